Context: an optimization exercise on an open-source flow, tuned for small area. The choices shown serve that exercise and are no tape-out recipe.
RTL that was checked went through simulation tests only; none was proved equivalent to the original.
The runs stand in the order in which they began. Some may have run side by side, so a run need not build on the results above it, and the first need not be the original design.
Not every run is shown, and edits may drop behaviour that the tests do not exercise.
The RTL of runs 6, 11, 12, 24 and 26 to 32 was laid out without a check of its function.
Power and IR drop assume default switching activity.

--- design/flow/run.sh ---
#!/bin/bash
# synth_recipe.tcl (not shown) runs the flow's synth.tcl, then flattens the netlist and writes it again
# the make line also repeats each setting of config.mk as NAME=value (left out here)
make -C /OpenROAD-flow-scripts/flow DESIGN_CONFIG=/design/flow/config.mk WORK_HOME=/design/flow/orfs CLKGATE_MAP_FILE= SYNTH_SCRIPT=/design/flow/synth_recipe.tcl finish
--- design/flow/design.v ---
module regfile (writenum, readnum, write, data_in, clk, data_out) ;
  input write ;
  input clk ;
  input [2:0] writenum ;
  input [2:0] readnum ;
  input [15:0] data_in ;
  output [15:0] data_out ;
  wire [7:0] decoder1_out;  
  wire [7:0] decoder2_out;  
  wire load0 ; 
  wire load1 ; 
  wire load2 ;
  wire load3 ;
  wire load4 ;
  wire load5 ;
  wire load6 ;
  wire load7 ;
  wire [15:0] R0_out ; 
  wire [15:0] R1_out ; 
  wire [15:0] R2_out ; 
  wire [15:0] R3_out ;
  wire [15:0] R4_out ;
  wire [15:0] R5_out ;
  wire [15:0] R6_out ;
  wire [15:0] R7_out ;
  Dec #(3,8) decoder1 (.dec_in(writenum), .dec_out(decoder1_out));  
  assign load0 = decoder1_out[0] & write ;  
  assign load1 = decoder1_out[1] & write ;
  assign load2 = decoder1_out[2] & write ;
  assign load3 = decoder1_out[3] & write ;
  assign load4 = decoder1_out[4] & write ;
  assign load5 = decoder1_out[5] & write ;
  assign load6 = decoder1_out[6] & write ;
  assign load7 = decoder1_out[7] & write ;
  dflipflop #(16) R0 (.in(data_in),.clk(clk), .load(load0), .out(R0_out)) ;  
  dflipflop #(16) R1 (.in(data_in),.clk(clk), .load(load1), .out(R1_out)) ;  
  dflipflop #(16) R2 (.in(data_in),.clk(clk), .load(load2), .out(R2_out)) ;  
  dflipflop #(16) R3 (.in(data_in),.clk(clk), .load(load3), .out(R3_out)) ;  
  dflipflop #(16) R4 (.in(data_in),.clk(clk), .load(load4), .out(R4_out)) ;  
  dflipflop #(16) R5 (.in(data_in),.clk(clk), .load(load5), .out(R5_out)) ;  
  dflipflop #(16) R6 (.in(data_in),.clk(clk), .load(load6), .out(R6_out)) ;  
  dflipflop #(16) R7 (.in(data_in),.clk(clk), .load(load7), .out(R7_out)) ;  
  Dec #(3,8) decoder2(.dec_in(readnum),.dec_out(decoder2_out)) ;  
  Mux8a #(16) mux(.in0(R0_out), .in1(R1_out), .in2(R2_out), .in3(R3_out), .in4(R4_out), .in5(R5_out), .in6(R6_out), .in7(R7_out), .sel(decoder2_out), .out(data_out)) ;
endmodule
module dflipflop(in, clk, load, out);
  parameter p = 16 ;
	input [p-1:0] in ;
	input clk ;
	input load ;
	output reg [p-1:0] out ;
    always@(posedge clk) begin 
		if(load) 
			out <= in;  
	end
endmodule
module Dec( dec_in, dec_out) ;  
  parameter n = 3 ;
  parameter m = 8 ;
  input  [n-1:0] dec_in ;  
  output [m-1:0] dec_out ;  
  wire [m-1:0] dec_out = 1'b1 << dec_in ;  
endmodule
module Mux8a(in0, in1, in2, in3, in4, in5, in6, in7, sel, out) ;  
  parameter p = 1 ;
  input [p-1:0] in0, in1, in2, in3, in4, in5, in6, in7 ;   
  input [7:0] sel ;  
  output [p-1:0] out ; 
  reg [p-1:0] out ; 
  always @(*) begin
    case(sel) 
      8'b00000001: out = in0 ;  
      8'b00000010: out = in1 ;  
      8'b00000100: out = in2 ;
      8'b00001000: out = in3 ;
      8'b00010000: out = in4 ;
      8'b00100000: out = in5 ;
      8'b01000000: out = in6 ;
      8'b10000000: out = in7 ;
	  default: out =  {p{1'bx}} ;  
    endcase
  end
endmodule
module shifter(shift, b, shift_out);
parameter m = 2;
parameter n = 16 ;
input [m-1:0] shift ;
input [n-1:0] b ;  
output reg [n-1:0] shift_out ;
always @ (*) begin
	case(shift)
		2'b00: shift_out = b ;
		2'b01: shift_out = b << 1 ;  
		2'b10: shift_out = b >> 1 ;  
		2'b11: {shift_out[15], shift_out[14:0]} = {b[15], b[15:1]} ;  
		default: shift_out = 16'bx ; 
	endcase
end
endmodule 
module ALU (ain, bin, alu_out, ALUop, status_in);
parameter m = 16 ;
parameter n = 2 ;
input [m-1:0] ain ;
input [m-1:0] bin ;
input [n-1:0] ALUop ;
output reg [m-1:0] alu_out ;
output reg status_in ;
always @ (*) begin
	case(ALUop)
		2'b00: alu_out = ain + bin ;
		2'b01: alu_out = ain - bin ;
		2'b10: alu_out = ain & bin ;
		2'b11: alu_out = ain ;
	endcase
	if (alu_out == 16'b0)
		status_in = 1'b1 ;
	else
		status_in = 1'b0 ;
 end
endmodule
module datapath (datapath_in, vsel, asel, bsel, loada, loadb, loadc, loads, writenum, write, readnum, clk, ALUop, shift, datapath_out, status) ;
parameter m = 16 ;
input  [m-1:0] datapath_in ;
input  [0:0] vsel ;
input  [0:0] asel ;
input  [0:0] bsel ;
input  [0:0] loada ;
input  [0:0] loadb ;
input  [0:0] loadc ;
input  [0:0] loads ;
input  [2:0] writenum ;
input  [0:0] write ;
input  [2:0] readnum ;
input  [0:0] clk ;
input  [1:0] ALUop ;
input  [1:0] shift ;
output [m-1:0] datapath_out ;
output [0:0] status ;  
wire [m-1:0] data_in ;  
wire [m-1:0] data_out ;
wire [m-1:0] aout ;  
wire [m-1:0] bout ;  
wire [m-1:0] shift_out ;  
wire [m-1:0] Ain ;  
wire [m-1:0] Bin ;  
wire [m-1:0] alu_out ;  
wire [0:0] status_in ;  
Mux2in #(16) mux1 (.in0(datapath_in), .in1(datapath_out), .sel(vsel), .out(data_in)) ; 
regfile regfile (.writenum(writenum), .readnum(readnum), .write(write), .data_in(data_in), .clk(clk), .data_out(data_out)) ;
dflipflop #(16) apipe (.in(data_out), .clk(clk), .load(loada), .out(aout)) ;  
dflipflop #(16) bpipe (.in(data_out), .clk(clk), .load(loadb), .out(bout)) ;  
shifter #(2, 16) shifter (.shift(shift), .b(bout), .shift_out(shift_out)) ;
Mux2in #(16) muxasel(.in0(aout), .in1(16'b0), .sel(asel), .out(Ain)) ;  
Mux2in #(16) muxbsel(.in0(shift_out), .in1({11'b0, datapath_in[4:0]}), .sel(bsel), .out(Bin)) ;  
ALU #(16, 2) alu (.ain(Ain), .bin(Bin), .alu_out(alu_out), .ALUop(ALUop), .status_in(status_in)) ;
dflipflop #(16) cpipe (.in(alu_out), .clk(clk), .load(loadc), .out(datapath_out)) ;  
dflipflop #(1) statuspipe (.in(status_in), .clk(clk), .load(loads), .out(status)) ;
endmodule
module Mux2in(in0, in1, sel, out) ;  
  parameter p = 1 ;
  input [p-1:0] in0, in1 ;   
  input [0:0] sel ;  
  output [p-1:0] out ; 
  reg [p-1:0] out ; 
  always @(*) begin
    case(sel) 
      1'b1: out = in0 ;  
      1'b0: out = in1 ;  
        default: out =  {p{1'bx}} ;  
    endcase
  end
endmodule
--- design/flow/constraint.sdc ---
create_clock -name core_clock -period 5.0 [get_ports {clk}]
set_input_delay 1.0000 -clock core_clock [delete_from_list [all_inputs] [get_ports {clk}]]
set_output_delay 1.0000 -clock core_clock [all_outputs]
set_load 0.01 [all_outputs]
--- design/flow/config.mk ---
export PLATFORM = sky130hd
export DESIGN_NAME = datapath
export DESIGN_NICKNAME = datapath
export VERILOG_FILES = /design/flow/design.v
export SDC_FILE = /design/flow/constraint.sdc
export NUM_CORES = 4
export LEC_CHECK = 0
export CAP_MARGIN = 20
export CORE_MARGIN = 2
export CORE_UTILIZATION = 40
export SLEW_MARGIN = 20
==> run notes, run 1 <==
* Outcome: no timing/DRC/antenna violations
* Setup violators final at 0
* DRT iter0 DRCs at about 370
* Req. time, crit path at 5260 ps
* RSZ-0062 raised after global routing: no
* GRT overflow at 0
* Power Density at about 350 nW/um2
* Final net count at about 840
* Share of layout cells above drive strength 1 at 0.219
* Synth unique cells at 67
* Share of the synthesized area in the top cell type at 0.614
* Number of remaining DRC errors at 0
* Most common cell after layout, fill and taps aside: edfxtp_1
* Met3 global-route usage at 0.0268
* Clk sinks at ~180
* Die Footprint at 22,800 um2
* Critical path class: input pin to register
* CTS tree: yes
* Buffers added on ports at 51
* RR Startpoint: bpipe.out[2]$_DFFE_PP_
* CORE AREA at approximately 21,000 um2
* CTS Buf Count at 17
* Synth warn at 6
* Peak VDD IR at 0.000201 V
* Final wirelength at 20,600 um
* Main synth FF type: edfxtp_1
* Max FO, Critical Path at 3
* Commonest non-fill, non-tap cells in the layout: edfxtp_1 (177), buf_4 (82), nor2_1 (58)
* Simple-gate share of the synthesized area at 0.101
* FP Rows at 53
* Initial Util at 0.409
* Antenna violations before repair at 0
* Hold_ws at approximately 600 ps
* Vias in the first global route at approximately 5,900
* M2 GR Usage at 0.331
* CP arrival at 4940 ps
* First-pass GRT wire length at around 33,000 um
* Final setup margin at 321 ps
* Top cells by area, synth: edfxtp_1 (61%), mux2i_1 (3.1%), mux2_2 (3.0%)
* Worst Reg-to-Reg Cells at 17
* XOR/XNOR Fraction of Synth Area at 0.0223
* CP endpoint: statuspipe.out$_DFFE_PP_
* Clk slew on worst S/H paths at 70 ps
* Leakage power at 3.93 nW
* Worst-Skew Late Latency at between 400 and 500 ps
* Slew headroom at 0.364
* Area grow syn2layout at 23.0%
* Reg2reg end: statuspipe.out$_DFFE_PP_
* Adder-cell share of the synthesized area at 0.0254
* I/O Pins at 52
* Avg Cell Area, Syn at around 13 um2
* Sequential share of the synthesized area at 0.614
* Vert. Die Dim at approximately 150 um
* Final worst path period need at 4680 ps
* Fin. max-slew vios at 0
* Final hold vios at 0
* Vias per cell at between 5 and 6
* Mapped cell area at around 8700 um2
* Vias after detailed routing at between 5,000 and 6,000
* Wirelength per Cell at approximately 19 um
* Hpwl dp at ~15,000 um
* Max frequency at 214 MHz
* Clock buffer depth at 2
* Area leader, netlist: edfxtp_1
* Largest family of logic cells by synthesized area: compound AO/OA/AOI/OAI gates
* Worst-margin pin slew at ~950 ps
* Share of synthesized registers carrying an async set or reset at 0
* Setup crit start kind: input pin
* Synth Area in Compound Gates at 0.123
* Worst reg-to-reg setup slack at just over 700 ps
* Pre-CTS setup slack at -518 ps
* Final worst-path cycle share at 0.936
* Die Wd at 151 um
* Clk_skew at about 15 ps
* Cells after synthesis at approximately 670
* Post-synthesis mux area share at 0.0807
* Largest net degree at the start of global routing at 44
* Min-delay worst type: register to register
* Number of synthesized register bits at 177
* Clock Root Buffer: clkbuf_16
* Detail Route Antenna Nets at 0
* Hold wc startpoint: regfile.R0.out[15]$_DFFE_PP_
* First drt pass iteration count at 4
* Max_cap viols at 0
* Total track usage at 0.190
* Crit path capture type: register
* Syn nets at 720
* Met1 usage in global routing at 0.247
* Launch point of the worst path: datapath_in[0]
* # H-tree levels at 4
* Most used routing layer: met2
* Number of diodes at 0
* EDFF count, synth at about 180
* RD Place Congestion at just under 0.9
* Hold-fix buffers, CTS at 0
## flip-flops by register name, summed over array words and instances (netlist names)
| name | flops |
|---|---|
| apipe.out | 16 |
| bpipe.out | 16 |
| cpipe.out | 16 |
| regfile.R0.out | 16 |
| regfile.R1.out | 16 |
| regfile.R2.out | 16 |
| regfile.R3.out | 16 |
| regfile.R4.out | 16 |
| regfile.R5.out | 16 |
| regfile.R6.out | 16 |
| regfile.R7.out | 16 |
| statuspipe.out | 1 |
## synthesized netlist by cell type (3+ instances only)
cell and n:
buf_2 4, nor3_1 10, ha_1 16, xnor2_1 12
a21oi_1 28, o21ai_0 32, clkbuf_1 21, o221ai_1 3
o31ai_1 5, a211oi_1 5, a221oi_1 20, xor2_1 10
o211ai_1 14, nor2b_1 8, nand2b_1 11, a31oi_1 5
buf_1 4, mux4_2 7, nand2_1 41, nand3_1 13
mux2i_1 27, nor2_1 58, a21o_1 3, o21a_1 5
buf_6 4, and2_1 13, mux2_2 23, edfxtp_1 177
or3_1 6, inv_1 31, a22o_1 6, a21oi_2 3
## worst min-delay path by stage
stage / endpoint / slack, ps / cells after the start
after CTS: bpipe.out[15]$_DFFE_PP_ / 610 / 2
after floorplan: apipe.out[0]$_DFFE_PP_ / 550 / 2
after global placement: apipe.out[15]$_DFFE_PP_ / 580 / 2
after detailed placement: apipe.out[9]$_DFFE_PP_ / 590 / 2
final: bpipe.out[15]$_DFFE_PP_ / 600 / 2
after global routing: apipe.out[4]$_DFFE_PP_ / 650 / 2
## report_power, final
group	internal, mW	switching [mW]
registers	1.74	0.0317
logic	0.309	0.357
clock network	0.671	0.624
total	2.72	1.01
## kinds of logic after synthesis
group | after synthesis
simple gates | 177
flops | 177
compound gates | 150
buf+inv | 67
mux | 58
xor+xnor | 22
fa+ha+maj | 17
## routing by layer
layer | up-vias | share of wire
met2 | 106 | 0.52
met5 | - | 0
li1 | 2794 | -
met4 | 0 | 0.013
met3 | 17 | 0.030
met1 | 2896 | 0.44
## critical path: stages
cell and delay, ps:
clkdlybuf4s50_1 450, nor2_1 100, a31o_2 130, inv_2 60, nor4_4 280, inv_1 80, or3_1 330, nor2_1 100
nor2_1 50, xnor2_1 120, ha_1 190, or2_1 240, buf_4 140, o311a_1 310, nor3_1 250, xor2_1 180
o21ai_0 140, or4_1 570, nor4_2 210
## layout make-up
class | instances | area [um2]
clock buffer | 17 | 425
clock inverter | 15 | 168
fill | 1801 | 10500
inverter | 34 | 128
multi-input combinational | 424 | 3110
sequential | 177 | 5320
tap | 275 | 344
timing repair buffer | 136 | 1160
## metrics by stage
step                instances  power [mW]   util  setup TNS, ps  area, um2
finish                   1078        3.73  0.503              0      10600
global route             1078        3.88  0.503              0      10600
floorplan                 668        2.15      -              0       8650
global placement         1044        2.43  0.472          -1140       9990
CTS                      1076        3.74  0.501              0      10600
detailed placement       1044        2.45  0.472          -1440       9990
## timing repair
action	4_1_cts	5_1_grt
gates resized for setup	5	13
pin swaps	2	5
buffers inserted	0	2
endpoints found under the setup margin	1	3
==> run 2: changes to the inputs <==
--- a/design/flow/config.mk
+++ b/design/flow/config.mk
@@ -5,7 +5,9 @@
 export SDC_FILE = /design/flow/constraint.sdc
 export NUM_CORES = 4
 export LEC_CHECK = 0
+export ABC_AREA = 1
 export CAP_MARGIN = 20
 export CORE_MARGIN = 2
 export CORE_UTILIZATION = 40
+export GPL_TIMING_DRIVEN = 0
 export SLEW_MARGIN = 20
==> run notes, run 2 <==
* Sequential share of the synthesized area at 0.604 (-0.00987)
* Largest net degree at the start of global routing at 20 (-55%)
* Final net count at 978 (+16%)
* I/O Pins at 52 (unchanged)
* Leakage power at 4.28 nW (+8.8%)
* DRT iter0 DRCs at 349 (-6.4%)
* Final worst-path cycle share at 0.904 (-0.0320)
* Power Density at 352 nW/um2 (+0.37%)
* Outcome: no timing/DRC/antenna violations
* Combinational Power Share at 0.154 (-0.025)
* Buffers added on ports at 45 (-12%)
* FP Rows at 54 (+1.9%)
* Main synth FF type: edfxtp_1
* Number of synthesized register bits at 177 (unchanged)
* CP arrival at 4790 ps (-150 ps)
* Power Internal at 2.61 mW (-3.9%)
* Max frequency at 221 MHz (+3.5%)
* Setup crit start kind: input pin
* Hpwl dp at 14,900 um (+0.23%)
* Sw Ratio at 0.276 (+0.00473)
* Avg Cell Area, Syn at 10.3 um2 (-21%)
* Antenna violations before repair at 0 (unchanged)
* Clock buffer depth at 2 (unchanged)
* Final worst path period need at 4520 ps (-160 ps)
* Min-delay worst type: register to register
* Number of diodes at 0 (unchanged)
* Share of the synthesized area in the top cell type at 0.604 (-0.00987)
* Clk sinks at 177 (unchanged)
* Worst-Skew Late Latency at 430 ps (about the same)
* Vert. Die Dim at 152 um (+0.79%)
* Worst Reg-to-Reg Cells at 20 (+3)
* Reg power frac at 0.490 (+0.016)
* Initial Util at 0.406 (-0.00356)
* Mapped cell area at 8800 um2 (+1.6%)
* Final wirelength at 19,200 um (-6.5%)
* Clock Root Buffer: clkbuf_16
* Clock share of power at 0.355 (+0.008)
* Post-CTS setup buffers at 0 (unchanged)
* Area grow syn2layout at 16.6%
* Setup violators final at 0 (unchanged)
* Hold Path Depth at 2 (unchanged)
* Share of synthesized registers carrying an async set or reset at 0 (unchanged)
* GRT overflow at 0 (unchanged)
* Top cells by instance count after synthesis: edfxtp_1 (177), inv_1 (170), nand2_1 (113)
* First-pass GRT wire length at 30,200 um (-7.3%)
* Most common cell after layout, fill and taps aside: edfxtp_1
* Worst-margin pin slew at 920 ps (-30.7 ps)
* Clk slew on worst S/H paths at 70 ps (about the same)
* Slew headroom at 0.386 (+0.0218)
* TNS Setup at 0 ps (unchanged)
* Area leader, netlist: edfxtp_1
* EDFF count, synth at 177 (unchanged)
* Die Footprint at 23,200 um2 (+1.6%)
* # H-tree levels at 4 (unchanged)
* Max FO, Critical Path at 10 (+7)
* Req. time, crit path at 5270 ps (about the same)
* Fin. max-slew vios at 0 (unchanged)
* Vias per cell at 4.89 (-9.3%)
* Detail Route Antenna Nets at 0 (unchanged)
* Commonest non-fill, non-tap cells in the layout: edfxtp_1 (177), inv_1 (170), nand2_1 (113)
* Number of remaining DRC errors at 0 (unchanged)
* First drt pass iteration count at 5 (+1)
* CTS Buf Count at 17 (unchanged)
* Clk_skew at 11.7 ps (-3.06 ps)
* Synth warn at 6 (unchanged)
* CTS tree: yes
* Wirelength per Cell at 15.8 um (-17%)
* RSZ-0062 raised after global routing: no
* Vias after detailed routing at 5,964 (+2.6%)
* RD Place Congestion at 0.872 (-0.25%)
* Vias in the first global route at 5,799 (-2.4%)
* Max_cap viols at 0 (unchanged)
* CORE AREA at 21,700 um2 (+2.5%)
* Syn nets at 910 (+26%)
* Net Sw Power at 0.996 mW (-1.6%)
* Cells after synthesis at 858 (+28%)
* Most frequent cell after synthesis: edfxtp_1
* Final hold vios at 0 (unchanged)
* Hold-fix buffers, CTS at 0 (unchanged)
* Crit path capture type: register
* Share of layout cells above drive strength 1 at 0.101 (-0.118)
* Final setup margin at 480 ps (+160 ps)
* Top cells by area, synth: edfxtp_1 (60%), inv_1 (7.3%), nand2_1 (4.8%)
* Peak VDD IR at 0.000236 V (+17%)
* CTS resizes at 0 (-5)
* Synth unique cells at 47 (-30%)
* Critical path class: input pin to register
* Die Wd at 152 um (+0.79%)
* Pre-CTS setup slack at 78.4 ps (+597 ps)
* Total track usage at 0.168 (-0.0224)
==> run 2: changes by cell type in the layout (fill, tap and decap cells not counted), moves of 26 or more <==
cell and delta:
buf_4 -81, inv_1 +139, mux2i_1 -26, nand2_1 +72, nand3_1 +58, o22ai_1 +50
==> run 2: power by group through the flow <==
stage	clock (mW)	combinational (mW)	sequential, mW
CTS	1.30	0.560	1.77
global route	1.35	0.622	1.78
global placement	0	0.548	1.80
floorplan	0	0.353	1.80
finish	1.28	0.557	1.77
detailed placement	0	0.557	1.80
==> run 2: per-layer routing <==
layer	GRT usage	wire, um
met2	0.306	9930
met3	0.0247	444
met4	0.0570	372
met5	0	0
met1	0.203	8470
==> run 2: stage by stage <==
stage | power (mW) | utilization | area [um2] | std cells | hold WS, ps
detailed placement | 2.36 | 0.446 | 9670 | 1187 | 590
floorplan | 2.15 | - | 8800 | 858 | 538
finish | 3.61 | 0.473 | 10300 | 1219 | 613
CTS | 3.63 | 0.473 | 10300 | 1219 | 608
global placement | 2.35 | 0.442 | 9600 | 1183 | 578
global route | 3.75 | 0.473 | 10300 | 1219 | 627
==> run 2: worst paths after layout <==
path,start,end,slack [ps]
max,shift[1],statuspipe.out$_DFFE_PP_,480
min,regfile.R1.out[13]$_DFFE_PP_,bpipe.out[13]$_DFFE_PP_,610
max reg2reg,bpipe.out[1]$_DFFE_PP_,statuspipe.out$_DFFE_PP_,1350
min reg2reg,regfile.R1.out[13]$_DFFE_PP_,bpipe.out[13]$_DFFE_PP_,610
==> run 2: cell type report <==
class	instances	area, um2
fillers	1991	11400
flip-flops and latches	177	5320
multi-input cells	476	2700
inverters	178	668
repair buffers	49	503
clock buffers	17	425
well taps	280	350
clock inverters	15	164
plain buffers	27	133
==> run 2: kinds of logic (layout without fill, tap and decap cells) <==
| kind of cell | Yosys count | in the layout | synth area share |
|---|---|---|---|
| adder cells (fa/ha/maj) | 17 | 17 | 0.0250 |
| flip-flops | 177 | 177 | 0.604 |
| multiplexers | 16 | 16 | 0.0205 |
| XOR/XNOR | 17 | 17 | 0.0169 |
| AND/OR/NAND/NOR | 277 | 277 | 0.141 |
| AO/OA/AOI/OAI | 149 | 149 | 0.102 |
| buffers and inverters | 205 | 286 | 0.0910 |
==> run 2: critical path, stage by stage <==
cell,delay (ps)
clkdlybuf4s50_1,560
buf_6,180
inv_2,90
nand3_1,80
nand3_1,100
nand2_2,110
nand3_1,130
nor2_1,140
and2_1,150
a21oi_1,80
xor2_1,140
inv_1,60
ha_1,350
a21oi_1,230
a21boi_1,260
nand2_1,150
a21oi_1,280
o21ai_0,120
a21oi_1,170
nor2_1,90
nor2_1,90
nand2_1,70
nor3_2,170
==> run 3: changes to the inputs <==
==> design/flow/design.v (replaced) <==
module datapath (datapath_in, vsel, asel, bsel, loada, loadb, loadc, loads,
                 writenum, write, readnum, clk, ALUop, shift, datapath_out, status);
  input  [15:0] datapath_in;
  input  [0:0]  vsel, asel, bsel, loada, loadb, loadc, loads;
  input  [2:0]  writenum;
  input  [0:0]  write;
  input  [2:0]  readnum;
  input  [0:0]  clk;
  input  [1:0]  ALUop;
  input  [1:0]  shift;
  output [15:0] datapath_out;
  output [0:0]  status;
  reg [15:0] R0, R1, R2, R3, R4, R5, R6, R7, A, B, C;
  reg        S;
  assign datapath_out = C;
  assign status = S;
  wire [7:0]  we, rs;
  wire [15:0] data_in;
  wire [15:0] rf, bb, alu, p, g;
  wire [16:0] cy;
  wire        zero;
  wire        t0, t1, t2, t03, nbi, sub, andop;
  wire [2:0] wn, rn;
  genvar k;
  generate
    for (k = 0; k < 3; k = k + 1) begin : dinv
      dp_inv iw (.a(writenum[k]), .y(wn[k]));
      dp_inv ir (.a(readnum[k]), .y(rn[k]));
    end
    for (k = 0; k < 8; k = k + 1) begin : dec
      dp_and4 dw (.a(write[0]), .b(k & 4 ? writenum[2] : wn[2]), .c(k & 2 ? writenum[1] : wn[1]),
                  .d(k & 1 ? writenum[0] : wn[0]), .y(we[k]));
      dp_and3 dr (.a(k & 4 ? readnum[2] : rn[2]), .b(k & 2 ? readnum[1] : rn[1]),
                  .c(k & 1 ? readnum[0] : rn[0]), .y(rs[k]));
    end
  endgenerate
  dp_ctl  ctl  (.ALUop(ALUop), .bsel(bsel[0]), .shift(shift), .t0(t0), .t1(t1),
                .t2(t2), .t03(t03), .nbi(nbi), .sub(sub), .andop(andop));
  always @(posedge clk) begin
    if (we[0]) R0 <= data_in;
    if (we[1]) R1 <= data_in;
    if (we[2]) R2 <= data_in;
    if (we[3]) R3 <= data_in;
    if (we[4]) R4 <= data_in;
    if (we[5]) R5 <= data_in;
    if (we[6]) R6 <= data_in;
    if (we[7]) R7 <= data_in;
    if (loada) A <= rf;
    if (loadb) B <= rf;
    if (loadc) C <= alu;
    if (loads) S <= zero;
  end
  assign cy[0] = sub;
  genvar i;
  generate
    for (i = 0; i < 16; i = i + 1) begin : sl
      wire dn;
      dp_mux2i dm (.a0(C[i]), .a1(datapath_in[i]), .s(vsel[0]), .y(dn));
      dp_inv   di (.a(dn), .y(data_in[i]));
      wire y1, y2;
      dp_aoi222 ra (.a1(rs[0]), .a2(R0[i]), .b1(rs[1]), .b2(R1[i]), .c1(rs[2]), .c2(R2[i]), .y(y1));
      dp_aoi222 rb (.a1(rs[3]), .a2(R3[i]), .b1(rs[4]), .b2(R4[i]), .c1(rs[5]), .c2(R5[i]), .y(y2));
      dp_rdtail rc (.y1(y1), .y2(y2), .a1(rs[6]), .a2(R6[i]), .b1(rs[7]), .b2(R7[i]), .y(rf[i]));
      if (i == 0) begin : b0
        wire ns;
        dp_aoi22 sa (.a1(t0), .a2(B[0]), .b1(t2), .b2(B[1]), .y(ns));
        dp_immx  sb (.ns(ns), .nbi(nbi), .d(datapath_in[0]), .sub(sub), .bb(bb[0]));
      end else if (i < 5) begin : imm
        wire ns;
        dp_aoi222 sa (.a1(t0), .a2(B[i]), .b1(t1), .b2(B[i-1]), .c1(t2), .c2(B[i+1]), .y(ns));
        dp_immx   sb (.ns(ns), .nbi(nbi), .d(datapath_in[i]), .sub(sub), .bb(bb[i]));
      end else if (i < 15) begin : mid
        dp_opb ob (.t0(t0), .t1(t1), .t2(t2), .b(B[i]), .bl(B[i-1]), .br(B[i+1]),
                   .sub(sub), .bb(bb[i]));
      end else begin : hi
        dp_opb15 ob (.t03(t03), .t1(t1), .b(B[15]), .bl(B[14]), .sub(sub), .bb(bb[15]));
      end
      wire xn;
      dp_nand2 an (.a(asel[0]), .b(A[i]), .y(xn));
      if (i % 2 == 0) begin : ev
        dp_xnor2 pp (.a(xn), .b(bb[i]), .y(p[i]));
        dp_and3  gg (.a(asel[0]), .b(A[i]), .c(bb[i]), .y(g[i]));
        dp_sum0  sm (.p(p[i]), .ci(cy[i]), .g(g[i]), .andop(andop), .r(alu[i]));
      end else begin : od
        dp_xor2  pp (.a(xn), .b(bb[i]), .y(p[i]));
        dp_nand3 gg (.a(asel[0]), .b(A[i]), .c(bb[i]), .y(g[i]));
        wire sn;
        dp_sn1   sx (.p0(p[i-1]), .g0(g[i-1]), .pn1(p[i]), .ci(cy[i-1]), .sn(sn));
        dp_mux2i sm (.a0(sn), .a1(g[i]), .s(andop), .y(alu[i]));
        if (i < 15) begin : cc
          dp_cy2 cy2 (.p0(p[i-1]), .g0(g[i-1]), .pn1(p[i]), .gn1(g[i]), .ci(cy[i-1]),
                      .co(cy[i+1]));
        end
      end
    end
  endgenerate
  dp_zero zr (.r(alu), .zero(zero));
endmodule
module dp_ctl (input [1:0] ALUop, input bsel, input [1:0] shift,
               output t0, t1, t2, t03, nbi, sub, andop);
  wire pass = ALUop[1] & ALUop[0];
  wire e = bsel & ~pass;
  assign t0 = e & ~shift[1] & ~shift[0];
  assign t1 = e & ~shift[1] & shift[0];
  assign t2 = e & shift[1];
  assign t03 = e & ~(shift[1] ^ shift[0]);
  assign nbi = ~bsel & ~pass;
  assign sub = ~ALUop[1] & ALUop[0];
  assign andop = ALUop[1] & ~ALUop[0];
endmodule
module dp_aoi222 (input a1, a2, b1, b2, c1, c2, output y);
  assign y = ~((a1 & a2) | (b1 & b2) | (c1 & c2));
endmodule
module dp_aoi22 (input a1, a2, b1, b2, output y);
  assign y = ~((a1 & a2) | (b1 & b2));
endmodule
module dp_rdtail (input y1, y2, a1, a2, b1, b2, output y);
  assign y = ~(y1 & y2 & ~((a1 & a2) | (b1 & b2)));
endmodule
module dp_immx (input ns, nbi, d, sub, output bb);
  wire nbin = ns & ~(nbi & d);
  assign bb = ~(nbin ^ sub);
endmodule
module dp_opb (input t0, t1, t2, b, bl, br, sub, output bb);
  wire nbin = ~((t0 & b) | (t1 & bl) | (t2 & br));
  assign bb = ~(nbin ^ sub);
endmodule
module dp_opb15 (input t03, t1, b, bl, sub, output bb);
  wire nbin = ~((t03 & b) | (t1 & bl));
  assign bb = ~(nbin ^ sub);
endmodule
module dp_nand2 (input a, b, output y);
  assign y = ~(a & b);
endmodule
module dp_nand3 (input a, b, c, output y);
  assign y = ~(a & b & c);
endmodule
module dp_and3 (input a, b, c, output y);
  assign y = a & b & c;
endmodule
module dp_xor2 (input a, b, output y);
  assign y = a ^ b;
endmodule
module dp_xnor2 (input a, b, output y);
  assign y = ~(a ^ b);
endmodule
module dp_sum0 (input p, ci, g, andop, output r);
  assign r = andop ? g : (p ^ ci);
endmodule
module dp_sn1 (input p0, g0, pn1, ci, output sn);
  wire c1n = ~(g0 | (p0 & ci));
  assign sn = ~(pn1 ^ c1n);
endmodule
module dp_cy2 (input p0, g0, pn1, gn1, ci, output co);
  wire c1n = ~(g0 | (p0 & ci));
  assign co = ~(gn1 & (pn1 | c1n));
endmodule
module dp_inv (input a, output y);
  assign y = ~a;
endmodule
module dp_and4 (input a, b, c, d, output y);
  assign y = a & b & c & d;
endmodule
module dp_mux2i (input a0, a1, s, output y);
  assign y = ~(s ? a1 : a0);
endmodule
module dp_zero (input [15:0] r, output zero);
  assign zero = ~|r;
endmodule
--- a/design/flow/config.mk
+++ b/design/flow/config.mk
@@ -5,9 +5,8 @@
 export SDC_FILE = /design/flow/constraint.sdc
 export NUM_CORES = 4
 export LEC_CHECK = 0
-export ABC_AREA = 1
 export CAP_MARGIN = 20
 export CORE_MARGIN = 2
 export CORE_UTILIZATION = 40
-export GPL_TIMING_DRIVEN = 0
 export SLEW_MARGIN = 20
+export SYNTH_HIERARCHICAL = 1
==> run notes, run 3 <==
* # H-tree levels at 4 (unchanged)
* GRT overflow at 0 (unchanged)
* CP most frequent cell: o21ai_2
* Worst-margin pin slew at 1070 ps (+148 ps)
* Number of synthesized register bits at 177 (unchanged)
* Largest net degree at the start of global routing at 30 (+50%)
* Synth warn at 7 (+1)
* Synth unique cells at 23 (-51%)
* RR Startpoint: B[1]$_DFFE_PP_
* Fillers at 1,493 (-25%)
* Final net count at 600 (-39%)
* FP Rows at 49 (-9.3%)
* Clk slew on worst S/H paths at 70 ps (about the same)
* Fin. max-slew vios at 0 (unchanged)
* I/O Pins at 52 (unchanged)
* CTS tree: yes
* Antenna violations before repair at 0 (unchanged)
* Leakage power at 3.23 nW (-24%)
* Share of layout cells above drive strength 1 at 0.182 (+0.0808)
* Sequential share of the synthesized area at 0.720 (+0.115)
* Buffers added on ports at 51 (+13%)
* Final wirelength at 17,300 um (-10%)
* DRT iter0 DRCs at 483 (+38%)
* Max frequency at 220 MHz (-0.71%)
* Power Density at 399 nW/um2 (+14%)
* Hold wc startpoint: R6[4]$_DFFE_PP_
* Clock buffer depth at 2 (unchanged)
* Share of synthesized registers carrying an async set or reset at 0 (unchanged)
* Slew headroom at 0.285 (-0.100)
* Main synth FF type: edfxtp_1
* Most frequent cell after synthesis: edfxtp_1
* Req. time, crit path at 5300 ps (+30 ps)
* Avg Cell Area, Syn at 16.2 um2 (+58%)
* Critical path class: input pin to register
* Net Sw Power at 0.885 mW (-11%)
* Outcome: no timing/DRC/antenna violations
* Worst-Skew Late Latency at 420 ps (about the same)
* Initial Util at 0.410 (+0.00427)
* Min-delay worst type: register to register
* Max_cap viols at 0 (unchanged)
* First drt pass iteration count at 7 (+2)
* Top cells by area, synth: edfxtp_1 (72%), a222oi_1 (6.2%), xnor2_1 (4.7%)
* CP arrival at 4850 ps (+60 ps)
* Clock share of power at 0.370 (+0.015)
* Vias after detailed routing at 4,614 (-23%)
* Bufs and invs on worst path at 2 (-2)
* Clk sinks at 177 (unchanged)
* Hpwl dp at 11,300 um (-24%)
* Top cells by instance count after synthesis: edfxtp_1 (177), a222oi_1 (46), xnor2_1 (40)
* EDFF count, synth at 177 (unchanged)
* Placed Area at 8500 um2 (-12%)
* Crit-path leading delay family: compound AO/OA/AOI/OAI gates
* Clk_skew at 7.88 ps (-3.85 ps)
* Max FO, Critical Path at 4 (-6)
* Design area at 9200 um2 (-10%)
* Commonest non-fill, non-tap cells in the layout: edfxtp_1 (177), a222oi_1 (46), clkdlybuf4s50_1 (46)
* Vert. Die Dim at 140 um (-8.1%)
* CORE AREA at 18,000 um2 (-17%)
* Syn nets at 492 (-46%)
* CTS Buf Count at 17 (unchanged)
* Pre-CTS setup slack at -274 ps (-353 ps)
* Crit path capture type: register
* Setup crit start kind: input pin
* Number of remaining DRC errors at 0 (unchanged)
* Final worst path period need at 4550 ps (+32.3 ps)
* Critical path's largest stage delay at 250 ps (-310 ps)
* Hold_ws at 592 ps (-20.8 ps)
* Overall power at 3.67 mW (+1.9%)
* Die Wd at 140 um (-8.1%)
* Vias in the first global route at 4,542 (-22%)
* Combinational Power Share at 0.141 (-0.013)
* First-pass GRT wire length at 26,200 um (-13%)
* Slowest-stage cell, CP: a21bo_4
* Total track usage at 0.179 (+0.0112)
* Reg power frac at 0.489 (about the same)
* Most common cell after layout, fill and taps aside: edfxtp_1
* Launch point of the worst path: ALUop[0]
* RSZ-0062 raised after global routing: no
* Die Footprint at 19,600 um2 (-16%)
* Number of diodes at 0 (unchanged)
* Wirelength per Cell at 21.4 um (+36%)
* Share of the synthesized area in the top cell type at 0.720 (+0.115)
* Mapped cell area at 7390 um2 (-16%)
* Final hold vios at 0 (unchanged)
* Cells after synthesis at 457 (-47%)
* Peak VDD IR at 0.000248 V (+5.2%)
* Vias per cell at 5.72 (+17%)
* RD Place Congestion at 0.767 (-12%)
* Clock Root Buffer: clkbuf_16
* Setup violators final at 0 (unchanged)
* Area leader, netlist: edfxtp_1
* Final setup margin at 448 ps (-32.3 ps)
* Area grow syn2layout at 24.5%
* Detail Route Antenna Nets at 0 (unchanged)
* Final worst-path cycle share at 0.910 (+0.00646)
* Power Internal at 2.79 mW (+6.9%)
* Sw Ratio at 0.241 (-0.0354)
==> run 3: cells by family after synthesis <==
logic type,count (synthesis),synth area share
XOR/XNOR,49,0.0581
flip-flops,177,0.720
AO/OA/AOI/OAI,101,0.117
AND/OR/NAND/NOR,83,0.0613
multiplexers,24,0.0325
buffers and inverters,23,0.0117
==> run 3: final cells by class <==
class,count,area (um2),share of cell area
Clock buffer,18,429,0.0466
Clock inverter,13,179,0.0194
Inverter,23,86.3,0.00938
Multi-Input combinational cell,257,2090,0.227
Sequential cell,177,5320,0.578
Tap cell,229,287,0.0311
Timing Repair Buffer,89,812,0.0883
==> run 3: routing by layer <==
layer | track usage | vias to the layer above | part of all wire
met2 | 0.298 | 145 | 0.50
li1 | - | 2120 | -
met5 | 0 | - | 0
met4 | 0.0511 | 0 | 0.011
met3 | 0.0315 | 12 | 0.052
met1 | 0.243 | 2337 | 0.43
==> run 3: modules after synthesis (local to each module, per instance), a selection <==
module / cell area, um2 / cells inside / flops+latches / times used
dp_and4: 8.76 / 1 / 0 / 8
dp_zero: 33.8 / 5 / 0 / 1
dp_opb15: 21.3 / 2 / 0 / 1
dp_ctl: 72.6 / 10 / 0 / 1
dp_immx: 20.0 / 2 / 0 / 5
dp_inv: 3.75 / 1 / 0 / 22
dp_sn1: 17.5 / 2 / 0 / 8
dp_cy2: 10.0 / 2 / 0 / 7
dp_nand3: 5.00 / 1 / 0 / 8
dp_rdtail: 12.5 / 2 / 0 / 16
dp_aoi222: 10.0 / 1 / 0 / 36
dp_nand2: 3.75 / 1 / 0 / 16
datapath: 5320 / 177 / 177 / 1
dp_aoi22: 12.5 / 1 / 0 / 1
dp_and3: 6.26 / 1 / 0 / 16
dp_sum0: 17.5 / 3 / 0 / 8
==> run 3: worst paths after layout <==
check	endpoint	slack, ps	cells past startpoint
min reg2reg	A[4]$_DFFE_PP_	590	2
max	S$_DFFE_PP_	450	26
min	A[4]$_DFFE_PP_	590	2
max reg2reg	S$_DFFE_PP_	1090	22
==> run 3: through the flow <==
step / utilization / instances / TNS (ps)
finish: 0.510 / 806 / 0
global route: 0.510 / 806 / 0
CTS: 0.505 / 804 / 0
detailed placement: 0.472 / 773 / -430
floorplan: - / 457 / -277
global placement: 0.472 / 773 / -164
==> run 3: worst reg2reg max path, stage by stage, from the launching register on <==
cell      delay, ps
edfxtp_1        430
a222oi_1        350
a21boi_2        250
xnor2_2          90
xor2_1          170
o21ai_2         160
a21oi_2          80
o21ai_2         170
a21oi_2          80
o21ai_2         180
a21oi_2          80
o21ai_2         180
a21oi_2          80
o21ai_2         180
a21oi_2          80
o21ai_2         190
a21oi_2          80
o21ai_2         190
buf_4           130
xnor2_1         100
o21ai_1          90
nor4_1          240
and4_1          210
==> run 3: repair_timing <==
item	in CTS	in global routing
buffers inserted	0	2
hold buffers	0	0
hold endpoints to repair	0	0
setup endpoints to repair	0	3
gates resized for setup	0	18
==> run 3: power groups by stage <==
stage	Clock (mW)	Combinational, mW	Sequential (mW)
finish	1.36	0.518	1.80
global route	1.44	0.562	1.80
CTS	1.39	0.511	1.80
detailed placement	0	0.510	1.83
global placement	0	0.499	1.83
floorplan	0	0.257	1.82
==> run 4: changes to the inputs <==
--- a/design/flow/config.mk
+++ b/design/flow/config.mk
@@ -8,5 +8,6 @@
 export CAP_MARGIN = 20
 export CORE_MARGIN = 2
 export CORE_UTILIZATION = 40
+export GPL_TIMING_DRIVEN = 0
 export SLEW_MARGIN = 20
 export SYNTH_HIERARCHICAL = 1
==> run notes, run 4 <==
* Hold-fix buffers, CTS at 0 (unchanged)
* Req. time, crit path at 5280 ps (-20 ps)
* Fin. max-slew vios at 0 (unchanged)
* Total track usage at 0.178 (-0.000519)
* Critical path class: input pin to register
* Setup violators final at 0 (unchanged)
* XOR/XNOR Fraction of Synth Area at 0.0581 (unchanged)
* Final wirelength at 17,000 um (-1.6%)
* Largest net degree at the start of global routing at 33 (+10%)
* Synth unique cells at 23 (unchanged)
* First drt pass iteration count at 5 (-2)
* Share of the synthesized area in the top cell type at 0.720 (unchanged)
* Top cells by instance count after synthesis: edfxtp_1 (177), a222oi_1 (46), xnor2_1 (40)
* Final worst path period need at 4720 ps (+169 ps)
* Setup crit start kind: input pin
* FP Rows at 49 (unchanged)
* Max FO, Critical Path at 4 (unchanged)
* Share of layout cells above drive strength 1 at 0.173 (-0.00914)
* CORE AREA at 18,000 um2 (unchanged)
* Hold wc startpoint: R4[5]$_DFFE_PP_
* Clk sinks at 177 (unchanged)
* Worst-margin pin slew at 1070 ps (-0.897 ps)
* Slew headroom at 0.286 (+0.000600)
* GRT overflow at 0 (unchanged)
* Vert. Die Dim at 140 um (unchanged)
* Clock buffer depth at 2 (unchanged)
* Peak VDD IR at 0.000252 V (+1.7%)
* Mapped cell area at 7390 um2 (unchanged)
* I/O Pins at 52 (unchanged)
* Power Density at 405 nW/um2 (+1.4%)
* Antenna violations before repair at 0 (unchanged)
* RR Startpoint: B[1]$_DFFE_PP_
* Final core occ at 0.507 (-0.00319)
* Critical path's largest stage delay at 280 ps (+30 ps)
* CP arrival at 5000 ps (+150 ps)
* Slowest-stage cell, CP: a21bo_4
* Overall power at 3.70 mW (+0.74%)
* Vias after detailed routing at 4,517 (-2.1%)
* Number of diodes at 0 (unchanged)
* RD Place Congestion at 0.754 (-1.8%)
* Vias per cell at 5.67 (-0.87%)
* CP most frequent cell: o21ai_2
* Largest family of logic cells by synthesized area: compound AO/OA/AOI/OAI gates
* Die Wd at 140 um (unchanged)
* Die Footprint at 19,600 um2 (unchanged)
* Leakage power at 3.17 nW (-1.9%)
* Initial Util at 0.410 (unchanged)
* Number of synthesized register bits at 177 (unchanged)
* Simple-gate share of the synthesized area at 0.0613 (unchanged)
* Max_cap viols at 0 (unchanged)
* Cells after synthesis at 457 (unchanged)
* EDFF count, synth at 177 (unchanged)
* Hold_ws at 585 ps (-7.14 ps)
* Crit path capture type: register
* CTS Buf Count at 17 (unchanged)
* Area leader, netlist: edfxtp_1
* Top cells by area, synth: edfxtp_1 (72%), a222oi_1 (6.2%), xnor2_1 (4.7%)
* First-pass GRT wire length at 25,900 um (-0.87%)
* Outcome: no timing/DRC/antenna violations
* Buffers added on ports at 51 (unchanged)
* Area grow syn2layout at 23.8%
* Clk_skew at 13.8 ps (+5.92 ps)
* Number of remaining DRC errors at 0 (unchanged)
* Most common cell after layout, fill and taps aside: edfxtp_1
* Avg Cell Area, Syn at 16.2 um2 (unchanged)
* Clk slew on worst S/H paths at 70 ps (about the same)
* Final hold vios at 0 (unchanged)
* Adder-cell share of the synthesized area at 0 (unchanged)
* CTS tree: yes
* Most frequent cell after synthesis: edfxtp_1
* Post-synthesis mux area share at 0.0325 (unchanged)
* DRT iter0 DRCs at 611 (+27%)
* Commonest non-fill, non-tap cells in the layout: edfxtp_1 (177), a222oi_1 (46), clkdlybuf4s50_1 (45)
* Synth Area in Compound Gates at 0.117 (unchanged)
* # H-tree levels at 4 (unchanged)
* Detail Route Antenna Nets at 0 (unchanged)
* Hpwl dp at 10,800 um (-5.1%)
* Vias in the first global route at 4,532 (-0.22%)
* Worst-Skew Late Latency at 420 ps (about the same)
* Fillers at 1,494 (+0.067%)
* Synth warn at 7 (unchanged)
* Syn nets at 492 (unchanged)
* Final net count at 589 (-1.8%)
* Min-delay worst type: register to register
* Max frequency at 212 MHz (-3.6%)
* Share of synthesized registers carrying an async set or reset at 0 (unchanged)
* Final worst-path cycle share at 0.944 (+0.0337)
* Main synth FF type: edfxtp_1
* Sequential share of the synthesized area at 0.720 (unchanged)
* Bufs and invs on worst path at 2 (unchanged)
* Wirelength per Cell at 21.3 um (-0.40%)
* Launch point of the worst path: bsel[0]
* Clock Root Buffer: clkbuf_16
* Crit-path leading delay family: compound AO/OA/AOI/OAI gates
## run 4: cell counts after synthesis
Identical to the previous run, type by type.
## run 4: cell type report
class                   instances  area (um2)  area share
clock buffers                  18         429      0.0469
clock inverters                14         201      0.0220
inverters                      23        86.3     0.00944
multi-input cells             257        2110       0.230
flip-flops and latches        177        5320       0.581
well taps                     229         287      0.0313
repair buffers                 78         718      0.0786
## run 4: per-stage QoR
| step | setup WS, ps | instances | cell area [um2] | setup TNS (ps) |
|---|---|---|---|---|
| floorplan | -277 | 457 | 7430 | -277 |
| global placement | -1380 | 737 | 8230 | -5360 |
| detailed placement | -1480 | 738 | 8240 | -6200 |
| CTS | 5.11 | 790 | 9080 | 0 |
| global route | -11.3 | 796 | 9140 | -11.3 |
| finish | 279 | 796 | 9140 | 0 |
## run 4: tightest hold or removal path: cells and delay by family (launching register included)
family / cells / cell delay [ps]
flip-flops: 1 / 320
AO/OA/AOI/OAI: 1 / 60
AND/OR/NAND/NOR: 1 / 90
## run 4: logic make-up after synthesis
group                     after synthesis
and+or+nand+nor                        83
DFF                                   177
muxes                                  24
AOI/OAI and AO/OA                     101
buffers and inverters                  23
xor gates and xnor gates               49
## run 4: path summary, 6_finish.rpt
check | end | slack [ps] | cells past startpoint
worst max-delay path | S$_DFFE_PP_ | 280 | 26
worst min-delay path | B[5]$_DFFE_PP_ | 580 | 2
worst min register to register | B[5]$_DFFE_PP_ | 580 | 2
worst max register to register | S$_DFFE_PP_ | 1100 | 21
## run 4: where the power goes
| part | leakage, nW | internal (mW) | switching, mW |
|---|---|---|---|
| Clock | 0.310 | 0.848 | 0.551 |
| Sequential | 1.66 | 1.76 | 0.0391 |
| Combinational | 1.21 | 0.223 | 0.282 |
| Total | 3.17 | 2.83 | 0.873 |
## run 4: repair_timing
action,in CTS,in global routing
resized for setup,17,10
setup buffers,20,6
endpoints found under the setup margin,5,3
pin swaps,23,21
## run 4: Yosys stat by module (local to each module, per instance), excerpt
module | cells | copies in the design
dp_xor2 | 1 | 8
dp_ctl | 10 | 1
dp_xnor2 | 1 | 8
dp_opb15 | 2 | 1
dp_aoi22 | 1 | 1
dp_sum0 | 3 | 8
dp_rdtail | 2 | 16
dp_and3 | 1 | 16
dp_sn1 | 2 | 8
dp_aoi222 | 1 | 36
dp_mux2i | 1 | 24
datapath | 177 | 1
## run 4: routing by layer
layer / routed length [um] / vias to the layer above / track usage
met1: 6980 / 2217 / 0.223
met2: 8270 / 171 / 0.291
met3: 1020 / 32 / 0.0403
met4: 716 / 0 / 0.0926
li1: - / 2097 / -
met5: 0 / - / 0
==> run 5: changes to the inputs <==
--- a/design/flow/config.mk
+++ b/design/flow/config.mk
@@ -8,6 +8,8 @@
 export CAP_MARGIN = 20
 export CORE_MARGIN = 2
 export CORE_UTILIZATION = 40
+export CTS_CLUSTER_DIAMETER = 100
+export CTS_CLUSTER_SIZE = 50
 export GPL_TIMING_DRIVEN = 0
 export SLEW_MARGIN = 20
 export SYNTH_HIERARCHICAL = 1
==> run notes, run 5 <==
* Share of the synthesized area in the top cell type at 0.720 (unchanged)
* Number of diodes at 0 (unchanged)
* Design area at 9140 um2 (unchanged)
* Pre-CTS setup slack at -1480 ps (unchanged)
* I/O Pins at 52 (unchanged)
* Detail Route Antenna Nets at 0 (unchanged)
* CORE AREA at 18,000 um2 (unchanged)
* CP arrival at 5000 ps (about the same)
* Vert. Die Dim at 140 um (unchanged)
* Synth unique cells at 23 (unchanged)
* Slowest-stage cell, CP: a21bo_4
* FP Rows at 49 (unchanged)
* Vias after detailed routing at 4,517 (unchanged)
* Die Footprint at 19,600 um2 (unchanged)
* EDFF count, synth at 177 (unchanged)
* CTS Buf Count at 17 (unchanged)
* Critical path class: input pin to register
* Vias per cell at 5.67 (unchanged)
* Final wirelength at 17,000 um (unchanged)
* Non-Filler Instances at 796 (unchanged)
* Outcome: no timing/DRC/antenna violations
* Most common cell after layout, fill and taps aside: edfxtp_1
* First drt pass iteration count at 5 (unchanged)
* Clock Root Buffer: clkbuf_16
* Final worst-path cycle share at 0.944 (unchanged)
* Share of layout cells above drive strength 1 at 0.173 (unchanged)
* Power Density at 405 nW/um2 (unchanged)
* Sequential share of the synthesized area at 0.720 (unchanged)
* Largest net degree at the start of global routing at 33 (unchanged)
* Top cells by instance count after synthesis: edfxtp_1 (177), a222oi_1 (46), xnor2_1 (40)
* Wirelength per Cell at 21.3 um (unchanged)
* Reg power frac at 0.485 (about the same)
* Final net count at 589 (unchanged)
* GRT overflow at 0 (unchanged)
* Final hold vios at 0 (unchanged)
* Setup violators final at 0 (unchanged)
* Number of synthesized register bits at 177 (unchanged)
* Setup crit start kind: input pin
* Hold Path Depth at 2 (unchanged)
* Worst-Skew Late Latency at 420 ps (about the same)
* Max FO, Critical Path at 4 (unchanged)
* Critical path's largest stage delay at 280 ps (about the same)
* Fin. max-slew vios at 0 (unchanged)
* First-pass GRT wire length at 25,900 um (unchanged)
* Clock share of power at 0.378 (about the same)
* Worst reg-to-reg setup slack at 1100 ps (about the same)
* Reg2reg end: S$_DFFE_PP_
* Commonest non-fill, non-tap cells in the layout: edfxtp_1 (177), a222oi_1 (46), clkdlybuf4s50_1 (45)
* Worst-margin pin slew at 1070 ps (unchanged)
* Clock buffer depth at 2 (unchanged)
* Crit path capture type: register
* Top cells by area, synth: edfxtp_1 (72%), a222oi_1 (6.2%), xnor2_1 (4.7%)
* Area leader, netlist: edfxtp_1
* Net Sw Power at 0.873 mW (unchanged)
* Vias in the first global route at 4,532 (unchanged)
* Syn nets at 492 (unchanged)
* Max frequency at 212 MHz (unchanged)
* Clk sinks at 177 (unchanged)
* Max_cap viols at 0 (unchanged)
* Final core occ at 0.507 (unchanged)
* Number of remaining DRC errors at 0 (unchanged)
* Area grow syn2layout at 23.8% (unchanged)
* Buffers added on ports at 51 (unchanged)
* Main synth FF type: edfxtp_1
* Antenna violations before repair at 0 (unchanged)
* Hold Crit Endpoint: B[5]$_DFFE_PP_
* Synth warn at 7 (unchanged)
* Total track usage at 0.178 (unchanged)
* Leakage power at 3.17 nW (unchanged)
* Combinational Power Share at 0.137 (about the same)
* Hpwl dp at 10,800 um (unchanged)
* Placed Area at 8240 um2 (unchanged)
* Avg Cell Area, Syn at 16.2 um2 (unchanged)
* Mapped cell area at 7390 um2 (unchanged)
* Final setup margin at 279 ps (unchanged)
* RD Place Congestion at 0.754 (unchanged)
* Clk_skew at 13.8 ps (unchanged)
* Share of synthesized registers carrying an async set or reset at 0 (unchanged)
* DP Cell Count at 738 (unchanged)
* Cells after synthesis at 457 (unchanged)
* Min-delay worst type: register to register
* Initial Util at 0.410 (unchanged)
* Slew headroom at 0.286 (unchanged)
* Power Internal at 2.83 mW (unchanged)
* Req. time, crit path at 5280 ps (about the same)
* Peak VDD IR at 0.000252 V (unchanged)
* Worst Reg-to-Reg Cells at 21 (unchanged)
* CTS tree: yes
* DRT iter0 DRCs at 611 (unchanged)
* CP most frequent cell: o21ai_2
* Clk slew on worst S/H paths at 70 ps (about the same)
* Final worst path period need at 4720 ps (unchanged)
* Hold wc startpoint: R4[5]$_DFFE_PP_
* Fillers at 1,494 (unchanged)
* RR Startpoint: B[1]$_DFFE_PP_
* Die Wd at 140 um (unchanged)
* Most frequent cell after synthesis: edfxtp_1
* # H-tree levels at 4 (unchanged)
* Sw Ratio at 0.236 (unchanged)
[run 5: through the flow]
step                      hold slack (ps)  TNS, ps  power (mW)
final                                 585        0        3.70
after global routing                  604    -11.3        3.84
after CTS                             585        0        3.71
after detailed placement              572    -6200        2.27
after global placement                566    -5360        2.26
after floorplan                       535     -277        2.08
[run 5: how the worst max path moves through the flow]
stage	startpoint	endpoint	slack, ps
final	bsel[0]	S$_DFFE_PP_	280
after global routing	bsel[0]	S$_DFFE_PP_	-10
after CTS	ALUop[0]	S$_DFFE_PP_	5
after detailed placement	ALUop[0]	S$_DFFE_PP_	-1480
after global placement	bsel[0]	S$_DFFE_PP_	-1380
after floorplan	bsel[0]	S$_DFFE_PP_	-280
[run 5: logic make-up (layout without fill, tap and decap cells)]
group	Yosys count	in the layout	share of synthesized area
xor gates and xnor gates	49	49	0.0581
AOI/OAI and AO/OA	101	101	0.117
muxes	24	24	0.0325
buffers and inverters	23	133	0.0117
and+or+nand+nor	83	83	0.0613
DFF	177	177	0.720
[run 5: cell type report]
cell class	instances	area, um2	share of cell area
clock buffers	18	429	0.0469
clock inverters	14	201	0.0220
inverters	23	86.3	0.00944
multi-input cells	257	2110	0.230
flip-flops and latches	177	5320	0.581
well taps	229	287	0.0313
repair buffers	78	718	0.0786
[run 5: power by group through the flow]
stage	sequential, mW	clock (mW)	combinational (mW)
6_report	1.80	1.40	0.505
5_1_grt	1.80	1.49	0.550
4_1_cts	1.80	1.42	0.491
3_5_place_dp	1.83	0	0.449
3_3_place_gp	1.83	0	0.434
2_1_floorplan	1.82	0	0.257
[run 5: per-layer routing]
metal / share of wire / GRT usage / vias up
met2: 0.49 / 0.291 / 171
met4: 0.042 / 0.0926 / 0
li1: - / - / 2097
met3: 0.060 / 0.0403 / 32
met5: 0 / 0 / -
met1: 0.41 / 0.223 / 2217
[run 5: critical path: cells and delay by family]
| family | cells | cell delay (ps) |
|---|---|---|
| AOI/OAI and AO/OA | 18 | 2370 |
| buffers and inverters | 2 | 330 |
| xor gates and xnor gates | 2 | 370 |
| and+or+nand+nor | 4 | 930 |
[run 5: timing repair]
item / CTS / global route
pin swaps: 23 / 21
resized for setup: 17 / 10
setup buffers: 20 / 6
hold buffers: 0 / 0
endpoints found under the setup margin: 5 / 3
[run 5: Yosys stat by module (local to each module, per instance), a selection]
| module | area, um2 | times used |
|---|---|---|
| dp_nand2 | 3.75 | 16 |
| dp_nand3 | 5.00 | 8 |
| dp_rdtail | 12.5 | 16 |
| dp_cy2 | 10.0 | 7 |
| dp_xnor2 | 8.76 | 8 |
| dp_and3 | 6.26 | 16 |
| dp_aoi222 | 10.0 | 36 |
| dp_ctl | 72.6 | 1 |
| dp_zero | 33.8 | 1 |
| dp_xor2 | 8.76 | 8 |
| dp_opb | 18.8 | 10 |
| dp_mux2i | 10.0 | 24 |
| dp_sum0 | 17.5 | 8 |
| dp_aoi22 | 12.5 | 1 |
| dp_sn1 | 17.5 | 8 |
| dp_immx | 20.0 | 5 |
==> run 6: changes to the inputs <==
--- a/design/flow/design.v
+++ b/design/flow/design.v
@@ -94,7 +94,10 @@
       end
     end
   endgenerate
-  dp_zero zr (.r(alu), .zero(zero));
+  wire zl, zh;
+  dp_zlow  zr0 (.r(alu[11:0]), .y(zl));
+  dp_or4   zr1 (.a(zl), .b(alu[12]), .c(alu[13]), .d(alu[14]), .y(zh));
+  dp_nor2  zr2 (.a(zh), .b(alu[15]), .y(zero));
 endmodule
 module dp_ctl (input [1:0] ALUop, input bsel, input [1:0] shift,
                output t0, t1, t2, t03, nbi, sub, andop);
@@ -164,6 +167,12 @@
 module dp_mux2i (input a0, a1, s, output y);
   assign y = ~(s ? a1 : a0);
 endmodule
-module dp_zero (input [15:0] r, output zero);
-  assign zero = ~|r;
+module dp_zlow (input [11:0] r, output y);
+  assign y = ~(~|r[3:0] & ~|r[7:4] & ~|r[11:8]);
 endmodule
+module dp_or4 (input a, b, c, d, output y);
+  assign y = a | b | c | d;
+endmodule
+module dp_nor2 (input a, b, output y);
+  assign y = ~(a | b);
+endmodule
--- a/design/flow/config.mk
+++ b/design/flow/config.mk
@@ -8,8 +8,6 @@
 export CAP_MARGIN = 20
 export CORE_MARGIN = 2
 export CORE_UTILIZATION = 40
-export CTS_CLUSTER_DIAMETER = 100
-export CTS_CLUSTER_SIZE = 50
 export GPL_TIMING_DRIVEN = 0
 export SLEW_MARGIN = 20
 export SYNTH_HIERARCHICAL = 1
==> run notes, run 6 <==
* Outcome: no timing/DRC/antenna violations
* DP Cell Count at 739 (+0.14%)
* RSZ-0062 raised after global routing: yes
* First-pass GRT wire length at 25,300 um (-2.4%)
* Share of layout cells above drive strength 1 at 0.188 (+0.0148)
* DRT iter0 DRCs at 475 (-22%)
* Clk_skew at 9.06 ps (-4.74 ps)
* Top cells by area, synth: edfxtp_1 (72%), a222oi_1 (6.2%), xnor2_1 (4.7%)
* Share of the synthesized area in the top cell type at 0.719 (about the same)
* Mapped cell area at 7390 um2 (about the same)
* Avg Cell Area, Syn at 16.1 um2 (-0.20%)
* Fillers at 1,516 (+1.5%)
* Area leader, netlist: edfxtp_1
* Hold Path Depth at 2 (unchanged)
* Largest family of logic cells by synthesized area: compound AO/OA/AOI/OAI gates
* Crit path capture type: register
* Non-Filler Instances at 794 (-0.25%)
* Buffers added on ports at 51 (unchanged)
* Synth warn at 7 (unchanged)
* Slowest-stage cell, CP: or4_4
* First drt pass iteration count at 6 (+1)
* Final core occ at 0.507 (about the same)
* Final worst-path cycle share at 0.990 (+0.0454)
* Worst-Skew Late Latency at 430 ps (about the same)
* Hold_ws at 589 ps (+4.36 ps)
* Final hold vios at 0 (unchanged)
* Number of remaining DRC errors at 0 (unchanged)
* Commonest non-fill, non-tap cells in the layout: edfxtp_1 (177), a222oi_1 (46), clkdlybuf4s50_1 (44)
* Die Wd at 140 um (about the same)
* Sw Ratio at 0.247 (+0.0114)
* Syn nets at 493 (+0.20%)
* I/O Pins at 52 (unchanged)
* Hold-fix buffers, CTS at 0 (unchanged)
* Slew headroom at 0.319 (+0.0333)
* Clock share of power at 0.367 (-0.011)
* Clock Root Buffer: clkbuf_16
* Setup crit start kind: input pin
* Worst-margin pin slew at 1020 ps (-46.6 ps)
* CTS tree: yes
* Clk sinks at 177 (unchanged)
* Worst path cell trace: buf_8, a21bo_4, buf_6, nor3b_4, a222oi_1, a21boi_2, xnor2_2, xor2_2, o21ai_2, a21oi_2, o21ai_2, a21oi_2, o21ai_2, a21oi_2, o21ai_2, a21oi_2, o21ai_2, a21oi_2, xnor2_1, mux2i_1, nor4_1, nand3_1, or4_4, nor2_4
* Final net count at 587 (-0.34%)
* Fin. max-slew vios at 0 (unchanged)
* Post-synthesis mux area share at 0.0325 (about the same)
* # H-tree levels at 4 (unchanged)
* Antenna violations before repair at 0 (unchanged)
* Vias in the first global route at 4,568 (+0.79%)
* Worst Reg-to-Reg Cells at 20 (-4.8%)
* Leakage power at 3.15 nW (-0.65%)
* Setup violators final at 0 (unchanged)
* Critical Path Stages at 24 (-7.7%)
* Number of diodes at 0 (unchanged)
* Peak VDD IR at 0.000241 V (-4.3%)
* Hpwl dp at 10,500 um (-2.8%)
* Top cells by instance count after synthesis: edfxtp_1 (177), a222oi_1 (46), xnor2_1 (40)
* CP arrival at 5240 ps (+240 ps)
* GRT overflow at 0 (unchanged)
* Area grow syn2layout at 23.8% (about the same)
* Die Footprint at 19,600 um2 (about the same)
* Main synth FF type: edfxtp_1
* Synth Area in Compound Gates at 0.117 (about the same)
* Largest net degree at the start of global routing at 33 (unchanged)
* Number of synthesized register bits at 177 (unchanged)
* Final setup margin at 52.5 ps (-227 ps)
* Cells after synthesis at 458 (+0.22%)
* Min-delay worst type: register to register
* Max_cap viols at 0 (unchanged)
* Initial Util at 0.410 (about the same)
* Vias per cell at 5.61 (-1.2%)
* Critical path's largest stage delay at 590 ps (+310 ps)
* Max frequency at 202 MHz (-4.6%)
* Clock buffer depth at 2 (unchanged)
* Pre-CTS setup slack at -1450 ps (+33.4 ps)
* Final wirelength at 16,900 um (-0.48%)
* Share of synthesized registers carrying an async set or reset at 0 (unchanged)
* Wirelength per Cell at 21.3 um (-0.23%)
* Req. time, crit path at 5290 ps (about the same)
* TNS Setup at 0 ps (unchanged)
* Total track usage at 0.175 (-0.00294)
* Synth unique cells at 24 (+4.3%)
* Multi-input gate area at 2140 um2 (+1.8%)
* Power Density at 396 nW/um2 (-2.2%)
* Crit-path leading delay family: compound AO/OA/AOI/OAI gates
* Power Internal at 2.73 mW (-3.6%)
* FP Rows at 49 (unchanged)
* Register area at 5320 um2 (unchanged)
* Bufs and invs on worst path at 2 (unchanged)
* Simple-gate share of the synthesized area at 0.0615 (+0.000159)
* CTS Buf Count at 17 (unchanged)
* RD Place Congestion at 0.758 (+0.61%)
* Adder-cell share of the synthesized area at 0 (unchanged)
* Final worst path period need at 4950 ps (+227 ps)
* Max FO, Critical Path at 4 (unchanged)
* CORE AREA at 18,000 um2 (unchanged)
* Combinational Power Share at 0.137 (about the same)
* Most frequent cell after synthesis: edfxtp_1
* Most common cell after layout, fill and taps aside: edfxtp_1
* Clk slew on worst S/H paths at 70 ps (about the same)
* EDFF count, synth at 177 (unchanged)
* Vert. Die Dim at 140 um (about the same)
* Critical path class: input pin to register
* Vias after detailed routing at 4,452 (-1.4%)
* Detail Route Antenna Nets at 0 (unchanged)
* Net Sw Power at 0.895 mW (+2.6%)
* Sequential share of the synthesized area at 0.719 (about the same)
* XOR/XNOR Fraction of Synth Area at 0.0581 (about the same)
* Reg power frac at 0.496 (+0.011)
run 6: area by class of cell:
| class | count | share of cell area |
|---|---|---|
| multi-input combinational | 258 | 0.234 |
| clock buffer | 17 | 0.0465 |
| sequential | 177 | 0.581 |
| tap | 229 | 0.0313 |
| clock inverter | 15 | 0.0194 |
| timing repair buffer | 75 | 0.0778 |
| inverter | 23 | 0.00944 |
run 6: per-stage QoR:
stage                     total power [mW]  instance area [um2]
after floorplan                       2.08                 7430
after global placement                2.26                 8230
after detailed placement              2.27                 8250
after CTS                             3.62                 9030
after global routing                  3.75                 9150
final                                 3.62                 9150
run 6: Yosys stat by module (local to each module, per instance), a selection:
module | copies in the design | cells inside | flip-flops and latches | area (um2)
dp_or4 | 1 | 1 | 0 | 7.51
dp_xor2 | 8 | 1 | 0 | 8.76
dp_opb15 | 1 | 2 | 0 | 21.3
dp_zlow | 1 | 4 | 0 | 23.8
dp_rdtail | 16 | 2 | 0 | 12.5
dp_immx | 5 | 2 | 0 | 20.0
dp_sum0 | 8 | 3 | 0 | 17.5
dp_cy2 | 7 | 2 | 0 | 10.0
dp_mux2i | 24 | 1 | 0 | 10.0
dp_nand2 | 16 | 1 | 0 | 3.75
dp_sn1 | 8 | 2 | 0 | 17.5
datapath | 1 | 177 | 177 | 5320
dp_aoi22 | 1 | 1 | 0 | 12.5
dp_xnor2 | 8 | 1 | 0 | 8.76
dp_aoi222 | 36 | 1 | 0 | 10.0
dp_inv | 22 | 1 | 0 | 3.75
run 6: timing repair:
| item | 4_1_cts | 5_1_grt |
|---|---|---|
| buffers inserted | 16 | 8 |
| endpoints found under the setup margin | 6 | 3 |
| hold endpoints to repair | 0 | 0 |
| gates resized for setup | 17 | 30 |
| pin swaps | 15 | 25 |
| cloned | 0 | 0 |
run 6: worst paths after layout:
path	slack, ps	startpoint	endpoint
min	590	R4[4]$_DFFE_PP_	B[4]$_DFFE_PP_
max	50	ALUop[1]	S$_DFFE_PP_
max reg2reg	780	B[1]$_DFFE_PP_	S$_DFFE_PP_
min reg2reg	590	R4[4]$_DFFE_PP_	B[4]$_DFFE_PP_
run 6: worst reg2reg max path: stages, from the launching register on:
cell and delay (ps):
edfxtp_1 420, a222oi_1 340, a21boi_2 250, xnor2_2 110, xor2_2 210, o21ai_2 190
a21oi_2 80, o21ai_2 160, a21oi_2 80, o21ai_2 160, a21oi_2 80, o21ai_2 170
a21oi_2 80, o21ai_2 200, a21oi_2 90, xnor2_1 170, mux2i_1 120, nor4_1 300
nand3_1 180, or4_4 590, nor2_4 110
run 6: routing by layer:
| layer | global-route usage | vias to the layer above | part of all wire | wire [um] |
|---|---|---|---|---|
| met5 | 0 | - | 0 | 0 |
| met4 | 0.0621 | 0 | 0.018 | 302 |
| met3 | 0.0335 | 17 | 0.051 | 862 |
| met2 | 0.294 | 132 | 0.51 | 8620 |
| met1 | 0.229 | 2213 | 0.42 | 7110 |
| li1 | - | 2090 | - | - |
run 6: cell families after synthesis:
kind of cell	count (synthesis)
AO/OA/AOI/OAI	101
XOR/XNOR	49
buffers and inverters	23
flip-flops	177
multiplexers	24
AND/OR/NAND/NOR	84
run 6: power groups by stage:
| stage | combinational [mW] | sequential (mW) | clock (mW) |
|---|---|---|---|
| after floorplan | 0.257 | 1.82 | 0 |
| after global placement | 0.432 | 1.82 | 0 |
| after detailed placement | 0.445 | 1.82 | 0 |
| after CTS | 0.476 | 1.79 | 1.35 |
| after global routing | 0.539 | 1.80 | 1.41 |
| final | 0.496 | 1.80 | 1.33 |
==> run 7: changes to the inputs <==
--- a/design/flow/design.v
+++ b/design/flow/design.v
@@ -94,10 +94,7 @@
       end
     end
   endgenerate
-  wire zl, zh;
-  dp_zlow  zr0 (.r(alu[11:0]), .y(zl));
-  dp_or4   zr1 (.a(zl), .b(alu[12]), .c(alu[13]), .d(alu[14]), .y(zh));
-  dp_nor2  zr2 (.a(zh), .b(alu[15]), .y(zero));
+  dp_zero zr (.r(alu), .zero(zero));
 endmodule
 module dp_ctl (input [1:0] ALUop, input bsel, input [1:0] shift,
                output t0, t1, t2, t03, nbi, sub, andop);
@@ -167,12 +164,6 @@
 module dp_mux2i (input a0, a1, s, output y);
   assign y = ~(s ? a1 : a0);
 endmodule
-module dp_zlow (input [11:0] r, output y);
-  assign y = ~(~|r[3:0] & ~|r[7:4] & ~|r[11:8]);
+module dp_zero (input [15:0] r, output zero);
+  assign zero = ~|r;
 endmodule
-module dp_or4 (input a, b, c, d, output y);
-  assign y = a | b | c | d;
-endmodule
-module dp_nor2 (input a, b, output y);
-  assign y = ~(a | b);
-endmodule
--- a/design/flow/config.mk
+++ b/design/flow/config.mk
@@ -8,6 +8,7 @@
 export CAP_MARGIN = 20
 export CORE_MARGIN = 2
 export CORE_UTILIZATION = 40
+export CTS_BUF_LIST = sky130_fd_sc_hd__clkbuf_8
 export GPL_TIMING_DRIVEN = 0
 export SLEW_MARGIN = 20
 export SYNTH_HIERARCHICAL = 1
==> run notes, run 7 <==
* Clock share of power at 0.317 (-0.050)
* Vias per cell at 5.69 (+1.4%)
* Max frequency at 210 MHz (+4.1%)
* Final hold vios at 0 (unchanged)
* Overall power at 3.36 mW (-7.1%)
* Slew headroom at 0.284 (-0.0348)
* Wirelength per Cell at 21.3 um (+0.21%)
* Vias after detailed routing at 4,526 (+1.7%)
* Reg power frac at 0.533 (+0.037)
* Leakage power at 3.09 nW (-2.0%)
* RD Place Congestion at 0.754 (-0.61%)
* CP most frequent cell: o21ai_2
* Power Internal at 2.53 mW (-7.1%)
* Final wirelength at 17,000 um (+0.46%)
* Avg Cell Area, Syn at 16.2 um2 (+0.20%)
* Met2 wire length at 8670 um (+0.57%)
* Die Footprint at 19,600 um2 (about the same)
* Metal-1 WL at 7100 um (-0.21%)
* Number of remaining DRC errors at 0 (unchanged)
* Crit-path leading delay family: compound AO/OA/AOI/OAI gates
* First-pass GRT wire length at 26,100 um (+3.1%)
* Vert. Die Dim at 140 um (about the same)
* Initial Util at 0.410 (about the same)
* Setup violators final at 0 (unchanged)
* Max FO, Critical Path at 4 (unchanged)
* Share of the synthesized area in the top cell type at 0.720 (about the same)
* Commonest non-fill, non-tap cells in the layout: edfxtp_1 (177), a222oi_1 (46), clkdlybuf4s50_1 (45)
* Most frequent cell after synthesis: edfxtp_1
* Max_cap viols at 0 (unchanged)
* Worst-margin pin slew at 1070 ps (+48.9 ps)
* CP arrival at 5070 ps (-170 ps)
* Clk_skew at 6.93 ps (-2.13 ps)
* # H-tree levels at 4 (unchanged)
* Min-delay worst type: register to register
* Largest net degree at the start of global routing at 33 (unchanged)
* Mapped cell area at 7390 um2 (about the same)
* DP Cell Count at 738 (-0.14%)
* Number of synthesized register bits at 177 (unchanged)
* Hpwl dp at 10,800 um (+2.8%)
* Placed Area at 8240 um2 (about the same)
* Die Wd at 140 um (about the same)
* Net Sw Power at 0.832 mW (-7.1%)
* Detail Route Antenna Nets at 0 (unchanged)
* Area leader, netlist: edfxtp_1
* FP Rows at 49 (unchanged)
* Critical path class: input pin to register
* Area grow syn2layout at 21.2%
* Critical path's largest stage delay at 320 ps (-270 ps)
* Design area at 8950 um2 (-2.2%)
* Register area at 5320 um2 (unchanged)
* Antenna violations before repair at 0 (unchanged)
* CTS Buf Count at 17 (unchanged)
* Synth unique cells at 23 (-4.2%)
* Combinational Power Share at 0.150 (+0.013)
* Most common cell after layout, fill and taps aside: edfxtp_1
* Number of diodes at 0 (unchanged)
* Sequential share of the synthesized area at 0.720 (about the same)
* Main synth FF type: edfxtp_1
* Cells after synthesis at 457 (-0.22%)
* Top cells by area, synth: edfxtp_1 (72%), a222oi_1 (6.2%), xnor2_1 (4.7%)
* Crit path capture type: register
* Met3 wire length at 908 um (+5.3%)
* Final net count at 589 (+0.34%)
* Top cells by instance count after synthesis: edfxtp_1 (177), a222oi_1 (46), xnor2_1 (40)
* Syn nets at 492 (-0.20%)
* CORE AREA at 18,000 um2 (unchanged)
* Buffers added on ports at 51 (unchanged)
* GRT overflow at 0 (unchanged)
* CTS tree: yes
* Power Density at 376 nW/um2 (-5.1%)
* Synth warn at 7 (unchanged)
* Slowest-stage cell, CP: a222oi_1
* I/O Pins at 52 (unchanged)
* Clk slew on worst S/H paths at 90 ps (+20 ps)
* First drt pass iteration count at 8 (+2)
* Hold_ws at 584 ps (-5.57 ps)
* Share of layout cells above drive strength 1 at 0.173 (-0.0148)
* Total track usage at 0.178 (+0.00294)
* Peak VDD IR at 0.000184 V (-24%)
* Fillers at 1,518 (+0.13%)
* Sw Ratio at 0.247 (about the same)
* Final worst path period need at 4750 ps (-194 ps)
* Clk sinks at 177 (unchanged)
* Clock buffer depth at 2 (unchanged)
* Req. time, crit path at 5310 ps (+20 ps)
* EDFF count, synth at 177 (unchanged)
* Share of synthesized registers carrying an async set or reset at 0 (unchanged)
* Top sig layer: met4
* Worst-Skew Late Latency at 440 ps (about the same)
* Setup crit start kind: input pin
* Multi-input gate area at 2110 um2 (-1.8%)
* Final worst-path cycle share at 0.951 (-0.0388)
* Clock Root Buffer: clkbuf_8
* Vias in the first global route at 4,533 (-0.77%)
* DRT iter0 DRCs at 602 (+27%)
* Non-Filler Instances at 796 (+0.25%)
* Bufs and invs on worst path at 2 (unchanged)
* Fin. max-slew vios at 0 (unchanged)
* Outcome: no timing/DRC/antenna violations
[run 7: cell count changes in the layout (fill, tap and decap cells not counted), sizes merged, moves of 2 or more]
cell         change
clkinvlp         -3
bufinv           +2
inv              +2
dlygate4sd2      +2
[run 7: power groups by stage]
stage          Clock [mW]  Sequential [mW]  Combinational [mW]
6_report             1.07             1.79               0.504
5_1_grt              1.15             1.80               0.549
4_1_cts              1.09             1.79               0.491
3_5_place_dp            0             1.83               0.449
3_3_place_gp            0             1.83               0.434
2_1_floorplan           0             1.82               0.257
[run 7: worst paths after layout]
path	start	endpoint	slack, ps	cells after the start
worst max-delay path	bsel[0]	S$_DFFE_PP_	250	25
worst min-delay path	R4[8]$_DFFE_PP_	B[8]$_DFFE_PP_	580	2
worst min register to register	R4[8]$_DFFE_PP_	B[8]$_DFFE_PP_	580	2
worst max register to register	B[1]$_DFFE_PP_	S$_DFFE_PP_	1060	21
[run 7: cell type report]
cell class / count / area share
well taps: 229 / 0.0320
clock inverters: 15 / 0.0229
repair buffers: 78 / 0.0801
flip-flops and latches: 177 / 0.594
inverters: 23 / 0.00965
clock buffers: 17 / 0.0261
multi-input cells: 257 / 0.235
[run 7: per-module statistics from Yosys, one instance, submodules excluded, a selection]
| module | flip-flops and latches | cell area (um2) |
|---|---|---|
| dp_opb15 | 0 | 21.3 |
| dp_and3 | 0 | 6.26 |
| dp_rdtail | 0 | 12.5 |
| dp_sum0 | 0 | 17.5 |
| datapath | 177 | 5320 |
| dp_aoi222 | 0 | 10.0 |
| dp_aoi22 | 0 | 12.5 |
| dp_nand3 | 0 | 5.00 |
[run 7: logic make-up after synthesis]
logic type	Yosys count	share of synthesized area
DFF	177	0.720
AOI/OAI and AO/OA	101	0.117
and+or+nand+nor	83	0.0613
xor gates and xnor gates	49	0.0581
muxes	24	0.0325
buffers and inverters	23	0.0117
[run 7: worst min-delay path: stages, from the launching register on]
cell	delay [ps]
edfxtp_1	330
a222oi_1	60
nand3_1	90
[run 7: timing repair]
action	in CTS	in global routing
gates resized for setup	17	9
endpoints found under the setup margin	5	2
hold buffers	0	0
setup buffers	20	6
pin swaps	23	19
hold endpoints to repair	0	0
[run 7: stage by stage]
stage	setup WS (ps)	util	TNS, ps
floorplan	-277	-	-277
global placement	-1380	0.456	-5360
detailed placement	-1480	0.457	-6200
CTS	48.0	0.493	0
global route	-5.09	0.497	-5.09
finish	246	0.497	0
[run 7: layer usage]
layer	vias to the layer above	global-route usage
li1	2094	-
met1	2263	0.230
met2	152	0.306
met3	17	0.0328
met4	0	0.0600
met5	-	0
==> run 8: changes to the inputs <==
--- a/design/flow/config.mk
+++ b/design/flow/config.mk
@@ -8,7 +8,7 @@
 export CAP_MARGIN = 20
 export CORE_MARGIN = 2
 export CORE_UTILIZATION = 40
-export CTS_BUF_LIST = sky130_fd_sc_hd__clkbuf_8
+export CTS_BUF_LIST = sky130_fd_sc_hd__clkbuf_4 sky130_fd_sc_hd__clkbuf_8
 export GPL_TIMING_DRIVEN = 0
 export SLEW_MARGIN = 20
 export SYNTH_HIERARCHICAL = 1
==> run notes, run 8 <==
* Outcome: no timing/DRC/antenna violations
* Most frequent cell after synthesis: edfxtp_1
* Number of remaining DRC errors at 0 (unchanged)
* Final wirelength at 17,000 um (-0.15%)
* Wirelength per Cell at 21.3 um (-0.15%)
* # H-tree levels at 4 (unchanged)
* Max FO, Critical Path at 4 (unchanged)
* Share of synthesized registers carrying an async set or reset at 0 (unchanged)
* FP Rows at 49 (unchanged)
* Mapped cell area at 7390 um2 (unchanged)
* Slew headroom at 0.287 (+0.00275)
* Max frequency at 210 MHz (about the same)
* Final net count at 589 (unchanged)
* Slowest-stage cell, CP: a222oi_1
* Crit path capture type: register
* Clock Root Buffer: clkbuf_8
* CORE AREA at 18,000 um2 (unchanged)
* Worst reg-to-reg setup slack at 1070 ps (about the same)
* Min-delay worst type: register to register
* CTS tree: yes
* Final worst path period need at 4750 ps (-2.42 ps)
* Vias per cell at 5.68 (about the same)
* Vias in the first global route at 4,533 (unchanged)
* Worst-margin pin slew at 1070 ps (-4.11 ps)
* Antenna violations before repair at 0 (unchanged)
* CP most frequent cell: o21ai_2
* Top cells by instance count after synthesis: edfxtp_1 (177), a222oi_1 (46), xnor2_1 (40)
* Share of the synthesized area in the top cell type at 0.720 (unchanged)
* Critical path class: input pin to register
* Leakage power at 3.09 nW (about the same)
* I/O Pins at 52 (unchanged)
* Initial Util at 0.410 (unchanged)
* Final setup margin at 249 ps (+2.42 ps)
* Buffers added on ports at 51 (unchanged)
* Number of synthesized register bits at 177 (unchanged)
* Fillers at 1,518 (unchanged)
* Final hold vios at 0 (unchanged)
* GRT overflow at 0 (unchanged)
* Sequential share of the synthesized area at 0.720 (unchanged)
* Worst-Skew Late Latency at 440 ps (about the same)
* Final worst-path cycle share at 0.950 (about the same)
* Share of layout cells above drive strength 1 at 0.175 (+0.00176)
* Vias after detailed routing at 4,522 (-0.088%)
* Non-Filler Instances at 796 (unchanged)
* Top cells by area, synth: edfxtp_1 (72%), a222oi_1 (6.2%), xnor2_1 (4.7%)
* Overall power at 3.37 mW (+0.17%)
* DP Cell Count at 738 (unchanged)
* Largest net degree at the start of global routing at 33 (unchanged)
* Placed Area at 8240 um2 (unchanged)
* Die Wd at 140 um (unchanged)
* First-pass GRT wire length at 26,100 um (unchanged)
* Cells after synthesis at 457 (unchanged)
* DRT iter0 DRCs at 601 (-0.17%)
* Setup crit start kind: input pin
* Avg Cell Area, Syn at 16.2 um2 (unchanged)
* Number of diodes at 0 (unchanged)
* Design area at 8950 um2 (about the same)
* Fin. max-slew vios at 0 (unchanged)
* Clk_skew at 7.15 ps (+0.220 ps)
* Setup violators final at 0 (unchanged)
* CTS Buf Count at 17 (unchanged)
* Synth warn at 7 (unchanged)
* Main synth FF type: edfxtp_1
* First drt pass iteration count at 7 (-1)
* Area leader, netlist: edfxtp_1
* Pre-CTS setup slack at -1480 ps (unchanged)
* Commonest non-fill, non-tap cells in the layout: edfxtp_1 (177), a222oi_1 (46), clkdlybuf4s50_1 (45)
* Clk slew on worst S/H paths at 90 ps (about the same)
* Most common cell after layout, fill and taps aside: edfxtp_1
* Area grow syn2layout at 21.2% (about the same)
* Syn nets at 492 (unchanged)
* CP arrival at 5060 ps (about the same)
* RD Place Congestion at 0.754 (unchanged)
* Crit-path leading delay family: compound AO/OA/AOI/OAI gates
* Hold-fix buffers, CTS at 0 (unchanged)
* Bufs and invs on worst path at 2 (unchanged)
* Detail Route Antenna Nets at 0 (unchanged)
* Hpwl dp at 10,800 um (unchanged)
* Vert. Die Dim at 140 um (unchanged)
* Clk sinks at 177 (unchanged)
* Max_cap viols at 0 (unchanged)
* Critical path's largest stage delay at 320 ps (about the same)
* Total track usage at 0.178 (unchanged)
* EDFF count, synth at 177 (unchanged)
* Die Footprint at 19,600 um2 (unchanged)
* Clock buffer depth at 2 (unchanged)
* Power Density at 376 nW/um2 (+0.13%)
* Req. time, crit path at 5310 ps (about the same)
* Synth unique cells at 23 (unchanged)
* Hold_ws at 583 ps (-0.916 ps)
* Peak VDD IR at 0.000183 V (-0.30%)
==> run 8: what timing repair did <==
action | CTS | global route
gates resized for setup | 17 | 9
buffers inserted | 20 | 6
pin swaps | 23 | 19
hold endpoints to repair | 0 | 0
endpoints found under the setup margin | 5 | 2
==> run 8: layout make-up <==
cell class                 count  area (um2)  area share
timing repair buffer          78         717      0.0801
sequential                   177        5320       0.594
multi-input combinational    257        2110       0.235
clock inverter                14         201      0.0225
tap                          229         287      0.0320
inverter                      23        86.3     0.00964
clock buffer                  18         241      0.0270
==> run 8: kinds of logic after synthesis <==
logic type,count (synthesis),synth area share
xor gates and xnor gates,49,0.0581
AOI/OAI and AO/OA,101,0.117
and+or+nand+nor,83,0.0613
buffers and inverters,23,0.0117
muxes,24,0.0325
DFF,177,0.720
==> run 8: layer usage <==
layer	up-vias	part of all wire	GRT usage
met1	2262	0.41	0.230
met3	18	0.056	0.0328
li1	2093	-	-
met4	0	0.018	0.0600
met2	149	0.51	0.306
met5	-	0	0
==> run 8: per-module statistics from Yosys (local to each module, per instance), excerpt <==
module,area (um2),copies in the design
dp_aoi222,10.0,36
dp_sum0,17.5,8
dp_nand3,5.00,8
dp_inv,3.75,22
dp_aoi22,12.5,1
dp_rdtail,12.5,16
dp_immx,20.0,5
dp_mux2i,10.0,24
dp_xor2,8.76,8
dp_ctl,72.6,1
dp_opb,18.8,10
dp_nand2,3.75,16
dp_opb15,21.3,1
datapath,5320,1
dp_sn1,17.5,8
dp_zero,33.8,1
==> run 8: metrics by stage <==
step | TNS [ps] | util
4_1_cts | 0 | 0.493
3_5_place_dp | -6200 | 0.457
2_1_floorplan | -277 | -
6_report | 0 | 0.497
5_1_grt | -5.09 | 0.497
3_3_place_gp | -5360 | 0.456
==> run 8: report_power, final <==
| part | switching, mW | internal [mW] |
|---|---|---|
| clock network | 0.510 | 0.562 |
| registers | 0.0392 | 1.76 |
| logic | 0.281 | 0.223 |
| total | 0.831 | 2.54 |
==> run 8: worst reg2reg max path, cell delays in order, from the launching register on <==
cell and delay (ps):
edfxtp_1 430, a222oi_1 360, a21boi_2 250, xnor2_2 90
xor2_1 220, o21ai_2 220, a21oi_2 80, o21ai_2 150
a21oi_2 80, o21ai_2 160, a21oi_2 80, o21ai_2 170
a21oi_2 80, o21ai_2 170, a21oi_2 80, o21ai_2 160
a21oi_2 80, o21ai_2 200, xnor2_1 140, o21ai_1 110
nor4_1 280, and4_1 210
==> run 8: path summary, 6_finish.rpt <==
path	depth (start not counted)	startpoint	endpoint
worst max-delay path	25	bsel[0]	S$_DFFE_PP_
worst min-delay path	2	R4[8]$_DFFE_PP_	B[8]$_DFFE_PP_
worst max register to register	21	B[1]$_DFFE_PP_	S$_DFFE_PP_
worst min register to register	2	R4[8]$_DFFE_PP_	B[8]$_DFFE_PP_
==> run 9: changes to the inputs <==
--- a/design/flow/config.mk
+++ b/design/flow/config.mk
@@ -7,8 +7,8 @@
 export LEC_CHECK = 0
 export CAP_MARGIN = 20
 export CORE_MARGIN = 2
-export CORE_UTILIZATION = 40
-export CTS_BUF_LIST = sky130_fd_sc_hd__clkbuf_4 sky130_fd_sc_hd__clkbuf_8
+export CORE_UTILIZATION = 60
+export CTS_BUF_LIST = sky130_fd_sc_hd__clkbuf_8
 export GPL_TIMING_DRIVEN = 0
 export SLEW_MARGIN = 20
 export SYNTH_HIERARCHICAL = 1
==> run notes, run 9 <==
* Most common cell after layout, fill and taps aside: edfxtp_1
* CTS Buf Count at 17 (unchanged)
* Vias after detailed routing at 4,568 (+1.0%)
* First drt pass iteration count at 6 (-1)
* Pre-CTS setup slack at -1520 ps (-40.3 ps)
* CTS tree: yes
* Reg power frac at 0.537 (+0.005)
* Top cells by area, synth: edfxtp_1 (72%), a222oi_1 (6.2%), xnor2_1 (4.7%)
* Clk slew on worst S/H paths at 100 ps (about the same)
* Largest net degree at the start of global routing at 33 (unchanged)
* CORE AREA at 12,000 um2 (-33%)
* Cells after synthesis at 457 (unchanged)
* DP Cell Count at 656 (-11%)
* Clk sinks at 177 (unchanged)
* Peak VDD IR at 0.000362 V (+98%)
* Total track usage at 0.258 (+0.0796)
* Buffers added on ports at 51 (unchanged)
* Top cells by instance count after synthesis: edfxtp_1 (177), a222oi_1 (46), xnor2_1 (40)
* Sw Ratio at 0.266 (+0.0201)
* Area grow syn2layout at 19.5%
* Slew headroom at 0.278 (-0.00940)
* Max_cap viols at 0 (unchanged)
* Req. time, crit path at 5230 ps (-80 ps)
* Die Footprint at 13,200 um2 (-32%)
* Commonest non-fill, non-tap cells in the layout: edfxtp_1 (177), a222oi_1 (46), clkdlybuf4s50_1 (45)
* Final hold vios at 0 (unchanged)
* Antenna violations before repair at 0 (unchanged)
* Share of the synthesized area in the top cell type at 0.720 (unchanged)
* Mapped cell area at 7390 um2 (unchanged)
* Main synth FF type: edfxtp_1
* Clock share of power at 0.313 (-0.005)
* Min-delay worst type: register to register
* DRT iter0 DRCs at 674 (+12%)
* Setup crit start kind: input pin
* Final setup margin at 236 ps (-12.4 ps)
* Worst-Skew Late Latency at 470 ps (+30 ps)
* Clock Root Buffer: clkbuf_8
* Vias per cell at 6.44 (+13%)
* Initial Util at 0.615 (+0.205)
* Final wirelength at 16,300 um (-3.8%)
* Syn nets at 492 (unchanged)
* Worst-margin pin slew at 1080 ps (+14.0 ps)
* Power Density at 378 nW/um2 (+0.49%)
* Fin. max-slew vios at 0 (unchanged)
* Avg Cell Area, Syn at 16.2 um2 (unchanged)
* EDFF count, synth at 177 (unchanged)
* Crit path capture type: register
* Detail Route Antenna Nets at 0 (unchanged)
* Max FO, Critical Path at 13 (+9)
* Synth warn at 7 (unchanged)
* Leakage power at 3.05 nW (-1.1%)
* Vias in the first global route at 4,355 (-3.9%)
* CP arrival at 5000 ps (-60 ps)
* Final worst-path cycle share at 0.953 (+0.00249)
* First-pass GRT wire length at 24,100 um (-7.6%)
* Share of synthesized registers carrying an async set or reset at 0 (unchanged)
* Combinational Power Share at 0.150 (about the same)
* Vert. Die Dim at 115 um (-18%)
* Overall power at 3.34 mW (-0.89%)
* FP Rows at 40 (-18%)
* Clock buffer depth at 2 (unchanged)
* Most frequent cell after synthesis: edfxtp_1
* Final net count at 584 (-0.85%)
* Synth unique cells at 23 (unchanged)
* Hpwl dp at 10,100 um (-5.8%)
* Critical path class: input pin to register
* Max frequency at 210 MHz (-0.26%)
* Number of diodes at 0 (unchanged)
* Clk_skew at 11.2 ps (+4.08 ps)
* Power Internal at 2.45 mW (-3.5%)
* RD Place Congestion at 0.785 (+4.2%)
* Number of synthesized register bits at 177 (unchanged)
* Final worst path period need at 4760 ps (+12.4 ps)
* GRT overflow at 0 (unchanged)
* Final core occ at 0.735 (+0.238)
* # H-tree levels at 4 (unchanged)
* Sequential share of the synthesized area at 0.720 (unchanged)
* Share of layout cells above drive strength 1 at 0.174 (-0.000226)
* Setup violators final at 0 (unchanged)
* Net Sw Power at 0.890 mW (+7.2%)
* Number of remaining DRC errors at 0 (unchanged)
* Die Wd at 115 um (-18%)
* Non-Filler Instances at 709 (-11%)
* Area leader, netlist: edfxtp_1
* Wirelength per Cell at 23.0 um (+8.0%)
* Outcome: no timing/DRC/antenna violations
* I/O Pins at 52 (unchanged)
run 9: cell counts after synthesis:
No cell type changed its count.
run 9: area by class of cell:
class / count / area (um2)
clock buffer: 17 / 234
clock inverter: 15 / 213
fill: 753 / 3180
inverter: 23 / 86.3
multi-input combinational: 257 / 2120
sequential: 177 / 5320
tap: 147 / 184
timing repair buffer: 73 / 679
run 9: critical path, cell delays in order:
cell and delay [ps]:
dlygate4sd2_1 260, a21bo_4 240, nor3_4 60, buf_4 150, buf_6 140, a222oi_1 310, a21boi_2 260, xnor2_2 160
and3_4 240, a21oi_1 50, o21ai_2 140, a21oi_1 90, o21ai_2 160, a21oi_2 70, o21ai_2 150, a21oi_2 70
o21ai_2 150, a21oi_2 80, o21ai_2 200, a21oi_2 80, o21ai_2 180, a21oi_2 80, xnor2_1 160, mux2i_1 110
buf_4 160, buf_4 120, buf_4 120
run 9: logic make-up after synthesis:
group,Yosys count,synth area share
AO/OA/AOI/OAI,101,0.117
AND/OR/NAND/NOR,83,0.0613
flip-flops,177,0.720
XOR/XNOR,49,0.0581
buffers and inverters,23,0.0117
multiplexers,24,0.0325
run 9: path summary, 6_finish.rpt:
kind / startpoint / end / slack (ps) / cells after the start
min: R4[4]$_DFFE_PP_ / A[4]$_DFFE_PP_ / 580 / 2
max reg2reg: B[1]$_DFFE_PP_ / C[15]$_DFFE_PP_ / 1080 / 23
max: bsel[0] / C[15]$_DFFE_PP_ / 240 / 27
min reg2reg: R4[4]$_DFFE_PP_ / A[4]$_DFFE_PP_ / 580 / 2
run 9: per-module statistics from Yosys (local to each module, per instance), excerpt:
module / times used / flops+latches
dp_cy2: 7 / 0
dp_and4: 8 / 0
dp_sn1: 8 / 0
dp_immx: 5 / 0
dp_aoi22: 1 / 0
dp_mux2i: 24 / 0
dp_xor2: 8 / 0
run 9: per-layer routing:
layer	up-vias	wire length, um	track usage
met4	0	227	0.0932
met2	210	8220	0.424
li1	2082	-	-
met5	-	0	0
met3	20	1160	0.0485
met1	2256	6700	0.350
run 9: stage by stage:
| stage | TNS [ps] | hold WS, ps | area [um2] |
|---|---|---|---|
| global route | -76.5 | 619 | 8830 |
| CTS | 0 | 565 | 8760 |
| finish | 0 | 580 | 8830 |
| global placement | -5180 | 551 | 8120 |
| floorplan | -277 | 535 | 7430 |
| detailed placement | -5660 | 560 | 8140 |
run 9: what timing repair did:
item | in CTS | in global routing
hold buffers | 0 | 0
cloned | 0 | 0
buffers inserted | 16 | 5
pin swaps | 18 | 19
resized for setup | 15 | 14
setup endpoints to repair | 5 | 2
run 9: power by group through the flow:
stage | Combinational (mW) | Sequential [mW] | Clock (mW)
3_5_place_dp | 0.445 | 1.83 | 0
5_1_grt | 0.544 | 1.80 | 1.12
2_1_floorplan | 0.257 | 1.82 | 0
4_1_cts | 0.480 | 1.79 | 1.06
3_3_place_gp | 0.428 | 1.82 | 0
6_report | 0.500 | 1.79 | 1.05
==> run 10: changes to the inputs <==
--- a/design/flow/config.mk
+++ b/design/flow/config.mk
@@ -5,10 +5,11 @@
 export SDC_FILE = /design/flow/constraint.sdc
 export NUM_CORES = 4
 export LEC_CHECK = 0
-export CAP_MARGIN = 20
+export CAP_MARGIN = 0
 export CORE_MARGIN = 2
 export CORE_UTILIZATION = 60
 export CTS_BUF_LIST = sky130_fd_sc_hd__clkbuf_8
 export GPL_TIMING_DRIVEN = 0
-export SLEW_MARGIN = 20
+export SLEW_MARGIN = 0
 export SYNTH_HIERARCHICAL = 1
+export TNS_END_PERCENT = 0
==> run notes, run 10 <==
* Die Wd at 115 um (unchanged)
* TNS Setup at 0 ps (unchanged)
* Final net count at 581 (-0.51%)
* Clock buffer depth at 2 (unchanged)
* Die Footprint at 13,200 um2 (unchanged)
* Clk slew on worst S/H paths at 90 ps (about the same)
* Leakage power at 3.06 nW (+0.17%)
* Final wirelength at 16,400 um (+0.41%)
* Setup crit start kind: input pin
* Cells after synthesis at 457 (unchanged)
* Wirelength per Cell at 23.2 um (+0.84%)
* Clk sinks at 177 (unchanged)
* Most used routing layer: met2
* Final core occ at 0.733 (-0.00198)
* Outcome: no timing/DRC/antenna violations
* First-pass GRT wire length at 24,700 um (+2.3%)
* Max FO, Critical Path at 4 (-9)
* Buffers added on ports at 51 (unchanged)
* Max_cap viols at 0 (unchanged)
* Req. time, crit path at 5220 ps (about the same)
* Initial Util at 0.615 (unchanged)
* Final setup margin at 288 ps (+51.4 ps)
* Largest net degree at the start of global routing at 33 (unchanged)
* First drt pass iteration count at 7 (+1)
* CORE AREA at 12,000 um2 (unchanged)
* Vias per cell at 6.43 (-0.21%)
* Met3 global-route usage at 0.0675 (+0.0190)
* Top cells by area, synth: edfxtp_1 (72%), a222oi_1 (6.2%), xnor2_1 (4.7%)
* Area grow syn2layout at 19.2%
* Worst-margin pin slew at 1060 ps (-22.6 ps)
* Vias in the first global route at 4,480 (+2.9%)
* CP most frequent cell: o21ai_2
* Clk_skew at 10.4 ps (-0.801 ps)
* CTS Buf Count at 17 (unchanged)
* Clock Root Buffer: clkbuf_8
* Critical path's largest stage delay at 320 ps (about the same)
* Clock share of power at 0.314 (about the same)
* Number of remaining DRC errors at 0 (unchanged)
* M2 GR Usage at 0.433 (+0.00980)
* Bufs and invs on worst path at 1 (-5)
* Setup violators final at 0 (unchanged)
* Synth warn at 7 (unchanged)
* Final hold vios at 0 (unchanged)
* CTS tree: yes
* Worst-Skew Late Latency at 470 ps (about the same)
* Reg power frac at 0.539 (+0.002)
* Crit-path leading delay family: compound AO/OA/AOI/OAI gates
* Met1 usage in global routing at 0.350 (-0.000853)
* Antenna violations before repair at 0 (unchanged)
* Top cells by instance count after synthesis: edfxtp_1 (177), a222oi_1 (46), xnor2_1 (40)
* Main synth FF type: edfxtp_1
* Critical path class: input pin to register
* Fin. max-slew vios at 0 (unchanged)
* Slew headroom at 0.293 (+0.0151)
* Hold_ws at 588 ps (+8.27 ps)
* Slowest-stage cell, CP: nor3_4
* Commonest non-fill, non-tap cells in the layout: edfxtp_1 (177), a222oi_1 (46), clkdlybuf4s50_1 (45)
* Power Density at 378 nW/um2 (about the same)
* Pre-CTS setup slack at -1530 ps (-9.66 ps)
* Worst reg-to-reg setup slack at 1180 ps (+100 ps)
* Final worst-path cycle share at 0.942 (-0.0103)
* Total track usage at 0.263 (+0.00514)
* Max frequency at 212 MHz (+1.1%)
* Syn nets at 492 (unchanged)
* Sw Ratio at 0.257 (-0.00988)
* Number of synthesized register bits at 177 (unchanged)
* Combinational Power Share at 0.147 (-0.003)
* Mapped cell area at 7390 um2 (unchanged)
* Share of layout cells above drive strength 1 at 0.168 (-0.00622)
* Most frequent cell after synthesis: edfxtp_1
* Vert. Die Dim at 115 um (unchanged)
* Net Sw Power at 0.855 mW (-3.9%)
* Area leader, netlist: edfxtp_1
* Synth unique cells at 23 (unchanged)
* RD Place Congestion at 0.785 (unchanged)
* Min-delay worst type: register to register
* Fillers at 756 (+0.40%)
* Power Internal at 2.48 mW (+1.1%)
* FP Rows at 40 (unchanged)
* CP arrival at 4930 ps (-70 ps)
* I/O Pins at 52 (unchanged)
* Number of diodes at 0 (unchanged)
* DRT iter0 DRCs at 627 (-7.0%)
* # H-tree levels at 4 (unchanged)
* Detail Route Antenna Nets at 0 (unchanged)
* Hpwl dp at 10,100 um (-0.22%)
* Peak VDD IR at 0.000261 V (-28%)
* Final worst path period need at 4710 ps (-51.4 ps)
* Share of synthesized registers carrying an async set or reset at 0 (unchanged)
* EDFF count, synth at 177 (unchanged)
* Sequential share of the synthesized area at 0.720 (unchanged)
* Most common cell after layout, fill and taps aside: edfxtp_1
* Share of the synthesized area in the top cell type at 0.720 (unchanged)
* Avg Cell Area, Syn at 16.2 um2 (unchanged)
* Vias after detailed routing at 4,539 (-0.63%)
* GRT overflow at 0 (unchanged)
* Crit path capture type: register
[run 10: cell count changes in the layout (fill, tap and decap cells not counted), moves of 2 or more]
| cell | delta |
|---|---|
| buf_6 | -2 |
| clkinv_2 | +2 |
| clkinv_8 | -3 |
| inv_8 | -2 |
| inv_6 | +3 |
| buf_4 | -2 |
[run 10: cells by family (layout without fill, tap and decap cells)]
logic type,count (synthesis),after routing,synth area share
DFF,177,177,0.720
AOI/OAI and AO/OA,101,101,0.117
and+or+nand+nor,83,83,0.0613
xor gates and xnor gates,49,49,0.0581
muxes,24,24,0.0325
buffers and inverters,23,125,0.0117
[run 10: final timing paths]
kind | from | to | depth (start not counted)
max reg2reg | B[1]$_DFFE_PP_ | S$_DFFE_PP_ | 22
max | bsel[0] | S$_DFFE_PP_ | 26
min reg2reg | R4[8]$_DFFE_PP_ | B[8]$_DFFE_PP_ | 2
min | R4[8]$_DFFE_PP_ | B[8]$_DFFE_PP_ | 2
[run 10: layer usage]
metal	part of all wire	vias to the layer above	wire length (um)
li1	-	2080	-
met1	0.41	2267	6720
met2	0.50	177	8260
met3	0.077	15	1260
met4	0.0082	0	134
met5	0	-	0
[run 10: timing repair]
| item | in CTS | in global routing |
|---|---|---|
| pin swaps | 19 | 13 |
| endpoints found under the setup margin | 5 | 2 |
| gates resized for setup | 18 | 10 |
| hold endpoints to repair | 0 | 0 |
| hold buffers | 0 | 0 |
| buffers inserted | 17 | 1 |
[run 10: per-stage QoR]
stage | area [um2] | power, mW | cells
2_1_floorplan | 7430 | 2.08 | 457
3_3_place_gp | 8120 | 2.25 | 655
3_5_place_dp | 8150 | 2.27 | 656
4_1_cts | 8780 | 3.34 | 705
5_1_grt | 8810 | 3.46 | 706
6_report | 8810 | 3.33 | 706
[run 10: worst min-delay path: cells and delay by family, from the launching register on]
family	cells	cell delay (ps)
AOI/OAI and AO/OA	1	60
DFF	1	330
and+or+nand+nor	1	90
[run 10: power by group through the flow]
stage / sequential, mW / clock, mW / combinational (mW)
after global placement: 1.82 / 0 / 0.428
after global routing: 1.80 / 1.13 / 0.534
after floorplan: 1.82 / 0 / 0.257
after detailed placement: 1.83 / 0 / 0.446
final: 1.79 / 1.05 / 0.491
after CTS: 1.79 / 1.07 / 0.485
[run 10: layout make-up]
| class | count | area (um2) | share of cell area |
|---|---|---|---|
| clock buffer | 17 | 234 | 0.0266 |
| clock inverter | 15 | 195 | 0.0222 |
| tap | 147 | 184 | 0.0209 |
| multi-input combinational | 257 | 2120 | 0.241 |
| inverter | 23 | 86.3 | 0.00980 |
| timing repair buffer | 70 | 673 | 0.0764 |
| sequential | 177 | 5320 | 0.603 |
[run 10: per-module statistics from Yosys (local to each module, per instance), a selection]
module / area (um2) / cells / flip-flops and latches / copies in the design
dp_rdtail: 12.5 / 2 / 0 / 16
dp_ctl: 72.6 / 10 / 0 / 1
dp_immx: 20.0 / 2 / 0 / 5
datapath: 5320 / 177 / 177 / 1
dp_aoi222: 10.0 / 1 / 0 / 36
dp_xor2: 8.76 / 1 / 0 / 8
dp_sn1: 17.5 / 2 / 0 / 8
dp_sum0: 17.5 / 3 / 0 / 8
dp_opb15: 21.3 / 2 / 0 / 1
dp_nand2: 3.75 / 1 / 0 / 16
dp_aoi22: 12.5 / 1 / 0 / 1
dp_cy2: 10.0 / 2 / 0 / 7
dp_xnor2: 8.76 / 1 / 0 / 8
dp_and4: 8.76 / 1 / 0 / 8
dp_zero: 33.8 / 5 / 0 / 1
==> run 11: changes to the inputs <==
--- a/design/flow/design.v
+++ b/design/flow/design.v
@@ -77,24 +77,35 @@
       end
       wire xn;
       dp_nand2 an (.a(asel[0]), .b(A[i]), .y(xn));
-      if (i % 2 == 0) begin : ev
-        dp_xnor2 pp (.a(xn), .b(bb[i]), .y(p[i]));
-        dp_and3  gg (.a(asel[0]), .b(A[i]), .c(bb[i]), .y(g[i]));
-        dp_sum0  sm (.p(p[i]), .ci(cy[i]), .g(g[i]), .andop(andop), .r(alu[i]));
-      end else begin : od
-        dp_xor2  pp (.a(xn), .b(bb[i]), .y(p[i]));
-        dp_nand3 gg (.a(asel[0]), .b(A[i]), .c(bb[i]), .y(g[i]));
-        wire sn;
-        dp_sn1   sx (.p0(p[i-1]), .g0(g[i-1]), .pn1(p[i]), .ci(cy[i-1]), .sn(sn));
-        dp_mux2i sm (.a0(sn), .a1(g[i]), .s(andop), .y(alu[i]));
-        if (i < 15) begin : cc
-          dp_cy2 cy2 (.p0(p[i-1]), .g0(g[i-1]), .pn1(p[i]), .gn1(g[i]), .ci(cy[i-1]),
-                      .co(cy[i+1]));
+      dp_xor2  pp (.a(xn), .b(bb[i]), .y(p[i]));
+      dp_nand3 gg (.a(asel[0]), .b(A[i]), .c(bb[i]), .y(g[i]));
+      if (i % 2 == 1) begin : grp
+        wire y1;
+        if ((i / 2) % 2 == 0) begin : ev
+          dp_res_c  r0 (.pn(p[i-1]), .c(cy[i-1]), .gn(g[i-1]), .andop(andop), .r(alu[i-1]));
+          dp_hi_c   h1 (.pn0(p[i-1]), .gn0(g[i-1]), .c(cy[i-1]), .pn1(p[i]), .y(y1));
+          if (i < 15) begin : nx
+            wire pg, gg2;
+            dp_gp_t  gp (.pn0(p[i-1]), .gn0(g[i-1]), .pn1(p[i]), .gn1(g[i]), .p(pg), .g(gg2));
+            dp_cy_t  cc (.p(pg), .g(gg2), .c(cy[i-1]), .con(cy[i+1]));
+          end
+        end else begin : od
+          dp_res_cn r0 (.pn(p[i-1]), .cn(cy[i-1]), .gn(g[i-1]), .andop(andop), .r(alu[i-1]));
+          dp_hi_cn  h1 (.pn0(p[i-1]), .gn0(g[i-1]), .cn(cy[i-1]), .pn1(p[i]), .y(y1));
+          if (i < 15) begin : nx
+            wire pgn, ggn;
+            dp_gp_n  gp (.pn0(p[i-1]), .gn0(g[i-1]), .pn1(p[i]), .gn1(g[i]), .pn(pgn), .gn(ggn));
+            dp_cy_n  cc (.pn(pgn), .gn(ggn), .cn(cy[i-1]), .co(cy[i+1]));
+          end
         end
+        dp_mux2i m1 (.a0(y1), .a1(g[i]), .s(andop), .y(alu[i]));
       end
     end
   endgenerate
-  dp_zero zr (.r(alu), .zero(zero));
+  wire zl, zh;
+  dp_zlow  zr0 (.r(alu[11:0]), .y(zl));
+  dp_or4   zr1 (.a(zl), .b(alu[12]), .c(alu[13]), .d(alu[14]), .y(zh));
+  dp_nor2  zr2 (.a(zh), .b(alu[15]), .y(zero));
 endmodule
 module dp_ctl (input [1:0] ALUop, input bsel, input [1:0] shift,
                output t0, t1, t2, t03, nbi, sub, andop);
@@ -144,17 +155,6 @@
 module dp_xnor2 (input a, b, output y);
   assign y = ~(a ^ b);
 endmodule
-module dp_sum0 (input p, ci, g, andop, output r);
-  assign r = andop ? g : (p ^ ci);
-endmodule
-module dp_sn1 (input p0, g0, pn1, ci, output sn);
-  wire c1n = ~(g0 | (p0 & ci));
-  assign sn = ~(pn1 ^ c1n);
-endmodule
-module dp_cy2 (input p0, g0, pn1, gn1, ci, output co);
-  wire c1n = ~(g0 | (p0 & ci));
-  assign co = ~(gn1 & (pn1 | c1n));
-endmodule
 module dp_inv (input a, output y);
   assign y = ~a;
 endmodule
@@ -164,6 +164,40 @@
 module dp_mux2i (input a0, a1, s, output y);
   assign y = ~(s ? a1 : a0);
 endmodule
-module dp_zero (input [15:0] r, output zero);
-  assign zero = ~|r;
-endmodule
+module dp_zlow (input [11:0] r, output y);
+  assign y = ~(~|r[3:0] & ~|r[7:4] & ~|r[11:8]);
+endmodule
+module dp_or4 (input a, b, c, d, output y);
+  assign y = a | b | c | d;
+endmodule
+module dp_nor2 (input a, b, output y);
+  assign y = ~(a | b);
+endmodule
+module dp_res_c (input pn, c, gn, andop, output r);
+  assign r = andop ? ~gn : ~(pn ^ c);
+endmodule
+module dp_res_cn (input pn, cn, gn, andop, output r);
+  assign r = andop ? ~gn : (pn ^ cn);
+endmodule
+module dp_hi_c (input pn0, gn0, c, pn1, output y);
+  wire c1 = ~gn0 | (~pn0 & c);
+  assign y = pn1 ^ c1;
+endmodule
+module dp_hi_cn (input pn0, gn0, cn, pn1, output y);
+  wire c1 = ~gn0 | (~pn0 & ~cn);
+  assign y = pn1 ^ c1;
+endmodule
+module dp_gp_t (input pn0, gn0, pn1, gn1, output p, g);
+  assign p = ~(pn0 | pn1);
+  assign g = ~((pn1 | gn0) & gn1);
+endmodule
+module dp_gp_n (input pn0, gn0, pn1, gn1, output pn, gn);
+  assign pn = pn0 | pn1;
+  assign gn = (pn1 | gn0) & gn1;
+endmodule
+module dp_cy_t (input p, g, c, output con);
+  assign con = ~(g | (p & c));
+endmodule
+module dp_cy_n (input pn, gn, cn, output co);
+  assign co = ~((pn | cn) & gn);
+endmodule
==> design/flow/config.mk (replaced) <==
export PLATFORM = sky130hd
export DESIGN_NAME = datapath
export DESIGN_NICKNAME = datapath
export VERILOG_FILES = /design/flow/design.v
export SDC_FILE = /design/flow/constraint.sdc
export NUM_CORES = 4
export LEC_CHECK = 0
export CAP_MARGIN = 20
export CORE_MARGIN = 2
export CORE_UTILIZATION = 60
export CTS_BUF_LIST = sky130_fd_sc_hd__clkbuf_8
export GPL_TIMING_DRIVEN = 0
export SLEW_MARGIN = 20
export SYNTH_HIERARCHICAL = 1
==> run notes, run 11 <==
* Clk sinks at 177 (unchanged)
* Synth Area in Compound Gates at 0.113 (-0.00349)
* DRT iter0 DRCs at 618 (-1.4%)
* Initial Util at 0.618 (+0.00346)
* Share of the synthesized area in the top cell type at 0.713 (-0.00700)
* Top cells by instance count after synthesis: edfxtp_1 (177), a222oi_1 (46), nand3_1 (33)
* I/O Pins at 52 (unchanged)
* Overall power at 3.27 mW (-1.8%)
* Vert. Die Dim at 116 um (+0.47%)
* Final wirelength at 16,200 um (-1.1%)
* Area grow syn2layout at 18.6%
* Total track usage at 0.255 (-0.00815)
* Buffers added on ports at 51 (unchanged)
* Largest net degree at the start of global routing at 33 (unchanged)
* RD Place Congestion at 0.814 (+3.7%)
* Number of remaining DRC errors at 0 (unchanged)
* First drt pass iteration count at 7 (unchanged)
* Synth unique cells at 27 (+17%)
* Crit path capture type: register
* Power Density at 370 nW/um2 (-2.2%)
* Final setup margin at 98.3 ps (-189 ps)
* Simple-gate share of the synthesized area at 0.0600 (-0.00127)
* Outcome: no timing/DRC/antenna violations
* Hold-fix buffers, CTS at 0 (unchanged)
* Hpwl dp at 10,200 um (+0.77%)
* Wirelength per Cell at 22.1 um (-4.7%)
* First-pass GRT wire length at 24,400 um (-1.1%)
* Hold wc startpoint: R4[15]$_DFFE_PP_
* Worst-margin pin slew at 1090 ps (+33.4 ps)
* CTS tree: yes
* Commonest non-fill, non-tap cells in the layout: edfxtp_1 (177), clkdlybuf4s50_1 (48), a222oi_1 (46)
* Vias in the first global route at 4,415 (-1.5%)
* Final worst path period need at 4900 ps (+189 ps)
* Die Footprint at 13,300 um2 (+0.94%)
* Launch point of the worst path: bsel[0]
* XOR/XNOR Fraction of Synth Area at 0.0575 (-0.000565)
* TNS Setup at 0 ps (unchanged)
* Non-Filler Instances at 733 (+3.8%)
* Die Wd at 116 um (+0.47%)
* Top cells by area, synth: edfxtp_1 (71%), a222oi_1 (6.2%), mux2i_1 (4.3%)
* Vias after detailed routing at 4,634 (+2.1%)
* Cells after synthesis at 461 (+0.88%)
* Slew headroom at 0.271 (-0.0223)
* Number of diodes at 0 (unchanged)
* Most common cell after layout, fill and taps aside: edfxtp_1
* FP Rows at 40 (unchanged)
* Placed Area at 8200 um2 (+0.55%)
* Clock buffer depth at 2 (unchanged)
* Largest family of logic cells by synthesized area: compound AO/OA/AOI/OAI gates
* Area leader, netlist: edfxtp_1
* Fin. max-slew vios at 0 (unchanged)
* Detail Route Antenna Nets at 0 (unchanged)
* Fillers at 771 (+2.0%)
* RR Startpoint: B[1]$_DFFE_PP_
* Max_cap viols at 0 (unchanged)
* Req. time, crit path at 5320 ps (+100 ps)
* Share of synthesized registers carrying an async set or reset at 0 (unchanged)
* Main synth FF type: edfxtp_1
* Pre-CTS setup slack at -1270 ps (+260 ps)
* Met3 wire length at 1120 um (-11%)
* Max FO, Critical Path at 4 (unchanged)
* Share of layout cells above drive strength 1 at 0.145 (-0.0230)
* Mapped cell area at 7460 um2 (+0.98%)
* Min-delay worst type: register to register
* Peak VDD IR at 0.000381 V (+46%)
* Setup violators final at 0 (unchanged)
* Synth warn at 7 (unchanged)
* DP Cell Count at 681 (+3.8%)
* Avg Cell Area, Syn at 16.2 um2 (+0.11%)
* CORE AREA at 12,100 um2 (+0.42%)
* Final core occ at 0.734 (about the same)
* Critical path class: input pin to register
* Final hold vios at 0 (unchanged)
* Clock Root Buffer: clkbuf_8
* Syn nets at 496 (+0.81%)
* GRT overflow at 0 (unchanged)
* CTS Buf Count at 17 (unchanged)
* Metal-1 WL at 6890 um (+2.7%)
* # H-tree levels at 4 (unchanged)
* Design area at 8850 um2 (+0.47%)
* Leakage power at 3.07 nW (+0.18%)
* EDFF count, synth at 177 (unchanged)
* Worst-Skew Late Latency at 450 ps (-20 ps)
* CP arrival at 5220 ps (+290 ps)
* Hold_ws at 588 ps (-0.129 ps)
* Antenna violations before repair at 0 (unchanged)
* Post-synthesis mux area share at 0.0429 (+0.0104)
* Clk_skew at 15.9 ps (+5.44 ps)
* Top sig layer: met4
* Final net count at 588 (+1.2%)
* Most frequent cell after synthesis: edfxtp_1
* Final worst-path cycle share at 0.980 (+0.0379)
* Clk slew on worst S/H paths at 90 ps (about the same)
* Sequential share of the synthesized area at 0.713 (-0.00700)
* Worst reg-to-reg setup slack at 990 ps (-190 ps)
* Met2 wire length at 7880 um (-4.6%)
* Number of synthesized register bits at 177 (unchanged)
* Max frequency at 204 MHz (-3.9%)
* Setup crit start kind: input pin
* Adder-cell share of the synthesized area at 0 (unchanged)
* Vias per cell at 6.32 (-1.7%)
-- run 11: cell count changes after synthesis, moves of 4 or more --
cell | previous run | this run
xnor2_1 | 40 | 20
xor2_1 | 9 | 29
nand3_1 | 24 | 33
and3_1 | 16 | 8
mux2i_1 | 24 | 32
nand2_1 | 24 | 16
o21ai_1 | 15 | 7
o21ai_2 | 0 | 8
a21oi_1 | 8 | 1
nor2_1 | 2 | 7
a21oi_2 | 8 | 4
inv_1 | 23 | 27
-- run 11: critical path, stage by stage --
cell	delay, ps
clkdlybuf4s50_1	430
a21bo_4	250
nor3_4	70
a222oi_1	370
a21boi_2	250
xnor2_2	140
xor2_1	300
nor2_1	120
a21oi_2	230
o21ai_4	110
a21oi_4	200
o21ai_4	90
a21oi_4	210
o21ai_2	90
xor2_1	140
mux2i_1	120
nor4_2	270
nand3_1	200
or4_1	540
nor2_1	90
-- run 11: final timing paths --
| check | to | cells after the start |
|---|---|---|
| setup / recovery | S$_DFFE_PP_ | 20 |
| hold / removal | A[15]$_DFFE_PP_ | 2 |
| setup reg to reg | S$_DFFE_PP_ | 17 |
| hold reg to reg | A[15]$_DFFE_PP_ | 2 |
-- run 11: Yosys stat by module (local to each module, per instance), a selection --
module	cells	cell area [um2]	flip-flops and latches	copies in the design
datapath	177	5320	177	1
dp_aoi22	1	12.5	0	1
dp_gp_t	2	8.76	0	4
dp_hi_c	3	21.3	0	4
dp_nand2	1	3.75	0	16
dp_opb	2	18.8	0	10
dp_res_cn	2	18.8	0	4
dp_xor2	1	8.76	0	16
dp_zlow	4	23.8	0	1
-- run 11: power breakdown --
part           switching (mW)  internal, mW  total [mW]
sequential             0.0402          1.76        1.80
clock                   0.528         0.459       0.987
combinational           0.283         0.208       0.491
total                   0.851          2.42        3.27
-- run 11: cells by family (layout without fill, tap and decap cells) --
kind of cell	count (synthesis)	in the layout
compound gates	93	93
xor+xnor	49	49
buf+inv	27	131
flops	177	177
mux	32	32
simple gates	83	83
-- run 11: layout make-up --
cell class / instances / area (um2) / area share
timing repair buffer: 73 / 687 / 0.0776
clock inverter: 14 / 174 / 0.0197
inverter: 27 / 101 / 0.0115
tap: 168 / 210 / 0.0238
clock buffer: 17 / 234 / 0.0264
sequential: 177 / 5320 / 0.601
multi-input combinational: 257 / 2130 / 0.240
-- run 11: per-layer routing --
metal | global-route usage | up-vias
met5 | 0 | -
met4 | 0.0940 | 0
met3 | 0.0617 | 25
met2 | 0.404 | 196
met1 | 0.348 | 2324
li1 | - | 2089
-- run 11: timing repair --
item	in CTS	in global routing
buffers inserted	17	4
pin swaps	10	8
resized for setup	9	8
endpoints found under the setup margin	4	1
==> run 12: changes to the inputs <==
--- a/design/flow/design.v
+++ b/design/flow/design.v
@@ -77,35 +77,33 @@
       end
       wire xn;
       dp_nand2 an (.a(asel[0]), .b(A[i]), .y(xn));
-      dp_xor2  pp (.a(xn), .b(bb[i]), .y(p[i]));
-      dp_nand3 gg (.a(asel[0]), .b(A[i]), .c(bb[i]), .y(g[i]));
-      if (i % 2 == 1) begin : grp
-        wire y1;
-        if ((i / 2) % 2 == 0) begin : ev
-          dp_res_c  r0 (.pn(p[i-1]), .c(cy[i-1]), .gn(g[i-1]), .andop(andop), .r(alu[i-1]));
-          dp_hi_c   h1 (.pn0(p[i-1]), .gn0(g[i-1]), .c(cy[i-1]), .pn1(p[i]), .y(y1));
-          if (i < 15) begin : nx
-            wire pg, gg2;
-            dp_gp_t  gp (.pn0(p[i-1]), .gn0(g[i-1]), .pn1(p[i]), .gn1(g[i]), .p(pg), .g(gg2));
-            dp_cy_t  cc (.p(pg), .g(gg2), .c(cy[i-1]), .con(cy[i+1]));
-          end
-        end else begin : od
-          dp_res_cn r0 (.pn(p[i-1]), .cn(cy[i-1]), .gn(g[i-1]), .andop(andop), .r(alu[i-1]));
-          dp_hi_cn  h1 (.pn0(p[i-1]), .gn0(g[i-1]), .cn(cy[i-1]), .pn1(p[i]), .y(y1));
-          if (i < 15) begin : nx
-            wire pgn, ggn;
-            dp_gp_n  gp (.pn0(p[i-1]), .gn0(g[i-1]), .pn1(p[i]), .gn1(g[i]), .pn(pgn), .gn(ggn));
-            dp_cy_n  cc (.pn(pgn), .gn(ggn), .cn(cy[i-1]), .co(cy[i+1]));
-          end
+      if (i % 2 == 0) begin : ev
+        dp_xnor2 pp (.a(xn), .b(bb[i]), .y(p[i]));
+        dp_and3  gg (.a(asel[0]), .b(A[i]), .c(bb[i]), .y(g[i]));
+        dp_sum0  sm (.p(p[i]), .ci(cy[i]), .g(g[i]), .andop(andop), .r(alu[i]));
+      end else begin : od
+        dp_xor2  pp (.a(xn), .b(bb[i]), .y(p[i]));
+        dp_nand3 gg (.a(asel[0]), .b(A[i]), .c(bb[i]), .y(g[i]));
+        wire sn;
+        dp_sn1   sx (.p0(p[i-1]), .g0(g[i-1]), .pn1(p[i]), .ci(cy[i-1]), .sn(sn));
+        dp_mux2i sm (.a0(sn), .a1(g[i]), .s(andop), .y(alu[i]));
+        if (i < 15) begin : cc
+          dp_cy2 cy2 (.p0(p[i-1]), .g0(g[i-1]), .pn1(p[i]), .gn1(g[i]), .ci(cy[i-1]),
+                      .co(cy[i+1]));
         end
-        dp_mux2i m1 (.a0(y1), .a1(g[i]), .s(andop), .y(alu[i]));
       end
     end
   endgenerate
-  wire zl, zh;
-  dp_zlow  zr0 (.r(alu[11:0]), .y(zl));
-  dp_or4   zr1 (.a(zl), .b(alu[12]), .c(alu[13]), .d(alu[14]), .y(zh));
-  dp_nor2  zr2 (.a(zh), .b(alu[15]), .y(zero));
+  wire [7:0] zp;
+  wire [1:0] zq;
+  generate
+    for (k = 0; k < 8; k = k + 1) begin : zt
+      dp_nor2 z0 (.a(alu[2*k]), .b(alu[2*k+1]), .y(zp[k]));
+    end
+  endgenerate
+  dp_nand4 z1 (.a(zp[0]), .b(zp[1]), .c(zp[2]), .d(zp[3]), .y(zq[0]));
+  dp_nand4 z2 (.a(zp[4]), .b(zp[5]), .c(zp[6]), .d(zp[7]), .y(zq[1]));
+  dp_nor2  z3 (.a(zq[0]), .b(zq[1]), .y(zero));
 endmodule
 module dp_ctl (input [1:0] ALUop, input bsel, input [1:0] shift,
                output t0, t1, t2, t03, nbi, sub, andop);
@@ -155,6 +153,17 @@
 module dp_xnor2 (input a, b, output y);
   assign y = ~(a ^ b);
 endmodule
+module dp_sum0 (input p, ci, g, andop, output r);
+  assign r = andop ? g : (p ^ ci);
+endmodule
+module dp_sn1 (input p0, g0, pn1, ci, output sn);
+  wire c1n = ~(g0 | (p0 & ci));
+  assign sn = ~(pn1 ^ c1n);
+endmodule
+module dp_cy2 (input p0, g0, pn1, gn1, ci, output co);
+  wire c1n = ~(g0 | (p0 & ci));
+  assign co = ~(gn1 & (pn1 | c1n));
+endmodule
 module dp_inv (input a, output y);
   assign y = ~a;
 endmodule
@@ -164,40 +173,9 @@
 module dp_mux2i (input a0, a1, s, output y);
   assign y = ~(s ? a1 : a0);
 endmodule
-module dp_zlow (input [11:0] r, output y);
-  assign y = ~(~|r[3:0] & ~|r[7:4] & ~|r[11:8]);
-endmodule
-module dp_or4 (input a, b, c, d, output y);
-  assign y = a | b | c | d;
+module dp_nand4 (input a, b, c, d, output y);
+  assign y = ~(a & b & c & d);
 endmodule
 module dp_nor2 (input a, b, output y);
   assign y = ~(a | b);
 endmodule
-module dp_res_c (input pn, c, gn, andop, output r);
-  assign r = andop ? ~gn : ~(pn ^ c);
-endmodule
-module dp_res_cn (input pn, cn, gn, andop, output r);
-  assign r = andop ? ~gn : (pn ^ cn);
-endmodule
-module dp_hi_c (input pn0, gn0, c, pn1, output y);
-  wire c1 = ~gn0 | (~pn0 & c);
-  assign y = pn1 ^ c1;
-endmodule
-module dp_hi_cn (input pn0, gn0, cn, pn1, output y);
-  wire c1 = ~gn0 | (~pn0 & ~cn);
-  assign y = pn1 ^ c1;
-endmodule
-module dp_gp_t (input pn0, gn0, pn1, gn1, output p, g);
-  assign p = ~(pn0 | pn1);
-  assign g = ~((pn1 | gn0) & gn1);
-endmodule
-module dp_gp_n (input pn0, gn0, pn1, gn1, output pn, gn);
-  assign pn = pn0 | pn1;
-  assign gn = (pn1 | gn0) & gn1;
-endmodule
-module dp_cy_t (input p, g, c, output con);
-  assign con = ~(g | (p & c));
-endmodule
-module dp_cy_n (input pn, gn, cn, output co);
-  assign co = ~((pn | cn) & gn);
-endmodule
--- a/design/flow/config.mk
+++ b/design/flow/config.mk
@@ -5,10 +5,11 @@
 export SDC_FILE = /design/flow/constraint.sdc
 export NUM_CORES = 4
 export LEC_CHECK = 0
-export CAP_MARGIN = 20
+export CAP_MARGIN = 0
 export CORE_MARGIN = 2
 export CORE_UTILIZATION = 60
 export CTS_BUF_LIST = sky130_fd_sc_hd__clkbuf_8
 export GPL_TIMING_DRIVEN = 0
-export SLEW_MARGIN = 20
+export SLEW_MARGIN = 0
 export SYNTH_HIERARCHICAL = 1
+export TNS_END_PERCENT = 0
==> run notes, run 12 <==
* Pre-CTS setup slack at -1420 ps (-151 ps)
* Vias after detailed routing at 4,591 (-0.93%)
* Clk_skew at 17.9 ps (+2.00 ps)
* Sequential share of the synthesized area at 0.718 (+0.00578)
* Most common cell after layout, fill and taps aside: edfxtp_1
* Mapped cell area at 7400 um2 (-0.81%)
* Area grow syn2layout at 18.4%
* Vias in the first global route at 4,531 (+2.6%)
* Max FO, Critical Path at 4 (unchanged)
* CP arrival at 4940 ps (-280 ps)
* Total track usage at 0.265 (+0.00990)
* Crit-path leading delay family: compound AO/OA/AOI/OAI gates
* Req. time, crit path at 5210 ps (-110 ps)
* Final net count at 590 (+0.34%)
* Commonest non-fill, non-tap cells in the layout: edfxtp_1 (177), a222oi_1 (46), clkdlybuf4s50_1 (45)
* Hold wc startpoint: R4[3]$_DFFE_PP_
* TNS Setup at 0 ps (unchanged)
* Setup crit start kind: input pin
* Fillers at 814 (+5.6%)
* Share of layout cells above drive strength 1 at 0.168 (+0.0224)
* Most frequent cell after synthesis: edfxtp_1
* Antenna violations before repair at 0 (unchanged)
* Overall power at 3.21 mW (-2.0%)
* Critical path's largest stage delay at 280 ps (-260 ps)
* First-pass GRT wire length at 25,200 um (+3.5%)
* Number of remaining DRC errors at 0 (unchanged)
* Power Density at 366 nW/um2 (-1.0%)
* Avg Cell Area, Syn at 16.0 um2 (-1.2%)
* Clk slew on worst S/H paths at 100 ps (about the same)
* Final worst-path cycle share at 0.947 (-0.0334)
* Vias per cell at 6.43 (+1.7%)
* Fin. max-slew vios at 0 (unchanged)
* Synth warn at 7 (unchanged)
* Share of the synthesized area in the top cell type at 0.718 (+0.00578)
* Final hold vios at 0 (unchanged)
* GRT overflow at 0 (unchanged)
* Wirelength per Cell at 23.5 um (+6.1%)
* Synth unique cells at 23 (-15%)
* Worst-Skew Late Latency at 460 ps (about the same)
* DP Cell Count at 662 (-2.8%)
* Launch point of the worst path: bsel[0]
* Syn nets at 498 (+0.40%)
* CP most frequent cell: o21ai_2
* Top cells by area, synth: edfxtp_1 (72%), a222oi_1 (6.2%), xnor2_1 (4.7%)
* Number of synthesized register bits at 177 (unchanged)
* RR Startpoint: B[2]$_DFFE_PP_
* Hpwl dp at 10,300 um (+0.66%)
* FP Rows at 40 (unchanged)
* Initial Util at 0.616 (-0.00242)
* Largest net degree at the start of global routing at 33 (unchanged)
* # H-tree levels at 4 (unchanged)
* Die Footprint at 13,200 um2 (-0.78%)
* RD Place Congestion at 0.823 (+1.2%)
* First drt pass iteration count at 8 (+1)
* Bufs and invs on worst path at 2 (+1)
* CTS tree: yes
* Worst-margin pin slew at 1070 ps (-17.9 ps)
* Clock buffer depth at 2 (unchanged)
* Top cells by instance count after synthesis: edfxtp_1 (177), a222oi_1 (46), xnor2_1 (40)
* EDFF count, synth at 177 (unchanged)
* Peak VDD IR at 0.000290 V (-24%)
* Number of diodes at 0 (unchanged)
* Main synth FF type: edfxtp_1
* Final wirelength at 16,700 um (+3.3%)
* Min-delay worst type: register to register
* Max frequency at 211 MHz (+3.5%)
* Non-Filler Instances at 714 (-2.6%)
* Crit path capture type: register
* Critical path class: input pin to register
* Final setup margin at 265 ps (+167 ps)
* Vert. Die Dim at 115 um (-0.39%)
* Hold-fix buffers, CTS at 0 (unchanged)
* Slew headroom at 0.285 (+0.0142)
* I/O Pins at 52 (unchanged)
* DRT iter0 DRCs at 642 (+3.9%)
* Buffers added on ports at 51 (unchanged)
* Detail Route Antenna Nets at 0 (unchanged)
* Slowest-stage cell, CP: nor3b_4
* Leakage power at 3.03 nW (-1.2%)
* CTS Buf Count at 17 (unchanged)
* Cells after synthesis at 463 (+0.43%)
* CORE AREA at 12,000 um2 (-0.42%)
* Area leader, netlist: edfxtp_1
* Die Wd at 115 um (-0.39%)
* Outcome: no timing/DRC/antenna violations
* Max_cap viols at 0 (unchanged)
* Clk sinks at 177 (unchanged)
* Clock Root Buffer: clkbuf_8
* Setup violators final at 0 (unchanged)
* Final worst path period need at 4730 ps (-167 ps)
* Share of synthesized registers carrying an async set or reset at 0 (unchanged)
## run 12: changes by cell type after synthesis, moves of 8 or more
| cell | before | now |
|---|---|---|
| xor2_1 | 29 | 9 |
| o21ai_1 | 7 | 15 |
| nand2_1 | 16 | 24 |
| xnor2_1 | 20 | 40 |
| nand3_1 | 33 | 24 |
| and3_1 | 8 | 16 |
| mux2i_1 | 32 | 24 |
| o21ai_2 | 8 | 0 |
## run 12: modules after synthesis (local to each module, per instance), excerpt
| module | cells | cell area (um2) | flip-flops and latches |
|---|---|---|---|
| dp_nand3 | 1 | 5.00 | 0 |
| dp_immx | 2 | 20.0 | 0 |
| dp_and3 | 1 | 6.26 | 0 |
| dp_opb | 2 | 18.8 | 0 |
| dp_nand4 | 1 | 6.26 | 0 |
| dp_rdtail | 2 | 12.5 | 0 |
| dp_inv | 1 | 3.75 | 0 |
| dp_opb15 | 2 | 21.3 | 0 |
| dp_xnor2 | 1 | 8.76 | 0 |
| dp_nand2 | 1 | 3.75 | 0 |
| dp_sum0 | 3 | 17.5 | 0 |
| dp_mux2i | 1 | 10.0 | 0 |
| dp_sn1 | 2 | 17.5 | 0 |
| dp_ctl | 10 | 72.6 | 0 |
## run 12: cell type report
type / count / area, um2 / area share
clock buffer: 17 / 234 / 0.0267
clock inverter: 14 / 138 / 0.0157
inverter: 23 / 86.3 / 0.00986
multi-input combinational: 263 / 2130 / 0.243
sequential: 177 / 5320 / 0.607
tap: 147 / 184 / 0.0210
timing repair buffer: 73 / 672 / 0.0767
## run 12: timing repair
item,4_1_cts,5_1_grt
endpoints found under the setup margin,5,2
pin swaps,15,16
gates resized for setup,16,12
buffers inserted,14,7
## run 12: path summary, 6_finish.rpt
kind         cells after the start  slack (ps)              to
max                             27         270     S$_DFFE_PP_
min                              2         580  B[3]$_DFFE_PP_
max reg2reg                     22        1110     S$_DFFE_PP_
min reg2reg                      2         580  B[3]$_DFFE_PP_
## run 12: cells by family (layout without fill, tap and decap cells)
logic type	Yosys count	in the layout	synth area share
AOI/OAI and AO/OA	101	101	0.117
xor gates and xnor gates	49	49	0.0580
buffers and inverters	23	127	0.0117
DFF	177	177	0.718
muxes	24	24	0.0325
and+or+nand+nor	89	89	0.0629
## run 12: worst min-delay path, cell delays in order, from the launching register on
cell and delay (ps):
edfxtp_1 330, a222oi_1 60, nand3_1 100
## run 12: through the flow
step           cell area (um2)  hold WS [ps]  utilization
2_1_floorplan             7440           535            -
5_1_grt                   8760           619        0.729
4_1_cts                   8670           591        0.722
3_3_place_gp              8140           556        0.677
3_5_place_dp              8150           567        0.679
6_report                  8760           585        0.729
## run 12: power breakdown
group | internal [mW] | switching [mW] | leakage (nW)
Sequential | 1.76 | 0.0388 | 1.66
Combinational | 0.211 | 0.281 | 1.18
Clock | 0.400 | 0.522 | 0.195
Total | 2.37 | 0.842 | 3.03
## run 12: per-layer routing
layer | wire length [um] | track usage | up-vias | share of wire
li1 | - | - | 2089 | -
met1 | 7030 | 0.365 | 2303 | 0.42
met2 | 8350 | 0.427 | 180 | 0.50
met3 | 1170 | 0.0601 | 19 | 0.070
met4 | 193 | 0.0843 | 0 | 0.012
met5 | 0 | 0 | - | 0
==> run 13: changes to the inputs <==
--- a/design/flow/design.v
+++ b/design/flow/design.v
@@ -77,20 +77,28 @@
       end
       wire xn;
       dp_nand2 an (.a(asel[0]), .b(A[i]), .y(xn));
-      if (i % 2 == 0) begin : ev
-        dp_xnor2 pp (.a(xn), .b(bb[i]), .y(p[i]));
-        dp_and3  gg (.a(asel[0]), .b(A[i]), .c(bb[i]), .y(g[i]));
-        dp_sum0  sm (.p(p[i]), .ci(cy[i]), .g(g[i]), .andop(andop), .r(alu[i]));
-      end else begin : od
-        dp_xor2  pp (.a(xn), .b(bb[i]), .y(p[i]));
-        dp_nand3 gg (.a(asel[0]), .b(A[i]), .c(bb[i]), .y(g[i]));
-        wire sn;
-        dp_sn1   sx (.p0(p[i-1]), .g0(g[i-1]), .pn1(p[i]), .ci(cy[i-1]), .sn(sn));
-        dp_mux2i sm (.a0(sn), .a1(g[i]), .s(andop), .y(alu[i]));
-        if (i < 15) begin : cc
-          dp_cy2 cy2 (.p0(p[i-1]), .g0(g[i-1]), .pn1(p[i]), .gn1(g[i]), .ci(cy[i-1]),
-                      .co(cy[i+1]));
+      dp_xor2  pp (.a(xn), .b(bb[i]), .y(p[i]));
+      dp_nand3 gg (.a(asel[0]), .b(A[i]), .c(bb[i]), .y(g[i]));
+      if (i % 2 == 1) begin : grp
+        wire y1;
+        if ((i / 2) % 2 == 0) begin : ev
+          dp_res_c  r0 (.pn(p[i-1]), .c(cy[i-1]), .gn(g[i-1]), .andop(andop), .r(alu[i-1]));
+          dp_hi_c   h1 (.pn0(p[i-1]), .gn0(g[i-1]), .c(cy[i-1]), .pn1(p[i]), .y(y1));
+          if (i < 15) begin : nx
+            wire pg, gg2;
+            dp_gp_t  gp (.pn0(p[i-1]), .gn0(g[i-1]), .pn1(p[i]), .gn1(g[i]), .p(pg), .g(gg2));
+            dp_cy_t  cc (.p(pg), .g(gg2), .c(cy[i-1]), .con(cy[i+1]));
+          end
+        end else begin : od
+          dp_res_cn r0 (.pn(p[i-1]), .cn(cy[i-1]), .gn(g[i-1]), .andop(andop), .r(alu[i-1]));
+          dp_hi_cn  h1 (.pn0(p[i-1]), .gn0(g[i-1]), .cn(cy[i-1]), .pn1(p[i]), .y(y1));
+          if (i < 15) begin : nx
+            wire pgn, ggn;
+            dp_gp_n  gp (.pn0(p[i-1]), .gn0(g[i-1]), .pn1(p[i]), .gn1(g[i]), .pn(pgn), .gn(ggn));
+            dp_cy_n  cc (.pn(pgn), .gn(ggn), .cn(cy[i-1]), .co(cy[i+1]));
+          end
         end
+        dp_mux2i m1 (.a0(y1), .a1(g[i]), .s(andop), .y(alu[i]));
       end
     end
   endgenerate
@@ -153,17 +161,6 @@
 module dp_xnor2 (input a, b, output y);
   assign y = ~(a ^ b);
 endmodule
-module dp_sum0 (input p, ci, g, andop, output r);
-  assign r = andop ? g : (p ^ ci);
-endmodule
-module dp_sn1 (input p0, g0, pn1, ci, output sn);
-  wire c1n = ~(g0 | (p0 & ci));
-  assign sn = ~(pn1 ^ c1n);
-endmodule
-module dp_cy2 (input p0, g0, pn1, gn1, ci, output co);
-  wire c1n = ~(g0 | (p0 & ci));
-  assign co = ~(gn1 & (pn1 | c1n));
-endmodule
 module dp_inv (input a, output y);
   assign y = ~a;
 endmodule
@@ -173,9 +170,37 @@
 module dp_mux2i (input a0, a1, s, output y);
   assign y = ~(s ? a1 : a0);
 endmodule
+module dp_nor2 (input a, b, output y);
+  assign y = ~(a | b);
+endmodule
+module dp_res_c (input pn, c, gn, andop, output r);
+  assign r = andop ? ~gn : ~(pn ^ c);
+endmodule
+module dp_res_cn (input pn, cn, gn, andop, output r);
+  assign r = andop ? ~gn : (pn ^ cn);
+endmodule
+module dp_hi_c (input pn0, gn0, c, pn1, output y);
+  wire c1 = ~gn0 | (~pn0 & c);
+  assign y = pn1 ^ c1;
+endmodule
+module dp_hi_cn (input pn0, gn0, cn, pn1, output y);
+  wire c1 = ~gn0 | (~pn0 & ~cn);
+  assign y = pn1 ^ c1;
+endmodule
+module dp_gp_t (input pn0, gn0, pn1, gn1, output p, g);
+  assign p = ~(pn0 | pn1);
+  assign g = ~((pn1 | gn0) & gn1);
+endmodule
+module dp_gp_n (input pn0, gn0, pn1, gn1, output pn, gn);
+  assign pn = pn0 | pn1;
+  assign gn = (pn1 | gn0) & gn1;
+endmodule
+module dp_cy_t (input p, g, c, output con);
+  assign con = ~(g | (p & c));
+endmodule
+module dp_cy_n (input pn, gn, cn, output co);
+  assign co = ~((pn | cn) & gn);
+endmodule
 module dp_nand4 (input a, b, c, d, output y);
   assign y = ~(a & b & c & d);
 endmodule
-module dp_nor2 (input a, b, output y);
-  assign y = ~(a | b);
-endmodule
==> run notes, run 13 <==
* Outcome: no timing/DRC/antenna violations
* Final wirelength at 16,000 um (-4.6%)
* GRT overflow at 0 (unchanged)
* Die Wd at 116 um (+0.47%)
* Share of synthesized registers carrying an async set or reset at 0 (unchanged)
* First-pass GRT wire length at 23,900 um (-5.2%)
* Hold Path Depth at 2 (unchanged)
* Design area at 8740 um2 (-0.23%)
* Number of remaining DRC errors at 0 (unchanged)
* Peak VDD IR at 0.000269 V (-7.3%)
* Hold-fix buffers, CTS at 0 (unchanged)
* FP Rows at 40 (unchanged)
* Sequential share of the synthesized area at 0.711 (-0.00686)
* Commonest non-fill, non-tap cells in the layout: edfxtp_1 (177), clkdlybuf4s50_1 (50), a222oi_1 (46)
* Synth warn at 7 (unchanged)
* TNS Setup at 0 ps (unchanged)
* Critical path class: input pin to register
* Vert. Die Dim at 116 um (+0.47%)
* Hpwl dp at 10,100 um (-1.2%)
* Most common cell after layout, fill and taps aside: edfxtp_1
* CORE AREA at 12,100 um2 (+0.42%)
* Power Density at 366 nW/um2 (about the same)
* Mapped cell area at 7470 um2 (+0.96%)
* Hold wc startpoint: R4[3]$_DFFE_PP_
* Buffers added on ports at 51 (unchanged)
* Die Footprint at 13,400 um2 (+0.93%)
* Most frequent cell after synthesis: edfxtp_1
* Antenna violations before repair at 0 (unchanged)
* First drt pass iteration count at 6 (-2)
* Final worst path period need at 4820 ps (+83.5 ps)
* Wirelength per Cell at 22.0 um (-6.4%)
* Worst-margin pin slew at 1090 ps (+19.5 ps)
* Number of diodes at 0 (unchanged)
* Req. time, crit path at 5300 ps (+90 ps)
* DRT iter0 DRCs at 525 (-18%)
* Initial Util at 0.619 (+0.00336)
* CP arrival at 5120 ps (+180 ps)
* Final net count at 582 (-1.4%)
* Hold Crit Endpoint: A[3]$_DFFE_PP_
* CTS tree: yes
* RD Place Congestion at 0.835 (+1.4%)
* Vias in the first global route at 4,317 (-4.7%)
* Vias after detailed routing at 4,519 (-1.6%)
* Setup violators final at 0 (unchanged)
* I/O Pins at 52 (unchanged)
* Worst-Skew Late Latency at 440 ps (-20 ps)
* Worst reg-to-reg setup slack at 1240 ps (+130 ps)
* Slew headroom at 0.269 (-0.0153)
* Leakage power at 3.00 nW (-0.85%)
* Final worst-path cycle share at 0.964 (+0.0167)
* Avg Cell Area, Syn at 16.0 um2 (+0.31%)
* Placed Area at 8210 um2 (+0.74%)
* Top cells by area, synth: edfxtp_1 (71%), a222oi_1 (6.2%), mux2i_1 (4.3%)
* Largest net degree at the start of global routing at 33 (unchanged)
* CTS Buf Count at 17 (unchanged)
* Max FO, Critical Path at 9 (+5)
* Setup crit start kind: input pin
* Area grow syn2layout at 17.0%
* Hold_ws at 595 ps (+10.0 ps)
* Max frequency at 208 MHz (-1.7%)
* Max_cap viols at 0 (unchanged)
* EDFF count, synth at 177 (unchanged)
* Number of synthesized register bits at 177 (unchanged)
* Fin. max-slew vios at 0 (unchanged)
* Main synth FF type: edfxtp_1
* Syn nets at 501 (+0.60%)
* Clk_skew at 9.98 ps (-7.89 ps)
* Clock Root Buffer: clkbuf_8
* Area leader, netlist: edfxtp_1
* Worst Reg-to-Reg Cells at 19 (-14%)
* Share of the synthesized area in the top cell type at 0.711 (-0.00686)
* Total track usage at 0.248 (-0.0172)
* Crit path capture type: register
* Share of layout cells above drive strength 1 at 0.129 (-0.0390)
* Vias per cell at 6.21 (-3.5%)
* Detail Route Antenna Nets at 0 (unchanged)
* Final hold vios at 0 (unchanged)
* Reg2reg end: S$_DFFE_PP_
* Final core occ at 0.725 (-0.00469)
* Min-delay worst type: register to register
* Cells after synthesis at 466 (+0.65%)
* Clk sinks at 177 (unchanged)
* # H-tree levels at 4 (unchanged)
* Overall power at 3.20 mW (-0.23%)
* Clock buffer depth at 2 (unchanged)
* RR Startpoint: B[1]$_DFFE_PP_
* Synth unique cells at 26 (+13%)
* Clk slew on worst S/H paths at 100 ps (about the same)
* Top cells by instance count after synthesis: edfxtp_1 (177), a222oi_1 (46), mux2i_1 (32), nand3_1 (32), xor2_1 (29)
run 13: cell types whose count changed in the layout (fill, tap and decap cells not counted), sizes merged, moves of 3 or more:
cell	change
inv	+6
and3	-8
nor2	+4
o21a	+3
or2	+3
nand2	-8
buf	-11
nand3	+8
mux2i	+8
xnor2	-20
xor2	+20
clkdlybuf4s50	+5
dlygate4sd2	-4
a21oi	-11
run 13: power breakdown:
| part | switching (mW) | leakage, nW | internal, mW |
|---|---|---|---|
| registers | 0.0389 | 1.66 | 1.76 |
| clock network | 0.526 | 0.198 | 0.410 |
| logic | 0.276 | 1.15 | 0.193 |
| total | 0.841 | 3.00 | 2.36 |
run 13: how the worst max path moves through the flow:
stage                  start     endpoint  slack [ps]  cells after the start
floorplan            bsel[0]  S$_DFFE_PP_         290                     20
global placement     bsel[0]  S$_DFFE_PP_        -890                     21
detailed placement   bsel[0]  S$_DFFE_PP_        -960                     21
CTS                 ALUop[0]  S$_DFFE_PP_          30                     22
global route        ALUop[1]  S$_DFFE_PP_         -20                     23
finish              ALUop[1]  S$_DFFE_PP_         180                     22
run 13: area by class of cell:
cell class	instances	area, um2
Clock inverter	15	154
Sequential cell	177	5320
Tap cell	168	210
Timing Repair Buffer	62	616
Multi-Input combinational cell	262	2110
Inverter	27	101
Fill cell	787	3320
Clock buffer	17	234
run 13: stage by stage:
stage          std cells  worst slack [ps]
5_1_grt              728             -18.6
3_3_place_gp         685              -892
3_5_place_dp         686              -962
4_1_cts              722              26.3
6_report             728               182
2_1_floorplan        466               291
run 13: Yosys stat by module, one instance, submodules excluded, a selection:
module | copies in the design | area [um2] | flip-flops and latches
datapath | 1 | 5320 | 177
dp_hi_c | 4 | 21.3 | 0
dp_immx | 5 | 20.0 | 0
dp_res_c | 4 | 18.8 | 0
dp_res_cn | 4 | 18.8 | 0
dp_hi_cn | 4 | 17.5 | 0
dp_aoi22 | 1 | 12.5 | 0
dp_aoi222 | 36 | 10.0 | 0
dp_mux2i | 24 | 10.0 | 0
dp_nand4 | 2 | 6.26 | 0
dp_nand3 | 16 | 5.00 | 0
dp_nand2 | 16 | 3.75 | 0
dp_inv | 22 | 3.75 | 0
run 13: worst max-delay path, stage by stage:
cell and delay [ps]:
clkdlybuf4s50_1 520, a21bo_4 210, nor3_4 60, buf_12 150, a222oi_1 380, a21boi_2 230
xnor2_1 100, xor2_1 220, or2_1 260, o21ai_2 230, a21oi_2 110, o21ai_2 220
a21oi_2 100, buf_4 140, buf_4 120, buf_4 130, o21ai_2 140, xor2_1 170
mux2i_1 120, nor2_1 140, nand4_1 200, nor2_1 160
run 13: timing repair:
item / CTS / global route
buffers inserted: 4 / 6
pin swaps: 4 / 9
resized for setup: 5 / 6
setup endpoints to repair: 4 / 2
run 13: layer usage:
| layer | global-route usage | part of all wire | vias up | wire, um |
|---|---|---|---|---|
| li1 | - | - | 2083 | - |
| met5 | 0 | 0 | - | 0 |
| met2 | 0.396 | 0.48 | 175 | 7730 |
| met1 | 0.351 | 0.44 | 2242 | 6960 |
| met4 | 0.0731 | 0.013 | 0 | 201 |
| met3 | 0.0481 | 0.068 | 19 | 1090 |
run 13: logic make-up after synthesis:
| logic type | synth area share |
|---|---|
| AND/OR/NAND/NOR | 0.0615 |
| AO/OA/AOI/OAI | 0.113 |
| multiplexers | 0.0429 |
| buffers and inverters | 0.0136 |
| flip-flops | 0.711 |
| XOR/XNOR | 0.0574 |
==> run 14: changes to the inputs <==
--- a/design/flow/config.mk
+++ b/design/flow/config.mk
@@ -9,6 +9,7 @@
 export CORE_MARGIN = 2
 export CORE_UTILIZATION = 60
 export CTS_BUF_LIST = sky130_fd_sc_hd__clkbuf_8
+export GPL_ROUTABILITY_DRIVEN = 0
 export GPL_TIMING_DRIVEN = 0
 export SLEW_MARGIN = 0
 export SYNTH_HIERARCHICAL = 1
==> run notes, run 14 <==
* Largest net degree at the start of global routing at 33 (unchanged)
* CP arrival at 5120 ps (about the same)
* Power Density at 366 nW/um2 (unchanged)
* Pre-CTS setup slack at -962 ps (unchanged)
* Total track usage at 0.248 (unchanged)
* GRT overflow at 0 (unchanged)
* Final setup margin at 182 ps (unchanged)
* First drt pass iteration count at 6 (unchanged)
* Multi-input gate area at 2110 um2 (unchanged)
* Final wirelength at 16,000 um (unchanged)
* FP Rows at 40 (unchanged)
* Reg2reg end: S$_DFFE_PP_
* Clock share of power at 0.293 (about the same)
* Setup crit start kind: input pin
* Number of remaining DRC errors at 0 (unchanged)
* Share of the synthesized area in the top cell type at 0.711 (unchanged)
* Clk sinks at 177 (unchanged)
* Cells after synthesis at 466 (unchanged)
* Area grow syn2layout at 17.0% (unchanged)
* First-pass GRT wire length at 23,900 um (unchanged)
* Share of synthesized registers carrying an async set or reset at 0 (unchanged)
* Final core occ at 0.725 (unchanged)
* Setup violators final at 0 (unchanged)
* Peak VDD IR at 0.000269 V (unchanged)
* CTS Buf Count at 17 (unchanged)
* DRT iter0 DRCs at 525 (unchanged)
* Max FO, Critical Path at 9 (unchanged)
* Net Sw Power at 0.841 mW (unchanged)
* Synth warn at 7 (unchanged)
* Number of diodes at 0 (unchanged)
* Commonest non-fill, non-tap cells in the layout: edfxtp_1 (177), clkdlybuf4s50_1 (50), a222oi_1 (46)
* Number of synthesized register bits at 177 (unchanged)
* Worst-Skew Late Latency at 440 ps (about the same)
* Vert. Die Dim at 116 um (unchanged)
* Outcome: no timing/DRC/antenna violations
* CTS tree: yes
* Area leader, netlist: edfxtp_1
* Clk_skew at 9.98 ps (unchanged)
* Hold_ws at 595 ps (unchanged)
* Min-delay worst type: register to register
* Hold Crit Endpoint: A[3]$_DFFE_PP_
* # H-tree levels at 4 (unchanged)
* Die Footprint at 13,400 um2 (unchanged)
* Buffers added on ports at 51 (unchanged)
* Register area at 5320 um2 (unchanged)
* Hpwl dp at 10,100 um (unchanged)
* Top cells by area, synth: edfxtp_1 (71%), a222oi_1 (6.2%), mux2i_1 (4.3%)
* Synth unique cells at 26 (unchanged)
* EDFF count, synth at 177 (unchanged)
* Hold wc startpoint: R4[3]$_DFFE_PP_
* Fin. max-slew vios at 0 (unchanged)
* Reg power frac at 0.561 (about the same)
* Fillers at 787 (unchanged)
* Share of layout cells above drive strength 1 at 0.129 (unchanged)
* Combinational Power Share at 0.147 (about the same)
* Worst reg-to-reg setup slack at 1240 ps (about the same)
* Most common cell after layout, fill and taps aside: edfxtp_1
* Critical path class: input pin to register
* Sequential share of the synthesized area at 0.711 (unchanged)
* Final hold vios at 0 (unchanged)
* RR Startpoint: B[1]$_DFFE_PP_
* Max_cap viols at 0 (unchanged)
* Vias in the first global route at 4,317 (unchanged)
* Initial Util at 0.619 (unchanged)
* Detail Route Antenna Nets at 0 (unchanged)
* Avg Cell Area, Syn at 16.0 um2 (unchanged)
* Clock buffer depth at 2 (unchanged)
* Top cells by instance count after synthesis: edfxtp_1 (177), a222oi_1 (46), mux2i_1 (32), nand3_1 (32), xor2_1 (29)
* Hold Path Depth at 2 (unchanged)
* Final net count at 582 (unchanged)
* Final worst-path cycle share at 0.964 (unchanged)
* Mapped cell area at 7470 um2 (unchanged)
* Final worst path period need at 4820 ps (unchanged)
* Vias after detailed routing at 4,519 (unchanged)
* Max frequency at 208 MHz (unchanged)
* Die Wd at 116 um (unchanged)
* Most frequent cell after synthesis: edfxtp_1
* Syn nets at 501 (unchanged)
* Req. time, crit path at 5300 ps (about the same)
* Crit path capture type: register
* Slew headroom at 0.269 (unchanged)
* Sw Ratio at 0.263 (unchanged)
* I/O Pins at 52 (unchanged)
* Power Internal at 2.36 mW (unchanged)
* Worst-margin pin slew at 1090 ps (unchanged)
* Clk slew on worst S/H paths at 100 ps (about the same)
* Worst Reg-to-Reg Cells at 19 (unchanged)
* Leakage power at 3.00 nW (unchanged)
* Wirelength per Cell at 22.0 um (unchanged)
* Clock Root Buffer: clkbuf_8
* Main synth FF type: edfxtp_1
* Vias per cell at 6.21 (unchanged)
* Antenna violations before repair at 0 (unchanged)
* CORE AREA at 12,100 um2 (unchanged)
[run 14: worst max-delay path by stage]
stage                         from           to  slack [ps]  depth (start not counted)
after floorplan            bsel[0]  S$_DFFE_PP_         290                         20
after global placement     bsel[0]  S$_DFFE_PP_        -890                         21
after detailed placement   bsel[0]  S$_DFFE_PP_        -960                         21
after CTS                 ALUop[0]  S$_DFFE_PP_          30                         22
after global routing      ALUop[1]  S$_DFFE_PP_         -20                         23
final                     ALUop[1]  S$_DFFE_PP_         180                         22
[run 14: area by class of cell]
class / instances / share of cell area
clock buffer: 17 / 0.0268
tap: 168 / 0.0241
inverter: 27 / 0.0116
sequential: 177 / 0.608
multi-input combinational: 262 / 0.241
clock inverter: 15 / 0.0176
timing repair buffer: 62 / 0.0704
[run 14: metrics by stage]
step | power [mW] | std cells | cell area (um2) | setup TNS, ps
floorplan | 2.08 | 466 | 7480 | 0
global placement | 2.25 | 685 | 8200 | -3200
detailed placement | 2.27 | 686 | 8210 | -3740
CTS | 3.20 | 722 | 8670 | 0
global route | 3.32 | 728 | 8740 | -18.6
finish | 3.20 | 728 | 8740 | 0
[run 14: worst max-delay path: stages]
cell and delay [ps]:
clkdlybuf4s50_1 520, a21bo_4 210, nor3_4 60, buf_12 150
a222oi_1 380, a21boi_2 230, xnor2_1 100, xor2_1 220
or2_1 260, o21ai_2 230, a21oi_2 110, o21ai_2 220
a21oi_2 100, buf_4 140, buf_4 120, buf_4 130
o21ai_2 140, xor2_1 170, mux2i_1 120, nor2_1 140
nand4_1 200, nor2_1 160
[run 14: kinds of logic (layout without fill, tap and decap cells)]
| family | Yosys count | after routing | share of synthesized area |
|---|---|---|---|
| AO/OA/AOI/OAI | 93 | 93 | 0.113 |
| XOR/XNOR | 49 | 49 | 0.0574 |
| buffers and inverters | 27 | 121 | 0.0136 |
| flip-flops | 177 | 177 | 0.711 |
| multiplexers | 32 | 32 | 0.0429 |
| AND/OR/NAND/NOR | 88 | 88 | 0.0615 |
[run 14: modules after synthesis (local to each module, per instance), excerpt]
| module | cell area, um2 | copies in the design | cells inside | flip-flops and latches |
|---|---|---|---|---|
| datapath | 5320 | 1 | 177 | 177 |
| dp_aoi222 | 10.0 | 36 | 1 | 0 |
| dp_ctl | 72.6 | 1 | 10 | 0 |
| dp_cy_n | 5.00 | 3 | 1 | 0 |
| dp_cy_t | 8.76 | 4 | 1 | 0 |
| dp_gp_n | 13.8 | 3 | 2 | 0 |
| dp_immx | 20.0 | 5 | 2 | 0 |
| dp_nand3 | 5.00 | 16 | 1 | 0 |
| dp_res_cn | 18.8 | 4 | 2 | 0 |
| dp_xor2 | 8.76 | 16 | 1 | 0 |
[run 14: per-layer routing]
metal  vias up  part of all wire  GRT usage
met5         -                 0          0
met4         0             0.013     0.0731
met1      2242              0.44      0.351
met3        19             0.068     0.0481
li1       2083                 -          -
met2       175              0.48      0.396
[run 14: repair_timing]
item,4_1_cts,5_1_grt
endpoints found under the setup margin,4,2
hold buffers,0,0
buffers inserted,4,6
pin swaps,4,9
gates resized for setup,5,6
[run 14: power groups by stage]
stage          logic, mW  clock network, mW  registers (mW)
2_1_floorplan      0.259                  0            1.83
3_3_place_gp       0.429                  0            1.82
3_5_place_dp       0.446                  0            1.83
4_1_cts            0.453              0.951            1.79
5_1_grt            0.514               1.01            1.80
6_report           0.469              0.936            1.80
==> run 15: changes to the inputs <==
--- a/design/flow/config.mk
+++ b/design/flow/config.mk
@@ -9,7 +9,8 @@
 export CORE_MARGIN = 2
 export CORE_UTILIZATION = 60
 export CTS_BUF_LIST = sky130_fd_sc_hd__clkbuf_8
-export GPL_ROUTABILITY_DRIVEN = 0
+export CTS_CLUSTER_DIAMETER = 30
+export CTS_CLUSTER_SIZE = 8
 export GPL_TIMING_DRIVEN = 0
 export SLEW_MARGIN = 0
 export SYNTH_HIERARCHICAL = 1
==> run notes, run 15 <==
* Outcome: no timing/DRC/antenna violations
* Top cells by instance count after synthesis: edfxtp_1 (177), a222oi_1 (46), mux2i_1 (32), nand3_1 (32), xor2_1 (29)
* Die Footprint at 13,400 um2 (unchanged)
* Worst reg-to-reg setup slack at 1240 ps (about the same)
* Largest family of logic cells by synthesized area: compound AO/OA/AOI/OAI gates
* Total track usage at 0.248 (unchanged)
* Vias per cell at 6.21 (unchanged)
* GRT overflow at 0 (unchanged)
* Launch point of the worst path: ALUop[1]
* Commonest non-fill, non-tap cells in the layout: edfxtp_1 (177), clkdlybuf4s50_1 (50), a222oi_1 (46)
* Clk slew on worst S/H paths at 100 ps (about the same)
* Area grow syn2layout at 17.0% (unchanged)
* Synth Area in Compound Gates at 0.113 (unchanged)
* Post-synthesis mux area share at 0.0429 (unchanged)
* Die Wd at 116 um (unchanged)
* Placed Area at 8210 um2 (unchanged)
* Vias after detailed routing at 4,519 (unchanged)
* Share of synthesized registers carrying an async set or reset at 0 (unchanged)
* TNS Setup at 0 ps (unchanged)
* Design area at 8740 um2 (unchanged)
* Mapped cell area at 7470 um2 (unchanged)
* Worst Reg-to-Reg Cells at 19 (unchanged)
* Share of the synthesized area in the top cell type at 0.711 (unchanged)
* CP endpoint: S$_DFFE_PP_
* Cells after synthesis at 466 (unchanged)
* RR Startpoint: B[1]$_DFFE_PP_
* Final core occ at 0.725 (unchanged)
* Buffers added on ports at 51 (unchanged)
* CP arrival at 5120 ps (about the same)
* Number of synthesized register bits at 177 (unchanged)
* Worst-Skew Late Latency at 440 ps (about the same)
* Simple-gate share of the synthesized area at 0.0615 (unchanged)
* Final hold vios at 0 (unchanged)
* Antenna violations before repair at 0 (unchanged)
* Slew headroom at 0.269 (unchanged)
* Detail Route Antenna Nets at 0 (unchanged)
* Reg2reg end: S$_DFFE_PP_
* Clock buffer depth at 2 (unchanged)
* First-pass GRT wire length at 23,900 um (unchanged)
* Wirelength per Cell at 22.0 um (unchanged)
* Critical path class: input pin to register
* Vias in the first global route at 4,317 (unchanged)
* Synth warn at 7 (unchanged)
* DRT iter0 DRCs at 525 (unchanged)
* Hold Path Depth at 2 (unchanged)
* EDFF count, synth at 177 (unchanged)
* CTS Buf Count at 17 (unchanged)
* Fin. max-slew vios at 0 (unchanged)
* Worst-margin pin slew at 1090 ps (unchanged)
* Avg Cell Area, Syn at 16.0 um2 (unchanged)
* Main synth FF type: edfxtp_1
* Most frequent cell after synthesis: edfxtp_1
* Hpwl dp at 10,100 um (unchanged)
* Crit path capture type: register
* Vert. Die Dim at 116 um (unchanged)
* Clk_skew at 9.98 ps (unchanged)
* Min-delay worst type: register to register
* Synth unique cells at 26 (unchanged)
* Share of layout cells above drive strength 1 at 0.129 (unchanged)
* Number of diodes at 0 (unchanged)
* Leakage power at 3.00 nW (unchanged)
* Area leader, netlist: edfxtp_1
* Largest net degree at the start of global routing at 33 (unchanged)
* Top cells by area, synth: edfxtp_1 (71%), a222oi_1 (6.2%), mux2i_1 (4.3%)
* Setup violators final at 0 (unchanged)
* FP Rows at 40 (unchanged)
* Final wirelength at 16,000 um (unchanged)
* Clk sinks at 177 (unchanged)
* Max frequency at 208 MHz (unchanged)
* Adder-cell share of the synthesized area at 0 (unchanged)
* First drt pass iteration count at 6 (unchanged)
* Max_cap viols at 0 (unchanged)
* Final worst-path cycle share at 0.964 (unchanged)
* XOR/XNOR Fraction of Synth Area at 0.0574 (unchanged)
* Power Density at 366 nW/um2 (unchanged)
* Final net count at 582 (unchanged)
* Most common cell after layout, fill and taps aside: edfxtp_1
* RD Place Congestion at around 0.83
* Sequential share of the synthesized area at 0.711 (unchanged)
* Syn nets at 501 (unchanged)
* Clock Root Buffer: clkbuf_8
* Initial Util at 0.619 (unchanged)
* CORE AREA at 12,100 um2 (unchanged)
* # H-tree levels at 4 (unchanged)
* CTS tree: yes
* Peak VDD IR at 0.000269 V (unchanged)
* Hold-fix buffers, CTS at 0 (unchanged)
* Final worst path period need at 4820 ps (unchanged)
* Number of remaining DRC errors at 0 (unchanged)
* Max FO, Critical Path at 9 (unchanged)
* Setup crit start kind: input pin
* I/O Pins at 52 (unchanged)
* Req. time, crit path at 5300 ps (about the same)
==> run 15: cell counts after synthesis <==
No cell type changed its count.
==> run 15: worst min-delay path by stage <==
stage	from	end	slack [ps]
after CTS	R6[3]$_DFFE_PP_	A[3]$_DFFE_PP_	590
after global routing	R4[10]$_DFFE_PP_	B[10]$_DFFE_PP_	610
after detailed placement	R4[3]$_DFFE_PP_	A[3]$_DFFE_PP_	560
after global placement	R4[10]$_DFFE_PP_	A[10]$_DFFE_PP_	550
after floorplan	R4[0]$_DFFE_PP_	A[0]$_DFFE_PP_	530
final	R4[3]$_DFFE_PP_	A[3]$_DFFE_PP_	590
==> run 15: final cells by class <==
class | instances | area [um2]
flip-flops and latches | 177 | 5320
fillers | 787 | 3320
multi-input cells | 262 | 2110
repair buffers | 62 | 616
clock buffers | 17 | 234
well taps | 168 | 210
clock inverters | 15 | 154
inverters | 27 | 101
==> run 15: power by group <==
part,internal (mW),switching [mW],total (mW)
Clock,0.410,0.526,0.936
Combinational,0.193,0.276,0.469
Sequential,1.76,0.0389,1.80
Total,2.36,0.841,3.20
==> run 15: metrics by stage <==
step / cells / total power, mW / setup slack, ps / hold slack (ps)
6_report: 728 / 3.20 / 182 / 595
3_5_place_dp: 686 / 2.27 / -962 / 559
4_1_cts: 722 / 3.20 / 26.3 / 592
5_1_grt: 728 / 3.32 / -18.6 / 614
2_1_floorplan: 466 / 2.08 / 291 / 535
3_3_place_gp: 685 / 2.25 / -892 / 553
==> run 15: repair_timing <==
action | in CTS | in global routing
gates resized for setup | 5 | 6
pin swaps | 4 | 9
setup endpoints to repair | 4 | 2
cloned | 0 | 0
buffers inserted | 4 | 6
==> run 15: layer usage <==
| metal | GRT usage | wire length (um) | vias to the layer above |
|---|---|---|---|
| met2 | 0.396 | 7730 | 175 |
| met3 | 0.0481 | 1090 | 19 |
| met1 | 0.351 | 6960 | 2242 |
| met5 | 0 | 0 | - |
| met4 | 0.0731 | 201 | 0 |
| li1 | - | - | 2083 |
==> run 15: per-module statistics from Yosys (local to each module, per instance), a selection <==
module / times used / area (um2) / cells
dp_res_cn: 4 / 18.8 / 2
dp_rdtail: 16 / 12.5 / 2
dp_aoi22: 1 / 12.5 / 1
datapath: 1 / 5320 / 177
dp_opb15: 1 / 21.3 / 2
dp_xor2: 16 / 8.76 / 1
dp_cy_t: 4 / 8.76 / 1
dp_gp_n: 3 / 13.8 / 2
dp_mux2i: 24 / 10.0 / 1
dp_and4: 8 / 8.76 / 1
dp_hi_cn: 4 / 17.5 / 2
==> run 15: critical path, stage by stage <==
cell	delay [ps]
clkdlybuf4s50_1	520
a21bo_4	210
nor3_4	60
buf_12	150
a222oi_1	380
a21boi_2	230
xnor2_1	100
xor2_1	220
or2_1	260
o21ai_2	230
a21oi_2	110
o21ai_2	220
a21oi_2	100
buf_4	140
buf_4	120
buf_4	130
o21ai_2	140
xor2_1	170
mux2i_1	120
nor2_1	140
nand4_1	200
nor2_1	160
==> run 15: cells by family (layout without fill, tap and decap cells) <==
| group | count (synthesis) | after routing |
|---|---|---|
| AOI/OAI and AO/OA | 93 | 93 |
| xor gates and xnor gates | 49 | 49 |
| buffers and inverters | 27 | 121 |
| DFF | 177 | 177 |
| muxes | 32 | 32 |
| and+or+nand+nor | 88 | 88 |
==> run 16: changes to the inputs <==
--- a/design/flow/config.mk
+++ b/design/flow/config.mk
@@ -9,8 +9,8 @@
 export CORE_MARGIN = 2
 export CORE_UTILIZATION = 60
 export CTS_BUF_LIST = sky130_fd_sc_hd__clkbuf_8
-export CTS_CLUSTER_DIAMETER = 30
-export CTS_CLUSTER_SIZE = 8
+export CTS_CLUSTER_DIAMETER = 300
+export CTS_CLUSTER_SIZE = 30
 export GPL_TIMING_DRIVEN = 0
 export SLEW_MARGIN = 0
 export SYNTH_HIERARCHICAL = 1
==> run notes, run 16 <==
* Detail Route Antenna Nets at 0 (unchanged)
* CTS Buf Count at 17 (unchanged)
* Share of layout cells above drive strength 1 at 0.129 (unchanged)
* Final hold vios at 0 (unchanged)
* Synth warn at 7 (unchanged)
* Slew headroom at 0.269 (unchanged)
* Max FO, Critical Path at 9 (unchanged)
* Clk_skew at 9.98 ps (unchanged)
* Area grow syn2layout at 17.0% (unchanged)
* Min-delay worst type: register to register
* EDFF count, synth at 177 (unchanged)
* CP arrival at 5120 ps (about the same)
* Clock buffer depth at 2 (unchanged)
* Buffers added on ports at 51 (unchanged)
* Peak VDD IR at 0.000269 V (unchanged)
* Placed Area at 8210 um2 (unchanged)
* Overall power at 3.20 mW (unchanged)
* Largest net degree at the start of global routing at 33 (unchanged)
* Vert. Die Dim at 116 um (unchanged)
* Sequential share of the synthesized area at 0.711 (unchanged)
* Avg Cell Area, Syn at 16.0 um2 (unchanged)
* Main synth FF type: edfxtp_1
* Initial Util at 0.619 (unchanged)
* TNS Setup at 0 ps (unchanged)
* Clk slew on worst S/H paths at 100 ps (about the same)
* Hpwl dp at 10,100 um (unchanged)
* DRT iter0 DRCs at 525 (unchanged)
* Power Density at 366 nW/um2 (unchanged)
* Wirelength per Cell at 22.0 um (unchanged)
* Syn nets at 501 (unchanged)
* Critical path class: input pin to register
* FP Rows at 40 (unchanged)
* Design area at 8740 um2 (unchanged)
* Crit path capture type: register
* GRT overflow at 0 (unchanged)
* Worst-Skew Late Latency at 440 ps (about the same)
* Setup crit start kind: input pin
* Commonest non-fill, non-tap cells in the layout: edfxtp_1 (177), clkdlybuf4s50_1 (50), a222oi_1 (46)
* Top cells by area, synth: edfxtp_1 (71%), a222oi_1 (6.2%), mux2i_1 (4.3%)
* Antenna violations before repair at 0 (unchanged)
* Hold-fix buffers, CTS at 0 (unchanged)
* Number of synthesized register bits at 177 (unchanged)
* Number of remaining DRC errors at 0 (unchanged)
* Area leader, netlist: edfxtp_1
* Share of synthesized registers carrying an async set or reset at 0 (unchanged)
* Vias after detailed routing at 4,519 (unchanged)
* Clock Root Buffer: clkbuf_8
* Vias in the first global route at 4,317 (unchanged)
* Outcome: no timing/DRC/antenna violations
* Req. time, crit path at 5300 ps (about the same)
* Most frequent cell after synthesis: edfxtp_1
* Vias per cell at 6.21 (unchanged)
* Most common cell after layout, fill and taps aside: edfxtp_1
* Final wirelength at 16,000 um (unchanged)
* Max frequency at 208 MHz (unchanged)
* Worst-margin pin slew at 1090 ps (unchanged)
* I/O Pins at 52 (unchanged)
* # H-tree levels at 4 (unchanged)
* Mapped cell area at 7470 um2 (unchanged)
* Share of the synthesized area in the top cell type at 0.711 (unchanged)
* Die Footprint at 13,400 um2 (unchanged)
* Top cells by instance count after synthesis: edfxtp_1 (177), a222oi_1 (46), mux2i_1 (32), nand3_1 (32), xor2_1 (29)
* Cells after synthesis at 466 (unchanged)
* Final worst path period need at 4820 ps (unchanged)
* Die Wd at 116 um (unchanged)
* Max_cap viols at 0 (unchanged)
* First drt pass iteration count at 6 (unchanged)
* Number of diodes at 0 (unchanged)
* CTS tree: yes
* Final net count at 582 (unchanged)
* Total track usage at 0.248 (unchanged)
* CORE AREA at 12,100 um2 (unchanged)
* Final worst-path cycle share at 0.964 (unchanged)
* First-pass GRT wire length at 23,900 um (unchanged)
* Fin. max-slew vios at 0 (unchanged)
* Synth unique cells at 26 (unchanged)
* Clk sinks at 177 (unchanged)
* RD Place Congestion at 0.835 (unchanged)
* Setup violators final at 0 (unchanged)
* Hold_ws at 595 ps (unchanged)
* Leakage power at 3.00 nW (unchanged)
run 16: worst paths after layout:
path | from | slack, ps | depth (start not counted) | to
worst max-delay path | ALUop[1] | 180 | 22 | S$_DFFE_PP_
worst min-delay path | R4[3]$_DFFE_PP_ | 590 | 2 | A[3]$_DFFE_PP_
worst max register to register | B[1]$_DFFE_PP_ | 1240 | 19 | S$_DFFE_PP_
worst min register to register | R4[3]$_DFFE_PP_ | 590 | 2 | A[3]$_DFFE_PP_
run 16: kinds of logic after synthesis:
| kind of cell | share of synthesized area |
|---|---|
| flops | 0.711 |
| simple gates | 0.0615 |
| mux | 0.0429 |
| compound gates | 0.113 |
| buf+inv | 0.0136 |
| xor+xnor | 0.0574 |
run 16: per-module statistics from Yosys, one instance, submodules excluded, excerpt:
module	flops+latches	cell area [um2]	cells
dp_res_c	0	18.8	2
dp_nand3	0	5.00	1
dp_rdtail	0	12.5	2
dp_immx	0	20.0	2
dp_cy_n	0	5.00	1
dp_mux2i	0	10.0	1
dp_gp_n	0	13.8	2
dp_xor2	0	8.76	1
dp_nor2	0	3.75	1
dp_hi_cn	0	17.5	2
dp_opb	0	18.8	2
dp_nand4	0	6.26	1
dp_aoi22	0	12.5	1
dp_gp_t	0	8.76	2
dp_hi_c	0	21.3	3
datapath	177	5320	177
run 16: power breakdown:
part	internal (mW)	total (mW)	switching [mW]
Sequential	1.76	1.80	0.0389
Clock	0.410	0.936	0.526
Combinational	0.193	0.469	0.276
Total	2.36	3.20	0.841
run 16: cell type report:
class | instances | area, um2
Sequential cell | 177 | 5320
Clock inverter | 15 | 154
Inverter | 27 | 101
Timing Repair Buffer | 62 | 616
Clock buffer | 17 | 234
Fill cell | 787 | 3320
Multi-Input combinational cell | 262 | 2110
Tap cell | 168 | 210
run 16: critical path, cell delays in order:
cell	delay, ps
clkdlybuf4s50_1	520
a21bo_4	210
nor3_4	60
buf_12	150
a222oi_1	380
a21boi_2	230
xnor2_1	100
xor2_1	220
or2_1	260
o21ai_2	230
a21oi_2	110
o21ai_2	220
a21oi_2	100
buf_4	140
buf_4	120
buf_4	130
o21ai_2	140
xor2_1	170
mux2i_1	120
nor2_1	140
nand4_1	200
nor2_1	160
run 16: timing repair:
action                                  CTS  global route
endpoints found under the setup margin    4             2
pin swaps                                 4             9
buffers inserted                          4             6
resized for setup                         5             6
run 16: per-layer routing:
| layer | global-route usage | up-vias | routed length, um |
|---|---|---|---|
| met5 | 0 | - | 0 |
| met4 | 0.0731 | 0 | 201 |
| met3 | 0.0481 | 19 | 1090 |
| met2 | 0.396 | 175 | 7730 |
| met1 | 0.351 | 2242 | 6960 |
| li1 | - | 2083 | - |
run 16: per-stage QoR:
stage	worst slack, ps	cells	util
after global routing	-18.6	728	0.725
after floorplan	291	466	-
after detailed placement	-962	686	0.681
after CTS	26.3	722	0.719
after global placement	-892	685	0.680
final	182	728	0.725
==> run 17: changes to the inputs <==
--- a/design/flow/design.v
+++ b/design/flow/design.v
@@ -19,7 +19,7 @@
   wire [15:0] rf, bb, alu, p, g;
   wire [16:0] cy;
   wire        zero;
-  wire        t0, t1, t2, t03, nbi, sub, andop;
+  wire        t0, t1, t2, t3, nbi, sub, andop;
   wire [2:0] wn, rn;
   genvar k;
   generate
@@ -35,7 +35,7 @@
     end
   endgenerate
   dp_ctl  ctl  (.ALUop(ALUop), .bsel(bsel[0]), .shift(shift), .t0(t0), .t1(t1),
-                .t2(t2), .t03(t03), .nbi(nbi), .sub(sub), .andop(andop));
+                .t2(t2), .t3(t3), .nbi(nbi), .sub(sub), .andop(andop));
   always @(posedge clk) begin
     if (we[0]) R0 <= data_in;
     if (we[1]) R1 <= data_in;
@@ -62,18 +62,20 @@
       dp_aoi222 rb (.a1(rs[3]), .a2(R3[i]), .b1(rs[4]), .b2(R4[i]), .c1(rs[5]), .c2(R5[i]), .y(y2));
       dp_rdtail rc (.y1(y1), .y2(y2), .a1(rs[6]), .a2(R6[i]), .b1(rs[7]), .b2(R7[i]), .y(rf[i]));
       if (i == 0) begin : b0
-        wire ns;
-        dp_aoi22 sa (.a1(t0), .a2(B[0]), .b1(t2), .b2(B[1]), .y(ns));
-        dp_immx  sb (.ns(ns), .nbi(nbi), .d(datapath_in[0]), .sub(sub), .bb(bb[0]));
+        dp_opb ob (.t0(t0), .t1(nbi), .t2(t2), .b(B[0]), .bl(datapath_in[0]), .br(B[1]),
+                   .sub(sub), .bb(bb[0]));
       end else if (i < 5) begin : imm
         wire ns;
         dp_aoi222 sa (.a1(t0), .a2(B[i]), .b1(t1), .b2(B[i-1]), .c1(t2), .c2(B[i+1]), .y(ns));
-        dp_immx   sb (.ns(ns), .nbi(nbi), .d(datapath_in[i]), .sub(sub), .bb(bb[i]));
+        wire nd;
+        dp_nand2  sd (.a(nbi), .b(datapath_in[i]), .y(nd));
+        dp_immx   sb (.ns(ns), .nd(nd), .sub(sub), .bb(bb[i]));
       end else if (i < 15) begin : mid
         dp_opb ob (.t0(t0), .t1(t1), .t2(t2), .b(B[i]), .bl(B[i-1]), .br(B[i+1]),
                    .sub(sub), .bb(bb[i]));
       end else begin : hi
-        dp_opb15 ob (.t03(t03), .t1(t1), .b(B[15]), .bl(B[14]), .sub(sub), .bb(bb[15]));
+        dp_opb ob (.t0(t0), .t1(t1), .t2(t3), .b(B[15]), .bl(B[14]), .br(B[15]),
+                   .sub(sub), .bb(bb[15]));
       end
       wire xn;
       dp_nand2 an (.a(asel[0]), .b(A[i]), .y(xn));
@@ -114,13 +116,13 @@
   dp_nor2  z3 (.a(zq[0]), .b(zq[1]), .y(zero));
 endmodule
 module dp_ctl (input [1:0] ALUop, input bsel, input [1:0] shift,
-               output t0, t1, t2, t03, nbi, sub, andop);
+               output t0, t1, t2, t3, nbi, sub, andop);
   wire pass = ALUop[1] & ALUop[0];
   wire e = bsel & ~pass;
   assign t0 = e & ~shift[1] & ~shift[0];
   assign t1 = e & ~shift[1] & shift[0];
   assign t2 = e & shift[1];
-  assign t03 = e & ~(shift[1] ^ shift[0]);
+  assign t3 = e & shift[1] & shift[0];
   assign nbi = ~bsel & ~pass;
   assign sub = ~ALUop[1] & ALUop[0];
   assign andop = ALUop[1] & ~ALUop[0];
@@ -128,24 +130,16 @@
 module dp_aoi222 (input a1, a2, b1, b2, c1, c2, output y);
   assign y = ~((a1 & a2) | (b1 & b2) | (c1 & c2));
 endmodule
-module dp_aoi22 (input a1, a2, b1, b2, output y);
-  assign y = ~((a1 & a2) | (b1 & b2));
-endmodule
 module dp_rdtail (input y1, y2, a1, a2, b1, b2, output y);
   assign y = ~(y1 & y2 & ~((a1 & a2) | (b1 & b2)));
 endmodule
-module dp_immx (input ns, nbi, d, sub, output bb);
-  wire nbin = ns & ~(nbi & d);
-  assign bb = ~(nbin ^ sub);
+module dp_immx (input ns, nd, sub, output bb);
+  assign bb = ~((ns & nd) ^ sub);
 endmodule
 module dp_opb (input t0, t1, t2, b, bl, br, sub, output bb);
   wire nbin = ~((t0 & b) | (t1 & bl) | (t2 & br));
   assign bb = ~(nbin ^ sub);
 endmodule
-module dp_opb15 (input t03, t1, b, bl, sub, output bb);
-  wire nbin = ~((t03 & b) | (t1 & bl));
-  assign bb = ~(nbin ^ sub);
-endmodule
 module dp_nand2 (input a, b, output y);
   assign y = ~(a & b);
 endmodule
--- a/design/flow/config.mk
+++ b/design/flow/config.mk
@@ -9,9 +9,8 @@
 export CORE_MARGIN = 2
 export CORE_UTILIZATION = 60
 export CTS_BUF_LIST = sky130_fd_sc_hd__clkbuf_8
-export CTS_CLUSTER_DIAMETER = 300
-export CTS_CLUSTER_SIZE = 30
 export GPL_TIMING_DRIVEN = 0
+export PLACE_DENSITY = 0.7
 export SLEW_MARGIN = 0
 export SYNTH_HIERARCHICAL = 1
 export TNS_END_PERCENT = 0
==> run notes, run 17 <==
* I/O Pins at 52 (unchanged)
* Req. time, crit path at 5200 ps (-100 ps)
* Share of layout cells above drive strength 1 at 0.106 (-0.0225)
* Final setup margin at 279 ps (+96.9 ps)
* EDFF count, synth at 177 (unchanged)
* Area leader, netlist: edfxtp_1
* Non-Filler Instances at 724 (-0.55%)
* Placed Area at 8150 um2 (-0.73%)
* Overall power at 3.15 mW (-1.6%)
* Antenna violations before repair at 0 (unchanged)
* Total track usage at 0.250 (+0.00275)
* Hold-fix buffers, CTS at 0 (unchanged)
* First drt pass iteration count at 6 (unchanged)
* Final hold vios at 0 (unchanged)
* Most common cell after layout, fill and taps aside: edfxtp_1
* Detail Route Antenna Nets at 0 (unchanged)
* Crit-path leading delay family: compound AO/OA/AOI/OAI gates
* CP arrival at 4930 ps (-190 ps)
* Net Sw Power at 0.810 mW (-3.7%)
* Wirelength per Cell at 21.8 um (-0.86%)
* Sequential share of the synthesized area at 0.715 (+0.00359)
* Sw Ratio at 0.257 (-0.00580)
* Clock buffer depth at 2 (unchanged)
* Clk_skew at 9.87 ps (-0.114 ps)
* Vias after detailed routing at 4,493 (-0.58%)
* Buffers added on ports at 51 (unchanged)
* Reg power frac at 0.570 (+0.009)
* Clk slew on worst S/H paths at 90 ps (about the same)
* RD Place Congestion at 0.804 (-3.7%)
* Worst-margin pin slew at 1120 ps (+29.1 ps)
* Combinational Power Share at 0.145 (-0.002)
* Pre-CTS setup slack at -611 ps (+350 ps)
* Number of remaining DRC errors at 0 (unchanged)
* Slew headroom at 0.250 (-0.0195)
* Max frequency at 212 MHz (+2.1%)
* Vias in the first global route at 4,242 (-1.7%)
* Mapped cell area at 7430 um2 (-0.50%)
* Top cells by area, synth: edfxtp_1 (72%), a222oi_1 (6.5%), mux2i_1 (4.3%)
* Share of the synthesized area in the top cell type at 0.715 (+0.00359)
* Final worst path period need at 4720 ps (-96.9 ps)
* Min-delay worst type: register to register
* Critical path class: input pin to register
* Syn nets at 502 (+0.20%)
* Design area at 8590 um2 (-1.7%)
* Final net count at 578 (-0.69%)
* Worst-Skew Late Latency at 440 ps (about the same)
* Bufs and invs on worst path at 1 (-4)
* Power Internal at 2.34 mW (-0.78%)
* CORE AREA at 12,100 um2 (unchanged)
* FP Rows at 40 (unchanged)
* DP Cell Count at 686 (unchanged)
* # H-tree levels at 4 (unchanged)
* Setup crit start kind: input pin
* Vias per cell at 6.21 (about the same)
* Leakage power at 2.96 nW (-1.4%)
* Initial Util at 0.616 (-0.00311)
* Area grow syn2layout at 15.6%
* Top cells by instance count after synthesis: edfxtp_1 (177), a222oi_1 (48), mux2i_1 (32), nand3_1 (32), xor2_1 (32)
* Die Wd at 115 um (-0.24%)
* Final wirelength at 15,800 um (-1.4%)
* Max FO, Critical Path at 15 (+6)
* Setup violators final at 0 (unchanged)
* Crit path capture type: register
* First-pass GRT wire length at 23,700 um (-0.92%)
* Fin. max-slew vios at 0 (unchanged)
* Final worst-path cycle share at 0.944 (-0.0194)
* Synth unique cells at 23 (-12%)
* Clock Root Buffer: clkbuf_8
* Critical path's largest stage delay at 530 ps (about the same)
* Commonest non-fill, non-tap cells in the layout: edfxtp_1 (177), clkdlybuf4s50_1 (51), a222oi_1 (48)
* Slowest-stage cell, CP: clkdlybuf4s50_1
* Vert. Die Dim at 115 um (-0.24%)
* Clk sinks at 177 (unchanged)
* Power Density at 367 nW/um2 (+0.13%)
* Most frequent cell after synthesis: edfxtp_1
* Avg Cell Area, Syn at 15.9 um2 (-0.72%)
* Die Footprint at 13,300 um2 (-0.48%)
* Cells after synthesis at 467 (+0.21%)
* Hpwl dp at 10,100 um (-0.17%)
* GRT overflow at 0 (unchanged)
* Worst reg-to-reg setup slack at 1380 ps (+140 ps)
* Worst path cell trace: clkdlybuf4s50_1, nand2_2, and3_2, a222oi_1, nand2_1, xor2_2, xor2_1, o21ai_1, a21oi_2, o21ai_2, a21oi_2, o21ai_2, a21oi_2, o21ai_2, a21oi_2, o21ai_2, xor2_1, mux2i_1, nor2_1, nand4_1, nor2_1
* CTS tree: yes
* Peak VDD IR at 0.000275 V (+2.1%)
* Outcome: no timing/DRC/antenna violations
* Main synth FF type: edfxtp_1
* Number of synthesized register bits at 177 (unchanged)
* Share of synthesized registers carrying an async set or reset at 0 (unchanged)
* Max_cap viols at 0 (unchanged)
* Hold_ws at 578 ps (-16.5 ps)
* Number of diodes at 0 (unchanged)
* Synth warn at 7 (unchanged)
* CTS Buf Count at 17 (unchanged)
* DRT iter0 DRCs at 636 (+21%)
* Clock share of power at 0.285 (-0.008)
* Largest net degree at the start of global routing at 33 (unchanged)
==> run 17: kinds of logic (layout without fill, tap and decap cells) <==
logic type                Yosys count  in the layout  synth area share
AOI/OAI and AO/OA                  87             87             0.103
xor gates and xnor gates           48             48            0.0566
buffers and inverters              26            115            0.0131
DFF                               177            177             0.715
muxes                              32             32            0.0431
and+or+nand+nor                    97             97            0.0688
==> run 17: routing by layer <==
metal / vias up / GRT usage / wire [um]
met1: 2197 / 0.369 / 6890
li1: 2077 / - / -
met3: 23 / 0.0522 / 1140
met4: 0 / 0.0779 / 309
met5: - / 0 / 0
met2: 196 / 0.381 / 7420
==> run 17: final timing paths <==
check	startpoint	endpoint	depth (start not counted)
worst max-delay path	ALUop[1]	S$_DFFE_PP_	21
worst min-delay path	R4[9]$_DFFE_PP_	B[9]$_DFFE_PP_	2
worst max register to register	B[1]$_DFFE_PP_	S$_DFFE_PP_	18
worst min register to register	R4[9]$_DFFE_PP_	B[9]$_DFFE_PP_	2
==> run 17: stage by stage <==
stage	utilization	TNS (ps)
after CTS	0.708	0
after global placement	0.676	-830
after floorplan	-	0
final	0.712	0
after global routing	0.712	-38.8
after detailed placement	0.676	-1260
==> run 17: modules after synthesis (local to each module, per instance), excerpt <==
module / cells inside / flip-flops and latches
datapath: 177 / 177
dp_res_cn: 2 / 0
dp_hi_cn: 2 / 0
dp_gp_n: 2 / 0
dp_mux2i: 1 / 0
dp_cy_t: 1 / 0
dp_xor2: 1 / 0
dp_gp_t: 2 / 0
dp_and3: 1 / 0
dp_nand3: 1 / 0
dp_nand2: 1 / 0
==> run 17: final cells by class <==
class                      instances  area [um2]
clock inverter                    15         134
timing repair buffer              57         556
inverter                          26        97.6
clock buffer                      17         234
tap                              168         210
multi-input combinational        264        2050
sequential                       177        5320
fill                             806        3470
==> run 17: power by group through the flow <==
stage	logic, mW	registers, mW	clock network, mW
2_1_floorplan	0.253	1.82	0
3_3_place_gp	0.421	1.82	0
3_5_place_dp	0.438	1.83	0
4_1_cts	0.443	1.79	0.915
5_1_grt	0.502	1.80	0.979
6_report	0.456	1.80	0.900
==> run 17: worst register-to-register path, cell delays in order, from the launching register on <==
cell,delay [ps]
edfxtp_1,420
a222oi_1,340
nand2_1,140
xor2_2,170
xor2_1,270
o21ai_1,130
a21oi_2,200
o21ai_2,130
a21oi_2,250
o21ai_2,120
a21oi_2,200
o21ai_2,120
a21oi_2,220
o21ai_2,90
xor2_1,140
mux2i_1,160
nor2_1,80
nand4_1,140
nor2_1,60
==> run 17: repair_timing <==
item	in CTS	in global routing
setup endpoints to repair	1	2
resized for setup	2	6
pin swaps	2	5
setup buffers	2	4
==> run 18: changes to the inputs <==
--- a/design/flow/config.mk
+++ b/design/flow/config.mk
@@ -10,7 +10,6 @@
 export CORE_UTILIZATION = 60
 export CTS_BUF_LIST = sky130_fd_sc_hd__clkbuf_8
 export GPL_TIMING_DRIVEN = 0
-export PLACE_DENSITY = 0.7
 export SLEW_MARGIN = 0
 export SYNTH_HIERARCHICAL = 1
 export TNS_END_PERCENT = 0
==> run notes, run 18 <==
* Top sig layer: met4
* Buffers added on ports at 51 (unchanged)
* FP Rows at 40 (unchanged)
* Final wirelength at 15,800 um (+0.53%)
* Setup violators final at 0 (unchanged)
* Sequential share of the synthesized area at 0.715 (unchanged)
* CTS tree: yes
* Initial Util at 0.616 (unchanged)
* Clock Root Buffer: clkbuf_8
* Critical path's largest stage delay at 540 ps (about the same)
* Vias in the first global route at 4,232 (-0.24%)
* Clk sinks at 177 (unchanged)
* CTS Buf Count at 17 (unchanged)
* RSZ-0062 raised after global routing: no
* Number of remaining DRC errors at 0 (unchanged)
* First drt pass iteration count at 6 (unchanged)
* Commonest non-fill, non-tap cells in the layout: edfxtp_1 (177), clkdlybuf4s50_1 (51), a222oi_1 (48)
* Max frequency at 214 MHz (+0.93%)
* Number of synthesized register bits at 177 (unchanged)
* Fillers at 812 (+0.74%)
* Detail Route Antenna Nets at 0 (unchanged)
* Syn nets at 502 (unchanged)
* Fin. max-slew vios at 0 (unchanged)
* Crit-path leading delay family: compound AO/OA/AOI/OAI gates
* Cells after synthesis at 467 (unchanged)
* Final worst-path cycle share at 0.936 (-0.00870)
* Final net count at 577 (-0.17%)
* Top cells by instance count after synthesis: edfxtp_1 (177), a222oi_1 (48), mux2i_1 (32), nand3_1 (32), xor2_1 (32)
* Outcome: no timing/DRC/antenna violations
* Max_cap viols at 0 (unchanged)
* Vert. Die Dim at 115 um (unchanged)
* Bufs and invs on worst path at 1 (unchanged)
* Number of diodes at 0 (unchanged)
* Clk slew on worst S/H paths at 90 ps (about the same)
* Synth unique cells at 23 (unchanged)
* Die Wd at 115 um (unchanged)
* Avg Cell Area, Syn at 15.9 um2 (unchanged)
* Slew headroom at 0.295 (+0.0451)
* Mapped cell area at 7430 um2 (unchanged)
* Req. time, crit path at 5210 ps (about the same)
* Main synth FF type: edfxtp_1
* Setup crit start kind: input pin
* Largest net degree at the start of global routing at 33 (unchanged)
* Share of layout cells above drive strength 1 at 0.0995 (-0.00666)
* Vias per cell at 6.27 (+0.97%)
* Share of the synthesized area in the top cell type at 0.715 (unchanged)
* Wirelength per Cell at 22.0 um (+0.95%)
* Clk_skew at 9.68 ps (-0.188 ps)
* DP Cell Count at 686 (unchanged)
* I/O Pins at 52 (unchanged)
* Non-Filler Instances at 721 (-0.41%)
* Combinational Power Share at 0.146 (about the same)
* RD Place Congestion at 0.792 (-1.6%)
* Critical path class: input pin to register
* Area leader, netlist: edfxtp_1
* Clock share of power at 0.276 (-0.009)
* Worst path cell trace: clkdlybuf4s50_1, nand2_2, and4bb_2, a222oi_1, nand2_1, xor2_2, xor2_2, o21ai_1, a21oi_2, o21ai_2, a21oi_2, o21ai_2, a21oi_2, o21ai_2, a21oi_2, o21ai_2, xor2_1, mux2i_1, nor2_1, nand4_1, nor2_1
* Worst-margin pin slew at 1050 ps (-67.4 ps)
* GRT overflow at 0 (unchanged)
* Slowest-stage cell, CP: clkdlybuf4s50_1
* Hpwl dp at 9840 um (-2.8%)
* Met3 wire length at 1070 um (-6.8%)
* Area grow syn2layout at 15.2%
* CORE AREA at 12,100 um2 (unchanged)
* Die Footprint at 13,300 um2 (unchanged)
* Final hold vios at 0 (unchanged)
* Final worst path period need at 4680 ps (-43.5 ps)
* Vias after detailed routing at 4,518 (+0.56%)
* Sw Ratio at 0.262 (+0.00467)
* Peak VDD IR at 0.000277 V (+1.0%)
* EDFF count, synth at 177 (unchanged)
* Leakage power at 2.94 nW (-0.62%)
* Crit path capture type: register
* Min-delay worst type: register to register
* Antenna violations before repair at 0 (unchanged)
* Total track usage at 0.246 (-0.00379)
* Reg power frac at 0.578 (+0.008)
* DRT iter0 DRCs at 689 (+8.3%)
* Most common cell after layout, fill and taps aside: edfxtp_1
* Clock buffer depth at 2 (unchanged)
* Max FO, Critical Path at 16 (+1)
* Overall power at 3.10 mW (-1.6%)
* Worst-Skew Late Latency at 440 ps (about the same)
* First-pass GRT wire length at 23,500 um (-1.0%)
* CP arrival at 4880 ps (-50 ps)
* Metal-1 WL at 6990 um (+1.5%)
* Share of synthesized registers carrying an async set or reset at 0 (unchanged)
* Power Density at 362 nW/um2 (-1.3%)
* Synth warn at 7 (unchanged)
* Top cells by area, synth: edfxtp_1 (72%), a222oi_1 (6.5%), mux2i_1 (4.3%)
* Most frequent cell after synthesis: edfxtp_1
* Met2 wire length at 7670 um (+3.3%)
* Net Sw Power at 0.812 mW (+0.21%)
* Power Internal at 2.29 mW (-2.2%)
* # H-tree levels at 4 (unchanged)
* Hold-fix buffers, CTS at 0 (unchanged)
==> run 18: cell counts after synthesis <==
Identical to the previous run, type by type.
==> run 18: routing by layer <==
layer / vias up / GRT usage
met5: - / 0
met4: 0 / 0.0771
met3: 15 / 0.0517
met2: 191 / 0.386
met1: 2241 / 0.353
li1: 2071 / -
==> run 18: cells by family after synthesis <==
group	count (synthesis)	share of synthesized area
compound gates	87	0.103
xor+xnor	48	0.0566
buf+inv	26	0.0131
flops	177	0.715
mux	32	0.0431
simple gates	97	0.0688
==> run 18: tightest hold or removal path: stages (launching register included) <==
cell and delay [ps]:
edfxtp_1 320, a222oi_1 60, nand3_1 90
==> run 18: per-stage QoR <==
| step | hold slack (ps) | setup slack [ps] | cell area, um2 | util | setup TNS [ps] |
|---|---|---|---|---|---|
| 2_1_floorplan | 535 | 625 | 7430 | - | 0 |
| 3_3_place_gp | 555 | -389 | 8150 | 0.676 | -612 |
| 3_5_place_dp | 567 | -521 | 8150 | 0.676 | -1120 |
| 4_1_cts | 583 | 12.8 | 8500 | 0.705 | 0 |
| 5_1_grt | 609 | 57.3 | 8560 | 0.710 | 0 |
| 6_report | 574 | 322 | 8560 | 0.710 | 0 |
==> run 18: area by class of cell <==
type	count	area [um2]	share of cell area
flip-flops and latches	177	5320	0.621
clock inverters	13	110	0.0129
repair buffers	56	548	0.0640
well taps	168	210	0.0245
multi-input cells	264	2050	0.239
clock buffers	17	234	0.0273
inverters	26	97.6	0.0114
==> run 18: repair_timing <==
item	4_1_cts	5_1_grt
hold endpoints to repair	0	0
pin swaps	0	5
buffers inserted	0	5
setup endpoints to repair	1	2
resized for setup	1	6
==> run 18: final timing paths <==
kind | from | end | slack (ps) | depth (start not counted)
worst max-delay path | ALUop[1] | S$_DFFE_PP_ | 320 | 21
worst min register to register | R4[3]$_DFFE_PP_ | B[3]$_DFFE_PP_ | 570 | 2
worst max register to register | B[1]$_DFFE_PP_ | S$_DFFE_PP_ | 1470 | 18
worst min-delay path | R4[3]$_DFFE_PP_ | B[3]$_DFFE_PP_ | 570 | 2
==> run 18: per-module statistics from Yosys (local to each module, per instance), a selection <==
module / cells inside / flops+latches
dp_gp_n: 2 / 0
dp_rdtail: 2 / 0
dp_cy_t: 1 / 0
dp_res_c: 2 / 0
dp_hi_cn: 2 / 0
dp_and4: 1 / 0
dp_mux2i: 1 / 0
dp_and3: 1 / 0
dp_nand2: 1 / 0
dp_nor2: 1 / 0
dp_cy_n: 1 / 0
dp_opb: 2 / 0
dp_hi_c: 3 / 0
==> run 18: power by group through the flow <==
stage,sequential [mW],combinational [mW],clock [mW]
2_1_floorplan,1.82,0.253,0
3_3_place_gp,1.82,0.417,0
3_5_place_dp,1.83,0.434,0
4_1_cts,1.79,0.434,0.872
5_1_grt,1.80,0.494,0.928
6_report,1.79,0.453,0.855
==> run 19: changes to the inputs <==
--- a/design/flow/config.mk
+++ b/design/flow/config.mk
@@ -7,7 +7,7 @@
 export LEC_CHECK = 0
 export CAP_MARGIN = 0
 export CORE_MARGIN = 2
-export CORE_UTILIZATION = 60
+export CORE_UTILIZATION = 55
 export CTS_BUF_LIST = sky130_fd_sc_hd__clkbuf_8
 export GPL_TIMING_DRIVEN = 0
 export SLEW_MARGIN = 0
==> run notes, run 19 <==
* Cells after synthesis at 467 (unchanged)
* Buffers added on ports at 51 (unchanged)
* Mapped cell area at 7430 um2 (unchanged)
* Leakage power at 2.96 nW (+0.84%)
* Initial Util at 0.561 (-0.0550)
* RR Startpoint: B[1]$_DFFE_PP_
* Setup crit start kind: input pin
* Commonest non-fill, non-tap cells in the layout: edfxtp_1 (177), clkdlybuf4s50_1 (51), a222oi_1 (48)
* Placed Area at 8160 um2 (+0.12%)
* Min-delay worst type: register to register
* Power Density at 373 nW/um2 (+3.1%)
* Largest net degree at the start of global routing at 33 (unchanged)
* Final setup margin at 240 ps (-82.2 ps)
* Syn nets at 502 (unchanged)
* First drt pass iteration count at 6 (unchanged)
* Share of the synthesized area in the top cell type at 0.715 (unchanged)
* Number of diodes at 0 (unchanged)
* Outcome: no timing/DRC/antenna violations
* Detail Route Antenna Nets at 0 (unchanged)
* I/O Pins at 52 (unchanged)
* Top cells by instance count after synthesis: edfxtp_1 (177), a222oi_1 (48), mux2i_1 (32), nand3_1 (32), xor2_1 (32)
* Critical path class: input pin to register
* Clock Root Buffer: clkbuf_8
* Avg Cell Area, Syn at 15.9 um2 (unchanged)
* Peak VDD IR at 0.000226 V (-18%)
* Vias per cell at 6.19 (-1.2%)
* Power Internal at 2.39 mW (+4.3%)
* Hold wc startpoint: R4[2]$_DFFE_PP_
* Share of layout cells above drive strength 1 at 0.0944 (-0.00508)
* Clk_skew at 13.4 ps (+3.76 ps)
* Crit-path leading delay family: compound AO/OA/AOI/OAI gates
* RSZ-0062 raised after global routing: no
* Crit path capture type: register
* Max_cap viols at 0 (unchanged)
* Synth warn at 7 (unchanged)
* CTS Buf Count at 17 (unchanged)
* Non-Filler Instances at 727 (+0.83%)
* Wirelength per Cell at 22.1 um (+0.78%)
* Combinational Power Share at 0.139 (-0.007)
* Design area at 8600 um2 (+0.48%)
* Sw Ratio at 0.256 (-0.00542)
* Worst path cell trace: clkdlybuf4s50_1, nand2_2, and4bb_2, a222oi_1, nand2_1, xor2_1, xor2_1, o21ai_1, a21oi_2, o21ai_2, a21oi_4, o21ai_2, a21oi_2, o21ai_2, a21oi_2, o21ai_2, xor2_1, mux2i_1, nor2_1, nand4_1, nor2_1
* DP Cell Count at 694 (+1.2%)
* Max frequency at 210 MHz (-1.7%)
* Area grow syn2layout at 15.8%
* Most frequent cell after synthesis: edfxtp_1
* First-pass GRT wire length at 24,600 um (+5.0%)
* Vias after detailed routing at 4,502 (-0.35%)
* Critical path's largest stage delay at 530 ps (about the same)
* Die Wd at 120 um (+4.3%)
* EDFF count, synth at 177 (unchanged)
* Worst-margin pin slew at 1110 ps (+55.7 ps)
* DRT iter0 DRCs at 635 (-7.8%)
* Req. time, crit path at 5200 ps (about the same)
* Bufs and invs on worst path at 1 (unchanged)
* Met1 usage in global routing at 0.335 (-0.0183)
* CTS tree: yes
* RD Place Congestion at 0.815 (+3.0%)
* Reg power frac at 0.559 (-0.019)
* Vert. Die Dim at 120 um (+4.3%)
* Final worst path period need at 4760 ps (+82.2 ps)
* Total track usage at 0.235 (-0.0116)
* Most common cell after layout, fill and taps aside: edfxtp_1
* Die Footprint at 14,500 um2 (+8.8%)
* FP Rows at 42 (+5.0%)
* Final hold vios at 0 (unchanged)
* CORE AREA at 13,200 um2 (+9.8%)
* Number of remaining DRC errors at 0 (unchanged)
* Hold-fix buffers, CTS at 0 (unchanged)
* Final net count at 575 (-0.35%)
* Main synth FF type: edfxtp_1
* Worst-Skew Late Latency at 450 ps (about the same)
* Vias in the first global route at 4,424 (+4.5%)
* Number of synthesized register bits at 177 (unchanged)
* Fin. max-slew vios at 0 (unchanged)
* Hpwl dp at 10,200 um (+3.2%)
* Final wirelength at 16,100 um (+1.6%)
* GRT overflow at 0 (unchanged)
* Antenna violations before repair at 0 (unchanged)
* M2 GR Usage at 0.373 (-0.0127)
* Clk slew on worst S/H paths at 100 ps (about the same)
* Slowest-stage cell, CP: clkdlybuf4s50_1
* Net Sw Power at 0.823 mW (+1.4%)
* Setup violators final at 0 (unchanged)
* CP arrival at 4960 ps (+80 ps)
* Max FO, Critical Path at 16 (unchanged)
* Synth unique cells at 23 (unchanged)
* Area leader, netlist: edfxtp_1
* Final worst-path cycle share at 0.952 (+0.0164)
* Most used routing layer: met2
* Overall power at 3.21 mW (+3.6%)
* Pre-CTS setup slack at -648 ps (-128 ps)
* Top cells by area, synth: edfxtp_1 (72%), a222oi_1 (6.5%), mux2i_1 (4.3%)
* Sequential share of the synthesized area at 0.715 (unchanged)
* Met3 global-route usage at 0.0519 (+0.000226)
* Clk sinks at 177 (unchanged)
* Share of synthesized registers carrying an async set or reset at 0 (unchanged)
* Launch point of the worst path: ALUop[1]
* Clock buffer depth at 2 (unchanged)
* Clock share of power at 0.302 (+0.026)
* CP most frequent cell: o21ai_2
* Slew headroom at 0.258 (-0.0373)
* # H-tree levels at 4 (unchanged)
-- run 19: metrics by stage --
| stage | hold slack (ps) | util | setup TNS (ps) |
|---|---|---|---|
| CTS | 587 | 0.647 | 0 |
| global placement | 557 | 0.616 | -958 |
| detailed placement | 572 | 0.616 | -1450 |
| floorplan | 535 | - | 0 |
| global route | 623 | 0.650 | 0 |
| finish | 583 | 0.650 | 0 |
-- run 19: final cells by class --
| type | count | area [um2] |
|---|---|---|
| fillers | 957 | 4640 |
| well taps | 176 | 220 |
| inverters | 26 | 97.6 |
| flip-flops and latches | 177 | 5320 |
| repair buffers | 54 | 533 |
| clock buffers | 17 | 234 |
| multi-input cells | 264 | 2040 |
| clock inverters | 13 | 163 |
-- run 19: repair_timing --
| item | in CTS | in global routing |
|---|---|---|
| pin swaps | 3 | 4 |
| buffers inserted | 1 | 2 |
| gates resized for setup | 3 | 4 |
| endpoints found under the hold margin | 0 | 0 |
| endpoints found under the setup margin | 1 | 1 |
-- run 19: power by group through the flow --
| stage | clock (mW) | combinational [mW] | sequential [mW] |
|---|---|---|---|
| CTS | 0.985 | 0.440 | 1.80 |
| global placement | 0 | 0.423 | 1.83 |
| global route | 1.04 | 0.489 | 1.81 |
| detailed placement | 0 | 0.437 | 1.83 |
| finish | 0.968 | 0.447 | 1.80 |
| floorplan | 0 | 0.253 | 1.82 |
-- run 19: cell families (layout without fill, tap and decap cells) --
| logic type | after synthesis | after routing | share of synthesized area |
|---|---|---|---|
| simple gates | 97 | 97 | 0.0688 |
| flops | 177 | 177 | 0.715 |
| xor+xnor | 48 | 48 | 0.0566 |
| buf+inv | 26 | 110 | 0.0131 |
| mux | 32 | 32 | 0.0431 |
| compound gates | 87 | 87 | 0.103 |
-- run 19: metal layers --
| layer | wire (um) | share of wire | vias up |
|---|---|---|---|
| met3 | 1040 | 0.065 | 9 |
| met5 | 0 | 0 | - |
| li1 | - | - | 2066 |
| met2 | 7690 | 0.48 | 182 |
| met1 | 7240 | 0.45 | 2245 |
| met4 | 129 | 0.0080 | 0 |
-- run 19: final timing paths --
path	end	slack [ps]	depth (start not counted)
max reg2reg	S$_DFFE_PP_	1310	18
min	A[2]$_DFFE_PP_	580	2
max	S$_DFFE_PP_	240	21
min reg2reg	A[2]$_DFFE_PP_	580	2
-- run 19: tightest hold or removal path, stage by stage, from the launching register on --
cell and delay, ps:
edfxtp_1 330, a222oi_1 60, nand3_1 90
-- run 19: Yosys stat by module (local to each module, per instance), excerpt --
| module | cell area [um2] | times used | flip-flops and latches |
|---|---|---|---|
| dp_hi_c | 21.3 | 4 | 0 |
| dp_mux2i | 10.0 | 24 | 0 |
| dp_nand3 | 5.00 | 16 | 0 |
| dp_aoi222 | 10.0 | 36 | 0 |
| dp_cy_n | 5.00 | 3 | 0 |
| dp_res_c | 18.8 | 4 | 0 |
| dp_xor2 | 8.76 | 16 | 0 |
| dp_gp_t | 8.76 | 4 | 0 |
| datapath | 5320 | 1 | 177 |
==> run 20: changes to the inputs <==
--- a/design/flow/config.mk
+++ b/design/flow/config.mk
@@ -7,9 +7,9 @@
 export LEC_CHECK = 0
 export CAP_MARGIN = 0
 export CORE_MARGIN = 2
-export CORE_UTILIZATION = 55
+export CORE_UTILIZATION = 60
 export CTS_BUF_LIST = sky130_fd_sc_hd__clkbuf_8
-export GPL_TIMING_DRIVEN = 0
+export GPL_TIMING_DRIVEN = 1
 export SLEW_MARGIN = 0
 export SYNTH_HIERARCHICAL = 1
 export TNS_END_PERCENT = 0
==> run notes, run 20 <==
* Area grow syn2layout at 16.2%
* Min-delay worst type: register to register
* Slew headroom at 0.316 (+0.0579)
* Final net count at 590 (+2.6%)
* Placed Area at 8290 um2 (+1.5%)
* Post-CTS setup buffers at 0 (-1)
* Number of remaining DRC errors at 0 (unchanged)
* Non-Filler Instances at 735 (+1.1%)
* Clock Root Buffer: clkbuf_8
* CTS tree: yes
* Vias after detailed routing at 4,551 (+1.1%)
* Power Density at 362 nW/um2 (-3.0%)
* GRT overflow at 0 (unchanged)
* Top cells by instance count after synthesis: edfxtp_1 (177), a222oi_1 (48), mux2i_1 (32), nand3_1 (32), xor2_1 (32)
* CTS Buf Count at 17 (unchanged)
* # H-tree levels at 4 (unchanged)
* Clock share of power at 0.279 (-0.023)
* First-pass GRT wire length at 23,800 um (-3.4%)
* Multi-input gate area at 2020 um2 (-1.0%)
* Final worst-path cycle share at 0.902 (-0.0500)
* Reg power frac at 0.573 (+0.014)
* Setup crit start kind: input pin
* Max_cap viols at 0 (unchanged)
* Syn nets at 502 (unchanged)
* Detail Route Antenna Nets at 0 (unchanged)
* DRT iter0 DRCs at 495 (-22%)
* First drt pass iteration count at 8 (+2)
* Sequential share of the synthesized area at 0.715 (unchanged)
* Buffers added on ports at 51 (unchanged)
* Hpwl dp at 10,100 um (-0.18%)
* TNS Setup at 0 ps (unchanged)
* Clk sinks at 177 (unchanged)
* CTS resizes at 0 (-3)
* Max frequency at 222 MHz (+5.5%)
* Final hold vios at 0 (unchanged)
* Crit path capture type: register
* Net Sw Power at 0.783 mW (-4.9%)
* Share of the synthesized area in the top cell type at 0.715 (unchanged)
* Worst-margin pin slew at 1020 ps (-86.5 ps)
* Hold-fix buffers, CTS at 0 (unchanged)
* Share of layout cells above drive strength 1 at 0.104 (+0.00968)
* Initial Util at 0.616 (+0.0550)
* Clock buffer depth at 2 (unchanged)
* EDFF count, synth at 177 (unchanged)
* Vias in the first global route at 4,357 (-1.5%)
* I/O Pins at 52 (unchanged)
* Max FO, Critical Path at 16 (unchanged)
* Final core occ at 0.716 (+0.0664)
* Wirelength per Cell at 21.1 um (-4.6%)
* Peak VDD IR at 0.000327 V (+45%)
* Area leader, netlist: edfxtp_1
* Final worst path period need at 4510 ps (-250 ps)
* Clk_skew at 10.7 ps (-2.74 ps)
* Total track usage at 0.249 (+0.0141)
* Power Internal at 2.34 mW (-1.9%)
* Synth unique cells at 23 (unchanged)
* Vias per cell at 6.19 (about the same)
* Final setup margin at 490 ps (+250 ps)
* Clk slew on worst S/H paths at 90 ps (about the same)
* Overall power at 3.13 mW (-2.7%)
* Mapped cell area at 7430 um2 (unchanged)
* RD Place Congestion at 0.838 (+2.8%)
* Design area at 8640 um2 (+0.39%)
* Outcome: no timing/DRC/antenna violations
* Worst-Skew Late Latency at 440 ps (about the same)
* Hold_ws at 588 ps (+5.43 ps)
* Final wirelength at 15,500 um (-3.6%)
* Synth warn at 7 (unchanged)
* Avg Cell Area, Syn at 15.9 um2 (unchanged)
* Critical path class: input pin to register
* Fin. max-slew vios at 0 (unchanged)
* Main synth FF type: edfxtp_1
* Antenna violations before repair at 0 (unchanged)
* Fillers at 800 (-16%)
* Setup violators final at 0 (unchanged)
* Sw Ratio at 0.250 (-0.00600)
* Most common cell after layout, fill and taps aside: edfxtp_1
* Pre-CTS setup slack at 31.7 ps (+680 ps)
* Number of diodes at 0 (unchanged)
* RSZ-0062 raised after global routing: no
* Die Footprint at 13,300 um2 (-8.1%)
* Most frequent cell after synthesis: edfxtp_1
* Top cells by area, synth: edfxtp_1 (72%), a222oi_1 (6.5%), mux2i_1 (4.3%)
* Cells after synthesis at 467 (unchanged)
* CP arrival at 4820 ps (-140 ps)
* Req. time, crit path at 5310 ps (+110 ps)
* Die Wd at 115 um (-4.1%)
* Number of synthesized register bits at 177 (unchanged)
* CORE AREA at 12,100 um2 (-8.9%)
* Commonest non-fill, non-tap cells in the layout: edfxtp_1 (177), clkdlybuf4s50_1 (51), a222oi_1 (48)
* Vert. Die Dim at 115 um (-4.1%)
* Combinational Power Share at 0.148 (+0.009)
* Share of synthesized registers carrying an async set or reset at 0 (unchanged)
* FP Rows at 40 (-4.8%)
* Largest net degree at the start of global routing at 27 (-18%)
* Register area at 5320 um2 (unchanged)
* Leakage power at 3.02 nW (+1.8%)
* DP Cell Count at 704 (+1.4%)
[run 20: cell counts after synthesis]
Identical to the previous run, type by type.
[run 20: power groups by stage]
stage	Sequential [mW]	Clock [mW]	Combinational, mW
after CTS	1.79	0.894	0.464
final	1.79	0.872	0.462
after detailed placement	1.83	0	0.463
after floorplan	1.82	0	0.253
after global placement	1.82	0	0.450
after global routing	1.80	0.950	0.510
[run 20: logic make-up (layout without fill, tap and decap cells)]
| family | count (synthesis) | count (layout) | share of synthesized area |
|---|---|---|---|
| flip-flops | 177 | 177 | 0.715 |
| AND/OR/NAND/NOR | 97 | 97 | 0.0688 |
| AO/OA/AOI/OAI | 87 | 87 | 0.103 |
| XOR/XNOR | 48 | 48 | 0.0566 |
| multiplexers | 32 | 32 | 0.0431 |
| buffers and inverters | 26 | 126 | 0.0131 |
[run 20: layout make-up]
class | instances | area share
clock buffer | 17 | 0.0271
clock inverter | 14 | 0.0133
inverter | 26 | 0.0113
multi-input combinational | 264 | 0.234
sequential | 177 | 0.615
tap | 168 | 0.0243
timing repair buffer | 69 | 0.0747
[run 20: worst paths after layout]
kind,startpoint,end,slack [ps],cells past startpoint
setup / recovery,ALUop[0],S$_DFFE_PP_,490,21
hold / removal,R4[2]$_DFFE_PP_,B[2]$_DFFE_PP_,590,2
setup reg to reg,B[1]$_DFFE_PP_,S$_DFFE_PP_,1680,18
hold reg to reg,R4[2]$_DFFE_PP_,B[2]$_DFFE_PP_,590,2
[run 20: per-layer routing]
layer / vias up / global-route usage / wire length, um
met3: 16 / 0.0585 / 1250
met2: 203 / 0.399 / 7430
met5: - / 0 / 0
met1: 2231 / 0.350 / 6700
li1: 2101 / - / -
met4: 0 / 0.0643 / 142
[run 20: modules after synthesis, one instance, submodules excluded, excerpt]
module / flip-flops and latches / times used / cells inside / cell area, um2
dp_and3: 0 / 8 / 1 / 6.26
dp_and4: 0 / 8 / 1 / 8.76
dp_cy_t: 0 / 4 / 1 / 8.76
dp_gp_n: 0 / 3 / 2 / 13.8
dp_inv: 0 / 22 / 1 / 3.75
dp_opb: 0 / 12 / 2 / 18.8
dp_rdtail: 0 / 16 / 2 / 12.5
dp_res_cn: 0 / 4 / 2 / 18.8
[run 20: worst max-delay path, cell delays in order]
cell and delay (ps):
clkdlybuf4s50_1 530, nand2_2 80, and4bb_1 370, a222oi_1 420, nand2_1 110, xor2_1 170
xor2_1 200, nor2_1 150, a21oi_2 80, o21ai_1 220, a21oi_2 90, o21ai_1 220
a21oi_2 90, o21ai_1 250, a21oi_2 110, o21ai_2 150, xor2_1 140, mux2i_1 100
nor2_1 130, nand4_1 100, nor2_1 100
==> run 21: changes to the inputs <==
--- a/design/flow/config.mk
+++ b/design/flow/config.mk
@@ -7,9 +7,9 @@
 export LEC_CHECK = 0
 export CAP_MARGIN = 0
 export CORE_MARGIN = 2
-export CORE_UTILIZATION = 60
+export CORE_UTILIZATION = 65
 export CTS_BUF_LIST = sky130_fd_sc_hd__clkbuf_8
-export GPL_TIMING_DRIVEN = 1
+export GPL_TIMING_DRIVEN = 0
 export SLEW_MARGIN = 0
 export SYNTH_HIERARCHICAL = 1
 export TNS_END_PERCENT = 0
==> run notes, run 21 <==
* Outcome: no timing/DRC/antenna violations
* CTS Buf Count at 17 (unchanged)
* Metal-1 WL at 6410 um (-4.3%)
* Met2 wire length at 7540 um (+1.5%)
* Met3 wire length at 1280 um (+1.7%)
* First-pass GRT wire length at 23,800 um (about the same)
* Design area at 8550 um2 (-0.97%)
* Clock buffer depth at 2 (unchanged)
* Reg power frac at 0.565 (-0.008)
* Main synth FF type: edfxtp_1
* Initial Util at 0.659 (+0.0432)
* Overall power at 3.17 mW (+1.5%)
* Number of remaining DRC errors at 0 (unchanged)
* Vias in the first global route at 4,469 (+2.6%)
* Area grow syn2layout at 15.1%
* Sw Ratio at 0.261 (+0.0104)
* Critical path class: input pin to register
* Sequential share of the synthesized area at 0.715 (unchanged)
* Setup crit start kind: input pin
* CORE AREA at 11,300 um2 (-6.5%)
* Req. time, crit path at 5300 ps (about the same)
* Hpwl dp at 10,000 um (-0.94%)
* CP arrival at 5030 ps (+210 ps)
* Hold-fix buffers, CTS at 0 (unchanged)
* Clock Root Buffer: clkbuf_8
* Die Footprint at 12,300 um2 (-7.4%)
* Vias per cell at 6.51 (+5.2%)
* DRT iter0 DRCs at 547 (+11%)
* Worst-Skew Late Latency at 450 ps (about the same)
* Clk_skew at 14.9 ps (+4.24 ps)
* Top sig layer: met4
* Antenna violations before repair at 0 (unchanged)
* Worst Reg-to-Reg Cells at 18 (unchanged)
* Number of synthesized register bits at 177 (unchanged)
* Most common cell after layout, fill and taps aside: edfxtp_1
* Worst-margin pin slew at 1060 ps (+36.6 ps)
* Fin. max-slew vios at 0 (unchanged)
* GRT overflow at 0 (unchanged)
* Power Density at 371 nW/um2 (+2.5%)
* Final net count at 577 (-2.2%)
* Pre-CTS setup slack at -593 ps (-624 ps)
* Vias after detailed routing at 4,539 (-0.26%)
* Cells after synthesis at 467 (unchanged)
* Mapped cell area at 7430 um2 (unchanged)
* Final worst path period need at 4730 ps (+220 ps)
* Leakage power at 2.95 nW (-2.2%)
* Max FO, Critical Path at 16 (unchanged)
* Vert. Die Dim at 111 um (-3.8%)
* Share of the synthesized area in the top cell type at 0.715 (unchanged)
* Wirelength per Cell at 22.2 um (+5.0%)
* Max_cap viols at 0 (unchanged)
* Combinational Power Share at 0.142 (-0.006)
* Buffers added on ports at 51 (unchanged)
* Largest net degree at the start of global routing at 33 (+22%)
* Top cells by instance count after synthesis: edfxtp_1 (177), a222oi_1 (48), mux2i_1 (32), nand3_1 (32), xor2_1 (32)
* Synth unique cells at 23 (unchanged)
* Final worst-path cycle share at 0.946 (+0.0441)
* Most frequent cell after synthesis: edfxtp_1
* Placed Area at 8120 um2 (-2.0%)
* Top cells by area, synth: edfxtp_1 (72%), a222oi_1 (6.5%), mux2i_1 (4.3%)
* FP Rows at 39 (-2.5%)
* Clk sinks at 177 (unchanged)
* Share of synthesized registers carrying an async set or reset at 0 (unchanged)
* Power Internal at 2.35 mW (+0.15%)
* Number of diodes at 0 (unchanged)
* Slew headroom at 0.291 (-0.0245)
* First drt pass iteration count at 6 (-2)
* Area leader, netlist: edfxtp_1
* Commonest non-fill, non-tap cells in the layout: edfxtp_1 (177), clkdlybuf4s50_1 (51), a222oi_1 (48)
* EDFF count, synth at 177 (unchanged)
* Share of layout cells above drive strength 1 at 0.101 (-0.00297)
* Detail Route Antenna Nets at 0 (unchanged)
* # H-tree levels at 4 (unchanged)
* Min-delay worst type: register to register
* Setup violators final at 0 (unchanged)
* Peak VDD IR at 0.000300 V (-8.5%)
* Syn nets at 502 (unchanged)
* Hold Path Depth at 2 (unchanged)
* Final hold vios at 0 (unchanged)
* Crit path capture type: register
* Die Wd at 111 um (-3.8%)
* CTS tree: yes
* RSZ-0062 raised after global routing: no
* Avg Cell Area, Syn at 15.9 um2 (unchanged)
* Net Sw Power at 0.828 mW (+5.8%)
* Clock share of power at 0.293 (+0.014)
* RD Place Congestion at 0.783 (-6.6%)
* Final setup margin at 270 ps (-220 ps)
* Synth warn at 7 (unchanged)
* Final wirelength at 15,500 um (-0.39%)
* Total track usage at 0.260 (+0.0110)
* I/O Pins at 52 (unchanged)
* Clk slew on worst S/H paths at 90 ps (about the same)
* Max frequency at 211 MHz (-4.7%)
-- run 21: cell counts after synthesis --
Identical to the previous run, type by type.
-- run 21: layout make-up --
class	count	area [um2]
clock buffer	17	234
sequential	177	5320
tap	143	179
multi-input combinational	264	2030
inverter	26	97.6
fill	685	2720
clock inverter	14	146
timing repair buffer	56	548
-- run 21: timing repair --
| action | 4_1_cts | 5_1_grt |
|---|---|---|
| setup endpoints to repair | 1 | 1 |
| setup buffers | 0 | 5 |
| resized for setup | 2 | 4 |
| pin swaps | 0 | 4 |
-- run 21: worst max-delay path: stages --
cell             delay, ps
clkdlybuf4s50_1        530
nand2_2                 80
and4bb_2               340
a222oi_1               440
xnor2_1                210
nand3_1                190
o21ai_1                240
a21oi_2                 70
o21ai_2                240
a21oi_2                120
o21ai_2                240
a21oi_2                100
o21ai_2                230
a21oi_2                120
o21ai_2                150
xor2_1                 150
mux2i_1                100
nor2_1                 140
nand4_1                180
nor2_1                 160
-- run 21: cells by family (layout without fill, tap and decap cells) --
logic type,after synthesis,after routing,share of synthesized area
multiplexers,32,32,0.0431
XOR/XNOR,48,48,0.0566
AO/OA/AOI/OAI,87,87,0.103
buffers and inverters,26,113,0.0131
AND/OR/NAND/NOR,97,97,0.0688
flip-flops,177,177,0.715
-- run 21: final timing paths --
check / start / end / slack, ps
max: ALUop[0] / S$_DFFE_PP_ / 270
max reg2reg: B[1]$_DFFE_PP_ / S$_DFFE_PP_ / 1380
min reg2reg: R4[6]$_DFFE_PP_ / A[6]$_DFFE_PP_ / 580
min: R4[6]$_DFFE_PP_ / A[6]$_DFFE_PP_ / 580
-- run 21: metrics by stage --
stage	util	std cells	hold WS (ps)	setup TNS [ps]
after floorplan	-	467	535	0
after global placement	0.721	661	552	-685
after detailed placement	0.721	661	560	-1160
after CTS	0.755	692	579	0
after global routing	0.759	697	600	0
final	0.759	697	579	0
-- run 21: power by group through the flow --
stage	Sequential, mW	Combinational, mW	Clock (mW)
2_1_floorplan	1.82	0.253	0
3_3_place_gp	1.82	0.415	0
3_5_place_dp	1.83	0.436	0
4_1_cts	1.79	0.436	0.944
5_1_grt	1.80	0.488	1.00
6_report	1.79	0.450	0.930
-- run 21: metal layers --
layer,global-route usage,vias up
met3,0.0678,21
met4,0.0767,0
li1,-,2073
met5,0,-
met2,0.411,200
met1,0.363,2245
-- run 21: modules after synthesis (local to each module, per instance), excerpt --
module | copies in the design | area, um2
dp_cy_t | 4 | 8.76
dp_opb | 12 | 18.8
dp_res_cn | 4 | 18.8
dp_aoi222 | 36 | 10.0
dp_mux2i | 24 | 10.0
dp_and4 | 8 | 8.76
dp_res_c | 4 | 18.8
dp_immx | 4 | 12.5
==> run 22: changes to the inputs <==
--- a/design/flow/config.mk
+++ b/design/flow/config.mk
@@ -6,8 +6,9 @@
 export NUM_CORES = 4
 export LEC_CHECK = 0
 export CAP_MARGIN = 0
+export CORE_ASPECT_RATIO = 0.6
 export CORE_MARGIN = 2
-export CORE_UTILIZATION = 65
+export CORE_UTILIZATION = 60
 export CTS_BUF_LIST = sky130_fd_sc_hd__clkbuf_8
 export GPL_TIMING_DRIVEN = 0
 export SLEW_MARGIN = 0
==> run notes, run 22 <==
* Final core occ at 0.708 (-0.0508)
* Max_cap viols at 0 (unchanged)
* Die Wd at 148 um (+33%)
* # H-tree levels at 4 (unchanged)
* Initial Util at 0.616 (-0.0432)
* Final worst-path cycle share at 0.964 (+0.0180)
* Max frequency at 207 MHz (-1.9%)
* CORE AREA at 12,100 um2 (+7.0%)
* Buffers added on ports at 51 (unchanged)
* Vias in the first global route at 4,518 (+1.1%)
* Number of synthesized register bits at 177 (unchanged)
* CP arrival at 5020 ps (about the same)
* DP Cell Count at 683 (+3.3%)
* Clk sinks at 177 (unchanged)
* Total track usage at 0.262 (+0.00159)
* Number of diodes at 0 (unchanged)
* Crit-path leading delay family: compound AO/OA/AOI/OAI gates
* Most common cell after layout, fill and taps aside: edfxtp_1
* Main synth FF type: edfxtp_1
* Power Density at 362 nW/um2 (-2.6%)
* Slew headroom at 0.199 (-0.0921)
* Worst path cell trace: clkdlybuf4s50_1, nand2_2, and3_2, a222oi_1, xnor2_1, xor2_1, nor2_1, a21oi_2, o21ai_2, a21oi_2, o21ai_2, a21oi_2, o21ai_2, a21oi_2, o21ai_2, xor2_1, mux2i_1, nor2_1, nand4_1, nor2_1
* Most frequent cell after synthesis: edfxtp_1
* Synth warn at 7 (unchanged)
* Leakage power at 2.94 nW (-0.48%)
* Vias after detailed routing at 4,564 (+0.55%)
* Syn nets at 502 (unchanged)
* Sequential share of the synthesized area at 0.715 (unchanged)
* Avg Cell Area, Syn at 15.9 um2 (unchanged)
* Synth unique cells at 23 (unchanged)
* Hold-fix buffers, CTS at 0 (unchanged)
* Critical path class: input pin to register
* Final hold vios at 0 (unchanged)
* Share of layout cells above drive strength 1 at 0.0975 (-0.00361)
* Critical path's largest stage delay at 540 ps (about the same)
* Vias per cell at 6.35 (-2.5%)
* Commonest non-fill, non-tap cells in the layout: edfxtp_1 (177), clkdlybuf4s50_1 (51), a222oi_1 (48)
* Clk slew on worst S/H paths at 90 ps (about the same)
* Vert. Die Dim at 90.2 um (-19%)
* Outcome: no timing/DRC/antenna violations
* Largest net degree at the start of global routing at 33 (unchanged)
* Top cells by area, synth: edfxtp_1 (72%), a222oi_1 (6.5%), mux2i_1 (4.3%)
* Die Footprint at 13,300 um2 (+8.3%)
* Setup violators final at 0 (unchanged)
* EDFF count, synth at 177 (unchanged)
* Worst-margin pin slew at 1200 ps (+138 ps)
* Top cells by instance count after synthesis: edfxtp_1 (177), a222oi_1 (48), mux2i_1 (32), nand3_1 (32), xor2_1 (32)
* Worst-Skew Late Latency at 440 ps (about the same)
* Number of remaining DRC errors at 0 (unchanged)
* Share of synthesized registers carrying an async set or reset at 0 (unchanged)
* Final worst path period need at 4820 ps (+89.9 ps)
* Area grow syn2layout at 14.9%
* FP Rows at 31 (-21%)
* Clock Root Buffer: clkbuf_8
* Clk_skew at 16.3 ps (+1.40 ps)
* First-pass GRT wire length at 25,600 um (+7.3%)
* Peak VDD IR at 0.000218 V (-27%)
* Share of the synthesized area in the top cell type at 0.715 (unchanged)
* Cells after synthesis at 467 (unchanged)
* Detail Route Antenna Nets at 0 (unchanged)
* Bufs and invs on worst path at 1 (unchanged)
* Req. time, crit path at 5200 ps (-100 ps)
* Wirelength per Cell at 23.2 um (+4.5%)
* First drt pass iteration count at 6 (unchanged)
* Min-delay worst type: register to register
* Mapped cell area at 7430 um2 (unchanged)
* Slowest-stage cell, CP: clkdlybuf4s50_1
* DRT iter0 DRCs at 611 (+12%)
* RD Place Congestion at 0.832 (+6.4%)
* Antenna violations before repair at 0 (unchanged)
* Clock buffer depth at 2 (unchanged)
* Hpwl dp at 10,800 um (+8.0%)
* CTS tree: yes
* Fin. max-slew vios at 0 (unchanged)
* Setup crit start kind: input pin
* CTS Buf Count at 17 (unchanged)
* I/O Pins at 52 (unchanged)
* GRT overflow at 0 (unchanged)
* Non-Filler Instances at 719 (+3.2%)
* Final wirelength at 16,700 um (+7.8%)
* Max FO, Critical Path at 15 (-1)
* Area leader, netlist: edfxtp_1
* Final net count at 576 (-0.17%)
* Crit path capture type: register
-- run 22: cell counts after synthesis --
No cell type changed its count.
-- run 22: cell type report --
type / instances / area [um2]
Sequential cell: 177 / 5320
Fill cell: 791 / 3520
Multi-Input combinational cell: 264 / 2050
Timing Repair Buffer: 55 / 541
Clock buffer: 17 / 234
Tap cell: 165 / 206
Inverter: 26 / 97.6
Clock inverter: 15 / 95.1
-- run 22: power breakdown --
part           leakage, nW  switching (mW)  internal [mW]
Combinational         1.11           0.278          0.182
Clock                0.173           0.498          0.340
Sequential            1.66          0.0353           1.76
-- run 22: repair_timing --
item,4_1_cts,5_1_grt
gates cloned,0,0
gates resized for setup,3,6
setup endpoints to repair,1,1
buffers inserted,2,2
pin swaps,4,3
-- run 22: through the flow --
step | setup WS (ps) | area [um2] | hold slack [ps] | TNS, ps | total power, mW
2_1_floorplan | 625 | 7430 | 535 | 0 | 2.08
3_3_place_gp | -523 | 8150 | 564 | -1110 | 2.25
3_5_place_dp | -700 | 8150 | 564 | -1870 | 2.27
4_1_cts | 36.6 | 8500 | 583 | 0 | 3.09
5_1_grt | -11.7 | 8540 | 630 | -11.7 | 3.21
6_report | 180 | 8540 | 580 | 0 | 3.09
-- run 22: modules after synthesis, one instance, submodules excluded, excerpt --
module | copies in the design | flops+latches
dp_gp_t | 4 | 0
dp_rdtail | 16 | 0
dp_aoi222 | 36 | 0
dp_nand4 | 2 | 0
dp_gp_n | 3 | 0
dp_nand2 | 20 | 0
dp_ctl | 1 | 0
dp_hi_c | 4 | 0
dp_cy_n | 3 | 0
dp_cy_t | 4 | 0
dp_inv | 22 | 0
datapath | 1 | 177
dp_hi_cn | 4 | 0
-- run 22: tightest hold or removal path, stage by stage (launching register included) --
cell	delay, ps
edfxtp_1	320
a222oi_1	60
nand3_1	90
-- run 22: per-layer routing --
layer / GRT usage / part of all wire / vias to the layer above
li1: - / - / 2065
met1: 0.387 / 0.42 / 2273
met2: 0.399 / 0.48 / 215
met3: 0.0609 / 0.090 / 11
met4: 0.0641 / 0.0094 / 0
met5: 0 / 0 / -
-- run 22: worst paths after layout --
check	end	cells after the start	from	slack, ps
worst max register to register	S$_DFFE_PP_	17	B[3]$_DFFE_PP_	1270
worst min-delay path	A[6]$_DFFE_PP_	2	R4[6]$_DFFE_PP_	580
worst min register to register	A[6]$_DFFE_PP_	2	R4[6]$_DFFE_PP_	580
worst max-delay path	S$_DFFE_PP_	20	ALUop[1]	180
-- run 22: cells by family (layout without fill, tap and decap cells) --
kind of cell	Yosys count	in the layout	share of synthesized area
AOI/OAI and AO/OA	87	87	0.103
muxes	32	32	0.0431
buffers and inverters	26	113	0.0131
DFF	177	177	0.715
and+or+nand+nor	97	97	0.0688
xor gates and xnor gates	48	48	0.0566
==> run 23: changes to the inputs <==
--- a/design/flow/design.v
+++ b/design/flow/design.v
@@ -21,6 +21,9 @@
   wire        zero;
   wire        t0, t1, t2, t3, nbi, sub, andop;
   wire [2:0] wn, rn;
+  wire [1:0] wh;      
+  dp_and2 wh0 (.a(write[0]), .b(wn[2]), .y(wh[0]));
+  dp_and2 wh1 (.a(write[0]), .b(writenum[2]), .y(wh[1]));
   genvar k;
   generate
     for (k = 0; k < 3; k = k + 1) begin : dinv
@@ -28,8 +31,8 @@
       dp_inv ir (.a(readnum[k]), .y(rn[k]));
     end
     for (k = 0; k < 8; k = k + 1) begin : dec
-      dp_and4 dw (.a(write[0]), .b(k & 4 ? writenum[2] : wn[2]), .c(k & 2 ? writenum[1] : wn[1]),
-                  .d(k & 1 ? writenum[0] : wn[0]), .y(we[k]));
+      dp_and3 dw (.a(wh[k >> 2]), .b(k & 2 ? writenum[1] : wn[1]),
+                  .c(k & 1 ? writenum[0] : wn[0]), .y(we[k]));
       dp_and3 dr (.a(k & 4 ? readnum[2] : rn[2]), .b(k & 2 ? readnum[1] : rn[1]),
                   .c(k & 1 ? readnum[0] : rn[0]), .y(rs[k]));
     end
@@ -104,16 +107,7 @@
       end
     end
   endgenerate
-  wire [7:0] zp;
-  wire [1:0] zq;
-  generate
-    for (k = 0; k < 8; k = k + 1) begin : zt
-      dp_nor2 z0 (.a(alu[2*k]), .b(alu[2*k+1]), .y(zp[k]));
-    end
-  endgenerate
-  dp_nand4 z1 (.a(zp[0]), .b(zp[1]), .c(zp[2]), .d(zp[3]), .y(zq[0]));
-  dp_nand4 z2 (.a(zp[4]), .b(zp[5]), .c(zp[6]), .d(zp[7]), .y(zq[1]));
-  dp_nor2  z3 (.a(zq[0]), .b(zq[1]), .y(zero));
+  dp_zero zr (.r(alu), .zero(zero));
 endmodule
 module dp_ctl (input [1:0] ALUop, input bsel, input [1:0] shift,
                output t0, t1, t2, t3, nbi, sub, andop);
@@ -158,8 +152,8 @@
 module dp_inv (input a, output y);
   assign y = ~a;
 endmodule
-module dp_and4 (input a, b, c, d, output y);
-  assign y = a & b & c & d;
+module dp_and2 (input a, b, output y);
+  assign y = a & b;
 endmodule
 module dp_mux2i (input a0, a1, s, output y);
   assign y = ~(s ? a1 : a0);
@@ -195,6 +189,6 @@
 module dp_cy_n (input pn, gn, cn, output co);
   assign co = ~((pn | cn) & gn);
 endmodule
-module dp_nand4 (input a, b, c, d, output y);
-  assign y = ~(a & b & c & d);
+module dp_zero (input [15:0] r, output zero);
+  assign zero = ~|r;
 endmodule
==> run notes, run 23 <==
* Vias after detailed routing at 4,665 (+2.2%)
* Hold-fix buffers, CTS at 0 (unchanged)
* Die Wd at 148 um (-0.13%)
* Vert. Die Dim at 90.1 um (-0.13%)
* First-pass GRT wire length at 26,400 um (+3.5%)
* RR Startpoint: B[3]$_DFFE_PP_
* Number of remaining DRC errors at 0 (unchanged)
* Total track usage at 0.272 (+0.0102)
* Final worst path period need at 4880 ps (+59.4 ps)
* Mapped cell area at 7410 um2 (-0.27%)
* Power Internal at 2.42 mW (+6.5%)
* Setup violators final at 0 (unchanged)
* Worst-Skew Late Latency at 440 ps (about the same)
* # H-tree levels at 4 (unchanged)
* Synth warn at 7 (unchanged)
* TNS Setup at 0 ps (unchanged)
* RD Place Congestion at 0.821 (-1.4%)
* Share of synthesized registers carrying an async set or reset at 0 (unchanged)
* Max FO, Critical Path at 5 (-10)
* EDFF count, synth at 177 (unchanged)
* Critical path class: input pin to register
* Combinational Power Share at 0.150 (about the same)
* Clock share of power at 0.308 (+0.037)
* Detail Route Antenna Nets at 0 (unchanged)
* Most frequent cell after synthesis: edfxtp_1
* Number of synthesized register bits at 177 (unchanged)
* Share of the synthesized area in the top cell type at 0.717 (+0.00193)
* Final core occ at 0.724 (+0.0157)
* Launch point of the worst path: bsel[0]
* Overall power at 3.31 mW (+7.2%)
* Net Sw Power at 0.887 mW (+9.4%)
* FP Rows at 31 (unchanged)
* Setup crit start kind: input pin
* CTS Buf Count at 17 (unchanged)
* Clock buffer depth at 2 (unchanged)
* DRT iter0 DRCs at 653 (+6.9%)
* Clk_skew at 20.7 ps (+4.37 ps)
* Avg Cell Area, Syn at 16.0 um2 (+0.59%)
* Clock Root Buffer: clkbuf_8
* Synth unique cells at 24 (+4.3%)
* Reg power frac at 0.541 (-0.039)
* Main synth FF type: edfxtp_1
* Top cells by area, synth: edfxtp_1 (72%), a222oi_1 (6.5%), mux2i_1 (4.3%)
* Power Density at 379 nW/um2 (+4.9%)
* GRT overflow at 0 (unchanged)
* Placed Area at 8130 um2 (-0.25%)
* Final worst-path cycle share at 0.976 (+0.0119)
* Wirelength per Cell at 24.1 um (+3.8%)
* Design area at 8730 um2 (+2.2%)
* Vias per cell at 6.47 (+1.9%)
* Slew headroom at 0.206 (+0.00672)
* Number of diodes at 0 (unchanged)
* Clk slew on worst S/H paths at 110 ps (+20 ps)
* Hpwl dp at 11,300 um (+4.1%)
* Outcome: no timing/DRC/antenna violations
* Die Footprint at 13,300 um2 (-0.26%)
* Leakage power at 3.06 nW (+4.1%)
* Share of layout cells above drive strength 1 at 0.121 (+0.0230)
* Fillers at 801 (+1.3%)
* First drt pass iteration count at 8 (+2)
* CTS tree: yes
* Area grow syn2layout at 17.8%
* Req. time, crit path at 5320 ps (+120 ps)
* Final net count at 578 (+0.35%)
* Largest net degree at the start of global routing at 33 (unchanged)
* CORE AREA at 12,100 um2 (unchanged)
* Min-delay worst type: register to register
* Sequential share of the synthesized area at 0.717 (+0.00193)
* Final wirelength at 17,400 um (+4.1%)
* Clk sinks at 177 (unchanged)
* Max_cap viols at 0 (unchanged)
* I/O Pins at 52 (unchanged)
* Most common cell after layout, fill and taps aside: edfxtp_1
* Initial Util at 0.615 (-0.00166)
* Buffers added on ports at 51 (unchanged)
* Sw Ratio at 0.268 (+0.00532)
* Final hold vios at 0 (unchanged)
* Crit path capture type: register
* Top cells by instance count after synthesis: edfxtp_1 (177), a222oi_1 (48), mux2i_1 (32), nand3_1 (32), xor2_1 (32)
* Max frequency at 205 MHz (-1.2%)
* Hold wc startpoint: R4[10]$_DFFE_PP_
* Fin. max-slew vios at 0 (unchanged)
* Cells after synthesis at 463 (-0.86%)
* CP arrival at 5200 ps (+180 ps)
* Worst-margin pin slew at 1190 ps (-8.28 ps)
* Peak VDD IR at 0.000209 V (-4.0%)
* Commonest non-fill, non-tap cells in the layout: edfxtp_1 (177), a222oi_1 (48), clkdlybuf4s50_1 (48)
* Vias in the first global route at 4,661 (+3.2%)
* Antenna violations before repair at 0 (unchanged)
* Area leader, netlist: edfxtp_1
* Syn nets at 498 (-0.80%)
-- run 23: cell type report --
class                   instances  area (um2)  share of cell area
flip-flops and latches        177        5320               0.609
multi-input cells             260        2080               0.239
repair buffers                 61         606              0.0694
clock buffers                  17         234              0.0268
well taps                     165         206              0.0236
clock inverters                15         188              0.0215
inverters                      26        97.6              0.0112
-- run 23: kinds of logic (layout without fill, tap and decap cells) --
kind of cell / Yosys count / after routing / synth area share
flip-flops: 177 / 177 / 0.717
XOR/XNOR: 48 / 48 / 0.0567
multiplexers: 32 / 32 / 0.0432
AO/OA/AOI/OAI: 87 / 87 / 0.104
buffers and inverters: 26 / 119 / 0.0132
AND/OR/NAND/NOR: 93 / 93 / 0.0663
-- run 23: through the flow --
| step | setup slack, ps | std cells | hold WS (ps) |
|---|---|---|---|
| after floorplan | 550 | 463 | 535 |
| after global placement | -1230 | 679 | 570 |
| after detailed placement | -1360 | 679 | 592 |
| after CTS | 19.4 | 714 | 610 |
| after global routing | -24.6 | 721 | 636 |
| final | 121 | 721 | 610 |
-- run 23: power groups by stage --
| stage | combinational, mW | clock, mW | sequential (mW) |
|---|---|---|---|
| 3_3_place_gp | 0.432 | 0 | 1.82 |
| 4_1_cts | 0.468 | 1.04 | 1.79 |
| 2_1_floorplan | 0.248 | 0 | 1.82 |
| 6_report | 0.497 | 1.02 | 1.79 |
| 3_5_place_dp | 0.449 | 0 | 1.83 |
| 5_1_grt | 0.536 | 1.09 | 1.80 |
-- run 23: per-module statistics from Yosys (local to each module, per instance), a selection --
| module | cell area (um2) | flops+latches | times used | cells |
|---|---|---|---|---|
| dp_and2 | 6.26 | 0 | 2 | 1 |
| dp_hi_cn | 17.5 | 0 | 4 | 2 |
| dp_aoi222 | 10.0 | 0 | 36 | 1 |
| dp_res_cn | 18.8 | 0 | 4 | 2 |
| dp_xor2 | 8.76 | 0 | 16 | 1 |
| dp_nand3 | 5.00 | 0 | 16 | 1 |
| dp_gp_n | 13.8 | 0 | 3 | 2 |
| dp_ctl | 66.3 | 0 | 1 | 8 |
| dp_res_c | 18.8 | 0 | 4 | 2 |
| dp_opb | 18.8 | 0 | 12 | 2 |
| dp_hi_c | 21.3 | 0 | 4 | 3 |
| dp_inv | 3.75 | 0 | 22 | 1 |
-- run 23: metal layers --
metal / share of wire / GRT usage / vias up
li1: - / - / 2064
met1: 0.40 / 0.392 / 2316
met2: 0.47 / 0.413 / 259
met3: 0.12 / 0.0756 / 26
met4: 0.016 / 0.0745 / 0
met5: 0 / 0 / -
-- run 23: timing repair --
item / 4_1_cts / 5_1_grt
buffers inserted: 3 / 7
resized for setup: 8 / 12
setup endpoints to repair: 5 / 1
pin swaps: 6 / 9
gates cloned: 0 / 0
-- run 23: worst paths after layout --
check                                  endpoint  slack (ps)  cells past startpoint
worst min register to register  B[10]$_DFFE_PP_         610                      2
worst max-delay path                S$_DFFE_PP_         120                     19
worst max register to register      S$_DFFE_PP_        1020                     17
worst min-delay path            B[10]$_DFFE_PP_         610                      2
-- run 23: critical path, stage by stage --
cell,delay (ps)
clkdlybuf4s50_1,510
a21oi_1,600
a222oi_1,210
xnor2_1,270
nand3_1,190
o21ai_1,240
a21oi_2,80
o21ai_4,190
buf_12,140
a21oi_4,70
o21ai_4,190
a21oi_2,110
o21ai_2,230
a21oi_2,120
o21ai_2,160
xor2_1,150
mux2i_1,130
nor4_4,340
and4_1,230
==> run 24: changes to the inputs <==
--- a/design/flow/design.v
+++ b/design/flow/design.v
@@ -57,9 +57,10 @@
   genvar i;
   generate
     for (i = 0; i < 16; i = i + 1) begin : sl
-      wire dn;
-      dp_mux2i dm (.a0(C[i]), .a1(datapath_in[i]), .s(vsel[0]), .y(dn));
-      dp_inv   di (.a(dn), .y(data_in[i]));
+      wire cn, dn;
+      dp_inv   ci (.a(C[i]), .y(cn));
+      dp_nand2 dd (.a(vsel[0]), .b(datapath_in[i]), .y(dn));
+      dp_o21ai dm (.a1(vsel[0]), .a2(cn), .b1(dn), .y(data_in[i]));
       wire y1, y2;
       dp_aoi222 ra (.a1(rs[0]), .a2(R0[i]), .b1(rs[1]), .b2(R1[i]), .c1(rs[2]), .c2(R2[i]), .y(y1));
       dp_aoi222 rb (.a1(rs[3]), .a2(R3[i]), .b1(rs[4]), .b2(R4[i]), .c1(rs[5]), .c2(R5[i]), .y(y2));
@@ -155,6 +156,9 @@
 module dp_and2 (input a, b, output y);
   assign y = a & b;
 endmodule
+module dp_o21ai (input a1, a2, b1, output y);
+  assign y = ~((a1 | a2) & b1);
+endmodule
 module dp_mux2i (input a0, a1, s, output y);
   assign y = ~(s ? a1 : a0);
 endmodule
--- a/design/flow/config.mk
+++ b/design/flow/config.mk
@@ -6,7 +6,6 @@
 export NUM_CORES = 4
 export LEC_CHECK = 0
 export CAP_MARGIN = 0
-export CORE_ASPECT_RATIO = 0.6
 export CORE_MARGIN = 2
 export CORE_UTILIZATION = 60
 export CTS_BUF_LIST = sky130_fd_sc_hd__clkbuf_8
==> run notes, run 24 <==
* Outcome: no timing/DRC/antenna violations
* Most frequent cell after synthesis: edfxtp_1
* Peak VDD IR at 0.000271 V (+30%)
* Clk slew on worst S/H paths at 90 ps (-20 ps)
* Syn nets at 514 (+3.2%)
* Final worst path period need at 4740 ps (-137 ps)
* Antenna violations before repair at 0 (unchanged)
* Sequential share of the synthesized area at 0.719 (+0.00194)
* Design area at 8560 um2 (-1.9%)
* Final net count at 590 (+2.1%)
* Fillers at 806 (+0.62%)
* Area leader, netlist: edfxtp_1
* Register area at 5320 um2 (unchanged)
* Worst reg-to-reg setup slack at 1370 ps (+350 ps)
* Number of diodes at 0 (unchanged)
* Hold_ws at 598 ps (-12.0 ps)
* Top cells by area, synth: edfxtp_1 (72%), a222oi_1 (6.5%), xor2_1 (3.8%)
* Multi-input gate area at 2000 um2 (-3.9%)
* CTS tree: yes
* I/O Pins at 52 (unchanged)
* Placed Area at 8090 um2 (-0.52%)
* Clk sinks at 177 (unchanged)
* Vert. Die Dim at 115 um (+28%)
* First drt pass iteration count at 6 (-2)
* Fin. max-slew vios at 0 (unchanged)
* CTS Buf Count at 17 (unchanged)
* Vias per cell at 6.36 (-1.7%)
* Final wirelength at 16,300 um (-6.0%)
* Hold Crit Endpoint: A[3]$_DFFE_PP_
* Mapped cell area at 7390 um2 (-0.27%)
* Max_cap viols at 0 (unchanged)
* TNS Setup at 0 ps (unchanged)
* Main synth FF type: edfxtp_1
* Max frequency at 211 MHz (+2.9%)
* Vias after detailed routing at 4,548 (-2.5%)
* Setup crit start kind: input pin
* FP Rows at 40 (+29%)
* Crit path capture type: register
* Largest net degree at the start of global routing at 33 (unchanged)
* Synth warn at 7 (unchanged)
* Number of remaining DRC errors at 0 (unchanged)
* Area grow syn2layout at 15.8%
* Max FO, Critical Path at 15 (+10)
* # H-tree levels at 4 (unchanged)
* Sw Ratio at 0.275 (+0.00698)
* Most common cell after layout, fill and taps aside: edfxtp_1
* Final worst-path cycle share at 0.948 (-0.0274)
* Setup violators final at 0 (unchanged)
* Clock buffer depth at 2 (unchanged)
* Slew headroom at 0.130 (-0.0759)
* Total track usage at 0.259 (-0.0129)
* Clock share of power at 0.296 (-0.012)
* Power Density at 372 nW/um2 (-2.0%)
* Detail Route Antenna Nets at 0 (unchanged)
* Hold wc startpoint: R4[3]$_DFFE_PP_
* Combinational Power Share at 0.141 (-0.009)
* Reg2reg end: S$_DFFE_PP_
* Number of synthesized register bits at 177 (unchanged)
* Worst Reg-to-Reg Cells at 17 (unchanged)
* Clock Root Buffer: clkbuf_8
* Buffers added on ports at 51 (unchanged)
* Initial Util at 0.616 (+0.000958)
* CP arrival at 4950 ps (-250 ps)
* Clk_skew at 14.4 ps (-6.35 ps)
* Critical path class: input pin to register
* Final setup margin at 258 ps (+137 ps)
* Share of synthesized registers carrying an async set or reset at 0 (unchanged)
* Share of layout cells above drive strength 1 at 0.104 (-0.0166)
* Top cells by instance count after synthesis: edfxtp_1 (177), a222oi_1 (48), nand2_1 (40)
* First-pass GRT wire length at 24,600 um (-6.8%)
* RR Startpoint: B[1]$_DFFE_PP_
* EDFF count, synth at 177 (unchanged)
* Min-delay worst type: register to register
* Pre-CTS setup slack at -737 ps (+619 ps)
* Final hold vios at 0 (unchanged)
* Die Footprint at 13,200 um2 (-0.48%)
* Cells after synthesis at 479 (+3.5%)
* Hold Path Depth at 2 (unchanged)
* Share of the synthesized area in the top cell type at 0.719 (+0.00194)
* Commonest non-fill, non-tap cells in the layout: edfxtp_1 (177), clkdlybuf4s50_1 (51), a222oi_1 (48)
* Die Wd at 115 um (-22%)
* Worst-margin pin slew at 1300 ps (+112 ps)
* Wirelength per Cell at 22.8 um (-5.2%)
* Leakage power at 2.94 nW (-3.7%)
* Net Sw Power at 0.875 mW (-1.4%)
* Synth unique cells at 24 (unchanged)
* Overall power at 3.18 mW (-3.9%)
* DRT iter0 DRCs at 511 (-22%)
* RD Place Congestion at 0.788 (-4.0%)
* GRT overflow at 0 (unchanged)
* Req. time, crit path at 5210 ps (-110 ps)
* Reg power frac at 0.563 (+0.022)
* Vias in the first global route at 4,395 (-5.7%)
* Worst-Skew Late Latency at 450 ps (about the same)
* Avg Cell Area, Syn at 15.4 um2 (-3.6%)
* Power Internal at 2.31 mW (-4.8%)
* CORE AREA at 12,000 um2 (-0.43%)
* Hpwl dp at 10,300 um (-8.7%)
-- run 24: logic make-up after synthesis --
family                 after synthesis  synth area share
multiplexers                        16            0.0217
flip-flops                         177             0.719
AO/OA/AOI/OAI                      103             0.115
buffers and inverters               26            0.0132
XOR/XNOR                            48            0.0569
AND/OR/NAND/NOR                    109            0.0746
-- run 24: repair_timing --
action | CTS | global route
endpoints found under the setup margin | 1 | 2
setup buffers | 1 | 5
pin swaps | 2 | 4
hold buffers | 0 | 0
gates resized for setup | 4 | 3
-- run 24: stage by stage --
stage | std cells | util
after detailed placement | 677 | 0.673
final | 715 | 0.713
after global routing | 715 | 0.713
after global placement | 677 | 0.673
after CTS | 710 | 0.709
after floorplan | 479 | -
-- run 24: area by class of cell --
type,count,area share
Clock inverter,15,0.0200
Timing Repair Buffer,57,0.0649
Clock buffer,17,0.0273
Sequential cell,177,0.621
Inverter,26,0.0114
Multi-Input combinational cell,276,0.234
Tap cell,147,0.0215
-- run 24: power groups by stage --
stage | Clock [mW] | Sequential, mW | Combinational [mW]
after floorplan | 0 | 1.82 | 0.245
after global placement | 0 | 1.82 | 0.413
after detailed placement | 0 | 1.82 | 0.428
after CTS | 0.961 | 1.79 | 0.433
after global routing | 1.02 | 1.80 | 0.492
final | 0.941 | 1.79 | 0.449
-- run 24: worst max-delay path by stage --
| stage | from | to | slack, ps | cells after the start |
|---|---|---|---|---|
| global route | ALUop[0] | S$_DFFE_PP_ | -50 | 20 |
| global placement | ALUop[1] | S$_DFFE_PP_ | -660 | 20 |
| CTS | ALUop[0] | S$_DFFE_PP_ | 3 | 20 |
| floorplan | ALUop[1] | S$_DFFE_PP_ | 550 | 19 |
| finish | ALUop[1] | S$_DFFE_PP_ | 260 | 20 |
| detailed placement | ALUop[0] | S$_DFFE_PP_ | -740 | 20 |
-- run 24: Yosys stat by module, one instance, submodules excluded, a selection --
module	cell area (um2)	flip-flops and latches	copies in the design	cells
dp_xor2	8.76	0	16	1
datapath	5320	177	1	177
dp_cy_t	8.76	0	4	1
dp_res_cn	18.8	0	4	2
dp_res_c	18.8	0	4	2
dp_cy_n	5.00	0	3	1
dp_rdtail	12.5	0	16	2
dp_opb	18.8	0	12	2
dp_nand2	3.75	0	36	1
dp_immx	12.5	0	4	2
dp_aoi222	10.0	0	36	1
dp_inv	3.75	0	22	1
dp_zero	33.8	0	1	5
dp_ctl	66.3	0	1	8
dp_gp_n	13.8	0	3	2
dp_and3	6.26	0	16	1
-- run 24: worst max-delay path, cell delays in order --
cell,delay [ps]
clkdlybuf4s50_1,530
nand2_2,80
and4b_1,370
a222oi_1,330
nand2_1,110
xor2_1,200
xor2_1,270
nor2_1,110
a21oi_2,230
o21ai_2,120
a21oi_2,210
o21ai_2,110
a21oi_2,190
o21ai_2,120
a21oi_2,210
o21ai_2,90
xor2_1,140
mux2i_1,230
nor4_2,80
and4_1,190
-- run 24: per-layer routing --
metal / track usage / routed length [um] / up-vias
li1: - / - / 2114
met5: 0 / 0 / -
met3: 0.0617 / 1400 / 20
met2: 0.418 / 7970 / 206
met4: 0.0867 / 262 / 0
met1: 0.352 / 6670 / 2208
==> run 25: changes to the inputs <==
--- a/design/flow/design.v
+++ b/design/flow/design.v
@@ -57,10 +57,9 @@
   genvar i;
   generate
     for (i = 0; i < 16; i = i + 1) begin : sl
-      wire cn, dn;
-      dp_inv   ci (.a(C[i]), .y(cn));
-      dp_nand2 dd (.a(vsel[0]), .b(datapath_in[i]), .y(dn));
-      dp_o21ai dm (.a1(vsel[0]), .a2(cn), .b1(dn), .y(data_in[i]));
+      wire dn;
+      dp_mux2i dm (.a0(C[i]), .a1(datapath_in[i]), .s(vsel[0]), .y(dn));
+      dp_inv   di (.a(dn), .y(data_in[i]));
       wire y1, y2;
       dp_aoi222 ra (.a1(rs[0]), .a2(R0[i]), .b1(rs[1]), .b2(R1[i]), .c1(rs[2]), .c2(R2[i]), .y(y1));
       dp_aoi222 rb (.a1(rs[3]), .a2(R3[i]), .b1(rs[4]), .b2(R4[i]), .c1(rs[5]), .c2(R5[i]), .y(y2));
@@ -156,9 +155,6 @@
 module dp_and2 (input a, b, output y);
   assign y = a & b;
 endmodule
-module dp_o21ai (input a1, a2, b1, output y);
-  assign y = ~((a1 | a2) & b1);
-endmodule
 module dp_mux2i (input a0, a1, s, output y);
   assign y = ~(s ? a1 : a0);
 endmodule
==> run notes, run 25 <==
* Outcome: no timing/DRC/antenna violations
* Final wirelength at 15,900 um (-2.7%)
* Clock share of power at 0.274 (-0.022)
* Top cells by instance count after synthesis: edfxtp_1 (177), a222oi_1 (48), mux2i_1 (32), nand3_1 (32), xor2_1 (32)
* Antenna violations before repair at 0 (unchanged)
* Vert. Die Dim at 115 um (+0.13%)
* Clock buffer depth at 2 (unchanged)
* Reg2reg end: S$_DFFE_PP_
* Most frequent cell after synthesis: edfxtp_1
* I/O Pins at 52 (unchanged)
* Wirelength per Cell at 22.8 um (+0.12%)
* Sw Ratio at 0.252 (-0.0223)
* CP arrival at 4980 ps (+30 ps)
* Clk sinks at 177 (unchanged)
* Final worst-path cycle share at 0.953 (+0.00477)
* CTS tree: yes
* Share of the synthesized area in the top cell type at 0.717 (-0.00194)
* Final net count at 572 (-3.1%)
* Clock Root Buffer: clkbuf_8
* FP Rows at 40 (unchanged)
* Worst-Skew Late Latency at 450 ps (about the same)
* Share of synthesized registers carrying an async set or reset at 0 (unchanged)
* EDFF count, synth at 177 (unchanged)
* Non-Filler Instances at 695 (-2.8%)
* Top cells by area, synth: edfxtp_1 (72%), a222oi_1 (6.5%), mux2i_1 (4.3%)
* Worst-margin pin slew at 1110 ps (-194 ps)
* Max FO, Critical Path at 16 (+1)
* Number of diodes at 0 (unchanged)
* Mapped cell area at 7410 um2 (+0.27%)
* Most common cell after layout, fill and taps aside: edfxtp_1
* Setup crit start kind: input pin
* RR Startpoint: B[1]$_DFFE_PP_
* First drt pass iteration count at 6 (unchanged)
* Vias in the first global route at 4,470 (+1.7%)
* Worst Reg-to-Reg Cells at 17 (unchanged)
* Worst reg-to-reg setup slack at 1340 ps (-30 ps)
* Largest net degree at the start of global routing at 33 (unchanged)
* CORE AREA at 12,000 um2 (unchanged)
* Slowest-stage cell, CP: clkdlybuf4s50_1
* Req. time, crit path at 5210 ps (about the same)
* RD Place Congestion at 0.820 (+4.0%)
* Area grow syn2layout at 15.0%
* Vias after detailed routing at 4,464 (-1.8%)
* CTS Buf Count at 17 (unchanged)
* Leakage power at 2.97 nW (+0.75%)
* Power Density at 364 nW/um2 (-2.1%)
* Cells after synthesis at 463 (-3.3%)
* Synth unique cells at 24 (unchanged)
* Sequential share of the synthesized area at 0.717 (-0.00194)
* First-pass GRT wire length at 23,900 um (-3.0%)
* Pre-CTS setup slack at -745 ps (-7.84 ps)
* Number of remaining DRC errors at 0 (unchanged)
* Min-delay worst type: register to register
* Peak VDD IR at 0.000258 V (-4.7%)
* Overall power at 3.10 mW (-2.5%)
* # H-tree levels at 4 (unchanged)
* Critical path's largest stage delay at 530 ps (about the same)
* Final setup margin at 234 ps (-23.8 ps)
* Max frequency at 210 MHz (-0.50%)
* Reg power frac at 0.579 (+0.016)
* DRT iter0 DRCs at 544 (+6.5%)
* Combinational Power Share at 0.147 (+0.006)
* Syn nets at 498 (-3.1%)
* Clk slew on worst S/H paths at 80 ps (about the same)
* Total track usage at 0.252 (-0.00732)
* Detail Route Antenna Nets at 0 (unchanged)
* GRT overflow at 0 (unchanged)
* Final hold vios at 0 (unchanged)
* Vias per cell at 6.42 (+0.98%)
* TNS Setup at 0 ps (unchanged)
* Initial Util at 0.617 (+0.00167)
* Hpwl dp at 10,200 um (-0.76%)
* Share of layout cells above drive strength 1 at 0.0985 (-0.00533)
* CP endpoint: S$_DFFE_PP_
* Worst path cell trace: clkdlybuf4s50_1, nand2_2, and4bb_2, a222oi_1, nand2_1, xor2_2, xor2_1, nor2_1, a21oi_2, o21ai_4, a21oi_4, o21ai_2, a21oi_2, o21ai_2, a21oi_2, o21ai_2, xor2_1, mux2i_1, nor4_2, and4_1
* Number of synthesized register bits at 177 (unchanged)
* Commonest non-fill, non-tap cells in the layout: edfxtp_1 (177), clkdlybuf4s50_1 (51), a222oi_1 (48)
* Crit path capture type: register
* Net Sw Power at 0.784 mW (-10%)
* Critical path class: input pin to register
* Slew headroom at 0.260 (+0.130)
* Fin. max-slew vios at 0 (unchanged)
* Setup violators final at 0 (unchanged)
* Fillers at 809 (+0.37%)
* Area leader, netlist: edfxtp_1
* Final worst path period need at 4770 ps (+23.8 ps)
* DP Cell Count at 661 (-2.4%)
* Max_cap viols at 0 (unchanged)
* Main synth FF type: edfxtp_1
* Avg Cell Area, Syn at 16.0 um2 (+3.7%)
* Clk_skew at 10.8 ps (-3.53 ps)
* Power Internal at 2.32 mW (+0.49%)
* Synth warn at 7 (unchanged)
* Launch point of the worst path: ALUop[1]
* Hold-fix buffers, CTS at 0 (unchanged)
* Die Footprint at 13,300 um2 (+0.26%)
* Hold wc startpoint: R6[0]$_DFFE_PP_
* Buffers added on ports at 51 (unchanged)
* Die Wd at 115 um (+0.13%)
run 25: cell types whose count changed after synthesis, sizes merged:
cell,previous run,this run
nand2,41,25
o21ai,31,15
mux2i,16,32
run 25: worst min-delay path by stage:
| stage | end | slack (ps) | cells past startpoint |
|---|---|---|---|
| global route | B[0]$_DFFE_PP_ | 610 | 2 |
| finish | A[0]$_DFFE_PP_ | 590 | 2 |
| global placement | B[6]$_DFFE_PP_ | 560 | 2 |
| floorplan | A[0]$_DFFE_PP_ | 530 | 2 |
| CTS | B[9]$_DFFE_PP_ | 580 | 2 |
| detailed placement | A[9]$_DFFE_PP_ | 560 | 2 |
run 25: per-stage QoR:
step / hold slack (ps) / cell area, um2 / util
5_1_grt: 608 / 8520 / 0.709
6_report: 586 / 8520 / 0.709
3_3_place_gp: 555 / 8110 / 0.675
2_1_floorplan: 535 / 7410 / -
4_1_cts: 582 / 8470 / 0.705
3_5_place_dp: 564 / 8110 / 0.675
run 25: final cells by class:
cell class,instances,area (um2),area share
sequential,177,5320,0.624
multi-input combinational,260,2050,0.241
timing repair buffer,55,541,0.0634
clock buffer,17,234,0.0275
tap,147,184,0.0216
clock inverter,13,98.8,0.0116
inverter,26,97.6,0.0115
run 25: power groups by stage:
| stage | logic (mW) | clock network [mW] | registers (mW) |
|---|---|---|---|
| after floorplan | 0.248 | 0 | 1.82 |
| after global placement | 0.421 | 0 | 1.83 |
| after detailed placement | 0.435 | 0 | 1.83 |
| after CTS | 0.444 | 0.865 | 1.80 |
| after global routing | 0.498 | 0.929 | 1.80 |
| final | 0.456 | 0.852 | 1.80 |
run 25: routing by layer:
metal / global-route usage / vias up / part of all wire
li1: - / 2049 / -
met1: 0.347 / 2241 / 0.43
met2: 0.403 / 153 / 0.49
met3: 0.0506 / 21 / 0.058
met4: 0.0948 / 0 / 0.014
met5: 0 / - / 0
run 25: cell families (layout without fill, tap and decap cells):
logic type	Yosys count	in the layout	synth area share
AOI/OAI and AO/OA	87	87	0.104
xor gates and xnor gates	48	48	0.0567
buffers and inverters	26	111	0.0132
DFF	177	177	0.717
muxes	32	32	0.0432
and+or+nand+nor	93	93	0.0663
run 25: per-module statistics from Yosys (local to each module, per instance), excerpt:
module    area (um2)  flops+latches
datapath        5320            177
dp_hi_c         21.3              0
dp_immx         12.5              0
dp_mux2i        10.0              0
dp_nand2        3.75              0
dp_res_c        18.8              0
dp_zero         33.8              0
run 25: timing repair:
item,in CTS,in global routing
cloned,0,0
setup endpoints to repair,1,1
pin swaps,2,3
setup buffers,2,2
resized for setup,4,7
run 25: critical path: cells and delay by family:
kind | cells | cell delay [ps]
compound gates | 9 | 1630
xor+xnor | 3 | 630
buf+inv | 1 | 530
mux | 1 | 220
simple gates | 6 | 960
==> run 26: changes to the inputs <==
--- a/design/flow/design.v
+++ b/design/flow/design.v
@@ -57,9 +57,10 @@
   genvar i;
   generate
     for (i = 0; i < 16; i = i + 1) begin : sl
-      wire dn;
-      dp_mux2i dm (.a0(C[i]), .a1(datapath_in[i]), .s(vsel[0]), .y(dn));
-      dp_inv   di (.a(dn), .y(data_in[i]));
+      wire cn, dn;
+      dp_inv   ci (.a(C[i]), .y(cn));
+      dp_nand2 dd (.a(vsel[0]), .b(datapath_in[i]), .y(dn));
+      dp_o21ai dm (.a1(vsel[0]), .a2(cn), .b1(dn), .y(data_in[i]));
       wire y1, y2;
       dp_aoi222 ra (.a1(rs[0]), .a2(R0[i]), .b1(rs[1]), .b2(R1[i]), .c1(rs[2]), .c2(R2[i]), .y(y1));
       dp_aoi222 rb (.a1(rs[3]), .a2(R3[i]), .b1(rs[4]), .b2(R4[i]), .c1(rs[5]), .c2(R5[i]), .y(y2));
@@ -155,6 +156,9 @@
 module dp_and2 (input a, b, output y);
   assign y = a & b;
 endmodule
+module dp_o21ai (input a1, a2, b1, output y);
+  assign y = ~((a1 | a2) & b1);
+endmodule
 module dp_mux2i (input a0, a1, s, output y);
   assign y = ~(s ? a1 : a0);
 endmodule
--- a/design/flow/config.mk
+++ b/design/flow/config.mk
@@ -7,7 +7,7 @@
 export LEC_CHECK = 0
 export CAP_MARGIN = 0
 export CORE_MARGIN = 2
-export CORE_UTILIZATION = 60
+export CORE_UTILIZATION = 58
 export CTS_BUF_LIST = sky130_fd_sc_hd__clkbuf_8
 export GPL_TIMING_DRIVEN = 0
 export SLEW_MARGIN = 0
==> run notes, run 26 <==
* Critical path class: input pin to register
* GRT overflow at 0 (unchanged)
* Share of the synthesized area in the top cell type at 0.719 (+0.00194)
* Synth unique cells at 24 (unchanged)
* Max frequency at 212 MHz (+1.2%)
* Final worst-path cycle share at 0.942 (-0.0110)
* # H-tree levels at 4 (unchanged)
* Worst-Skew Late Latency at 450 ps (about the same)
* Die Wd at 117 um (+1.5%)
* Power Density at 377 nW/um2 (+3.4%)
* CP arrival at 5030 ps (+50 ps)
* Mapped cell area at 7390 um2 (-0.27%)
* Worst-margin pin slew at 1300 ps (+197 ps)
* Most common cell after layout, fill and taps aside: edfxtp_1
* Final worst path period need at 4710 ps (-54.8 ps)
* Outcome: no timing/DRC/antenna violations
* Avg Cell Area, Syn at 15.4 um2 (-3.6%)
* Detail Route Antenna Nets at 0 (unchanged)
* Number of remaining DRC errors at 0 (unchanged)
* Peak VDD IR at 0.000287 V (+11%)
* Clock Root Buffer: clkbuf_8
* Final setup margin at 289 ps (+54.8 ps)
* Top cells by area, synth: edfxtp_1 (72%), a222oi_1 (6.5%), xor2_1 (3.8%)
* Die Footprint at 13,700 um2 (+3.1%)
* Vert. Die Dim at 117 um (+1.5%)
* CTS tree: yes
* Number of synthesized register bits at 177 (unchanged)
* Top cells by instance count after synthesis: edfxtp_1 (177), a222oi_1 (48), nand2_1 (40)
* Overall power at 3.24 mW (+4.4%)
* First-pass GRT wire length at 23,100 um (-3.3%)
* Largest net degree at the start of global routing at 33 (unchanged)
* Share of layout cells above drive strength 1 at 0.101 (+0.00270)
* Design area at 8600 um2 (+0.97%)
* Area leader, netlist: edfxtp_1
* Clk sinks at 177 (unchanged)
* Area grow syn2layout at 16.4%
* Vias per cell at 6.10 (-5.0%)
* Min-delay worst type: register to register
* Wirelength per Cell at 21.5 um (-5.9%)
* Vias after detailed routing at 4,486 (+0.49%)
* Clock buffer depth at 2 (unchanged)
* Worst Reg-to-Reg Cells at 17 (unchanged)
* Main synth FF type: edfxtp_1
* Number of diodes at 0 (unchanged)
* Antenna violations before repair at 0 (unchanged)
* CORE AREA at 12,500 um2 (+4.2%)
* Crit path capture type: register
* Sequential share of the synthesized area at 0.719 (+0.00194)
* Max_cap viols at 0 (unchanged)
* Final wirelength at 15,800 um (-0.48%)
* I/O Pins at 52 (unchanged)
* Setup crit start kind: input pin
* Clk slew on worst S/H paths at 90 ps (about the same)
* Commonest non-fill, non-tap cells in the layout: edfxtp_1 (177), clkdlybuf4s50_1 (51), a222oi_1 (48)
* Syn nets at 514 (+3.2%)
* Hpwl dp at 10,100 um (-1.2%)
* Setup violators final at 0 (unchanged)
* First drt pass iteration count at 5 (-1)
* Initial Util at 0.591 (-0.0265)
* Total track usage at 0.243 (-0.00844)
* Max FO, Critical Path at 15 (-1)
* Req. time, crit path at 5320 ps (+110 ps)
* TNS Setup at 0 ps (unchanged)
* Fin. max-slew vios at 0 (unchanged)
* Cells after synthesis at 479 (+3.5%)
* Synth warn at 7 (unchanged)
* FP Rows at 41 (+2.5%)
* DRT iter0 DRCs at 577 (+6.1%)
* Pre-CTS setup slack at -725 ps (+20.1 ps)
* CTS Buf Count at 17 (unchanged)
* RD Place Congestion at 0.813 (-0.87%)
* Clk_skew at 13.2 ps (+2.38 ps)
* Buffers added on ports at 51 (unchanged)
* Placed Area at 8120 um2 (+0.14%)
* Final hold vios at 0 (unchanged)
* Hold Path Depth at 2 (unchanged)
* Share of synthesized registers carrying an async set or reset at 0 (unchanged)
* Final net count at 588 (+2.8%)
* Slew headroom at 0.128 (-0.132)
* Vias in the first global route at 4,236 (-5.2%)
* Leakage power at 2.95 nW (-0.50%)
* Most frequent cell after synthesis: edfxtp_1
* EDFF count, synth at 177 (unchanged)
==> run 26: cell types whose count changed in the layout (fill, tap and decap cells not counted), moves of 2 or more <==
cell / delta
o21ai_1: +16
clkinv_2: -4
nand2_1: +16
mux2i_1: -16
bufinv_16: +2
clkinv_1: -2
inv_8: +3
==> run 26: cell type report <==
type	instances	area [um2]
fill	901	3910
clock inverter	12	179
tap	172	215
inverter	26	97.6
timing repair buffer	55	541
clock buffer	17	234
multi-input combinational	276	2020
sequential	177	5320
==> run 26: path summary, 6_finish.rpt <==
kind	from	to	slack, ps
worst max-delay path	ALUop[1]	S$_DFFE_PP_	290
worst min-delay path	R6[2]$_DFFE_PP_	B[2]$_DFFE_PP_	590
worst max register to register	B[1]$_DFFE_PP_	S$_DFFE_PP_	1370
worst min register to register	R6[2]$_DFFE_PP_	B[2]$_DFFE_PP_	590
==> run 26: power breakdown <==
group / internal, mW / leakage (nW) / switching [mW]
Sequential: 1.75 / 1.66 / 0.0400
Clock: 0.503 / 0.213 / 0.501
Combinational: 0.179 / 1.08 / 0.267
Total: 2.43 / 2.95 / 0.808
==> run 26: kinds of logic after synthesis <==
kind of cell,Yosys count,share of synthesized area
xor+xnor,48,0.0569
flops,177,0.719
mux,16,0.0217
buf+inv,26,0.0132
simple gates,109,0.0746
compound gates,103,0.115
==> run 26: modules after synthesis, one instance, submodules excluded, excerpt <==
| module | copies in the design | cells inside | area (um2) |
|---|---|---|---|
| dp_mux2i | 8 | 1 | 10.0 |
| dp_cy_t | 4 | 1 | 8.76 |
| dp_rdtail | 16 | 2 | 12.5 |
| dp_res_c | 4 | 2 | 18.8 |
| dp_hi_cn | 4 | 2 | 17.5 |
| dp_ctl | 1 | 8 | 66.3 |
| dp_hi_c | 4 | 3 | 21.3 |
| dp_gp_t | 4 | 2 | 8.76 |
| dp_gp_n | 3 | 2 | 13.8 |
| dp_aoi222 | 36 | 1 | 10.0 |
| dp_immx | 4 | 2 | 12.5 |
| dp_nand2 | 36 | 1 | 3.75 |
| dp_and3 | 16 | 1 | 6.26 |
| dp_zero | 1 | 5 | 33.8 |
| dp_nand3 | 16 | 1 | 5.00 |
| dp_and2 | 2 | 1 | 6.26 |
==> run 26: worst max-delay path: stages <==
cell             delay (ps)
clkdlybuf4s50_1         530
nand2_2                  90
and3_2                  330
a222oi_1                350
nand2_1                 160
xor2_2                  190
xor2_2                  220
nor2_1                  140
a21oi_2                  90
o21ai_2                 230
a21oi_2                 120
o21ai_2                 200
a21oi_2                 100
o21ai_2                 220
a21oi_2                 110
o21ai_2                 150
xor2_1                  150
mux2i_1                 110
nor4_2                  310
and4_1                  220
==> run 26: per-stage QoR <==
stage                util  hold slack [ps]  std cells
detailed placement  0.649              566        702
finish              0.687              594        735
floorplan               -              535        479
CTS                 0.684              594        733
global route        0.687              622        735
global placement    0.649              551        702
==> run 26: repair_timing <==
item                       4_1_cts  5_1_grt
pin swaps                        4        5
buffers inserted                 2        2
resized for setup                4        7
hold buffers                     0        0
setup endpoints to repair        1        1
==> run 26: per-layer routing <==
metal / track usage / wire length (um)
met1: 0.336 / 6860
met4: 0.101 / 271
met3: 0.0510 / 1150
met2: 0.382 / 7520
met5: 0 / 0
==> run 27: changes to the inputs <==
--- a/design/flow/config.mk
+++ b/design/flow/config.mk
@@ -7,7 +7,7 @@
 export LEC_CHECK = 0
 export CAP_MARGIN = 0
 export CORE_MARGIN = 2
-export CORE_UTILIZATION = 58
+export CORE_UTILIZATION = 62
 export CTS_BUF_LIST = sky130_fd_sc_hd__clkbuf_8
 export GPL_TIMING_DRIVEN = 0
 export SLEW_MARGIN = 0
==> run notes, run 27 <==
* Vias in the first global route at 4,419 (+4.3%)
* CTS tree: yes
* CTS Buf Count at 17 (unchanged)
* Min-delay worst type: register to register
* Area grow syn2layout at 15.2%
* Final hold vios at 0 (unchanged)
* Top cells by instance count after synthesis: edfxtp_1 (177), a222oi_1 (48), nand2_1 (40)
* GRT overflow at 0 (unchanged)
* FP Rows at 39 (-4.9%)
* Total track usage at 0.260 (+0.0173)
* CORE AREA at 11,500 um2 (-8.0%)
* Power Density at 375 nW/um2 (-0.53%)
* Placed Area at 8080 um2 (-0.45%)
* Final setup margin at 262 ps (-26.9 ps)
* Worst-margin pin slew at 1350 ps (+48.5 ps)
* Clock Root Buffer: clkbuf_8
* Outcome: no timing/DRC/antenna violations
* Worst-Skew Late Latency at 450 ps (about the same)
* Hpwl dp at 10,200 um (+1.4%)
* Fin. max-slew vios at 0 (unchanged)
* Non-Filler Instances at 707 (-3.8%)
* Critical path class: input pin to register
* Die Footprint at 12,800 um2 (-6.2%)
* Setup crit start kind: input pin
* Number of diodes at 0 (unchanged)
* Vias per cell at 6.51 (+6.6%)
* Detail Route Antenna Nets at 0 (unchanged)
* Most common cell after layout, fill and taps aside: edfxtp_1
* Hold-fix buffers, CTS at 0 (unchanged)
* Max frequency at 211 MHz (-0.57%)
* Synth warn at 7 (unchanged)
* Vias after detailed routing at 4,602 (+2.6%)
* Final wirelength at 16,000 um (+1.4%)
* Buffers added on ports at 51 (unchanged)
* Main synth FF type: edfxtp_1
* Mapped cell area at 7390 um2 (unchanged)
* Die Wd at 113 um (-3.2%)
* Share of layout cells above drive strength 1 at 0.0940 (-0.00727)
* Cells after synthesis at 479 (unchanged)
* Design area at 8520 um2 (-1.0%)
* Top cells by area, synth: edfxtp_1 (72%), a222oi_1 (6.5%), xor2_1 (3.8%)
* Req. time, crit path at 5320 ps (about the same)
* Synth unique cells at 24 (unchanged)
* Avg Cell Area, Syn at 15.4 um2 (unchanged)
* Max_cap viols at 0 (unchanged)
* Fillers at 738 (-18%)
* Initial Util at 0.642 (+0.0513)
* Vert. Die Dim at 113 um (-3.2%)
* First-pass GRT wire length at 24,300 um (+5.0%)
* Wirelength per Cell at 22.7 um (+5.4%)
* Sequential share of the synthesized area at 0.719 (unchanged)
* I/O Pins at 52 (unchanged)
* CP arrival at 5060 ps (+30 ps)
* Area leader, netlist: edfxtp_1
* Share of the synthesized area in the top cell type at 0.719 (unchanged)
* Max FO, Critical Path at 15 (unchanged)
* Share of synthesized registers carrying an async set or reset at 0 (unchanged)
* DRT iter0 DRCs at 507 (-12%)
* Peak VDD IR at 0.000339 V (+18%)
* Syn nets at 514 (unchanged)
* Leakage power at 2.92 nW (-1.2%)
* EDFF count, synth at 177 (unchanged)
* Setup violators final at 0 (unchanged)
* DP Cell Count at 673 (-4.1%)
* Largest net degree at the start of global routing at 33 (unchanged)
* Number of remaining DRC errors at 0 (unchanged)
* Most frequent cell after synthesis: edfxtp_1
* First drt pass iteration count at 17 (+12)
* Final net count at 586 (-0.34%)
* Clock buffer depth at 2 (unchanged)
* Slew headroom at 0.0957 (-0.0325)
* Antenna violations before repair at 0 (unchanged)
* # H-tree levels at 4 (unchanged)
* Clk_skew at 8.61 ps (-4.60 ps)
* Final worst path period need at 4740 ps (+26.9 ps)
* RD Place Congestion at 0.819 (+0.76%)
* Clk sinks at 177 (unchanged)
* Clk slew on worst S/H paths at 90 ps (about the same)
* Number of synthesized register bits at 177 (unchanged)
* RSZ-0062 raised after global routing: no
* Final worst-path cycle share at 0.948 (+0.00538)
* Commonest non-fill, non-tap cells in the layout: edfxtp_1 (177), clkdlybuf4s50_1 (51), a222oi_1 (48)
* Pre-CTS setup slack at -682 ps (+43.4 ps)
* Crit path capture type: register
run 27: cell counts after synthesis:
No cell type changed its count.
run 27: worst max-delay path, cell delays in order:
cell	delay [ps]
clkdlybuf4s50_1	530
nand2_2	80
and3_2	330
a222oi_1	350
nand2_1	150
xor2_2	170
xor2_1	220
o21ai_1	180
a21oi_2	80
o21ai_2	250
a21oi_2	100
o21ai_2	210
a21oi_2	100
o21ai_2	240
inv_1	80
o21ai_2	150
xor2_1	160
mux2i_1	120
nor4_1	320
and4_1	230
run 27: timing repair:
item	4_1_cts	5_1_grt
pin swaps	2	3
setup endpoints to repair	1	1
resized for setup	4	5
buffers inserted	1	1
run 27: kinds of logic after synthesis:
logic type,Yosys count,share of synthesized area
flops,177,0.719
simple gates,109,0.0746
compound gates,103,0.115
xor+xnor,48,0.0569
buf+inv,26,0.0132
mux,16,0.0217
run 27: per-layer routing:
metal	routed length [um]	vias up	share of wire	global-route usage
met3	1300	21	0.081	0.0605
met1	6600	2257	0.41	0.357
met5	0	-	0	0
met2	7830	227	0.49	0.418
li1	-	2097	-	-
met4	289	0	0.018	0.0894
run 27: worst paths after layout:
| check | depth (start not counted) | to | slack [ps] | start |
|---|---|---|---|---|
| max reg2reg | 17 | S$_DFFE_PP_ | 1350 | B[1]$_DFFE_PP_ |
| min | 2 | A[13]$_DFFE_PP_ | 590 | R4[13]$_DFFE_PP_ |
| min reg2reg | 2 | A[13]$_DFFE_PP_ | 590 | R4[13]$_DFFE_PP_ |
| max | 20 | S$_DFFE_PP_ | 260 | ALUop[0] |
run 27: through the flow:
step / utilization / power (mW) / hold WS (ps) / setup TNS (ps)
after floorplan: - / 2.06 / 535 / 0
after CTS: 0.737 / 3.20 / 594 / 0
final: 0.740 / 3.19 / 590 / 0
after global placement: 0.702 / 2.24 / 550 / -900
after detailed placement: 0.702 / 2.25 / 570 / -1180
after global routing: 0.740 / 3.31 / 633 / 0
run 27: per-module statistics from Yosys, one instance, submodules excluded, a selection:
| module | copies in the design | cell area, um2 |
|---|---|---|
| dp_and2 | 2 | 6.26 |
| dp_cy_n | 3 | 5.00 |
| dp_hi_c | 4 | 21.3 |
| dp_hi_cn | 4 | 17.5 |
| dp_res_c | 4 | 18.8 |
| dp_res_cn | 4 | 18.8 |
run 27: area by class of cell:
type	count	area, um2	area share
Clock buffer	17	234	0.0275
Tap cell	143	179	0.0210
Inverter	26	97.6	0.0115
Sequential cell	177	5320	0.624
Clock inverter	15	155	0.0182
Timing Repair Buffer	53	526	0.0617
Multi-Input combinational cell	276	2010	0.236
run 27: where the power goes:
part           internal [mW]  leakage (nW)  total [mW]  switching, mW
Combinational          0.175          1.06       0.438          0.263
Sequential              1.75          1.66        1.79         0.0434
Clock                  0.450         0.191       0.959          0.509
==> run 28: changes to the inputs <==
--- a/design/flow/config.mk
+++ b/design/flow/config.mk
@@ -7,9 +7,10 @@
 export LEC_CHECK = 0
 export CAP_MARGIN = 0
 export CORE_MARGIN = 2
-export CORE_UTILIZATION = 62
+export CORE_UTILIZATION = 60
 export CTS_BUF_LIST = sky130_fd_sc_hd__clkbuf_8
 export GPL_TIMING_DRIVEN = 0
+export PLACE_DENSITY = 0.65
 export SLEW_MARGIN = 0
 export SYNTH_HIERARCHICAL = 1
 export TNS_END_PERCENT = 0
==> run notes, run 28 <==
* Number of diodes at 0 (unchanged)
* Placed Area at 8090 um2 (about the same)
* Vias in the first global route at 4,395 (-0.54%)
* Clock Root Buffer: clkbuf_8
* Final worst-path cycle share at 0.948 (about the same)
* CP arrival at 4950 ps (-110 ps)
* Final worst path period need at 4740 ps (+4.03 ps)
* Buffers added on ports at 51 (unchanged)
* First drt pass iteration count at 6 (-11)
* Wirelength per Cell at 22.8 um (+0.68%)
* Initial Util at 0.616 (-0.0265)
* Vias per cell at 6.36 (-2.3%)
* Clock buffer depth at 2 (unchanged)
* CP endpoint: S$_DFFE_PP_
* Hpwl dp at 10,300 um (+0.55%)
* Worst-margin pin slew at 1300 ps (-50.9 ps)
* Top cells by instance count after synthesis: edfxtp_1 (177), a222oi_1 (48), nand2_1 (40)
* Synth unique cells at 24 (unchanged)
* Commonest non-fill, non-tap cells in the layout: edfxtp_1 (177), clkdlybuf4s50_1 (51), a222oi_1 (48)
* Share of synthesized registers carrying an async set or reset at 0 (unchanged)
* Vias after detailed routing at 4,548 (-1.2%)
* # H-tree levels at 4 (unchanged)
* Non-Filler Instances at 715 (+1.1%)
* Clk slew on worst S/H paths at 90 ps (about the same)
* Final wirelength at 16,300 um (+1.8%)
* Max FO, Critical Path at 15 (unchanged)
* DP Cell Count at 677 (+0.59%)
* Total track usage at 0.259 (-0.00157)
* Most common cell after layout, fill and taps aside: edfxtp_1
* Share of layout cells above drive strength 1 at 0.104 (+0.00990)
* Fin. max-slew vios at 0 (unchanged)
* Min-delay worst type: register to register
* Critical path class: input pin to register
* Crit path capture type: register
* Vert. Die Dim at 115 um (+1.6%)
* Final net count at 590 (+0.68%)
* Setup violators final at 0 (unchanged)
* RD Place Congestion at 0.788 (-3.7%)
* Detail Route Antenna Nets at 0 (unchanged)
* Peak VDD IR at 0.000271 V (-20%)
* Avg Cell Area, Syn at 15.4 um2 (unchanged)
* Main synth FF type: edfxtp_1
* Area grow syn2layout at 15.8%
* Overall power at 3.18 mW (-0.24%)
* Most frequent cell after synthesis: edfxtp_1
* Die Wd at 115 um (+1.6%)
* CORE AREA at 12,000 um2 (+4.3%)
* Req. time, crit path at 5210 ps (-110 ps)
* Worst path cell trace: clkdlybuf4s50_1, nand2_2, and4b_1, a222oi_1, nand2_1, xor2_1, xor2_1, nor2_1, a21oi_2, o21ai_2, a21oi_2, o21ai_2, a21oi_2, o21ai_2, a21oi_2, o21ai_2, xor2_1, mux2i_1, nor4_2, and4_1
* CTS Buf Count at 17 (unchanged)
* Number of synthesized register bits at 177 (unchanged)
* Launch point of the worst path: ALUop[1]
* GRT overflow at 0 (unchanged)
* Die Footprint at 13,200 um2 (+3.2%)
* Worst-Skew Late Latency at 450 ps (about the same)
* Worst Reg-to-Reg Cells at 17 (unchanged)
* Power Density at 372 nW/um2 (-0.74%)
* Cells after synthesis at 479 (unchanged)
* Reg2reg end: S$_DFFE_PP_
* RR Startpoint: B[1]$_DFFE_PP_
* Synth warn at 7 (unchanged)
* Clk_skew at 14.4 ps (+5.76 ps)
* Design area at 8560 um2 (+0.50%)
* Largest net degree at the start of global routing at 33 (unchanged)
* Area leader, netlist: edfxtp_1
* EDFF count, synth at 177 (unchanged)
* Critical Path Stages at 20 (unchanged)
* Top cells by area, synth: edfxtp_1 (72%), a222oi_1 (6.5%), xor2_1 (3.8%)
* First-pass GRT wire length at 24,600 um (+1.5%)
* Max_cap viols at 0 (unchanged)
* Slowest-stage cell, CP: clkdlybuf4s50_1
* Slew headroom at 0.130 (+0.0341)
* Final hold vios at 0 (unchanged)
* Leakage power at 2.94 nW (+0.93%)
* CTS tree: yes
* Mapped cell area at 7390 um2 (unchanged)
* Worst reg-to-reg setup slack at 1370 ps (+20 ps)
* Number of remaining DRC errors at 0 (unchanged)
* Crit-path leading delay family: compound AO/OA/AOI/OAI gates
* Outcome: no timing/DRC/antenna violations
* I/O Pins at 52 (unchanged)
* Bufs and invs on worst path at 1 (-1)
* FP Rows at 40 (+2.6%)
* Share of the synthesized area in the top cell type at 0.719 (unchanged)
* DRT iter0 DRCs at 511 (+0.79%)
* Max frequency at 211 MHz (about the same)
* Setup crit start kind: input pin
* Clk sinks at 177 (unchanged)
* Sequential share of the synthesized area at 0.719 (unchanged)
* Antenna violations before repair at 0 (unchanged)
* Syn nets at 514 (unchanged)
* Critical path's largest stage delay at 530 ps (about the same)
## run 28: cell counts after synthesis
Identical to the previous run, type by type.
## run 28: kinds of logic after synthesis
| group | count (synthesis) | share of synthesized area |
|---|---|---|
| DFF | 177 | 0.719 |
| and+or+nand+nor | 109 | 0.0746 |
| AOI/OAI and AO/OA | 103 | 0.115 |
| xor gates and xnor gates | 48 | 0.0569 |
| buffers and inverters | 26 | 0.0132 |
| muxes | 16 | 0.0217 |
## run 28: metrics by stage
| step | hold WS (ps) | setup WS, ps | util | TNS [ps] |
|---|---|---|---|---|
| 6_report | 598 | 258 | 0.713 | 0 |
| 5_1_grt | 626 | -45.7 | 0.713 | -45.7 |
| 4_1_cts | 599 | 2.88 | 0.709 | 0 |
| 3_5_place_dp | 570 | -737 | 0.673 | -1290 |
| 3_3_place_gp | 552 | -663 | 0.673 | -964 |
| 2_1_floorplan | 535 | 550 | - | 0 |
## run 28: cell type report
cell class | instances | area, um2
inverters | 26 | 97.6
clock buffers | 17 | 234
multi-input cells | 276 | 2000
well taps | 147 | 184
flip-flops and latches | 177 | 5320
fillers | 806 | 3450
clock inverters | 15 | 171
repair buffers | 57 | 556
## run 28: worst min-delay path by stage
stage	start	to	slack, ps	cells after the start
6_report	R4[3]$_DFFE_PP_	A[3]$_DFFE_PP_	600	2
5_1_grt	R4[3]$_DFFE_PP_	A[3]$_DFFE_PP_	630	2
4_1_cts	R4[3]$_DFFE_PP_	A[3]$_DFFE_PP_	600	2
3_5_place_dp	R4[0]$_DFFE_PP_	A[0]$_DFFE_PP_	570	2
3_3_place_gp	R4[3]$_DFFE_PP_	A[3]$_DFFE_PP_	550	2
2_1_floorplan	R4[0]$_DFFE_PP_	A[0]$_DFFE_PP_	530	2
## run 28: routing by layer
layer | part of all wire | up-vias | track usage
li1 | - | 2114 | -
met1 | 0.41 | 2208 | 0.352
met2 | 0.49 | 206 | 0.418
met3 | 0.086 | 20 | 0.0617
met4 | 0.016 | 0 | 0.0867
met5 | 0 | - | 0
## run 28: what timing repair did
action | in CTS | in global routing
buffers inserted | 1 | 5
pin swaps | 2 | 4
gates resized for setup | 4 | 3
endpoints found under the setup margin | 1 | 2
hold buffers | 0 | 0
## run 28: modules after synthesis (local to each module, per instance), a selection
module,flops+latches,cells inside,area [um2]
dp_mux2i,0,1,10.0
dp_cy_t,0,1,8.76
dp_immx,0,2,12.5
dp_hi_cn,0,2,17.5
dp_o21ai,0,1,5.00
dp_opb,0,2,18.8
dp_aoi222,0,1,10.0
dp_xor2,0,1,8.76
dp_res_cn,0,2,18.8
dp_nand3,0,1,5.00
## run 28: worst reg2reg max path: cells and delay by family (launching register included)
| family | cells | cell delay (ps) |
|---|---|---|
| AOI/OAI and AO/OA | 9 | 1620 |
| muxes | 1 | 230 |
| DFF | 1 | 420 |
| and+or+nand+nor | 4 | 490 |
| xor gates and xnor gates | 3 | 610 |
## run 28: power by group
group          total [mW]  leakage [nW]  internal [mW]  switching, mW
clock network       0.941         0.200          0.376          0.565
logic               0.449          1.08          0.182          0.267
registers            1.79          1.66           1.75         0.0429
total                3.18          2.94           2.31          0.875
==> run 29: changes to the inputs <==
--- a/design/flow/config.mk
+++ b/design/flow/config.mk
@@ -6,11 +6,11 @@
 export NUM_CORES = 4
 export LEC_CHECK = 0
 export CAP_MARGIN = 0
+export CORE_ASPECT_RATIO = 1.5
 export CORE_MARGIN = 2
 export CORE_UTILIZATION = 60
 export CTS_BUF_LIST = sky130_fd_sc_hd__clkbuf_8
 export GPL_TIMING_DRIVEN = 0
-export PLACE_DENSITY = 0.65
 export SLEW_MARGIN = 0
 export SYNTH_HIERARCHICAL = 1
 export TNS_END_PERCENT = 0
==> run notes, run 29 <==
* Top cells by instance count after synthesis: edfxtp_1 (177), a222oi_1 (48), nand2_1 (40)
* CTS Buf Count at 17 (unchanged)
* Vias per cell at 6.40 (+0.67%)
* Clk slew on worst S/H paths at 100 ps (about the same)
* Worst-margin pin slew at 1350 ps (+53.0 ps)
* Number of remaining DRC errors at 0 (unchanged)
* Worst path cell trace: clkdlybuf4s50_1, nand2_2, and4bb_4, a222oi_1, nand2_1, xor2_2, xor2_2, nor2_1, a21oi_2, o21ai_2, a21oi_2, o21ai_2, a21oi_2, o21ai_2, a21oi_2, o21ai_2, xor2_1, mux2i_1, nor4_2, and4_1
* Met3 global-route usage at 0.0436 (-0.0181)
* Crit path capture type: register
* Top cells by area, synth: edfxtp_1 (72%), a222oi_1 (6.5%), xor2_1 (3.8%)
* Final worst path period need at 4730 ps (-10.4 ps)
* # H-tree levels at 4 (unchanged)
* Cells after synthesis at 479 (unchanged)
* Antenna violations before repair at 0 (unchanged)
* Vias in the first global route at 4,530 (+3.1%)
* Buffers added on ports at 51 (unchanged)
* Initial Util at 0.615 (about the same)
* First-pass GRT wire length at 24,500 um (-0.65%)
* Met1 usage in global routing at 0.328 (-0.0245)
* Slew headroom at 0.0943 (-0.0355)
* Combinational Power Share at 0.139 (-0.002)
* Commonest non-fill, non-tap cells in the layout: edfxtp_1 (177), clkdlybuf4s50_1 (51), a222oi_1 (48)
* Pre-CTS setup slack at -810 ps (-73.1 ps)
* Clock Root Buffer: clkbuf_8
* Number of diodes at 0 (unchanged)
* Share of layout cells above drive strength 1 at 0.101 (-0.00263)
* Die Footprint at 13,200 um2 (+0.14%)
* Share of the synthesized area in the top cell type at 0.719 (unchanged)
* Hold-fix buffers, CTS at 0 (unchanged)
* CP arrival at 5060 ps (+110 ps)
* Fillers at 822 (+2.0%)
* DRT iter0 DRCs at 429 (-16%)
* CTS tree: yes
* Vias after detailed routing at 4,585 (+0.81%)
* First drt pass iteration count at 8 (+2)
* Final setup margin at 268 ps (+10.4 ps)
* Worst Reg-to-Reg Cells at 17 (unchanged)
* Hpwl dp at 10,500 um (+2.3%)
* Area grow syn2layout at 15.7% (about the same)
* Max_cap viols at 0 (unchanged)
* Clk_skew at 11.8 ps (-2.61 ps)
* Mapped cell area at 7390 um2 (unchanged)
* Main synth FF type: edfxtp_1
* GRT overflow at 0 (unchanged)
* Final wirelength at 16,300 um (-0.17%)
* Final worst-path cycle share at 0.946 (-0.00208)
* Max FO, Critical Path at 16 (+1)
* I/O Pins at 52 (unchanged)
* Overall power at 3.20 mW (+0.52%)
* Worst-Skew Late Latency at 450 ps (about the same)
* RR Startpoint: B[1]$_DFFE_PP_
* Setup violators final at 0 (unchanged)
* Largest net degree at the start of global routing at 33 (unchanged)
* RD Place Congestion at 0.779 (-1.2%)
* Slowest-stage cell, CP: clkdlybuf4s50_1
* Power Density at 374 nW/um2 (+0.61%)
* CORE AREA at 12,000 um2 (about the same)
* Vert. Die Dim at 140 um (+22%)
* Net Sw Power at 0.853 mW (-2.4%)
* Max frequency at 211 MHz (+0.22%)
* FP Rows at 49 (+23%)
* Die Wd at 94.6 um (-18%)
* Hold wc startpoint: R4[3]$_DFFE_PP_
* EDFF count, synth at 177 (unchanged)
* Synth unique cells at 24 (unchanged)
* Area leader, netlist: edfxtp_1
* Synth warn at 7 (unchanged)
* TNS Setup at 0 ps (unchanged)
* Most frequent cell after synthesis: edfxtp_1
* Reg2reg end: S$_DFFE_PP_
* Fin. max-slew vios at 0 (unchanged)
* Setup crit start kind: input pin
* Clock buffer depth at 2 (unchanged)
* Power Internal at 2.35 mW (+1.6%)
* Leakage power at 2.93 nW (-0.50%)
* Outcome: no timing/DRC/antenna violations
* Detail Route Antenna Nets at 0 (unchanged)
* Syn nets at 514 (unchanged)
* Wirelength per Cell at 22.7 um (-0.31%)
* Clock share of power at 0.302 (+0.006)
* Most used routing layer: met2
* Avg Cell Area, Syn at 15.4 um2 (unchanged)
* Sw Ratio at 0.267 (-0.00811)
* Peak VDD IR at 0.000241 V (-11%)
* Reg power frac at 0.559 (-0.004)
* Total track usage at 0.256 (-0.00254)
* Final net count at 586 (-0.68%)
* Critical path class: input pin to register
* Final hold vios at 0 (unchanged)
* Share of synthesized registers carrying an async set or reset at 0 (unchanged)
* Req. time, crit path at 5330 ps (+120 ps)
* Sequential share of the synthesized area at 0.719 (unchanged)
* M2 GR Usage at 0.442 (+0.0247)
* Worst reg-to-reg setup slack at 1280 ps (-90 ps)
* RSZ-0062 raised after global routing: no
* Critical path's largest stage delay at 530 ps (about the same)
* Number of synthesized register bits at 177 (unchanged)
* Hold Path Depth at 2 (unchanged)
* Min-delay worst type: register to register
* Most common cell after layout, fill and taps aside: edfxtp_1
* Clk sinks at 177 (unchanged)
* Hold Crit Endpoint: B[3]$_DFFE_PP_
## run 29: final cells by class
type	count	area, um2	share of cell area
multi-input combinational	276	2030	0.237
sequential	177	5320	0.621
clock inverter	14	164	0.0192
inverter	26	97.6	0.0114
timing repair buffer	53	526	0.0614
clock buffer	17	234	0.0274
tap	153	191	0.0224
## run 29: power groups by stage
stage / Clock, mW / Combinational [mW] / Sequential, mW
floorplan: 0 / 0.245 / 1.82
global placement: 0 / 0.417 / 1.82
detailed placement: 0 / 0.433 / 1.82
CTS: 0.979 / 0.441 / 1.79
global route: 1.03 / 0.487 / 1.79
finish: 0.967 / 0.446 / 1.79
## run 29: modules after synthesis, one instance, submodules excluded, a selection
module / cell area [um2] / times used / flops+latches
dp_aoi222: 10.0 / 36 / 0
dp_hi_c: 21.3 / 4 / 0
dp_inv: 3.75 / 22 / 0
dp_res_c: 18.8 / 4 / 0
dp_xor2: 8.76 / 16 / 0
dp_rdtail: 12.5 / 16 / 0
dp_zero: 33.8 / 1 / 0
dp_res_cn: 18.8 / 4 / 0
dp_nand2: 3.75 / 36 / 0
dp_cy_t: 8.76 / 4 / 0
dp_cy_n: 5.00 / 3 / 0
datapath: 5320 / 1 / 177
dp_and2: 6.26 / 2 / 0
dp_gp_n: 13.8 / 3 / 0
dp_nand3: 5.00 / 16 / 0
dp_and3: 6.26 / 16 / 0
## run 29: through the flow
stage               hold WS (ps)  instances  instance area (um2)  utilization
floorplan                    535        479                 7390            -
global placement             555        683                 8100        0.674
detailed placement           565        683                 8100        0.674
CTS                          581        716                 8520        0.709
global route                 622        716                 8550        0.712
finish                       576        716                 8550        0.712
## run 29: cell families after synthesis
group / share of synthesized area
mux: 0.0217
buf+inv: 0.0132
compound gates: 0.115
simple gates: 0.0746
xor+xnor: 0.0569
flops: 0.719
## run 29: worst max path at each step
stage               cells past startpoint           to     start  slack (ps)
global placement                       20  S$_DFFE_PP_  ALUop[1]        -700
global route                           20  S$_DFFE_PP_  ALUop[1]          30
finish                                 20  S$_DFFE_PP_  ALUop[1]         270
detailed placement                     20  S$_DFFE_PP_  ALUop[1]        -810
floorplan                              19  S$_DFFE_PP_  ALUop[1]         550
CTS                                    20  S$_DFFE_PP_  ALUop[1]          10
## run 29: timing repair
| item | 4_1_cts | 5_1_grt |
|---|---|---|
| resized for setup | 4 | 8 |
| buffers inserted | 2 | 0 |
| cloned | 0 | 0 |
| pin swaps | 3 | 5 |
| setup endpoints to repair | 1 | 1 |
## run 29: layer usage
metal	share of wire	up-vias
li1	-	2098
met1	0.38	2243
met2	0.53	225
met3	0.074	19
met4	0.014	0
met5	0	-
## run 29: worst max-delay path: cells and delay by family
kind,cells,cell delay (ps)
AND/OR/NAND/NOR,6,1220
AO/OA/AOI/OAI,9,1630
buffers and inverters,1,530
multiplexers,1,110
XOR/XNOR,3,550
==> run 30: changes to the inputs <==
--- a/design/flow/config.mk
+++ b/design/flow/config.mk
@@ -6,7 +6,7 @@
 export NUM_CORES = 4
 export LEC_CHECK = 0
 export CAP_MARGIN = 0
-export CORE_ASPECT_RATIO = 1.5
+export CORE_ASPECT_RATIO = 0.8
 export CORE_MARGIN = 2
 export CORE_UTILIZATION = 60
 export CTS_BUF_LIST = sky130_fd_sc_hd__clkbuf_8
==> run notes, run 30 <==
* Register area at 5320 um2 (unchanged)
* Non-Filler Instances at 714 (-0.28%)
* Die Footprint at 13,200 um2 (-0.10%)
* Launch point of the worst path: ALUop[0]
* DP Cell Count at 682 (-0.15%)
* Hold wc startpoint: R4[9]$_DFFE_PP_
* Number of synthesized register bits at 177 (unchanged)
* Most common cell after layout, fill and taps aside: edfxtp_1
* # H-tree levels at 4 (unchanged)
* Main synth FF type: edfxtp_1
* Clock buffer depth at 2 (unchanged)
* Most frequent cell after synthesis: edfxtp_1
* Share of layout cells above drive strength 1 at 0.0925 (-0.00872)
* Commonest non-fill, non-tap cells in the layout: edfxtp_1 (177), clkdlybuf4s50_1 (51), a222oi_1 (48)
* Final worst path period need at 4650 ps (-78.8 ps)
* Outcome: no timing/DRC/antenna violations
* Fillers at 834 (+1.5%)
* Vias in the first global route at 4,439 (-2.0%)
* Metal-1 WL at 7090 um (+15%)
* Area grow syn2layout at 15.4%
* Max_cap viols at 0 (unchanged)
* Final worst-path cycle share at 0.931 (-0.0158)
* Pre-CTS setup slack at -750 ps (+60.3 ps)
* Hold_ws at 604 ps (+28.1 ps)
* Initial Util at 0.610 (-0.00508)
* Min-delay worst type: register to register
* Number of remaining DRC errors at 0 (unchanged)
* Vert. Die Dim at 103 um (-26%)
* CTS Buf Count at 17 (unchanged)
* EDFF count, synth at 177 (unchanged)
* Clk slew on worst S/H paths at 90 ps (about the same)
* Top cells by instance count after synthesis: edfxtp_1 (177), a222oi_1 (48), nand2_1 (40)
* Final core occ at 0.704 (-0.00784)
* Setup crit start kind: input pin
* DRT iter0 DRCs at 650 (+52%)
* Synth warn at 7 (unchanged)
* Final wirelength at 17,300 um (+6.0%)
* Worst reg-to-reg setup slack at 1370 ps (+90 ps)
* Worst-margin pin slew at 1440 ps (+82.6 ps)
* Wirelength per Cell at 24.2 um (+6.3%)
* Power Density at 368 nW/um2 (-1.7%)
* Final hold vios at 0 (unchanged)
* Top cells by area, synth: edfxtp_1 (72%), a222oi_1 (6.5%), xor2_1 (3.8%)
* CORE AREA at 12,100 um2 (+0.83%)
* Share of synthesized registers carrying an async set or reset at 0 (unchanged)
* Syn nets at 514 (unchanged)
* Worst Reg-to-Reg Cells at 17 (unchanged)
* Multi-input gate area at 2060 um2 (+1.5%)
* Critical path class: input pin to register
* CP arrival at 4970 ps (-90 ps)
* FP Rows at 36 (-27%)
* Buffers added on ports at 51 (unchanged)
* RD Place Congestion at 0.807 (+3.6%)
* Setup violators final at 0 (unchanged)
* First-pass GRT wire length at 25,500 um (+4.0%)
* Total track usage at 0.273 (+0.0162)
* Reg2reg end: S$_DFFE_PP_
* Largest net degree at the start of global routing at 33 (unchanged)
* Fin. max-slew vios at 0 (unchanged)
* Die Wd at 128 um (+35%)
* Hpwl dp at 10,600 um (+0.97%)
* Area leader, netlist: edfxtp_1
* Worst-Skew Late Latency at 450 ps (about the same)
* Overall power at 3.14 mW (-2.0%)
* I/O Pins at 52 (unchanged)
* Top sig layer: met4
* First drt pass iteration count at 7 (-1)
* Vias after detailed routing at 4,707 (+2.7%)
* Final net count at 585 (-0.17%)
* Max FO, Critical Path at 16 (unchanged)
* CTS tree: yes
* Peak VDD IR at 0.000223 V (-7.4%)
* Number of diodes at 0 (unchanged)
* Leakage power at 2.89 nW (-1.2%)
* Sequential share of the synthesized area at 0.719 (unchanged)
* Met3 wire length at 1500 um (+25%)
* Final setup margin at 347 ps (+78.8 ps)
* Met2 wire length at 8430 um (-3.2%)
* RR Startpoint: B[1]$_DFFE_PP_
* Detail Route Antenna Nets at 0 (unchanged)
* Mapped cell area at 7390 um2 (unchanged)
* Cells after synthesis at 479 (unchanged)
* Max frequency at 215 MHz (+1.7%)
* Vias per cell at 6.59 (+2.9%)
* RSZ-0062 raised after global routing: no
* Slew headroom at 0.0391 (-0.0552)
* Synth unique cells at 24 (unchanged)
* GRT overflow at 0 (unchanged)
* Req. time, crit path at 5320 ps (about the same)
* Crit path capture type: register
* Antenna violations before repair at 0 (unchanged)
* CP endpoint: S$_DFFE_PP_
* Share of the synthesized area in the top cell type at 0.719 (unchanged)
* Avg Cell Area, Syn at 15.4 um2 (unchanged)
* Clk sinks at 177 (unchanged)
* Clock Root Buffer: clkbuf_8
* Clk_skew at 13.4 ps (+1.68 ps)
[run 30: how the worst min path moves through the flow]
stage	slack [ps]	cells past startpoint	end
4_1_cts	590	2	B[11]$_DFFE_PP_
6_report	600	2	A[9]$_DFFE_PP_
3_5_place_dp	580	2	B[11]$_DFFE_PP_
3_3_place_gp	580	2	B[11]$_DFFE_PP_
2_1_floorplan	530	2	A[0]$_DFFE_PP_
5_1_grt	630	2	B[11]$_DFFE_PP_
[run 30: stage by stage]
step / setup TNS [ps] / cell area [um2]
floorplan: 0 / 7390
detailed placement: -1860 / 8090
global route: 0 / 8530
global placement: -1490 / 8090
finish: 0 / 8530
CTS: 0 / 8470
[run 30: area by class of cell]
cell class / instances / area share
multi-input cells: 276 / 0.241
clock inverters: 14 / 0.0139
flip-flops and latches: 177 / 0.623
clock buffers: 17 / 0.0274
repair buffers: 52 / 0.0607
well taps: 152 / 0.0223
inverters: 26 / 0.0114
[run 30: logic make-up (layout without fill, tap and decap cells)]
logic type             after synthesis  count (layout)  share of synthesized area
AND/OR/NAND/NOR                    109             109                     0.0746
flip-flops                         177             177                      0.719
XOR/XNOR                            48              48                     0.0569
buffers and inverters               26             109                     0.0132
multiplexers                        16              16                     0.0217
AO/OA/AOI/OAI                      103             103                      0.115
[run 30: routing by layer]
metal	GRT usage	up-vias
met5	0	-
met2	0.442	247
li1	-	2090
met1	0.384	2351
met3	0.0525	19
met4	0.0845	0
[run 30: per-module statistics from Yosys (local to each module, per instance), a selection]
module,flip-flops and latches,cells,times used
dp_xor2,0,1,16
dp_aoi222,0,1,36
dp_hi_c,0,3,4
dp_inv,0,1,22
dp_ctl,0,8,1
dp_res_cn,0,2,4
dp_mux2i,0,1,8
dp_o21ai,0,1,16
dp_res_c,0,2,4
dp_nand3,0,1,16
dp_and2,0,1,2
dp_hi_cn,0,2,4
[run 30: what timing repair did]
action | CTS | global route
endpoints found under the hold margin | 0 | 0
setup endpoints to repair | 1 | 1
pin swaps | 0 | 7
hold buffers | 0 | 0
buffers inserted | 0 | 1
resized for setup | 6 | 10
[run 30: critical path, cell delays in order]
cell and delay (ps):
clkdlybuf4s50_1 530, nand2_2 90, and4bb_4 280, a222oi_1 410
nand2_1 110, xor2_1 170, xor2_1 220, or2_1 260
o21ai_4 220, a21oi_4 120, o21ai_4 230, a21oi_4 110
o21ai_2 230, inv_1 90, o21ai_2 150, xor2_1 170
mux2i_1 140, nor4_2 190, and4_1 220
[run 30: report_power, final]
part	switching (mW)	internal, mW	total [mW]
Combinational	0.283	0.178	0.461
Sequential	0.0388	1.75	1.79
Clock	0.498	0.388	0.887
Total	0.820	2.32	3.14
==> run 31: changes to the inputs <==
--- a/design/flow/config.mk
+++ b/design/flow/config.mk
@@ -6,7 +6,7 @@
 export NUM_CORES = 4
 export LEC_CHECK = 0
 export CAP_MARGIN = 0
-export CORE_ASPECT_RATIO = 0.8
+export CORE_ASPECT_RATIO = 1.2
 export CORE_MARGIN = 2
 export CORE_UTILIZATION = 60
 export CTS_BUF_LIST = sky130_fd_sc_hd__clkbuf_8
==> run notes, run 31 <==
* # H-tree levels at 4 (unchanged)
* Final setup margin at 289 ps (-57.5 ps)
* Power Density at 374 nW/um2 (+1.8%)
* Worst path cell trace: clkdlybuf4s50_1, nand2_2, and3_2, a222oi_1, nand2_1, xor2_2, xor2_2, o21ai_1, a21oi_2, o21ai_4, a21oi_4, o21ai_2, a21oi_2, o21ai_2, a21oi_2, o21ai_2, xor2_1, mux2i_1, nor4_1, and4_1
* Synth unique cells at 24 (unchanged)
* Register area at 5320 um2 (unchanged)
* Hold Path Depth at 2 (unchanged)
* CP arrival at 5010 ps (+40 ps)
* Die Wd at 105 um (-18%)
* Pre-CTS setup slack at -584 ps (+166 ps)
* Outcome: no timing/DRC/antenna violations
* Share of layout cells above drive strength 1 at 0.101 (+0.00836)
* Area leader, netlist: edfxtp_1
* Overall power at 3.21 mW (+2.3%)
* Hold wc startpoint: R4[6]$_DFFE_PP_
* DP Cell Count at 691 (+1.3%)
* Top cells by instance count after synthesis: edfxtp_1 (177), a222oi_1 (48), nand2_1 (40)
* CTS Buf Count at 17 (unchanged)
* Slew headroom at 0.293 (+0.254)
* Worst-margin pin slew at 1060 ps (-379 ps)
* Area grow syn2layout at 16.0%
* Die Footprint at 13,200 um2 (about the same)
* Initial Util at 0.613 (+0.00304)
* Final worst path period need at 4710 ps (+57.5 ps)
* Vias after detailed routing at 4,528 (-3.8%)
* Clock buffer depth at 2 (unchanged)
* Non-Filler Instances at 726 (+1.7%)
* Most common cell after layout, fill and taps aside: edfxtp_1
* Number of diodes at 0 (unchanged)
* Min-delay worst type: register to register
* Vias per cell at 6.24 (-5.4%)
* Reg2reg end: S$_DFFE_PP_
* Share of synthesized registers carrying an async set or reset at 0 (unchanged)
* Antenna violations before repair at 0 (unchanged)
* Avg Cell Area, Syn at 15.4 um2 (unchanged)
* Number of synthesized register bits at 177 (unchanged)
* Largest net degree at the start of global routing at 33 (unchanged)
* Peak VDD IR at 0.000285 V (+28%)
* Fillers at 789 (-5.4%)
* Final worst-path cycle share at 0.942 (+0.0115)
* Sequential share of the synthesized area at 0.719 (unchanged)
* First drt pass iteration count at 5 (-2)
* Buffers added on ports at 51 (unchanged)
* I/O Pins at 52 (unchanged)
* GRT overflow at 0 (unchanged)
* Vert. Die Dim at 126 um (+22%)
* Share of the synthesized area in the top cell type at 0.719 (unchanged)
* CORE AREA at 12,100 um2 (-0.50%)
* Mapped cell area at 7390 um2 (unchanged)
* Total track usage at 0.254 (-0.0184)
* Hold_ws at 582 ps (-22.0 ps)
* Clock Root Buffer: clkbuf_8
* Critical path class: input pin to register
* Vias in the first global route at 4,509 (+1.6%)
* Final net count at 587 (+0.34%)
* DRT iter0 DRCs at 505 (-22%)
* Clk sinks at 177 (unchanged)
* EDFF count, synth at 177 (unchanged)
* Cells after synthesis at 479 (unchanged)
* Wirelength per Cell at 21.8 um (-9.8%)
* FP Rows at 44 (+22%)
* RD Place Congestion at 0.833 (+3.2%)
* Req. time, crit path at 5300 ps (-20 ps)
* Final wirelength at 15,800 um (-8.2%)
* Max FO, Critical Path at 15 (-1)
* Slowest-stage cell, CP: clkdlybuf4s50_1
* Clk_skew at 8.96 ps (-4.48 ps)
* Top cells by area, synth: edfxtp_1 (72%), a222oi_1 (6.5%), xor2_1 (3.8%)
* Leakage power at 2.93 nW (+1.4%)
* Hold Crit Endpoint: A[6]$_DFFE_PP_
* Clk slew on worst S/H paths at 90 ps (about the same)
* Setup violators final at 0 (unchanged)
* Main synth FF type: edfxtp_1
* Final hold vios at 0 (unchanged)
* Setup crit start kind: input pin
* First-pass GRT wire length at 24,400 um (-4.2%)
* Worst-Skew Late Latency at 440 ps (about the same)
* Commonest non-fill, non-tap cells in the layout: edfxtp_1 (177), clkdlybuf4s50_1 (50), a222oi_1 (48)
* Hold-fix buffers, CTS at 0 (unchanged)
* Worst Reg-to-Reg Cells at 17 (unchanged)
* Max_cap viols at 0 (unchanged)
* Crit path capture type: register
* CTS tree: yes
* Most frequent cell after synthesis: edfxtp_1
* Max frequency at 212 MHz (-1.2%)
* Fin. max-slew vios at 0 (unchanged)
* Worst reg-to-reg setup slack at 1370 ps (about the same)
* Synth warn at 7 (unchanged)
* Hpwl dp at 10,200 um (-4.3%)
* Critical path's largest stage delay at 530 ps (about the same)
* Multi-input gate area at 2030 um2 (-1.3%)
* Detail Route Antenna Nets at 0 (unchanged)
* Syn nets at 514 (unchanged)
* RR Startpoint: B[1]$_DFFE_PP_
* Number of remaining DRC errors at 0 (unchanged)
run 31: final cells by class:
type / count / share of cell area
inverter: 26 / 0.0114
clock buffer: 17 / 0.0273
clock inverter: 15 / 0.0203
timing repair buffer: 54 / 0.0616
multi-input combinational: 276 / 0.236
tap: 161 / 0.0235
sequential: 177 / 0.620
run 31: logic make-up (layout without fill, tap and decap cells):
kind of cell,count (synthesis),after routing,share of synthesized area
muxes,16,16,0.0217
xor gates and xnor gates,48,48,0.0569
buffers and inverters,26,112,0.0132
AOI/OAI and AO/OA,103,103,0.115
and+or+nand+nor,109,109,0.0746
DFF,177,177,0.719
run 31: metal layers:
layer  part of all wire  vias up  global-route usage
met5                  0        -                   0
met4              0.014        0               0.101
met3              0.071       20              0.0433
met2               0.52      172               0.425
met1               0.39     2231               0.334
li1                   -     2105                   -
run 31: metrics by stage:
stage / utilization / setup TNS [ps] / instance area [um2]
2_1_floorplan: - / 0 / 7390
3_3_place_gp: 0.672 / -931 / 8110
3_5_place_dp: 0.672 / -1160 / 8110
4_1_cts: 0.707 / 0 / 8530
5_1_grt: 0.711 / -11.4 / 8580
6_report: 0.711 / 0 / 8580
run 31: critical path, delay by kind of cell:
kind,cells,cell delay (ps)
AO/OA/AOI/OAI,10,1760
AND/OR/NAND/NOR,5,1040
XOR/XNOR,3,570
buffers and inverters,1,530
multiplexers,1,110
run 31: where the power goes:
| group | switching [mW] | internal, mW |
|---|---|---|
| Clock | 0.517 | 0.461 |
| Sequential | 0.0357 | 1.75 |
| Combinational | 0.270 | 0.177 |
run 31: what timing repair did:
item,CTS,global route
pin swaps,3,3
setup endpoints to repair,1,1
setup buffers,1,2
gates resized for setup,3,8
hold endpoints to repair,0,0
run 31: worst max path at each step:
stage	from	end	slack, ps	cells after the start
4_1_cts	ALUop[1]	S$_DFFE_PP_	80	20
6_report	ALUop[1]	S$_DFFE_PP_	290	20
3_5_place_dp	ALUop[1]	S$_DFFE_PP_	-580	20
3_3_place_gp	ALUop[1]	S$_DFFE_PP_	-520	20
5_1_grt	ALUop[0]	S$_DFFE_PP_	-10	19
2_1_floorplan	ALUop[1]	S$_DFFE_PP_	550	19
run 31: Yosys stat by module, one instance, submodules excluded, excerpt:
module,cells inside,copies in the design,cell area [um2]
dp_hi_cn,2,4,17.5
dp_o21ai,1,16,5.00
dp_gp_t,2,4,8.76
dp_cy_t,1,4,8.76
dp_res_cn,2,4,18.8
dp_immx,2,4,12.5
==> run 32: changes to the inputs <==
--- a/design/flow/config.mk
+++ b/design/flow/config.mk
@@ -6,10 +6,9 @@
 export NUM_CORES = 4
 export LEC_CHECK = 0
 export CAP_MARGIN = 0
-export CORE_ASPECT_RATIO = 1.2
 export CORE_MARGIN = 2
 export CORE_UTILIZATION = 60
-export CTS_BUF_LIST = sky130_fd_sc_hd__clkbuf_8
+export CTS_BUF_LIST = sky130_fd_sc_hd__clkbuf_8 sky130_fd_sc_hd__clkbuf_16
 export GPL_TIMING_DRIVEN = 0
 export SLEW_MARGIN = 0
 export SYNTH_HIERARCHICAL = 1
==> run notes, run 32 <==
* Outcome: no timing/DRC/antenna violations
* Final net count at 588 (+0.17%)
* Req. time, crit path at 5290 ps (about the same)
* Setup crit start kind: input pin
* Worst reg-to-reg setup slack at 1390 ps (+20 ps)
* Pre-CTS setup slack at -737 ps (-153 ps)
* Hold wc startpoint: R4[0]$_DFFE_PP_
* Power Density at 401 nW/um2 (+7.3%)
* Number of synthesized register bits at 177 (unchanged)
* Peak VDD IR at 0.000313 V (+10%)
* Clk sinks at 177 (unchanged)
* Worst-Skew Late Latency at 420 ps (-20 ps)
* Crit path capture type: register
* Min-delay worst type: register to register
* CORE AREA at 12,000 um2 (-0.37%)
* EDFF count, synth at 177 (unchanged)
* Most frequent cell after synthesis: edfxtp_1
* Hold Path Depth at 2 (unchanged)
* Final wirelength at 16,200 um (+2.6%)
* Clock buffer depth at 2 (unchanged)
* Total track usage at 0.260 (+0.00538)
* Hpwl dp at 10,300 um (+1.2%)
* Critical path class: input pin to register
* Launch point of the worst path: ALUop[1]
* Largest net degree at the start of global routing at 33 (unchanged)
* Share of layout cells above drive strength 1 at 0.106 (+0.00512)
* Most common cell after layout, fill and taps aside: edfxtp_1
* Buffers added on ports at 51 (unchanged)
* CP arrival at 5020 ps (about the same)
* Final setup margin at 265 ps (-23.9 ps)
* Hold Crit Endpoint: B[0]$_DFFE_PP_
* Area leader, netlist: edfxtp_1
* Commonest non-fill, non-tap cells in the layout: edfxtp_1 (177), clkdlybuf4s50_1 (51), a222oi_1 (48)
* Antenna violations before repair at 0 (unchanged)
* Detail Route Antenna Nets at 0 (unchanged)
* First drt pass iteration count at 7 (+2)
* Top cells by instance count after synthesis: edfxtp_1 (177), a222oi_1 (48), nand2_1 (40)
* Clock Root Buffer: clkbuf_16
* RR Startpoint: B[1]$_DFFE_PP_
* Hold-fix buffers, CTS at 0 (unchanged)
* Die Wd at 115 um (+9.2%)
* Clk slew on worst S/H paths at 70 ps (-20 ps)
* Vias per cell at 6.38 (+2.2%)
* Final hold vios at 0 (unchanged)
* Share of the synthesized area in the top cell type at 0.719 (unchanged)
* Number of diodes at 0 (unchanged)
* Syn nets at 514 (unchanged)
* Initial Util at 0.616 (+0.00230)
* Reg2reg end: S$_DFFE_PP_
* Share of synthesized registers carrying an async set or reset at 0 (unchanged)
* Die Footprint at 13,200 um2 (about the same)
* Leakage power at 3.02 nW (+3.1%)
* CTS Buf Count at 17 (unchanged)
* Sequential share of the synthesized area at 0.719 (unchanged)
* DRT iter0 DRCs at 521 (+3.2%)
* Clk_skew at 9.52 ps (+0.565 ps)
* Slew headroom at 0.147 (-0.145)
* Max frequency at 211 MHz (-0.50%)
* Cells after synthesis at 479 (unchanged)
* I/O Pins at 52 (unchanged)
* Final worst-path cycle share at 0.947 (+0.00479)
* GRT overflow at 0 (unchanged)
* Synth warn at 7 (unchanged)
* Vert. Die Dim at 115 um (-8.4%)
* Max_cap viols at 0 (unchanged)
* Number of remaining DRC errors at 0 (unchanged)
* Fin. max-slew vios at 0 (unchanged)
* Vias in the first global route at 4,428 (-1.8%)
* Area grow syn2layout at 18.4%
* First-pass GRT wire length at 24,600 um (+1.1%)
* # H-tree levels at 4 (unchanged)
* Synth unique cells at 24 (unchanged)
* Overall power at 3.51 mW (+9.5%)
* RD Place Congestion at 0.788 (-5.3%)
* Max FO, Critical Path at 15 (unchanged)
* Avg Cell Area, Syn at 15.4 um2 (unchanged)
* Final worst path period need at 4730 ps (+23.9 ps)
* Top cells by area, synth: edfxtp_1 (72%), a222oi_1 (6.5%), xor2_1 (3.8%)
* FP Rows at 40 (-9.1%)
* Fillers at 772 (-2.2%)
* Main synth FF type: edfxtp_1
* Wirelength per Cell at 22.8 um (+4.5%)
* CTS tree: yes
* Setup violators final at 0 (unchanged)
* Mapped cell area at 7390 um2 (unchanged)
* Worst Reg-to-Reg Cells at 17 (unchanged)
* Vias after detailed routing at 4,546 (+0.40%)
* Worst-margin pin slew at 1270 ps (+217 ps)
-- run 32: routing by layer --
metal,vias to the layer above,GRT usage,share of wire
met2,193,0.414,0.48
met4,0,0.0996,0.019
met1,2220,0.352,0.42
li1,2115,-,-
met5,-,0,0
met3,18,0.0622,0.080
-- run 32: modules after synthesis (local to each module, per instance), excerpt --
module,cells inside,flops+latches,copies in the design,area (um2)
datapath,177,177,1,5320
dp_aoi222,1,0,36,10.0
dp_ctl,8,0,1,66.3
dp_hi_c,3,0,4,21.3
dp_immx,2,0,4,12.5
dp_inv,1,0,22,3.75
dp_nand2,1,0,36,3.75
dp_nand3,1,0,16,5.00
dp_o21ai,1,0,16,5.00
dp_res_cn,2,0,4,18.8
dp_xor2,1,0,16,8.76
-- run 32: cell families (layout without fill, tap and decap cells) --
family                    Yosys count  in the layout  share of synthesized area
AOI/OAI and AO/OA                 103            103                      0.115
xor gates and xnor gates           48             48                     0.0569
buffers and inverters              26            113                     0.0132
DFF                               177            177                      0.719
muxes                              16             16                     0.0217
and+or+nand+nor                   109            109                     0.0746
-- run 32: layout make-up --
type / instances / area [um2] / share of cell area
Sequential cell: 177 / 5320 / 0.607
Multi-Input combinational cell: 276 / 2020 / 0.231
Timing Repair Buffer: 55 / 541 / 0.0617
Clock buffer: 17 / 425 / 0.0486
Tap cell: 147 / 184 / 0.0210
Clock inverter: 15 / 171 / 0.0196
Inverter: 26 / 97.6 / 0.0111
-- run 32: worst max-delay path, cell delays in order --
cell,delay [ps]
clkdlybuf4s50_1,530
nand2_2,80
and3_2,320
a222oi_1,350
nand2_1,150
xor2_2,180
xor2_2,220
nor2_1,160
a21oi_2,110
o21ai_2,240
a21oi_2,100
o21ai_2,220
a21oi_2,100
o21ai_2,230
a21oi_2,120
o21ai_2,160
xor2_1,160
mux2i_1,120
nor4_2,240
and4_1,230
-- run 32: per-stage QoR --
step           cell area [um2]  hold WS (ps)  TNS, ps   util  instances
3_3_place_gp              8090           552     -964  0.673        677
3_5_place_dp              8090           570    -1290  0.673        677
6_report                  8750           588        0  0.729        713
2_1_floorplan             7390           535        0      -        479
5_1_grt                   8750           617    -20.8  0.729        713
4_1_cts                   8710           590        0  0.725        710
-- run 32: report_power, final --
group / internal (mW) / leakage (nW) / switching (mW)
Combinational: 0.180 / 1.07 / 0.269
Sequential: 1.75 / 1.66 / 0.0428
Clock: 0.669 / 0.287 / 0.601
Total: 2.60 / 3.02 / 0.913
-- run 32: how the worst max path moves through the flow --
stage / endpoint / depth (start not counted) / slack [ps]
floorplan: S$_DFFE_PP_ / 19 / 550
global placement: S$_DFFE_PP_ / 20 / -660
detailed placement: S$_DFFE_PP_ / 20 / -740
CTS: S$_DFFE_PP_ / 20 / 10
global route: S$_DFFE_PP_ / 20 / -20
finish: S$_DFFE_PP_ / 20 / 270
-- run 32: repair_timing --
item | in CTS | in global routing
setup buffers | 1 | 3
endpoints found under the setup margin | 1 | 1
pin swaps | 2 | 4
resized for setup | 5 | 5
endpoints found under the hold margin | 0 | 0
